Context: an optimization exercise on an open-source flow, tuned for small area, a short achievable clock period and few clock cycles. The choices shown serve that exercise and are no tape-out recipe. Where RTL was checked, it was by simulation tests only, not by an equivalence proof against the original. The runs stand in the order in which they began. Some may have run side by side, so a run need not build on the results above it, and the first need not be the original design. Some runs may be left out. An edit can pass the tests and still lose a function that they never use. Function not checked in runs 2 to 10 and 13 to 15: the RTL went through the layout flow alone. Power figures rest on the tool's default switching activity, not on a simulated workload.

$ cat flow/run.sh
#!/bin/bash
# synth_recipe.tcl (not shown) runs the flow's synth.tcl, then flattens the netlist and writes it again
# the make line also repeats each setting of config.mk as NAME=value (left out here)
make -C /OpenROAD-flow-scripts/flow DESIGN_CONFIG=/design/flow/config.mk WORK_HOME=/design/flow/orfs CLKGATE_MAP_FILE= SYNTH_SCRIPT=/design/flow/synth_recipe.tcl finish
$ cat flow/config.mk
export PLATFORM = sky130hd
export DESIGN_NAME = divider
export DESIGN_NICKNAME = divider
export VERILOG_FILES = /design/flow/design.v
export SDC_FILE = /design/flow/constraint.sdc
export NUM_CORES = 4
export LEC_CHECK = 0
export CAP_MARGIN = 20
export CORE_MARGIN = 2
export CORE_UTILIZATION = 40
export SLEW_MARGIN = 20
$ cat flow/constraint.sdc
create_clock -name core_clock -period 8.0 [get_ports {div_clk}]
set_input_delay 1.6000 -clock core_clock [delete_from_list [all_inputs] [get_ports {div_clk}]]
set_output_delay 1.6000 -clock core_clock [all_outputs]
set_load 0.01 [all_outputs]
$ cat flow/design.v
module divider (
    input div_clk, reset,
    input div,
    input div_signed,
    input [31:0] x, y,
    input use_mod,
    output [31:0] div_result,
    output div_ok
);
    wire [31:0] s;
    wire [31:0] r;
    wire complete;
    wire div0_err;
    assign div_result = use_mod ? r : s;
    assign div_ok = complete || !div;
    srt_divider my_srt(
        .srt_clk(div_clk),
        .reset(reset),
        .div(div),
        .div_signed(div_signed),
        .dividend(x), .divisor(y), .Q(s), .rem(r),
        .complete(complete),
        .div_zero_err(div0_err)
    );
endmodule
module srt_divider (
    input srt_clk,
    input div,
    input reset,
    input div_signed,
    input [31:0] dividend,
    input [31:0] divisor,
    output reg complete,
    output reg div_zero_err,
    output reg [31:0] Q,
    output reg [31:0] rem
);
    reg [1:0] status;
    localparam WAITING   = 2'b00;
    localparam NORMALIZE = 2'b01;
    localparam DIVIDING  = 2'b10;
    localparam FINISHED  = 2'b11;
    reg [32:0] S; 
    reg [32:0] D, mD;
    wire [32:0] SpD  = S + D;
    wire [32:0] SpmD = S + mD;
    reg [5:0] counter, rounds, shifter;
    wire Q_is_neg, S_is_neg, D_is_neg, R_is_neg;
    assign Q_is_neg = div_signed & (dividend[31] ^ divisor[31]);
    assign S_is_neg = div_signed & dividend[31];
    assign D_is_neg = div_signed & divisor[31];
    assign R_is_neg = S_is_neg;
    reg q_sign, rem_sign;
    wire [5:0] s_zero, s_one, d_zero;
    wire [5:0] delta_zero = d_zero - s_zero;
    leading0_detector div_s0(
        .data(S[31:0]),
        .zero_count(s_zero)
    );
    leading0_detector norm_d(
        .data({D[31] | D[32], D[30:0]}),
        .zero_count(d_zero)
    );
    wire [31:0] ulp = {31'd0, S[32]};
    reg [31:0] posQ, negQ;  
    always @(posedge srt_clk) begin
        if(reset | complete) begin
            complete <= 1'b0;
            status <= WAITING;
            S  <= 33'd0;
            D  <= 33'd0;
            mD <= 33'd0;
            q_sign  <= 1'b0;
            rem_sign<= 1'b0;
            counter <= 6'd0;
            rounds  <= 6'd0;
            div_zero_err <= 1'b0;
            posQ <= 32'd0;
            negQ <= 32'd0;
        end else if(div) begin
            case(status)
                WAITING: begin 
                    status <= NORMALIZE;
                    S <= S_is_neg ? {1'b0, -dividend} : {1'b0, dividend};
                    D <= D_is_neg ? {1'b0, -divisor } : {1'b0,  divisor};
                    q_sign   <= Q_is_neg;
                    rem_sign <= R_is_neg;
                    complete <= 1'b0;
                    posQ <= 32'd0;
                    negQ <= 32'd0;
                    counter <= 6'd0;
                    rounds  <= 6'd0;
                    div_zero_err <= 1'b0;
                end
                NORMALIZE: begin
                    if(d_zero == 6'd32) begin: divide_zero_error
                        div_zero_err <= 1'b1;
                        complete <= 1'b1;
                        status <= WAITING;
                    end else if (delta_zero[5]) begin
                        complete <= 1'b1;
                        status <= WAITING;
                        rem <= dividend;
                        Q <= 32'd0;
                    end begin
                        S  <=  S   << s_zero;
                        D  <=  D   << d_zero;
                        mD <= (-D) << d_zero;
                        posQ    <= 32'd0;
                        negQ    <= 32'd0;
                        shifter <= s_zero;
                        counter <= 6'd0;
                        rounds  <= delta_zero;
                        status  <= DIVIDING;
                    end
                end
                DIVIDING: begin
                    if(counter == rounds) begin
                        case(S[32:31])
                            2'b11: begin
                                posQ <= {posQ[30:0], 1'b0};
                                negQ <= {negQ[30:0], 1'b0};
                            end
                            2'b00: begin
                                posQ <= {posQ[30:0], 1'b0};
                                negQ <= {negQ[30:0], 1'b0};
                            end
                            2'b01: begin: q_1_last
                                S    <= SpmD;
                                posQ <= {posQ[30:0], 1'b1};
                                negQ <= {negQ[30:0], 1'b0};
                            end
                            2'b10: begin: q_m1_last
                                S    <= SpD;
                                posQ <= {posQ[30:0], 1'b0};
                                negQ <= {negQ[30:0], 1'b1};
                            end
                        endcase
                        status <= FINISHED;
                    end else begin
                        counter <= counter + 6'd1;
                        case(S[32:31])
                            2'b11: begin
                                S    <= {S[31:0],    1'b0};
                                posQ <= {posQ[30:0], 1'b0};
                                negQ <= {negQ[30:0], 1'b0};
                            end
                            2'b00: begin
                                S    <= {S[31:0],    1'b0};
                                posQ <= {posQ[30:0], 1'b0};
                                negQ <= {negQ[30:0], 1'b0};
                            end
                            2'b01: begin: q_1
                                S    <= {SpmD[31:0], 1'b0};
                                posQ <= {posQ[30:0], 1'b1};
                                negQ <= {negQ[30:0], 1'b0};
                            end
                            2'b10: begin: q_m1
                                S    <= {SpD[31:0] , 1'b0};
                                posQ <= {posQ[30:0], 1'b0};
                                negQ <= {negQ[30
                                :0], 1'b1};
                            end
                        endcase
                    end
                end
                FINISHED: begin
                    complete <= 1'b1;
                    rem <= rem_sign ? -((S[32] ? (S+D) : S) >> (rounds + shifter)) : ((S[32] ? (S+D) : S) >> (rounds + shifter));
                    Q <= q_sign ? (negQ - posQ + ulp) : (posQ - negQ - ulp);
                    S <= {1'b0, dividend};
                    D <= {1'b0, divisor };
                    mD <= 33'd0;
                    status <= WAITING;
                end
            endcase
        end
    end
endmodule
module leading0_detector(
    input [31:0] data,
    output reg [5:0] zero_count
);
    wire [31:0] x;
    assign x = data;
    always @* begin
    case(x[31:16])
        16'd0: begin  
            case(x[15:8]) 
                8'd0: begin  
                    case(x[7:4])
                        4'd0: begin  
                            case(x[3:2])
                            2'b00: begin  
                                if(x[1] == 1'b1) zero_count = 6'd30;
                                else if(x[0] == 1'b1) zero_count = 6'd31;
                                else zero_count = 6'd32;
                            end
                            default: begin  
                                if(x[3] == 1'b1) zero_count = 6'd28;
                                else zero_count = 6'd29;
                            end
                            endcase
                        end
                        default: begin  
                            case(x[7:6])
                            2'b00: begin  
                                if(x[5] == 1'b1) zero_count = 6'd26;
                                else zero_count = 6'd27;
                            end
                            default:begin  
                                if(x[7] == 1'b1) zero_count = 6'd24;
                                else zero_count = 6'd25;
                            end
                            endcase
                        end
                    endcase
                end
                default: begin  
                    case(x[15:12])
                        4'd0: begin  
                            case(x[11:10])
                            2'b00: begin  
                                if(x[9] == 1'b1) zero_count = 6'd22;
                                else zero_count = 6'd23;
                            end
                            default:begin  
                                if(x[11] == 1'b1) zero_count = 6'd20;
                                else zero_count = 6'd21;
                            end
                            endcase
                        end
                        default: begin 
                            case(x[15:14])
                            2'b00: begin  
                                if(x[13] == 1'b1) zero_count = 6'd18;
                                else zero_count = 6'd19;
                            end
                            default:begin  
                                if(x[15] == 1'b1) zero_count = 6'd16;
                                else zero_count = 6'd17;
                            end
                            endcase
                        end
                    endcase
                end
            endcase
        end
        default: begin  
            case(x[31:24])
                8'd0: begin  
                    case(x[23:20])
                        4'd0: begin  
                            case(x[19:18])
                            2'b00: begin  
                                if(x[17] == 1'b1) zero_count = 6'd14;
                                else zero_count = 6'd15;
                            end
                            default: begin  
                                if(x[19] == 1'b1) zero_count = 6'd12;
                                else zero_count = 6'd13;
                            end
                            endcase
                        end
                        default: begin 
                            case(x[23:22])
                            2'b00: begin  
                                if(x[21] == 1'b1) zero_count = 6'd10;
                                else zero_count = 6'd11;
                            end
                            default:begin  
                                if(x[23] == 1'b1) zero_count = 6'd8;
                                else zero_count = 6'd9;
                            end
                            endcase
                        end
                    endcase
                end
                default: begin  
                    case(x[31:28])
                        4'd0: begin 
                            case(x[27:26])
                            2'b00: begin  
                                if(x[25] == 1'b1) zero_count = 6'd6;
                                else zero_count = 6'd7;
                            end
                            default:begin  
                                if(x[27] == 1'b1) zero_count = 6'd4;
                                else zero_count = 6'd5;
                            end
                            endcase
                        end
                        default: begin 
                            case(x[31:30])
                            2'b00: begin  
                                if(x[29] == 1'b1) zero_count = 6'd2;
                                else zero_count = 6'd3;
                            end
                            default:begin  
                                if(x[31] == 1'b1) zero_count = 6'd0;
                                else zero_count = 6'd1;
                            end
                            endcase
                        end
                    endcase
                end
            endcase
        end
    endcase
    end
endmodule
==> impl_results.html, run 1 <==
<table>
<tr><th>Metric</th><th>Value</th></tr>
<tr><th colspan="2">Routing</th></tr>
<tr><td>Initial DRT Pass Iterations</td><td>9</td></tr>
<tr><td>Number of nets with antenna violations after detailed routing</td><td>0</td></tr>
<tr><td>Violation count after the first detailed-route iteration</td><td>4,058</td></tr>
<tr><td>DRC Markers</td><td>0</td></tr>
<tr><td>Via count normalized by instance count</td><td>6.559</td></tr>
<tr><td>Routed length on met1</td><td>56,030 µm</td></tr>
<tr><td>Routed WL per cell</td><td>25.91 µm</td></tr>
<tr><td>Routed length on met3</td><td>13,030 µm</td></tr>
<tr><td>Via count</td><td>34,290</td></tr>
<tr><td>Highest routed metal layer</td><td>met5</td></tr>
<tr><td>Met2 Routed Length</td><td>57,170 µm</td></tr>
<tr><td>Final wirelength</td><td>135,500 µm</td></tr>
<tr><th colspan="2">Min path</th></tr>
<tr><td>Worst hold path class</td><td>reg -&gt; reg</td></tr>
<tr><th colspan="2">Clocking</th></tr>
<tr><td>Clock transition at the register clock pins on the worst setup and hold paths after CTS</td><td>0.06 ns</td></tr>
<tr><td>Postcts setup bufs</td><td>0</td></tr>
<tr><td>Number of cells upsized or downsized after cts</td><td>0</td></tr>
<tr><td>CTS hold repair buffers</td><td>0</td></tr>
<tr><td>Sinks on the clock net</td><td>250</td></tr>
<tr><td>Cell chosen for the clock root</td><td>clkbuf_16</td></tr>
<tr><td>Clock tree buffer depth</td><td>3</td></tr>
<tr><td>Clock tree from TritonCTS</td><td>yes</td></tr>
<tr><td>H-tree depth</td><td>2</td></tr>
<tr><td>Clock buffer count from CTS</td><td>35</td></tr>
<tr><td>Worst skew pair latency</td><td>0.59 ns</td></tr>
<tr><th colspan="2">Placed design</th></tr>
<tr><td>Number of buffers added on ports</td><td>101</td></tr>
<tr><td>Half-perimeter wire length after detailed placement</td><td>102,700 µm</td></tr>
<tr><td>Final RePlAce weighted congestion</td><td>1.024</td></tr>
<tr><td>Post-DP Area</td><td>32,730 µm²</td></tr>
<tr><th colspan="2">Floorplan</th></tr>
<tr><td>Num ports</td><td>102</td></tr>
<tr><td>Total Die Area</td><td>79,300 µm²</td></tr>
<tr><td>Overall die height</td><td>281.6 µm</td></tr>
<tr><td>Area of the core region</td><td>76,080 µm²</td></tr>
<tr><td>Standard-cell rows</td><td>101</td></tr>
<tr><td>Initial Util</td><td>40.52%</td></tr>
<tr><td>Die X-Extent</td><td>281.6 µm</td></tr>
<tr><th colspan="2">Yosys</th></tr>
<tr><td>Library cells used by synthesis</td><td>95</td></tr>
<tr><td>Number of synthesized flops with an enable pin</td><td>70</td></tr>
<tr><td>Sequential share of the synthesized area</td><td>18.51%</td></tr>
<tr><td>Total of flip-flops plus latches after synthesis</td><td>250</td></tr>
<tr><td>Average footprint of a synthesized cell</td><td>7.230 µm²</td></tr>
<tr><td>Async set-reset flop share out of synthesis</td><td>0%</td></tr>
<tr><td>Number of instances in the synthesized netlist</td><td>4,263</td></tr>
<tr><td>Mapped cell area</td><td>30,820 µm²</td></tr>
<tr><td>Total of warnings raised by yosys</td><td>2</td></tr>
<tr><td>Synthesized netlist net count</td><td>4,519</td></tr>
<tr><td>Dominant synthesized flop cell</td><td>dfxtp_1</td></tr>
<tr><th colspan="2">Layout</th></tr>
<tr><td>Post-route cell area</td><td>33,850 µm²</td></tr>
<tr><td>Leading cell type in the layout, fill and taps excluded</td><td>nand2_1</td></tr>
<tr><td>Signed area change from the synthesized netlist to the final layout</td><td>9.819%</td></tr>
<tr><td>FILL cells</td><td>7,860</td></tr>
<tr><td>Commonest cells after routing, fill and taps aside</td><td>423 x nand2_1, 418 x nor2_1, 384 x a21oi_1</td></tr>
<tr><td>Fraction of final layout cells sized beyond drive strength 1</td><td>7.076%</td></tr>
<tr><td>Number of nets in the layout</td><td>4,427</td></tr>
<tr><th colspan="2">Setup path</th></tr>
<tr><td>Data required, critical path</td><td>8.40 ns</td></tr>
<tr><td>Sort of element at the start of the critical path</td><td>flip-flop</td></tr>
<tr><td>Crit Path Max Fanout</td><td>14</td></tr>
<tr><td>Endpoint arrival time on the critical path</td><td>6.97 ns</td></tr>
<tr><td>Category of the worst setup path capture point</td><td>flip-flop</td></tr>
<tr><td>Critical Setup Path Class</td><td>reg -&gt; reg</td></tr>
<tr><th colspan="2">Power</th></tr>
<tr><td>Total power per unit cell area</td><td>242.1 nW/µm²</td></tr>
<tr><td>Switching share of power</td><td>52.20%</td></tr>
<tr><td>Power share of the combinational group</td><td>61.5%</td></tr>
<tr><td>Power share of the sequential group</td><td>19.4%</td></tr>
<tr><td>Share of power burned in the clock network</td><td>19.2%</td></tr>
<tr><td>NetSw</td><td>0.004278 W</td></tr>
<tr><td>Reported leakage power</td><td>12.80 nW</td></tr>
<tr><td>Peak VDD IR</td><td>0.1582 mV</td></tr>
<tr><td>Internal</td><td>0.003917 W</td></tr>
<tr><th colspan="2">Timing</th></tr>
<tr><td>Worst slew slack as a fraction of its limit</td><td>26.89%</td></tr>
<tr><td>Unrepaired setup endpoints after global routing</td><td>no</td></tr>
<tr><td>TNS Setup</td><td>0 ns</td></tr>
<tr><td>Clock tree skew after final layout</td><td>0.03868 ns</td></tr>
<tr><td>Final setup violation count</td><td>0</td></tr>
<tr><td>Final worst path period need</td><td>6.573 ns</td></tr>
<tr><td>Final worst-path cycle share</td><td>82.17%</td></tr>
<tr><td>Final max-slew violation count</td><td>0</td></tr>
<tr><td>Maximum clock frequency</td><td>152.1 MHz</td></tr>
<tr><td>Tightest Pin Transition</td><td>1.089 ns</td></tr>
<tr><td>Number of hold violations in the final report</td><td>0</td></tr>
<tr><th colspan="2">Global routing</th></tr>
<tr><td>Global-route usage over all layers</td><td>33.13%</td></tr>
<tr><td>Vias in the first global route</td><td>31,780</td></tr>
<tr><td>Pin count of the biggest net entering global routing</td><td>80</td></tr>
<tr><td>Total global routing overflow</td><td>0</td></tr>
<tr><td>Global-route wire length before repair</td><td>201,600 µm</td></tr>
<tr><td>Number of antenna violations at the first check in global routing</td><td>6</td></tr>
<tr><th colspan="2">Run status</th></tr>
<tr><td>Outcome</td><td>complete, no violations</td></tr>
<tr><th colspan="2">Job</th></tr>
<tr><td>Max cap viols</td><td>0</td></tr>
</table>
worst paths after layout:
check | startpoint | endpoint | slack (ns) | cells past startpoint
worst min-delay path | my_srt.posQ[12]$_SDFFE_PP0P_ | my_srt.posQ[12]$_SDFFE_PP0P_ | 0.46 | 2
worst max-delay path | my_srt.S[0]$_SDFFE_PP0P_ | my_srt.rem[23]$_DFFE_PP_ | 1.43 | 16
worst max register to register | my_srt.S[0]$_SDFFE_PP0P_ | my_srt.rem[23]$_DFFE_PP_ | 1.43 | 16
worst min register to register | my_srt.posQ[12]$_SDFFE_PP0P_ | my_srt.posQ[12]$_SDFFE_PP0P_ | 0.46 | 2
flip-flops by register name (all words and copies together), names as in the netlist, 2 cells and up:
| register | flops |
|---|---|
| my_srt.S | 33 |
| my_srt.shifter | 6 |
| my_srt.rounds | 6 |
| my_srt.mD | 33 |
| my_srt.rem | 32 |
| my_srt.counter | 6 |
| my_srt.negQ | 32 |
| my_srt.Q | 32 |
| my_srt.D | 33 |
| my_srt.posQ | 32 |
| my_srt.status | 2 |
final cells by class:
cell class | instances | area, µm² | share of cell area (%)
multi-input combinational | 3510 | 23360 | 69.00
clock buffer | 53 | 983.4 | 2.905
clock inverter | 10 | 105.1 | 0.3105
timing repair buffer | 191 | 1719 | 5.079
inverter | 183 | 686.9 | 2.029
antenna | 1 | 2.502 | 0.007393
tap | 1030 | 1289 | 3.807
sequential | 250 | 5708 | 16.86
synth_stat cells (all sizes together), types with 17 or more instances:
library cell / number / area [µm²]
inv: 177 / 664.4
mux2i: 173 / 1732
o41ai: 18 / 165.2
nand3: 163 / 815.8
or4: 24 / 183.9
buf: 57 / 227.7
or3: 32 / 200.2
a21o: 55 / 412.9
a211oi: 94 / 730.7
a221oi: 43 / 389.1
dfxtp: 180 / 3603
a21oi: 385 / 1938
o21bai: 27 / 202.7
nor4: 32 / 221.5
nor2: 419 / 1573
a2111oi: 18 / 157.7
ha: 180 / 2252
o221ai: 30 / 262.8
o22ai: 18 / 112.6
a31oi: 59 / 369.1
nand2: 424 / 1592
xnor2: 127 / 1112
edfxtp: 70 / 2102
o211ai: 73 / 548.0
nor3: 110 / 550.5
o21ai: 272 / 1365
mux2: 67 / 754.5
a211o: 23 / 201.4
o31ai: 42 / 315.3
xor2: 83 / 727.0
nor2b: 32 / 200.2
or2: 18 / 112.6
o21a: 47 / 352.8
clkbuf: 263 / 988.4
nand2b: 35 / 219.0
and2: 30 / 187.7
o2111ai: 17 / 148.9
and3: 21 / 131.4
a22oi: 50 / 375.4
nand4: 45 / 281.5
metal layers:
layer / GRT usage [%] / vias up
met4: 19.48 / 8
met3: 6.389 / 442
met1: 43.84 / 16170
met5: 0 / -
li1: - / 15750
met2: 50.00 / 1917
through the flow:
stage / instances / power, W / hold WS [ns] / setup slack [ns] / util, %
after floorplan: 4263 / 0.004829 / 0.4315 / 1.656 / -
after global placement: 5163 / 0.006437 / 0.4523 / 1.648 / 43.02
after detailed placement: 5163 / 0.006420 / 0.4609 / 1.570 / 43.02
after CTS: 5226 / 0.007996 / 0.4699 / 1.542 / 44.45
after global routing: 5227 / 0.008540 / 0.4812 / 1.080 / 44.49
final: 5228 / 0.008195 / 0.4647 / 1.427 / 44.50
cell families (layout without fill, tap and decap cells):
kind of cell	count (synthesis)	in the layout	share of synthesized area (%)
AO/OA/AOI/OAI	1448	1448	31.46
AND/OR/NAND/NOR	1411	1411	21.04
buffers and inverters	503	437	6.174
multiplexers	254	254	9.089
flip-flops	250	250	18.51
XOR/XNOR	210	210	5.967
adder cells (fa/ha/maj)	187	187	7.761
other	0	1	0
power by group through the flow:
stage	Sequential, W	Combinational (W)	Clock (W)
after floorplan	0.00149	0.00334	0
after global placement	0.00160	0.00484	0
after detailed placement	0.00160	0.00482	0
after CTS	0.00157	0.00484	0.00158
final	0.00159	0.00504	0.00157
after global routing	0.00159	0.00532	0.00163
worst max-delay path, stage by stage (launching register included):
cell	delay, ns
dfxtp_1	0.43
ha_1	0.31
fa_1	0.47
a211oi_1	0.38
o21ai_1	0.26
a31oi_1	0.55
xnor2_1	0.24
o22ai_1	0.47
nor2_1	0.13
mux4_2	0.50
a222oi_1	0.43
nor2_1	0.09
nand3b_1	0.18
or4b_1	0.82
or4_4	0.64
or4_1	0.41
o311ai_1	0.08
Testbench counts, summed over its fixed seeds: cycles 33,445.
==> run 2, diff against run 1 <==
==> flow/design.v (replaced) <==
module divider (
    input div_clk, reset,
    input div,
    input div_signed,
    input [31:0] x, y,
    input use_mod,
    output [31:0] div_result,
    output div_ok
);
    localparam IDLE = 2'd0, NORM = 2'd1, ITER = 2'd2, DONE = 2'd3;
    reg  [1:0]  state;
    reg         done;
    reg  [32:0] V;       
    reg  [32:0] D;       
    reg  [31:0] A, B;    
    reg  [4:0]  cnt;
    reg         xneg, yneg, qneg, mod, sub;
    assign div_ok     = done;
    assign div_result = mod ? V[31:0] : A;
    wire [31:0] xa = V[31:0] ^ {32{xneg}};    
    wire [31:0] ya = D[31:0] ^ {32{yneg}};    
    wire [5:0]  xz, yz;
    wire        xall0, yall0;
    lzc32 lzx (.a(xa), .z(xz), .all0(xall0));
    lzc32 lzy (.a(ya), .z(yz), .all0(yall0));
    wire xp = xneg & ~|(~V[31:1] & V[30:0]);
    wire yp = yneg & ~|(~D[31:1] & D[30:0]);
    wire [5:0]  cx = xz - {5'd0, xp};         
    wire [5:0]  cy = yz - {5'd0, yp};         
    wire [6:0]  dd = {1'b0, cy} - {1'b0, cx};
    wire        trivial = dd[6] | (cy == 6'd32);    
    wire [32:0] Dsh = D << dd[4:0];
    wire [32:0] T = V + D + {32'd0, sub};
    wire [32:0] zs = (V ^ D) ^ {(V[31:0] | D[31:0]), 1'b0};
    wire        Z  = sub ? (V == ~D) : ~|zs;
    wire        acc = xneg ? (T[32] | Z) : ~T[32];
    wire [31:0] M = qneg ? B : A;
    always @(posedge div_clk) begin
        if (reset) begin
            state <= IDLE;
            done  <= 1'b0;
        end else begin
            case (state)
                IDLE: if (div) state <= NORM;
                NORM: if (trivial) begin
                          state <= DONE;
                          done  <= 1'b1;
                      end else
                          state <= ITER;
                ITER: if (cnt == 5'd0) begin
                          state <= DONE;
                          done  <= 1'b1;
                      end
                DONE: begin
                          state <= IDLE;
                          done  <= 1'b0;
                      end
            endcase
        end
    end
    always @(posedge div_clk) begin
        case (state)
            IDLE: begin
                V    <= {div_signed & x[31], x};
                D    <= {div_signed & y[31], y};
                xneg <= div_signed & x[31];
                yneg <= div_signed & y[31];
                qneg <= div_signed & (x[31] ^ y[31]);
                sub  <= ~(div_signed & (x[31] ^ y[31]));
                mod  <= use_mod;
                A    <= 32'd0;
                B    <= 32'hffffffff;
            end
            NORM: begin
                D   <= Dsh ^ {33{sub}};
                cnt <= dd[4:0];
            end
            ITER: begin
                if (acc) V <= T;
                D <= {D[32], D[32:1]};
                A <= acc ? {M[30:0], 1'b1} : {A[30:0], 1'b0};
                B <= acc ? {M[30:0], 1'b0} : {B[30:0], 1'b1};
                cnt <= cnt - 5'd1;
            end
            default: ;
        endcase
    end
endmodule
module lzc32 (
    input  [31:0] a,
    output [5:0]  z,
    output        all0
);
    wire [15:0] v1; wire [15:0] c1;           
    wire [7:0]  v2; wire [15:0] c2;           
    wire [3:0]  v3; wire [11:0] c3;           
    wire [1:0]  v4; wire [7:0]  c4;           
    genvar i;
    generate
        for (i = 0; i < 16; i = i + 1) begin : g1
            assign v1[i] = a[2*i+1] | a[2*i];
            assign c1[i] = ~a[2*i+1];
        end
        for (i = 0; i < 8; i = i + 1) begin : g2
            assign v2[i] = v1[2*i+1] | v1[2*i];
            assign c2[2*i+1:2*i] = v1[2*i+1] ? {1'b0, c1[2*i+1]} : {1'b1, c1[2*i]};
        end
        for (i = 0; i < 4; i = i + 1) begin : g3
            assign v3[i] = v2[2*i+1] | v2[2*i];
            assign c3[3*i+2:3*i] = v2[2*i+1] ? {1'b0, c2[4*i+3:4*i+2]} : {1'b1, c2[4*i+1:4*i]};
        end
        for (i = 0; i < 2; i = i + 1) begin : g4
            assign v4[i] = v3[2*i+1] | v3[2*i];
            assign c4[4*i+3:4*i] = v3[2*i+1] ? {1'b0, c3[6*i+5:6*i+3]} : {1'b1, c3[6*i+2:6*i]};
        end
    endgenerate
    assign all0 = ~(v4[1] | v4[0]);
    assign z = all0 ? 6'd32 : (v4[1] ? {2'b00, c4[7:4]} : {2'b01, c4[3:0]});
endmodule
--- a/flow/config.mk
+++ b/flow/config.mk
@@ -6,6 +6,8 @@
 export NUM_CORES = 4
 export LEC_CHECK = 0
+export ABC_CLOCK_PERIOD_IN_PS = 2500
 export CAP_MARGIN = 20
 export CORE_MARGIN = 2
 export CORE_UTILIZATION = 40
+export SETUP_SLACK_MARGIN = 5
 export SLEW_MARGIN = 20
==> run 2 against run 1 <==
Net effect: still clean; utilization is 13 points higher; setup slack better by 1.2 ns; die area is 54% lower; cell count is 56% lower; global-route usage is 3.5 points lower; synthesized cell count is 63% lower; clock-buffer cell count is 36 lower; cell area is 41% lower; critical path type unchanged; highest routed layer unchanged.
==> impl_results.html, run 2 <==
<table>
<tr><th>Metric</th><th>Value</th></tr>
<tr><th colspan="2">Timing</th></tr>
<tr><td>Tightest Pin Transition</td><td>1.022 ns (-0.06650 ns)</td></tr>
<tr><td>TNS Setup</td><td>0 ns (unchanged)</td></tr>
<tr><td>Final worst-path cycle share</td><td>67.28% (-15 points)</td></tr>
<tr><td>Clock tree skew after final layout</td><td>0.01384 ns (-0.02485 ns)</td></tr>
<tr><td>Unrepaired setup endpoints after global routing</td><td>yes</td></tr>
<tr><td>Number of hold violations in the final report</td><td>0 (unchanged)</td></tr>
<tr><td>Final worst path period need</td><td>5.383 ns (-1.191 ns)</td></tr>
<tr><td>Maximum clock frequency</td><td>185.8 MHz (+22%)</td></tr>
<tr><td>Final setup violation count</td><td>0 (unchanged)</td></tr>
<tr><td>Worst slew slack as a fraction of its limit</td><td>31.85% (+5.0 points)</td></tr>
<tr><td>Final max-slew violation count</td><td>0 (unchanged)</td></tr>
<tr><th colspan="2">Job</th></tr>
<tr><td>Max cap viols</td><td>0 (unchanged)</td></tr>
<tr><th colspan="2">Setup path</th></tr>
<tr><td>Data required, critical path</td><td>8.17 ns (-0.23 ns)</td></tr>
<tr><td>Minimum setup slack among reg-to-reg paths</td><td>2.62 ns (+1.19 ns)</td></tr>
<tr><td>Worst reg2reg endpoint</td><td>D[31]$_DFFE_PP_</td></tr>
<tr><td>Critical R2R Launch</td><td>V[1]$_DFFE_PP_</td></tr>
<tr><td>Peak per-stage delay on the critical path</td><td>0.86 ns (+0.04 ns)</td></tr>
<tr><td>Crit-path most repeated cell</td><td>a21oi_2</td></tr>
<tr><td>Crit Path Max Fanout</td><td>11 (-3)</td></tr>
<tr><td>Endpoint arrival time on the critical path</td><td>5.55 ns (-1.42 ns)</td></tr>
<tr><td>Worst reg2reg path depth</td><td>26 (+10)</td></tr>
<tr><td>Category of the worst setup path capture point</td><td>flip-flop</td></tr>
<tr><td>Sort of element at the start of the critical path</td><td>flip-flop</td></tr>
<tr><td>Critical Setup Path Class</td><td>reg -&gt; reg</td></tr>
<tr><td>Cell with the largest stage delay on the worst path</td><td>fa_4</td></tr>
<tr><th colspan="2">Global routing</th></tr>
<tr><td>Global-route wire length before repair</td><td>81,540 µm (-60%)</td></tr>
<tr><td>Pin count of the biggest net entering global routing</td><td>106 (+33%)</td></tr>
<tr><td>Total global routing overflow</td><td>0 (unchanged)</td></tr>
<tr><td>Number of antenna violations at the first check in global routing</td><td>1 (-5)</td></tr>
<tr><td>Global-route usage over all layers</td><td>29.60% (-3.5 points)</td></tr>
<tr><td>Vias in the first global route</td><td>13,530 (-57%)</td></tr>
<tr><th colspan="2">Yosys</th></tr>
<tr><td>Library cells used by synthesis</td><td>91 (-4.2%)</td></tr>
<tr><td>Number of synthesized flops with an enable pin</td><td>139 (+99%)</td></tr>
<tr><td>Largest area contributor in the netlist</td><td>edfxtp_1</td></tr>
<tr><td>Total of flip-flops plus latches after synthesis</td><td>142 (-43%)</td></tr>
<tr><td>Sequential share of the synthesized area</td><td>30.22% (+12 points)</td></tr>
<tr><td>Number of instances in the synthesized netlist</td><td>1,559 (-63%)</td></tr>
<tr><td>Most common library cells after synthesis</td><td>191 x nand2_1, 139 x edfxtp_1, 120 x inv_1</td></tr>
<tr><td>Total of warnings raised by yosys</td><td>1 (-1)</td></tr>
<tr><td>Most frequent cell after synthesis</td><td>nand2_1</td></tr>
<tr><td>Synthesized netlist net count</td><td>1,711 (-62%)</td></tr>
<tr><td>Share of Yosys cell area claimed by the top area cell type</td><td>29.79% (+18 points)</td></tr>
<tr><td>Async set-reset flop share out of synthesis</td><td>0% (unchanged)</td></tr>
<tr><td>Dominant synthesized flop cell</td><td>edfxtp_1</td></tr>
<tr><td>Average footprint of a synthesized cell</td><td>8.986 µm² (+24%)</td></tr>
<tr><td>Mapped cell area</td><td>14,010 µm² (-55%)</td></tr>
<tr><td>Top area cells in the synthesized netlist</td><td>edfxtp_1 30%, mux2i_1 7.8%, ha_1 7.1%, nand2_1 5.1%, mux2_2 4.7%</td></tr>
<tr><th colspan="2">Routing</th></tr>
<tr><td>Final wirelength</td><td>56,380 µm (-58%)</td></tr>
<tr><td>Number of nets with antenna violations after detailed routing</td><td>0 (unchanged)</td></tr>
<tr><td>Initial DRT Pass Iterations</td><td>7 (-2)</td></tr>
<tr><td>Via count</td><td>14,400 (-58%)</td></tr>
<tr><td>Via count normalized by instance count</td><td>6.206 (-5.4%)</td></tr>
<tr><td>DRC Markers</td><td>0 (unchanged)</td></tr>
<tr><td>Violation count after the first detailed-route iteration</td><td>1,645 (-59%)</td></tr>
<tr><td>Routed WL per cell</td><td>24.30 µm (-6.2%)</td></tr>
<tr><th colspan="2">Clocking</th></tr>
<tr><td>Clock buffer count from CTS</td><td>17 (-51%)</td></tr>
<tr><td>Clock transition at the register clock pins on the worst setup and hold paths after CTS</td><td>0.06 ns (about the same)</td></tr>
<tr><td>H-tree depth</td><td>4 (+2)</td></tr>
<tr><td>Sinks on the clock net</td><td>142 (-43%)</td></tr>
<tr><td>Cell chosen for the clock root</td><td>clkbuf_16</td></tr>
<tr><td>Clock tree from TritonCTS</td><td>yes</td></tr>
<tr><td>Clock tree buffer depth</td><td>2 (-1)</td></tr>
<tr><td>Worst skew pair latency</td><td>0.46 ns (-0.13 ns)</td></tr>
<tr><th colspan="2">Placed design</th></tr>
<tr><td>Post-DP Area</td><td>15,410 µm² (-53%)</td></tr>
<tr><td>Half-perimeter wire length after detailed placement</td><td>32,670 µm (-68%)</td></tr>
<tr><td>Final RePlAce weighted congestion</td><td>0.9267 (-9.5%)</td></tr>
<tr><td>Number of buffers added on ports</td><td>101 (unchanged)</td></tr>
<tr><th colspan="2">Layout</th></tr>
<tr><td>Signed area change from the synthesized netlist to the final layout</td><td>41.55%</td></tr>
<tr><td>Ant diodes</td><td>0 (-1)</td></tr>
<tr><td>FILL cells</td><td>2,938 (-63%)</td></tr>
<tr><td>Fraction of final layout cells sized beyond drive strength 1</td><td>34.69% (+28 points)</td></tr>
<tr><td>Finished Core Util</td><td>57.41% (+13 points)</td></tr>
<tr><td>Leading cell type in the layout, fill and taps excluded</td><td>buf_4</td></tr>
<tr><td>Commonest cells after routing, fill and taps aside</td><td>183 x buf_4, 182 x nand2_1, 139 x edfxtp_1</td></tr>
<tr><td>Post-route cell area</td><td>19,830 µm² (-41%)</td></tr>
<tr><td>Largest regs</td><td>D (33), V (33), A (32)</td></tr>
<tr><td>Number of nets in the layout</td><td>2,005 (-55%)</td></tr>
<tr><th colspan="2">Run status</th></tr>
<tr><td>Outcome</td><td>complete, no violations</td></tr>
<tr><th colspan="2">Floorplan</th></tr>
<tr><td>Num ports</td><td>102 (unchanged)</td></tr>
<tr><td>Initial Util</td><td>40.56% (about the same)</td></tr>
<tr><td>Overall die height</td><td>191.1 µm (-32%)</td></tr>
<tr><td>Standard-cell rows</td><td>68 (-33%)</td></tr>
<tr><td>Total Die Area</td><td>36,540 µm² (-54%)</td></tr>
<tr><td>Area of the core region</td><td>34,540 µm² (-55%)</td></tr>
<tr><td>Die X-Extent</td><td>191.1 µm (-32%)</td></tr>
<tr><th colspan="2">Min path</th></tr>
<tr><td>Min-Delay Endpoint</td><td>done$_SDFFE_PP0P_</td></tr>
<tr><td>Worst hold path class</td><td>reg -&gt; reg</td></tr>
<tr><td>Hold Crit Start</td><td>done$_SDFFE_PP0P_</td></tr>
<tr><td>Cell count of the worst hold path</td><td>2 (unchanged)</td></tr>
</table>
-- run 2: changes by cell type after synthesis, moves of 62 or more --
cell / change
nor3_1: -82
mux2i_1: -64
xnor2_1: -74
nand2_1: -233
a211oi_1: -77
ha_1: -100
o211ai_1: -62
o21ai_0: -189
clkbuf_1: -169
a21oi_1: -288
nand3_1: -108
nor2_1: -340
edfxtp_1: +69
dfxtp_1: -177
-- run 2: final cells by class --
| class | instances | area (µm²) | area share (%) |
|---|---|---|---|
| clock buffer | 17 | 425.4 | 2.145 |
| inverter | 123 | 484.2 | 2.442 |
| timing repair buffer | 383 | 3836 | 19.35 |
| tap | 455 | 569.3 | 2.871 |
| multi-input combinational | 1186 | 10180 | 51.36 |
| clock inverter | 14 | 96.34 | 0.4858 |
| sequential | 142 | 4234 | 21.35 |
-- run 2: cell families after synthesis --
logic type                 Yosys count  share of synthesized area [%]
AOI/OAI and AO/OA                  359                          17.83
xor gates and xnor gates            96                          6.377
adders and majority gates           83                          7.573
buffers and inverters              238                          6.743
DFF                                142                          30.22
muxes                              189                          15.91
and+or+nand+nor                    452                          15.35
-- run 2: layer usage --
metal / share of wire (%) / global-route usage, % / up-vias / wire [µm]
met2: 44 / 45.86 / 939 / 24940
met4: 5.3 / 13.17 / 4 / 2972
met1: 41 / 40.07 / 6922 / 22930
li1: - / - / 6316 / -
met5: 0.074 / 0 / - / 42
met3: 9.7 / 5.710 / 217 / 5489
-- run 2: worst max-delay path, delay by kind of cell (launching register included) --
family,cells,cell delay [ns]
adder cells (fa/ha/maj),3,1.36
multiplexers,2,0.60
buffers and inverters,5,0.61
flip-flops,1,0.48
XOR/XNOR,1,0.16
AND/OR/NAND/NOR,3,0.31
AO/OA/AOI/OAI,12,1.56
-- run 2: stage by stage --
| step | worst slack [ns] | hold WS (ns) | cells |
|---|---|---|---|
| 2_1_floorplan | 3.192 | 0.5228 | 1559 |
| 3_3_place_gp | 1.618 | 0.5147 | 2012 |
| 3_5_place_dp | 1.618 | 0.5224 | 2012 |
| 4_1_cts | 2.809 | 0.5413 | 2267 |
| 5_1_grt | 2.486 | 0.5774 | 2320 |
| 6_report | 2.617 | 0.5179 | 2320 |
-- run 2: worst max path at each step --
| stage | start | to | slack (ns) | cells after the start |
|---|---|---|---|---|
| 2_1_floorplan | D[1]$_DFFE_PP_ | D[17]$_DFFE_PP_ | 3.19 | 21 |
| 3_3_place_gp | xneg$_DFFE_PP_ | D[31]$_DFFE_PP_ | 1.62 | 25 |
| 3_5_place_dp | xneg$_DFFE_PP_ | D[31]$_DFFE_PP_ | 1.62 | 25 |
| 4_1_cts | D[17]$_DFFE_PP_ | D[31]$_DFFE_PP_ | 2.81 | 17 |
| 5_1_grt | V[1]$_DFFE_PP_ | D[22]$_DFFE_PP_ | 2.49 | 26 |
| 6_report | V[1]$_DFFE_PP_ | D[31]$_DFFE_PP_ | 2.62 | 26 |
-- run 2: what timing repair did --
item	in CTS	in global routing
setup buffers	210	51
hold buffers	0	0
endpoints found under the hold margin	0	0
gates cloned	14	2
pin swaps	68	79
setup endpoints to repair	191	192
gates resized for setup	382	120
Power of run 2 is not shown: default switching activity piles up to over one toggle a cycle in this logic, so the estimate is an artifact.
==> run 3, diff against run 2 <==
--- a/flow/design.v
+++ b/flow/design.v
@@ -18,18 +18,19 @@
     assign div_ok     = done;
     assign div_result = mod ? V[31:0] : A;
-    wire [31:0] xa = V[31:0] ^ {32{xneg}};    
-    wire [31:0] ya = D[31:0] ^ {32{yneg}};    
-    wire [5:0]  xz, yz;
+    wire        sx = div_signed & x[31];
+    wire        sy = div_signed & y[31];
+    wire [5:0]  xz_in, yz_in;
     wire        xall0, yall0;
-    lzc32 lzx (.a(xa), .z(xz), .all0(xall0));
-    lzc32 lzy (.a(ya), .z(yz), .all0(yall0));
-    wire xp = xneg & ~|(~V[31:1] & V[30:0]);
-    wire yp = yneg & ~|(~D[31:1] & D[30:0]);
-    wire [5:0]  cx = xz - {5'd0, xp};         
-    wire [5:0]  cy = yz - {5'd0, yp};         
-    wire [6:0]  dd = {1'b0, cy} - {1'b0, cx};
-    wire        trivial = dd[6] | (cy == 6'd32);    
+    lzc32 lzx (.a(x ^ {32{sx}}), .z(xz_in), .all0(xall0));
+    lzc32 lzy (.a(y ^ {32{sy}}), .z(yz_in), .all0(yall0));
+    wire        xp_in = sx & ~|(~x[31:1] & x[30:0]);
+    wire        yp_in = sy & ~|(~y[31:1] & y[30:0]);
+    reg  [5:0]  xz, yz;
+    reg         xp, yp;
+    wire [6:0]  dd = {1'b0, yz} + {1'b1, ~xz} + {6'd0, xp} + {6'd0, ~yp};
+    wire        trivial = dd[6] | (yz[5] & ~yp);    
     wire [32:0] Dsh = D << dd[4:0];
-    wire [32:0] T = V + D + {32'd0, sub};
+    wire [33:0] Tc = {V, 1'b1} + {D, sub};
+    wire [32:0] T = Tc[33:1];
     wire [32:0] zs = (V ^ D) ^ {(V[31:0] | D[31:0]), 1'b0};
     wire        Z  = sub ? (V == ~D) : ~|zs;
@@ -69,4 +70,8 @@
                 sub  <= ~(div_signed & (x[31] ^ y[31]));
                 mod  <= use_mod;
+                xz   <= xz_in;
+                yz   <= yz_in;
+                xp   <= xp_in;
+                yp   <= yp_in;
                 A    <= 32'd0;
                 B    <= 32'hffffffff;
--- a/flow/config.mk
+++ b/flow/config.mk
@@ -6,8 +6,7 @@
 export NUM_CORES = 4
 export LEC_CHECK = 0
-export ABC_CLOCK_PERIOD_IN_PS = 2500
 export CAP_MARGIN = 20
 export CORE_MARGIN = 2
 export CORE_UTILIZATION = 40
-export SETUP_SLACK_MARGIN = 5
+export SETUP_SLACK_MARGIN = 4
 export SLEW_MARGIN = 20
==> run 3 against run 2 <==
Net effect: clock-buffer cell count unchanged; critical path depth decreased by 19; area after synthesis increased by 3.7%; synthesized cell count increased by 4.1%; clock skew decreased by 0.00075 ns; register-to-register slack improved by 1.5 ns; utilization decreased by 11 points; sequential share of layout area increased by 6.8 points; maximum frequency increased by 37%; setup slack improved by 1.5 ns; die area increased by 3.6%; via count decreased by 15%.
==> impl_results.html, run 3 <==
<table>
<tr><th>Metric</th><th>Value</th></tr>
<tr><th colspan="2">Run status</th></tr>
<tr><td>Outcome</td><td>complete, no violations</td></tr>
<tr><th colspan="2">Floorplan</th></tr>
<tr><td>Die X-Extent</td><td>194.6 µm (+1.8%)</td></tr>
<tr><td>Overall die height</td><td>194.6 µm (+1.8%)</td></tr>
<tr><td>Num ports</td><td>102 (unchanged)</td></tr>
<tr><td>Area of the core region</td><td>35,660 µm² (+3.2%)</td></tr>
<tr><td>Total Die Area</td><td>37,860 µm² (+3.6%)</td></tr>
<tr><td>Standard-cell rows</td><td>69 (+1.5%)</td></tr>
<tr><td>Initial Util</td><td>40.74% (+0.18 points)</td></tr>
<tr><th colspan="2">Yosys</th></tr>
<tr><td>Number of instances in the synthesized netlist</td><td>1,623 (+4.1%)</td></tr>
<tr><td>Async set-reset flop share out of synthesis</td><td>0% (unchanged)</td></tr>
<tr><td>Most frequent cell after synthesis</td><td>nor2_1</td></tr>
<tr><td>Share of Yosys cell area claimed by the top area cell type</td><td>31.42% (+1.6 points)</td></tr>
<tr><td>Largest area contributor in the netlist</td><td>edfxtp_1</td></tr>
<tr><td>Library cells used by synthesis</td><td>84 (-7.7%)</td></tr>
<tr><td>Top area cells in the synthesized netlist</td><td>edfxtp_1 31%, mux2i_1 8.4%, ha_1 7.1%, mux2_2 4.7%, nor2_1 4.6%</td></tr>
<tr><td>Sequential share of the synthesized area</td><td>31.83% (+1.6 points)</td></tr>
<tr><td>Total of flip-flops plus latches after synthesis</td><td>155 (+9.2%)</td></tr>
<tr><td>Synthesized netlist net count</td><td>1,777 (+3.9%)</td></tr>
<tr><td>Total of warnings raised by yosys</td><td>1 (unchanged)</td></tr>
<tr><td>Average footprint of a synthesized cell</td><td>8.950 µm² (-0.40%)</td></tr>
<tr><td>Number of synthesized flops with an enable pin</td><td>152 (+9.4%)</td></tr>
<tr><td>Dominant synthesized flop cell</td><td>edfxtp_1</td></tr>
<tr><td>Most common library cells after synthesis</td><td>177 x nor2_1, 169 x nand2_1, 152 x edfxtp_1</td></tr>
<tr><td>Mapped cell area</td><td>14,530 µm² (+3.7%)</td></tr>
<tr><th colspan="2">Setup path</th></tr>
<tr><td>Worst reg2reg endpoint</td><td>D[24]$_DFFE_PP_</td></tr>
<tr><td>Cell family with most CP delay</td><td>simple AND/OR/NAND/NOR gates</td></tr>
<tr><td>Cell with the largest stage delay on the worst path</td><td>clkdlybuf4s50_1</td></tr>
<tr><td>Crit Path Max Fanout</td><td>9 (-2)</td></tr>
<tr><td>Category of the worst setup path capture point</td><td>flip-flop</td></tr>
<tr><td>Minimum setup slack among reg-to-reg paths</td><td>4.10 ns (+1.48 ns)</td></tr>
<tr><td>Worst path buffer plus inverter count</td><td>1 (-4)</td></tr>
<tr><td>Endpoint arrival time on the critical path</td><td>4.12 ns (-1.43 ns)</td></tr>
<tr><td>Worst reg2reg path depth</td><td>12 (-54%)</td></tr>
<tr><td>Peak per-stage delay on the critical path</td><td>0.68 ns (-0.18 ns)</td></tr>
<tr><td>Critical Setup Path Class</td><td>in -&gt; reg</td></tr>
<tr><td>Critical R2R Launch</td><td>yz[0]$_SDFFCE_PN0P_</td></tr>
<tr><td>Critical-path cell list</td><td>clkdlybuf4s50_1 &gt; or3_1 &gt; o22ai_1 &gt; nand2_1 &gt; or3_1 &gt; nor3_1 &gt; nor3_1</td></tr>
<tr><td>Sort of element at the start of the critical path</td><td>input pin</td></tr>
<tr><td>Data required, critical path</td><td>8.19 ns (+0.02 ns)</td></tr>
<tr><th colspan="2">Timing</th></tr>
<tr><td>Tightest Pin Transition</td><td>0.8749 ns (-0.1474 ns)</td></tr>
<tr><td>Final max-slew violation count</td><td>0 (unchanged)</td></tr>
<tr><td>Maximum clock frequency</td><td>254.5 MHz (+37%)</td></tr>
<tr><td>Clock tree skew after final layout</td><td>0.01309 ns (-0.0007463 ns)</td></tr>
<tr><td>TNS Setup</td><td>0 ns (unchanged)</td></tr>
<tr><td>Final worst path period need</td><td>3.929 ns (-1.454 ns)</td></tr>
<tr><td>Worst slew slack as a fraction of its limit</td><td>41.68% (+9.8 points)</td></tr>
<tr><td>Final setup violation count</td><td>0 (unchanged)</td></tr>
<tr><td>Number of hold violations in the final report</td><td>0 (unchanged)</td></tr>
<tr><td>Unrepaired setup endpoints after global routing</td><td>yes</td></tr>
<tr><td>Final worst-path cycle share</td><td>49.11% (-18 points)</td></tr>
<tr><th colspan="2">Layout</th></tr>
<tr><td>Footprint of the flip-flops and latches</td><td>4624 µm² (+9.2%)</td></tr>
<tr><td>Leading cell type in the layout, fill and taps excluded</td><td>nor2_1</td></tr>
<tr><td>Largest regs</td><td>D (33), V (33), A (32)</td></tr>
<tr><td>Ant diodes</td><td>0 (unchanged)</td></tr>
<tr><td>Commonest cells after routing, fill and taps aside</td><td>177 x nor2_1, 165 x nand2_1, 152 x edfxtp_1</td></tr>
<tr><td>Post-route cell area</td><td>16,460 µm² (-17%)</td></tr>
<tr><td>FILL cells</td><td>3,436 (+17%)</td></tr>
<tr><td>Area taken by multi-input logic gates</td><td>9045 µm² (-11%)</td></tr>
<tr><td>Fraction of final layout cells sized beyond drive strength 1</td><td>11.04% (-24 points)</td></tr>
<tr><td>Signed area change from the synthesized netlist to the final layout</td><td>13.28%</td></tr>
<tr><td>Number of nets in the layout</td><td>1,807 (-9.9%)</td></tr>
<tr><td>Finished Core Util</td><td>46.15% (-11 points)</td></tr>
<tr><th colspan="2">Clocking</th></tr>
<tr><td>Clock tree from TritonCTS</td><td>yes</td></tr>
<tr><td>Clock buffer count from CTS</td><td>17 (unchanged)</td></tr>
<tr><td>Cell chosen for the clock root</td><td>clkbuf_16</td></tr>
<tr><td>Worst skew pair latency</td><td>0.46 ns (about the same)</td></tr>
<tr><td>H-tree depth</td><td>4 (unchanged)</td></tr>
<tr><td>Clock tree buffer depth</td><td>2 (unchanged)</td></tr>
<tr><td>Clock transition at the register clock pins on the worst setup and hold paths after CTS</td><td>0.06 ns (about the same)</td></tr>
<tr><td>Sinks on the clock net</td><td>155 (+9.2%)</td></tr>
<tr><th colspan="2">Min path</th></tr>
<tr><td>Worst hold path class</td><td>reg -&gt; reg</td></tr>
<tr><td>Cell count of the worst hold path</td><td>2 (unchanged)</td></tr>
<tr><td>Hold Crit Start</td><td>done$_SDFFE_PP0P_</td></tr>
<tr><td>Min-Delay Endpoint</td><td>done$_SDFFE_PP0P_</td></tr>
<tr><th colspan="2">Routing</th></tr>
<tr><td>Number of nets with antenna violations after detailed routing</td><td>0 (unchanged)</td></tr>
<tr><td>Initial DRT Pass Iterations</td><td>5 (-2)</td></tr>
<tr><td>DRC Markers</td><td>0 (unchanged)</td></tr>
<tr><td>Final wirelength</td><td>43,620 µm (-23%)</td></tr>
<tr><td>Via count normalized by instance count</td><td>5.748 (-7.4%)</td></tr>
<tr><td>Routed WL per cell</td><td>20.51 µm (-16%)</td></tr>
<tr><td>Violation count after the first detailed-route iteration</td><td>1,163 (-29%)</td></tr>
<tr><td>Via count</td><td>12,230 (-15%)</td></tr>
<tr><th colspan="2">Placed design</th></tr>
<tr><td>Post-DP Area</td><td>15,690 µm² (+1.9%)</td></tr>
<tr><td>Half-perimeter wire length after detailed placement</td><td>32,450 µm (-0.66%)</td></tr>
<tr><td>Final RePlAce weighted congestion</td><td>0.9083 (-2.0%)</td></tr>
<tr><td>Number of buffers added on ports</td><td>101 (unchanged)</td></tr>
<tr><th colspan="2">Global routing</th></tr>
<tr><td>Total global routing overflow</td><td>0 (unchanged)</td></tr>
<tr><td>Pin count of the biggest net entering global routing</td><td>78 (-26%)</td></tr>
<tr><td>Vias in the first global route</td><td>11,800 (-13%)</td></tr>
<tr><td>Global-route wire length before repair</td><td>67,900 µm (-17%)</td></tr>
<tr><td>Number of antenna violations at the first check in global routing</td><td>0 (-1)</td></tr>
<tr><td>Global-route usage over all layers</td><td>23.11% (-6.5 points)</td></tr>
<tr><th colspan="2">Job</th></tr>
<tr><td>Max cap viols</td><td>0 (unchanged)</td></tr>
</table>
[run 3: cell types whose count changed after synthesis, sizes merged, moves of 21 or more]
| cell | change |
|---|---|
| buf | +33 |
| a22oi | +30 |
| clkbuf | -42 |
| nor2 | +98 |
| o221ai | -25 |
| a21oi | +21 |
| nand2 | -21 |
| nand3 | -23 |
[run 3: metal layers]
layer  share of wire [%]  GRT usage, %  vias up
met5                   0             0        -
met4                 1.7         6.325        0
met3                 6.8         5.518       51
met2                  46         36.67      385
met1                  46         31.49     5893
li1                    -             -     5897
[run 3: area by class of cell]
class	instances	share of cell area (%)
multi-input cells	1240	54.96
inverters	117	2.676
flip-flops and latches	155	28.10
repair buffers	122	7.314
clock inverters	15	0.8516
clock buffers	17	2.585
well taps	461	3.505
[run 3: worst max-delay path by stage]
| stage | depth (start not counted) | from | slack [ns] | to |
|---|---|---|---|---|
| after floorplan | 13 | yz[0]$_SDFFCE_PN0P_ | 4.34 | D[26]$_DFFE_PP_ |
| after global placement | 10 | div_signed | 3.02 | xz[1]$_SDFFCE_PN0P_ |
| after detailed placement | 10 | div_signed | 2.84 | xz[1]$_SDFFCE_PN0P_ |
| after CTS | 10 | x[31] | 3.99 | xz[1]$_SDFFCE_PN0P_ |
| after global routing | 13 | yz[0]$_SDFFCE_PN0P_ | 3.98 | D[19]$_DFFE_PP_ |
| final | 7 | x[23] | 4.07 | xz[1]$_SDFFCE_PN0P_ |
[run 3: stage by stage]
stage / setup slack [ns] / cells / hold WS (ns)
after floorplan: 4.335 / 1623 / 0.5149
after global placement: 3.019 / 2089 / 0.5215
after detailed placement: 2.842 / 2089 / 0.5254
final: 4.071 / 2127 / 0.5322
after CTS: 3.993 / 2123 / 0.5412
after global routing: 3.985 / 2127 / 0.5613
[run 3: worst register-to-register path, delay by kind of cell, from the launching register on]
family,cells,cell delay [ns]
compound gates,3,0.47
mux,2,0.82
flops,1,0.38
fa+ha+maj,3,1.54
buf+inv,3,0.26
xor+xnor,1,0.16
[run 3: logic make-up (layout without fill, tap and decap cells)]
kind of cell / count (synthesis) / count (layout) / synth area share (%)
AND/OR/NAND/NOR: 510 / 510 / 15.86
AO/OA/AOI/OAI: 339 / 339 / 15.15
buffers and inverters: 229 / 271 / 7.063
multiplexers: 203 / 203 / 16.31
flip-flops: 155 / 155 / 31.83
XOR/XNOR: 102 / 103 / 6.305
adder cells (fa/ha/maj): 85 / 85 / 7.476
[run 3: repair_timing]
item | in CTS | in global routing
pin swaps | 1 | 15
hold buffers | 0 | 0
cloned | 0 | 1
endpoints found under the setup margin | 69 | 54
buffers inserted | 2 | 3
gates resized for setup | 10 | 29
Power of run 3 is left out for the same reason.
==> run 4, diff against run 3 <==
--- a/flow/config.mk
+++ b/flow/config.mk
@@ -9,4 +9,4 @@
 export CORE_MARGIN = 2
 export CORE_UTILIZATION = 40
-export SETUP_SLACK_MARGIN = 4
+export SETUP_SLACK_MARGIN = 0
 export SLEW_MARGIN = 20
==> run 4 against run 3 <==
Net effect: global-route usage down 0.15 points; die area unchanged; cell count fell by 0.28%; via count decreased by 1.2%; sequential share of layout area up 0.34 points; largest cell class unchanged.
==> impl_results.html, run 4 <==
<table>
<tr><th>Metric</th><th>Value</th></tr>
<tr><th colspan="2">Yosys</th></tr>
<tr><td>Sequential share of the synthesized area</td><td>31.83% (unchanged)</td></tr>
<tr><td>Average footprint of a synthesized cell</td><td>8.950 µm² (unchanged)</td></tr>
<tr><td>Largest area contributor in the netlist</td><td>edfxtp_1</td></tr>
<tr><td>Mapped cell area</td><td>14,530 µm² (unchanged)</td></tr>
<tr><td>Most frequent cell after synthesis</td><td>nor2_1</td></tr>
<tr><td>Top area cells in the synthesized netlist</td><td>edfxtp_1 31%, mux2i_1 8.4%, ha_1 7.1%, mux2_2 4.7%, nor2_1 4.6%</td></tr>
<tr><td>Async set-reset flop share out of synthesis</td><td>0% (unchanged)</td></tr>
<tr><td>Synthesized netlist net count</td><td>1,777 (unchanged)</td></tr>
<tr><td>Number of synthesized flops with an enable pin</td><td>152 (unchanged)</td></tr>
<tr><td>Library cells used by synthesis</td><td>84 (unchanged)</td></tr>
<tr><td>Number of instances in the synthesized netlist</td><td>1,623 (unchanged)</td></tr>
<tr><td>Share of Yosys cell area claimed by the top area cell type</td><td>31.42% (unchanged)</td></tr>
<tr><td>Total of warnings raised by yosys</td><td>1 (unchanged)</td></tr>
<tr><td>Dominant synthesized flop cell</td><td>edfxtp_1</td></tr>
<tr><td>Total of flip-flops plus latches after synthesis</td><td>155 (unchanged)</td></tr>
<tr><td>Most common library cells after synthesis</td><td>177 x nor2_1, 169 x nand2_1, 152 x edfxtp_1</td></tr>
<tr><th colspan="2">Floorplan</th></tr>
<tr><td>Standard-cell rows</td><td>69 (unchanged)</td></tr>
<tr><td>Initial Util</td><td>40.74% (unchanged)</td></tr>
<tr><td>Overall die height</td><td>194.6 µm (unchanged)</td></tr>
<tr><td>Num ports</td><td>102 (unchanged)</td></tr>
<tr><td>Total Die Area</td><td>37,860 µm² (unchanged)</td></tr>
<tr><td>Die X-Extent</td><td>194.6 µm (unchanged)</td></tr>
<tr><td>Area of the core region</td><td>35,660 µm² (unchanged)</td></tr>
<tr><th colspan="2">Setup path</th></tr>
<tr><td>Critical Setup Path Class</td><td>in -&gt; reg</td></tr>
<tr><td>Data required, critical path</td><td>8.19 ns (about the same)</td></tr>
<tr><td>Category of the worst setup path capture point</td><td>flip-flop</td></tr>
<tr><td>Worst path buffer plus inverter count</td><td>2 (+1)</td></tr>
<tr><td>Cell family with most CP delay</td><td>buffers and inverters</td></tr>
<tr><td>Endpoint arrival time on the critical path</td><td>4.92 ns (+0.80 ns)</td></tr>
<tr><td>Critical-path cell list</td><td>clkdlybuf4s50_1 &gt; nand2_1 &gt; clkinv_1 &gt; o22ai_1 &gt; nor2b_1 &gt; a211oi_1 &gt; o221ai_1 &gt; a221oi_1 &gt; a21oi_1 &gt; nor3_1</td></tr>
<tr><td>Cell with the largest stage delay on the worst path</td><td>clkdlybuf4s50_1</td></tr>
<tr><td>Crit Path Max Fanout</td><td>19 (+10)</td></tr>
<tr><td>Sort of element at the start of the critical path</td><td>input pin</td></tr>
<tr><td>Peak per-stage delay on the critical path</td><td>0.68 ns (about the same)</td></tr>
<tr><th colspan="2">Clocking</th></tr>
<tr><td>Sinks on the clock net</td><td>155 (unchanged)</td></tr>
<tr><td>Clock tree from TritonCTS</td><td>yes</td></tr>
<tr><td>Clock tree buffer depth</td><td>2 (unchanged)</td></tr>
<tr><td>Postcts setup bufs</td><td>0 (-2)</td></tr>
<tr><td>Cell chosen for the clock root</td><td>clkbuf_16</td></tr>
<tr><td>H-tree depth</td><td>4 (unchanged)</td></tr>
<tr><td>Clock buffer count from CTS</td><td>17 (unchanged)</td></tr>
<tr><td>Clock transition at the register clock pins on the worst setup and hold paths after CTS</td><td>0.06 ns (about the same)</td></tr>
<tr><td>Number of cells upsized or downsized after cts</td><td>0 (-10)</td></tr>
<tr><td>Worst skew pair latency</td><td>0.46 ns (about the same)</td></tr>
<tr><td>CTS hold repair buffers</td><td>0 (unchanged)</td></tr>
<tr><th colspan="2">Timing</th></tr>
<tr><td>Number of hold violations in the final report</td><td>0 (unchanged)</td></tr>
<tr><td>Tightest Pin Transition</td><td>0.9937 ns (+0.1189 ns)</td></tr>
<tr><td>Final max-slew violation count</td><td>0 (unchanged)</td></tr>
<tr><td>TNS Setup</td><td>0 ns (unchanged)</td></tr>
<tr><td>Maximum clock frequency</td><td>211.5 MHz (-17%)</td></tr>
<tr><td>Final worst path period need</td><td>4.727 ns (+0.7980 ns)</td></tr>
<tr><td>Unrepaired setup endpoints after global routing</td><td>no</td></tr>
<tr><td>Final setup violation count</td><td>0 (unchanged)</td></tr>
<tr><td>Clock tree skew after final layout</td><td>0.01331 ns (+0.0002180 ns)</td></tr>
<tr><td>Final worst-path cycle share</td><td>59.09% (+10 points)</td></tr>
<tr><td>Worst slew slack as a fraction of its limit</td><td>33.75% (-7.9 points)</td></tr>
<tr><th colspan="2">Layout</th></tr>
<tr><td>Leading cell type in the layout, fill and taps excluded</td><td>nor2_1</td></tr>
<tr><td>Signed area change from the synthesized netlist to the final layout</td><td>11.93%</td></tr>
<tr><td>FILL cells</td><td>3,447 (+0.32%)</td></tr>
<tr><td>Post-route cell area</td><td>16,260 µm² (-1.2%)</td></tr>
<tr><td>Ant diodes</td><td>0 (unchanged)</td></tr>
<tr><td>Finished Core Util</td><td>45.60% (-0.55 points)</td></tr>
<tr><td>Largest regs</td><td>D (33), V (33), A (32)</td></tr>
<tr><td>Number of nets in the layout</td><td>1,801 (-0.33%)</td></tr>
<tr><td>Commonest cells after routing, fill and taps aside</td><td>177 x nor2_1, 169 x nand2_1, 152 x edfxtp_1</td></tr>
<tr><td>Fraction of final layout cells sized beyond drive strength 1</td><td>9.458% (-1.6 points)</td></tr>
<tr><th colspan="2">Routing</th></tr>
<tr><td>Final wirelength</td><td>43,140 µm (-1.1%)</td></tr>
<tr><td>Initial DRT Pass Iterations</td><td>5 (unchanged)</td></tr>
<tr><td>Number of nets with antenna violations after detailed routing</td><td>0 (unchanged)</td></tr>
<tr><td>Violation count after the first detailed-route iteration</td><td>1,104 (-5.1%)</td></tr>
<tr><td>DRC Markers</td><td>0 (unchanged)</td></tr>
<tr><td>Via count normalized by instance count</td><td>5.696 (-0.90%)</td></tr>
<tr><td>Routed WL per cell</td><td>20.34 µm (-0.82%)</td></tr>
<tr><td>Via count</td><td>12,080 (-1.2%)</td></tr>
<tr><th colspan="2">Placed design</th></tr>
<tr><td>Final RePlAce weighted congestion</td><td>0.9083 (unchanged)</td></tr>
<tr><td>Half-perimeter wire length after detailed placement</td><td>32,450 µm (unchanged)</td></tr>
<tr><td>Number of buffers added on ports</td><td>101 (unchanged)</td></tr>
<tr><td>Post-DP Area</td><td>15,690 µm² (unchanged)</td></tr>
<tr><th colspan="2">Job</th></tr>
<tr><td>Max cap viols</td><td>0 (unchanged)</td></tr>
<tr><th colspan="2">Run status</th></tr>
<tr><td>Outcome</td><td>complete, no violations</td></tr>
<tr><th colspan="2">Global routing</th></tr>
<tr><td>Met3 usage in global routing</td><td>5.501% (-0.017 points)</td></tr>
<tr><td>Pin count of the biggest net entering global routing</td><td>78 (unchanged)</td></tr>
<tr><td>Total global routing overflow</td><td>0 (unchanged)</td></tr>
<tr><td>Fraction of met2 tracks used by global routing</td><td>36.47% (-0.20 points)</td></tr>
<tr><td>Most Crowded Layer GR</td><td>met2</td></tr>
<tr><td>Vias in the first global route</td><td>11,750 (-0.39%)</td></tr>
<tr><td>Number of antenna violations at the first check in global routing</td><td>0 (unchanged)</td></tr>
<tr><td>Global-route usage over all layers</td><td>22.96% (-0.15 points)</td></tr>
<tr><td>Global routing met1 resource utilization</td><td>31.23% (-0.26 points)</td></tr>
<tr><td>Global-route wire length before repair</td><td>67,540 µm (-0.53%)</td></tr>
<tr><th colspan="2">Min path</th></tr>
<tr><td>Worst hold path class</td><td>reg -&gt; reg</td></tr>
</table>
-- run 4: cell counts after synthesis --
No cell type changed its count.
-- run 4: cell families (layout without fill, tap and decap cells) --
group                    after synthesis  after routing  share of synthesized area [%]
adder cells (fa/ha/maj)               85             85                          7.476
flip-flops                           155            155                          31.83
multiplexers                         203            203                          16.31
AO/OA/AOI/OAI                        339            339                          15.15
buffers and inverters                229            266                          7.063
AND/OR/NAND/NOR                      510            510                          15.86
XOR/XNOR                             102            102                          6.305
-- run 4: area by class of cell --
type | count | area, µm² | area share, %
clock inverter | 15 | 140.1 | 0.8619
sequential | 155 | 4624 | 28.44
inverter | 117 | 439.2 | 2.701
multi-input combinational | 1239 | 8922 | 54.88
clock buffer | 17 | 425.4 | 2.616
tap | 461 | 576.8 | 3.548
timing repair buffer | 117 | 1131 | 6.957
-- run 4: through the flow --
step	std cells	hold WS (ns)	worst slack [ns]
CTS	2121	0.5412	3.351
floorplan	1623	0.5149	4.335
detailed placement	2089	0.5254	2.842
global placement	2089	0.5215	3.019
global route	2121	0.5613	3.024
finish	2121	0.5324	3.273
-- run 4: final timing paths --
| kind | startpoint | to | slack, ns | cells past startpoint |
|---|---|---|---|---|
| setup / recovery | div_signed | xz[1]$_SDFFCE_PN0P_ | 3.27 | 10 |
| hold / removal | done$_SDFFE_PP0P_ | done$_SDFFE_PP0P_ | 0.53 | 2 |
| setup reg to reg | yz[0]$_SDFFCE_PN0P_ | D[24]$_DFFE_PP_ | 3.70 | 11 |
| hold reg to reg | done$_SDFFE_PP0P_ | done$_SDFFE_PP0P_ | 0.53 | 2 |
-- run 4: worst reg2reg max path, cell delays in order (launching register included) --
cell      delay (ns)
edfxtp_1        0.36
inv_1           0.09
fa_1            0.54
inv_1           0.05
ha_2            0.18
fa_2            1.23
mux2_2          0.45
o21a_1          0.21
mux4_2          0.51
xnor2_1         0.16
a22oi_1         0.16
a21oi_1         0.09
-- run 4: layer usage --
layer / wire length, µm / part of all wire [%]
met1: 19820 / 46
met2: 19780 / 46
met3: 2744 / 6.4
met4: 790 / 1.8
met5: 0 / 0
Power of run 4 is left out for the same reason.
==> run 5, diff against run 4 <==
--- a/flow/design.v
+++ b/flow/design.v
@@ -13,7 +13,7 @@
     reg  [32:0] V;       
     reg  [32:0] D;       
-    reg  [31:0] A, B;    
+    reg  [31:0] A;       
     reg  [4:0]  cnt;
-    reg         xneg, yneg, qneg, mod, sub;
+    reg         xneg, qneg, mod, sub;
     assign div_ok     = done;
     assign div_result = mod ? V[31:0] : A;
@@ -36,5 +36,4 @@
     wire        Z  = sub ? (V == ~D) : ~|zs;
     wire        acc = xneg ? (T[32] | Z) : ~T[32];
-    wire [31:0] M = qneg ? B : A;
     always @(posedge div_clk) begin
         if (reset) begin
@@ -66,5 +65,4 @@
                 D    <= {div_signed & y[31], y};
                 xneg <= div_signed & x[31];
-                yneg <= div_signed & y[31];
                 qneg <= div_signed & (x[31] ^ y[31]);
                 sub  <= ~(div_signed & (x[31] ^ y[31]));
@@ -74,8 +72,9 @@
                 xp   <= xp_in;
                 yp   <= yp_in;
-                A    <= 32'd0;
-                B    <= 32'hffffffff;
             end
             NORM: begin
+                if (qneg & acc) V <= T;
+                qneg <= qneg & acc;
+                A    <= {32{qneg & acc}};
                 D   <= Dsh ^ {33{sub}};
                 cnt <= dd[4:0];
@@ -84,6 +83,5 @@
                 if (acc) V <= T;
                 D <= {D[32], D[32:1]};
-                A <= acc ? {M[30:0], 1'b1} : {A[30:0], 1'b0};
-                B <= acc ? {M[30:0], 1'b0} : {B[30:0], 1'b1};
+                A <= {A[30:0], acc ^ qneg};
                 cnt <= cnt - 5'd1;
             end
--- a/flow/config.mk
+++ b/flow/config.mk
@@ -9,4 +9,4 @@
 export CORE_MARGIN = 2
 export CORE_UTILIZATION = 40
-export SETUP_SLACK_MARGIN = 0
+export SETUP_SLACK_MARGIN = 5
 export SLEW_MARGIN = 20
==> run 5 against run 4 <==
Net effect: global-route usage grew 5.1 points; cell area grew 6.1%; wire length grew 12%; maximum frequency grew 23%; sequential share of layout area shrank 7.0 points; flip-flop and latch count shrank 31; clock-buffer cell count grew 2; synthesized cell count shrank 11%; register-to-register slack gained 0.44 ns; clock skew grew 0.0040 ns.
==> impl_results.html, run 5 <==
<table>
<tr><th>Metric</th><th>Value</th></tr>
<tr><th colspan="2">Placed design</th></tr>
<tr><td>Number of buffers added on ports</td><td>101 (unchanged)</td></tr>
<tr><td>Final RePlAce weighted congestion</td><td>0.9415 (+3.7%)</td></tr>
<tr><td>Half-perimeter wire length after detailed placement</td><td>29,570 µm (-8.9%)</td></tr>
<tr><th colspan="2">Clocking</th></tr>
<tr><td>H-tree depth</td><td>4 (unchanged)</td></tr>
<tr><td>Cell chosen for the clock root</td><td>clkbuf_16</td></tr>
<tr><td>Clock tree buffer depth</td><td>2 (unchanged)</td></tr>
<tr><td>Worst skew pair latency</td><td>0.45 ns (about the same)</td></tr>
<tr><td>Clock transition at the register clock pins on the worst setup and hold paths after CTS</td><td>0.07 ns (about the same)</td></tr>
<tr><td>Clock tree from TritonCTS</td><td>yes</td></tr>
<tr><td>Clock buffer count from CTS</td><td>17 (unchanged)</td></tr>
<tr><td>Sinks on the clock net</td><td>124 (-20%)</td></tr>
<tr><th colspan="2">Yosys</th></tr>
<tr><td>Top area cells in the synthesized netlist</td><td>edfxtp_1 30%, ha_1 8.5%, xnor2_1 5.9%, nand2_1 5.0%, mux2_2 5.0%</td></tr>
<tr><td>Dominant synthesized flop cell</td><td>edfxtp_1</td></tr>
<tr><td>Number of instances in the synthesized netlist</td><td>1,437 (-11%)</td></tr>
<tr><td>Mux cell area share after synthesis</td><td>11.51% (-4.8 points)</td></tr>
<tr><td>Synthesized netlist net count</td><td>1,592 (-10%)</td></tr>
<tr><td>Total of warnings raised by yosys</td><td>1 (unchanged)</td></tr>
<tr><td>Library cells used by synthesis</td><td>68 (-19%)</td></tr>
<tr><td>Total of flip-flops plus latches after synthesis</td><td>124 (-20%)</td></tr>
<tr><td>Synth Area in Simple Gates</td><td>16.97% (+1.1 points)</td></tr>
<tr><td>Largest area contributor in the netlist</td><td>edfxtp_1</td></tr>
<tr><td>Mapped cell area</td><td>12,270 µm² (-16%)</td></tr>
<tr><td>Average footprint of a synthesized cell</td><td>8.540 µm² (-4.6%)</td></tr>
<tr><td>Most common library cells after synthesis</td><td>165 x nand2_1, 122 x nor2_1, 121 x edfxtp_1</td></tr>
<tr><td>Xor and xnor fraction of the mapped netlist area</td><td>7.351% (+1.0 points)</td></tr>
<tr><td>Combinational family with the most area after synthesis</td><td>compound AO/OA/AOI/OAI gates</td></tr>
<tr><td>Sequential share of the synthesized area</td><td>30.10% (-1.7 points)</td></tr>
<tr><td>Async set-reset flop share out of synthesis</td><td>0% (unchanged)</td></tr>
<tr><td>Post-Synth Adder-Cell Area</td><td>8.952% (+1.5 points)</td></tr>
<tr><td>Number of synthesized flops with an enable pin</td><td>121 (-20%)</td></tr>
<tr><td>Share of the synthesized area in compound gates (AO/OA/AOI/OAI)</td><td>18.29% (+3.1 points)</td></tr>
<tr><td>Most frequent cell after synthesis</td><td>nand2_1</td></tr>
<tr><td>Share of Yosys cell area claimed by the top area cell type</td><td>29.61% (-1.8 points)</td></tr>
<tr><th colspan="2">Run status</th></tr>
<tr><td>Outcome</td><td>complete, no violations</td></tr>
<tr><th colspan="2">Timing</th></tr>
<tr><td>Clock tree skew after final layout</td><td>0.01734 ns (+0.004035 ns)</td></tr>
<tr><td>Final worst path period need</td><td>3.855 ns (-0.8717 ns)</td></tr>
<tr><td>Final worst-path cycle share</td><td>48.19% (-11 points)</td></tr>
<tr><td>Final setup violation count</td><td>0 (unchanged)</td></tr>
<tr><td>Tightest Pin Transition</td><td>1.179 ns (+0.1850 ns)</td></tr>
<tr><td>Unrepaired setup endpoints after global routing</td><td>yes</td></tr>
<tr><td>Worst slew slack as a fraction of its limit</td><td>21.33% (-12 points)</td></tr>
<tr><td>TNS Setup</td><td>0 ns (unchanged)</td></tr>
<tr><td>Maximum clock frequency</td><td>259.4 MHz (+23%)</td></tr>
<tr><td>Number of hold violations in the final report</td><td>0 (unchanged)</td></tr>
<tr><td>Final max-slew violation count</td><td>0 (unchanged)</td></tr>
<tr><th colspan="2">Setup path</th></tr>
<tr><td>Critical-path cell list</td><td>inv_2 &gt; fa_1 &gt; inv_1 &gt; ha_2 &gt; fa_4 &gt; buf_12 &gt; mux4_2 &gt; nand2_1 &gt; nand2_1 &gt; nor2_1 &gt; a211oi_1 &gt; a31oi_1 &gt; xnor2_1 &gt; a221oi_2 &gt; nor2_1</td></tr>
<tr><td>Data required, critical path</td><td>8.19 ns (about the same)</td></tr>
<tr><td>Category of the worst setup path capture point</td><td>flip-flop</td></tr>
<tr><td>Crit Path Max Fanout</td><td>11 (-8)</td></tr>
<tr><td>Peak per-stage delay on the critical path</td><td>0.85 ns (+0.17 ns)</td></tr>
<tr><td>Sort of element at the start of the critical path</td><td>flip-flop</td></tr>
<tr><td>Critical Setup Path Class</td><td>reg -&gt; reg</td></tr>
<tr><td>Cell with the largest stage delay on the worst path</td><td>fa_4</td></tr>
<tr><td>Endpoint arrival time on the critical path</td><td>4.04 ns (-0.88 ns)</td></tr>
<tr><td>Minimum setup slack among reg-to-reg paths</td><td>4.14 ns (+0.44 ns)</td></tr>
<tr><th colspan="2">Floorplan</th></tr>
<tr><td>Standard-cell rows</td><td>64 (-7.2%)</td></tr>
<tr><td>Die X-Extent</td><td>179.2 µm (-7.9%)</td></tr>
<tr><td>Num ports</td><td>102 (unchanged)</td></tr>
<tr><td>Total Die Area</td><td>32,100 µm² (-15%)</td></tr>
<tr><td>Area of the core region</td><td>30,430 µm² (-15%)</td></tr>
<tr><td>Initial Util</td><td>40.33% (-0.41 points)</td></tr>
<tr><td>Overall die height</td><td>179.2 µm (-7.9%)</td></tr>
<tr><th colspan="2">Layout</th></tr>
<tr><td>Leading cell type in the layout, fill and taps excluded</td><td>nand2_1</td></tr>
<tr><td>Number of nets in the layout</td><td>1,793 (-0.44%)</td></tr>
<tr><td>Signed area change from the synthesized netlist to the final layout</td><td>40.54%</td></tr>
<tr><td>Fraction of final layout cells sized beyond drive strength 1</td><td>35.33% (+26 points)</td></tr>
<tr><td>Ant diodes</td><td>0 (unchanged)</td></tr>
<tr><td>Commonest cells after routing, fill and taps aside</td><td>153 x nand2_1, 130 x buf_4, 121 x edfxtp_1</td></tr>
<tr><td>Largest regs</td><td>D (33), V (33), A (32)</td></tr>
<tr><th colspan="2">Routing</th></tr>
<tr><td>Initial DRT Pass Iterations</td><td>6 (+1)</td></tr>
<tr><td>Violation count after the first detailed-route iteration</td><td>1,455 (+32%)</td></tr>
<tr><td>Number of nets with antenna violations after detailed routing</td><td>0 (unchanged)</td></tr>
<tr><td>Via count</td><td>12,490 (+3.4%)</td></tr>
<tr><td>Via count normalized by instance count</td><td>6.105 (+7.2%)</td></tr>
<tr><td>Final wirelength</td><td>48,150 µm (+12%)</td></tr>
<tr><td>DRC Markers</td><td>0 (unchanged)</td></tr>
<tr><td>Routed WL per cell</td><td>23.53 µm (+16%)</td></tr>
<tr><th colspan="2">Job</th></tr>
<tr><td>Max cap viols</td><td>0 (unchanged)</td></tr>
<tr><th colspan="2">Global routing</th></tr>
<tr><td>Pin count of the biggest net entering global routing</td><td>75 (-3.8%)</td></tr>
<tr><td>Total global routing overflow</td><td>0 (unchanged)</td></tr>
<tr><td>Global-route usage over all layers</td><td>28.02% (+5.1 points)</td></tr>
<tr><td>Vias in the first global route</td><td>11,160 (-5.0%)</td></tr>
<tr><td>Global-route wire length before repair</td><td>67,030 µm (-0.76%)</td></tr>
<tr><td>Number of antenna violations at the first check in global routing</td><td>2 (+2)</td></tr>
<tr><th colspan="2">Min path</th></tr>
<tr><td>Worst hold path class</td><td>reg -&gt; reg</td></tr>
</table>
run 5: changes by cell type after synthesis, moves of 16 or more:
cell,delta
a21oi_1,-16
xor2_1,-25
a211oi_1,+23
edfxtp_1,-31
clkbuf_1,+18
nor2_1,-55
a22oi_1,-34
mux2i_1,-81
xnor2_1,+29
a221oi_1,+29
run 5: what timing repair did:
action | in CTS | in global routing
resized for setup | 371 | 257
pin swaps | 56 | 79
endpoints found under the setup margin | 162 | 158
gates cloned | 9 | 6
hold buffers | 0 | 0
buffers inserted | 65 | 88
run 5: final timing paths:
check | cells after the start | to | start
worst min-delay path | 2 | A[23]$_DFFE_PN_ | A[22]$_DFFE_PN_
worst max register to register | 15 | D[19]$_DFFE_PP_ | xp$_DFFE_PP_
worst max-delay path | 15 | D[19]$_DFFE_PP_ | xp$_DFFE_PP_
worst min register to register | 2 | A[23]$_DFFE_PN_ | A[22]$_DFFE_PN_
run 5: metal layers:
metal  up-vias  GRT usage, %  part of all wire (%)
met5         -             0                     0
met4         0         12.74                   5.0
met3       136         5.344                   9.7
met2       686         42.53                    45
met1      6028         38.56                    41
li1       5641             -                     -
run 5: kinds of logic after synthesis:
family	count (synthesis)
and+or+nand+nor	455
AOI/OAI and AO/OA	338
buffers and inverters	218
DFF	124
muxes	113
xor gates and xnor gates	103
adders and majority gates	86
run 5: final cells by class:
class                           count  area (µm²)
Clock buffer                       19       432.9
Timing Repair Buffer              271        2629
Fill cell                        2720       13180
Sequential cell                   124        3694
Timing Repair inverter              1       7.507
Clock inverter                     12       125.1
Inverter                          118       457.9
Tap cell                          396       495.5
Multi-Input combinational cell   1105        9405
run 5: stage by stage:
| stage | hold WS (ns) | utilization (%) | worst slack (ns) | cell area [µm²] | instances |
|---|---|---|---|---|---|
| detailed placement | 0.4981 | 45.14 | 3.190 | 13740 | 1847 |
| floorplan | 0.5149 | - | 4.643 | 12670 | 1437 |
| CTS | 0.5063 | 51.33 | 4.158 | 15620 | 1952 |
| finish | 0.5444 | 56.68 | 4.145 | 17250 | 2046 |
| global placement | 0.4969 | 45.14 | 3.286 | 13740 | 1847 |
| global route | 0.5683 | 56.68 | 3.997 | 17250 | 2046 |
run 5: critical path: cells and delay by family (launching register included):
kind | cells | cell delay (ns)
adders and majority gates | 3 | 1.53
AOI/OAI and AO/OA | 3 | 0.61
DFF | 1 | 0.39
muxes | 1 | 0.33
and+or+nand+nor | 4 | 0.33
buffers and inverters | 3 | 0.27
xor gates and xnor gates | 1 | 0.12
Power of run 5 is left out for the same reason.
==> run 6, diff against run 5 <==
--- a/flow/config.mk
+++ b/flow/config.mk
@@ -9,4 +9,4 @@
 export CORE_MARGIN = 2
 export CORE_UTILIZATION = 40
-export SETUP_SLACK_MARGIN = 5
+export SETUP_SLACK_MARGIN = 4.5
 export SLEW_MARGIN = 20
==> run 6 against run 5 <==
Net effect: flip-flop and latch count unchanged; clock skew decreased by 0.0033 ns; cell area decreased by 11%; setup slack got worse by 0.013 ns; maximum frequency decreased by 0.34%; utilization decreased by 6.1 points; cell count decreased by 4.7%; via count decreased by 6.1%; first-iteration DRC count decreased by 11%; hold slack got worse by 0.038 ns; highest routed layer unchanged.
==> impl_results.html, run 6 <==
<table>
<tr><th>Metric</th><th>Value</th></tr>
<tr><th colspan="2">Clocking</th></tr>
<tr><td>CTS hold repair buffers</td><td>0 (unchanged)</td></tr>
<tr><td>Clock transition at the register clock pins on the worst setup and hold paths after CTS</td><td>0.06 ns (about the same)</td></tr>
<tr><td>Worst skew pair latency</td><td>0.44 ns (about the same)</td></tr>
<tr><td>Clock tree buffer depth</td><td>2 (unchanged)</td></tr>
<tr><td>Clock tree from TritonCTS</td><td>yes</td></tr>
<tr><td>Sinks on the clock net</td><td>124 (unchanged)</td></tr>
<tr><td>H-tree depth</td><td>4 (unchanged)</td></tr>
<tr><td>Clock buffer count from CTS</td><td>17 (unchanged)</td></tr>
<tr><td>Cell chosen for the clock root</td><td>clkbuf_16</td></tr>
<tr><th colspan="2">Routing</th></tr>
<tr><td>Number of nets with antenna violations after detailed routing</td><td>0 (unchanged)</td></tr>
<tr><td>Violation count after the first detailed-route iteration</td><td>1,298 (-11%)</td></tr>
<tr><td>Initial DRT Pass Iterations</td><td>5 (-1)</td></tr>
<tr><td>Via count</td><td>11,720 (-6.1%)</td></tr>
<tr><td>DRC Markers</td><td>0 (unchanged)</td></tr>
<tr><td>Final wirelength</td><td>44,070 µm (-8.5%)</td></tr>
<tr><td>Via count normalized by instance count</td><td>6.015 (-1.5%)</td></tr>
<tr><td>Routed WL per cell</td><td>22.61 µm (-3.9%)</td></tr>
<tr><th colspan="2">Yosys</th></tr>
<tr><td>Number of synthesized flops with an enable pin</td><td>121 (unchanged)</td></tr>
<tr><td>Dominant synthesized flop cell</td><td>edfxtp_1</td></tr>
<tr><td>Most frequent cell after synthesis</td><td>nand2_1</td></tr>
<tr><td>Number of instances in the synthesized netlist</td><td>1,437 (unchanged)</td></tr>
<tr><td>Total of warnings raised by yosys</td><td>1 (unchanged)</td></tr>
<tr><td>Average footprint of a synthesized cell</td><td>8.540 µm² (unchanged)</td></tr>
<tr><td>Most common library cells after synthesis</td><td>165 x nand2_1, 122 x nor2_1, 121 x edfxtp_1</td></tr>
<tr><td>Sequential share of the synthesized area</td><td>30.10% (unchanged)</td></tr>
<tr><td>Top area cells in the synthesized netlist</td><td>edfxtp_1 30%, ha_1 8.5%, xnor2_1 5.9%, nand2_1 5.0%, mux2_2 5.0%</td></tr>
<tr><td>Mapped cell area</td><td>12,270 µm² (unchanged)</td></tr>
<tr><td>Async set-reset flop share out of synthesis</td><td>0% (unchanged)</td></tr>
<tr><td>Share of Yosys cell area claimed by the top area cell type</td><td>29.61% (unchanged)</td></tr>
<tr><td>Largest area contributor in the netlist</td><td>edfxtp_1</td></tr>
<tr><td>Library cells used by synthesis</td><td>68 (unchanged)</td></tr>
<tr><td>Synthesized netlist net count</td><td>1,592 (unchanged)</td></tr>
<tr><td>Total of flip-flops plus latches after synthesis</td><td>124 (unchanged)</td></tr>
<tr><th colspan="2">Global routing</th></tr>
<tr><td>Vias in the first global route</td><td>10,680 (-4.3%)</td></tr>
<tr><td>Total global routing overflow</td><td>0 (unchanged)</td></tr>
<tr><td>Global-route usage over all layers</td><td>27.28% (-0.74 points)</td></tr>
<tr><td>Number of antenna violations at the first check in global routing</td><td>1 (-1)</td></tr>
<tr><td>Pin count of the biggest net entering global routing</td><td>75 (unchanged)</td></tr>
<tr><td>Global-route wire length before repair</td><td>64,940 µm (-3.1%)</td></tr>
<tr><th colspan="2">Layout</th></tr>
<tr><td>Leading cell type in the layout, fill and taps excluded</td><td>nand2_1</td></tr>
<tr><td>Largest regs</td><td>D (33), V (33), A (32)</td></tr>
<tr><td>Ant diodes</td><td>0 (unchanged)</td></tr>
<tr><td>Signed area change from the synthesized netlist to the final layout</td><td>25.41%</td></tr>
<tr><td>Area taken by multi-input logic gates</td><td>8403 µm² (-11%)</td></tr>
<tr><td>Number of nets in the layout</td><td>1,695 (-5.5%)</td></tr>
<tr><td>Commonest cells after routing, fill and taps aside</td><td>156 x nand2_1, 121 x edfxtp_1, 119 x nor2_1</td></tr>
<tr><td>FILL cells</td><td>2,943 (+8.2%)</td></tr>
<tr><td>Footprint of the flip-flops and latches</td><td>3694 µm² (unchanged)</td></tr>
<tr><td>Fraction of final layout cells sized beyond drive strength 1</td><td>19.19% (-16 points)</td></tr>
<tr><th colspan="2">Setup path</th></tr>
<tr><td>Category of the worst setup path capture point</td><td>flip-flop</td></tr>
<tr><td>Endpoint arrival time on the critical path</td><td>4.04 ns (about the same)</td></tr>
<tr><td>Crit Path Max Fanout</td><td>4 (-7)</td></tr>
<tr><td>Crit path launch</td><td>yz[0]$_SDFFCE_PN0P_</td></tr>
<tr><td>Sort of element at the start of the critical path</td><td>flip-flop</td></tr>
<tr><td>Data required, critical path</td><td>8.17 ns (-0.02 ns)</td></tr>
<tr><td>Critical Setup Path Class</td><td>reg -&gt; reg</td></tr>
<tr><td>Critical R2R Launch</td><td>yz[0]$_SDFFCE_PN0P_</td></tr>
<tr><th colspan="2">Floorplan</th></tr>
<tr><td>Die X-Extent</td><td>179.2 µm (unchanged)</td></tr>
<tr><td>Standard-cell rows</td><td>64 (unchanged)</td></tr>
<tr><td>Initial Util</td><td>40.33% (unchanged)</td></tr>
<tr><td>Area of the core region</td><td>30,430 µm² (unchanged)</td></tr>
<tr><td>Num ports</td><td>102 (unchanged)</td></tr>
<tr><td>Overall die height</td><td>179.2 µm (unchanged)</td></tr>
<tr><td>Total Die Area</td><td>32,100 µm² (unchanged)</td></tr>
<tr><th colspan="2">Timing</th></tr>
<tr><td>Final worst-path cycle share</td><td>48.36% (+0.16 points)</td></tr>
<tr><td>Clock tree skew after final layout</td><td>0.01401 ns (-0.003328 ns)</td></tr>
<tr><td>Final worst path period need</td><td>3.869 ns (+0.01319 ns)</td></tr>
<tr><td>Final max-slew violation count</td><td>0 (unchanged)</td></tr>
<tr><td>Tightest Pin Transition</td><td>0.8764 ns (-0.3023 ns)</td></tr>
<tr><td>Unrepaired setup endpoints after global routing</td><td>yes</td></tr>
<tr><td>Number of hold violations in the final report</td><td>0 (unchanged)</td></tr>
<tr><td>Worst slew slack as a fraction of its limit</td><td>41.57% (+20 points)</td></tr>
<tr><td>Maximum clock frequency</td><td>258.5 MHz (-0.34%)</td></tr>
<tr><td>Final setup violation count</td><td>0 (unchanged)</td></tr>
<tr><td>TNS Setup</td><td>0 ns (unchanged)</td></tr>
<tr><th colspan="2">Min path</th></tr>
<tr><td>Worst hold path class</td><td>reg -&gt; reg</td></tr>
<tr><td>Hold Crit Start</td><td>done$_SDFFE_PP0P_</td></tr>
<tr><th colspan="2">Placed design</th></tr>
<tr><td>Number of buffers added on ports</td><td>101 (unchanged)</td></tr>
<tr><td>Half-perimeter wire length after detailed placement</td><td>29,350 µm (-0.76%)</td></tr>
<tr><td>Final RePlAce weighted congestion</td><td>0.9110 (-3.2%)</td></tr>
<tr><th colspan="2">Job</th></tr>
<tr><td>Max cap viols</td><td>0 (unchanged)</td></tr>
<tr><th colspan="2">Run status</th></tr>
<tr><td>Outcome</td><td>complete, no violations</td></tr>
</table>
## run 6: cell types whose count changed in the layout (fill, tap and decap cells not counted), sizes merged, moves of 5 or more
cell	change
buf	-134
clkdlybuf4s50	+45
clkbuf	-8
dlygate4sd2	+5
## run 6: logic make-up after synthesis
family	after synthesis	synth area share, %
XOR/XNOR	103	7.351
adder cells (fa/ha/maj)	86	8.952
multiplexers	113	11.51
AO/OA/AOI/OAI	338	18.29
buffers and inverters	218	6.831
AND/OR/NAND/NOR	455	16.97
flip-flops	124	30.10
## run 6: critical path, stage by stage, from the launching register on
cell and delay [ns]:
edfxtp_1 0.36, inv_2 0.05, fa_1 0.55, inv_2 0.05, ha_4 0.16, fa_4 0.81
buf_12 0.13, buf_6 0.10, mux4_2 0.32, mux2_4 0.31, nor2_1 0.09, a21oi_1 0.07
mux2i_1 0.19, xnor2_1 0.09, a221oi_1 0.26, nor2_1 0.08
## run 6: final timing paths
kind                       endpoint  depth (start not counted)  slack (ns)
setup / recovery    D[29]$_DFFE_PP_                         15        4.13
hold reg to reg   done$_SDFFE_PP0P_                          2        0.51
setup reg to reg    D[29]$_DFFE_PP_                         15        4.13
hold / removal    done$_SDFFE_PP0P_                          2        0.51
## run 6: repair_timing
action                                  CTS  global route
pin swaps                                24            27
resized for setup                       106            94
cloned                                    7             2
endpoints found under the setup margin  145           135
hold endpoints to repair                  0             0
buffers inserted                         45            14
## run 6: per-layer routing
metal / share of wire [%] / vias up / GRT usage [%]
met5: 0 / - / 0
met4: 4.4 / 0 / 11.73
met3: 7.6 / 96 / 4.644
met2: 45 / 530 / 42.04
met1: 43 / 5658 / 37.64
li1: - / 5439 / -
## run 6: through the flow
step                setup WS [ns]  instances  area [µm²]  hold slack, ns  utilization [%]
floorplan                   4.501       1437       12300          0.5149                -
global placement            2.839       1849       13550          0.4940            44.54
detailed placement          2.736       1849       13550          0.5047            44.54
CTS                         4.157       1933       14900          0.5127            48.96
global route                4.035       1949       15390          0.5416            50.58
finish                      4.131       1949       15390          0.5066            50.58
## run 6: layout make-up
type                            count  share of cell area (%)
Clock buffer                       17                   2.764
Timing Repair Buffer              180                   11.67
Clock inverter                     15                  0.8130
Tap cell                          396                   3.220
Multi-Input combinational cell   1098                   54.60
Sequential cell                   124                   24.00
Inverter                          118                   2.902
Timing Repair inverter              1                 0.03252
Power of run 6 is left out for the same reason.
==> run 7, diff against run 6 <==
--- a/flow/design.v
+++ b/flow/design.v
@@ -26,9 +26,15 @@
     wire        xp_in = sx & ~|(~x[31:1] & x[30:0]);
     wire        yp_in = sy & ~|(~y[31:1] & y[30:0]);
-    reg  [5:0]  xz, yz;
-    reg         xp, yp;
-    wire [6:0]  dd = {1'b0, yz} + {1'b1, ~xz} + {6'd0, xp} + {6'd0, ~yp};
-    wire        trivial = dd[6] | (yz[5] & ~yp);    
-    wire [32:0] Dsh = D << dd[4:0];
+    reg  [5:0]  ncx, cy;                      
+    wire [6:0]  dd = {1'b0, cy} + {1'b1, ncx} + 7'd1;   
+    wire        trivial = dd[6] | cy[5];      
+    wire [32:0] s1  = dd[0] ? {D[31:0],   sub}        : D;
+    wire [32:0] s2  = dd[1] ? {s1[30:0],  {2{sub}}}   : s1;
+    wire [32:0] s3  = dd[2] ? {s2[28:0],  {4{sub}}}   : s2;
+    wire [32:0] s4  = dd[3] ? {s3[24:0],  {8{sub}}}   : s3;
+    wire [32:0] Dsh = dd[4] ? {s4[16:0],  {16{sub}}}  : s4;
+    wire        msb_lt;
+    msb_less lt (.a(x ^ {32{sx}}), .b(y ^ {32{sy}}), .lt(msb_lt));
+    wire        fast = msb_lt & ~xp_in;
     wire [33:0] Tc = {V, 1'b1} + {D, sub};
     wire [32:0] T = Tc[33:1];
@@ -42,5 +48,11 @@
         end else begin
             case (state)
-                IDLE: if (div) state <= NORM;
+                IDLE: if (div) begin
+                          if (fast) begin
+                              state <= DONE;
+                              done  <= 1'b1;
+                          end else
+                              state <= NORM;
+                      end
                 NORM: if (trivial) begin
                           state <= DONE;
@@ -63,13 +75,12 @@
             IDLE: begin
                 V    <= {div_signed & x[31], x};
-                D    <= {div_signed & y[31], y};
+                D    <= {div_signed & y[31], y} ^ {33{~(div_signed & (x[31] ^ y[31]))}};
                 xneg <= div_signed & x[31];
                 qneg <= div_signed & (x[31] ^ y[31]);
                 sub  <= ~(div_signed & (x[31] ^ y[31]));
                 mod  <= use_mod;
-                xz   <= xz_in;
-                yz   <= yz_in;
-                xp   <= xp_in;
-                yp   <= yp_in;
+                ncx  <= ~(xz_in - {5'd0, xp_in});
+                cy   <= yz_in - {5'd0, yp_in};
+                A    <= 32'd0;
             end
             NORM: begin
@@ -77,5 +88,5 @@
                 qneg <= qneg & acc;
                 A    <= {32{qneg & acc}};
-                D   <= Dsh ^ {33{sub}};
+                D   <= Dsh;
                 cnt <= dd[4:0];
             end
@@ -121,2 +132,35 @@
     assign z = all0 ? 6'd32 : (v4[1] ? {2'b00, c4[7:4]} : {2'b01, c4[3:0]});
 endmodule
+module msb_less (
+    input  [31:0] a, b,
+    output        lt
+);
+    wire [15:0] a1, b1, l1;
+    wire [7:0]  a2, b2, l2;
+    wire [3:0]  a3, b3, l3;
+    wire [1:0]  a4, b4, l4;
+    genvar i;
+    generate
+        for (i = 0; i < 16; i = i + 1) begin : g1
+            assign a1[i] = a[2*i+1] | a[2*i];
+            assign b1[i] = b[2*i+1] | b[2*i];
+            assign l1[i] = (a[2*i+1] | b[2*i+1]) ? ~a[2*i+1] : (b[2*i] & ~a[2*i]);
+        end
+        for (i = 0; i < 8; i = i + 1) begin : g2
+            assign a2[i] = a1[2*i+1] | a1[2*i];
+            assign b2[i] = b1[2*i+1] | b1[2*i];
+            assign l2[i] = (a1[2*i+1] | b1[2*i+1]) ? l1[2*i+1] : l1[2*i];
+        end
+        for (i = 0; i < 4; i = i + 1) begin : g3
+            assign a3[i] = a2[2*i+1] | a2[2*i];
+            assign b3[i] = b2[2*i+1] | b2[2*i];
+            assign l3[i] = (a2[2*i+1] | b2[2*i+1]) ? l2[2*i+1] : l2[2*i];
+        end
+        for (i = 0; i < 2; i = i + 1) begin : g4
+            assign a4[i] = a3[2*i+1] | a3[2*i];
+            assign b4[i] = b3[2*i+1] | b3[2*i];
+            assign l4[i] = (a3[2*i+1] | b3[2*i+1]) ? l3[2*i+1] : l3[2*i];
+        end
+    endgenerate
+    assign lt = (a4[1] | b4[1]) ? l4[1] : l4[0];
+endmodule
--- a/flow/config.mk
+++ b/flow/config.mk
@@ -6,7 +6,8 @@
 export NUM_CORES = 4
 export LEC_CHECK = 0
+export ABC_AREA = 1
 export CAP_MARGIN = 20
 export CORE_MARGIN = 2
 export CORE_UTILIZATION = 40
-export SETUP_SLACK_MARGIN = 4.5
+export SETUP_SLACK_MARGIN = 5
 export SLEW_MARGIN = 20
==> run 7 against run 6 <==
Net effect: critical path depth grew 1; via count rose by 42%; register-to-register slack gained 0.65 ns; area after synthesis grew 12%; clock skew is 0.0021 ns lower; clock-buffer cell count rose by 2; hold slack gained 0.014 ns; die area increased by 12%; utilization is 9.0 points higher; setup slack improved by 0.39 ns; synthesized cell count increased by 45%.
==> impl_results.html, run 7 <==
<table>
<tr><th>Metric</th><th>Value</th></tr>
<tr><th colspan="2">Run status</th></tr>
<tr><td>Outcome</td><td>complete, no violations</td></tr>
<tr><th colspan="2">Setup path</th></tr>
<tr><td>Critical R2R Launch</td><td>V[28]$_DFFE_PP_</td></tr>
<tr><td>Worst path buffer plus inverter count</td><td>4 (unchanged)</td></tr>
<tr><td>Cell family with most CP delay</td><td>simple AND/OR/NAND/NOR gates</td></tr>
<tr><td>Category of the worst setup path capture point</td><td>flip-flop</td></tr>
<tr><td>Worst reg2reg endpoint</td><td>V[7]$_DFFE_PP_</td></tr>
<tr><td>Data required, critical path</td><td>8.20 ns (+0.03 ns)</td></tr>
<tr><td>Cell with the largest stage delay on the worst path</td><td>bufbuf_16</td></tr>
<tr><td>Sort of element at the start of the critical path</td><td>input pin</td></tr>
<tr><td>Critical Setup Path Class</td><td>in -&gt; reg</td></tr>
<tr><td>Minimum setup slack among reg-to-reg paths</td><td>4.78 ns (+0.65 ns)</td></tr>
<tr><td>Endpoint arrival time on the critical path</td><td>3.68 ns (-0.36 ns)</td></tr>
<tr><td>Crit Path Max Fanout</td><td>12 (+8)</td></tr>
<tr><td>Critical-path cell list</td><td>buf_12 &gt; bufbuf_16 &gt; nand3_2 &gt; nand2_2 &gt; inv_1 &gt; nand2_2 &gt; clkinv_1 &gt; nand2_1 &gt; nor2_4 &gt; nand2_4 &gt; nor2_4 &gt; a32oi_2 &gt; ha_4 &gt; ha_4 &gt; nand3_2 &gt; xnor2_1</td></tr>
<tr><td>Worst reg2reg path depth</td><td>17 (+2)</td></tr>
<tr><td>Peak per-stage delay on the critical path</td><td>0.32 ns (-0.49 ns)</td></tr>
<tr><th colspan="2">Clocking</th></tr>
<tr><td>Clock tree buffer depth</td><td>2 (unchanged)</td></tr>
<tr><td>Cell chosen for the clock root</td><td>clkbuf_16</td></tr>
<tr><td>CTS hold repair buffers</td><td>0 (unchanged)</td></tr>
<tr><td>H-tree depth</td><td>4 (unchanged)</td></tr>
<tr><td>Sinks on the clock net</td><td>122 (-1.6%)</td></tr>
<tr><td>Clock transition at the register clock pins on the worst setup and hold paths after CTS</td><td>0.07 ns (about the same)</td></tr>
<tr><td>Clock tree from TritonCTS</td><td>yes</td></tr>
<tr><td>Worst skew pair latency</td><td>0.45 ns (about the same)</td></tr>
<tr><td>Clock buffer count from CTS</td><td>17 (unchanged)</td></tr>
<tr><th colspan="2">Global routing</th></tr>
<tr><td>Global-route wire length before repair</td><td>101,300 µm (+56%)</td></tr>
<tr><td>Total global routing overflow</td><td>0 (unchanged)</td></tr>
<tr><td>Met3 usage in global routing</td><td>7.099% (+2.5 points)</td></tr>
<tr><td>Number of antenna violations at the first check in global routing</td><td>0 (-1)</td></tr>
<tr><td>Vias in the first global route</td><td>15,630 (+46%)</td></tr>
<tr><td>Fraction of met2 tracks used by global routing</td><td>63.79% (+22 points)</td></tr>
<tr><td>Global routing met1 resource utilization</td><td>46.47% (+8.8 points)</td></tr>
<tr><td>Global-route usage over all layers</td><td>38.86% (+12 points)</td></tr>
<tr><td>Most Crowded Layer GR</td><td>met2</td></tr>
<tr><td>Pin count of the biggest net entering global routing</td><td>70 (-6.7%)</td></tr>
<tr><th colspan="2">Floorplan</th></tr>
<tr><td>Overall die height</td><td>189.3 µm (+5.7%)</td></tr>
<tr><td>Standard-cell rows</td><td>67 (+4.7%)</td></tr>
<tr><td>Total Die Area</td><td>35,830 µm² (+12%)</td></tr>
<tr><td>Num ports</td><td>102 (unchanged)</td></tr>
<tr><td>Initial Util</td><td>40.75% (+0.42 points)</td></tr>
<tr><td>Area of the core region</td><td>33,700 µm² (+11%)</td></tr>
<tr><td>Die X-Extent</td><td>189.3 µm (+5.7%)</td></tr>
<tr><th colspan="2">Timing</th></tr>
<tr><td>Tightest Pin Transition</td><td>0.8984 ns (+0.02201 ns)</td></tr>
<tr><td>Final worst-path cycle share</td><td>43.54% (-4.8 points)</td></tr>
<tr><td>Final worst path period need</td><td>3.483 ns (-0.3855 ns)</td></tr>
<tr><td>Clock tree skew after final layout</td><td>0.01193 ns (-0.002080 ns)</td></tr>
<tr><td>Final max-slew violation count</td><td>0 (unchanged)</td></tr>
<tr><td>TNS Setup</td><td>0 ns (unchanged)</td></tr>
<tr><td>Number of hold violations in the final report</td><td>0 (unchanged)</td></tr>
<tr><td>Worst slew slack as a fraction of its limit</td><td>39.67% (-1.9 points)</td></tr>
<tr><td>Unrepaired setup endpoints after global routing</td><td>yes</td></tr>
<tr><td>Final setup violation count</td><td>0 (unchanged)</td></tr>
<tr><td>Maximum clock frequency</td><td>287.1 MHz (+11%)</td></tr>
<tr><th colspan="2">Job</th></tr>
<tr><td>Max cap viols</td><td>0 (unchanged)</td></tr>
<tr><th colspan="2">Yosys</th></tr>
<tr><td>Number of instances in the synthesized netlist</td><td>2,079 (+45%)</td></tr>
<tr><td>Library cells used by synthesis</td><td>54 (-21%)</td></tr>
<tr><td>Top area cells in the synthesized netlist</td><td>edfxtp_1 26%, nand2_1 17%, ha_1 7.5%, inv_1 6.6%, a21oi_1 6.6%</td></tr>
<tr><td>Async set-reset flop share out of synthesis</td><td>0% (unchanged)</td></tr>
<tr><td>Mapped cell area</td><td>13,730 µm² (+12%)</td></tr>
<tr><td>Number of synthesized flops with an enable pin</td><td>119 (-1.7%)</td></tr>
<tr><td>Synthesized netlist net count</td><td>2,232 (+40%)</td></tr>
<tr><td>Largest area contributor in the netlist</td><td>edfxtp_1</td></tr>
<tr><td>Dominant synthesized flop cell</td><td>edfxtp_1</td></tr>
<tr><td>Total of flip-flops plus latches after synthesis</td><td>122 (-1.6%)</td></tr>
<tr><td>Most common library cells after synthesis</td><td>616 x nand2_1, 243 x inv_1, 181 x a21oi_1</td></tr>
<tr><td>Average footprint of a synthesized cell</td><td>6.606 µm² (-23%)</td></tr>
<tr><td>Most frequent cell after synthesis</td><td>nand2_1</td></tr>
<tr><td>Sequential share of the synthesized area</td><td>26.46% (-3.6 points)</td></tr>
<tr><td>Total of warnings raised by yosys</td><td>1 (unchanged)</td></tr>
<tr><td>Share of Yosys cell area claimed by the top area cell type</td><td>26.02% (-3.6 points)</td></tr>
<tr><th colspan="2">Layout</th></tr>
<tr><td>Commonest cells after routing, fill and taps aside</td><td>541 x nand2_1, 172 x inv_1, 163 x buf_4</td></tr>
<tr><td>FILL cells</td><td>3,167 (+7.6%)</td></tr>
<tr><td>Largest regs</td><td>D (33), V (33), A (32)</td></tr>
<tr><td>Ant diodes</td><td>0 (unchanged)</td></tr>
<tr><td>Leading cell type in the layout, fill and taps excluded</td><td>nand2_1</td></tr>
<tr><td>Number of nets in the layout</td><td>2,522 (+49%)</td></tr>
<tr><td>Area taken by multi-input logic gates</td><td>10,850 µm² (+29%)</td></tr>
<tr><td>Signed area change from the synthesized netlist to the final layout</td><td>46.16%</td></tr>
<tr><td>Fraction of final layout cells sized beyond drive strength 1</td><td>32.20% (+13 points)</td></tr>
<tr><td>Footprint of the flip-flops and latches</td><td>3633 µm² (-1.6%)</td></tr>
<tr><th colspan="2">Routing</th></tr>
<tr><td>DRC Markers</td><td>0 (unchanged)</td></tr>
<tr><td>Via count normalized by instance count</td><td>5.876 (-2.3%)</td></tr>
<tr><td>Via count</td><td>16,630 (+42%)</td></tr>
<tr><td>Final wirelength</td><td>72,510 µm (+65%)</td></tr>
<tr><td>Initial DRT Pass Iterations</td><td>5 (unchanged)</td></tr>
<tr><td>Number of nets with antenna violations after detailed routing</td><td>0 (unchanged)</td></tr>
<tr><td>Violation count after the first detailed-route iteration</td><td>1,839 (+42%)</td></tr>
<tr><td>Routed WL per cell</td><td>25.62 µm (+13%)</td></tr>
<tr><th colspan="2">Placed design</th></tr>
<tr><td>Number of buffers added on ports</td><td>101 (unchanged)</td></tr>
<tr><td>Final RePlAce weighted congestion</td><td>1.033 (+13%)</td></tr>
<tr><td>Half-perimeter wire length after detailed placement</td><td>49,630 µm (+69%)</td></tr>
<tr><th colspan="2">Min path</th></tr>
<tr><td>Hold Crit Start</td><td>done$_SDFFE_PP0P_</td></tr>
<tr><td>Worst hold path class</td><td>reg -&gt; reg</td></tr>
<tr><td>Cell count of the worst hold path</td><td>2 (unchanged)</td></tr>
<tr><td>Min-Delay Endpoint</td><td>done$_SDFFE_PP0P_</td></tr>
</table>
==> run 7: cell count changes after synthesis, sizes merged, moves of 26 or more <==
cell    change
a211oi     -31
nand3     +102
a221oi     -27
xnor2      -61
a21oi      +80
mux2       -55
inv       +128
nand2     +465
nor2       +26
o21ai     +128
xor2       +27
==> run 7: worst max path at each step <==
stage | start | slack [ns] | end | depth (start not counted)
final | div_signed | 4.52 | cy[4]$_DFFE_PP_ | 16
after global routing | div_signed | 4.44 | cy[4]$_DFFE_PP_ | 16
after CTS | div_signed | 4.60 | cy[4]$_DFFE_PP_ | 15
after detailed placement | x[31] | 2.55 | ncx[4]$_DFFE_PP_ | 15
after global placement | x[31] | 2.60 | ncx[4]$_DFFE_PP_ | 15
after floorplan | y[31] | 4.34 | cy[4]$_DFFE_PP_ | 16
==> run 7: routing by layer <==
layer | up-vias | wire [µm]
li1 | 7553 | -
met1 | 7805 | 26910
met2 | 1002 | 33400
met3 | 269 | 6380
met4 | 0 | 5816
met5 | - | 0
==> run 7: metrics by stage <==
stage               hold WS (ns)  util, %  setup WS (ns)  area [µm²]  instances
global placement          0.5202    44.74          2.601       15080       2548
floorplan                 0.4878        -          4.339       13890       2079
CTS                       0.5099    55.57          4.596       18730       2752
global route              0.5308    59.56          4.436       20070       2830
detailed placement        0.4966    44.74          2.549       15080       2548
finish                    0.5205    59.56          4.517       20070       2830
==> run 7: final cells by class <==
class                      count  area share, %
tap                          448          2.792
timing repair buffer         342          16.99
sequential                   122          18.10
clock buffer                  19          2.207
timing repair inverter         7         0.2680
clock inverter                13         0.6483
multi-input combinational   1629          54.03
inverter                     250          4.962
==> run 7: worst reg2reg max path, delay by kind of cell, from the launching register on <==
family | cells | cell delay [ns]
AND/OR/NAND/NOR | 11 | 1.52
buffers and inverters | 4 | 0.47
flip-flops | 1 | 0.47
adder cells (fa/ha/maj) | 2 | 0.47
==> run 7: logic make-up after synthesis <==
logic type / count (synthesis) / synth area share (%)
buf+inv: 343 / 10.28
mux: 23 / 1.676
simple gates: 969 / 29.87
compound gates: 469 / 19.33
flops: 122 / 26.46
xor+xnor: 69 / 4.619
fa+ha+maj: 84 / 7.762
==> run 7: what timing repair did <==
action                                  CTS  global route
buffers inserted                        142            69
cloned                                   30             9
gates resized for setup                 664           173
pin swaps                               100            79
endpoints found under the setup margin  163           152
Power of run 7 is not shown: the default activity estimate is doubtful for this run.
==> run 8, diff against run 7 <==
--- a/flow/config.mk
+++ b/flow/config.mk
@@ -10,4 +10,4 @@
 export CORE_MARGIN = 2
 export CORE_UTILIZATION = 40
-export SETUP_SLACK_MARGIN = 5
+export SETUP_SLACK_MARGIN = 4.5
 export SLEW_MARGIN = 20
==> run 8 against run 7 <==
Net effect: sequential share of layout area increased by 2.5 points; synthesized cell count unchanged; cell area fell by 12%; hold slack worse by 0.041 ns; via count fell by 4.8%; first-iteration DRC count increased by 13%; maximum frequency is 2.4% lower; global-route usage decreased by 3.4 points; setup slack lost 0.086 ns; critical path type unchanged.
==> impl_results.html, run 8 <==
<table>
<tr><th>Metric</th><th>Value</th></tr>
<tr><th colspan="2">Floorplan</th></tr>
<tr><td>Standard-cell rows</td><td>67 (unchanged)</td></tr>
<tr><td>Total Die Area</td><td>35,830 µm² (unchanged)</td></tr>
<tr><td>Initial Util</td><td>40.75% (unchanged)</td></tr>
<tr><td>Die X-Extent</td><td>189.3 µm (unchanged)</td></tr>
<tr><td>Overall die height</td><td>189.3 µm (unchanged)</td></tr>
<tr><td>Area of the core region</td><td>33,700 µm² (unchanged)</td></tr>
<tr><td>Num ports</td><td>102 (unchanged)</td></tr>
<tr><th colspan="2">Yosys</th></tr>
<tr><td>Total of warnings raised by yosys</td><td>1 (unchanged)</td></tr>
<tr><td>Library cells used by synthesis</td><td>54 (unchanged)</td></tr>
<tr><td>Average footprint of a synthesized cell</td><td>6.606 µm² (unchanged)</td></tr>
<tr><td>Sequential share of the synthesized area</td><td>26.46% (unchanged)</td></tr>
<tr><td>Async set-reset flop share out of synthesis</td><td>0% (unchanged)</td></tr>
<tr><td>Number of instances in the synthesized netlist</td><td>2,079 (unchanged)</td></tr>
<tr><td>Most common library cells after synthesis</td><td>616 x nand2_1, 243 x inv_1, 181 x a21oi_1</td></tr>
<tr><td>Top area cells in the synthesized netlist</td><td>edfxtp_1 26%, nand2_1 17%, ha_1 7.5%, inv_1 6.6%, a21oi_1 6.6%</td></tr>
<tr><td>Synthesized netlist net count</td><td>2,232 (unchanged)</td></tr>
<tr><td>Mapped cell area</td><td>13,730 µm² (unchanged)</td></tr>
<tr><td>Number of synthesized flops with an enable pin</td><td>119 (unchanged)</td></tr>
<tr><td>Largest area contributor in the netlist</td><td>edfxtp_1</td></tr>
<tr><td>Total of flip-flops plus latches after synthesis</td><td>122 (unchanged)</td></tr>
<tr><td>Share of Yosys cell area claimed by the top area cell type</td><td>26.02% (unchanged)</td></tr>
<tr><td>Dominant synthesized flop cell</td><td>edfxtp_1</td></tr>
<tr><td>Most frequent cell after synthesis</td><td>nand2_1</td></tr>
<tr><th colspan="2">Clocking</th></tr>
<tr><td>Sinks on the clock net</td><td>122 (unchanged)</td></tr>
<tr><td>Clock tree buffer depth</td><td>2 (unchanged)</td></tr>
<tr><td>CTS hold repair buffers</td><td>0 (unchanged)</td></tr>
<tr><td>Clock transition at the register clock pins on the worst setup and hold paths after CTS</td><td>0.06 ns (about the same)</td></tr>
<tr><td>H-tree depth</td><td>4 (unchanged)</td></tr>
<tr><td>Worst skew pair latency</td><td>0.45 ns (about the same)</td></tr>
<tr><td>Clock tree from TritonCTS</td><td>yes</td></tr>
<tr><td>Clock buffer count from CTS</td><td>17 (unchanged)</td></tr>
<tr><td>Cell chosen for the clock root</td><td>clkbuf_16</td></tr>
<tr><th colspan="2">Routing</th></tr>
<tr><td>Violation count after the first detailed-route iteration</td><td>2,086 (+13%)</td></tr>
<tr><td>Initial DRT Pass Iterations</td><td>6 (+1)</td></tr>
<tr><td>Final wirelength</td><td>65,960 µm (-9.0%)</td></tr>
<tr><td>Via count</td><td>15,830 (-4.8%)</td></tr>
<tr><td>Via count normalized by instance count</td><td>5.868 (-0.13%)</td></tr>
<tr><td>Number of nets with antenna violations after detailed routing</td><td>0 (unchanged)</td></tr>
<tr><td>DRC Markers</td><td>0 (unchanged)</td></tr>
<tr><td>Routed WL per cell</td><td>24.46 µm (-4.5%)</td></tr>
<tr><th colspan="2">Global routing</th></tr>
<tr><td>Pin count of the biggest net entering global routing</td><td>74 (+5.7%)</td></tr>
<tr><td>Total global routing overflow</td><td>0 (unchanged)</td></tr>
<tr><td>Global-route wire length before repair</td><td>92,560 µm (-8.7%)</td></tr>
<tr><td>Vias in the first global route</td><td>14,310 (-8.5%)</td></tr>
<tr><td>Global-route usage over all layers</td><td>35.44% (-3.4 points)</td></tr>
<tr><td>Number of antenna violations at the first check in global routing</td><td>3 (+3)</td></tr>
<tr><th colspan="2">Min path</th></tr>
<tr><td>Cell count of the worst hold path</td><td>2 (unchanged)</td></tr>
<tr><td>Worst hold path class</td><td>reg -&gt; reg</td></tr>
<tr><td>Hold Crit Start</td><td>done$_SDFFE_PP0P_</td></tr>
<tr><td>Min-Delay Endpoint</td><td>done$_SDFFE_PP0P_</td></tr>
<tr><th colspan="2">Layout</th></tr>
<tr><td>Largest regs</td><td>D (33), V (33), A (32)</td></tr>
<tr><td>Leading cell type in the layout, fill and taps excluded</td><td>nand2_1</td></tr>
<tr><td>FILL cells</td><td>3,445 (+8.8%)</td></tr>
<tr><td>Commonest cells after routing, fill and taps aside</td><td>578 x nand2_1, 208 x inv_1, 171 x a21oi_1</td></tr>
<tr><td>Fraction of final layout cells sized beyond drive strength 1</td><td>17.30% (-15 points)</td></tr>
<tr><td>Signed area change from the synthesized netlist to the final layout</td><td>28.33%</td></tr>
<tr><td>Number of nets in the layout</td><td>2,388 (-5.3%)</td></tr>
<tr><th colspan="2">Job</th></tr>
<tr><td>Max cap viols</td><td>0 (unchanged)</td></tr>
<tr><th colspan="2">Timing</th></tr>
<tr><td>Maximum clock frequency</td><td>280.2 MHz (-2.4%)</td></tr>
<tr><td>TNS Setup</td><td>0 ns (unchanged)</td></tr>
<tr><td>Worst slew slack as a fraction of its limit</td><td>36.95% (-2.7 points)</td></tr>
<tr><td>Number of hold violations in the final report</td><td>0 (unchanged)</td></tr>
<tr><td>Unrepaired setup endpoints after global routing</td><td>yes</td></tr>
<tr><td>Clock tree skew after final layout</td><td>0.01207 ns (+0.0001375 ns)</td></tr>
<tr><td>Final worst-path cycle share</td><td>44.62% (+1.1 points)</td></tr>
<tr><td>Final max-slew violation count</td><td>0 (unchanged)</td></tr>
<tr><td>Final setup violation count</td><td>0 (unchanged)</td></tr>
<tr><td>Tightest Pin Transition</td><td>0.9458 ns (+0.04737 ns)</td></tr>
<tr><td>Final worst path period need</td><td>3.569 ns (+0.08623 ns)</td></tr>
<tr><th colspan="2">Setup path</th></tr>
<tr><td>Endpoint arrival time on the critical path</td><td>3.77 ns (+0.09 ns)</td></tr>
<tr><td>Cell with the largest stage delay on the worst path</td><td>clkdlybuf4s50_1</td></tr>
<tr><td>Category of the worst setup path capture point</td><td>flip-flop</td></tr>
<tr><td>Critical-path cell list</td><td>clkdlybuf4s50_1 &gt; inv_2 &gt; nand2_1 &gt; o2111ai_1 &gt; a2111oi_2 &gt; and3_1 &gt; ha_2 &gt; ha_4 &gt; nand3_2 &gt; xnor2_1</td></tr>
<tr><td>Crit Path Max Fanout</td><td>3 (-9)</td></tr>
<tr><td>Minimum setup slack among reg-to-reg paths</td><td>4.58 ns (-0.20 ns)</td></tr>
<tr><td>Worst reg2reg path depth</td><td>17 (unchanged)</td></tr>
<tr><td>Critical R2R Launch</td><td>D[15]$_DFFE_PP_</td></tr>
<tr><td>Worst reg2reg endpoint</td><td>V[26]$_DFFE_PP_</td></tr>
<tr><td>Critical Setup Path Class</td><td>in -&gt; reg</td></tr>
<tr><td>Sort of element at the start of the critical path</td><td>input pin</td></tr>
<tr><td>Peak per-stage delay on the critical path</td><td>0.50 ns (+0.18 ns)</td></tr>
<tr><td>Data required, critical path</td><td>8.20 ns (about the same)</td></tr>
<tr><td>Crit path launch</td><td>x[23]</td></tr>
<tr><th colspan="2">Placed design</th></tr>
<tr><td>Half-perimeter wire length after detailed placement</td><td>48,690 µm (-1.9%)</td></tr>
<tr><td>Number of buffers added on ports</td><td>101 (unchanged)</td></tr>
<tr><td>Final RePlAce weighted congestion</td><td>1.016 (-1.7%)</td></tr>
<tr><th colspan="2">Run status</th></tr>
<tr><td>Outcome</td><td>complete, no violations</td></tr>
</table>
==> run 8: worst max-delay path, delay by kind of cell <==
kind / cells / cell delay (ns)
simple gates: 3 / 0.56
compound gates: 2 / 0.54
buf+inv: 2 / 0.57
xor+xnor: 1 / 0.12
fa+ha+maj: 2 / 0.37
==> run 8: worst max path at each step <==
stage | to | cells after the start
2_1_floorplan | cy[4]$_DFFE_PP_ | 15
3_3_place_gp | cy[4]$_DFFE_PP_ | 16
3_5_place_dp | cy[4]$_DFFE_PP_ | 16
4_1_cts | div_result[30] | 4
5_1_grt | ncx[4]$_DFFE_PP_ | 16
6_report | ncx[4]$_DFFE_PP_ | 10
==> run 8: routing by layer <==
metal,wire length [µm],up-vias,share of wire [%],GRT usage [%]
met3,5732,155,8.7,5.542
met1,26990,7445,41,47.02
met5,0,-,0,0
li1,-,7270,-,-
met4,3852,0,5.8,20.27
met2,29390,957,45,54.86
==> run 8: through the flow <==
stage	util [%]	worst slack (ns)	instance area, µm²	std cells	hold slack [ns]
2_1_floorplan	-	4.339	13810	2079	0.4878
3_3_place_gp	44.62	3.060	15040	2550	0.4688
3_5_place_dp	44.62	3.024	15040	2550	0.4692
4_1_cts	49.60	4.443	16720	2647	0.4839
5_1_grt	52.29	4.421	17620	2696	0.5143
6_report	52.30	4.431	17620	2697	0.4797
==> run 8: timing repair <==
item,CTS,global route
gates resized for setup,219,155
setup buffers,49,43
pin swaps,26,42
gates cloned,16,6
setup endpoints to repair,140,110
==> run 8: cells by family after synthesis <==
kind of cell	Yosys count	share of synthesized area (%)
AND/OR/NAND/NOR	969	29.87
AO/OA/AOI/OAI	469	19.33
buffers and inverters	343	10.28
flip-flops	122	26.46
adder cells (fa/ha/maj)	84	7.762
XOR/XNOR	69	4.619
multiplexers	23	1.676
==> run 8: layout make-up <==
class	instances	area, µm²	share of cell area, %
Timing Repair inverter	4	43.79	0.2485
Antenna cell	1	2.502	0.01420
Inverter	250	984.7	5.587
Clock buffer	17	425.4	2.414
Multi-Input combinational cell	1623	9642	54.71
Clock inverter	15	118.9	0.6744
Timing Repair Buffer	217	2213	12.56
Sequential cell	122	3633	20.62
Tap cell	448	560.5	3.180
Power of run 8 is not shown: the default activity estimate is doubtful for this run.
==> run 9, diff against run 8 <==
--- a/flow/config.mk
+++ b/flow/config.mk
@@ -10,4 +10,4 @@
 export CORE_MARGIN = 2
 export CORE_UTILIZATION = 40
-export SETUP_SLACK_MARGIN = 4.5
+export SETUP_SLACK_MARGIN = 4
 export SLEW_MARGIN = 20
==> run 9 against run 8 <==
Net effect: non-clock buffer count shrank 92; flip-flop and latch count stayed put; die area unchanged; critical endpoint is now cy[4]$_DFFE_PP_.
==> impl_results.html, run 9 <==
<table>
<tr><th>Metric</th><th>Value</th></tr>
<tr><th colspan="2">Run status</th></tr>
<tr><td>Outcome</td><td>complete, no violations</td></tr>
<tr><th colspan="2">Floorplan</th></tr>
<tr><td>Overall die height</td><td>189.3 µm (unchanged)</td></tr>
<tr><td>Area of the core region</td><td>33,700 µm² (unchanged)</td></tr>
<tr><td>Die X-Extent</td><td>189.3 µm (unchanged)</td></tr>
<tr><td>Standard-cell rows</td><td>67 (unchanged)</td></tr>
<tr><td>Total Die Area</td><td>35,830 µm² (unchanged)</td></tr>
<tr><td>Initial Util</td><td>40.75% (unchanged)</td></tr>
<tr><td>Num ports</td><td>102 (unchanged)</td></tr>
<tr><th colspan="2">Timing</th></tr>
<tr><td>Least setup slack across all paths after layout</td><td>4.024 ns (-0.4067 ns)</td></tr>
<tr><td>TNS Setup</td><td>0 ns (unchanged)</td></tr>
<tr><td>Final worst-path cycle share</td><td>49.70% (+5.1 points)</td></tr>
<tr><td>Worst hold slack across all endpoints</td><td>0.4971 ns (+0.01741 ns)</td></tr>
<tr><td>Final worst path period need</td><td>3.976 ns (+0.4067 ns)</td></tr>
<tr><td>Tightest Pin Transition</td><td>0.9502 ns (+0.004389 ns)</td></tr>
<tr><td>Worst slew slack as a fraction of its limit</td><td>36.65% (-0.29 points)</td></tr>
<tr><td>Unrepaired setup endpoints after global routing</td><td>yes</td></tr>
<tr><td>Number of hold violations in the final report</td><td>0 (unchanged)</td></tr>
<tr><td>Final setup violation count</td><td>0 (unchanged)</td></tr>
<tr><td>Final max-slew violation count</td><td>0 (unchanged)</td></tr>
<tr><td>Maximum clock frequency</td><td>251.5 MHz (-10%)</td></tr>
<tr><td>Clock tree skew after final layout</td><td>0.01360 ns (+0.001529 ns)</td></tr>
<tr><th colspan="2">Global routing</th></tr>
<tr><td>Total global routing overflow</td><td>0 (unchanged)</td></tr>
<tr><td>Global-route wire length before repair</td><td>91,070 µm (-1.6%)</td></tr>
<tr><td>Vias in the first global route</td><td>14,050 (-1.8%)</td></tr>
<tr><td>Global-route usage over all layers</td><td>34.69% (-0.75 points)</td></tr>
<tr><td>Number of antenna violations at the first check in global routing</td><td>2 (-1)</td></tr>
<tr><td>Pin count of the biggest net entering global routing</td><td>100 (+35%)</td></tr>
<tr><th colspan="2">Setup path</th></tr>
<tr><td>Category of the worst setup path capture point</td><td>flip-flop</td></tr>
<tr><td>Data required, critical path</td><td>8.20 ns (about the same)</td></tr>
<tr><td>Sort of element at the start of the critical path</td><td>input pin</td></tr>
<tr><td>Endpoint arrival time on the critical path</td><td>4.18 ns (+0.41 ns)</td></tr>
<tr><td>Crit Path Max Fanout</td><td>4 (+1)</td></tr>
<tr><td>Critical Setup Path Class</td><td>in -&gt; reg</td></tr>
<tr><th colspan="2">Yosys</th></tr>
<tr><td>Average footprint of a synthesized cell</td><td>6.606 µm² (unchanged)</td></tr>
<tr><td>Total of flip-flops plus latches after synthesis</td><td>122 (unchanged)</td></tr>
<tr><td>Async set-reset flop share out of synthesis</td><td>0% (unchanged)</td></tr>
<tr><td>Most common library cells after synthesis</td><td>616 x nand2_1, 243 x inv_1, 181 x a21oi_1</td></tr>
<tr><td>Number of instances in the synthesized netlist</td><td>2,079 (unchanged)</td></tr>
<tr><td>Sequential share of the synthesized area</td><td>26.46% (unchanged)</td></tr>
<tr><td>Total of warnings raised by yosys</td><td>1 (unchanged)</td></tr>
<tr><td>Dominant synthesized flop cell</td><td>edfxtp_1</td></tr>
<tr><td>Top area cells in the synthesized netlist</td><td>edfxtp_1 26%, nand2_1 17%, ha_1 7.5%, inv_1 6.6%, a21oi_1 6.6%</td></tr>
<tr><td>Synthesized netlist net count</td><td>2,232 (unchanged)</td></tr>
<tr><td>Most frequent cell after synthesis</td><td>nand2_1</td></tr>
<tr><td>Mapped cell area</td><td>13,730 µm² (unchanged)</td></tr>
<tr><td>Share of Yosys cell area claimed by the top area cell type</td><td>26.02% (unchanged)</td></tr>
<tr><td>Largest area contributor in the netlist</td><td>edfxtp_1</td></tr>
<tr><td>Number of synthesized flops with an enable pin</td><td>119 (unchanged)</td></tr>
<tr><td>Library cells used by synthesis</td><td>54 (unchanged)</td></tr>
<tr><th colspan="2">Clocking</th></tr>
<tr><td>Clock tree from TritonCTS</td><td>yes</td></tr>
<tr><td>Sinks on the clock net</td><td>122 (unchanged)</td></tr>
<tr><td>Clock transition at the register clock pins on the worst setup and hold paths after CTS</td><td>0.06 ns (about the same)</td></tr>
<tr><td>Clock buffer count from CTS</td><td>17 (unchanged)</td></tr>
<tr><td>Worst skew pair latency</td><td>0.46 ns (about the same)</td></tr>
<tr><td>Clock tree buffer depth</td><td>2 (unchanged)</td></tr>
<tr><td>H-tree depth</td><td>4 (unchanged)</td></tr>
<tr><td>Cell chosen for the clock root</td><td>clkbuf_16</td></tr>
<tr><th colspan="2">Routing</th></tr>
<tr><td>Via count normalized by instance count</td><td>5.776 (-1.6%)</td></tr>
<tr><td>Initial DRT Pass Iterations</td><td>6 (unchanged)</td></tr>
<tr><td>Violation count after the first detailed-route iteration</td><td>1,981 (-5.0%)</td></tr>
<tr><td>Routed length on met3</td><td>5611 µm (-2.1%)</td></tr>
<tr><td>Via count</td><td>14,990 (-5.3%)</td></tr>
<tr><td>Routed length on met1</td><td>26,420 µm (-2.1%)</td></tr>
<tr><td>Routed WL per cell</td><td>24.21 µm (-1.0%)</td></tr>
<tr><td>Met2 Routed Length</td><td>27,490 µm (-6.5%)</td></tr>
<tr><td>DRC Markers</td><td>0 (unchanged)</td></tr>
<tr><td>Final wirelength</td><td>62,820 µm (-4.8%)</td></tr>
<tr><td>Highest routed metal layer</td><td>met4</td></tr>
<tr><td>Number of nets with antenna violations after detailed routing</td><td>0 (unchanged)</td></tr>
<tr><th colspan="2">Layout</th></tr>
<tr><td>Largest regs</td><td>D (33), V (33), A (32)</td></tr>
<tr><td>Commonest cells after routing, fill and taps aside</td><td>615 x nand2_1, 227 x inv_1, 180 x a21oi_1</td></tr>
<tr><td>FILL cells</td><td>3,591 (+4.2%)</td></tr>
<tr><td>Fraction of final layout cells sized beyond drive strength 1</td><td>7.313% (-10 points)</td></tr>
<tr><td>Ant diodes</td><td>0 (-1)</td></tr>
<tr><td>Number of nets in the layout</td><td>2,287 (-4.2%)</td></tr>
<tr><td>Footprint of the flip-flops and latches</td><td>3633 µm² (unchanged)</td></tr>
<tr><td>Leading cell type in the layout, fill and taps excluded</td><td>nand2_1</td></tr>
<tr><td>Signed area change from the synthesized netlist to the final layout</td><td>15.84%</td></tr>
<tr><td>Area taken by multi-input logic gates</td><td>8876 µm² (-7.9%)</td></tr>
<tr><th colspan="2">Placed design</th></tr>
<tr><td>Pre-CTS WS</td><td>2.631 ns (-0.3927 ns)</td></tr>
<tr><td>Half-perimeter wire length after detailed placement</td><td>49,990 µm (+2.7%)</td></tr>
<tr><td>Number of buffers added on ports</td><td>101 (unchanged)</td></tr>
<tr><td>Final RePlAce weighted congestion</td><td>1.044 (+2.8%)</td></tr>
<tr><th colspan="2">Job</th></tr>
<tr><td>Max cap viols</td><td>0 (unchanged)</td></tr>
<tr><th colspan="2">Min path</th></tr>
<tr><td>Worst hold path class</td><td>reg -&gt; reg</td></tr>
</table>
==> run 9: cell counts after synthesis <==
No cell type changed its count.
==> run 9: repair_timing <==
action	4_1_cts	5_1_grt
resized for setup	29	54
buffers inserted	2	5
cloned	3	2
hold buffers	0	0
endpoints found under the hold margin	0	0
setup endpoints to repair	77	80
pin swaps	3	3
==> run 9: cell families (layout without fill, tap and decap cells) <==
logic type / after synthesis / after routing / synth area share (%)
adder cells (fa/ha/maj): 84 / 84 / 7.762
buffers and inverters: 343 / 407 / 10.28
AND/OR/NAND/NOR: 969 / 973 / 29.87
flip-flops: 122 / 122 / 26.46
AO/OA/AOI/OAI: 469 / 469 / 19.33
XOR/XNOR: 69 / 69 / 4.619
multiplexers: 23 / 23 / 1.676
==> run 9: through the flow <==
step	util, %	instance area (µm²)	std cells
floorplan	-	13730	2079
global placement	44.44	14980	2551
detailed placement	44.44	14980	2551
CTS	46.58	15700	2588
global route	47.21	15910	2595
finish	47.21	15910	2595
==> run 9: layout make-up <==
cell class	count	area share, %
Clock buffer	18	2.761
Clock inverter	14	1.085
Inverter	250	6.024
Multi-Input combinational cell	1618	55.79
Sequential cell	122	22.84
Tap cell	448	3.523
Timing Repair Buffer	125	7.975
==> run 9: worst paths after layout <==
kind	startpoint	to	slack, ns	cells past startpoint
worst max-delay path	y[24]	cy[4]$_DFFE_PP_	4.02	11
worst min register to register	done$_SDFFE_PP0P_	done$_SDFFE_PP0P_	0.50	2
worst min-delay path	done$_SDFFE_PP0P_	done$_SDFFE_PP0P_	0.50	2
worst max register to register	D[1]$_DFFE_PP_	V[27]$_DFFE_PP_	4.20	19
==> run 9: metal layers <==
layer	global-route usage, %	vias up
li1	-	7043
met1	46.48	7037
met2	53.07	799
met3	6.710	109
met4	17.92	0
met5	0	-
==> run 9: critical path, stage by stage <==
cell and delay [ns]:
clkdlybuf4s50_1 0.69, inv_2 0.18, nand2_1 0.09, o211ai_1 0.22, a2111oi_0 0.36, nand2_1 0.13, nor3_2 0.20, ha_2 0.26
ha_1 0.20, nand3_2 0.09, xnor2_1 0.14
Power of run 9 is not shown: the default activity estimate is doubtful for this run.
==> run 10, diff against run 9 <==
--- a/flow/config.mk
+++ b/flow/config.mk
@@ -6,8 +6,7 @@
 export NUM_CORES = 4
 export LEC_CHECK = 0
-export ABC_AREA = 1
 export CAP_MARGIN = 20
 export CORE_MARGIN = 2
 export CORE_UTILIZATION = 40
-export SETUP_SLACK_MARGIN = 4
+export SETUP_SLACK_MARGIN = 4.5
 export SLEW_MARGIN = 20
==> run 10 against run 9 <==
Net effect: still clean; cell count decreased by 12%; area after synthesis increased by 2.2%; cell area increased by 12%; global-route usage decreased by 4.7 points; first-iteration DRC count increased by 0.61%.
==> impl_results.html, run 10 <==
<table>
<tr><th>Metric</th><th>Value</th></tr>
<tr><th colspan="2">Setup path</th></tr>
<tr><td>Cell family with most CP delay</td><td>buffers and inverters</td></tr>
<tr><td>Category of the worst setup path capture point</td><td>flip-flop</td></tr>
<tr><td>Critical Setup Path Class</td><td>in -&gt; reg</td></tr>
<tr><td>Crit Path Max Fanout</td><td>6 (+2)</td></tr>
<tr><td>Sort of element at the start of the critical path</td><td>input pin</td></tr>
<tr><td>Critical-path cell list</td><td>dlygate4sd2_1 &gt; inv_1 &gt; a222oi_1 &gt; nand3_1 &gt; nor4_2 &gt; ha_2 &gt; ha_4 &gt; nand2_2 &gt; mux2_4</td></tr>
<tr><td>Cell with the largest stage delay on the worst path</td><td>a222oi_1</td></tr>
<tr><td>Worst path buffer plus inverter count</td><td>2 (unchanged)</td></tr>
<tr><td>Endpoint arrival time on the critical path</td><td>4.08 ns (-0.10 ns)</td></tr>
<tr><td>Peak per-stage delay on the critical path</td><td>0.49 ns (-0.20 ns)</td></tr>
<tr><td>Data required, critical path</td><td>8.18 ns (-0.02 ns)</td></tr>
<tr><th colspan="2">Min path</th></tr>
<tr><td>Worst hold path class</td><td>reg -&gt; reg</td></tr>
<tr><th colspan="2">Routing</th></tr>
<tr><td>Via count</td><td>14,630 (-2.4%)</td></tr>
<tr><td>Via count normalized by instance count</td><td>6.389 (+11%)</td></tr>
<tr><td>Number of nets with antenna violations after detailed routing</td><td>0 (unchanged)</td></tr>
<tr><td>Violation count after the first detailed-route iteration</td><td>1,993 (+0.61%)</td></tr>
<tr><td>Final wirelength</td><td>57,560 µm (-8.4%)</td></tr>
<tr><td>Initial DRT Pass Iterations</td><td>7 (+1)</td></tr>
<tr><td>DRC Markers</td><td>0 (unchanged)</td></tr>
<tr><td>Routed WL per cell</td><td>25.14 µm (+3.8%)</td></tr>
<tr><th colspan="2">Yosys</th></tr>
<tr><td>Library cells used by synthesis</td><td>91 (+69%)</td></tr>
<tr><td>Sequential share of the synthesized area</td><td>25.89% (-0.57 points)</td></tr>
<tr><td>Number of synthesized flops with an enable pin</td><td>119 (unchanged)</td></tr>
<tr><td>Most frequent cell after synthesis</td><td>nand2_1</td></tr>
<tr><td>Top area cells in the synthesized netlist</td><td>edfxtp_1 25%, ha_1 7.3%, a21oi_1 5.6%, nand2_1 5.0%, o21ai_0 3.9%</td></tr>
<tr><td>Synthesized netlist net count</td><td>1,876 (-16%)</td></tr>
<tr><td>Number of instances in the synthesized netlist</td><td>1,723 (-17%)</td></tr>
<tr><td>Most common library cells after synthesis</td><td>186 x nand2_1, 157 x a21oi_1, 127 x inv_1</td></tr>
<tr><td>Largest area contributor in the netlist</td><td>edfxtp_1</td></tr>
<tr><td>Async set-reset flop share out of synthesis</td><td>0% (unchanged)</td></tr>
<tr><td>Total of warnings raised by yosys</td><td>1 (unchanged)</td></tr>
<tr><td>Dominant synthesized flop cell</td><td>edfxtp_1</td></tr>
<tr><td>Total of flip-flops plus latches after synthesis</td><td>122 (unchanged)</td></tr>
<tr><td>Mapped cell area</td><td>14,030 µm² (+2.2%)</td></tr>
<tr><td>Average footprint of a synthesized cell</td><td>8.145 µm² (+23%)</td></tr>
<tr><td>Share of Yosys cell area claimed by the top area cell type</td><td>25.46% (-0.56 points)</td></tr>
<tr><th colspan="2">Layout</th></tr>
<tr><td>Ant diodes</td><td>0 (unchanged)</td></tr>
<tr><td>Post-route cell area</td><td>17,760 µm² (+12%)</td></tr>
<tr><td>Number of nets in the layout</td><td>1,975 (-14%)</td></tr>
<tr><td>Signed area change from the synthesized netlist to the final layout</td><td>26.53%</td></tr>
<tr><td>Leading cell type in the layout, fill and taps excluded</td><td>nand2_1</td></tr>
<tr><td>Commonest cells after routing, fill and taps aside</td><td>178 x nand2_1, 122 x a21oi_1, 119 x edfxtp_1</td></tr>
<tr><td>Post-layout instance count excluding filler cells</td><td>2,290 (-12%)</td></tr>
<tr><td>Fraction of final layout cells sized beyond drive strength 1</td><td>23.22% (+16 points)</td></tr>
<tr><td>Largest regs</td><td>D (33), V (33), A (32)</td></tr>
<tr><th colspan="2">Clocking</th></tr>
<tr><td>Clock buffer count from CTS</td><td>17 (unchanged)</td></tr>
<tr><td>Clock transition at the register clock pins on the worst setup and hold paths after CTS</td><td>0.06 ns (about the same)</td></tr>
<tr><td>Worst skew pair latency</td><td>0.44 ns (-0.02 ns)</td></tr>
<tr><td>Sinks on the clock net</td><td>122 (unchanged)</td></tr>
<tr><td>H-tree depth</td><td>4 (unchanged)</td></tr>
<tr><td>Cell chosen for the clock root</td><td>clkbuf_16</td></tr>
<tr><td>Clock tree from TritonCTS</td><td>yes</td></tr>
<tr><td>Clock tree buffer depth</td><td>2 (unchanged)</td></tr>
<tr><th colspan="2">Run status</th></tr>
<tr><td>Outcome</td><td>complete, no violations</td></tr>
<tr><th colspan="2">Timing</th></tr>
<tr><td>Maximum clock frequency</td><td>256.1 MHz (+1.8%)</td></tr>
<tr><td>Final worst path period need</td><td>3.905 ns (-0.07084 ns)</td></tr>
<tr><td>Unrepaired setup endpoints after global routing</td><td>yes</td></tr>
<tr><td>Final worst-path cycle share</td><td>48.81% (-0.89 points)</td></tr>
<tr><td>Worst hold slack across all endpoints</td><td>0.5979 ns (+0.1008 ns)</td></tr>
<tr><td>TNS Setup</td><td>0 ns (unchanged)</td></tr>
<tr><td>Worst slew slack as a fraction of its limit</td><td>30.05% (-6.6 points)</td></tr>
<tr><td>Number of hold violations in the final report</td><td>0 (unchanged)</td></tr>
<tr><td>Final max-slew violation count</td><td>0 (unchanged)</td></tr>
<tr><td>Final setup violation count</td><td>0 (unchanged)</td></tr>
<tr><td>Tightest Pin Transition</td><td>1.049 ns (+0.09901 ns)</td></tr>
<tr><td>Clock tree skew after final layout</td><td>0.01489 ns (+0.001284 ns)</td></tr>
<tr><th colspan="2">Global routing</th></tr>
<tr><td>Total global routing overflow</td><td>0 (unchanged)</td></tr>
<tr><td>Global-route usage over all layers</td><td>29.97% (-4.7 points)</td></tr>
<tr><td>Pin count of the biggest net entering global routing</td><td>76 (-24%)</td></tr>
<tr><td>Number of antenna violations at the first check in global routing</td><td>3 (+1)</td></tr>
<tr><td>Global-route wire length before repair</td><td>82,500 µm (-9.4%)</td></tr>
<tr><td>Vias in the first global route</td><td>13,420 (-4.5%)</td></tr>
<tr><th colspan="2">Placed design</th></tr>
<tr><td>Final RePlAce weighted congestion</td><td>0.9680 (-7.3%)</td></tr>
<tr><td>Post-Place Cells</td><td>2,149 (-16%)</td></tr>
<tr><td>Half-perimeter wire length after detailed placement</td><td>38,320 µm (-23%)</td></tr>
<tr><td>Number of buffers added on ports</td><td>101 (unchanged)</td></tr>
<tr><td>Post-DP Area</td><td>15,250 µm² (+1.8%)</td></tr>
<tr><th colspan="2">Floorplan</th></tr>
<tr><td>Overall die height</td><td>191.3 µm (+1.1%)</td></tr>
<tr><td>Area of the core region</td><td>34,540 µm² (+2.5%)</td></tr>
<tr><td>Standard-cell rows</td><td>68 (+1.5%)</td></tr>
<tr><td>Die X-Extent</td><td>191.3 µm (+1.1%)</td></tr>
<tr><td>Total Die Area</td><td>36,600 µm² (+2.1%)</td></tr>
<tr><td>Num ports</td><td>102 (unchanged)</td></tr>
<tr><td>Initial Util</td><td>40.63% (-0.13 points)</td></tr>
<tr><th colspan="2">Job</th></tr>
<tr><td>Max cap viols</td><td>0 (unchanged)</td></tr>
</table>
## run 10: path summary, 6_finish.rpt
check                         from                    end  slack (ns)  depth (start not counted)
min          state[1]$_SDFFE_PP0P_  state[1]$_SDFFE_PP0P_        0.60                          2
max                          x[12]       ncx[4]$_DFFE_PP_        4.09                          9
max reg2reg         D[2]$_DFFE_PP_        V[21]$_DFFE_PP_        4.30                         13
min reg2reg  state[1]$_SDFFE_PP0P_  state[1]$_SDFFE_PP0P_        0.60                          2
## run 10: kinds of logic after synthesis
logic type | synth area share (%)
multiplexers | 9.469
AO/OA/AOI/OAI | 25.85
buffers and inverters | 8.024
XOR/XNOR | 7.543
AND/OR/NAND/NOR | 15.63
flip-flops | 25.89
adder cells (fa/ha/maj) | 7.596
## run 10: per-stage QoR
step / util [%] / worst slack [ns]
after floorplan: - / 3.907
after global placement: 44.14 / 2.286
after global routing: 51.41 / 4.123
final: 51.41 / 4.095
after detailed placement: 44.14 / 2.168
after CTS: 49.03 / 4.245
## run 10: timing repair
| item | in CTS | in global routing |
|---|---|---|
| pin swaps | 27 | 18 |
| setup endpoints to repair | 134 | 122 |
| resized for setup | 261 | 134 |
| hold buffers | 0 | 0 |
| buffers inserted | 53 | 36 |
| cloned | 13 | 7 |
## run 10: worst min-delay path: cells and delay by family (launching register included)
kind            cells  cell delay (ns)
compound gates      1             0.06
flops               1             0.37
simple gates        1             0.13
## run 10: layer usage
layer | track usage (%) | share of wire (%)
met5 | 0 | 0.045
met4 | 16.86 | 5.8
met3 | 4.865 | 9.3
met1 | 39.73 | 40
met2 | 46.28 | 45
## run 10: cell type report
class                   instances  area (µm²)
clock buffers                  17       425.4
clock inverters                15       173.9
multi-input cells            1330       10120
repair inverters                1       8.758
repair buffers                221        2311
fillers                      3290       16790
flip-flops and latches        122        3633
well taps                     455       569.3
inverters                     129       510.5
Power of run 10 is not shown: the default activity estimate is doubtful for this run.
==> run 11, diff against run 10 <==
--- a/flow/design.v
+++ b/flow/design.v
@@ -14,5 +14,4 @@
     reg  [32:0] D;       
     reg  [31:0] A;       
-    reg  [4:0]  cnt;
     reg         xneg, qneg, mod, sub;
     assign div_ok     = done;
@@ -20,11 +19,11 @@
     wire        sx = div_signed & x[31];
     wire        sy = div_signed & y[31];
+    wire [31:0] xu = sx ? {~x[30:0], 1'b1} : x;
+    wire [31:0] yu = sy ? {~y[31:1], 1'b1} : y;      
     wire [5:0]  xz_in, yz_in;
     wire        xall0, yall0;
-    lzc32 lzx (.a(x ^ {32{sx}}), .z(xz_in), .all0(xall0));
-    lzc32 lzy (.a(y ^ {32{sy}}), .z(yz_in), .all0(yall0));
-    wire        xp_in = sx & ~|(~x[31:1] & x[30:0]);
-    wire        yp_in = sy & ~|(~y[31:1] & y[30:0]);
-    reg  [5:0]  ncx, cy;                      
+    lzc32 lzx (.a(xu), .z(xz_in), .all0(xall0));
+    lzc32 lzy (.a(yu), .z(yz_in), .all0(yall0));
+    reg  [5:0]  ncx, cy;   
     wire [6:0]  dd = {1'b0, cy} + {1'b1, ncx} + 7'd1;   
     wire        trivial = dd[6] | cy[5];      
@@ -34,7 +33,6 @@
     wire [32:0] s4  = dd[3] ? {s3[24:0],  {8{sub}}}   : s3;
     wire [32:0] Dsh = dd[4] ? {s4[16:0],  {16{sub}}}  : s4;
-    wire        msb_lt;
-    msb_less lt (.a(x ^ {32{sx}}), .b(y ^ {32{sy}}), .lt(msb_lt));
-    wire        fast = msb_lt & ~xp_in;
+    wire        fast;
+    msb_less lt (.a(xu), .b(yu), .lt(fast));
     wire [33:0] Tc = {V, 1'b1} + {D, sub};
     wire [32:0] T = Tc[33:1];
@@ -60,5 +58,5 @@
                       end else
                           state <= ITER;
-                ITER: if (cnt == 5'd0) begin
+                ITER: if (cy[4:0] == 5'd0) begin
                           state <= DONE;
                           done  <= 1'b1;
@@ -80,6 +78,6 @@
                 sub  <= ~(div_signed & (x[31] ^ y[31]));
                 mod  <= use_mod;
-                ncx  <= ~(xz_in - {5'd0, xp_in});
-                cy   <= yz_in - {5'd0, yp_in};
+                ncx  <= ~xz_in;
+                cy   <= yz_in;
                 A    <= 32'd0;
             end
@@ -89,5 +87,5 @@
                 A    <= {32{qneg & acc}};
                 D   <= Dsh;
-                cnt <= dd[4:0];
+                cy  <= {1'b0, dd[4:0]};
             end
             ITER: begin
@@ -95,5 +93,5 @@
                 D <= {D[32], D[32:1]};
                 A <= {A[30:0], acc ^ qneg};
-                cnt <= cnt - 5'd1;
+                cy  <= cy - 6'd1;
             end
             default: ;
==> flow/flow/run.sh (new file) <==
#!/bin/bash
# The standard layout, with the ports buffered by buf_4 cells instead of
# the delay cells buffer_ports picks by default. Each step's output goes to a
# log of its own.
set -euo pipefail
bash standard.sh synth > synth.log 2>&1
bash standard.sh 'BUFFER_PORTS_ARGS=-buffer_cell sky130_fd_sc_hd__buf_4' finish > layout.log 2>&1
==> flow/standard.sh (new file) <==
#!/bin/bash
# synth_recipe.tcl (not shown) runs the flow's synth.tcl, then flattens the netlist and writes it again
# the make line also repeats each setting of config.mk as NAME=value (left out here)
make -C /OpenROAD-flow-scripts/flow DESIGN_CONFIG=/design/flow/config.mk WORK_HOME=/design/flow/orfs CLKGATE_MAP_FILE= SYNTH_SCRIPT=/design/flow/synth_recipe.tcl "${@:-finish}"
--- a/flow/config.mk
+++ b/flow/config.mk
@@ -6,4 +6,5 @@
 export NUM_CORES = 4
 export LEC_CHECK = 0
+export ABC_AREA = 1
 export CAP_MARGIN = 20
 export CORE_MARGIN = 2
removed: flow/run.sh
==> run 11 against run 10 <==
Net effect: highest routed layer is now met4; still clean; cell count grew 4.8%; hold slack worse by 0.10 ns; critical endpoint is now cy[2]$_DFFE_PP_; non-clock buffer count fell by 99; cell area is 19% lower; die area decreased by 9.8%; register-to-register slack improved by 0.39 ns; clock-buffer cell count did not move; clock skew increased by 0.0027 ns; flip-flop and latch count fell by 5.
==> impl_results.html, run 11 <==
<table>
<tr><th>Metric</th><th>Value</th></tr>
<tr><th colspan="2">Run status</th></tr>
<tr><td>Outcome</td><td>complete, no violations</td></tr>
<tr><th colspan="2">Routing</th></tr>
<tr><td>Final wirelength</td><td>51,240 µm (-11%)</td></tr>
<tr><td>Initial DRT Pass Iterations</td><td>6 (-1)</td></tr>
<tr><td>Via count normalized by instance count</td><td>5.614 (-12%)</td></tr>
<tr><td>DRC Markers</td><td>0 (unchanged)</td></tr>
<tr><td>Number of nets with antenna violations after detailed routing</td><td>0 (unchanged)</td></tr>
<tr><td>Violation count after the first detailed-route iteration</td><td>1,234 (-38%)</td></tr>
<tr><td>Via count</td><td>13,480 (-7.9%)</td></tr>
<tr><td>Routed WL per cell</td><td>21.34 µm (-15%)</td></tr>
<tr><th colspan="2">Yosys</th></tr>
<tr><td>Library cells used by synthesis</td><td>59 (-35%)</td></tr>
<tr><td>Sequential share of the synthesized area</td><td>27.59% (+1.7 points)</td></tr>
<tr><td>Mapped cell area</td><td>12,620 µm² (-10%)</td></tr>
<tr><td>Top area cells in the synthesized netlist</td><td>edfxtp_1 27%, nand2_1 16%, o21ai_0 9.4%, inv_1 7.6%, ha_1 7.5%</td></tr>
<tr><td>Total of flip-flops plus latches after synthesis</td><td>117 (-4.1%)</td></tr>
<tr><td>Most common library cells after synthesis</td><td>551 x nand2_1, 256 x inv_1, 236 x o21ai_0</td></tr>
<tr><td>Largest area contributor in the netlist</td><td>edfxtp_1</td></tr>
<tr><td>Synthesized netlist net count</td><td>2,073 (+11%)</td></tr>
<tr><td>Average footprint of a synthesized cell</td><td>6.555 µm² (-20%)</td></tr>
<tr><td>Number of synthesized flops with an enable pin</td><td>114 (-4.2%)</td></tr>
<tr><td>Async set-reset flop share out of synthesis</td><td>0% (unchanged)</td></tr>
<tr><td>Dominant synthesized flop cell</td><td>edfxtp_1</td></tr>
<tr><td>Total of warnings raised by yosys</td><td>1 (unchanged)</td></tr>
<tr><td>Number of instances in the synthesized netlist</td><td>1,926 (+12%)</td></tr>
<tr><td>Most frequent cell after synthesis</td><td>nand2_1</td></tr>
<tr><td>Share of Yosys cell area claimed by the top area cell type</td><td>27.12% (+1.7 points)</td></tr>
<tr><th colspan="2">Floorplan</th></tr>
<tr><td>Overall die height</td><td>181.7 µm (-5.0%)</td></tr>
<tr><td>Area of the core region</td><td>31,310 µm² (-9.4%)</td></tr>
<tr><td>Die X-Extent</td><td>181.7 µm (-5.0%)</td></tr>
<tr><td>Standard-cell rows</td><td>65 (-4.4%)</td></tr>
<tr><td>Initial Util</td><td>40.32% (-0.31 points)</td></tr>
<tr><td>Num ports</td><td>102 (unchanged)</td></tr>
<tr><td>Total Die Area</td><td>33,000 µm² (-9.8%)</td></tr>
<tr><th colspan="2">Timing</th></tr>
<tr><td>Worst slew slack as a fraction of its limit</td><td>45.22% (+15 points)</td></tr>
<tr><td>Clock tree skew after final layout</td><td>0.01754 ns (+0.002660 ns)</td></tr>
<tr><td>Unrepaired setup endpoints after global routing</td><td>no</td></tr>
<tr><td>Maximum clock frequency</td><td>293.3 MHz (+15%)</td></tr>
<tr><td>Tightest Pin Transition</td><td>0.8205 ns (-0.2287 ns)</td></tr>
<tr><td>Final worst-path cycle share</td><td>42.62% (-6.2 points)</td></tr>
<tr><td>Number of hold violations in the final report</td><td>0 (unchanged)</td></tr>
<tr><td>Final max-slew violation count</td><td>0 (unchanged)</td></tr>
<tr><td>Final setup violation count</td><td>0 (unchanged)</td></tr>
<tr><td>TNS Setup</td><td>0 ns (unchanged)</td></tr>
<tr><td>Final worst path period need</td><td>3.410 ns (-0.4953 ns)</td></tr>
<tr><th colspan="2">Layout</th></tr>
<tr><td>Area taken by multi-input logic gates</td><td>7903 µm² (-22%)</td></tr>
<tr><td>Largest regs</td><td>D (33), V (33), A (32)</td></tr>
<tr><td>Fraction of final layout cells sized beyond drive strength 1</td><td>11.96% (-11 points)</td></tr>
<tr><td>Footprint of the flip-flops and latches</td><td>3483 µm² (-4.1%)</td></tr>
<tr><td>Signed area change from the synthesized netlist to the final layout</td><td>14.20%</td></tr>
<tr><td>Leading cell type in the layout, fill and taps excluded</td><td>nand2_1</td></tr>
<tr><td>FILL cells</td><td>3,281 (-0.27%)</td></tr>
<tr><td>Commonest cells after routing, fill and taps aside</td><td>549 x nand2_1, 251 x inv_1, 231 x o21ai_0</td></tr>
<tr><td>Number of nets in the layout</td><td>2,133 (+8.0%)</td></tr>
<tr><td>Ant diodes</td><td>0 (unchanged)</td></tr>
<tr><th colspan="2">Global routing</th></tr>
<tr><td>Global-route wire length before repair</td><td>76,110 µm (-7.7%)</td></tr>
<tr><td>Pin count of the biggest net entering global routing</td><td>68 (-11%)</td></tr>
<tr><td>Number of antenna violations at the first check in global routing</td><td>1 (-2)</td></tr>
<tr><td>Total global routing overflow</td><td>0 (unchanged)</td></tr>
<tr><td>Vias in the first global route</td><td>12,640 (-5.8%)</td></tr>
<tr><td>Global-route usage over all layers</td><td>30.77% (+0.80 points)</td></tr>
<tr><th colspan="2">Clocking</th></tr>
<tr><td>Clock buffer count from CTS</td><td>17 (unchanged)</td></tr>
<tr><td>Clock tree buffer depth</td><td>2 (unchanged)</td></tr>
<tr><td>Clock tree from TritonCTS</td><td>yes</td></tr>
<tr><td>Clock transition at the register clock pins on the worst setup and hold paths after CTS</td><td>0.06 ns (about the same)</td></tr>
<tr><td>Sinks on the clock net</td><td>117 (-4.1%)</td></tr>
<tr><td>Cell chosen for the clock root</td><td>clkbuf_16</td></tr>
<tr><td>Worst skew pair latency</td><td>0.44 ns (about the same)</td></tr>
<tr><td>H-tree depth</td><td>4 (unchanged)</td></tr>
<tr><th colspan="2">Setup path</th></tr>
<tr><td>Worst reg2reg path depth</td><td>18 (+5)</td></tr>
<tr><td>Sort of element at the start of the critical path</td><td>input pin</td></tr>
<tr><td>Worst reg2reg endpoint</td><td>V[28]$_DFFE_PP_</td></tr>
<tr><td>Endpoint arrival time on the critical path</td><td>3.56 ns (-0.52 ns)</td></tr>
<tr><td>Data required, critical path</td><td>8.15 ns (-0.03 ns)</td></tr>
<tr><td>Critical R2R Launch</td><td>D[26]$_DFFE_PP_</td></tr>
<tr><td>Critical Setup Path Class</td><td>in -&gt; reg</td></tr>
<tr><td>Minimum setup slack among reg-to-reg paths</td><td>4.69 ns (+0.39 ns)</td></tr>
<tr><td>Crit Path Max Fanout</td><td>26 (+20)</td></tr>
<tr><td>Category of the worst setup path capture point</td><td>flip-flop</td></tr>
<tr><th colspan="2">Placed design</th></tr>
<tr><td>Half-perimeter wire length after detailed placement</td><td>40,070 µm (+4.5%)</td></tr>
<tr><td>Final RePlAce weighted congestion</td><td>0.9980 (+3.1%)</td></tr>
<tr><td>Number of buffers added on ports</td><td>101 (unchanged)</td></tr>
<tr><th colspan="2">Min path</th></tr>
<tr><td>Cell count of the worst hold path</td><td>2 (unchanged)</td></tr>
<tr><td>Min-Delay Endpoint</td><td>done$_SDFFE_PP0P_</td></tr>
<tr><td>Hold Crit Start</td><td>done$_SDFFE_PP0P_</td></tr>
<tr><td>Worst hold path class</td><td>reg -&gt; reg</td></tr>
<tr><th colspan="2">Job</th></tr>
<tr><td>Max cap viols</td><td>0 (unchanged)</td></tr>
</table>
run 11: timing repair:
| item | CTS | global route |
|---|---|---|
| setup endpoints to repair | 104 | 90 |
| gates resized for setup | 11 | 43 |
| hold buffers | 0 | 0 |
| gates cloned | 0 | 3 |
| pin swaps | 2 | 5 |
| setup buffers | 1 | 7 |
run 11: how the worst max path moves through the flow:
stage                   start               to  slack [ns]  cells after the start
3_3_place_gp       div_signed  cy[2]$_DFFE_PP_        3.82                     11
4_1_cts        D[3]$_DFFE_PP_  V[11]$_DFFE_PP_        4.51                     19
6_report           div_signed  cy[2]$_DFFE_PP_        4.59                     12
2_1_floorplan      div_signed  cy[4]$_DFFE_PP_        4.74                     10
5_1_grt        D[9]$_DFFE_PP_  V[17]$_DFFE_PP_        4.48                     18
3_5_place_dp       div_signed  cy[3]$_DFFE_PP_        3.72                     11
run 11: metal layers:
metal / track usage, % / vias to the layer above / routed length, µm
li1: - / 6529 / -
met1: 42.82 / 6305 / 22860
met2: 49.49 / 574 / 23270
met3: 3.690 / 71 / 3536
met4: 10.44 / 0 / 1570
met5: 0 / - / 0
run 11: critical path: stages:
cell	delay [ns]
buf_8	0.20
nand2_8	0.17
clkinv_4	0.15
nand2_1	0.08
nand2_1	0.08
nor2_1	0.06
nand2_1	0.16
inv_1	0.07
o21ai_0	0.49
o22ai_1	0.22
nand3_1	0.13
o221ai_1	0.12
run 11: metrics by stage:
stage                     worst slack (ns)  hold WS (ns)  area (µm²)  instances  util [%]
after global routing                 4.484        0.5253       14420       2401     46.05
after global placement               3.819        0.4917       13570       2358     43.34
final                                4.590        0.4963       14420       2401     46.05
after CTS                            4.505        0.5046       14200       2391     45.34
after detailed placement             3.723        0.4917       13570       2358     43.34
after floorplan                      4.737        0.4724       12620       1926         -
run 11: kinds of logic (layout without fill, tap and decap cells):
logic type / count (synthesis) / in the layout / synth area share [%]
AND/OR/NAND/NOR: 872 / 874 / 28.79
AO/OA/AOI/OAI: 448 / 448 / 19.84
buffers and inverters: 349 / 420 / 11.15
flip-flops: 117 / 117 / 27.59
adder cells (fa/ha/maj): 78 / 78 / 7.849
XOR/XNOR: 44 / 44 / 3.350
multiplexers: 18 / 18 / 1.427
run 11: final cells by class:
class / instances / area share, %
Tap cell: 402 / 3.489
Clock inverter: 15 / 0.9720
Multi-Input combinational cell: 1462 / 54.81
Timing Repair Buffer: 122 / 6.613
Sequential cell: 117 / 24.16
Clock buffer: 17 / 2.951
Inverter: 266 / 7.003
Testbench counts for the RTL of run 11, summed over its fixed seeds: cycles 30,551.
Power of run 11 is not shown: the default activity estimate is doubtful for this run.
==> run 12, diff against run 11 <==
==> flow/run.sh (new file) <==
#!/bin/bash
# synth_recipe.tcl (not shown) runs the flow's synth.tcl, then flattens the netlist and writes it again
# the make line also repeats each setting of config.mk as NAME=value (left out here)
make -C /OpenROAD-flow-scripts/flow DESIGN_CONFIG=/design/flow/config.mk WORK_HOME=/design/flow/orfs CLKGATE_MAP_FILE= SYNTH_SCRIPT=/design/flow/synth_recipe.tcl finish
removed: flow/flow/run.sh
removed: flow/standard.sh
==> run 12 against run 11 <==
Net effect: utilization is 2.4 points higher; sequential share of layout area is 1.2 points lower; setup slack got worse by 0.036 ns; area after synthesis did not move; synthesized cell count is the same; clock-buffer cell count grew 1; hold slack better by 0.018 ns; flip-flop and latch count stayed put; register-to-register slack got worse by 0.07 ns; critical path type is now reg -> out.
==> impl_results.html, run 12 <==
<table>
<tr><th>Metric</th><th>Value</th></tr>
<tr><th colspan="2">Run status</th></tr>
<tr><td>Outcome</td><td>complete, no violations</td></tr>
<tr><th colspan="2">Timing</th></tr>
<tr><td>TNS Setup</td><td>0 ns (unchanged)</td></tr>
<tr><td>Unrepaired setup endpoints after global routing</td><td>yes</td></tr>
<tr><td>Tightest Pin Transition</td><td>0.8852 ns (+0.06475 ns)</td></tr>
<tr><td>Worst slew slack as a fraction of its limit</td><td>40.98% (-4.2 points)</td></tr>
<tr><td>Final max-slew violation count</td><td>0 (unchanged)</td></tr>
<tr><td>Final setup violation count</td><td>0 (unchanged)</td></tr>
<tr><td>Maximum clock frequency</td><td>290.2 MHz (-1.0%)</td></tr>
<tr><td>Final worst-path cycle share</td><td>43.07% (+0.44 points)</td></tr>
<tr><td>Number of hold violations in the final report</td><td>0 (unchanged)</td></tr>
<tr><td>Clock tree skew after final layout</td><td>0.01340 ns (-0.004149 ns)</td></tr>
<tr><td>Final worst path period need</td><td>3.445 ns (+0.03552 ns)</td></tr>
<tr><th colspan="2">Clocking</th></tr>
<tr><td>Clock transition at the register clock pins on the worst setup and hold paths after CTS</td><td>0.06 ns (about the same)</td></tr>
<tr><td>H-tree depth</td><td>4 (unchanged)</td></tr>
<tr><td>Clock tree from TritonCTS</td><td>yes</td></tr>
<tr><td>Cell chosen for the clock root</td><td>clkbuf_16</td></tr>
<tr><td>Worst skew pair latency</td><td>0.44 ns (about the same)</td></tr>
<tr><td>Sinks on the clock net</td><td>117 (unchanged)</td></tr>
<tr><td>Clock buffer count from CTS</td><td>17 (unchanged)</td></tr>
<tr><td>CTS hold repair buffers</td><td>0 (unchanged)</td></tr>
<tr><td>Clock tree buffer depth</td><td>2 (unchanged)</td></tr>
<tr><th colspan="2">Yosys</th></tr>
<tr><td>Sequential share of the synthesized area</td><td>27.59% (unchanged)</td></tr>
<tr><td>Number of synthesized flops with an enable pin</td><td>114 (unchanged)</td></tr>
<tr><td>Async set-reset flop share out of synthesis</td><td>0% (unchanged)</td></tr>
<tr><td>Combinational family with the most area after synthesis</td><td>simple AND/OR/NAND/NOR gates</td></tr>
<tr><td>Mux cell area share after synthesis</td><td>1.427% (unchanged)</td></tr>
<tr><td>Library cells used by synthesis</td><td>59 (unchanged)</td></tr>
<tr><td>Mapped cell area</td><td>12,620 µm² (unchanged)</td></tr>
<tr><td>Share of the synthesized area in compound gates (AO/OA/AOI/OAI)</td><td>19.84% (unchanged)</td></tr>
<tr><td>Synthesized netlist net count</td><td>2,073 (unchanged)</td></tr>
<tr><td>Synth Area in Simple Gates</td><td>28.79% (unchanged)</td></tr>
<tr><td>Largest area contributor in the netlist</td><td>edfxtp_1</td></tr>
<tr><td>Total of warnings raised by yosys</td><td>1 (unchanged)</td></tr>
<tr><td>Total of flip-flops plus latches after synthesis</td><td>117 (unchanged)</td></tr>
<tr><td>Most common library cells after synthesis</td><td>551 x nand2_1, 256 x inv_1, 236 x o21ai_0</td></tr>
<tr><td>Number of instances in the synthesized netlist</td><td>1,926 (unchanged)</td></tr>
<tr><td>Top area cells in the synthesized netlist</td><td>edfxtp_1 27%, nand2_1 16%, o21ai_0 9.4%, inv_1 7.6%, ha_1 7.5%</td></tr>
<tr><td>Xor and xnor fraction of the mapped netlist area</td><td>3.350% (unchanged)</td></tr>
<tr><td>Average footprint of a synthesized cell</td><td>6.555 µm² (unchanged)</td></tr>
<tr><td>Most frequent cell after synthesis</td><td>nand2_1</td></tr>
<tr><td>Dominant synthesized flop cell</td><td>edfxtp_1</td></tr>
<tr><td>Share of Yosys cell area claimed by the top area cell type</td><td>27.12% (unchanged)</td></tr>
<tr><td>Post-Synth Adder-Cell Area</td><td>7.849% (unchanged)</td></tr>
<tr><th colspan="2">Routing</th></tr>
<tr><td>Number of nets with antenna violations after detailed routing</td><td>0 (unchanged)</td></tr>
<tr><td>Via count</td><td>13,600 (+0.88%)</td></tr>
<tr><td>DRC Markers</td><td>0 (unchanged)</td></tr>
<tr><td>Initial DRT Pass Iterations</td><td>6 (unchanged)</td></tr>
<tr><td>Via count normalized by instance count</td><td>5.598 (-0.28%)</td></tr>
<tr><td>Routed WL per cell</td><td>21.50 µm (+0.76%)</td></tr>
<tr><td>Final wirelength</td><td>52,230 µm (+1.9%)</td></tr>
<tr><td>Violation count after the first detailed-route iteration</td><td>1,316 (+6.6%)</td></tr>
<tr><th colspan="2">Min path</th></tr>
<tr><td>Min-Delay Endpoint</td><td>state[0]$_SDFFE_PP0P_</td></tr>
<tr><td>Hold Crit Start</td><td>state[0]$_SDFFE_PP0P_</td></tr>
<tr><td>Worst hold path class</td><td>reg -&gt; reg</td></tr>
<tr><td>Cell count of the worst hold path</td><td>2 (unchanged)</td></tr>
<tr><th colspan="2">Floorplan</th></tr>
<tr><td>Standard-cell rows</td><td>65 (unchanged)</td></tr>
<tr><td>Die X-Extent</td><td>181.7 µm (unchanged)</td></tr>
<tr><td>Area of the core region</td><td>31,310 µm² (unchanged)</td></tr>
<tr><td>Initial Util</td><td>40.32% (unchanged)</td></tr>
<tr><td>Total Die Area</td><td>33,000 µm² (unchanged)</td></tr>
<tr><td>Overall die height</td><td>181.7 µm (unchanged)</td></tr>
<tr><td>Num ports</td><td>102 (unchanged)</td></tr>
<tr><th colspan="2">Layout</th></tr>
<tr><td>Signed area change from the synthesized netlist to the final layout</td><td>20.06%</td></tr>
<tr><td>Leading cell type in the layout, fill and taps excluded</td><td>nand2_1</td></tr>
<tr><td>Footprint of the flip-flops and latches</td><td>3483 µm² (unchanged)</td></tr>
<tr><td>Number of nets in the layout</td><td>2,161 (+1.3%)</td></tr>
<tr><td>Post-route cell area</td><td>15,160 µm² (+5.1%)</td></tr>
<tr><td>FILL cells</td><td>3,199 (-2.5%)</td></tr>
<tr><td>Finished Core Util</td><td>48.41% (+2.4 points)</td></tr>
<tr><td>Area taken by multi-input logic gates</td><td>8026 µm² (+1.6%)</td></tr>
<tr><td>Commonest cells after routing, fill and taps aside</td><td>546 x nand2_1, 243 x inv_1, 227 x o21ai_0</td></tr>
<tr><td>Ant diodes</td><td>0 (unchanged)</td></tr>
<tr><td>Fraction of final layout cells sized beyond drive strength 1</td><td>9.521% (-2.4 points)</td></tr>
<tr><td>Largest regs</td><td>D (33), V (33), A (32)</td></tr>
<tr><th colspan="2">Setup path</th></tr>
<tr><td>Crit Path Max Fanout</td><td>64 (+150%)</td></tr>
<tr><td>Worst reg2reg endpoint</td><td>V[28]$_DFFE_PP_</td></tr>
<tr><td>Worst reg2reg path depth</td><td>19 (+1)</td></tr>
<tr><td>Critical Setup Path Class</td><td>reg -&gt; out</td></tr>
<tr><td>Data required, critical path</td><td>6.40 ns (-1.75 ns)</td></tr>
<tr><td>Endpoint arrival time on the critical path</td><td>1.85 ns (-1.71 ns)</td></tr>
<tr><td>Critical R2R Launch</td><td>D[25]$_DFFE_PP_</td></tr>
<tr><td>Crit path launch</td><td>mod$_DFFE_PP_</td></tr>
<tr><td>Category of the worst setup path capture point</td><td>output pin</td></tr>
<tr><td>Sort of element at the start of the critical path</td><td>flip-flop</td></tr>
<tr><td>Minimum setup slack among reg-to-reg paths</td><td>4.62 ns (-0.07 ns)</td></tr>
<tr><th colspan="2">Global routing</th></tr>
<tr><td>Global-route wire length before repair</td><td>75,940 µm (-0.23%)</td></tr>
<tr><td>Vias in the first global route</td><td>12,570 (-0.56%)</td></tr>
<tr><td>Number of antenna violations at the first check in global routing</td><td>1 (unchanged)</td></tr>
<tr><td>Pin count of the biggest net entering global routing</td><td>68 (unchanged)</td></tr>
<tr><td>Global-route usage over all layers</td><td>30.86% (+0.095 points)</td></tr>
<tr><td>Total global routing overflow</td><td>0 (unchanged)</td></tr>
<tr><th colspan="2">Placed design</th></tr>
<tr><td>Number of buffers added on ports</td><td>101 (unchanged)</td></tr>
<tr><td>Final RePlAce weighted congestion</td><td>0.9966 (-0.14%)</td></tr>
<tr><td>Post-DP Area</td><td>13,840 µm² (+2.0%)</td></tr>
<tr><td>Half-perimeter wire length after detailed placement</td><td>40,260 µm (+0.50%)</td></tr>
<tr><th colspan="2">Job</th></tr>
<tr><td>Max cap viols</td><td>0 (unchanged)</td></tr>
</table>
==> run 12: changes by cell type in the layout (fill, tap and decap cells not counted), moves of 4 or more <==
| cell | previous run | this run |
|---|---|---|
| o21ai_0 | 231 | 227 |
| o21ai_1 | 24 | 28 |
| buf_4 | 119 | 38 |
| ha_4 | 3 | 7 |
| nor2_1 | 127 | 122 |
| ha_1 | 56 | 52 |
| dlymetal6s2s_1 | 0 | 10 |
| clkdlybuf4s50_1 | 0 | 87 |
| inv_1 | 251 | 243 |
| inv_2 | 10 | 17 |
==> run 12: repair_timing <==
action,CTS,global route
gates resized for setup,30,93
buffers inserted,5,25
endpoints found under the hold margin,0,0
pin swaps,2,5
gates cloned,3,4
endpoints found under the setup margin,136,94
==> run 12: layer usage <==
metal	GRT usage [%]	wire length (µm)	up-vias
met5	0	0	-
met4	12.03	1865	0
met3	3.389	3312	82
met2	50.57	24210	532
met1	41.80	22840	6415
li1	-	-	6569
==> run 12: logic make-up (layout without fill, tap and decap cells) <==
kind of cell             after synthesis  in the layout
adder cells (fa/ha/maj)               78             78
buffers and inverters                349            447
flip-flops                           117            117
multiplexers                          18             18
AO/OA/AOI/OAI                        448            448
XOR/XNOR                              44             44
AND/OR/NAND/NOR                      872            875
==> run 12: layout make-up <==
| type | count | share of cell area, % |
|---|---|---|
| clock buffers | 18 | 2.831 |
| flip-flops and latches | 117 | 22.98 |
| repair buffers | 149 | 9.914 |
| multi-input cells | 1463 | 52.96 |
| clock inverters | 14 | 1.222 |
| inverters | 266 | 6.777 |
| well taps | 402 | 3.318 |
==> run 12: worst max-delay path by stage <==
stage,end,slack [ns],depth (start not counted)
global placement,cy[2]$_DFFE_PP_,3.12,12
floorplan,cy[4]$_DFFE_PP_,4.74,10
CTS,A[24]$_DFFE_PP_,4.46,17
detailed placement,cy[4]$_DFFE_PP_,3.02,11
global route,V[11]$_DFFE_PP_,4.46,21
finish,div_result[4],4.55,4
==> run 12: critical path, stage by stage, from the launching register on <==
cell and delay (ns):
edfxtp_1 0.37, buf_12 0.24, nand2_1 0.11, o21ai_0 0.08, clkdlybuf4s50_1 0.56
==> run 12: stage by stage <==
step	hold WS, ns	cells	setup slack, ns
floorplan	0.4724	1926	4.737
global placement	0.5024	2360	3.115
detailed placement	0.5041	2360	3.021
CTS	0.5160	2400	4.461
global route	0.5374	2429	4.457
finish	0.5145	2429	4.555
Power of run 12 is not shown: the default activity estimate is doubtful for this run.
==> run 13, diff against run 12 <==
--- a/flow/design.v
+++ b/flow/design.v
@@ -16,5 +16,5 @@
     reg         xneg, qneg, mod, sub;
     assign div_ok     = done;
-    assign div_result = mod ? V[31:0] : A;
+    assign div_result = A;
     wire        sx = div_signed & x[31];
     wire        sy = div_signed & y[31];
@@ -80,10 +80,13 @@
                 ncx  <= ~xz_in;
                 cy   <= yz_in;
-                A    <= 32'd0;
+                A    <= use_mod ? x : 32'd0;
             end
             NORM: begin
                 if (qneg & acc) V <= T;
                 qneg <= qneg & acc;
-                A    <= {32{qneg & acc}};
+                if (mod) begin
+                    if (qneg & acc) A <= T[31:0];
+                end else
+                    A <= {32{qneg & acc}};
                 D   <= Dsh;
                 cy  <= {1'b0, dd[4:0]};
@@ -92,5 +95,8 @@
                 if (acc) V <= T;
                 D <= {D[32], D[32:1]};
-                A <= {A[30:0], acc ^ qneg};
+                if (mod) begin
+                    if (acc) A <= T[31:0];
+                end else
+                    A <= {A[30:0], acc ^ qneg};
                 cy  <= cy - 6'd1;
             end
==> flow/flow/run.sh (new file) <==
#!/bin/bash
# The standard layout, with the ports buffered by buf_4 cells instead of
# the delay cells buffer_ports picks by default. Each step's output goes to a
# log of its own.
set -euo pipefail
bash standard.sh synth > synth.log 2>&1
bash standard.sh 'BUFFER_PORTS_ARGS=-buffer_cell sky130_fd_sc_hd__buf_4' finish > layout.log 2>&1
==> flow/standard.sh (new file) <==
#!/bin/bash
# synth_recipe.tcl (not shown) runs the flow's synth.tcl, then flattens the netlist and writes it again
# the make line also repeats each setting of config.mk as NAME=value (left out here)
make -C /OpenROAD-flow-scripts/flow DESIGN_CONFIG=/design/flow/config.mk WORK_HOME=/design/flow/orfs CLKGATE_MAP_FILE= SYNTH_SCRIPT=/design/flow/synth_recipe.tcl "${@:-finish}"
removed: flow/run.sh
==> run 13 against run 12 <==
Net effect: die area grew 1.0%; cell area fell by 0.88%; cell count grew 0.86%; hold slack gained 0.00078 ns; clock skew increased by 0.0015 ns; non-clock buffer count increased by 13; critical path type is now reg -> reg; largest cell class unchanged.
==> impl_results.html, run 13 <==
<table>
<tr><th>Metric</th><th>Value</th></tr>
<tr><th colspan="2">Timing</th></tr>
<tr><td>Number of hold violations in the final report</td><td>0 (unchanged)</td></tr>
<tr><td>Unrepaired setup endpoints after global routing</td><td>yes</td></tr>
<tr><td>Clock tree skew after final layout</td><td>0.01489 ns (+0.001494 ns)</td></tr>
<tr><td>TNS Setup</td><td>0 ns (unchanged)</td></tr>
<tr><td>Final max-slew violation count</td><td>0 (unchanged)</td></tr>
<tr><td>Final setup violation count</td><td>0 (unchanged)</td></tr>
<tr><td>Final worst-path cycle share</td><td>42.86% (-0.20 points)</td></tr>
<tr><td>Maximum clock frequency</td><td>291.6 MHz (+0.47%)</td></tr>
<tr><td>Worst hold slack across all endpoints</td><td>0.5153 ns (+0.0007840 ns)</td></tr>
<tr><td>Tightest Pin Transition</td><td>1.009 ns (+0.1241 ns)</td></tr>
<tr><td>Final worst path period need</td><td>3.429 ns (-0.01622 ns)</td></tr>
<tr><td>Worst slew slack as a fraction of its limit</td><td>32.71% (-8.3 points)</td></tr>
<tr><th colspan="2">Setup path</th></tr>
<tr><td>Critical Setup Path Class</td><td>reg -&gt; reg</td></tr>
<tr><td>Critical R2R Launch</td><td>V[15]$_DFFE_PP_</td></tr>
<tr><td>Crit path launch</td><td>V[15]$_DFFE_PP_</td></tr>
<tr><td>Sort of element at the start of the critical path</td><td>flip-flop</td></tr>
<tr><td>Cell family with most CP delay</td><td>compound AO/OA/AOI/OAI gates</td></tr>
<tr><td>Cell with the largest stage delay on the worst path</td><td>edfxtp_1</td></tr>
<tr><td>Peak per-stage delay on the critical path</td><td>0.47 ns (-0.09 ns)</td></tr>
<tr><td>Data required, critical path</td><td>8.17 ns (+1.77 ns)</td></tr>
<tr><td>Endpoint arrival time on the critical path</td><td>3.59 ns (+1.74 ns)</td></tr>
<tr><td>Worst path buffer plus inverter count</td><td>3 (+1)</td></tr>
<tr><td>Category of the worst setup path capture point</td><td>flip-flop</td></tr>
<tr><td>Critical-path cell list</td><td>inv_1 &gt; ha_4 &gt; a21oi_1 &gt; o21ai_0 &gt; a21oi_1 &gt; nand2_1 &gt; nand2_1 &gt; nand2_1 &gt; nand2_1 &gt; nand2_1 &gt; nand2_1 &gt; nand2_1 &gt; ha_1 &gt; nor2_2 &gt; nor2_4 &gt; clkinvlp_4 &gt; buf_6 &gt; o21ai_0 &gt; o21ai_0 &gt; o31ai_1</td></tr>
<tr><td>Crit Path Max Fanout</td><td>16 (-75%)</td></tr>
<tr><td>Worst reg2reg endpoint</td><td>A[15]$_DFFE_PP_</td></tr>
<tr><td>Crit-path most repeated cell</td><td>nand2_1</td></tr>
<tr><td>Worst reg2reg path depth</td><td>20 (+1)</td></tr>
<tr><td>Minimum setup slack among reg-to-reg paths</td><td>4.57 ns (-0.05 ns)</td></tr>
<tr><th colspan="2">Floorplan</th></tr>
<tr><td>Initial Util</td><td>40.53% (+0.21 points)</td></tr>
<tr><td>Total Die Area</td><td>33,340 µm² (+1.0%)</td></tr>
<tr><td>Die X-Extent</td><td>182.6 µm (+0.51%)</td></tr>
<tr><td>Num ports</td><td>102 (unchanged)</td></tr>
<tr><td>Area of the core region</td><td>31,470 µm² (+0.52%)</td></tr>
<tr><td>Standard-cell rows</td><td>65 (unchanged)</td></tr>
<tr><td>Overall die height</td><td>182.6 µm (+0.51%)</td></tr>
<tr><th colspan="2">Min path</th></tr>
<tr><td>Min-Delay Endpoint</td><td>state[0]$_SDFFE_PP0P_</td></tr>
<tr><td>Cell count of the worst hold path</td><td>2 (unchanged)</td></tr>
<tr><td>Worst hold path class</td><td>reg -&gt; reg</td></tr>
<tr><td>Hold Crit Start</td><td>state[0]$_SDFFE_PP0P_</td></tr>
<tr><th colspan="2">Yosys</th></tr>
<tr><td>Combinational family with the most area after synthesis</td><td>simple AND/OR/NAND/NOR gates</td></tr>
<tr><td>Number of synthesized flops with an enable pin</td><td>114 (unchanged)</td></tr>
<tr><td>Xor and xnor fraction of the mapped netlist area</td><td>4.404% (+1.1 points)</td></tr>
<tr><td>Post-Synth Adder-Cell Area</td><td>7.768% (-0.082 points)</td></tr>
<tr><td>Dominant synthesized flop cell</td><td>edfxtp_1</td></tr>
<tr><td>Average footprint of a synthesized cell</td><td>6.596 µm² (+0.63%)</td></tr>
<tr><td>Mapped cell area</td><td>12,760 µm² (+1.1%)</td></tr>
<tr><td>Largest area contributor in the netlist</td><td>edfxtp_1</td></tr>
<tr><td>Total of flip-flops plus latches after synthesis</td><td>117 (unchanged)</td></tr>
<tr><td>Total of warnings raised by yosys</td><td>1 (unchanged)</td></tr>
<tr><td>Async set-reset flop share out of synthesis</td><td>0% (unchanged)</td></tr>
<tr><td>Share of Yosys cell area claimed by the top area cell type</td><td>26.83% (-0.28 points)</td></tr>
<tr><td>Number of instances in the synthesized netlist</td><td>1,934 (+0.42%)</td></tr>
<tr><td>Mux cell area share after synthesis</td><td>1.491% (+0.064 points)</td></tr>
<tr><td>Library cells used by synthesis</td><td>60 (+1.7%)</td></tr>
<tr><td>Synth Area in Simple Gates</td><td>29.34% (+0.54 points)</td></tr>
<tr><td>Sequential share of the synthesized area</td><td>27.30% (-0.29 points)</td></tr>
<tr><td>Most common library cells after synthesis</td><td>574 x nand2_1, 250 x o21ai_0, 212 x inv_1</td></tr>
<tr><td>Synthesized netlist net count</td><td>2,081 (+0.39%)</td></tr>
<tr><td>Most frequent cell after synthesis</td><td>nand2_1</td></tr>
<tr><td>Top area cells in the synthesized netlist</td><td>edfxtp_1 27%, nand2_1 17%, o21ai_0 9.8%, ha_1 7.5%, inv_1 6.2%</td></tr>
<tr><td>Share of the synthesized area in compound gates (AO/OA/AOI/OAI)</td><td>19.76% (-0.079 points)</td></tr>
<tr><th colspan="2">Routing</th></tr>
<tr><td>DRC Markers</td><td>0 (unchanged)</td></tr>
<tr><td>Via count</td><td>14,030 (+3.2%)</td></tr>
<tr><td>Routed WL per cell</td><td>22.83 µm (+6.2%)</td></tr>
<tr><td>Number of nets with antenna violations after detailed routing</td><td>0 (unchanged)</td></tr>
<tr><td>Violation count after the first detailed-route iteration</td><td>1,842 (+40%)</td></tr>
<tr><td>Via count normalized by instance count</td><td>5.728 (+2.3%)</td></tr>
<tr><td>Initial DRT Pass Iterations</td><td>5 (-1)</td></tr>
<tr><td>Final wirelength</td><td>55,940 µm (+7.1%)</td></tr>
<tr><th colspan="2">Placed design</th></tr>
<tr><td>Post-Place Cells</td><td>2,368 (+0.34%)</td></tr>
<tr><td>Half-perimeter wire length after detailed placement</td><td>44,150 µm (+9.7%)</td></tr>
<tr><td>Post-DP Area</td><td>13,730 µm² (-0.81%)</td></tr>
<tr><td>Final RePlAce weighted congestion</td><td>0.9809 (-1.6%)</td></tr>
<tr><td>Number of buffers added on ports</td><td>101 (unchanged)</td></tr>
<tr><th colspan="2">Job</th></tr>
<tr><td>Max cap viols</td><td>0 (unchanged)</td></tr>
<tr><th colspan="2">Layout</th></tr>
<tr><td>Fraction of final layout cells sized beyond drive strength 1</td><td>14.75% (+5.2 points)</td></tr>
<tr><td>Largest regs</td><td>D (33), V (33), A (32)</td></tr>
<tr><td>Number of nets in the layout</td><td>2,181 (+0.93%)</td></tr>
<tr><td>Post-route cell area</td><td>15,020 µm² (-0.88%)</td></tr>
<tr><td>Commonest cells after routing, fill and taps aside</td><td>573 x nand2_1, 248 x o21ai_0, 207 x inv_1</td></tr>
<tr><td>Area taken by multi-input logic gates</td><td>8319 µm² (+3.6%)</td></tr>
<tr><td>Footprint of the flip-flops and latches</td><td>3483 µm² (unchanged)</td></tr>
<tr><td>FILL cells</td><td>3,263 (+2.0%)</td></tr>
<tr><td>Signed area change from the synthesized netlist to the final layout</td><td>17.76%</td></tr>
<tr><td>Leading cell type in the layout, fill and taps excluded</td><td>nand2_1</td></tr>
<tr><td>Post-layout instance count excluding filler cells</td><td>2,450 (+0.86%)</td></tr>
<tr><th colspan="2">Clocking</th></tr>
<tr><td>H-tree depth</td><td>4 (unchanged)</td></tr>
<tr><td>Clock buffer count from CTS</td><td>17 (unchanged)</td></tr>
<tr><td>Worst skew pair latency</td><td>0.45 ns (about the same)</td></tr>
<tr><td>CTS hold repair buffers</td><td>0 (unchanged)</td></tr>
<tr><td>Clock transition at the register clock pins on the worst setup and hold paths after CTS</td><td>0.07 ns (about the same)</td></tr>
<tr><td>Cell chosen for the clock root</td><td>clkbuf_16</td></tr>
<tr><td>Clock tree buffer depth</td><td>2 (unchanged)</td></tr>
<tr><td>Sinks on the clock net</td><td>117 (unchanged)</td></tr>
<tr><td>Clock tree from TritonCTS</td><td>yes</td></tr>
<tr><th colspan="2">Global routing</th></tr>
<tr><td>Global-route usage over all layers</td><td>32.97% (+2.1 points)</td></tr>
<tr><td>Global-route wire length before repair</td><td>80,810 µm (+6.4%)</td></tr>
<tr><td>Number of antenna violations at the first check in global routing</td><td>0 (-1)</td></tr>
<tr><td>Vias in the first global route</td><td>12,610 (+0.33%)</td></tr>
<tr><td>Pin count of the biggest net entering global routing</td><td>94 (+38%)</td></tr>
<tr><td>Total global routing overflow</td><td>0 (unchanged)</td></tr>
<tr><th colspan="2">Run status</th></tr>
<tr><td>Outcome</td><td>complete, no violations</td></tr>
</table>
## run 13: cell count changes in the layout (fill, tap and decap cells not counted), sizes merged, moves of 7 or more
cell           previous run  this run
inv                     260       231
dlymetal6s2s             10         0
clkbuf                   24        17
or2                      15         5
clkinv                   11         3
a22o                      0        14
o21ai                   260       275
clkdlybuf4s50            87         0
nand2                   563       590
nand4                    13         5
buf                      44       162
nor2                    137       147
o221ai                   18         9
xnor2                    15        29
## run 13: cell type report
type | instances | area share [%]
clock buffers | 17 | 2.832
repair buffers | 162 | 8.462
multi-input cells | 1512 | 55.38
diodes | 1 | 0.01666
well taps | 402 | 3.348
clock inverters | 15 | 1.016
flip-flops and latches | 117 | 23.19
repair inverters | 1 | 0.04997
inverters | 223 | 5.713
## run 13: worst register-to-register path, cell delays in order, from the launching register on
cell and delay [ns]:
edfxtp_1 0.47, inv_1 0.14, ha_4 0.23, a21oi_1 0.26
o21ai_0 0.24, a21oi_1 0.17, nand2_1 0.13, nand2_1 0.10
nand2_1 0.05, nand2_1 0.07, nand2_1 0.08, nand2_1 0.09
nand2_1 0.08, ha_1 0.21, nor2_2 0.13, nor2_4 0.08
clkinvlp_4 0.09, buf_6 0.19, o21ai_0 0.14, o21ai_0 0.10
o31ai_1 0.11
## run 13: kinds of logic after synthesis
logic type      count (synthesis)
compound gates                455
fa+ha+maj                      78
mux                            19
buf+inv                       306
xor+xnor                       59
simple gates                  900
flops                         117
## run 13: worst max-delay path by stage
stage,end,slack [ns],cells past startpoint
after global routing,A[15]$_DFFE_PP_,4.39,22
after CTS,A[15]$_DFFE_PP_,4.46,21
after detailed placement,A[15]$_DFFE_PP_,3.76,20
after global placement,A[23]$_DFFE_PP_,3.73,20
final,A[15]$_DFFE_PP_,4.57,20
after floorplan,A[0]$_DFFE_PP_,4.79,19
## run 13: what timing repair did
action,CTS,global route
gates resized for setup,16,62
setup buffers,10,37
gates cloned,1,1
pin swaps,1,4
endpoints found under the setup margin,109,118
## run 13: metal layers
metal / vias up / GRT usage [%] / wire length [µm]
li1: 6621 / - / -
met4: 0 / 10.26 / 1443
met5: - / 0 / 0
met1: 6565 / 46.38 / 24360
met2: 771 / 50.63 / 24510
met3: 76 / 6.825 / 5613
## run 13: through the flow
step | utilization [%] | setup WS [ns]
finish | 47.73 | 4.571
CTS | 45.87 | 4.457
global route | 47.72 | 4.392
global placement | 43.53 | 3.727
floorplan | - | 4.793
detailed placement | 43.61 | 3.762
Power of run 13 is not shown: the default activity estimate is doubtful for this run.
==> run 14, diff against run 13 <==
--- a/flow/design.v
+++ b/flow/design.v
@@ -70,13 +70,13 @@
     end
     always @(posedge div_clk) begin
+        xneg <= div_signed & x[31];
+        sub  <= ~(div_signed & (x[31] ^ y[31]));
+        mod  <= use_mod;
+        ncx  <= ~xz_in;
         case (state)
             IDLE: begin
                 V    <= {div_signed & x[31], x};
                 D    <= {div_signed & y[31], y} ^ {33{~(div_signed & (x[31] ^ y[31]))}};
-                xneg <= div_signed & x[31];
                 qneg <= div_signed & (x[31] ^ y[31]);
-                sub  <= ~(div_signed & (x[31] ^ y[31]));
-                mod  <= use_mod;
-                ncx  <= ~xz_in;
                 cy   <= yz_in;
                 A    <= use_mod ? x : 32'd0;
@@ -92,14 +92,13 @@
                 cy  <= {1'b0, dd[4:0]};
             end
-            ITER: begin
+            default: begin
                 if (acc) V <= T;
-                D <= {D[32], D[32:1]};
                 if (mod) begin
                     if (acc) A <= T[31:0];
                 end else
                     A <= {A[30:0], acc ^ qneg};
+                D   <= {D[32], D[32:1]};
                 cy  <= cy - 6'd1;
             end
-            default: ;
         endcase
     end
==> run 14 against run 13 <==
Net effect: wire length is 5.6% lower; maximum frequency increased by 2.9%; hold slack lost 0.024 ns; flip-flop and latch count stayed put; largest cell class unchanged.
==> impl_results.html, run 14 <==
<table>
<tr><th>Metric</th><th>Value</th></tr>
<tr><th colspan="2">Min path</th></tr>
<tr><td>Cell count of the worst hold path</td><td>2 (unchanged)</td></tr>
<tr><td>Hold Crit Start</td><td>done$_SDFFE_PP0P_</td></tr>
<tr><td>Worst hold path class</td><td>reg -&gt; reg</td></tr>
<tr><td>Min-Delay Endpoint</td><td>done$_SDFFE_PP0P_</td></tr>
<tr><th colspan="2">Layout</th></tr>
<tr><td>Largest regs</td><td>D (33), V (33), A (32)</td></tr>
<tr><td>FILL cells</td><td>3,205 (-1.8%)</td></tr>
<tr><td>Signed area change from the synthesized netlist to the final layout</td><td>17.44%</td></tr>
<tr><td>Fraction of final layout cells sized beyond drive strength 1</td><td>14.96% (+0.20 points)</td></tr>
<tr><td>Commonest cells after routing, fill and taps aside</td><td>560 x nand2_1, 247 x o21ai_0, 211 x inv_1</td></tr>
<tr><td>Area taken by multi-input logic gates</td><td>8408 µm² (+1.1%)</td></tr>
<tr><td>Footprint of the flip-flops and latches</td><td>3049 µm² (-12%)</td></tr>
<tr><td>Leading cell type in the layout, fill and taps excluded</td><td>nand2_1</td></tr>
<tr><td>Ant diodes</td><td>0 (-1)</td></tr>
<tr><td>Number of nets in the layout</td><td>2,160 (-0.96%)</td></tr>
<tr><th colspan="2">Global routing</th></tr>
<tr><td>Number of antenna violations at the first check in global routing</td><td>0 (unchanged)</td></tr>
<tr><td>Total global routing overflow</td><td>0 (unchanged)</td></tr>
<tr><td>Pin count of the biggest net entering global routing</td><td>66 (-30%)</td></tr>
<tr><td>Global-route wire length before repair</td><td>77,720 µm (-3.8%)</td></tr>
<tr><td>Global-route usage over all layers</td><td>31.52% (-1.5 points)</td></tr>
<tr><td>Vias in the first global route</td><td>12,870 (+2.0%)</td></tr>
<tr><th colspan="2">Floorplan</th></tr>
<tr><td>Area of the core region</td><td>30,510 µm² (-3.1%)</td></tr>
<tr><td>Standard-cell rows</td><td>64 (-1.5%)</td></tr>
<tr><td>Num ports</td><td>102 (unchanged)</td></tr>
<tr><td>Total Die Area</td><td>32,290 µm² (-3.1%)</td></tr>
<tr><td>Initial Util</td><td>40.47% (-0.059 points)</td></tr>
<tr><td>Die X-Extent</td><td>179.7 µm (-1.6%)</td></tr>
<tr><td>Overall die height</td><td>179.7 µm (-1.6%)</td></tr>
<tr><th colspan="2">Clocking</th></tr>
<tr><td>Clock tree from TritonCTS</td><td>yes</td></tr>
<tr><td>H-tree depth</td><td>4 (unchanged)</td></tr>
<tr><td>CTS hold repair buffers</td><td>0 (unchanged)</td></tr>
<tr><td>Clock tree buffer depth</td><td>2 (unchanged)</td></tr>
<tr><td>Clock transition at the register clock pins on the worst setup and hold paths after CTS</td><td>0.08 ns (about the same)</td></tr>
<tr><td>Worst skew pair latency</td><td>0.45 ns (about the same)</td></tr>
<tr><td>Cell chosen for the clock root</td><td>clkbuf_16</td></tr>
<tr><td>Sinks on the clock net</td><td>117 (unchanged)</td></tr>
<tr><td>Clock buffer count from CTS</td><td>17 (unchanged)</td></tr>
<tr><th colspan="2">Yosys</th></tr>
<tr><td>Number of instances in the synthesized netlist</td><td>1,946 (+0.62%)</td></tr>
<tr><td>Most frequent cell after synthesis</td><td>nand2_1</td></tr>
<tr><td>Total of flip-flops plus latches after synthesis</td><td>117 (unchanged)</td></tr>
<tr><td>Number of synthesized flops with an enable pin</td><td>68 (-40%)</td></tr>
<tr><td>Top area cells in the synthesized netlist</td><td>nand2_1 17%, edfxtp_1 17%, o21ai_0 10%, dfxtp_1 7.9%, ha_1 7.7%</td></tr>
<tr><td>Sequential share of the synthesized area</td><td>24.48% (-2.8 points)</td></tr>
<tr><td>Library cells used by synthesis</td><td>59 (-1.7%)</td></tr>
<tr><td>Async set-reset flop share out of synthesis</td><td>0% (unchanged)</td></tr>
<tr><td>Most common library cells after synthesis</td><td>566 x nand2_1, 254 x o21ai_0, 220 x inv_1</td></tr>
<tr><td>Share of Yosys cell area claimed by the top area cell type</td><td>17.21% (-9.6 points)</td></tr>
<tr><td>Dominant synthesized flop cell</td><td>edfxtp_1</td></tr>
<tr><td>Mapped cell area</td><td>12,350 µm² (-3.2%)</td></tr>
<tr><td>Largest area contributor in the netlist</td><td>nand2_1</td></tr>
<tr><td>Average footprint of a synthesized cell</td><td>6.345 µm² (-3.8%)</td></tr>
<tr><td>Synthesized netlist net count</td><td>2,093 (+0.58%)</td></tr>
<tr><td>Total of warnings raised by yosys</td><td>1 (unchanged)</td></tr>
<tr><th colspan="2">Placed design</th></tr>
<tr><td>Number of buffers added on ports</td><td>101 (unchanged)</td></tr>
<tr><td>Final RePlAce weighted congestion</td><td>0.9764 (-0.46%)</td></tr>
<tr><td>Half-perimeter wire length after detailed placement</td><td>41,280 µm (-6.5%)</td></tr>
<tr><th colspan="2">Routing</th></tr>
<tr><td>Routed WL per cell</td><td>21.79 µm (-4.5%)</td></tr>
<tr><td>Final wirelength</td><td>52,780 µm (-5.6%)</td></tr>
<tr><td>Via count</td><td>13,870 (-1.1%)</td></tr>
<tr><td>Violation count after the first detailed-route iteration</td><td>1,502 (-18%)</td></tr>
<tr><td>Initial DRT Pass Iterations</td><td>8 (+3)</td></tr>
<tr><td>Number of nets with antenna violations after detailed routing</td><td>0 (unchanged)</td></tr>
<tr><td>DRC Markers</td><td>0 (unchanged)</td></tr>
<tr><td>Via count normalized by instance count</td><td>5.727 (about the same)</td></tr>
<tr><th colspan="2">Timing</th></tr>
<tr><td>Worst slew slack as a fraction of its limit</td><td>24.16% (-8.6 points)</td></tr>
<tr><td>TNS Setup</td><td>0 ns (unchanged)</td></tr>
<tr><td>Number of hold violations in the final report</td><td>0 (unchanged)</td></tr>
<tr><td>Final setup violation count</td><td>0 (unchanged)</td></tr>
<tr><td>Maximum clock frequency</td><td>300.2 MHz (+2.9%)</td></tr>
<tr><td>Unrepaired setup endpoints after global routing</td><td>yes</td></tr>
<tr><td>Final worst-path cycle share</td><td>41.64% (-1.2 points)</td></tr>
<tr><td>Clock tree skew after final layout</td><td>0.01695 ns (+0.002059 ns)</td></tr>
<tr><td>Final max-slew violation count</td><td>0 (unchanged)</td></tr>
<tr><td>Tightest Pin Transition</td><td>1.136 ns (+0.1271 ns)</td></tr>
<tr><td>Final worst path period need</td><td>3.331 ns (-0.09788 ns)</td></tr>
<tr><th colspan="2">Setup path</th></tr>
<tr><td>Worst reg2reg path depth</td><td>21 (+5.0%)</td></tr>
<tr><td>Minimum setup slack among reg-to-reg paths</td><td>4.67 ns (+0.10 ns)</td></tr>
<tr><td>Data required, critical path</td><td>8.28 ns (+0.11 ns)</td></tr>
<tr><td>Category of the worst setup path capture point</td><td>flip-flop</td></tr>
<tr><td>Critical R2R Launch</td><td>D[11]$_DFF_P_</td></tr>
<tr><td>Crit Path Max Fanout</td><td>7 (-9)</td></tr>
<tr><td>Endpoint arrival time on the critical path</td><td>3.62 ns (+0.03 ns)</td></tr>
<tr><td>Worst reg2reg endpoint</td><td>A[16]$_DFFE_PP_</td></tr>
<tr><td>Sort of element at the start of the critical path</td><td>flip-flop</td></tr>
<tr><td>Critical Setup Path Class</td><td>reg -&gt; reg</td></tr>
<tr><th colspan="2">Run status</th></tr>
<tr><td>Outcome</td><td>complete, no violations</td></tr>
<tr><th colspan="2">Job</th></tr>
<tr><td>Max cap viols</td><td>0 (unchanged)</td></tr>
</table>
[run 14: cell count changes after synthesis, moves of 9 or more]
cell,change
a21oi_1,+11
clkbuf_1,+11
dfxtp_1,+46
edfxtp_1,-46
nand4_1,+12
nor2_1,-9
nor3_1,-9
o211ai_1,+19
[run 14: area by class of cell]
class,instances,share of cell area (%)
Clock inverter,15,1.199
Timing Repair inverter,2,0.08628
Tap cell,396,3.417
Clock buffer,17,2.934
Timing Repair Buffer,139,7.299
Sequential cell,117,21.03
Inverter,229,6.057
Multi-Input combinational cell,1507,57.98
[run 14: cell families after synthesis]
logic type | share of synthesized area [%]
AND/OR/NAND/NOR | 30.09
AO/OA/AOI/OAI | 21.47
buffers and inverters | 10.83
flip-flops | 24.48
adder cells (fa/ha/maj) | 8.025
XOR/XNOR | 3.232
multiplexers | 1.864
[run 14: worst max-delay path, cell delays in order (launching register included)]
cell        delay, ns
dfxtp_2          0.37
inv_1            0.12
ha_4             0.32
nand2_1          0.13
nor2_2           0.20
nand2_2          0.11
nor3_4           0.13
nor2_1           0.06
nand2_1          0.12
nand2_1          0.08
nand2_1          0.06
nand2_1          0.06
nand2_1          0.11
nand2_1          0.09
nand2_2          0.11
ha_2             0.18
nor2_1           0.06
nor2_4           0.23
clkinvlp_4       0.16
buf_4            0.18
a22o_1           0.20
o21ai_0          0.06
[run 14: how the worst max path moves through the flow]
stage,start,endpoint,cells after the start
2_1_floorplan,D[10]$_DFF_P_,A[0]$_DFFE_PP_,19
3_3_place_gp,D[2]$_DFF_P_,A[11]$_DFFE_PP_,19
3_5_place_dp,D[10]$_DFF_P_,A[13]$_DFFE_PP_,20
4_1_cts,D[13]$_DFF_P_,A[3]$_DFFE_PP_,21
5_1_grt,D[24]$_DFF_P_,A[3]$_DFFE_PP_,19
6_report,D[11]$_DFF_P_,A[16]$_DFFE_PP_,21
[run 14: metal layers]
layer	vias up	global-route usage [%]	part of all wire (%)
met5	-	0	0
li1	6596	-	-
met2	731	50.15	45
met4	0	14.02	4.5
met1	6409	41.45	42
met3	136	6.199	9.0
[run 14: per-stage QoR]
stage	instances	util, %	hold slack, ns	instance area, µm²	worst slack [ns]
floorplan	1946	-	0.4755	12350	4.697
CTS	2401	45.74	0.4948	13960	4.503
detailed placement	2363	43.45	0.4791	13260	3.939
global route	2422	47.53	0.5277	14500	4.469
finish	2422	47.53	0.4909	14500	4.669
global placement	2363	43.45	0.4669	13260	3.973
[run 14: timing repair]
| action | in CTS | in global routing |
|---|---|---|
| setup endpoints to repair | 128 | 122 |
| pin swaps | 1 | 13 |
| gates cloned | 1 | 1 |
| gates resized for setup | 17 | 101 |
| buffers inserted | 5 | 20 |
Power of run 14 is not shown: the default activity estimate is doubtful for this run.
==> run 15, diff against run 14 <==
--- a/flow/config.mk
+++ b/flow/config.mk
@@ -9,5 +9,6 @@
 export CAP_MARGIN = 20
 export CORE_MARGIN = 2
-export CORE_UTILIZATION = 40
+export CORE_UTILIZATION = 60
+export PLACE_DENSITY = 0.7
 export SETUP_SLACK_MARGIN = 4.5
 export SLEW_MARGIN = 20
==> run 15 against run 14 <==
Net effect: first-iteration DRC count grew 21%; clock-buffer cell count is the same; sequential share of layout area grew 0.47 points; die area shrank 33%; maximum frequency shrank 3.8%; global-route usage grew 13 points; cell count shrank 5.7%; hold slack lost 0.00095 ns.
==> impl_results.html, run 15 <==
<table>
<tr><th>Metric</th><th>Value</th></tr>
<tr><th colspan="2">Global routing</th></tr>
<tr><td>Global-route usage over all layers</td><td>44.03% (+13 points)</td></tr>
<tr><td>Vias in the first global route</td><td>13,020 (+1.2%)</td></tr>
<tr><td>Pin count of the biggest net entering global routing</td><td>66 (unchanged)</td></tr>
<tr><td>Number of antenna violations at the first check in global routing</td><td>0 (unchanged)</td></tr>
<tr><td>Global-route wire length before repair</td><td>73,330 µm (-5.7%)</td></tr>
<tr><td>Total global routing overflow</td><td>0 (unchanged)</td></tr>
<tr><th colspan="2">Setup path</th></tr>
<tr><td>Cell with the largest stage delay on the worst path</td><td>ha_1</td></tr>
<tr><td>Data required, critical path</td><td>8.26 ns (-0.02 ns)</td></tr>
<tr><td>Critical Setup Path Class</td><td>reg -&gt; reg</td></tr>
<tr><td>Critical-path cell list</td><td>inv_1 &gt; ha_1 &gt; inv_1 &gt; nor3_2 &gt; nor3b_2 &gt; nand2_1 &gt; inv_1 &gt; nand2_1 &gt; nand2_1 &gt; nand2_1 &gt; nand2_1 &gt; nand2_1 &gt; nand2_1 &gt; ha_2 &gt; nor2_2 &gt; nor2_4 &gt; clkinvlp_4 &gt; buf_4 &gt; a22o_1 &gt; o21ai_0</td></tr>
<tr><td>Minimum setup slack among reg-to-reg paths</td><td>4.54 ns (-0.13 ns)</td></tr>
<tr><td>Sort of element at the start of the critical path</td><td>flip-flop</td></tr>
<tr><td>Crit Path Max Fanout</td><td>15 (+8)</td></tr>
<tr><td>Crit-path most repeated cell</td><td>nand2_1</td></tr>
<tr><td>Endpoint arrival time on the critical path</td><td>3.73 ns (+0.11 ns)</td></tr>
<tr><td>Worst path buffer plus inverter count</td><td>5 (+2)</td></tr>
<tr><td>Peak per-stage delay on the critical path</td><td>0.44 ns (+0.07 ns)</td></tr>
<tr><td>Category of the worst setup path capture point</td><td>flip-flop</td></tr>
<tr><td>Cell family with most CP delay</td><td>simple AND/OR/NAND/NOR gates</td></tr>
<tr><th colspan="2">Routing</th></tr>
<tr><td>DRC Markers</td><td>0 (unchanged)</td></tr>
<tr><td>Via count</td><td>14,400 (+3.8%)</td></tr>
<tr><td>Violation count after the first detailed-route iteration</td><td>1,815 (+21%)</td></tr>
<tr><td>Number of nets with antenna violations after detailed routing</td><td>0 (unchanged)</td></tr>
<tr><td>Routed WL per cell</td><td>21.85 µm (+0.28%)</td></tr>
<tr><td>Via count normalized by instance count</td><td>6.306 (+10%)</td></tr>
<tr><td>Initial DRT Pass Iterations</td><td>8 (unchanged)</td></tr>
<tr><td>Final wirelength</td><td>49,910 µm (-5.4%)</td></tr>
<tr><th colspan="2">Floorplan</th></tr>
<tr><td>Die X-Extent</td><td>147.5 µm (-18%)</td></tr>
<tr><td>Total Die Area</td><td>21,740 µm² (-33%)</td></tr>
<tr><td>Num ports</td><td>102 (unchanged)</td></tr>
<tr><td>Initial Util</td><td>61.03% (+21 points)</td></tr>
<tr><td>Area of the core region</td><td>20,230 µm² (-34%)</td></tr>
<tr><td>Standard-cell rows</td><td>52 (-19%)</td></tr>
<tr><td>Overall die height</td><td>147.5 µm (-18%)</td></tr>
<tr><th colspan="2">Layout</th></tr>
<tr><td>Number of nets in the layout</td><td>2,148 (-0.56%)</td></tr>
<tr><td>Leading cell type in the layout, fill and taps excluded</td><td>nand2_1</td></tr>
<tr><td>Ant diodes</td><td>0 (unchanged)</td></tr>
<tr><td>Signed area change from the synthesized netlist to the final layout</td><td>14.39%</td></tr>
<tr><td>Finished Core Util</td><td>69.81% (+22 points)</td></tr>
<tr><td>FILL cells</td><td>1,797 (-44%)</td></tr>
<tr><td>Commonest cells after routing, fill and taps aside</td><td>563 x nand2_1, 248 x o21ai_0, 212 x inv_1</td></tr>
<tr><td>Fraction of final layout cells sized beyond drive strength 1</td><td>13.16% (-1.8 points)</td></tr>
<tr><td>Largest regs</td><td>D (33), V (33), A (32)</td></tr>
<tr><th colspan="2">Timing</th></tr>
<tr><td>Final max-slew violation count</td><td>0 (unchanged)</td></tr>
<tr><td>Final setup violation count</td><td>0 (unchanged)</td></tr>
<tr><td>Number of hold violations in the final report</td><td>0 (unchanged)</td></tr>
<tr><td>Worst slew slack as a fraction of its limit</td><td>25.33% (+1.2 points)</td></tr>
<tr><td>Least setup slack across all paths after layout</td><td>4.538 ns (-0.1306 ns)</td></tr>
<tr><td>Clock tree skew after final layout</td><td>0.01627 ns (-0.0006804 ns)</td></tr>
<tr><td>Final worst path period need</td><td>3.462 ns (+0.1306 ns)</td></tr>
<tr><td>Unrepaired setup endpoints after global routing</td><td>yes</td></tr>
<tr><td>Final worst-path cycle share</td><td>43.27% (+1.6 points)</td></tr>
<tr><td>TNS Setup</td><td>0 ns (unchanged)</td></tr>
<tr><td>Tightest Pin Transition</td><td>1.116 ns (-0.02043 ns)</td></tr>
<tr><td>Maximum clock frequency</td><td>288.9 MHz (-3.8%)</td></tr>
<tr><th colspan="2">Yosys</th></tr>
<tr><td>Library cells used by synthesis</td><td>59 (unchanged)</td></tr>
<tr><td>Average footprint of a synthesized cell</td><td>6.345 µm² (unchanged)</td></tr>
<tr><td>Mapped cell area</td><td>12,350 µm² (unchanged)</td></tr>
<tr><td>Number of synthesized flops with an enable pin</td><td>68 (unchanged)</td></tr>
<tr><td>Sequential share of the synthesized area</td><td>24.48% (unchanged)</td></tr>
<tr><td>Top area cells in the synthesized netlist</td><td>nand2_1 17%, edfxtp_1 17%, o21ai_0 10%, dfxtp_1 7.9%, ha_1 7.7%</td></tr>
<tr><td>Async set-reset flop share out of synthesis</td><td>0% (unchanged)</td></tr>
<tr><td>Number of instances in the synthesized netlist</td><td>1,946 (unchanged)</td></tr>
<tr><td>Total of flip-flops plus latches after synthesis</td><td>117 (unchanged)</td></tr>
<tr><td>Synthesized netlist net count</td><td>2,093 (unchanged)</td></tr>
<tr><td>Share of Yosys cell area claimed by the top area cell type</td><td>17.21% (unchanged)</td></tr>
<tr><td>Total of warnings raised by yosys</td><td>1 (unchanged)</td></tr>
<tr><td>Most frequent cell after synthesis</td><td>nand2_1</td></tr>
<tr><td>Dominant synthesized flop cell</td><td>edfxtp_1</td></tr>
<tr><td>Most common library cells after synthesis</td><td>566 x nand2_1, 254 x o21ai_0, 220 x inv_1</td></tr>
<tr><td>Largest area contributor in the netlist</td><td>nand2_1</td></tr>
<tr><th colspan="2">Placed design</th></tr>
<tr><td>Final RePlAce weighted congestion</td><td>1.041 (+6.6%)</td></tr>
<tr><td>Half-perimeter wire length after detailed placement</td><td>37,960 µm (-8.1%)</td></tr>
<tr><td>Number of buffers added on ports</td><td>101 (unchanged)</td></tr>
<tr><td>Pre-CTS WS</td><td>3.732 ns (-0.2065 ns)</td></tr>
<tr><th colspan="2">Clocking</th></tr>
<tr><td>Cell chosen for the clock root</td><td>clkbuf_16</td></tr>
<tr><td>Clock buffer count from CTS</td><td>17 (unchanged)</td></tr>
<tr><td>Clock tree buffer depth</td><td>2 (unchanged)</td></tr>
<tr><td>Clock tree from TritonCTS</td><td>yes</td></tr>
<tr><td>H-tree depth</td><td>4 (unchanged)</td></tr>
<tr><td>Worst skew pair latency</td><td>0.44 ns (about the same)</td></tr>
<tr><td>Sinks on the clock net</td><td>117 (unchanged)</td></tr>
<tr><td>Clock transition at the register clock pins on the worst setup and hold paths after CTS</td><td>0.07 ns (about the same)</td></tr>
<tr><th colspan="2">Job</th></tr>
<tr><td>Max cap viols</td><td>0 (unchanged)</td></tr>
<tr><th colspan="2">Min path</th></tr>
<tr><td>Worst hold path class</td><td>reg -&gt; reg</td></tr>
<tr><th colspan="2">Run status</th></tr>
<tr><td>Outcome</td><td>complete, no violations</td></tr>
</table>
-- run 15: layout make-up --
type                       count  area (µm²)  share of cell area, %
timing repair buffer         126       964.7                  6.830
inverter                     229       877.1                  6.210
clock inverter                15       156.4                  1.107
timing repair inverter         2       12.51                0.08858
tap                          270       337.8                  2.392
clock buffer                  17       425.4                  3.012
sequential                   117        3037                  21.50
multi-input combinational   1508        8314                  58.86
-- run 15: path summary, 6_finish.rpt --
path,endpoint,from,cells after the start
worst max-delay path,A[16]$_DFFE_PP_,D[30]$_DFF_P_,20
worst min-delay path,done$_SDFFE_PP0P_,done$_SDFFE_PP0P_,2
worst max register to register,A[16]$_DFFE_PP_,D[30]$_DFF_P_,20
worst min register to register,done$_SDFFE_PP0P_,done$_SDFFE_PP0P_,2
-- run 15: repair_timing --
item / 4_1_cts / 5_1_grt
hold buffers: 0 / 0
pin swaps: 0 / 8
gates resized for setup: 16 / 71
cloned: 1 / 2
endpoints found under the setup margin: 128 / 131
setup buffers: 4 / 8
-- run 15: metrics by stage --
step / instance area [µm²] / hold WS (ns) / cells
2_1_floorplan: 12350 / 0.4755 / 1946
6_report: 14120 / 0.4900 / 2284
3_3_place_gp: 13100 / 0.4687 / 2237
4_1_cts: 13770 / 0.4997 / 2274
3_5_place_dp: 13100 / 0.4834 / 2237
5_1_grt: 14120 / 0.5360 / 2284
-- run 15: cell families (layout without fill, tap and decap cells) --
family,count (synthesis),after routing,share of synthesized area [%]
and+or+nand+nor,886,887,30.09
AOI/OAI and AO/OA,477,477,21.47
buffers and inverters,322,389,10.83
DFF,117,117,24.48
adders and majority gates,78,78,8.025
xor gates and xnor gates,43,43,3.232
muxes,23,23,1.864
-- run 15: worst reg2reg max path, stage by stage, from the launching register on --
cell and delay, ns:
dfxtp_1 0.33, inv_1 0.08, ha_1 0.44, inv_1 0.11, nor3_2 0.25, nor3b_2 0.28, nand2_1 0.09, inv_1 0.08
nand2_1 0.07, nand2_1 0.06, nand2_1 0.06, nand2_1 0.10, nand2_1 0.08, nand2_1 0.11, ha_2 0.21, nor2_2 0.05
nor2_4 0.25, clkinvlp_4 0.15, buf_4 0.21, a22o_1 0.22, o21ai_0 0.08
-- run 15: layer usage --
metal / GRT usage, % / vias to the layer above / share of wire [%]
met5: 0 / - / 0
met1: 58.02 / 6522 / 38
met3: 12.22 / 211 / 14
met4: 19.76 / 0 / 5.4
met2: 67.69 / 1100 / 43
li1: - / 6569 / -
Power of run 15 is not shown: the default activity estimate is doubtful for this run.
==> run 16, diff against run 15 <==
--- a/flow/design.v
+++ b/flow/design.v
@@ -35,9 +35,10 @@
     wire        fast;
     msb_less lt (.a(xu), .b(yu), .lt(fast));
-    wire [33:0] Tc = {V, 1'b1} + {D, sub};
-    wire [32:0] T = Tc[33:1];
+    wire [33:0] Tc = {1'b0, V[31:0], 1'b1} + {1'b0, D[31:0], sub};
+    wire        c32 = Tc[33];
+    wire [32:0] T = {V[32] ^ D[32] ^ c32, Tc[32:1]};
     wire [32:0] zs = (V ^ D) ^ {(V[31:0] | D[31:0]), 1'b0};
     wire        Z  = sub ? (V == ~D) : ~|zs;
-    wire        acc = xneg ? (T[32] | Z) : ~T[32];
+    wire        acc = xneg ? ((V[32] ^ c32) | Z) : c32;
     always @(posedge div_clk) begin
         if (reset) begin
--- a/flow/config.mk
+++ b/flow/config.mk
@@ -9,6 +9,5 @@
 export CAP_MARGIN = 20
 export CORE_MARGIN = 2
-export CORE_UTILIZATION = 60
-export PLACE_DENSITY = 0.7
+export CORE_UTILIZATION = 40
 export SETUP_SLACK_MARGIN = 4.5
 export SLEW_MARGIN = 20
==> run 16 against run 15 <==
Net effect: clock skew fell by 0.0021 ns; setup slack improved by 0.057 ns; maximum frequency rose by 1.7%; clock-buffer cell count rose by 7; die area rose by 45%; register-to-register slack improved by 0.06 ns; area after synthesis fell by 2.3%; non-clock buffer count fell by 10; global-route usage fell by 14 points; critical endpoint is now D[23]$_DFF_P_; largest cell class unchanged; highest routed layer is now met5.
==> impl_results.html, run 16 <==
<table>
<tr><th>Metric</th><th>Value</th></tr>
<tr><th colspan="2">Placed design</th></tr>
<tr><td>Final RePlAce weighted congestion</td><td>1.022 (-1.8%)</td></tr>
<tr><td>Half-perimeter wire length after detailed placement</td><td>38,260 µm (+0.80%)</td></tr>
<tr><td>Number of buffers added on ports</td><td>101 (unchanged)</td></tr>
<tr><th colspan="2">Yosys</th></tr>
<tr><td>Synthesized netlist net count</td><td>2,061 (-1.5%)</td></tr>
<tr><td>Largest area contributor in the netlist</td><td>nand2_1</td></tr>
<tr><td>Average footprint of a synthesized cell</td><td>6.304 µm² (-0.66%)</td></tr>
<tr><td>Mapped cell area</td><td>12,070 µm² (-2.3%)</td></tr>
<tr><td>Top area cells in the synthesized netlist</td><td>nand2_1 17%, edfxtp_1 17%, o21ai_0 9.9%, dfxtp_1 8.1%, ha_1 7.9%</td></tr>
<tr><td>Total of warnings raised by yosys</td><td>1 (unchanged)</td></tr>
<tr><td>Async set-reset flop share out of synthesis</td><td>0% (unchanged)</td></tr>
<tr><td>Number of synthesized flops with an enable pin</td><td>68 (unchanged)</td></tr>
<tr><td>Number of instances in the synthesized netlist</td><td>1,914 (-1.6%)</td></tr>
<tr><td>Total of flip-flops plus latches after synthesis</td><td>117 (unchanged)</td></tr>
<tr><td>Most common library cells after synthesis</td><td>558 x nand2_1, 238 x o21ai_0, 227 x inv_1</td></tr>
<tr><td>Library cells used by synthesis</td><td>54 (-8.5%)</td></tr>
<tr><td>Share of Yosys cell area claimed by the top area cell type</td><td>17.36% (+0.15 points)</td></tr>
<tr><td>Most frequent cell after synthesis</td><td>nand2_1</td></tr>
<tr><td>Sequential share of the synthesized area</td><td>25.05% (+0.57 points)</td></tr>
<tr><td>Dominant synthesized flop cell</td><td>edfxtp_1</td></tr>
<tr><th colspan="2">Clocking</th></tr>
<tr><td>Clock transition at the register clock pins on the worst setup and hold paths after CTS</td><td>0.06 ns (about the same)</td></tr>
<tr><td>Clock buffer count from CTS</td><td>17 (unchanged)</td></tr>
<tr><td>CTS hold repair buffers</td><td>0 (unchanged)</td></tr>
<tr><td>Clock tree buffer depth</td><td>2 (unchanged)</td></tr>
<tr><td>Worst skew pair latency</td><td>0.43 ns (about the same)</td></tr>
<tr><td>Cell chosen for the clock root</td><td>clkbuf_16</td></tr>
<tr><td>Sinks on the clock net</td><td>117 (unchanged)</td></tr>
<tr><td>Clock tree from TritonCTS</td><td>yes</td></tr>
<tr><td>Postcts setup bufs</td><td>0 (-4)</td></tr>
<tr><td>H-tree depth</td><td>4 (unchanged)</td></tr>
<tr><th colspan="2">Layout</th></tr>
<tr><td>Fraction of final layout cells sized beyond drive strength 1</td><td>9.692% (-3.5 points)</td></tr>
<tr><td>Signed area change from the synthesized netlist to the final layout</td><td>13.98%</td></tr>
<tr><td>Commonest cells after routing, fill and taps aside</td><td>555 x nand2_1, 237 x o21ai_0, 226 x inv_1</td></tr>
<tr><td>Number of nets in the layout</td><td>2,115 (-1.5%)</td></tr>
<tr><td>Ant diodes</td><td>0 (unchanged)</td></tr>
<tr><td>Leading cell type in the layout, fill and taps excluded</td><td>nand2_1</td></tr>
<tr><td>Largest regs</td><td>D (33), V (33), A (32)</td></tr>
<tr><td>FILL cells</td><td>3,181 (+77%)</td></tr>
<tr><th colspan="2">Global routing</th></tr>
<tr><td>Number of antenna violations at the first check in global routing</td><td>1 (+1)</td></tr>
<tr><td>Total global routing overflow</td><td>0 (unchanged)</td></tr>
<tr><td>Global-route wire length before repair</td><td>71,370 µm (-2.7%)</td></tr>
<tr><td>Pin count of the biggest net entering global routing</td><td>67 (+1.5%)</td></tr>
<tr><td>Global-route usage over all layers</td><td>30.25% (-14 points)</td></tr>
<tr><td>Vias in the first global route</td><td>12,130 (-6.8%)</td></tr>
<tr><th colspan="2">Routing</th></tr>
<tr><td>Routed WL per cell</td><td>20.44 µm (-6.5%)</td></tr>
<tr><td>Number of nets with antenna violations after detailed routing</td><td>0 (unchanged)</td></tr>
<tr><td>Via count normalized by instance count</td><td>5.554 (-12%)</td></tr>
<tr><td>DRC Markers</td><td>0 (unchanged)</td></tr>
<tr><td>Violation count after the first detailed-route iteration</td><td>1,577 (-13%)</td></tr>
<tr><td>Initial DRT Pass Iterations</td><td>6 (-2)</td></tr>
<tr><td>Final wirelength</td><td>48,470 µm (-2.9%)</td></tr>
<tr><td>Via count</td><td>13,170 (-8.6%)</td></tr>
<tr><th colspan="2">Timing</th></tr>
<tr><td>Unrepaired setup endpoints after global routing</td><td>yes</td></tr>
<tr><td>Maximum clock frequency</td><td>293.7 MHz (+1.7%)</td></tr>
<tr><td>Final max-slew violation count</td><td>0 (unchanged)</td></tr>
<tr><td>Final worst-path cycle share</td><td>42.56% (-0.71 points)</td></tr>
<tr><td>Number of hold violations in the final report</td><td>0 (unchanged)</td></tr>
<tr><td>Final worst path period need</td><td>3.405 ns (-0.05686 ns)</td></tr>
<tr><td>Worst slew slack as a fraction of its limit</td><td>44.43% (+19 points)</td></tr>
<tr><td>Clock tree skew after final layout</td><td>0.01412 ns (-0.002146 ns)</td></tr>
<tr><td>Final setup violation count</td><td>0 (unchanged)</td></tr>
<tr><td>TNS Setup</td><td>0 ns (unchanged)</td></tr>
<tr><td>Tightest Pin Transition</td><td>0.8306 ns (-0.2854 ns)</td></tr>
<tr><th colspan="2">Floorplan</th></tr>
<tr><td>Standard-cell rows</td><td>63 (+21%)</td></tr>
<tr><td>Overall die height</td><td>177.7 µm (+20%)</td></tr>
<tr><td>Num ports</td><td>102 (unchanged)</td></tr>
<tr><td>Die X-Extent</td><td>177.7 µm (+20%)</td></tr>
<tr><td>Total Die Area</td><td>31,570 µm² (+45%)</td></tr>
<tr><td>Initial Util</td><td>40.71% (-20 points)</td></tr>
<tr><td>Area of the core region</td><td>29,640 µm² (+46%)</td></tr>
<tr><th colspan="2">Setup path</th></tr>
<tr><td>Data required, critical path</td><td>8.37 ns (+0.11 ns)</td></tr>
<tr><td>Crit Path Max Fanout</td><td>11 (-4)</td></tr>
<tr><td>Worst reg2reg path depth</td><td>12 (-40%)</td></tr>
<tr><td>Endpoint arrival time on the critical path</td><td>3.78 ns (+0.05 ns)</td></tr>
<tr><td>Critical R2R Launch</td><td>cy[0]$_DFF_P_</td></tr>
<tr><td>Sort of element at the start of the critical path</td><td>flip-flop</td></tr>
<tr><td>Worst reg2reg endpoint</td><td>D[23]$_DFF_P_</td></tr>
<tr><td>Crit path launch</td><td>cy[0]$_DFF_P_</td></tr>
<tr><td>Minimum setup slack among reg-to-reg paths</td><td>4.60 ns (+0.06 ns)</td></tr>
<tr><td>Category of the worst setup path capture point</td><td>flip-flop</td></tr>
<tr><td>Critical Setup Path Class</td><td>reg -&gt; reg</td></tr>
<tr><th colspan="2">Min path</th></tr>
<tr><td>Min-Delay Endpoint</td><td>done$_SDFFE_PP0P_</td></tr>
<tr><td>Worst hold path class</td><td>reg -&gt; reg</td></tr>
<tr><td>Hold Crit Start</td><td>done$_SDFFE_PP0P_</td></tr>
<tr><td>Cell count of the worst hold path</td><td>2 (unchanged)</td></tr>
<tr><th colspan="2">Job</th></tr>
<tr><td>Max cap viols</td><td>0 (unchanged)</td></tr>
<tr><th colspan="2">Run status</th></tr>
<tr><td>Outcome</td><td>complete, no violations</td></tr>
</table>
[run 16: cell types whose count changed after synthesis, sizes merged, moves of 7 or more]
cell   change
o21ai     -14
a21oi      -7
buf       -11
inv       +10
nand3     -23
nand2     -17
nor2      +10
xnor2      +8
[run 16: metrics by stage]
stage / instances / utilization [%] / setup slack [ns] / cell area [µm²] / hold slack, ns
6_report: 2371 / 46.40 / 4.595 / 13750 / 0.4850
5_1_grt: 2371 / 46.40 / 4.456 / 13750 / 0.5245
4_1_cts: 2370 / 46.16 / 4.494 / 13680 / 0.4907
3_5_place_dp: 2338 / 44.14 / 3.377 / 13080 / 0.4743
3_3_place_gp: 2338 / 44.14 / 3.377 / 13080 / 0.4676
2_1_floorplan: 1914 / - / 4.745 / 12070 / 0.4705
[run 16: area by class of cell]
cell class / instances / area [µm²] / share of cell area [%]
clock buffer: 24 / 483.0 / 3.512
tap: 390 / 488.0 / 3.548
inverter: 238 / 905.9 / 6.587
sequential: 117 / 3024 / 21.99
clock inverter: 8 / 73.82 / 0.5368
timing repair buffer: 116 / 889.6 / 6.469
multi-input combinational: 1478 / 7888 / 57.36
[run 16: kinds of logic (layout without fill, tap and decap cells)]
family / count (synthesis) / in the layout / share of synthesized area [%]
XOR/XNOR: 53 / 53 / 3.972
multiplexers: 20 / 20 / 1.659
flip-flops: 117 / 117 / 25.05
buffers and inverters: 320 / 386 / 10.45
AND/OR/NAND/NOR: 853 / 854 / 28.73
adder cells (fa/ha/maj): 78 / 78 / 8.213
AO/OA/AOI/OAI: 473 / 473 / 21.92
[run 16: timing repair]
item,CTS,global route
resized for setup,12,19
endpoints found under the setup margin,73,106
cloned,0,1
pin swaps,0,1
[run 16: per-layer routing]
metal	vias up	track usage (%)	part of all wire (%)
li1	6433	-	-
met4	2	10.01	2.9
met3	81	4.284	6.7
met1	6089	39.91	43
met5	-	0	0.037
met2	564	50.65	47
[run 16: worst max-delay path: stages (launching register included)]
cell	delay, ns
dfxtp_1	0.33
inv_1	0.07
ha_1	0.21
fa_1	0.43
nand3b_1	0.18
nand2_1	0.09
or2_1	0.10
nand2_1	0.19
nor2_1	0.70
inv_1	0.42
o211ai_1	0.43
o21ai_0	0.13
inv_1	0.06
[run 16: worst max path at each step]
stage | endpoint | slack [ns] | depth (start not counted)
global route | A[10]$_DFFE_PP_ | 4.46 | 19
global placement | cy[1]$_DFF_P_ | 3.38 | 12
CTS | cy[1]$_DFF_P_ | 4.49 | 12
finish | D[23]$_DFF_P_ | 4.60 | 12
floorplan | A[0]$_DFFE_PP_ | 4.75 | 17
detailed placement | cy[1]$_DFF_P_ | 3.38 | 12
Testbench counts for the RTL of run 16, summed over its fixed seeds: cycles 30,551.
Power of run 16 is not shown: the default activity estimate is doubtful for this run.
==> run 17, diff against run 16 <==
--- a/flow/config.mk
+++ b/flow/config.mk
@@ -10,4 +10,6 @@
 export CORE_MARGIN = 2
 export CORE_UTILIZATION = 40
+export CTS_BUF_LIST = sky130_fd_sc_hd__clkbuf_8
+export CTS_CLUSTER_SIZE = 25
 export SETUP_SLACK_MARGIN = 4.5
 export SLEW_MARGIN = 20
==> run 17 against run 16 <==
Net effect: die area did not move; area after synthesis did not move; clock skew rose by 0.0085 ns; first-iteration DRC count fell by 5.5%; maximum frequency rose by 1.8%; utilization fell by 0.66 points; via count fell by 0.58%; largest cell class unchanged.
==> impl_results.html, run 17 <==
<table>
<tr><th>Metric</th><th>Value</th></tr>
<tr><th colspan="2">Yosys</th></tr>
<tr><td>Dominant synthesized flop cell</td><td>edfxtp_1</td></tr>
<tr><td>Share of Yosys cell area claimed by the top area cell type</td><td>17.36% (unchanged)</td></tr>
<tr><td>Largest area contributor in the netlist</td><td>nand2_1</td></tr>
<tr><td>Average footprint of a synthesized cell</td><td>6.304 µm² (unchanged)</td></tr>
<tr><td>Total of flip-flops plus latches after synthesis</td><td>117 (unchanged)</td></tr>
<tr><td>Sequential share of the synthesized area</td><td>25.05% (unchanged)</td></tr>
<tr><td>Total of warnings raised by yosys</td><td>1 (unchanged)</td></tr>
<tr><td>Async set-reset flop share out of synthesis</td><td>0% (unchanged)</td></tr>
<tr><td>Number of instances in the synthesized netlist</td><td>1,914 (unchanged)</td></tr>
<tr><td>Number of synthesized flops with an enable pin</td><td>68 (unchanged)</td></tr>
<tr><td>Mapped cell area</td><td>12,070 µm² (unchanged)</td></tr>
<tr><td>Most frequent cell after synthesis</td><td>nand2_1</td></tr>
<tr><td>Synthesized netlist net count</td><td>2,061 (unchanged)</td></tr>
<tr><td>Library cells used by synthesis</td><td>54 (unchanged)</td></tr>
<tr><td>Most common library cells after synthesis</td><td>558 x nand2_1, 238 x o21ai_0, 227 x inv_1</td></tr>
<tr><td>Top area cells in the synthesized netlist</td><td>nand2_1 17%, edfxtp_1 17%, o21ai_0 9.9%, dfxtp_1 8.1%, ha_1 7.9%</td></tr>
<tr><th colspan="2">Timing</th></tr>
<tr><td>Tightest Pin Transition</td><td>0.7781 ns (-0.05245 ns)</td></tr>
<tr><td>Number of hold violations in the final report</td><td>0 (unchanged)</td></tr>
<tr><td>Clock tree skew after final layout</td><td>0.02259 ns (+0.008463 ns)</td></tr>
<tr><td>Final setup violation count</td><td>0 (unchanged)</td></tr>
<tr><td>Worst slew slack as a fraction of its limit</td><td>48.07% (+3.6 points)</td></tr>
<tr><td>Final worst-path cycle share</td><td>41.80% (-0.76 points)</td></tr>
<tr><td>TNS Setup</td><td>0 ns (unchanged)</td></tr>
<tr><td>Maximum clock frequency</td><td>299.0 MHz (+1.8%)</td></tr>
<tr><td>Unrepaired setup endpoints after global routing</td><td>no</td></tr>
<tr><td>Final max-slew violation count</td><td>0 (unchanged)</td></tr>
<tr><td>Least setup slack across all paths after layout</td><td>4.656 ns (+0.06064 ns)</td></tr>
<tr><td>Final worst path period need</td><td>3.344 ns (-0.06064 ns)</td></tr>
<tr><th colspan="2">Floorplan</th></tr>
<tr><td>Area of the core region</td><td>29,640 µm² (unchanged)</td></tr>
<tr><td>Total Die Area</td><td>31,570 µm² (unchanged)</td></tr>
<tr><td>Num ports</td><td>102 (unchanged)</td></tr>
<tr><td>Die X-Extent</td><td>177.7 µm (unchanged)</td></tr>
<tr><td>Standard-cell rows</td><td>63 (unchanged)</td></tr>
<tr><td>Initial Util</td><td>40.71% (unchanged)</td></tr>
<tr><td>Overall die height</td><td>177.7 µm (unchanged)</td></tr>
<tr><th colspan="2">Setup path</th></tr>
<tr><td>Crit-path most repeated cell</td><td>nand2_1</td></tr>
<tr><td>Cell with the largest stage delay on the worst path</td><td>nor3b_4</td></tr>
<tr><td>Category of the worst setup path capture point</td><td>flip-flop</td></tr>
<tr><td>Crit Path Max Fanout</td><td>34 (+23)</td></tr>
<tr><td>Endpoint arrival time on the critical path</td><td>3.66 ns (-0.12 ns)</td></tr>
<tr><td>Critical-path cell list</td><td>buf_6 &gt; nand2_8 &gt; inv_6 &gt; nand2_1 &gt; nand2_1 &gt; nand3_1 &gt; nor2_2 &gt; nand2_2 &gt; nor3b_4 &gt; nand2_1 &gt; nand4_1 &gt; o211ai_1</td></tr>
<tr><td>Sort of element at the start of the critical path</td><td>input pin</td></tr>
<tr><td>Critical Setup Path Class</td><td>in -&gt; reg</td></tr>
<tr><td>Data required, critical path</td><td>8.32 ns (-0.05 ns)</td></tr>
<tr><td>Peak per-stage delay on the critical path</td><td>0.27 ns (-0.43 ns)</td></tr>
<tr><th colspan="2">Placed design</th></tr>
<tr><td>Half-perimeter wire length after detailed placement</td><td>38,260 µm (unchanged)</td></tr>
<tr><td>Number of buffers added on ports</td><td>101 (unchanged)</td></tr>
<tr><td>Final RePlAce weighted congestion</td><td>1.022 (unchanged)</td></tr>
<tr><td>Pre-CTS WS</td><td>3.377 ns (unchanged)</td></tr>
<tr><th colspan="2">Global routing</th></tr>
<tr><td>Vias in the first global route</td><td>12,030 (-0.80%)</td></tr>
<tr><td>Pin count of the biggest net entering global routing</td><td>67 (unchanged)</td></tr>
<tr><td>Global-route wire length before repair</td><td>71,130 µm (-0.34%)</td></tr>
<tr><td>Global-route usage over all layers</td><td>30.10% (-0.14 points)</td></tr>
<tr><td>Total global routing overflow</td><td>0 (unchanged)</td></tr>
<tr><td>Number of antenna violations at the first check in global routing</td><td>1 (unchanged)</td></tr>
<tr><th colspan="2">Layout</th></tr>
<tr><td>Number of nets in the layout</td><td>2,114 (-0.047%)</td></tr>
<tr><td>Signed area change from the synthesized netlist to the final layout</td><td>12.36%</td></tr>
<tr><td>Finished Core Util</td><td>45.74% (-0.66 points)</td></tr>
<tr><td>Commonest cells after routing, fill and taps aside</td><td>555 x nand2_1, 237 x o21ai_0, 231 x inv_1</td></tr>
<tr><td>Largest regs</td><td>D (33), V (33), A (32)</td></tr>
<tr><td>Ant diodes</td><td>0 (unchanged)</td></tr>
<tr><td>Fraction of final layout cells sized beyond drive strength 1</td><td>9.697% (about the same)</td></tr>
<tr><td>Leading cell type in the layout, fill and taps excluded</td><td>nand2_1</td></tr>
<tr><th colspan="2">Routing</th></tr>
<tr><td>Routed WL per cell</td><td>20.31 µm (-0.63%)</td></tr>
<tr><td>Number of nets with antenna violations after detailed routing</td><td>0 (unchanged)</td></tr>
<tr><td>Initial DRT Pass Iterations</td><td>7 (+1)</td></tr>
<tr><td>Via count normalized by instance count</td><td>5.524 (-0.54%)</td></tr>
<tr><td>Violation count after the first detailed-route iteration</td><td>1,490 (-5.5%)</td></tr>
<tr><td>Via count</td><td>13,090 (-0.58%)</td></tr>
<tr><td>Final wirelength</td><td>48,140 µm (-0.67%)</td></tr>
<tr><td>DRC Markers</td><td>0 (unchanged)</td></tr>
<tr><th colspan="2">Min path</th></tr>
<tr><td>Worst hold path class</td><td>reg -&gt; reg</td></tr>
<tr><th colspan="2">Clocking</th></tr>
<tr><td>Clock tree buffer depth</td><td>2 (unchanged)</td></tr>
<tr><td>Sinks on the clock net</td><td>117 (unchanged)</td></tr>
<tr><td>Postcts setup bufs</td><td>0 (unchanged)</td></tr>
<tr><td>H-tree depth</td><td>4 (unchanged)</td></tr>
<tr><td>Clock transition at the register clock pins on the worst setup and hold paths after CTS</td><td>0.09 ns (+0.03 ns)</td></tr>
<tr><td>Worst skew pair latency</td><td>0.47 ns (+0.04 ns)</td></tr>
<tr><td>Clock buffer count from CTS</td><td>17 (unchanged)</td></tr>
<tr><td>Cell chosen for the clock root</td><td>clkbuf_8</td></tr>
<tr><td>Clock tree from TritonCTS</td><td>yes</td></tr>
<tr><th colspan="2">Job</th></tr>
<tr><td>Max cap viols</td><td>0 (unchanged)</td></tr>
<tr><th colspan="2">Run status</th></tr>
<tr><td>Outcome</td><td>complete, no violations</td></tr>
</table>
==> run 17: changes by cell type in the layout (fill, tap and decap cells not counted), moves of 5 or more <==
cell	previous run	this run
clkbuf_1	5	0
clkbuf_8	1	18
inv_1	226	231
clkbuf_16	18	0
==> run 17: worst max-delay path: cells and delay by family <==
family / cells / cell delay, ns
and+or+nand+nor: 9 / 1.48
buffers and inverters: 2 / 0.44
AOI/OAI and AO/OA: 1 / 0.12
==> run 17: per-layer routing <==
| metal | GRT usage, % | part of all wire, % | up-vias |
|---|---|---|---|
| met3 | 3.706 | 6.8 | 85 |
| met2 | 50.45 | 47 | 551 |
| met5 | 0 | 0.029 | - |
| li1 | - | - | 6423 |
| met1 | 40.24 | 43 | 6032 |
| met4 | 9.426 | 2.9 | 2 |
==> run 17: logic make-up after synthesis <==
family	Yosys count	synth area share (%)
AOI/OAI and AO/OA	473	21.92
buffers and inverters	320	10.45
DFF	117	25.05
xor gates and xnor gates	53	3.972
muxes	20	1.659
and+or+nand+nor	853	28.73
adders and majority gates	78	8.213
==> run 17: area by class of cell <==
| cell class | instances | area (µm²) |
|---|---|---|
| Multi-Input combinational cell | 1477 | 7879 |
| Tap cell | 390 | 488.0 |
| Inverter | 238 | 905.9 |
| Fill cell | 3199 | 16080 |
| Clock buffer | 18 | 247.7 |
| Timing Repair Buffer | 116 | 889.6 |
| Sequential cell | 117 | 3024 |
| Clock inverter | 14 | 122.6 |
==> run 17: timing repair <==
item | CTS | global route
hold buffers | 0 | 0
gates resized for setup | 10 | 22
setup endpoints to repair | 68 | 109
endpoints found under the hold margin | 0 | 0
==> run 17: through the flow <==
stage	hold slack [ns]	area [µm²]	instances
after floorplan	0.4705	12070	1914
after global placement	0.4676	13080	2338
after detailed placement	0.4743	13080	2338
after CTS	0.4967	13490	2370
after global routing	0.5317	13560	2370
final	0.4907	13560	2370
==> run 17: worst paths after layout <==
kind	from	to	slack [ns]	cells after the start
max reg2reg	D[19]$_DFF_P_	A[10]$_DFFE_PP_	4.75	18
min	done$_SDFFE_PP0P_	done$_SDFFE_PP0P_	0.49	2
min reg2reg	done$_SDFFE_PP0P_	done$_SDFFE_PP0P_	0.49	2
max	div_signed	cy[1]$_DFF_P_	4.66	12
Power of run 17 is not shown: the default activity estimate is doubtful for this run.
==> run 18, diff against run 17 <==
--- a/flow/config.mk
+++ b/flow/config.mk
@@ -10,6 +10,4 @@
 export CORE_MARGIN = 2
 export CORE_UTILIZATION = 40
-export CTS_BUF_LIST = sky130_fd_sc_hd__clkbuf_8
-export CTS_CLUSTER_SIZE = 25
-export SETUP_SLACK_MARGIN = 4.5
+export SETUP_SLACK_MARGIN = 4.7
 export SLEW_MARGIN = 20
==> run 18 against run 17 <==
Net effect: still clean; cell count increased by 0.46%; sequential share of layout area decreased by 0.98 points; global-route usage increased by 0.21 points; utilization increased by 2.3 points; critical path type is now reg -> reg.
==> impl_results.html, run 18 <==
<table>
<tr><th>Metric</th><th>Value</th></tr>
<tr><th colspan="2">Setup path</th></tr>
<tr><td>Category of the worst setup path capture point</td><td>flip-flop</td></tr>
<tr><td>Worst reg2reg path depth</td><td>12 (-6)</td></tr>
<tr><td>Crit Path Max Fanout</td><td>33 (-2.9%)</td></tr>
<tr><td>Peak per-stage delay on the critical path</td><td>0.43 ns (+0.16 ns)</td></tr>
<tr><td>Cell with the largest stage delay on the worst path</td><td>fa_1</td></tr>
<tr><td>Cell family with most CP delay</td><td>buffers and inverters</td></tr>
<tr><td>Critical-path cell list</td><td>inv_1 &gt; ha_1 &gt; fa_1 &gt; buf_4 &gt; inv_1 &gt; buf_4 &gt; mux2i_1 &gt; mux2i_1 &gt; o21ai_0 &gt; o211ai_1 &gt; o21ai_0 &gt; inv_1</td></tr>
<tr><td>Minimum setup slack among reg-to-reg paths</td><td>4.79 ns (+0.04 ns)</td></tr>
<tr><td>Endpoint arrival time on the critical path</td><td>3.52 ns (-0.14 ns)</td></tr>
<tr><td>Crit-path most repeated cell</td><td>inv_1</td></tr>
<tr><td>Sort of element at the start of the critical path</td><td>flip-flop</td></tr>
<tr><td>Critical Setup Path Class</td><td>reg -&gt; reg</td></tr>
<tr><td>Worst reg2reg endpoint</td><td>D[22]$_DFF_P_</td></tr>
<tr><td>Worst path buffer plus inverter count</td><td>5 (+3)</td></tr>
<tr><td>Critical R2R Launch</td><td>cy[0]$_DFF_P_</td></tr>
<tr><td>Data required, critical path</td><td>8.31 ns (about the same)</td></tr>
<tr><th colspan="2">Yosys</th></tr>
<tr><td>Synthesized netlist net count</td><td>2,061 (unchanged)</td></tr>
<tr><td>Number of synthesized flops with an enable pin</td><td>68 (unchanged)</td></tr>
<tr><td>Dominant synthesized flop cell</td><td>edfxtp_1</td></tr>
<tr><td>Top area cells in the synthesized netlist</td><td>nand2_1 17%, edfxtp_1 17%, o21ai_0 9.9%, dfxtp_1 8.1%, ha_1 7.9%</td></tr>
<tr><td>Average footprint of a synthesized cell</td><td>6.304 µm² (unchanged)</td></tr>
<tr><td>Async set-reset flop share out of synthesis</td><td>0% (unchanged)</td></tr>
<tr><td>Share of Yosys cell area claimed by the top area cell type</td><td>17.36% (unchanged)</td></tr>
<tr><td>Most frequent cell after synthesis</td><td>nand2_1</td></tr>
<tr><td>Mapped cell area</td><td>12,070 µm² (unchanged)</td></tr>
<tr><td>Total of warnings raised by yosys</td><td>1 (unchanged)</td></tr>
<tr><td>Total of flip-flops plus latches after synthesis</td><td>117 (unchanged)</td></tr>
<tr><td>Most common library cells after synthesis</td><td>558 x nand2_1, 238 x o21ai_0, 227 x inv_1</td></tr>
<tr><td>Library cells used by synthesis</td><td>54 (unchanged)</td></tr>
<tr><td>Number of instances in the synthesized netlist</td><td>1,914 (unchanged)</td></tr>
<tr><td>Sequential share of the synthesized area</td><td>25.05% (unchanged)</td></tr>
<tr><td>Largest area contributor in the netlist</td><td>nand2_1</td></tr>
<tr><th colspan="2">Floorplan</th></tr>
<tr><td>Area of the core region</td><td>29,640 µm² (unchanged)</td></tr>
<tr><td>Overall die height</td><td>177.7 µm (unchanged)</td></tr>
<tr><td>Die X-Extent</td><td>177.7 µm (unchanged)</td></tr>
<tr><td>Initial Util</td><td>40.71% (unchanged)</td></tr>
<tr><td>Total Die Area</td><td>31,570 µm² (unchanged)</td></tr>
<tr><td>Num ports</td><td>102 (unchanged)</td></tr>
<tr><td>Standard-cell rows</td><td>63 (unchanged)</td></tr>
<tr><th colspan="2">Layout</th></tr>
<tr><td>Largest regs</td><td>D (33), V (33), A (32)</td></tr>
<tr><td>Post-layout instance count excluding filler cells</td><td>2,381 (+0.46%)</td></tr>
<tr><td>Commonest cells after routing, fill and taps aside</td><td>555 x nand2_1, 234 x o21ai_0, 226 x inv_1</td></tr>
<tr><td>Fraction of final layout cells sized beyond drive strength 1</td><td>12.96% (+3.3 points)</td></tr>
<tr><td>Ant diodes</td><td>0 (unchanged)</td></tr>
<tr><td>Number of nets in the layout</td><td>2,125 (+0.52%)</td></tr>
<tr><td>Leading cell type in the layout, fill and taps excluded</td><td>nand2_1</td></tr>
<tr><td>Signed area change from the synthesized netlist to the final layout</td><td>17.90%</td></tr>
<tr><td>Finished Core Util</td><td>47.99% (+2.3 points)</td></tr>
<tr><th colspan="2">Global routing</th></tr>
<tr><td>Total global routing overflow</td><td>0 (unchanged)</td></tr>
<tr><td>Number of antenna violations at the first check in global routing</td><td>1 (unchanged)</td></tr>
<tr><td>Global-route usage over all layers</td><td>30.31% (+0.21 points)</td></tr>
<tr><td>Global-route wire length before repair</td><td>71,490 µm (+0.51%)</td></tr>
<tr><td>Pin count of the biggest net entering global routing</td><td>67 (unchanged)</td></tr>
<tr><td>Vias in the first global route</td><td>12,160 (+1.0%)</td></tr>
<tr><th colspan="2">Min path</th></tr>
<tr><td>Hold Crit Start</td><td>done$_SDFFE_PP0P_</td></tr>
<tr><td>Cell count of the worst hold path</td><td>2 (unchanged)</td></tr>
<tr><td>Min-Delay Endpoint</td><td>done$_SDFFE_PP0P_</td></tr>
<tr><td>Worst hold path class</td><td>reg -&gt; reg</td></tr>
<tr><th colspan="2">Routing</th></tr>
<tr><td>Number of nets with antenna violations after detailed routing</td><td>0 (unchanged)</td></tr>
<tr><td>DRC Markers</td><td>0 (unchanged)</td></tr>
<tr><td>Via count</td><td>13,270 (+1.3%)</td></tr>
<tr><td>Routed WL per cell</td><td>20.69 µm (+1.8%)</td></tr>
<tr><td>Via count normalized by instance count</td><td>5.572 (+0.85%)</td></tr>
<tr><td>Violation count after the first detailed-route iteration</td><td>1,472 (-1.2%)</td></tr>
<tr><td>Final wirelength</td><td>49,260 µm (+2.3%)</td></tr>
<tr><td>Initial DRT Pass Iterations</td><td>8 (+1)</td></tr>
<tr><th colspan="2">Placed design</th></tr>
<tr><td>Final RePlAce weighted congestion</td><td>1.022 (unchanged)</td></tr>
<tr><td>Post-Place Cells</td><td>2,338 (unchanged)</td></tr>
<tr><td>Half-perimeter wire length after detailed placement</td><td>38,260 µm (unchanged)</td></tr>
<tr><td>Number of buffers added on ports</td><td>101 (unchanged)</td></tr>
<tr><th colspan="2">Timing</th></tr>
<tr><td>Number of hold violations in the final report</td><td>0 (unchanged)</td></tr>
<tr><td>Worst slew slack as a fraction of its limit</td><td>47.64% (-0.43 points)</td></tr>
<tr><td>Tightest Pin Transition</td><td>0.7773 ns (-0.0008461 ns)</td></tr>
<tr><td>Final max-slew violation count</td><td>0 (unchanged)</td></tr>
<tr><td>Final setup violation count</td><td>0 (unchanged)</td></tr>
<tr><td>Final worst path period need</td><td>3.209 ns (-0.1357 ns)</td></tr>
<tr><td>Clock tree skew after final layout</td><td>0.01487 ns (-0.007710 ns)</td></tr>
<tr><td>Final worst-path cycle share</td><td>40.11% (-1.7 points)</td></tr>
<tr><td>Unrepaired setup endpoints after global routing</td><td>yes</td></tr>
<tr><td>Maximum clock frequency</td><td>311.7 MHz (+4.2%)</td></tr>
<tr><td>TNS Setup</td><td>0 ns (unchanged)</td></tr>
<tr><th colspan="2">Run status</th></tr>
<tr><td>Outcome</td><td>complete, no violations</td></tr>
<tr><th colspan="2">Clocking</th></tr>
<tr><td>H-tree depth</td><td>4 (unchanged)</td></tr>
<tr><td>Cell chosen for the clock root</td><td>clkbuf_16</td></tr>
<tr><td>Clock tree buffer depth</td><td>2 (unchanged)</td></tr>
<tr><td>Worst skew pair latency</td><td>0.44 ns (-0.03 ns)</td></tr>
<tr><td>Clock buffer count from CTS</td><td>17 (unchanged)</td></tr>
<tr><td>Clock transition at the register clock pins on the worst setup and hold paths after CTS</td><td>0.06 ns (-0.03 ns)</td></tr>
<tr><td>Clock tree from TritonCTS</td><td>yes</td></tr>
<tr><td>Sinks on the clock net</td><td>117 (unchanged)</td></tr>
<tr><th colspan="2">Job</th></tr>
<tr><td>Max cap viols</td><td>0 (unchanged)</td></tr>
</table>
==> run 18: cell counts after synthesis <==
No cell type changed its count.
==> run 18: metal layers <==
metal	GRT usage (%)	share of wire (%)	vias to the layer above	wire length, µm
met4	10.28	3.1	2	1526
met2	50.66	47	611	23300
li1	-	-	6461	-
met5	0	0.026	-	13
met1	40.00	42	6109	20720
met3	4.263	7.5	83	3693
==> run 18: worst max-delay path by stage <==
stage | slack (ns) | cells past startpoint | startpoint | end
floorplan | 4.75 | 17 | D[0]$_DFF_P_ | A[0]$_DFFE_PP_
global placement | 3.38 | 12 | div_signed | cy[1]$_DFF_P_
detailed placement | 3.38 | 12 | div_signed | cy[1]$_DFF_P_
CTS | 4.70 | 12 | cy[0]$_DFF_P_ | D[19]$_DFF_P_
global route | 4.62 | 19 | V[11]$_DFFE_PP_ | A[19]$_DFFE_PP_
finish | 4.79 | 12 | cy[0]$_DFF_P_ | D[22]$_DFF_P_
==> run 18: layout make-up <==
class                      instances  area [µm²]
fill                            3123       15410
multi-input combinational       1479        8233
sequential                       117        3034
timing repair buffer             122       975.9
inverter                         238       913.4
tap                              390       488.0
clock buffer                      24       483.0
clock inverter                     8       73.82
timing repair inverter             3       23.77
==> run 18: cell families after synthesis <==
| group | share of synthesized area [%] |
|---|---|
| AO/OA/AOI/OAI | 21.92 |
| XOR/XNOR | 3.972 |
| adder cells (fa/ha/maj) | 8.213 |
| buffers and inverters | 10.45 |
| flip-flops | 25.05 |
| multiplexers | 1.659 |
| AND/OR/NAND/NOR | 28.73 |
==> run 18: what timing repair did <==
| item | CTS | global route |
|---|---|---|
| hold buffers | 0 | 0 |
| gates cloned | 1 | 4 |
| setup endpoints to repair | 139 | 133 |
| setup buffers | 0 | 6 |
| pin swaps | 0 | 2 |
| resized for setup | 25 | 96 |
==> run 18: per-stage QoR <==
step | setup WS [ns] | instance area (µm²) | hold slack (ns)
floorplan | 4.745 | 12070 | 0.4705
global placement | 3.377 | 13080 | 0.4676
detailed placement | 3.377 | 13080 | 0.4743
CTS | 4.699 | 13730 | 0.4907
global route | 4.620 | 14220 | 0.5245
finish | 4.791 | 14220 | 0.4849
==> run 18: worst reg2reg max path, stage by stage, from the launching register on <==
cell	delay [ns]
dfxtp_1	0.33
inv_1	0.07
ha_1	0.21
fa_1	0.43
buf_4	0.24
inv_1	0.09
buf_4	0.36
mux2i_1	0.38
mux2i_1	0.18
o21ai_0	0.32
o211ai_1	0.20
o21ai_0	0.21
inv_1	0.06
Power of run 18 is not shown: the default activity estimate is doubtful for this run.
==> run 19, diff against run 18 <==
==> flow/flow/run.sh (replaced) <==
#!/bin/bash
# The standard layout, with the ports buffered by buf_2 cells instead of
# the delay cells buffer_ports picks by default. Each step's output goes to a
# log of its own.
set -euo pipefail
bash standard.sh synth > synth.log 2>&1
bash standard.sh 'BUFFER_PORTS_ARGS=-buffer_cell sky130_fd_sc_hd__buf_2' finish > layout.log 2>&1
--- a/flow/config.mk
+++ b/flow/config.mk
@@ -10,4 +10,6 @@
 export CORE_MARGIN = 2
 export CORE_UTILIZATION = 40
+export CTS_BUF_LIST = sky130_fd_sc_hd__clkbuf_8
+export CTS_CLUSTER_SIZE = 25
 export SETUP_SLACK_MARGIN = 4.7
 export SLEW_MARGIN = 20
==> run 19 against run 18 <==
Net effect: critical path depth rose by 3; via count decreased by 0.17%; largest cell class unchanged; cell area down 3.3%; die area unchanged; synthesized cell count stayed put; utilization decreased by 1.6 points; sequential share of layout area up 0.73 points.
==> impl_results.html, run 19 <==
<table>
<tr><th>Metric</th><th>Value</th></tr>
<tr><th colspan="2">Run status</th></tr>
<tr><td>Outcome</td><td>complete, no violations</td></tr>
<tr><th colspan="2">Clocking</th></tr>
<tr><td>Clock buffer count from CTS</td><td>17 (unchanged)</td></tr>
<tr><td>H-tree depth</td><td>4 (unchanged)</td></tr>
<tr><td>Clock transition at the register clock pins on the worst setup and hold paths after CTS</td><td>0.08 ns (+0.02 ns)</td></tr>
<tr><td>Clock tree buffer depth</td><td>2 (unchanged)</td></tr>
<tr><td>CTS hold repair buffers</td><td>0 (unchanged)</td></tr>
<tr><td>Clock tree from TritonCTS</td><td>yes</td></tr>
<tr><td>Worst skew pair latency</td><td>0.49 ns (+0.05 ns)</td></tr>
<tr><td>Cell chosen for the clock root</td><td>clkbuf_8</td></tr>
<tr><td>Sinks on the clock net</td><td>117 (unchanged)</td></tr>
<tr><th colspan="2">Yosys</th></tr>
<tr><td>Library cells used by synthesis</td><td>54 (unchanged)</td></tr>
<tr><td>Async set-reset flop share out of synthesis</td><td>0% (unchanged)</td></tr>
<tr><td>Synth Area in Simple Gates</td><td>28.73% (unchanged)</td></tr>
<tr><td>Top area cells in the synthesized netlist</td><td>nand2_1 17%, edfxtp_1 17%, o21ai_0 9.9%, dfxtp_1 8.1%, ha_1 7.9%</td></tr>
<tr><td>Sequential share of the synthesized area</td><td>25.05% (unchanged)</td></tr>
<tr><td>Synthesized netlist net count</td><td>2,061 (unchanged)</td></tr>
<tr><td>Most common library cells after synthesis</td><td>558 x nand2_1, 238 x o21ai_0, 227 x inv_1</td></tr>
<tr><td>Combinational family with the most area after synthesis</td><td>simple AND/OR/NAND/NOR gates</td></tr>
<tr><td>Mux cell area share after synthesis</td><td>1.659% (unchanged)</td></tr>
<tr><td>Number of synthesized flops with an enable pin</td><td>68 (unchanged)</td></tr>
<tr><td>Total of flip-flops plus latches after synthesis</td><td>117 (unchanged)</td></tr>
<tr><td>Dominant synthesized flop cell</td><td>edfxtp_1</td></tr>
<tr><td>Share of the synthesized area in compound gates (AO/OA/AOI/OAI)</td><td>21.92% (unchanged)</td></tr>
<tr><td>Mapped cell area</td><td>12,070 µm² (unchanged)</td></tr>
<tr><td>Average footprint of a synthesized cell</td><td>6.304 µm² (unchanged)</td></tr>
<tr><td>Post-Synth Adder-Cell Area</td><td>8.213% (unchanged)</td></tr>
<tr><td>Share of Yosys cell area claimed by the top area cell type</td><td>17.36% (unchanged)</td></tr>
<tr><td>Total of warnings raised by yosys</td><td>1 (unchanged)</td></tr>
<tr><td>Most frequent cell after synthesis</td><td>nand2_1</td></tr>
<tr><td>Number of instances in the synthesized netlist</td><td>1,914 (unchanged)</td></tr>
<tr><td>Largest area contributor in the netlist</td><td>nand2_1</td></tr>
<tr><td>Xor and xnor fraction of the mapped netlist area</td><td>3.972% (unchanged)</td></tr>
<tr><th colspan="2">Setup path</th></tr>
<tr><td>Sort of element at the start of the critical path</td><td>input pin</td></tr>
<tr><td>Data required, critical path</td><td>8.38 ns (+0.07 ns)</td></tr>
<tr><td>Endpoint arrival time on the critical path</td><td>3.56 ns (+0.04 ns)</td></tr>
<tr><td>Worst path buffer plus inverter count</td><td>3 (-2)</td></tr>
<tr><td>Crit Path Max Fanout</td><td>34 (+3.0%)</td></tr>
<tr><td>Crit-path most repeated cell</td><td>nand2_1</td></tr>
<tr><td>Critical-path cell list</td><td>buf_4 &gt; nand2_8 &gt; buf_12 &gt; o21ai_2 &gt; nand2_1 &gt; nor2_2 &gt; inv_1 &gt; nor2_1 &gt; a21oi_1 &gt; nand2_1 &gt; nand2_1 &gt; nand2_1 &gt; nand3_1 &gt; nand2_1 &gt; nor2_1</td></tr>
<tr><td>Peak per-stage delay on the critical path</td><td>0.23 ns (-0.20 ns)</td></tr>
<tr><td>Category of the worst setup path capture point</td><td>flip-flop</td></tr>
<tr><td>Cell with the largest stage delay on the worst path</td><td>buf_4</td></tr>
<tr><td>Critical Setup Path Class</td><td>in -&gt; reg</td></tr>
<tr><td>Cell family with most CP delay</td><td>simple AND/OR/NAND/NOR gates</td></tr>
<tr><th colspan="2">Routing</th></tr>
<tr><td>Initial DRT Pass Iterations</td><td>6 (-2)</td></tr>
<tr><td>Routed WL per cell</td><td>20.49 µm (-0.96%)</td></tr>
<tr><td>Number of nets with antenna violations after detailed routing</td><td>0 (unchanged)</td></tr>
<tr><td>DRC Markers</td><td>0 (unchanged)</td></tr>
<tr><td>Final wirelength</td><td>48,930 µm (-0.67%)</td></tr>
<tr><td>Violation count after the first detailed-route iteration</td><td>1,473 (+0.068%)</td></tr>
<tr><td>Via count normalized by instance count</td><td>5.546 (-0.46%)</td></tr>
<tr><td>Via count</td><td>13,240 (-0.17%)</td></tr>
<tr><th colspan="2">Floorplan</th></tr>
<tr><td>Overall die height</td><td>177.7 µm (unchanged)</td></tr>
<tr><td>Standard-cell rows</td><td>63 (unchanged)</td></tr>
<tr><td>Total Die Area</td><td>31,570 µm² (unchanged)</td></tr>
<tr><td>Die X-Extent</td><td>177.7 µm (unchanged)</td></tr>
<tr><td>Initial Util</td><td>40.71% (unchanged)</td></tr>
<tr><td>Num ports</td><td>102 (unchanged)</td></tr>
<tr><td>Area of the core region</td><td>29,640 µm² (unchanged)</td></tr>
<tr><th colspan="2">Layout</th></tr>
<tr><td>Post-route cell area</td><td>13,760 µm² (-3.3%)</td></tr>
<tr><td>Leading cell type in the layout, fill and taps excluded</td><td>nand2_1</td></tr>
<tr><td>Ant diodes</td><td>0 (unchanged)</td></tr>
<tr><td>FILL cells</td><td>3,205 (+2.6%)</td></tr>
<tr><td>Commonest cells after routing, fill and taps aside</td><td>556 x nand2_1, 234 x o21ai_0, 225 x inv_1</td></tr>
<tr><td>Number of nets in the layout</td><td>2,132 (+0.33%)</td></tr>
<tr><td>Signed area change from the synthesized netlist to the final layout</td><td>14.06%</td></tr>
<tr><td>Fraction of final layout cells sized beyond drive strength 1</td><td>12.86% (-0.095 points)</td></tr>
<tr><td>Largest regs</td><td>D (33), V (33), A (32)</td></tr>
<tr><th colspan="2">Placed design</th></tr>
<tr><td>Final RePlAce weighted congestion</td><td>0.9390 (-8.1%)</td></tr>
<tr><td>Number of buffers added on ports</td><td>101 (unchanged)</td></tr>
<tr><td>Half-perimeter wire length after detailed placement</td><td>38,660 µm (+1.0%)</td></tr>
<tr><td>Post-DP Area</td><td>12,840 µm² (-1.9%)</td></tr>
<tr><th colspan="2">Global routing</th></tr>
<tr><td>Vias in the first global route</td><td>12,270 (+0.89%)</td></tr>
<tr><td>Global-route usage over all layers</td><td>30.71% (+0.40 points)</td></tr>
<tr><td>Global-route wire length before repair</td><td>72,440 µm (+1.3%)</td></tr>
<tr><td>Number of antenna violations at the first check in global routing</td><td>0 (-1)</td></tr>
<tr><td>Pin count of the biggest net entering global routing</td><td>67 (unchanged)</td></tr>
<tr><td>Total global routing overflow</td><td>0 (unchanged)</td></tr>
<tr><th colspan="2">Timing</th></tr>
<tr><td>Clock tree skew after final layout</td><td>0.01744 ns (+0.002561 ns)</td></tr>
<tr><td>Tightest Pin Transition</td><td>0.8152 ns (+0.03795 ns)</td></tr>
<tr><td>Worst slew slack as a fraction of its limit</td><td>45.08% (-2.6 points)</td></tr>
<tr><td>Number of hold violations in the final report</td><td>0 (unchanged)</td></tr>
<tr><td>Maximum clock frequency</td><td>315.0 MHz (+1.1%)</td></tr>
<tr><td>Final worst path period need</td><td>3.175 ns (-0.03385 ns)</td></tr>
<tr><td>TNS Setup</td><td>0 ns (unchanged)</td></tr>
<tr><td>Final worst-path cycle share</td><td>39.68% (-0.42 points)</td></tr>
<tr><td>Final max-slew violation count</td><td>0 (unchanged)</td></tr>
<tr><td>Unrepaired setup endpoints after global routing</td><td>no</td></tr>
<tr><td>Final setup violation count</td><td>0 (unchanged)</td></tr>
<tr><th colspan="2">Job</th></tr>
<tr><td>Max cap viols</td><td>0 (unchanged)</td></tr>
<tr><th colspan="2">Min path</th></tr>
<tr><td>Worst hold path class</td><td>reg -&gt; reg</td></tr>
</table>
## run 19: worst min-delay path, cell delays in order, from the launching register on
cell     delay, ns
dfxtp_1       0.35
a21oi_1       0.05
nor2_1        0.09
## run 19: area by class of cell
cell class | count | area (µm²) | share of cell area (%)
clock buffer | 17 | 234.0 | 1.700
clock inverter | 15 | 152.6 | 1.109
inverter | 238 | 908.4 | 6.601
multi-input combinational | 1478 | 8135 | 59.11
sequential | 117 | 3035 | 22.06
tap | 390 | 488.0 | 3.546
timing repair buffer | 131 | 793.3 | 5.764
timing repair inverter | 2 | 15.01 | 0.1091
## run 19: stage by stage
| stage | hold slack, ns | setup slack, ns | util (%) | cells |
|---|---|---|---|---|
| 6_report | 0.5105 | 4.825 | 46.43 | 2388 |
| 5_1_grt | 0.5512 | 4.643 | 46.43 | 2388 |
| 4_1_cts | 0.5137 | 4.697 | 45.03 | 2373 |
| 3_5_place_dp | 0.4924 | 3.427 | 43.31 | 2339 |
| 3_3_place_gp | 0.4800 | 3.366 | 43.31 | 2339 |
| 2_1_floorplan | 0.4705 | 4.745 | - | 1914 |
## run 19: logic make-up after synthesis
| group | Yosys count |
|---|---|
| mux | 20 |
| flops | 117 |
| simple gates | 853 |
| fa+ha+maj | 78 |
| buf+inv | 320 |
| xor+xnor | 53 |
| compound gates | 473 |
## run 19: repair_timing
item,4_1_cts,5_1_grt
hold endpoints to repair,0,0
setup endpoints to repair,141,132
pin swaps,1,7
resized for setup,33,73
cloned,1,2
buffers inserted,1,13
## run 19: per-layer routing
metal	up-vias	GRT usage (%)	wire length [µm]
met4	0	11.20	1537
met2	541	51.28	23180
met1	6167	40.32	20610
li1	6465	-	-
met3	71	4.220	3595
met5	-	0	0
## run 19: path summary, 6_finish.rpt
kind                     start           endpoint  slack, ns  cells past startpoint
min          done$_SDFFE_PP0P_  done$_SDFFE_PP0P_       0.51                      2
max                      x[31]  done$_SDFFE_PP0P_       4.83                     15
max reg2reg     V[7]$_DFFE_PP_    A[30]$_DFFE_PP_       4.83                     19
min reg2reg  done$_SDFFE_PP0P_  done$_SDFFE_PP0P_       0.51                      2
Power of run 19 is not shown: the default activity estimate is doubtful for this run.
==> run 20, diff against run 19 <==
==> flow/flow/run.sh (replaced) <==
#!/bin/bash
# The standard layout, with the ports buffered by buf_4 cells instead of
# the delay cells buffer_ports picks by default. Each step's output goes to a
# log of its own.
set -euo pipefail
bash standard.sh synth > synth.log 2>&1
bash standard.sh 'BUFFER_PORTS_ARGS=-buffer_cell sky130_fd_sc_hd__buf_4' finish > layout.log 2>&1
==> run 20 against run 19 <==
Net effect: still clean; setup slack worse by 0.056 ns; synthesized cell count unchanged; die area unchanged; largest cell class unchanged; maximum frequency down 1.7%.
==> impl_results.html, run 20 <==
<table>
<tr><th>Metric</th><th>Value</th></tr>
<tr><th colspan="2">Run status</th></tr>
<tr><td>Outcome</td><td>complete, no violations</td></tr>
<tr><th colspan="2">Layout</th></tr>
<tr><td>Fraction of final layout cells sized beyond drive strength 1</td><td>11.92% (-0.95 points)</td></tr>
<tr><td>Number of nets in the layout</td><td>2,123 (-0.42%)</td></tr>
<tr><td>Leading cell type in the layout, fill and taps excluded</td><td>nand2_1</td></tr>
<tr><td>Commonest cells after routing, fill and taps aside</td><td>553 x nand2_1, 235 x o21ai_0, 230 x inv_1</td></tr>
<tr><td>Signed area change from the synthesized netlist to the final layout</td><td>14.90%</td></tr>
<tr><td>Ant diodes</td><td>0 (unchanged)</td></tr>
<tr><td>Post-route cell area</td><td>13,860 µm² (+0.74%)</td></tr>
<tr><td>Largest regs</td><td>D (33), V (33), A (32)</td></tr>
<tr><th colspan="2">Floorplan</th></tr>
<tr><td>Initial Util</td><td>40.71% (unchanged)</td></tr>
<tr><td>Die X-Extent</td><td>177.7 µm (unchanged)</td></tr>
<tr><td>Area of the core region</td><td>29,640 µm² (unchanged)</td></tr>
<tr><td>Overall die height</td><td>177.7 µm (unchanged)</td></tr>
<tr><td>Standard-cell rows</td><td>63 (unchanged)</td></tr>
<tr><td>Total Die Area</td><td>31,570 µm² (unchanged)</td></tr>
<tr><td>Num ports</td><td>102 (unchanged)</td></tr>
<tr><th colspan="2">Job</th></tr>
<tr><td>Max cap viols</td><td>0 (unchanged)</td></tr>
<tr><th colspan="2">Routing</th></tr>
<tr><td>Initial DRT Pass Iterations</td><td>8 (+2)</td></tr>
<tr><td>Via count</td><td>13,310 (+0.47%)</td></tr>
<tr><td>Number of nets with antenna violations after detailed routing</td><td>0 (unchanged)</td></tr>
<tr><td>Via count normalized by instance count</td><td>5.593 (+0.85%)</td></tr>
<tr><td>DRC Markers</td><td>0 (unchanged)</td></tr>
<tr><td>Final wirelength</td><td>48,830 µm (-0.21%)</td></tr>
<tr><td>Violation count after the first detailed-route iteration</td><td>1,441 (-2.2%)</td></tr>
<tr><td>Routed WL per cell</td><td>20.52 µm (+0.17%)</td></tr>
<tr><th colspan="2">Setup path</th></tr>
<tr><td>Cell family with most CP delay</td><td>compound AO/OA/AOI/OAI gates</td></tr>
<tr><td>Critical-path cell list</td><td>buf_4 &gt; nand2_8 &gt; buf_8 &gt; o21ai_1 &gt; nand2_1 &gt; nor2_4 &gt; nand2_2 &gt; o21ai_0 &gt; nand2_1 &gt; o2111ai_1</td></tr>
<tr><td>Worst path buffer plus inverter count</td><td>2 (-1)</td></tr>
<tr><td>Number of logic stages on the critical path including buffering</td><td>10 (-5)</td></tr>
<tr><td>Crit Path Max Fanout</td><td>31 (-8.8%)</td></tr>
<tr><td>Worst reg2reg path depth</td><td>12 (-7)</td></tr>
<tr><td>Cell with the largest stage delay on the worst path</td><td>o21ai_0</td></tr>
<tr><td>Endpoint arrival time on the critical path</td><td>3.57 ns (about the same)</td></tr>
<tr><td>Peak per-stage delay on the critical path</td><td>0.42 ns (+0.19 ns)</td></tr>
<tr><td>Category of the worst setup path capture point</td><td>flip-flop</td></tr>
<tr><td>Data required, critical path</td><td>8.34 ns (-0.04 ns)</td></tr>
<tr><td>Crit-path most repeated cell</td><td>nand2_1</td></tr>
<tr><td>Critical Setup Path Class</td><td>in -&gt; reg</td></tr>
<tr><td>Sort of element at the start of the critical path</td><td>input pin</td></tr>
<tr><th colspan="2">Yosys</th></tr>
<tr><td>Top area cells in the synthesized netlist</td><td>nand2_1 17%, edfxtp_1 17%, o21ai_0 9.9%, dfxtp_1 8.1%, ha_1 7.9%</td></tr>
<tr><td>Library cells used by synthesis</td><td>54 (unchanged)</td></tr>
<tr><td>Average footprint of a synthesized cell</td><td>6.304 µm² (unchanged)</td></tr>
<tr><td>Most common library cells after synthesis</td><td>558 x nand2_1, 238 x o21ai_0, 227 x inv_1</td></tr>
<tr><td>Async set-reset flop share out of synthesis</td><td>0% (unchanged)</td></tr>
<tr><td>Largest area contributor in the netlist</td><td>nand2_1</td></tr>
<tr><td>Total of flip-flops plus latches after synthesis</td><td>117 (unchanged)</td></tr>
<tr><td>Mapped cell area</td><td>12,070 µm² (unchanged)</td></tr>
<tr><td>Number of synthesized flops with an enable pin</td><td>68 (unchanged)</td></tr>
<tr><td>Dominant synthesized flop cell</td><td>edfxtp_1</td></tr>
<tr><td>Synthesized netlist net count</td><td>2,061 (unchanged)</td></tr>
<tr><td>Most frequent cell after synthesis</td><td>nand2_1</td></tr>
<tr><td>Sequential share of the synthesized area</td><td>25.05% (unchanged)</td></tr>
<tr><td>Number of instances in the synthesized netlist</td><td>1,914 (unchanged)</td></tr>
<tr><td>Total of warnings raised by yosys</td><td>1 (unchanged)</td></tr>
<tr><td>Share of Yosys cell area claimed by the top area cell type</td><td>17.36% (unchanged)</td></tr>
<tr><th colspan="2">Clocking</th></tr>
<tr><td>Cell chosen for the clock root</td><td>clkbuf_8</td></tr>
<tr><td>Clock tree from TritonCTS</td><td>yes</td></tr>
<tr><td>Worst skew pair latency</td><td>0.47 ns (-0.02 ns)</td></tr>
<tr><td>Clock buffer count from CTS</td><td>17 (unchanged)</td></tr>
<tr><td>H-tree depth</td><td>4 (unchanged)</td></tr>
<tr><td>CTS hold repair buffers</td><td>0 (unchanged)</td></tr>
<tr><td>Clock tree buffer depth</td><td>2 (unchanged)</td></tr>
<tr><td>Sinks on the clock net</td><td>117 (unchanged)</td></tr>
<tr><td>Clock transition at the register clock pins on the worst setup and hold paths after CTS</td><td>0.09 ns (about the same)</td></tr>
<tr><th colspan="2">Global routing</th></tr>
<tr><td>Pin count of the biggest net entering global routing</td><td>67 (unchanged)</td></tr>
<tr><td>Vias in the first global route</td><td>12,060 (-1.7%)</td></tr>
<tr><td>Number of antenna violations at the first check in global routing</td><td>1 (+1)</td></tr>
<tr><td>Global-route usage over all layers</td><td>30.15% (-0.56 points)</td></tr>
<tr><td>Total global routing overflow</td><td>0 (unchanged)</td></tr>
<tr><td>Global-route wire length before repair</td><td>71,210 µm (-1.7%)</td></tr>
<tr><th colspan="2">Placed design</th></tr>
<tr><td>Number of buffers added on ports</td><td>101 (unchanged)</td></tr>
<tr><td>Post-DP Area</td><td>13,080 µm² (+1.9%)</td></tr>
<tr><td>Pre-CTS WS</td><td>3.377 ns (-0.05055 ns)</td></tr>
<tr><td>Half-perimeter wire length after detailed placement</td><td>38,260 µm (-1.0%)</td></tr>
<tr><td>Final RePlAce weighted congestion</td><td>1.022 (+8.8%)</td></tr>
<tr><th colspan="2">Timing</th></tr>
<tr><td>Number of hold violations in the final report</td><td>0 (unchanged)</td></tr>
<tr><td>Final worst-path cycle share</td><td>40.38% (+0.70 points)</td></tr>
<tr><td>Least setup slack across all paths after layout</td><td>4.770 ns (-0.05564 ns)</td></tr>
<tr><td>TNS Setup</td><td>0 ns (unchanged)</td></tr>
<tr><td>Maximum clock frequency</td><td>309.6 MHz (-1.7%)</td></tr>
<tr><td>Clock tree skew after final layout</td><td>0.02167 ns (+0.004236 ns)</td></tr>
<tr><td>Tightest Pin Transition</td><td>0.7562 ns (-0.05900 ns)</td></tr>
<tr><td>Final max-slew violation count</td><td>0 (unchanged)</td></tr>
<tr><td>Final worst path period need</td><td>3.230 ns (+0.05564 ns)</td></tr>
<tr><td>Unrepaired setup endpoints after global routing</td><td>yes</td></tr>
<tr><td>Final setup violation count</td><td>0 (unchanged)</td></tr>
<tr><td>Worst hold slack across all endpoints</td><td>0.4909 ns (-0.01954 ns)</td></tr>
<tr><td>Worst slew slack as a fraction of its limit</td><td>49.53% (+4.5 points)</td></tr>
<tr><th colspan="2">Min path</th></tr>
<tr><td>Worst hold path class</td><td>reg -&gt; reg</td></tr>
<tr><td>Cell count of the worst hold path</td><td>2 (unchanged)</td></tr>
</table>
## run 20: cell counts after synthesis
Identical to the previous run, type by type.
## run 20: metrics by stage
| stage | utilization, % | std cells |
|---|---|---|
| floorplan | - | 1914 |
| CTS | 45.69 | 2371 |
| detailed placement | 44.14 | 2338 |
| finish | 46.77 | 2379 |
| global placement | 44.14 | 2338 |
| global route | 46.77 | 2379 |
## run 20: timing repair
item | 4_1_cts | 5_1_grt
setup endpoints to repair | 139 | 134
gates resized for setup | 23 | 64
cloned | 1 | 4
buffers inserted | 0 | 4
pin swaps | 0 | 2
## run 20: kinds of logic (layout without fill, tap and decap cells)
kind of cell / count (synthesis) / count (layout) / synth area share, %
AO/OA/AOI/OAI: 473 / 473 / 21.92
XOR/XNOR: 53 / 53 / 3.972
adder cells (fa/ha/maj): 78 / 78 / 8.213
buffers and inverters: 320 / 393 / 10.45
flip-flops: 117 / 117 / 25.05
multiplexers: 20 / 20 / 1.659
AND/OR/NAND/NOR: 853 / 855 / 28.73
## run 20: final cells by class
class                      count  area [µm²]
clock buffer                  18       247.7
clock inverter                14       122.6
inverter                     238       908.4
fill                        3169       15780
timing repair buffer         123        1027
multi-input combinational   1479        8040
tap                          390       488.0
sequential                   117        3029
## run 20: worst register-to-register path: stages, from the launching register on
cell      delay (ns)
dfxtp_1         0.34
inv_1           0.07
ha_1            0.21
fa_1            0.43
nand3b_1        0.18
nand2_1         0.09
or2_1           0.10
nand2_1         0.21
nor2_2          0.52
inv_1           0.36
o211ai_1        0.43
o21ai_0         0.13
inv_1           0.06
## run 20: worst paths after layout
kind	startpoint	endpoint	slack (ns)
max	x[31]	ncx[1]$_DFF_P_	4.77
min reg2reg	done$_SDFFE_PP0P_	done$_SDFFE_PP0P_	0.49
max reg2reg	cy[0]$_DFF_P_	D[23]$_DFF_P_	4.82
min	done$_SDFFE_PP0P_	done$_SDFFE_PP0P_	0.49
## run 20: per-layer routing
layer | track usage (%) | part of all wire (%) | up-vias
li1 | - | - | 6457
met1 | 40.13 | 42 | 6176
met2 | 50.42 | 47 | 592
met3 | 3.920 | 7.7 | 79
met4 | 9.768 | 3.0 | 2
met5 | 0 | 0.037 | -
Power of run 20 is not shown: the default activity estimate is doubtful for this run.
==> run 21, diff against run 20 <==
--- a/flow/design.v
+++ b/flow/design.v
@@ -16,5 +16,5 @@
     reg         xneg, qneg, mod, sub;
     assign div_ok     = done;
-    assign div_result = A;
+    assign div_result = mod ? V[31:0] : A;
     wire        sx = div_signed & x[31];
     wire        sy = div_signed & y[31];
@@ -81,13 +81,10 @@
                 qneg <= div_signed & (x[31] ^ y[31]);
                 cy   <= yz_in;
-                A    <= use_mod ? x : 32'd0;
+                A    <= 32'd0;
             end
             NORM: begin
                 if (qneg & acc) V <= T;
                 qneg <= qneg & acc;
-                if (mod) begin
-                    if (qneg & acc) A <= T[31:0];
-                end else
-                    A <= {32{qneg & acc}};
+                A    <= {32{qneg & acc}};
                 D   <= Dsh;
                 cy  <= {1'b0, dd[4:0]};
@@ -95,8 +92,5 @@
             default: begin
                 if (acc) V <= T;
-                if (mod) begin
-                    if (acc) A <= T[31:0];
-                end else
-                    A <= {A[30:0], acc ^ qneg};
+                A    <= {A[30:0], acc ^ qneg};
                 D   <= {D[32], D[32:1]};
                 cy  <= cy - 6'd1;
==> flow/flow/run.sh (replaced) <==
#!/bin/bash
# The standard layout, with the ports buffered by buf_2 cells instead of
# the delay cells buffer_ports picks by default. Each step's output goes to a
# log of its own.
set -euo pipefail
bash standard.sh synth > synth.log 2>&1
bash standard.sh 'BUFFER_PORTS_ARGS=-buffer_cell sky130_fd_sc_hd__buf_2' finish > layout.log 2>&1
==> run 21 against run 20 <==
Net effect: still clean on timing, DRC and antenna; utilization shrank 0.29 points; flip-flop and latch count stayed put; sequential share of layout area fell by 1.5 points; wire length shrank 5.9%; non-clock buffer count up 10; die area is 2.8% lower; largest cell class unchanged; highest routed layer unchanged.
==> impl_results.html, run 21 <==
<table>
<tr><th>Metric</th><th>Value</th></tr>
<tr><th colspan="2">Routing</th></tr>
<tr><td>Routed WL per cell</td><td>19.30 µm (-6.0%)</td></tr>
<tr><td>Via count</td><td>13,100 (-1.5%)</td></tr>
<tr><td>Via count normalized by instance count</td><td>5.503 (-1.6%)</td></tr>
<tr><td>Initial DRT Pass Iterations</td><td>6 (-2)</td></tr>
<tr><td>Violation count after the first detailed-route iteration</td><td>1,275 (-12%)</td></tr>
<tr><td>Final wirelength</td><td>45,960 µm (-5.9%)</td></tr>
<tr><td>Number of nets with antenna violations after detailed routing</td><td>0 (unchanged)</td></tr>
<tr><td>DRC Markers</td><td>0 (unchanged)</td></tr>
<tr><th colspan="2">Placed design</th></tr>
<tr><td>Post-Place Cells</td><td>2,326 (-0.51%)</td></tr>
<tr><td>Number of buffers added on ports</td><td>101 (unchanged)</td></tr>
<tr><td>Final RePlAce weighted congestion</td><td>1.013 (-0.85%)</td></tr>
<tr><td>Half-perimeter wire length after detailed placement</td><td>35,990 µm (-5.9%)</td></tr>
<tr><th colspan="2">Yosys</th></tr>
<tr><td>Mapped cell area</td><td>11,720 µm² (-2.9%)</td></tr>
<tr><td>Total of flip-flops plus latches after synthesis</td><td>117 (unchanged)</td></tr>
<tr><td>Dominant synthesized flop cell</td><td>dfxtp_1</td></tr>
<tr><td>Most common library cells after synthesis</td><td>523 x nand2_1, 264 x inv_1, 258 x o21ai_0</td></tr>
<tr><td>Number of synthesized flops with an enable pin</td><td>36 (-47%)</td></tr>
<tr><td>Synthesized netlist net count</td><td>2,062 (+0.049%)</td></tr>
<tr><td>Largest area contributor in the netlist</td><td>nand2_1</td></tr>
<tr><td>Total of warnings raised by yosys</td><td>1 (unchanged)</td></tr>
<tr><td>Top area cells in the synthesized netlist</td><td>nand2_1 17%, dfxtp_1 14%, o21ai_0 11%, edfxtp_1 9.2%, inv_1 8.5%</td></tr>
<tr><td>Async set-reset flop share out of synthesis</td><td>0% (unchanged)</td></tr>
<tr><td>Most frequent cell after synthesis</td><td>nand2_1</td></tr>
<tr><td>Sequential share of the synthesized area</td><td>23.06% (-2.0 points)</td></tr>
<tr><td>Average footprint of a synthesized cell</td><td>6.119 µm² (-2.9%)</td></tr>
<tr><td>Number of instances in the synthesized netlist</td><td>1,915 (+0.052%)</td></tr>
<tr><td>Share of Yosys cell area claimed by the top area cell type</td><td>16.75% (-0.61 points)</td></tr>
<tr><td>Library cells used by synthesis</td><td>53 (-1.9%)</td></tr>
<tr><th colspan="2">Timing</th></tr>
<tr><td>Final worst-path cycle share</td><td>39.91% (-0.47 points)</td></tr>
<tr><td>Final setup violation count</td><td>0 (unchanged)</td></tr>
<tr><td>Number of hold violations in the final report</td><td>0 (unchanged)</td></tr>
<tr><td>Final max-slew violation count</td><td>0 (unchanged)</td></tr>
<tr><td>Worst slew slack as a fraction of its limit</td><td>43.00% (-6.5 points)</td></tr>
<tr><td>Unrepaired setup endpoints after global routing</td><td>yes</td></tr>
<tr><td>Maximum clock frequency</td><td>313.2 MHz (+1.2%)</td></tr>
<tr><td>Tightest Pin Transition</td><td>0.8550 ns (+0.09884 ns)</td></tr>
<tr><td>Clock tree skew after final layout</td><td>0.02217 ns (+0.0005013 ns)</td></tr>
<tr><td>TNS Setup</td><td>0 ns (unchanged)</td></tr>
<tr><td>Worst hold slack across all endpoints</td><td>0.4676 ns (-0.02334 ns)</td></tr>
<tr><td>Final worst path period need</td><td>3.192 ns (-0.03797 ns)</td></tr>
<tr><th colspan="2">Clocking</th></tr>
<tr><td>Clock tree buffer depth</td><td>2 (unchanged)</td></tr>
<tr><td>Clock buffer count from CTS</td><td>17 (unchanged)</td></tr>
<tr><td>Cell chosen for the clock root</td><td>clkbuf_8</td></tr>
<tr><td>Clock tree from TritonCTS</td><td>yes</td></tr>
<tr><td>Sinks on the clock net</td><td>117 (unchanged)</td></tr>
<tr><td>Worst skew pair latency</td><td>0.47 ns (about the same)</td></tr>
<tr><td>CTS hold repair buffers</td><td>0 (unchanged)</td></tr>
<tr><td>Clock transition at the register clock pins on the worst setup and hold paths after CTS</td><td>0.09 ns (about the same)</td></tr>
<tr><td>H-tree depth</td><td>4 (unchanged)</td></tr>
<tr><th colspan="2">Floorplan</th></tr>
<tr><td>Overall die height</td><td>175.2 µm (-1.4%)</td></tr>
<tr><td>Total Die Area</td><td>30,680 µm² (-2.8%)</td></tr>
<tr><td>Num ports</td><td>102 (unchanged)</td></tr>
<tr><td>Initial Util</td><td>40.71% (about the same)</td></tr>
<tr><td>Die X-Extent</td><td>175.2 µm (-1.4%)</td></tr>
<tr><td>Area of the core region</td><td>28,780 µm² (-2.9%)</td></tr>
<tr><td>Standard-cell rows</td><td>62 (-1.6%)</td></tr>
<tr><th colspan="2">Setup path</th></tr>
<tr><td>Critical path destination</td><td>V[27]$_DFFE_PP_</td></tr>
<tr><td>Category of the worst setup path capture point</td><td>flip-flop</td></tr>
<tr><td>Worst reg2reg endpoint</td><td>V[27]$_DFFE_PP_</td></tr>
<tr><td>Sort of element at the start of the critical path</td><td>flip-flop</td></tr>
<tr><td>Worst reg2reg path depth</td><td>15 (+3)</td></tr>
<tr><td>Critical Setup Path Class</td><td>reg -&gt; reg</td></tr>
<tr><td>Crit Path Max Fanout</td><td>16 (-48%)</td></tr>
<tr><td>Critical R2R Launch</td><td>D[31]$_DFFE_PP_</td></tr>
<tr><td>Endpoint arrival time on the critical path</td><td>3.35 ns (-0.22 ns)</td></tr>
<tr><td>Crit path launch</td><td>D[31]$_DFFE_PP_</td></tr>
<tr><td>Data required, critical path</td><td>8.16 ns (-0.18 ns)</td></tr>
<tr><td>Minimum setup slack among reg-to-reg paths</td><td>4.81 ns (about the same)</td></tr>
<tr><th colspan="2">Layout</th></tr>
<tr><td>Post-layout instance count excluding filler cells</td><td>2,381 (+0.084%)</td></tr>
<tr><td>Signed area change from the synthesized netlist to the final layout</td><td>14.18%</td></tr>
<tr><td>Number of nets in the layout</td><td>2,131 (+0.38%)</td></tr>
<tr><td>Commonest cells after routing, fill and taps aside</td><td>516 x nand2_1, 260 x inv_1, 253 x o21ai_0</td></tr>
<tr><td>Largest regs</td><td>D (33), V (33), A (32)</td></tr>
<tr><td>Leading cell type in the layout, fill and taps excluded</td><td>nand2_1</td></tr>
<tr><td>FILL cells</td><td>3,086 (-2.6%)</td></tr>
<tr><td>Fraction of final layout cells sized beyond drive strength 1</td><td>13.87% (+2.0 points)</td></tr>
<tr><td>Ant diodes</td><td>0 (unchanged)</td></tr>
<tr><th colspan="2">Min path</th></tr>
<tr><td>Worst hold path class</td><td>reg -&gt; reg</td></tr>
<tr><td>Hold Crit Start</td><td>A[18]$_DFF_P_</td></tr>
<tr><th colspan="2">Global routing</th></tr>
<tr><td>Vias in the first global route</td><td>11,940 (-0.98%)</td></tr>
<tr><td>Global-route usage over all layers</td><td>29.21% (-0.94 points)</td></tr>
<tr><td>Number of antenna violations at the first check in global routing</td><td>1 (unchanged)</td></tr>
<tr><td>Pin count of the biggest net entering global routing</td><td>76 (+13%)</td></tr>
<tr><td>Global-route wire length before repair</td><td>68,820 µm (-3.4%)</td></tr>
<tr><td>Total global routing overflow</td><td>0 (unchanged)</td></tr>
<tr><th colspan="2">Job</th></tr>
<tr><td>Max cap viols</td><td>0 (unchanged)</td></tr>
<tr><th colspan="2">Run status</th></tr>
<tr><td>Outcome</td><td>complete, no violations</td></tr>
</table>
==> run 21: cell types whose count changed after synthesis, moves of 12 or more <==
cell,previous run,this run
nor2_1,143,108
o211ai_1,37,25
nand3_1,103,116
o21ai_0,238,258
edfxtp_1,68,36
nand2_1,558,523
dfxtp_1,49,81
inv_1,227,264
or2_2,8,26
==> run 21: logic make-up (layout without fill, tap and decap cells) <==
family / Yosys count / count (layout) / share of synthesized area, %
buffers and inverters: 357 / 436 / 12.07
AOI/OAI and AO/OA: 485 / 486 / 22.84
xor gates and xnor gates: 35 / 35 / 2.680
muxes: 20 / 20 / 1.708
adders and majority gates: 78 / 78 / 8.457
and+or+nand+nor: 823 / 825 / 29.18
DFF: 117 / 117 / 23.06
==> run 21: worst min-delay path by stage <==
stage / endpoint / slack (ns) / cells after the start
after detailed placement: A[2]$_DFF_P_ / 0.46 / 2
after global routing: A[2]$_DFF_P_ / 0.49 / 2
after CTS: A[19]$_DFF_P_ / 0.46 / 2
final: A[19]$_DFF_P_ / 0.47 / 2
after global placement: A[9]$_DFF_P_ / 0.45 / 2
after floorplan: A[10]$_DFF_P_ / 0.45 / 2
==> run 21: through the flow <==
stage          utilization [%]  setup WS, ns  cell area [µm²]
2_1_floorplan                -         4.810            11720
3_3_place_gp             43.12         3.296            12410
3_5_place_dp             43.21         3.348            12440
4_1_cts                  45.13         4.677            12990
5_1_grt                  46.49         4.642            13380
6_report                 46.49         4.808            13380
==> run 21: cell type report <==
cell class	instances	area, µm²	share of cell area [%]
inverter	270	1036	7.743
timing repair buffer	133	789.5	5.901
tap	384	480.5	3.591
clock buffer	18	247.7	1.852
clock inverter	14	147.6	1.104
timing repair inverter	1	11.26	0.08417
multi-input combinational	1444	7946	59.39
sequential	117	2720	20.33
==> run 21: per-layer routing <==
layer  share of wire (%)  up-vias  track usage [%]  routed length [µm]
li1                    -     6428                -                   -
met1                  43     6043            39.74               19780
met2                  45      562            47.42               20830
met3                 8.3       68            4.112                3821
met4                 3.3        2            9.757                1517
met5               0.024        -                0                  11
==> run 21: repair_timing <==
item / in CTS / in global routing
resized for setup: 27 / 73
setup endpoints to repair: 116 / 99
gates cloned: 1 / 3
pin swaps: 2 / 8
buffers inserted: 7 / 12
==> run 21: critical path, cell delays in order (launching register included) <==
cell and delay, ns:
edfxtp_1 0.46, inv_1 0.11, ha_2 0.32, nand2_4 0.12
nand4_1 0.14, nor3_4 0.32, nand4_1 0.21, nor2_2 0.19
nand2_1 0.07, nand2_1 0.06, nand2_1 0.08, nand2_1 0.11
ha_2 0.22, or2_2 0.15, nand2_4 0.13, inv_8 0.19
Testbench counts for the RTL of run 21, summed over its fixed seeds: cycles 30,551.
Power of run 21 is not shown: the default activity estimate is doubtful for this run.
==> run 22, diff against run 21 <==
--- a/flow/config.mk
+++ b/flow/config.mk
@@ -12,4 +12,4 @@
 export CTS_BUF_LIST = sky130_fd_sc_hd__clkbuf_8
 export CTS_CLUSTER_SIZE = 25
-export SETUP_SLACK_MARGIN = 4.7
+export SETUP_SLACK_MARGIN = 4.9
 export SLEW_MARGIN = 20
==> run 22 against run 21 <==
Net effect: still clean on timing, DRC and antenna; first-iteration DRC count fell by 2.4%; register-to-register slack improved by 0.07 ns; cell area grew 5.6%; sequential share of layout area decreased by 0.96 points; hold slack lost 0.0072 ns; critical path type unchanged; highest routed layer is now met4.
==> impl_results.html, run 22 <==
<table>
<tr><th>Metric</th><th>Value</th></tr>
<tr><th colspan="2">Routing</th></tr>
<tr><td>Initial DRT Pass Iterations</td><td>6 (unchanged)</td></tr>
<tr><td>DRC Markers</td><td>0 (unchanged)</td></tr>
<tr><td>Number of nets with antenna violations after detailed routing</td><td>0 (unchanged)</td></tr>
<tr><td>Final wirelength</td><td>46,060 µm (+0.22%)</td></tr>
<tr><td>Violation count after the first detailed-route iteration</td><td>1,245 (-2.4%)</td></tr>
<tr><td>Via count</td><td>13,190 (+0.69%)</td></tr>
<tr><td>Via count normalized by instance count</td><td>5.463 (-0.72%)</td></tr>
<tr><td>Routed WL per cell</td><td>19.07 µm (-1.2%)</td></tr>
<tr><th colspan="2">Timing</th></tr>
<tr><td>Number of hold violations in the final report</td><td>0 (unchanged)</td></tr>
<tr><td>Final worst path period need</td><td>3.124 ns (-0.06858 ns)</td></tr>
<tr><td>Maximum clock frequency</td><td>320.1 MHz (+2.2%)</td></tr>
<tr><td>TNS Setup</td><td>0 ns (unchanged)</td></tr>
<tr><td>Unrepaired setup endpoints after global routing</td><td>yes</td></tr>
<tr><td>Clock tree skew after final layout</td><td>0.02193 ns (-0.0002405 ns)</td></tr>
<tr><td>Worst slew slack as a fraction of its limit</td><td>42.32% (-0.68 points)</td></tr>
<tr><td>Final worst-path cycle share</td><td>39.05% (-0.86 points)</td></tr>
<tr><td>Final setup violation count</td><td>0 (unchanged)</td></tr>
<tr><td>Tightest Pin Transition</td><td>0.8652 ns (+0.01015 ns)</td></tr>
<tr><td>Final max-slew violation count</td><td>0 (unchanged)</td></tr>
<tr><th colspan="2">Clocking</th></tr>
<tr><td>H-tree depth</td><td>4 (unchanged)</td></tr>
<tr><td>Cell chosen for the clock root</td><td>clkbuf_8</td></tr>
<tr><td>Clock buffer count from CTS</td><td>17 (unchanged)</td></tr>
<tr><td>Clock tree buffer depth</td><td>2 (unchanged)</td></tr>
<tr><td>Clock transition at the register clock pins on the worst setup and hold paths after CTS</td><td>0.09 ns (about the same)</td></tr>
<tr><td>Sinks on the clock net</td><td>117 (unchanged)</td></tr>
<tr><td>Worst skew pair latency</td><td>0.48 ns (about the same)</td></tr>
<tr><td>Clock tree from TritonCTS</td><td>yes</td></tr>
<tr><th colspan="2">Floorplan</th></tr>
<tr><td>Num ports</td><td>102 (unchanged)</td></tr>
<tr><td>Standard-cell rows</td><td>62 (unchanged)</td></tr>
<tr><td>Die X-Extent</td><td>175.2 µm (unchanged)</td></tr>
<tr><td>Total Die Area</td><td>30,680 µm² (unchanged)</td></tr>
<tr><td>Area of the core region</td><td>28,780 µm² (unchanged)</td></tr>
<tr><td>Overall die height</td><td>175.2 µm (unchanged)</td></tr>
<tr><td>Initial Util</td><td>40.71% (unchanged)</td></tr>
<tr><th colspan="2">Setup path</th></tr>
<tr><td>Crit Path Max Fanout</td><td>8 (-8)</td></tr>
<tr><td>Endpoint arrival time on the critical path</td><td>3.34 ns (about the same)</td></tr>
<tr><td>Data required, critical path</td><td>8.22 ns (+0.06 ns)</td></tr>
<tr><td>Minimum setup slack among reg-to-reg paths</td><td>4.88 ns (+0.07 ns)</td></tr>
<tr><td>Worst reg2reg path depth</td><td>16 (+1)</td></tr>
<tr><td>Category of the worst setup path capture point</td><td>flip-flop</td></tr>
<tr><td>Sort of element at the start of the critical path</td><td>flip-flop</td></tr>
<tr><td>Critical Setup Path Class</td><td>reg -&gt; reg</td></tr>
<tr><th colspan="2">Min path</th></tr>
<tr><td>Cell count of the worst hold path</td><td>2 (unchanged)</td></tr>
<tr><td>Worst hold path class</td><td>reg -&gt; reg</td></tr>
<tr><th colspan="2">Yosys</th></tr>
<tr><td>Top area cells in the synthesized netlist</td><td>nand2_1 17%, dfxtp_1 14%, o21ai_0 11%, edfxtp_1 9.2%, inv_1 8.5%</td></tr>
<tr><td>Number of synthesized flops with an enable pin</td><td>36 (unchanged)</td></tr>
<tr><td>Largest area contributor in the netlist</td><td>nand2_1</td></tr>
<tr><td>Synth Area in Simple Gates</td><td>29.18% (unchanged)</td></tr>
<tr><td>Synthesized netlist net count</td><td>2,062 (unchanged)</td></tr>
<tr><td>Most frequent cell after synthesis</td><td>nand2_1</td></tr>
<tr><td>Number of instances in the synthesized netlist</td><td>1,915 (unchanged)</td></tr>
<tr><td>Share of Yosys cell area claimed by the top area cell type</td><td>16.75% (unchanged)</td></tr>
<tr><td>Total of warnings raised by yosys</td><td>1 (unchanged)</td></tr>
<tr><td>Mux cell area share after synthesis</td><td>1.708% (unchanged)</td></tr>
<tr><td>Mapped cell area</td><td>11,720 µm² (unchanged)</td></tr>
<tr><td>Total of flip-flops plus latches after synthesis</td><td>117 (unchanged)</td></tr>
<tr><td>Post-Synth Adder-Cell Area</td><td>8.457% (unchanged)</td></tr>
<tr><td>Dominant synthesized flop cell</td><td>dfxtp_1</td></tr>
<tr><td>Share of the synthesized area in compound gates (AO/OA/AOI/OAI)</td><td>22.84% (unchanged)</td></tr>
<tr><td>Sequential share of the synthesized area</td><td>23.06% (unchanged)</td></tr>
<tr><td>Most common library cells after synthesis</td><td>523 x nand2_1, 264 x inv_1, 258 x o21ai_0</td></tr>
<tr><td>Xor and xnor fraction of the mapped netlist area</td><td>2.680% (unchanged)</td></tr>
<tr><td>Library cells used by synthesis</td><td>53 (unchanged)</td></tr>
<tr><td>Average footprint of a synthesized cell</td><td>6.119 µm² (unchanged)</td></tr>
<tr><td>Async set-reset flop share out of synthesis</td><td>0% (unchanged)</td></tr>
<tr><td>Combinational family with the most area after synthesis</td><td>simple AND/OR/NAND/NOR gates</td></tr>
<tr><th colspan="2">Global routing</th></tr>
<tr><td>Pin count of the biggest net entering global routing</td><td>77 (+1.3%)</td></tr>
<tr><td>Most Crowded Layer GR</td><td>met2</td></tr>
<tr><td>Global-route wire length before repair</td><td>67,410 µm (-2.0%)</td></tr>
<tr><td>Number of antenna violations at the first check in global routing</td><td>0 (-1)</td></tr>
<tr><td>Global-route usage over all layers</td><td>28.59% (-0.62 points)</td></tr>
<tr><td>Global routing met1 resource utilization</td><td>40.00% (+0.26 points)</td></tr>
<tr><td>Met3 usage in global routing</td><td>3.634% (-0.48 points)</td></tr>
<tr><td>Total global routing overflow</td><td>0 (unchanged)</td></tr>
<tr><td>Fraction of met2 tracks used by global routing</td><td>45.23% (-2.2 points)</td></tr>
<tr><td>Vias in the first global route</td><td>11,940 (-0.0084%)</td></tr>
<tr><th colspan="2">Layout</th></tr>
<tr><td>Leading cell type in the layout, fill and taps excluded</td><td>nand2_1</td></tr>
<tr><td>Commonest cells after routing, fill and taps aside</td><td>506 x nand2_1, 256 x inv_1, 245 x o21ai_0</td></tr>
<tr><td>Largest regs</td><td>D (33), V (33), A (32)</td></tr>
<tr><td>Number of nets in the layout</td><td>2,166 (+1.6%)</td></tr>
<tr><td>Finished Core Util</td><td>49.09% (+2.6 points)</td></tr>
<tr><td>Post-route cell area</td><td>14,130 µm² (+5.6%)</td></tr>
<tr><td>Fraction of final layout cells sized beyond drive strength 1</td><td>18.22% (+4.3 points)</td></tr>
<tr><td>Ant diodes</td><td>0 (unchanged)</td></tr>
<tr><td>Signed area change from the synthesized netlist to the final layout</td><td>20.58%</td></tr>
<tr><th colspan="2">Placed design</th></tr>
<tr><td>Post-DP Area</td><td>12,450 µm² (+0.11%)</td></tr>
<tr><td>Final RePlAce weighted congestion</td><td>0.9889 (-2.4%)</td></tr>
<tr><td>Half-perimeter wire length after detailed placement</td><td>34,040 µm (-5.4%)</td></tr>
<tr><td>Number of buffers added on ports</td><td>101 (unchanged)</td></tr>
<tr><th colspan="2">Job</th></tr>
<tr><td>Max cap viols</td><td>0 (unchanged)</td></tr>
<tr><th colspan="2">Run status</th></tr>
<tr><td>Outcome</td><td>complete, no violations</td></tr>
</table>
[run 22: cell type report]
type,count,area (µm²)
inverter,270,1025
fill,3034,14650
clock inverter,11,73.82
tap,384,480.5
clock buffer,20,275.3
timing repair inverter,1,7.507
multi-input combinational,1445,8371
sequential,117,2736
timing repair buffer,167,1160
[run 22: worst paths after layout]
path / start / end
worst min register to register: A[11]$_DFF_P_ / A[12]$_DFF_P_
worst min-delay path: A[11]$_DFF_P_ / A[12]$_DFF_P_
worst max-delay path: D[26]$_DFF_P_ / V[13]$_DFFE_PP_
worst max register to register: D[26]$_DFF_P_ / V[13]$_DFFE_PP_
[run 22: stage by stage]
| step | setup slack [ns] | hold WS, ns | cells |
|---|---|---|---|
| final | 4.876 | 0.4605 | 2415 |
| after CTS | 4.877 | 0.4592 | 2377 |
| after global routing | 4.818 | 0.4799 | 2415 |
| after detailed placement | 3.289 | 0.4615 | 2325 |
| after floorplan | 4.903 | 0.4458 | 1915 |
| after global placement | 3.290 | 0.4511 | 2325 |
[run 22: kinds of logic after synthesis]
family | Yosys count
flops | 117
simple gates | 823
mux | 20
buf+inv | 357
xor+xnor | 35
compound gates | 485
fa+ha+maj | 78
[run 22: metal layers]
metal,share of wire [%],wire [µm]
met1,44,20450
met2,45,20880
met3,7.2,3296
met4,3.1,1431
met5,0,0
[run 22: repair_timing]
action                     in CTS  in global routing
gates resized for setup        74                120
setup endpoints to repair     146                115
pin swaps                       6                 14
gates cloned                    3                  4
hold buffers                    0                  0
buffers inserted               18                 34
[run 22: critical path: stages, from the launching register on]
cell and delay (ns):
dfxtp_2 0.43, inv_1 0.07, ha_2 0.40, nand2_1 0.15, o21ai_2 0.24, nand2_1 0.08, nand3_1 0.14, a31oi_4 0.06
nand2_2 0.10, nand2_1 0.06, nand2_2 0.08, nand2_2 0.07, ha_4 0.17, or2_2 0.31, nand2_4 0.12, clkinvlp_4 0.18
clkbuf_16 0.21
Power of run 22 is not shown: the default activity estimate is doubtful for this run.
==> run 23, diff against run 22 <==
==> flow/flow/run.sh (replaced) <==
#!/bin/bash
# The standard layout, with the ports buffered by buf_1 cells instead of
# the delay cells buffer_ports picks by default. Each step's output goes to a
# log of its own.
set -euo pipefail
bash standard.sh synth > synth.log 2>&1
bash standard.sh 'BUFFER_PORTS_ARGS=-buffer_cell sky130_fd_sc_hd__buf_1' finish > layout.log 2>&1
--- a/flow/config.mk
+++ b/flow/config.mk
@@ -12,4 +12,4 @@
 export CTS_BUF_LIST = sky130_fd_sc_hd__clkbuf_8
 export CTS_CLUSTER_SIZE = 25
-export SETUP_SLACK_MARGIN = 4.9
+export SETUP_SLACK_MARGIN = 4.7
 export SLEW_MARGIN = 20
==> run 23 against run 22 <==
Net effect: still clean on timing, DRC and antenna; synthesized cell count did not move; utilization decreased by 2.7 points; die area is the same; non-clock buffer count fell by 32; critical path depth unchanged; clock-buffer cell count is 2 lower; sequential share of layout area grew 1.0 points; wire length is 2.4% higher; register-to-register slack worse by 0.14 ns; area after synthesis stayed put; setup slack worse by 0.14 ns; cell area is 5.6% lower; critical path type unchanged.
==> impl_results.html, run 23 <==
<table>
<tr><th>Metric</th><th>Value</th></tr>
<tr><th colspan="2">Routing</th></tr>
<tr><td>DRC Markers</td><td>0 (unchanged)</td></tr>
<tr><td>Via count</td><td>13,170 (-0.21%)</td></tr>
<tr><td>Routed WL per cell</td><td>19.77 µm (+3.7%)</td></tr>
<tr><td>Number of nets with antenna violations after detailed routing</td><td>0 (unchanged)</td></tr>
<tr><td>Final wirelength</td><td>47,150 µm (+2.4%)</td></tr>
<tr><td>Initial DRT Pass Iterations</td><td>5 (-1)</td></tr>
<tr><td>Via count normalized by instance count</td><td>5.520 (+1.0%)</td></tr>
<tr><td>Violation count after the first detailed-route iteration</td><td>1,233 (-0.96%)</td></tr>
<tr><th colspan="2">Timing</th></tr>
<tr><td>Tightest Pin Transition</td><td>0.8415 ns (-0.02373 ns)</td></tr>
<tr><td>TNS Setup</td><td>0 ns (unchanged)</td></tr>
<tr><td>Clock tree skew after final layout</td><td>0.02022 ns (-0.001707 ns)</td></tr>
<tr><td>Final worst path period need</td><td>3.269 ns (+0.1447 ns)</td></tr>
<tr><td>Worst hold slack across all endpoints</td><td>0.4691 ns (+0.008673 ns)</td></tr>
<tr><td>Maximum clock frequency</td><td>305.9 MHz (-4.4%)</td></tr>
<tr><td>Final max-slew violation count</td><td>0 (unchanged)</td></tr>
<tr><td>Worst slew slack as a fraction of its limit</td><td>43.90% (+1.6 points)</td></tr>
<tr><td>Final setup violation count</td><td>0 (unchanged)</td></tr>
<tr><td>Final worst-path cycle share</td><td>40.86% (+1.8 points)</td></tr>
<tr><td>Number of hold violations in the final report</td><td>0 (unchanged)</td></tr>
<tr><td>Unrepaired setup endpoints after global routing</td><td>yes</td></tr>
<tr><th colspan="2">Placed design</th></tr>
<tr><td>Final RePlAce weighted congestion</td><td>0.9548 (-3.4%)</td></tr>
<tr><td>Number of buffers added on ports</td><td>101 (unchanged)</td></tr>
<tr><td>Half-perimeter wire length after detailed placement</td><td>36,430 µm (+7.0%)</td></tr>
<tr><td>Post-DP Area</td><td>12,310 µm² (-1.2%)</td></tr>
<tr><th colspan="2">Setup path</th></tr>
<tr><td>Sort of element at the start of the critical path</td><td>flip-flop</td></tr>
<tr><td>Critical Setup Path Class</td><td>reg -&gt; reg</td></tr>
<tr><td>Minimum setup slack among reg-to-reg paths</td><td>4.73 ns (-0.14 ns)</td></tr>
<tr><td>Endpoint arrival time on the critical path</td><td>3.43 ns (+0.09 ns)</td></tr>
<tr><td>Crit Path Max Fanout</td><td>16 (+8)</td></tr>
<tr><td>Data required, critical path</td><td>8.16 ns (-0.06 ns)</td></tr>
<tr><td>Category of the worst setup path capture point</td><td>flip-flop</td></tr>
<tr><td>Worst reg2reg path depth</td><td>16 (unchanged)</td></tr>
<tr><th colspan="2">Yosys</th></tr>
<tr><td>Combinational family with the most area after synthesis</td><td>simple AND/OR/NAND/NOR gates</td></tr>
<tr><td>Most frequent cell after synthesis</td><td>nand2_1</td></tr>
<tr><td>Number of instances in the synthesized netlist</td><td>1,915 (unchanged)</td></tr>
<tr><td>Total of warnings raised by yosys</td><td>1 (unchanged)</td></tr>
<tr><td>Most common library cells after synthesis</td><td>523 x nand2_1, 264 x inv_1, 258 x o21ai_0</td></tr>
<tr><td>Xor and xnor fraction of the mapped netlist area</td><td>2.680% (unchanged)</td></tr>
<tr><td>Mapped cell area</td><td>11,720 µm² (unchanged)</td></tr>
<tr><td>Top area cells in the synthesized netlist</td><td>nand2_1 17%, dfxtp_1 14%, o21ai_0 11%, edfxtp_1 9.2%, inv_1 8.5%</td></tr>
<tr><td>Largest area contributor in the netlist</td><td>nand2_1</td></tr>
<tr><td>Post-Synth Adder-Cell Area</td><td>8.457% (unchanged)</td></tr>
<tr><td>Share of Yosys cell area claimed by the top area cell type</td><td>16.75% (unchanged)</td></tr>
<tr><td>Library cells used by synthesis</td><td>53 (unchanged)</td></tr>
<tr><td>Mux cell area share after synthesis</td><td>1.708% (unchanged)</td></tr>
<tr><td>Share of the synthesized area in compound gates (AO/OA/AOI/OAI)</td><td>22.84% (unchanged)</td></tr>
<tr><td>Synth Area in Simple Gates</td><td>29.18% (unchanged)</td></tr>
<tr><td>Number of synthesized flops with an enable pin</td><td>36 (unchanged)</td></tr>
<tr><td>Total of flip-flops plus latches after synthesis</td><td>117 (unchanged)</td></tr>
<tr><td>Average footprint of a synthesized cell</td><td>6.119 µm² (unchanged)</td></tr>
<tr><td>Sequential share of the synthesized area</td><td>23.06% (unchanged)</td></tr>
<tr><td>Dominant synthesized flop cell</td><td>dfxtp_1</td></tr>
<tr><td>Async set-reset flop share out of synthesis</td><td>0% (unchanged)</td></tr>
<tr><td>Synthesized netlist net count</td><td>2,062 (unchanged)</td></tr>
<tr><th colspan="2">Global routing</th></tr>
<tr><td>Global-route usage over all layers</td><td>29.53% (+0.94 points)</td></tr>
<tr><td>Vias in the first global route</td><td>12,040 (+0.88%)</td></tr>
<tr><td>Pin count of the biggest net entering global routing</td><td>76 (-1.3%)</td></tr>
<tr><td>Total global routing overflow</td><td>0 (unchanged)</td></tr>
<tr><td>Global-route wire length before repair</td><td>69,320 µm (+2.8%)</td></tr>
<tr><td>Number of antenna violations at the first check in global routing</td><td>0 (unchanged)</td></tr>
<tr><th colspan="2">Floorplan</th></tr>
<tr><td>Die X-Extent</td><td>175.2 µm (unchanged)</td></tr>
<tr><td>Area of the core region</td><td>28,780 µm² (unchanged)</td></tr>
<tr><td>Total Die Area</td><td>30,680 µm² (unchanged)</td></tr>
<tr><td>Initial Util</td><td>40.71% (unchanged)</td></tr>
<tr><td>Num ports</td><td>102 (unchanged)</td></tr>
<tr><td>Standard-cell rows</td><td>62 (unchanged)</td></tr>
<tr><td>Overall die height</td><td>175.2 µm (unchanged)</td></tr>
<tr><th colspan="2">Layout</th></tr>
<tr><td>Post-route cell area</td><td>13,340 µm² (-5.6%)</td></tr>
<tr><td>Commonest cells after routing, fill and taps aside</td><td>515 x nand2_1, 263 x inv_1, 254 x o21ai_0</td></tr>
<tr><td>Signed area change from the synthesized netlist to the final layout</td><td>13.87%</td></tr>
<tr><td>Number of nets in the layout</td><td>2,134 (-1.5%)</td></tr>
<tr><td>Largest regs</td><td>D (33), V (33), A (32)</td></tr>
<tr><td>Finished Core Util</td><td>46.36% (-2.7 points)</td></tr>
<tr><td>Leading cell type in the layout, fill and taps excluded</td><td>nand2_1</td></tr>
<tr><td>Fraction of final layout cells sized beyond drive strength 1</td><td>9.200% (-9.0 points)</td></tr>
<tr><td>FILL cells</td><td>3,155 (+4.0%)</td></tr>
<tr><th colspan="2">Clocking</th></tr>
<tr><td>Clock transition at the register clock pins on the worst setup and hold paths after CTS</td><td>0.09 ns (about the same)</td></tr>
<tr><td>CTS hold repair buffers</td><td>0 (unchanged)</td></tr>
<tr><td>H-tree depth</td><td>4 (unchanged)</td></tr>
<tr><td>Clock buffer count from CTS</td><td>17 (unchanged)</td></tr>
<tr><td>Clock tree from TritonCTS</td><td>yes</td></tr>
<tr><td>Sinks on the clock net</td><td>117 (unchanged)</td></tr>
<tr><td>Clock tree buffer depth</td><td>2 (unchanged)</td></tr>
<tr><td>Worst skew pair latency</td><td>0.47 ns (about the same)</td></tr>
<tr><td>Cell chosen for the clock root</td><td>clkbuf_8</td></tr>
<tr><th colspan="2">Min path</th></tr>
<tr><td>Cell count of the worst hold path</td><td>2 (unchanged)</td></tr>
<tr><td>Worst hold path class</td><td>reg -&gt; reg</td></tr>
<tr><th colspan="2">Job</th></tr>
<tr><td>Max cap viols</td><td>0 (unchanged)</td></tr>
<tr><th colspan="2">Run status</th></tr>
<tr><td>Outcome</td><td>complete, no violations</td></tr>
</table>
## run 23: final cells by class
class	instances	area, µm²	share of cell area [%]
clock buffer	18	247.7	1.857
antenna	1	2.502	0.01875
sequential	117	2719	20.38
clock inverter	14	122.6	0.9190
timing repair buffer	135	763.2	5.720
multi-input combinational	1446	7981	59.82
inverter	270	1026	7.689
tap	384	480.5	3.601
## run 23: cell families (layout without fill, tap and decap cells)
kind of cell,count (synthesis),after routing
simple gates,823,828
compound gates,485,485
buf+inv,357,437
flops,117,117
fa+ha+maj,78,78
xor+xnor,35,35
mux,20,20
other cells,0,1
## run 23: worst paths after layout
kind,to,start
worst max-delay path,V[20]$_DFFE_PP_,V[9]$_DFFE_PP_
worst min-delay path,A[21]$_DFF_P_,A[20]$_DFF_P_
worst max register to register,V[20]$_DFFE_PP_,V[9]$_DFFE_PP_
worst min register to register,A[21]$_DFF_P_,A[20]$_DFF_P_
## run 23: metrics by stage
stage / instances / setup slack [ns]
2_1_floorplan: 1915 / 4.810
3_3_place_gp: 2328 / 3.113
3_5_place_dp: 2328 / 3.050
4_1_cts: 2368 / 4.688
5_1_grt: 2384 / 4.608
6_report: 2385 / 4.731
## run 23: what timing repair did
| item | in CTS | in global routing |
|---|---|---|
| pin swaps | 2 | 5 |
| setup endpoints to repair | 116 | 84 |
| resized for setup | 40 | 73 |
| setup buffers | 6 | 8 |
| gates cloned | 2 | 8 |
## run 23: worst max-delay path, stage by stage (launching register included)
cell and delay (ns):
edfxtp_1 0.43, inv_1 0.07, ha_2 0.40, or2_2 0.13, nand4_1 0.12, nor3_4 0.34
nand4_1 0.25, nor2_2 0.21, nand2_1 0.07, nand2_1 0.05, nand2_1 0.07, nand2_1 0.08
ha_2 0.21, or2_2 0.12, nand2_1 0.08, inv_4 0.13, buf_12 0.18
## run 23: layer usage
metal	vias to the layer above	global-route usage [%]	wire length (µm)
met5	-	0	0
met4	0	10.52	1775
met3	96	4.330	3367
met2	547	48.21	21640
met1	6095	39.58	20360
li1	6428	-	-
Power of run 23 is not shown: the default activity estimate is doubtful for this run.
==> run 24, diff against run 23 <==
==> flow/flow/run.sh (replaced) <==
#!/bin/bash
# The standard layout, with the ports buffered by buf_2 cells instead of
# the delay cells buffer_ports picks by default. Each step's output goes to a
# log of its own.
set -euo pipefail
bash standard.sh synth > synth.log 2>&1
bash standard.sh 'BUFFER_PORTS_ARGS=-buffer_cell sky130_fd_sc_hd__buf_2' finish > layout.log 2>&1
--- a/flow/config.mk
+++ b/flow/config.mk
@@ -12,4 +12,5 @@
 export CTS_BUF_LIST = sky130_fd_sc_hd__clkbuf_8
 export CTS_CLUSTER_SIZE = 25
+export PLACE_DENSITY = 0.7
 export SETUP_SLACK_MARGIN = 4.7
 export SLEW_MARGIN = 20
==> run 24 against run 23 <==
Net effect: first-iteration DRC count increased by 15%; clock skew grew 0.0073 ns; flip-flop and latch count unchanged; critical endpoint is now div_result[5]; highest routed layer unchanged.
==> impl_results.html, run 24 <==
<table>
<tr><th>Metric</th><th>Value</th></tr>
<tr><th colspan="2">Floorplan</th></tr>
<tr><td>Initial Util</td><td>40.71% (unchanged)</td></tr>
<tr><td>Die X-Extent</td><td>175.2 µm (unchanged)</td></tr>
<tr><td>Total Die Area</td><td>30,680 µm² (unchanged)</td></tr>
<tr><td>Area of the core region</td><td>28,780 µm² (unchanged)</td></tr>
<tr><td>Standard-cell rows</td><td>62 (unchanged)</td></tr>
<tr><td>Overall die height</td><td>175.2 µm (unchanged)</td></tr>
<tr><td>Num ports</td><td>102 (unchanged)</td></tr>
<tr><th colspan="2">Yosys</th></tr>
<tr><td>Most frequent cell after synthesis</td><td>nand2_1</td></tr>
<tr><td>Synthesized netlist net count</td><td>2,062 (unchanged)</td></tr>
<tr><td>Mapped cell area</td><td>11,720 µm² (unchanged)</td></tr>
<tr><td>Largest area contributor in the netlist</td><td>nand2_1</td></tr>
<tr><td>Total of warnings raised by yosys</td><td>1 (unchanged)</td></tr>
<tr><td>Dominant synthesized flop cell</td><td>dfxtp_1</td></tr>
<tr><td>Top area cells in the synthesized netlist</td><td>nand2_1 17%, dfxtp_1 14%, o21ai_0 11%, edfxtp_1 9.2%, inv_1 8.5%</td></tr>
<tr><td>Share of Yosys cell area claimed by the top area cell type</td><td>16.75% (unchanged)</td></tr>
<tr><td>Number of instances in the synthesized netlist</td><td>1,915 (unchanged)</td></tr>
<tr><td>Average footprint of a synthesized cell</td><td>6.119 µm² (unchanged)</td></tr>
<tr><td>Number of synthesized flops with an enable pin</td><td>36 (unchanged)</td></tr>
<tr><td>Sequential share of the synthesized area</td><td>23.06% (unchanged)</td></tr>
<tr><td>Library cells used by synthesis</td><td>53 (unchanged)</td></tr>
<tr><td>Async set-reset flop share out of synthesis</td><td>0% (unchanged)</td></tr>
<tr><td>Total of flip-flops plus latches after synthesis</td><td>117 (unchanged)</td></tr>
<tr><td>Most common library cells after synthesis</td><td>523 x nand2_1, 264 x inv_1, 258 x o21ai_0</td></tr>
<tr><th colspan="2">Clocking</th></tr>
<tr><td>H-tree depth</td><td>4 (unchanged)</td></tr>
<tr><td>Sinks on the clock net</td><td>117 (unchanged)</td></tr>
<tr><td>Clock tree buffer depth</td><td>2 (unchanged)</td></tr>
<tr><td>Clock transition at the register clock pins on the worst setup and hold paths after CTS</td><td>0.08 ns (about the same)</td></tr>
<tr><td>Clock buffer count from CTS</td><td>17 (unchanged)</td></tr>
<tr><td>Clock tree from TritonCTS</td><td>yes</td></tr>
<tr><td>Cell chosen for the clock root</td><td>clkbuf_8</td></tr>
<tr><td>Worst skew pair latency</td><td>0.49 ns (+0.02 ns)</td></tr>
<tr><th colspan="2">Setup path</th></tr>
<tr><td>Category of the worst setup path capture point</td><td>output pin</td></tr>
<tr><td>Worst reg2reg endpoint</td><td>V[29]$_DFFE_PP_</td></tr>
<tr><td>Crit path launch</td><td>mod$_DFF_P_</td></tr>
<tr><td>Sort of element at the start of the critical path</td><td>flip-flop</td></tr>
<tr><td>Critical R2R Launch</td><td>D[11]$_DFF_P_</td></tr>
<tr><td>Critical Setup Path Class</td><td>reg -&gt; out</td></tr>
<tr><td>Worst reg2reg path depth</td><td>17 (+1)</td></tr>
<tr><td>Data required, critical path</td><td>6.40 ns (-1.76 ns)</td></tr>
<tr><td>Minimum setup slack among reg-to-reg paths</td><td>4.77 ns (+0.04 ns)</td></tr>
<tr><td>Endpoint arrival time on the critical path</td><td>1.65 ns (-1.78 ns)</td></tr>
<tr><td>Crit Path Max Fanout</td><td>33 (+17)</td></tr>
<tr><th colspan="2">Timing</th></tr>
<tr><td>Maximum clock frequency</td><td>308.1 MHz (+0.71%)</td></tr>
<tr><td>Final worst-path cycle share</td><td>40.57% (-0.29 points)</td></tr>
<tr><td>TNS Setup</td><td>0 ns (unchanged)</td></tr>
<tr><td>Tightest Pin Transition</td><td>0.8411 ns (-0.0003974 ns)</td></tr>
<tr><td>Final setup violation count</td><td>0 (unchanged)</td></tr>
<tr><td>Worst slew slack as a fraction of its limit</td><td>43.93% (about the same)</td></tr>
<tr><td>Final worst path period need</td><td>3.245 ns (-0.02314 ns)</td></tr>
<tr><td>Final max-slew violation count</td><td>0 (unchanged)</td></tr>
<tr><td>Number of hold violations in the final report</td><td>0 (unchanged)</td></tr>
<tr><td>Clock tree skew after final layout</td><td>0.02754 ns (+0.007316 ns)</td></tr>
<tr><td>Unrepaired setup endpoints after global routing</td><td>no</td></tr>
<tr><th colspan="2">Routing</th></tr>
<tr><td>Number of nets with antenna violations after detailed routing</td><td>0 (unchanged)</td></tr>
<tr><td>Via count normalized by instance count</td><td>5.660 (+2.5%)</td></tr>
<tr><td>DRC Markers</td><td>0 (unchanged)</td></tr>
<tr><td>Highest routed metal layer</td><td>met4</td></tr>
<tr><td>Routed WL per cell</td><td>19.01 µm (-3.8%)</td></tr>
<tr><td>Violation count after the first detailed-route iteration</td><td>1,417 (+15%)</td></tr>
<tr><td>Via count</td><td>13,580 (+3.2%)</td></tr>
<tr><td>Met2 Routed Length</td><td>20,470 µm (-5.4%)</td></tr>
<tr><td>Initial DRT Pass Iterations</td><td>6 (+1)</td></tr>
<tr><td>Routed length on met3</td><td>4662 µm (+38%)</td></tr>
<tr><td>Routed length on met1</td><td>18,880 µm (-7.3%)</td></tr>
<tr><td>Final wirelength</td><td>45,630 µm (-3.2%)</td></tr>
<tr><th colspan="2">Layout</th></tr>
<tr><td>Leading cell type in the layout, fill and taps excluded</td><td>nand2_1</td></tr>
<tr><td>FILL cells</td><td>2,944 (-6.7%)</td></tr>
<tr><td>Post-route cell area</td><td>13,840 µm² (+3.8%)</td></tr>
<tr><td>Largest regs</td><td>D (33), V (33), A (32)</td></tr>
<tr><td>Ant diodes</td><td>0 (-1)</td></tr>
<tr><td>Signed area change from the synthesized netlist to the final layout</td><td>18.14%</td></tr>
<tr><td>Commonest cells after routing, fill and taps aside</td><td>509 x nand2_1, 258 x inv_1, 251 x o21ai_0</td></tr>
<tr><td>Fraction of final layout cells sized beyond drive strength 1</td><td>16.57% (+7.4 points)</td></tr>
<tr><td>Number of nets in the layout</td><td>2,151 (+0.80%)</td></tr>
<tr><th colspan="2">Min path</th></tr>
<tr><td>Cell count of the worst hold path</td><td>2 (unchanged)</td></tr>
<tr><td>Worst hold path class</td><td>reg -&gt; reg</td></tr>
<tr><td>Hold Crit Start</td><td>A[14]$_DFF_P_</td></tr>
<tr><td>Min-Delay Endpoint</td><td>A[15]$_DFF_P_</td></tr>
<tr><th colspan="2">Global routing</th></tr>
<tr><td>Vias in the first global route</td><td>11,950 (-0.76%)</td></tr>
<tr><td>Total global routing overflow</td><td>0 (unchanged)</td></tr>
<tr><td>Global-route wire length before repair</td><td>66,850 µm (-3.6%)</td></tr>
<tr><td>Pin count of the biggest net entering global routing</td><td>76 (unchanged)</td></tr>
<tr><td>Number of antenna violations at the first check in global routing</td><td>0 (unchanged)</td></tr>
<tr><td>Global-route usage over all layers</td><td>28.22% (-1.3 points)</td></tr>
<tr><th colspan="2">Placed design</th></tr>
<tr><td>Number of buffers added on ports</td><td>101 (unchanged)</td></tr>
<tr><td>Final RePlAce weighted congestion</td><td>1.113 (+17%)</td></tr>
<tr><td>Half-perimeter wire length after detailed placement</td><td>34,760 µm (-4.6%)</td></tr>
<tr><td>Post-DP Area</td><td>12,420 µm² (+0.95%)</td></tr>
<tr><th colspan="2">Run status</th></tr>
<tr><td>Outcome</td><td>complete, no violations</td></tr>
<tr><th colspan="2">Job</th></tr>
<tr><td>Max cap viols</td><td>0 (unchanged)</td></tr>
</table>
==> run 24: cell counts after synthesis <==
No cell type changed its count.
==> run 24: how the worst max path moves through the flow <==
stage | endpoint | slack (ns)
floorplan | V[0]$_DFFE_PP_ | 4.81
global placement | done$_SDFFE_PP0P_ | 3.42
detailed placement | done$_SDFFE_PP0P_ | 3.39
CTS | div_result[0] | 4.70
global route | V[29]$_DFFE_PP_ | 4.63
finish | div_result[5] | 4.75
==> run 24: layer usage <==
metal	vias up	global-route usage [%]
li1	6461	-
met4	0	9.757
met2	768	44.87
met1	6258	38.54
met3	96	4.809
met5	-	0
==> run 24: metrics by stage <==
stage	util, %	setup WS, ns	std cells	hold slack [ns]
4_1_cts	45.21	4.703	2363	0.4629
6_report	48.10	4.755	2400	0.4588
3_5_place_dp	43.16	3.385	2325	0.4602
3_3_place_gp	43.09	3.420	2324	0.4484
2_1_floorplan	-	4.810	1915	0.4458
5_1_grt	48.10	4.633	2400	0.4941
==> run 24: cell type report <==
class / instances / area [µm²] / share of cell area [%]
repair buffers: 155 / 1047 / 7.565
multi-input cells: 1443 / 8130 / 58.73
clock buffers: 19 / 261.5 / 1.889
well taps: 384 / 480.5 / 3.471
flip-flops and latches: 117 / 2738 / 19.78
clock inverters: 12 / 163.9 / 1.184
inverters: 270 / 1022 / 7.384
==> run 24: kinds of logic after synthesis <==
group	synth area share [%]
compound gates	22.84
buf+inv	12.07
mux	1.708
fa+ha+maj	8.457
flops	23.06
xor+xnor	2.680
simple gates	29.18
==> run 24: timing repair <==
| item | in CTS | in global routing |
|---|---|---|
| hold buffers | 0 | 0 |
| resized for setup | 33 | 119 |
| endpoints found under the hold margin | 0 | 0 |
| setup endpoints to repair | 147 | 98 |
| cloned | 0 | 6 |
| setup buffers | 7 | 31 |
| pin swaps | 3 | 8 |
==> run 24: worst max-delay path: stages, from the launching register on <==
cell,delay (ns)
dfxtp_4,0.61
buf_16,0.23
nand2_1,0.07
o21ai_0,0.09
buf_2,0.17
Power of run 24 is not shown: the default activity estimate is doubtful for this run.
==> run 25, diff against run 24 <==
--- a/flow/config.mk
+++ b/flow/config.mk
@@ -11,6 +11,6 @@
 export CORE_UTILIZATION = 40
 export CTS_BUF_LIST = sky130_fd_sc_hd__clkbuf_8
+export CTS_CLUSTER_DIAMETER = 60
 export CTS_CLUSTER_SIZE = 25
-export PLACE_DENSITY = 0.7
 export SETUP_SLACK_MARGIN = 4.7
 export SLEW_MARGIN = 20
==> run 25 against run 24 <==
Net effect: area after synthesis did not move; wire length rose by 0.72%; first-iteration DRC count fell by 10%; cell count fell by 0.79%; maximum frequency rose by 1.7%; setup slack improved by 0.053 ns; clock skew fell by 0.0054 ns; critical path type is now reg -> reg; critical endpoint is now V[27]$_DFFE_PP_.
==> impl_results.html, run 25 <==
<table>
<tr><th>Metric</th><th>Value</th></tr>
<tr><th colspan="2">Clocking</th></tr>
<tr><td>H-tree depth</td><td>4 (unchanged)</td></tr>
<tr><td>Sinks on the clock net</td><td>117 (unchanged)</td></tr>
<tr><td>Clock tree buffer depth</td><td>2 (unchanged)</td></tr>
<tr><td>Clock transition at the register clock pins on the worst setup and hold paths after CTS</td><td>0.09 ns (about the same)</td></tr>
<tr><td>Clock buffer count from CTS</td><td>17 (unchanged)</td></tr>
<tr><td>Worst skew pair latency</td><td>0.47 ns (-0.02 ns)</td></tr>
<tr><td>Clock tree from TritonCTS</td><td>yes</td></tr>
<tr><td>CTS hold repair buffers</td><td>0 (unchanged)</td></tr>
<tr><td>Cell chosen for the clock root</td><td>clkbuf_8</td></tr>
<tr><th colspan="2">Routing</th></tr>
<tr><td>Violation count after the first detailed-route iteration</td><td>1,275 (-10%)</td></tr>
<tr><td>Number of nets with antenna violations after detailed routing</td><td>0 (unchanged)</td></tr>
<tr><td>Via count normalized by instance count</td><td>5.503 (-2.8%)</td></tr>
<tr><td>Final wirelength</td><td>45,960 µm (+0.72%)</td></tr>
<tr><td>Via count</td><td>13,100 (-3.5%)</td></tr>
<tr><td>Routed WL per cell</td><td>19.30 µm (+1.5%)</td></tr>
<tr><td>Initial DRT Pass Iterations</td><td>6 (unchanged)</td></tr>
<tr><td>DRC Markers</td><td>0 (unchanged)</td></tr>
<tr><th colspan="2">Layout</th></tr>
<tr><td>Largest regs</td><td>D (33), V (33), A (32)</td></tr>
<tr><td>Fraction of final layout cells sized beyond drive strength 1</td><td>13.87% (-2.7 points)</td></tr>
<tr><td>FILL cells</td><td>3,086 (+4.8%)</td></tr>
<tr><td>Signed area change from the synthesized netlist to the final layout</td><td>14.18%</td></tr>
<tr><td>Finished Core Util</td><td>46.49% (-1.6 points)</td></tr>
<tr><td>Commonest cells after routing, fill and taps aside</td><td>516 x nand2_1, 260 x inv_1, 253 x o21ai_0</td></tr>
<tr><td>Ant diodes</td><td>0 (unchanged)</td></tr>
<tr><td>Number of nets in the layout</td><td>2,131 (-0.93%)</td></tr>
<tr><td>Leading cell type in the layout, fill and taps excluded</td><td>nand2_1</td></tr>
<tr><th colspan="2">Global routing</th></tr>
<tr><td>Number of antenna violations at the first check in global routing</td><td>1 (+1)</td></tr>
<tr><td>Vias in the first global route</td><td>11,940 (-0.10%)</td></tr>
<tr><td>Global-route wire length before repair</td><td>68,820 µm (+3.0%)</td></tr>
<tr><td>Pin count of the biggest net entering global routing</td><td>76 (unchanged)</td></tr>
<tr><td>Total global routing overflow</td><td>0 (unchanged)</td></tr>
<tr><td>Global-route usage over all layers</td><td>29.21% (+0.99 points)</td></tr>
<tr><th colspan="2">Yosys</th></tr>
<tr><td>Total of warnings raised by yosys</td><td>1 (unchanged)</td></tr>
<tr><td>Largest area contributor in the netlist</td><td>nand2_1</td></tr>
<tr><td>Synthesized netlist net count</td><td>2,062 (unchanged)</td></tr>
<tr><td>Dominant synthesized flop cell</td><td>dfxtp_1</td></tr>
<tr><td>Mapped cell area</td><td>11,720 µm² (unchanged)</td></tr>
<tr><td>Async set-reset flop share out of synthesis</td><td>0% (unchanged)</td></tr>
<tr><td>Most common library cells after synthesis</td><td>523 x nand2_1, 264 x inv_1, 258 x o21ai_0</td></tr>
<tr><td>Top area cells in the synthesized netlist</td><td>nand2_1 17%, dfxtp_1 14%, o21ai_0 11%, edfxtp_1 9.2%, inv_1 8.5%</td></tr>
<tr><td>Total of flip-flops plus latches after synthesis</td><td>117 (unchanged)</td></tr>
<tr><td>Number of synthesized flops with an enable pin</td><td>36 (unchanged)</td></tr>
<tr><td>Share of Yosys cell area claimed by the top area cell type</td><td>16.75% (unchanged)</td></tr>
<tr><td>Library cells used by synthesis</td><td>53 (unchanged)</td></tr>
<tr><td>Sequential share of the synthesized area</td><td>23.06% (unchanged)</td></tr>
<tr><td>Number of instances in the synthesized netlist</td><td>1,915 (unchanged)</td></tr>
<tr><td>Average footprint of a synthesized cell</td><td>6.119 µm² (unchanged)</td></tr>
<tr><td>Most frequent cell after synthesis</td><td>nand2_1</td></tr>
<tr><th colspan="2">Min path</th></tr>
<tr><td>Worst hold path class</td><td>reg -&gt; reg</td></tr>
<tr><th colspan="2">Setup path</th></tr>
<tr><td>Worst reg2reg path depth</td><td>15 (-2)</td></tr>
<tr><td>Endpoint arrival time on the critical path</td><td>3.35 ns (+1.70 ns)</td></tr>
<tr><td>Crit path launch</td><td>D[31]$_DFFE_PP_</td></tr>
<tr><td>Critical Setup Path Class</td><td>reg -&gt; reg</td></tr>
<tr><td>Category of the worst setup path capture point</td><td>flip-flop</td></tr>
<tr><td>Crit Path Max Fanout</td><td>16 (-52%)</td></tr>
<tr><td>Minimum setup slack among reg-to-reg paths</td><td>4.81 ns (+0.04 ns)</td></tr>
<tr><td>Sort of element at the start of the critical path</td><td>flip-flop</td></tr>
<tr><td>Worst reg2reg endpoint</td><td>V[27]$_DFFE_PP_</td></tr>
<tr><td>Critical path destination</td><td>V[27]$_DFFE_PP_</td></tr>
<tr><td>Critical R2R Launch</td><td>D[31]$_DFFE_PP_</td></tr>
<tr><td>Data required, critical path</td><td>8.16 ns (+1.76 ns)</td></tr>
<tr><th colspan="2">Floorplan</th></tr>
<tr><td>Die X-Extent</td><td>175.2 µm (unchanged)</td></tr>
<tr><td>Initial Util</td><td>40.71% (unchanged)</td></tr>
<tr><td>Area of the core region</td><td>28,780 µm² (unchanged)</td></tr>
<tr><td>Overall die height</td><td>175.2 µm (unchanged)</td></tr>
<tr><td>Standard-cell rows</td><td>62 (unchanged)</td></tr>
<tr><td>Num ports</td><td>102 (unchanged)</td></tr>
<tr><td>Total Die Area</td><td>30,680 µm² (unchanged)</td></tr>
<tr><th colspan="2">Timing</th></tr>
<tr><td>Maximum clock frequency</td><td>313.2 MHz (+1.7%)</td></tr>
<tr><td>TNS Setup</td><td>0 ns (unchanged)</td></tr>
<tr><td>Tightest Pin Transition</td><td>0.8550 ns (+0.01398 ns)</td></tr>
<tr><td>Final setup violation count</td><td>0 (unchanged)</td></tr>
<tr><td>Unrepaired setup endpoints after global routing</td><td>yes</td></tr>
<tr><td>Final max-slew violation count</td><td>0 (unchanged)</td></tr>
<tr><td>Final worst-path cycle share</td><td>39.91% (-0.66 points)</td></tr>
<tr><td>Final worst path period need</td><td>3.192 ns (-0.05297 ns)</td></tr>
<tr><td>Clock tree skew after final layout</td><td>0.02217 ns (-0.005368 ns)</td></tr>
<tr><td>Worst slew slack as a fraction of its limit</td><td>43.00% (-0.93 points)</td></tr>
<tr><td>Number of hold violations in the final report</td><td>0 (unchanged)</td></tr>
<tr><th colspan="2">Placed design</th></tr>
<tr><td>Final RePlAce weighted congestion</td><td>1.013 (-9.0%)</td></tr>
<tr><td>Half-perimeter wire length after detailed placement</td><td>35,990 µm (+3.5%)</td></tr>
<tr><td>Number of buffers added on ports</td><td>101 (unchanged)</td></tr>
<tr><th colspan="2">Job</th></tr>
<tr><td>Max cap viols</td><td>0 (unchanged)</td></tr>
<tr><th colspan="2">Run status</th></tr>
<tr><td>Outcome</td><td>complete, no violations</td></tr>
</table>
==> run 25: cell counts after synthesis <==
No cell type changed its count.
==> run 25: area by class of cell <==
type / instances / area [µm²] / area share (%)
Sequential cell: 117 / 2720 / 20.33
Clock buffer: 18 / 247.7 / 1.852
Clock inverter: 14 / 147.6 / 1.104
Inverter: 270 / 1036 / 7.743
Timing Repair inverter: 1 / 11.26 / 0.08417
Multi-Input combinational cell: 1444 / 7946 / 59.39
Tap cell: 384 / 480.5 / 3.591
Timing Repair Buffer: 133 / 789.5 / 5.901
==> run 25: how the worst min path moves through the flow <==
stage,slack (ns),cells after the start,end,start
3_3_place_gp,0.45,2,A[9]$_DFF_P_,A[8]$_DFF_P_
5_1_grt,0.49,2,A[2]$_DFF_P_,A[1]$_DFF_P_
6_report,0.47,2,A[19]$_DFF_P_,A[18]$_DFF_P_
3_5_place_dp,0.46,2,A[2]$_DFF_P_,A[1]$_DFF_P_
4_1_cts,0.46,2,A[19]$_DFF_P_,A[18]$_DFF_P_
2_1_floorplan,0.45,2,A[10]$_DFF_P_,A[9]$_DFF_P_
==> run 25: routing by layer <==
layer	vias up	share of wire, %	global-route usage (%)
met3	68	8.3	4.112
met5	-	0.024	0
met4	2	3.3	9.757
li1	6428	-	-
met1	6043	43	39.74
met2	562	45	47.42
==> run 25: critical path, stage by stage (launching register included) <==
cell and delay, ns:
edfxtp_1 0.46, inv_1 0.11, ha_2 0.32, nand2_4 0.12, nand4_1 0.14, nor3_4 0.32
nand4_1 0.21, nor2_2 0.19, nand2_1 0.07, nand2_1 0.06, nand2_1 0.08, nand2_1 0.11
ha_2 0.22, or2_2 0.15, nand2_4 0.13, inv_8 0.19
==> run 25: kinds of logic after synthesis <==
logic type                 after synthesis  synth area share (%)
xor gates and xnor gates                35                 2.680
adders and majority gates               78                 8.457
AOI/OAI and AO/OA                      485                 22.84
muxes                                   20                 1.708
buffers and inverters                  357                 12.07
and+or+nand+nor                        823                 29.18
DFF                                    117                 23.06
==> run 25: stage by stage <==
| stage | std cells | area (µm²) | hold WS, ns | worst slack [ns] |
|---|---|---|---|---|
| after floorplan | 1915 | 11720 | 0.4458 | 4.810 |
| after global placement | 2325 | 12410 | 0.4504 | 3.296 |
| after detailed placement | 2326 | 12440 | 0.4617 | 3.348 |
| after CTS | 2366 | 12990 | 0.4622 | 4.677 |
| after global routing | 2381 | 13380 | 0.4864 | 4.642 |
| final | 2381 | 13380 | 0.4676 | 4.808 |
==> run 25: what timing repair did <==
action,CTS,global route
resized for setup,27,73
setup buffers,7,12
cloned,1,3
setup endpoints to repair,116,99
pin swaps,2,8
Power of run 25 is not shown: the default activity estimate is doubtful for this run.
==> run 26, diff against run 25 <==
==> flow/flow/run.sh (replaced) <==
#!/bin/bash
# The standard layout, with the ports buffered by buf_2 cells instead of
# the delay cells buffer_ports picks by default. Each step's output goes to a
# log of its own in this folder (ORFS also keeps its per-step logs in orfs/logs).
set -euo pipefail
BUF='BUFFER_PORTS_ARGS=-buffer_cell sky130_fd_sc_hd__buf_2'
bash standard.sh synth > synth.log 2>&1
bash standard.sh "$BUF" floorplan > floorplan.log 2>&1
bash standard.sh "$BUF" place > place.log 2>&1
bash standard.sh "$BUF" cts > cts.log 2>&1
bash standard.sh "$BUF" route > route.log 2>&1
bash standard.sh "$BUF" finish > finish.log 2>&1
--- a/flow/config.mk
+++ b/flow/config.mk
@@ -11,6 +11,6 @@
 export CORE_UTILIZATION = 40
 export CTS_BUF_LIST = sky130_fd_sc_hd__clkbuf_8
-export CTS_CLUSTER_DIAMETER = 60
 export CTS_CLUSTER_SIZE = 25
+export GPL_ROUTABILITY_DRIVEN = 0
 export SETUP_SLACK_MARGIN = 4.7
 export SLEW_MARGIN = 20
==> run 26 against run 25 <==
Net effect: flip-flop and latch count is the same; non-clock buffer count shrank 3; first-iteration DRC count grew 2.6%.
==> impl_results.html, run 26 <==
<table>
<tr><th>Metric</th><th>Value</th></tr>
<tr><th colspan="2">Routing</th></tr>
<tr><td>Routed WL per cell</td><td>18.91 µm (-2.0%)</td></tr>
<tr><td>Number of nets with antenna violations after detailed routing</td><td>0 (unchanged)</td></tr>
<tr><td>Violation count after the first detailed-route iteration</td><td>1,308 (+2.6%)</td></tr>
<tr><td>Initial DRT Pass Iterations</td><td>7 (+1)</td></tr>
<tr><td>DRC Markers</td><td>0 (unchanged)</td></tr>
<tr><td>Via count normalized by instance count</td><td>5.556 (+0.95%)</td></tr>
<tr><td>Via count</td><td>13,220 (+0.87%)</td></tr>
<tr><td>Final wirelength</td><td>44,980 µm (-2.1%)</td></tr>
<tr><th colspan="2">Yosys</th></tr>
<tr><td>Most frequent cell after synthesis</td><td>nand2_1</td></tr>
<tr><td>Total of flip-flops plus latches after synthesis</td><td>117 (unchanged)</td></tr>
<tr><td>Synthesized netlist net count</td><td>2,062 (unchanged)</td></tr>
<tr><td>Sequential share of the synthesized area</td><td>23.06% (unchanged)</td></tr>
<tr><td>Dominant synthesized flop cell</td><td>dfxtp_1</td></tr>
<tr><td>Top area cells in the synthesized netlist</td><td>nand2_1 17%, dfxtp_1 14%, o21ai_0 11%, edfxtp_1 9.2%, inv_1 8.5%</td></tr>
<tr><td>Library cells used by synthesis</td><td>53 (unchanged)</td></tr>
<tr><td>Largest area contributor in the netlist</td><td>nand2_1</td></tr>
<tr><td>Mapped cell area</td><td>11,720 µm² (unchanged)</td></tr>
<tr><td>Share of Yosys cell area claimed by the top area cell type</td><td>16.75% (unchanged)</td></tr>
<tr><td>Number of instances in the synthesized netlist</td><td>1,915 (unchanged)</td></tr>
<tr><td>Average footprint of a synthesized cell</td><td>6.119 µm² (unchanged)</td></tr>
<tr><td>Number of synthesized flops with an enable pin</td><td>36 (unchanged)</td></tr>
<tr><td>Total of warnings raised by yosys</td><td>1 (unchanged)</td></tr>
<tr><td>Most common library cells after synthesis</td><td>523 x nand2_1, 264 x inv_1, 258 x o21ai_0</td></tr>
<tr><td>Async set-reset flop share out of synthesis</td><td>0% (unchanged)</td></tr>
<tr><th colspan="2">Clocking</th></tr>
<tr><td>Clock buffer count from CTS</td><td>17 (unchanged)</td></tr>
<tr><td>Clock tree buffer depth</td><td>2 (unchanged)</td></tr>
<tr><td>Clock transition at the register clock pins on the worst setup and hold paths after CTS</td><td>0.09 ns (about the same)</td></tr>
<tr><td>CTS hold repair buffers</td><td>0 (unchanged)</td></tr>
<tr><td>Cell chosen for the clock root</td><td>clkbuf_8</td></tr>
<tr><td>Clock tree from TritonCTS</td><td>yes</td></tr>
<tr><td>H-tree depth</td><td>4 (unchanged)</td></tr>
<tr><td>Sinks on the clock net</td><td>117 (unchanged)</td></tr>
<tr><td>Worst skew pair latency</td><td>0.46 ns (about the same)</td></tr>
<tr><th colspan="2">Job</th></tr>
<tr><td>Max cap viols</td><td>0 (unchanged)</td></tr>
<tr><th colspan="2">Setup path</th></tr>
<tr><td>Crit Path Max Fanout</td><td>30 (+14)</td></tr>
<tr><td>Cell with the largest stage delay on the worst path</td><td>fa_1</td></tr>
<tr><td>Critical Setup Path Class</td><td>reg -&gt; reg</td></tr>
<tr><td>Sort of element at the start of the critical path</td><td>flip-flop</td></tr>
<tr><td>Crit-path most repeated cell</td><td>o21ai_0</td></tr>
<tr><td>Worst path buffer plus inverter count</td><td>4 (+2)</td></tr>
<tr><td>Data required, critical path</td><td>8.31 ns (+0.15 ns)</td></tr>
<tr><td>Category of the worst setup path capture point</td><td>flip-flop</td></tr>
<tr><td>Critical-path cell list</td><td>inv_1 &gt; ha_1 &gt; fa_1 &gt; buf_4 &gt; inv_1 &gt; buf_4 &gt; or2_2 &gt; o21ai_0 &gt; mux2i_1 &gt; nand2_1 &gt; o21ai_0 &gt; o21ai_0 &gt; o211ai_1</td></tr>
<tr><td>Cell family with most CP delay</td><td>compound AO/OA/AOI/OAI gates</td></tr>
<tr><td>Peak per-stage delay on the critical path</td><td>0.48 ns (+0.02 ns)</td></tr>
<tr><td>Endpoint arrival time on the critical path</td><td>3.48 ns (+0.13 ns)</td></tr>
<tr><th colspan="2">Floorplan</th></tr>
<tr><td>Total Die Area</td><td>30,680 µm² (unchanged)</td></tr>
<tr><td>Initial Util</td><td>40.71% (unchanged)</td></tr>
<tr><td>Num ports</td><td>102 (unchanged)</td></tr>
<tr><td>Area of the core region</td><td>28,780 µm² (unchanged)</td></tr>
<tr><td>Overall die height</td><td>175.2 µm (unchanged)</td></tr>
<tr><td>Standard-cell rows</td><td>62 (unchanged)</td></tr>
<tr><td>Die X-Extent</td><td>175.2 µm (unchanged)</td></tr>
<tr><th colspan="2">Layout</th></tr>
<tr><td>Leading cell type in the layout, fill and taps excluded</td><td>nand2_1</td></tr>
<tr><td>Area taken by multi-input logic gates</td><td>7991 µm² (+0.57%)</td></tr>
<tr><td>Footprint of the flip-flops and latches</td><td>2725 µm² (+0.18%)</td></tr>
<tr><td>Largest regs</td><td>D (33), V (33), A (32)</td></tr>
<tr><td>Commonest cells after routing, fill and taps aside</td><td>516 x nand2_1, 258 x inv_1, 253 x o21ai_0</td></tr>
<tr><td>Ant diodes</td><td>0 (unchanged)</td></tr>
<tr><td>Finished Core Util</td><td>46.66% (+0.17 points)</td></tr>
<tr><td>Fraction of final layout cells sized beyond drive strength 1</td><td>14.49% (+0.62 points)</td></tr>
<tr><td>FILL cells</td><td>3,072 (-0.45%)</td></tr>
<tr><td>Number of nets in the layout</td><td>2,129 (-0.094%)</td></tr>
<tr><td>Signed area change from the synthesized netlist to the final layout</td><td>14.61%</td></tr>
<tr><td>Post-layout instance count excluding filler cells</td><td>2,379 (-0.084%)</td></tr>
<tr><th colspan="2">Global routing</th></tr>
<tr><td>Vias in the first global route</td><td>12,040 (+0.84%)</td></tr>
<tr><td>Global-route usage over all layers</td><td>28.58% (-0.64 points)</td></tr>
<tr><td>Pin count of the biggest net entering global routing</td><td>77 (+1.3%)</td></tr>
<tr><td>Number of antenna violations at the first check in global routing</td><td>1 (unchanged)</td></tr>
<tr><td>Global-route wire length before repair</td><td>67,580 µm (-1.8%)</td></tr>
<tr><td>Total global routing overflow</td><td>0 (unchanged)</td></tr>
<tr><th colspan="2">Timing</th></tr>
<tr><td>Maximum clock frequency</td><td>315.6 MHz (+0.77%)</td></tr>
<tr><td>Final worst-path cycle share</td><td>39.60% (-0.30 points)</td></tr>
<tr><td>Unrepaired setup endpoints after global routing</td><td>no</td></tr>
<tr><td>Tightest Pin Transition</td><td>0.9040 ns (+0.04894 ns)</td></tr>
<tr><td>Worst slew slack as a fraction of its limit</td><td>39.73% (-3.3 points)</td></tr>
<tr><td>TNS Setup</td><td>0 ns (unchanged)</td></tr>
<tr><td>Final worst path period need</td><td>3.168 ns (-0.02430 ns)</td></tr>
<tr><td>Least setup slack across all paths after layout</td><td>4.832 ns (+0.02430 ns)</td></tr>
<tr><td>Clock tree skew after final layout</td><td>0.01781 ns (-0.004364 ns)</td></tr>
<tr><td>Final max-slew violation count</td><td>0 (unchanged)</td></tr>
<tr><td>Final setup violation count</td><td>0 (unchanged)</td></tr>
<tr><td>Number of hold violations in the final report</td><td>0 (unchanged)</td></tr>
<tr><th colspan="2">Placed design</th></tr>
<tr><td>Half-perimeter wire length after detailed placement</td><td>35,080 µm (-2.5%)</td></tr>
<tr><td>Post-Place Cells</td><td>2,326 (unchanged)</td></tr>
<tr><td>Number of buffers added on ports</td><td>101 (unchanged)</td></tr>
<tr><td>Pre-CTS WS</td><td>3.435 ns (+0.08738 ns)</td></tr>
<tr><th colspan="2">Min path</th></tr>
<tr><td>Worst hold path class</td><td>reg -&gt; reg</td></tr>
<tr><th colspan="2">Run status</th></tr>
<tr><td>Outcome</td><td>complete, no violations</td></tr>
</table>
-- run 26: kinds of logic after synthesis --
logic type / count (synthesis) / share of synthesized area, %
buffers and inverters: 357 / 12.07
AND/OR/NAND/NOR: 823 / 29.18
AO/OA/AOI/OAI: 485 / 22.84
XOR/XNOR: 35 / 2.680
adder cells (fa/ha/maj): 78 / 8.457
flip-flops: 117 / 23.06
multiplexers: 20 / 1.708
-- run 26: timing repair --
item,4_1_cts,5_1_grt
setup buffers,7,9
pin swaps,3,8
cloned,2,3
resized for setup,31,82
endpoints found under the hold margin,0,0
setup endpoints to repair,115,101
-- run 26: final cells by class --
| type | count | share of cell area [%] |
|---|---|---|
| Sequential cell | 117 | 20.29 |
| Inverter | 270 | 7.715 |
| Multi-Input combinational cell | 1445 | 59.51 |
| Timing Repair Buffer | 130 | 5.711 |
| Clock inverter | 14 | 1.267 |
| Tap cell | 384 | 3.578 |
| Timing Repair inverter | 1 | 0.08385 |
| Clock buffer | 18 | 1.845 |
-- run 26: stage by stage --
step | hold slack (ns) | area [µm²]
finish | 0.4692 | 13430
global route | 0.4940 | 13430
CTS | 0.4684 | 13050
detailed placement | 0.4627 | 12440
global placement | 0.4482 | 12410
floorplan | 0.4458 | 11720
-- run 26: worst paths after layout --
kind | startpoint | end | slack [ns] | depth (start not counted)
min | A[11]$_DFF_P_ | A[12]$_DFF_P_ | 0.47 | 2
min reg2reg | A[11]$_DFF_P_ | A[12]$_DFF_P_ | 0.47 | 2
max | cy[0]$_DFF_P_ | D[11]$_DFF_P_ | 4.83 | 13
max reg2reg | cy[0]$_DFF_P_ | D[11]$_DFF_P_ | 4.83 | 13
-- run 26: tightest hold or removal path, stage by stage, from the launching register on --
cell	delay [ns]
dfxtp_1	0.30
inv_1	0.05
o21ai_0	0.07
-- run 26: routing by layer --
| layer | track usage, % | share of wire [%] | vias to the layer above |
|---|---|---|---|
| met5 | 0 | 0.024 | - |
| met4 | 10.69 | 4.2 | 2 |
| met3 | 5.983 | 9.1 | 106 |
| met2 | 45.73 | 44 | 648 |
| met1 | 37.80 | 43 | 6047 |
| li1 | - | - | 6414 |
Power of run 26 is not shown: the default activity estimate is doubtful for this run.
==> run 27, diff against run 26 <==
--- a/flow/config.mk
+++ b/flow/config.mk
@@ -12,5 +12,4 @@
 export CTS_BUF_LIST = sky130_fd_sc_hd__clkbuf_8
 export CTS_CLUSTER_SIZE = 25
-export GPL_ROUTABILITY_DRIVEN = 0
-export SETUP_SLACK_MARGIN = 4.7
+export SETUP_SLACK_MARGIN = 4.6
 export SLEW_MARGIN = 20
==> run 27 against run 26 <==
Net effect: highest routed layer unchanged; clock-buffer cell count unchanged; utilization decreased by 0.50 points; register-to-register slack got worse by 0.17 ns; cell area decreased by 1.1%; critical path type unchanged; non-clock buffer count decreased by 3; via count decreased by 0.73%; area after synthesis unchanged; setup slack got worse by 0.17 ns; first-iteration DRC count decreased by 1.1%; clock skew increased by 0.0050 ns; critical path depth increased by 2.
==> impl_results.html, run 27 <==
<table>
<tr><th>Metric</th><th>Value</th></tr>
<tr><th colspan="2">Layout</th></tr>
<tr><td>Commonest cells after routing, fill and taps aside</td><td>516 x nand2_1, 261 x inv_1, 256 x o21ai_0</td></tr>
<tr><td>Largest regs</td><td>D (33), V (33), A (32)</td></tr>
<tr><td>Leading cell type in the layout, fill and taps excluded</td><td>nand2_1</td></tr>
<tr><td>Number of nets in the layout</td><td>2,125 (-0.19%)</td></tr>
<tr><td>Signed area change from the synthesized netlist to the final layout</td><td>13.37%</td></tr>
<tr><td>Ant diodes</td><td>0 (unchanged)</td></tr>
<tr><td>Fraction of final layout cells sized beyond drive strength 1</td><td>13.26% (-1.2 points)</td></tr>
<tr><th colspan="2">Routing</th></tr>
<tr><td>Routed WL per cell</td><td>19.30 µm (+2.1%)</td></tr>
<tr><td>Violation count after the first detailed-route iteration</td><td>1,294 (-1.1%)</td></tr>
<tr><td>Number of nets with antenna violations after detailed routing</td><td>0 (unchanged)</td></tr>
<tr><td>Final wirelength</td><td>45,850 µm (+1.9%)</td></tr>
<tr><td>Via count</td><td>13,120 (-0.73%)</td></tr>
<tr><td>Initial DRT Pass Iterations</td><td>6 (-1)</td></tr>
<tr><td>DRC Markers</td><td>0 (unchanged)</td></tr>
<tr><td>Via count normalized by instance count</td><td>5.524 (-0.57%)</td></tr>
<tr><th colspan="2">Clocking</th></tr>
<tr><td>Clock buffer count from CTS</td><td>17 (unchanged)</td></tr>
<tr><td>Clock tree buffer depth</td><td>2 (unchanged)</td></tr>
<tr><td>Clock transition at the register clock pins on the worst setup and hold paths after CTS</td><td>0.08 ns (about the same)</td></tr>
<tr><td>CTS hold repair buffers</td><td>0 (unchanged)</td></tr>
<tr><td>Sinks on the clock net</td><td>117 (unchanged)</td></tr>
<tr><td>Worst skew pair latency</td><td>0.47 ns (about the same)</td></tr>
<tr><td>H-tree depth</td><td>4 (unchanged)</td></tr>
<tr><td>Clock tree from TritonCTS</td><td>yes</td></tr>
<tr><td>Cell chosen for the clock root</td><td>clkbuf_8</td></tr>
<tr><th colspan="2">Yosys</th></tr>
<tr><td>Total of flip-flops plus latches after synthesis</td><td>117 (unchanged)</td></tr>
<tr><td>Library cells used by synthesis</td><td>53 (unchanged)</td></tr>
<tr><td>Sequential share of the synthesized area</td><td>23.06% (unchanged)</td></tr>
<tr><td>Largest area contributor in the netlist</td><td>nand2_1</td></tr>
<tr><td>Most frequent cell after synthesis</td><td>nand2_1</td></tr>
<tr><td>Most common library cells after synthesis</td><td>523 x nand2_1, 264 x inv_1, 258 x o21ai_0</td></tr>
<tr><td>Number of synthesized flops with an enable pin</td><td>36 (unchanged)</td></tr>
<tr><td>Mapped cell area</td><td>11,720 µm² (unchanged)</td></tr>
<tr><td>Number of instances in the synthesized netlist</td><td>1,915 (unchanged)</td></tr>
<tr><td>Top area cells in the synthesized netlist</td><td>nand2_1 17%, dfxtp_1 14%, o21ai_0 11%, edfxtp_1 9.2%, inv_1 8.5%</td></tr>
<tr><td>Share of Yosys cell area claimed by the top area cell type</td><td>16.75% (unchanged)</td></tr>
<tr><td>Async set-reset flop share out of synthesis</td><td>0% (unchanged)</td></tr>
<tr><td>Dominant synthesized flop cell</td><td>dfxtp_1</td></tr>
<tr><td>Average footprint of a synthesized cell</td><td>6.119 µm² (unchanged)</td></tr>
<tr><td>Synthesized netlist net count</td><td>2,062 (unchanged)</td></tr>
<tr><td>Total of warnings raised by yosys</td><td>1 (unchanged)</td></tr>
<tr><th colspan="2">Setup path</th></tr>
<tr><td>Worst path buffer plus inverter count</td><td>3 (-1)</td></tr>
<tr><td>Crit Path Max Fanout</td><td>17 (-43%)</td></tr>
<tr><td>Data required, critical path</td><td>8.21 ns (-0.10 ns)</td></tr>
<tr><td>Endpoint arrival time on the critical path</td><td>3.55 ns (+0.07 ns)</td></tr>
<tr><td>Minimum setup slack among reg-to-reg paths</td><td>4.66 ns (-0.17 ns)</td></tr>
<tr><td>Sort of element at the start of the critical path</td><td>flip-flop</td></tr>
<tr><td>Peak per-stage delay on the critical path</td><td>0.45 ns (-0.03 ns)</td></tr>
<tr><td>Category of the worst setup path capture point</td><td>flip-flop</td></tr>
<tr><td>Critical R2R Launch</td><td>D[21]$_DFF_P_</td></tr>
<tr><td>Crit-path most repeated cell</td><td>nand2_1</td></tr>
<tr><td>Worst reg2reg endpoint</td><td>V[12]$_DFFE_PP_</td></tr>
<tr><td>Critical Setup Path Class</td><td>reg -&gt; reg</td></tr>
<tr><td>Critical-path cell list</td><td>inv_1 &gt; ha_2 &gt; inv_1 &gt; o21ai_0 &gt; a21boi_2 &gt; o21ai_0 &gt; a31oi_1 &gt; nand2_1 &gt; nand2_1 &gt; nand2_1 &gt; nand2_1 &gt; ha_1 &gt; or2_2 &gt; nand2_4 &gt; bufinv_16</td></tr>
<tr><td>Cell family with most CP delay</td><td>simple AND/OR/NAND/NOR gates</td></tr>
<tr><td>Worst reg2reg path depth</td><td>15 (+2)</td></tr>
<tr><td>Cell with the largest stage delay on the worst path</td><td>ha_2</td></tr>
<tr><th colspan="2">Global routing</th></tr>
<tr><td>Number of antenna violations at the first check in global routing</td><td>1 (unchanged)</td></tr>
<tr><td>Global-route wire length before repair</td><td>68,700 µm (+1.7%)</td></tr>
<tr><td>Total global routing overflow</td><td>0 (unchanged)</td></tr>
<tr><td>Vias in the first global route</td><td>11,970 (-0.56%)</td></tr>
<tr><td>Pin count of the biggest net entering global routing</td><td>76 (-1.3%)</td></tr>
<tr><td>Global-route usage over all layers</td><td>29.18% (+0.60 points)</td></tr>
<tr><th colspan="2">Min path</th></tr>
<tr><td>Min-Delay Endpoint</td><td>A[19]$_DFF_P_</td></tr>
<tr><td>Hold Crit Start</td><td>A[18]$_DFF_P_</td></tr>
<tr><td>Worst hold path class</td><td>reg -&gt; reg</td></tr>
<tr><td>Cell count of the worst hold path</td><td>2 (unchanged)</td></tr>
<tr><th colspan="2">Timing</th></tr>
<tr><td>Final worst path period need</td><td>3.343 ns (+0.1749 ns)</td></tr>
<tr><td>Final max-slew violation count</td><td>0 (unchanged)</td></tr>
<tr><td>Final setup violation count</td><td>0 (unchanged)</td></tr>
<tr><td>Maximum clock frequency</td><td>299.1 MHz (-5.2%)</td></tr>
<tr><td>Unrepaired setup endpoints after global routing</td><td>yes</td></tr>
<tr><td>Tightest Pin Transition</td><td>0.8474 ns (-0.05658 ns)</td></tr>
<tr><td>Clock tree skew after final layout</td><td>0.02282 ns (+0.005008 ns)</td></tr>
<tr><td>Worst slew slack as a fraction of its limit</td><td>43.51% (+3.8 points)</td></tr>
<tr><td>Number of hold violations in the final report</td><td>0 (unchanged)</td></tr>
<tr><td>TNS Setup</td><td>0 ns (unchanged)</td></tr>
<tr><td>Final worst-path cycle share</td><td>41.79% (+2.2 points)</td></tr>
<tr><th colspan="2">Floorplan</th></tr>
<tr><td>Initial Util</td><td>40.71% (unchanged)</td></tr>
<tr><td>Standard-cell rows</td><td>62 (unchanged)</td></tr>
<tr><td>Overall die height</td><td>175.2 µm (unchanged)</td></tr>
<tr><td>Area of the core region</td><td>28,780 µm² (unchanged)</td></tr>
<tr><td>Die X-Extent</td><td>175.2 µm (unchanged)</td></tr>
<tr><td>Total Die Area</td><td>30,680 µm² (unchanged)</td></tr>
<tr><td>Num ports</td><td>102 (unchanged)</td></tr>
<tr><th colspan="2">Placed design</th></tr>
<tr><td>Half-perimeter wire length after detailed placement</td><td>35,990 µm (+2.6%)</td></tr>
<tr><td>Number of buffers added on ports</td><td>101 (unchanged)</td></tr>
<tr><td>Final RePlAce weighted congestion</td><td>1.013</td></tr>
<tr><th colspan="2">Job</th></tr>
<tr><td>Max cap viols</td><td>0 (unchanged)</td></tr>
<tr><th colspan="2">Run status</th></tr>
<tr><td>Outcome</td><td>complete, no violations</td></tr>
</table>
run 27: cell families after synthesis:
family                   after synthesis  synth area share, %
adder cells (fa/ha/maj)               78                8.457
flip-flops                           117                23.06
AO/OA/AOI/OAI                        485                22.84
AND/OR/NAND/NOR                      823                29.18
XOR/XNOR                              35                2.680
multiplexers                          20                1.708
buffers and inverters                357                12.07
run 27: cell type report:
cell class / instances / area [µm²]
inverter: 270 / 1044
tap: 384 / 480.5
clock buffer: 18 / 247.7
fill: 3081 / 15500
timing repair buffer: 127 / 739.5
sequential: 117 / 2716
multi-input combinational: 1444 / 7900
clock inverter: 14 / 147.6
timing repair inverter: 1 / 8.758
run 27: metal layers:
layer	wire [µm]	vias up	GRT usage (%)
met2	20640	544	47.28
met3	3331	81	4.439
li1	-	6417	-
met1	20250	6076	39.49
met5	11	-	0
met4	1613	2	9.965
run 27: worst max-delay path by stage:
stage / start / endpoint / slack [ns] / cells past startpoint
after global routing: y[31] / done$_SDFFE_PP0P_ / 4.60 / 16
after CTS: div_signed / done$_SDFFE_PP0P_ / 4.55 / 16
final: D[21]$_DFF_P_ / V[12]$_DFFE_PP_ / 4.66 / 15
after global placement: div_signed / D[16]$_DFF_P_ / 3.30 / 10
after floorplan: V[1]$_DFFE_PP_ / V[0]$_DFFE_PP_ / 4.81 / 18
after detailed placement: div_signed / done$_SDFFE_PP0P_ / 3.35 / 16
run 27: what timing repair did:
action | in CTS | in global routing
pin swaps | 1 | 3
setup endpoints to repair | 113 | 90
gates cloned | 1 | 3
resized for setup | 16 | 64
hold endpoints to repair | 0 | 0
setup buffers | 6 | 7
run 27: worst register-to-register path, stage by stage, from the launching register on:
cell	delay (ns)
dfxtp_2	0.41
inv_1	0.12
ha_2	0.45
inv_1	0.06
o21ai_0	0.31
a21boi_2	0.11
o21ai_0	0.14
a31oi_1	0.17
nand2_1	0.14
nand2_1	0.06
nand2_1	0.08
nand2_1	0.09
ha_1	0.23
or2_2	0.34
nand2_4	0.14
bufinv_16	0.22
run 27: metrics by stage:
stage / setup WS (ns) / area (µm²) / instances / util, % / hold slack [ns]
floorplan: 4.810 / 11720 / 1915 / - / 0.4458
global placement: 3.296 / 12410 / 2325 / 43.12 / 0.4504
detailed placement: 3.348 / 12440 / 2326 / 43.21 / 0.4617
CTS: 4.554 / 12960 / 2365 / 45.04 / 0.4622
global route: 4.598 / 13280 / 2375 / 46.16 / 0.4864
finish: 4.657 / 13280 / 2375 / 46.16 / 0.4642
Power of run 27 is not shown: the default activity estimate is doubtful for this run.
==> run 28, diff against run 27 <==
==> flow/run.sh (new file) <==
#!/bin/bash
# synth_recipe.tcl (not shown) runs the flow's synth.tcl, then flattens the netlist and writes it again
# the make line also repeats each setting of config.mk as NAME=value (left out here)
make -C /OpenROAD-flow-scripts/flow DESIGN_CONFIG=/design/flow/config.mk WORK_HOME=/design/flow/orfs CLKGATE_MAP_FILE= SYNTH_SCRIPT=/design/flow/synth_recipe.tcl finish
--- a/flow/config.mk
+++ b/flow/config.mk
@@ -12,4 +12,4 @@
 export CTS_BUF_LIST = sky130_fd_sc_hd__clkbuf_8
 export CTS_CLUSTER_SIZE = 25
-export SETUP_SLACK_MARGIN = 4.6
+export SETUP_SLACK_MARGIN = 4.7
 export SLEW_MARGIN = 20
removed: flow/flow/run.sh
removed: flow/standard.sh
==> run 28 against run 27 <==
Net effect: cell area up 7.1%; maximum frequency grew 2.7%; critical path type is now in -> reg; utilization is 3.3 points higher; clock skew is 0.0066 ns lower; setup slack improved by 0.088 ns.
==> impl_results.html, run 28 <==
<table>
<tr><th>Metric</th><th>Value</th></tr>
<tr><th colspan="2">Run status</th></tr>
<tr><td>Outcome</td><td>complete, no violations</td></tr>
<tr><th colspan="2">Global routing</th></tr>
<tr><td>Global-route usage over all layers</td><td>30.86% (+1.7 points)</td></tr>
<tr><td>Global-route wire length before repair</td><td>72,100 µm (+4.9%)</td></tr>
<tr><td>Total global routing overflow</td><td>0 (unchanged)</td></tr>
<tr><td>Vias in the first global route</td><td>12,450 (+4.0%)</td></tr>
<tr><td>Number of antenna violations at the first check in global routing</td><td>0 (-1)</td></tr>
<tr><td>Pin count of the biggest net entering global routing</td><td>71 (-6.6%)</td></tr>
<tr><th colspan="2">Routing</th></tr>
<tr><td>Initial DRT Pass Iterations</td><td>8 (+2)</td></tr>
<tr><td>Highest routed metal layer</td><td>met4</td></tr>
<tr><td>Routed length on met3</td><td>3679 µm (+10%)</td></tr>
<tr><td>Number of nets with antenna violations after detailed routing</td><td>0 (unchanged)</td></tr>
<tr><td>Via count</td><td>13,350 (+1.7%)</td></tr>
<tr><td>Violation count after the first detailed-route iteration</td><td>1,293 (-0.077%)</td></tr>
<tr><td>Via count normalized by instance count</td><td>5.568 (+0.80%)</td></tr>
<tr><td>Routed WL per cell</td><td>20.21 µm (+4.7%)</td></tr>
<tr><td>Met2 Routed Length</td><td>22,430 µm (+8.7%)</td></tr>
<tr><td>DRC Markers</td><td>0 (unchanged)</td></tr>
<tr><td>Final wirelength</td><td>48,450 µm (+5.7%)</td></tr>
<tr><td>Routed length on met1</td><td>20,600 µm (+1.7%)</td></tr>
<tr><th colspan="2">Yosys</th></tr>
<tr><td>Dominant synthesized flop cell</td><td>dfxtp_1</td></tr>
<tr><td>Largest area contributor in the netlist</td><td>nand2_1</td></tr>
<tr><td>Total of warnings raised by yosys</td><td>1 (unchanged)</td></tr>
<tr><td>Number of instances in the synthesized netlist</td><td>1,915 (unchanged)</td></tr>
<tr><td>Top area cells in the synthesized netlist</td><td>nand2_1 17%, dfxtp_1 14%, o21ai_0 11%, edfxtp_1 9.2%, inv_1 8.5%</td></tr>
<tr><td>Async set-reset flop share out of synthesis</td><td>0% (unchanged)</td></tr>
<tr><td>Sequential share of the synthesized area</td><td>23.06% (unchanged)</td></tr>
<tr><td>Most frequent cell after synthesis</td><td>nand2_1</td></tr>
<tr><td>Synthesized netlist net count</td><td>2,062 (unchanged)</td></tr>
<tr><td>Most common library cells after synthesis</td><td>523 x nand2_1, 264 x inv_1, 258 x o21ai_0</td></tr>
<tr><td>Total of flip-flops plus latches after synthesis</td><td>117 (unchanged)</td></tr>
<tr><td>Average footprint of a synthesized cell</td><td>6.119 µm² (unchanged)</td></tr>
<tr><td>Mapped cell area</td><td>11,720 µm² (unchanged)</td></tr>
<tr><td>Number of synthesized flops with an enable pin</td><td>36 (unchanged)</td></tr>
<tr><td>Library cells used by synthesis</td><td>53 (unchanged)</td></tr>
<tr><td>Share of Yosys cell area claimed by the top area cell type</td><td>16.75% (unchanged)</td></tr>
<tr><th colspan="2">Clocking</th></tr>
<tr><td>Sinks on the clock net</td><td>117 (unchanged)</td></tr>
<tr><td>Cell chosen for the clock root</td><td>clkbuf_8</td></tr>
<tr><td>H-tree depth</td><td>4 (unchanged)</td></tr>
<tr><td>CTS hold repair buffers</td><td>0 (unchanged)</td></tr>
<tr><td>Clock tree buffer depth</td><td>2 (unchanged)</td></tr>
<tr><td>Clock buffer count from CTS</td><td>17 (unchanged)</td></tr>
<tr><td>Worst skew pair latency</td><td>0.48 ns (about the same)</td></tr>
<tr><td>Clock tree from TritonCTS</td><td>yes</td></tr>
<tr><td>Clock transition at the register clock pins on the worst setup and hold paths after CTS</td><td>0.08 ns (about the same)</td></tr>
<tr><th colspan="2">Setup path</th></tr>
<tr><td>Sort of element at the start of the critical path</td><td>input pin</td></tr>
<tr><td>Critical Setup Path Class</td><td>in -&gt; reg</td></tr>
<tr><td>Crit Path Max Fanout</td><td>8 (-9)</td></tr>
<tr><td>Data required, critical path</td><td>8.32 ns (+0.11 ns)</td></tr>
<tr><td>Category of the worst setup path capture point</td><td>flip-flop</td></tr>
<tr><td>Endpoint arrival time on the critical path</td><td>3.57 ns (+0.02 ns)</td></tr>
<tr><td>Minimum setup slack among reg-to-reg paths</td><td>4.81 ns (+0.15 ns)</td></tr>
<tr><th colspan="2">Timing</th></tr>
<tr><td>Clock tree skew after final layout</td><td>0.01626 ns (-0.006554 ns)</td></tr>
<tr><td>Final max-slew violation count</td><td>0 (unchanged)</td></tr>
<tr><td>Final worst-path cycle share</td><td>40.68% (-1.1 points)</td></tr>
<tr><td>Final setup violation count</td><td>0 (unchanged)</td></tr>
<tr><td>Tightest Pin Transition</td><td>0.7844 ns (-0.06295 ns)</td></tr>
<tr><td>Final worst path period need</td><td>3.255 ns (-0.08832 ns)</td></tr>
<tr><td>Unrepaired setup endpoints after global routing</td><td>no</td></tr>
<tr><td>Number of hold violations in the final report</td><td>0 (unchanged)</td></tr>
<tr><td>Worst slew slack as a fraction of its limit</td><td>47.70% (+4.2 points)</td></tr>
<tr><td>TNS Setup</td><td>0 ns (unchanged)</td></tr>
<tr><td>Maximum clock frequency</td><td>307.2 MHz (+2.7%)</td></tr>
<tr><th colspan="2">Floorplan</th></tr>
<tr><td>Initial Util</td><td>40.71% (unchanged)</td></tr>
<tr><td>Die X-Extent</td><td>175.2 µm (unchanged)</td></tr>
<tr><td>Overall die height</td><td>175.2 µm (unchanged)</td></tr>
<tr><td>Standard-cell rows</td><td>62 (unchanged)</td></tr>
<tr><td>Area of the core region</td><td>28,780 µm² (unchanged)</td></tr>
<tr><td>Num ports</td><td>102 (unchanged)</td></tr>
<tr><td>Total Die Area</td><td>30,680 µm² (unchanged)</td></tr>
<tr><th colspan="2">Layout</th></tr>
<tr><td>Commonest cells after routing, fill and taps aside</td><td>507 x nand2_1, 253 x inv_1, 249 x o21ai_0</td></tr>
<tr><td>Ant diodes</td><td>0 (unchanged)</td></tr>
<tr><td>Number of nets in the layout</td><td>2,147 (+1.0%)</td></tr>
<tr><td>Fraction of final layout cells sized beyond drive strength 1</td><td>10.88% (-2.4 points)</td></tr>
<tr><td>Leading cell type in the layout, fill and taps excluded</td><td>nand2_1</td></tr>
<tr><td>Signed area change from the synthesized netlist to the final layout</td><td>21.40%</td></tr>
<tr><td>Largest regs</td><td>D (33), V (33), A (32)</td></tr>
<tr><th colspan="2">Placed design</th></tr>
<tr><td>Half-perimeter wire length after detailed placement</td><td>37,240 µm (+3.5%)</td></tr>
<tr><td>Final RePlAce weighted congestion</td><td>1.024 (+1.1%)</td></tr>
<tr><td>Number of buffers added on ports</td><td>101 (unchanged)</td></tr>
<tr><th colspan="2">Min path</th></tr>
<tr><td>Worst hold path class</td><td>reg -&gt; reg</td></tr>
<tr><th colspan="2">Job</th></tr>
<tr><td>Max cap viols</td><td>0 (unchanged)</td></tr>
</table>
run 28: kinds of logic (layout without fill, tap and decap cells):
logic type      after synthesis  in the layout  share of synthesized area, %
simple gates                823            829                         29.18
compound gates              485            486                         22.84
buf+inv                     357            448                         12.07
fa+ha+maj                    78             78                         8.457
xor+xnor                     35             35                         2.680
mux                          20             20                         1.708
flops                       117            117                         23.06
run 28: cell type report:
type	count	area, µm²
Sequential cell	117	2724
Clock inverter	14	222.7
Inverter	270	1031
Tap cell	384	480.5
Multi-Input combinational cell	1448	8066
Clock buffer	18	247.7
Fill cell	3057	14560
Timing Repair Buffer	146	1453
run 28: path summary, 6_finish.rpt:
kind                   startpoint         endpoint  depth (start not counted)
setup / recovery       div_signed  D[31]$_DFFE_PP_                          9
hold / removal       A[3]$_DFF_P_     A[4]$_DFF_P_                          2
setup reg to reg  V[15]$_DFFE_PP_   V[4]$_DFFE_PP_                         16
hold reg to reg      A[3]$_DFF_P_     A[4]$_DFF_P_                          2
run 28: through the flow:
step / worst slack [ns] / cells / hold WS [ns] / area, µm² / utilization [%]
2_1_floorplan: 4.810 / 1915 / 0.4458 / 11720 / -
3_3_place_gp: 2.440 / 2326 / 0.4495 / 12920 / 44.90
3_5_place_dp: 2.468 / 2327 / 0.4601 / 12950 / 45.00
4_1_cts: 4.700 / 2382 / 0.4744 / 13830 / 48.05
5_1_grt: 4.667 / 2397 / 0.5025 / 14220 / 49.43
6_report: 4.745 / 2397 / 0.4700 / 14220 / 49.43
run 28: repair_timing:
item | in CTS | in global routing
pin swaps | 4 | 5
cloned | 6 | 3
buffers inserted | 17 | 12
gates resized for setup | 95 | 81
endpoints found under the setup margin | 116 | 92
run 28: worst max-delay path, cell delays in order:
cell and delay, ns:
clkbuf_2 0.15, buf_12 0.17, buf_12 0.15, nand2_8 0.11, clkinvlp_4 0.17, buf_4 0.17, nor2_1 0.43, o21ai_0 0.34
a31oi_1 0.26
run 28: per-layer routing:
metal,global-route usage [%],up-vias
li1,-,6456
met1,40.88,6218
met2,50.95,577
met3,4.439,96
met4,11.25,0
met5,0,-
Power of run 28 is not shown: the default activity estimate is doubtful for this run.
==> run 29, diff against run 28 <==
==> flow/flow/run.sh (new file) <==
#!/bin/bash
# The standard layout, with the ports buffered by buf_2 cells instead of
# the delay cells buffer_ports picks by default, and clock tree synthesis
# without dummy loads. Each step's output goes to a log of its own in this
# folder (ORFS also keeps its per-step logs in orfs/logs).
set -euo pipefail
BUF='BUFFER_PORTS_ARGS=-buffer_cell sky130_fd_sc_hd__buf_2'
CTS='CTS_ARGS=-sink_clustering_enable -repair_clock_nets -sink_clustering_size 25 -buf_list sky130_fd_sc_hd__clkbuf_8 -dont_use_dummy_load'
bash standard.sh synth > synth.log 2>&1
bash standard.sh "$BUF" floorplan > floorplan.log 2>&1
bash standard.sh "$BUF" place > place.log 2>&1
bash standard.sh "$BUF" "$CTS" cts > cts.log 2>&1
bash standard.sh "$BUF" "$CTS" route > route.log 2>&1
bash standard.sh "$BUF" "$CTS" finish > finish.log 2>&1
==> flow/standard.sh (new file) <==
#!/bin/bash
# synth_recipe.tcl (not shown) runs the flow's synth.tcl, then flattens the netlist and writes it again
# the make line also repeats each setting of config.mk as NAME=value (left out here)
make -C /OpenROAD-flow-scripts/flow DESIGN_CONFIG=/design/flow/config.mk WORK_HOME=/design/flow/orfs CLKGATE_MAP_FILE= SYNTH_SCRIPT=/design/flow/synth_recipe.tcl "${@:-finish}"
removed: flow/run.sh
==> run 29 against run 28 <==
Net effect: still clean on timing, DRC and antenna; sequential share of layout area rose by 1.3 points; clock-buffer cell count fell by 1; maximum frequency rose by 0.39%; synthesized cell count did not move; first-iteration DRC count fell by 5.7%; wire length fell by 5.0%; non-clock buffer count fell by 11.
==> impl_results.html, run 29 <==
<table>
<tr><th>Metric</th><th>Value</th></tr>
<tr><th colspan="2">Routing</th></tr>
<tr><td>Via count normalized by instance count</td><td>5.522 (-0.82%)</td></tr>
<tr><td>DRC Markers</td><td>0 (unchanged)</td></tr>
<tr><td>Number of nets with antenna violations after detailed routing</td><td>0 (unchanged)</td></tr>
<tr><td>Final wirelength</td><td>46,050 µm (-5.0%)</td></tr>
<tr><td>Violation count after the first detailed-route iteration</td><td>1,219 (-5.7%)</td></tr>
<tr><td>Via count</td><td>13,080 (-2.0%)</td></tr>
<tr><td>Initial DRT Pass Iterations</td><td>5 (-3)</td></tr>
<tr><td>Routed WL per cell</td><td>19.45 µm (-3.8%)</td></tr>
<tr><th colspan="2">Floorplan</th></tr>
<tr><td>Num ports</td><td>102 (unchanged)</td></tr>
<tr><td>Overall die height</td><td>175.2 µm (unchanged)</td></tr>
<tr><td>Initial Util</td><td>40.71% (unchanged)</td></tr>
<tr><td>Area of the core region</td><td>28,780 µm² (unchanged)</td></tr>
<tr><td>Standard-cell rows</td><td>62 (unchanged)</td></tr>
<tr><td>Die X-Extent</td><td>175.2 µm (unchanged)</td></tr>
<tr><td>Total Die Area</td><td>30,680 µm² (unchanged)</td></tr>
<tr><th colspan="2">Setup path</th></tr>
<tr><td>Peak per-stage delay on the critical path</td><td>0.45 ns (+0.02 ns)</td></tr>
<tr><td>Data required, critical path</td><td>8.14 ns (-0.18 ns)</td></tr>
<tr><td>Cell family with most CP delay</td><td>simple AND/OR/NAND/NOR gates</td></tr>
<tr><td>Category of the worst setup path capture point</td><td>flip-flop</td></tr>
<tr><td>Critical Setup Path Class</td><td>reg -&gt; reg</td></tr>
<tr><td>Crit-path most repeated cell</td><td>nand2_1</td></tr>
<tr><td>Cell with the largest stage delay on the worst path</td><td>edfxtp_1</td></tr>
<tr><td>Worst path buffer plus inverter count</td><td>2 (-3)</td></tr>
<tr><td>Sort of element at the start of the critical path</td><td>flip-flop</td></tr>
<tr><td>Endpoint arrival time on the critical path</td><td>3.38 ns (-0.19 ns)</td></tr>
<tr><td>Critical-path cell list</td><td>inv_1 &gt; ha_2 &gt; nand2_2 &gt; nand4_1 &gt; nor3_4 &gt; nand4_1 &gt; nor2_2 &gt; nand2_1 &gt; nand2_1 &gt; nand2_1 &gt; nand2_1 &gt; ha_2 &gt; or2_2 &gt; nand2_4 &gt; inv_8</td></tr>
<tr><td>Crit Path Max Fanout</td><td>16 (+8)</td></tr>
<tr><th colspan="2">Yosys</th></tr>
<tr><td>Dominant synthesized flop cell</td><td>dfxtp_1</td></tr>
<tr><td>Sequential share of the synthesized area</td><td>23.06% (unchanged)</td></tr>
<tr><td>Largest area contributor in the netlist</td><td>nand2_1</td></tr>
<tr><td>Mapped cell area</td><td>11,720 µm² (unchanged)</td></tr>
<tr><td>Share of the synthesized area in compound gates (AO/OA/AOI/OAI)</td><td>22.84% (unchanged)</td></tr>
<tr><td>Average footprint of a synthesized cell</td><td>6.119 µm² (unchanged)</td></tr>
<tr><td>Most common library cells after synthesis</td><td>523 x nand2_1, 264 x inv_1, 258 x o21ai_0</td></tr>
<tr><td>Most frequent cell after synthesis</td><td>nand2_1</td></tr>
<tr><td>Synth Area in Simple Gates</td><td>29.18% (unchanged)</td></tr>
<tr><td>Number of synthesized flops with an enable pin</td><td>36 (unchanged)</td></tr>
<tr><td>Mux cell area share after synthesis</td><td>1.708% (unchanged)</td></tr>
<tr><td>Combinational family with the most area after synthesis</td><td>simple AND/OR/NAND/NOR gates</td></tr>
<tr><td>Top area cells in the synthesized netlist</td><td>nand2_1 17%, dfxtp_1 14%, o21ai_0 11%, edfxtp_1 9.2%, inv_1 8.5%</td></tr>
<tr><td>Total of warnings raised by yosys</td><td>1 (unchanged)</td></tr>
<tr><td>Post-Synth Adder-Cell Area</td><td>8.457% (unchanged)</td></tr>
<tr><td>Total of flip-flops plus latches after synthesis</td><td>117 (unchanged)</td></tr>
<tr><td>Number of instances in the synthesized netlist</td><td>1,915 (unchanged)</td></tr>
<tr><td>Synthesized netlist net count</td><td>2,062 (unchanged)</td></tr>
<tr><td>Async set-reset flop share out of synthesis</td><td>0% (unchanged)</td></tr>
<tr><td>Share of Yosys cell area claimed by the top area cell type</td><td>16.75% (unchanged)</td></tr>
<tr><td>Library cells used by synthesis</td><td>53 (unchanged)</td></tr>
<tr><td>Xor and xnor fraction of the mapped netlist area</td><td>2.680% (unchanged)</td></tr>
<tr><th colspan="2">Clocking</th></tr>
<tr><td>Clock transition at the register clock pins on the worst setup and hold paths after CTS</td><td>0.08 ns (about the same)</td></tr>
<tr><td>Cell chosen for the clock root</td><td>clkbuf_8</td></tr>
<tr><td>Clock buffer count from CTS</td><td>17 (unchanged)</td></tr>
<tr><td>H-tree depth</td><td>4 (unchanged)</td></tr>
<tr><td>Clock tree buffer depth</td><td>2 (unchanged)</td></tr>
<tr><td>Worst skew pair latency</td><td>0.47 ns (about the same)</td></tr>
<tr><td>Sinks on the clock net</td><td>117 (unchanged)</td></tr>
<tr><td>CTS hold repair buffers</td><td>0 (unchanged)</td></tr>
<tr><td>Clock tree from TritonCTS</td><td>yes</td></tr>
<tr><th colspan="2">Global routing</th></tr>
<tr><td>Global-route wire length before repair</td><td>68,700 µm (-4.7%)</td></tr>
<tr><td>Total global routing overflow</td><td>0 (unchanged)</td></tr>
<tr><td>Global-route usage over all layers</td><td>29.16% (-1.7 points)</td></tr>
<tr><td>Pin count of the biggest net entering global routing</td><td>76 (+7.0%)</td></tr>
<tr><td>Vias in the first global route</td><td>11,930 (-4.2%)</td></tr>
<tr><td>Number of antenna violations at the first check in global routing</td><td>1 (+1)</td></tr>
<tr><th colspan="2">Timing</th></tr>
<tr><td>Final setup violation count</td><td>0 (unchanged)</td></tr>
<tr><td>Tightest Pin Transition</td><td>0.8468 ns (+0.06237 ns)</td></tr>
<tr><td>Worst slew slack as a fraction of its limit</td><td>43.55% (-4.2 points)</td></tr>
<tr><td>TNS Setup</td><td>0 ns (unchanged)</td></tr>
<tr><td>Final worst-path cycle share</td><td>40.53% (-0.16 points)</td></tr>
<tr><td>Maximum clock frequency</td><td>308.4 MHz (+0.39%)</td></tr>
<tr><td>Number of hold violations in the final report</td><td>0 (unchanged)</td></tr>
<tr><td>Unrepaired setup endpoints after global routing</td><td>yes</td></tr>
<tr><td>Clock tree skew after final layout</td><td>0.03706 ns (+0.02079 ns)</td></tr>
<tr><td>Final max-slew violation count</td><td>0 (unchanged)</td></tr>
<tr><td>Final worst path period need</td><td>3.242 ns (-0.01253 ns)</td></tr>
<tr><th colspan="2">Layout</th></tr>
<tr><td>Number of nets in the layout</td><td>2,133 (-0.65%)</td></tr>
<tr><td>Signed area change from the synthesized netlist to the final layout</td><td>13.31%</td></tr>
<tr><td>Commonest cells after routing, fill and taps aside</td><td>515 x nand2_1, 259 x inv_1, 253 x o21ai_0</td></tr>
<tr><td>Fraction of final layout cells sized beyond drive strength 1</td><td>13.81% (+2.9 points)</td></tr>
<tr><td>Leading cell type in the layout, fill and taps excluded</td><td>nand2_1</td></tr>
<tr><td>Largest regs</td><td>D (33), V (33), A (32)</td></tr>
<tr><td>Ant diodes</td><td>0 (unchanged)</td></tr>
<tr><th colspan="2">Placed design</th></tr>
<tr><td>Number of buffers added on ports</td><td>101 (unchanged)</td></tr>
<tr><td>Final RePlAce weighted congestion</td><td>1.013 (-1.1%)</td></tr>
<tr><td>Half-perimeter wire length after detailed placement</td><td>35,990 µm (-3.4%)</td></tr>
<tr><th colspan="2">Job</th></tr>
<tr><td>Max cap viols</td><td>0 (unchanged)</td></tr>
<tr><th colspan="2">Run status</th></tr>
<tr><td>Outcome</td><td>complete, no violations</td></tr>
<tr><th colspan="2">Min path</th></tr>
<tr><td>Worst hold path class</td><td>reg -&gt; reg</td></tr>
</table>
-- run 29: layout make-up --
class | count | area, µm²
tap | 384 | 480.5
inverter | 270 | 1037
sequential | 117 | 2720
clock buffer | 17 | 234.0
timing repair inverter | 1 | 11.26
multi-input combinational | 1444 | 7985
timing repair buffer | 135 | 808.3
fill | 3105 | 15500
-- run 29: timing repair --
item | in CTS | in global routing
resized for setup | 26 | 86
endpoints found under the setup margin | 115 | 119
cloned | 1 | 3
buffers inserted | 7 | 14
pin swaps | 2 | 8
-- run 29: worst reg2reg max path: stages, from the launching register on --
cell      delay, ns
edfxtp_1       0.45
inv_1          0.11
ha_2           0.32
nand2_2        0.15
nand4_1        0.16
nor3_4         0.32
nand4_1        0.21
nor2_2         0.16
nand2_1        0.07
nand2_1        0.06
nand2_1        0.08
nand2_1        0.12
ha_2           0.22
or2_2          0.15
nand2_4        0.14
inv_8          0.20
-- run 29: path summary, 6_finish.rpt --
kind	slack (ns)	cells after the start	from	to
worst min register to register	0.45	2	A[18]$_DFF_P_	A[19]$_DFF_P_
worst max-delay path	4.76	15	D[31]$_DFFE_PP_	V[31]$_DFFE_PP_
worst min-delay path	0.45	2	A[18]$_DFF_P_	A[19]$_DFF_P_
worst max register to register	4.76	15	D[31]$_DFFE_PP_	V[31]$_DFFE_PP_
-- run 29: per-stage QoR --
step	setup slack (ns)	instance area [µm²]	hold slack, ns	util, %	std cells
6_report	4.758	13280	0.4521	46.13	2368
5_1_grt	4.683	13280	0.4883	46.13	2368
4_1_cts	4.677	12820	0.4485	44.56	2351
3_5_place_dp	3.348	12440	0.4617	43.21	2326
3_3_place_gp	3.296	12410	0.4504	43.12	2325
2_1_floorplan	4.810	11720	0.4458	-	1915
-- run 29: cell families (layout without fill, tap and decap cells) --
family | count (synthesis) | after routing
and+or+nand+nor | 823 | 825
adders and majority gates | 78 | 78
DFF | 117 | 117
buffers and inverters | 357 | 423
muxes | 20 | 20
AOI/OAI and AO/OA | 485 | 486
xor gates and xnor gates | 35 | 35
-- run 29: metal layers --
layer / part of all wire, % / track usage [%]
met4: 3.8 / 10.21
met5: 0.024 / 0
met2: 45 / 47.15
met1: 43 / 39.62
met3: 7.9 / 4.134
Power of run 29 is not shown: the default activity estimate is doubtful for this run.
==> run 30, diff against run 29 <==
--- a/flow/config.mk
+++ b/flow/config.mk
@@ -12,4 +12,4 @@
 export CTS_BUF_LIST = sky130_fd_sc_hd__clkbuf_8
 export CTS_CLUSTER_SIZE = 25
-export SETUP_SLACK_MARGIN = 4.7
+export SETUP_SLACK_MARGIN = 4.8
 export SLEW_MARGIN = 20
==> run 30 against run 29 <==
Net effect: hold slack better by 0.0027 ns; largest cell class unchanged; die area unchanged; sequential share of layout area down 0.19 points; utilization up 0.44 points; non-clock buffer count up 6; register-to-register slack better by 0.11 ns; clock skew up 0.00075 ns; setup slack better by 0.11 ns; wire length up 0.52%; critical path type unchanged.
==> impl_results.html, run 30 <==
<table>
<tr><th>Metric</th><th>Value</th></tr>
<tr><th colspan="2">Setup path</th></tr>
<tr><td>Critical-path cell list</td><td>inv_1 &gt; ha_2 &gt; nand2_2 &gt; nand4_1 &gt; nor3_4 &gt; nand4_1 &gt; nor2_2 &gt; nand2_1 &gt; nand2_1 &gt; nand2_1 &gt; nand2_1 &gt; ha_1 &gt; or2_4 &gt; nand2_8 &gt; inv_12</td></tr>
<tr><td>Crit-path most repeated cell</td><td>nand2_1</td></tr>
<tr><td>Sort of element at the start of the critical path</td><td>flip-flop</td></tr>
<tr><td>Endpoint arrival time on the critical path</td><td>3.28 ns (-0.10 ns)</td></tr>
<tr><td>Peak per-stage delay on the critical path</td><td>0.39 ns (-0.06 ns)</td></tr>
<tr><td>Crit Path Max Fanout</td><td>16 (unchanged)</td></tr>
<tr><td>Minimum setup slack among reg-to-reg paths</td><td>4.87 ns (+0.11 ns)</td></tr>
<tr><td>Worst reg2reg endpoint</td><td>V[31]$_DFFE_PP_</td></tr>
<tr><td>Critical Setup Path Class</td><td>reg -&gt; reg</td></tr>
<tr><td>Cell with the largest stage delay on the worst path</td><td>edfxtp_1</td></tr>
<tr><td>Category of the worst setup path capture point</td><td>flip-flop</td></tr>
<tr><td>Crit path launch</td><td>V[31]$_DFFE_PP_</td></tr>
<tr><td>Worst reg2reg path depth</td><td>15 (unchanged)</td></tr>
<tr><td>Data required, critical path</td><td>8.15 ns (about the same)</td></tr>
<tr><td>Critical R2R Launch</td><td>V[31]$_DFFE_PP_</td></tr>
<tr><th colspan="2">Global routing</th></tr>
<tr><td>Number of antenna violations at the first check in global routing</td><td>1 (unchanged)</td></tr>
<tr><td>Vias in the first global route</td><td>12,080 (+1.3%)</td></tr>
<tr><td>Total global routing overflow</td><td>0 (unchanged)</td></tr>
<tr><td>Global-route usage over all layers</td><td>29.80% (+0.64 points)</td></tr>
<tr><td>Pin count of the biggest net entering global routing</td><td>76 (unchanged)</td></tr>
<tr><td>Global-route wire length before repair</td><td>69,980 µm (+1.9%)</td></tr>
<tr><th colspan="2">Timing</th></tr>
<tr><td>Maximum clock frequency</td><td>319.4 MHz (+3.6%)</td></tr>
<tr><td>Final max-slew violation count</td><td>0 (unchanged)</td></tr>
<tr><td>Unrepaired setup endpoints after global routing</td><td>yes</td></tr>
<tr><td>Tightest Pin Transition</td><td>0.8536 ns (+0.006812 ns)</td></tr>
<tr><td>Final worst path period need</td><td>3.131 ns (-0.1116 ns)</td></tr>
<tr><td>Final setup violation count</td><td>0 (unchanged)</td></tr>
<tr><td>Final worst-path cycle share</td><td>39.13% (-1.4 points)</td></tr>
<tr><td>Clock tree skew after final layout</td><td>0.03781 ns (+0.0007494 ns)</td></tr>
<tr><td>Number of hold violations in the final report</td><td>0 (unchanged)</td></tr>
<tr><td>Worst slew slack as a fraction of its limit</td><td>43.09% (-0.45 points)</td></tr>
<tr><td>TNS Setup</td><td>0 ns (unchanged)</td></tr>
<tr><th colspan="2">Layout</th></tr>
<tr><td>Largest regs</td><td>D (33), V (33), A (32)</td></tr>
<tr><td>Leading cell type in the layout, fill and taps excluded</td><td>nand2_1</td></tr>
<tr><td>Area taken by multi-input logic gates</td><td>8040 µm² (+0.69%)</td></tr>
<tr><td>Post-route cell area</td><td>13,400 µm² (+0.96%)</td></tr>
<tr><td>Number of nets in the layout</td><td>2,139 (+0.28%)</td></tr>
<tr><td>Post-layout instance count excluding filler cells</td><td>2,374 (+0.25%)</td></tr>
<tr><td>FILL cells</td><td>3,090 (-0.48%)</td></tr>
<tr><td>Footprint of the flip-flops and latches</td><td>2721 µm² (about the same)</td></tr>
<tr><td>Signed area change from the synthesized netlist to the final layout</td><td>14.39%</td></tr>
<tr><td>Commonest cells after routing, fill and taps aside</td><td>514 x nand2_1, 257 x inv_1, 249 x o21ai_0</td></tr>
<tr><td>Fraction of final layout cells sized beyond drive strength 1</td><td>14.42% (+0.61 points)</td></tr>
<tr><td>Ant diodes</td><td>0 (unchanged)</td></tr>
<tr><th colspan="2">Placed design</th></tr>
<tr><td>Half-perimeter wire length after detailed placement</td><td>35,990 µm (unchanged)</td></tr>
<tr><td>Final RePlAce weighted congestion</td><td>1.013 (unchanged)</td></tr>
<tr><td>Post-Place Cells</td><td>2,326 (unchanged)</td></tr>
<tr><td>Post-DP Area</td><td>12,440 µm² (unchanged)</td></tr>
<tr><td>Number of buffers added on ports</td><td>101 (unchanged)</td></tr>
<tr><th colspan="2">Clocking</th></tr>
<tr><td>Worst skew pair latency</td><td>0.47 ns (about the same)</td></tr>
<tr><td>Clock buffer count from CTS</td><td>17 (unchanged)</td></tr>
<tr><td>H-tree depth</td><td>4 (unchanged)</td></tr>
<tr><td>Clock tree buffer depth</td><td>2 (unchanged)</td></tr>
<tr><td>Clock tree from TritonCTS</td><td>yes</td></tr>
<tr><td>Sinks on the clock net</td><td>117 (unchanged)</td></tr>
<tr><td>Cell chosen for the clock root</td><td>clkbuf_8</td></tr>
<tr><td>Clock transition at the register clock pins on the worst setup and hold paths after CTS</td><td>0.07 ns (about the same)</td></tr>
<tr><th colspan="2">Routing</th></tr>
<tr><td>Routed length on met1</td><td>19,640 µm (-1.5%)</td></tr>
<tr><td>Via count</td><td>13,120 (+0.33%)</td></tr>
<tr><td>Highest routed metal layer</td><td>met5</td></tr>
<tr><td>Initial DRT Pass Iterations</td><td>7 (+2)</td></tr>
<tr><td>Final wirelength</td><td>46,290 µm (+0.52%)</td></tr>
<tr><td>Number of nets with antenna violations after detailed routing</td><td>0 (unchanged)</td></tr>
<tr><td>Met2 Routed Length</td><td>20,940 µm (+1.2%)</td></tr>
<tr><td>Violation count after the first detailed-route iteration</td><td>1,240 (+1.7%)</td></tr>
<tr><td>Routed length on met3</td><td>4102 µm (+12%)</td></tr>
<tr><td>Routed WL per cell</td><td>19.50 µm (+0.26%)</td></tr>
<tr><td>Via count normalized by instance count</td><td>5.527 (about the same)</td></tr>
<tr><td>DRC Markers</td><td>0 (unchanged)</td></tr>
<tr><th colspan="2">Min path</th></tr>
<tr><td>Worst hold path class</td><td>reg -&gt; reg</td></tr>
<tr><td>Hold Crit Start</td><td>A[18]$_DFF_P_</td></tr>
<tr><td>Min-Delay Endpoint</td><td>A[19]$_DFF_P_</td></tr>
<tr><td>Cell count of the worst hold path</td><td>2 (unchanged)</td></tr>
<tr><th colspan="2">Yosys</th></tr>
<tr><td>Most common library cells after synthesis</td><td>523 x nand2_1, 264 x inv_1, 258 x o21ai_0</td></tr>
<tr><td>Dominant synthesized flop cell</td><td>dfxtp_1</td></tr>
<tr><td>Sequential share of the synthesized area</td><td>23.06% (unchanged)</td></tr>
<tr><td>Most frequent cell after synthesis</td><td>nand2_1</td></tr>
<tr><td>Library cells used by synthesis</td><td>53 (unchanged)</td></tr>
<tr><td>Mapped cell area</td><td>11,720 µm² (unchanged)</td></tr>
<tr><td>Share of Yosys cell area claimed by the top area cell type</td><td>16.75% (unchanged)</td></tr>
<tr><td>Total of warnings raised by yosys</td><td>1 (unchanged)</td></tr>
<tr><td>Largest area contributor in the netlist</td><td>nand2_1</td></tr>
<tr><td>Top area cells in the synthesized netlist</td><td>nand2_1 17%, dfxtp_1 14%, o21ai_0 11%, edfxtp_1 9.2%, inv_1 8.5%</td></tr>
<tr><td>Total of flip-flops plus latches after synthesis</td><td>117 (unchanged)</td></tr>
<tr><td>Async set-reset flop share out of synthesis</td><td>0% (unchanged)</td></tr>
<tr><td>Number of instances in the synthesized netlist</td><td>1,915 (unchanged)</td></tr>
<tr><td>Synthesized netlist net count</td><td>2,062 (unchanged)</td></tr>
<tr><td>Number of synthesized flops with an enable pin</td><td>36 (unchanged)</td></tr>
<tr><td>Average footprint of a synthesized cell</td><td>6.119 µm² (unchanged)</td></tr>
<tr><th colspan="2">Floorplan</th></tr>
<tr><td>Total Die Area</td><td>30,680 µm² (unchanged)</td></tr>
<tr><td>Initial Util</td><td>40.71% (unchanged)</td></tr>
<tr><td>Standard-cell rows</td><td>62 (unchanged)</td></tr>
<tr><td>Num ports</td><td>102 (unchanged)</td></tr>
<tr><td>Die X-Extent</td><td>175.2 µm (unchanged)</td></tr>
<tr><td>Overall die height</td><td>175.2 µm (unchanged)</td></tr>
<tr><td>Area of the core region</td><td>28,780 µm² (unchanged)</td></tr>
<tr><th colspan="2">Run status</th></tr>
<tr><td>Outcome</td><td>complete, no violations</td></tr>
<tr><th colspan="2">Job</th></tr>
<tr><td>Max cap viols</td><td>0 (unchanged)</td></tr>
</table>
==> run 30: routing by layer <==
metal	track usage, %	vias up
met2	47.93	594
met5	0	-
met4	11.32	2
met1	40.09	6011
met3	4.678	86
li1	-	6427
==> run 30: repair_timing <==
action                     CTS  global route
hold endpoints to repair     0             0
gates resized for setup     77            55
hold buffers                 0             0
setup endpoints to repair  128            96
pin swaps                    5             9
setup buffers               14            13
cloned                       4             0
==> run 30: worst max-delay path by stage <==
stage                     slack (ns)                 to
after CTS                       4.75  done$_SDFFE_PP0P_
after floorplan                 4.81     V[0]$_DFFE_PP_
final                           4.87    V[31]$_DFFE_PP_
after global placement          3.30      D[16]$_DFF_P_
after detailed placement        3.35  done$_SDFFE_PP0P_
after global routing            4.77  done$_SDFFE_PP0P_
==> run 30: cell type report <==
type,instances,share of cell area [%]
inverters,270,7.785
multi-input cells,1444,59.98
repair inverters,1,0.1213
well taps,384,3.584
clock buffers,17,1.746
flip-flops and latches,117,20.30
repair buffers,141,6.478
==> run 30: per-stage QoR <==
stage               util (%)  hold slack (ns)  worst slack [ns]
floorplan                  -           0.4458             4.810
global placement       43.12           0.4504             3.296
detailed placement     43.21           0.4617             3.348
CTS                    45.51           0.4485             4.751
global route           46.57           0.4883             4.773
finish                 46.57           0.4548             4.869
==> run 30: kinds of logic (layout without fill, tap and decap cells) <==
family / after synthesis / count (layout) / share of synthesized area [%]
buffers and inverters: 357 / 429 / 12.07
multiplexers: 20 / 20 / 1.708
AO/OA/AOI/OAI: 485 / 486 / 22.84
XOR/XNOR: 35 / 35 / 2.680
AND/OR/NAND/NOR: 823 / 825 / 29.18
adder cells (fa/ha/maj): 78 / 78 / 8.457
flip-flops: 117 / 117 / 23.06
==> run 30: worst max-delay path, delay by kind of cell, from the launching register on <==
kind | cells | cell delay, ns
adder cells (fa/ha/maj) | 2 | 0.56
flip-flops | 1 | 0.39
buffers and inverters | 2 | 0.29
AND/OR/NAND/NOR | 11 | 1.58
Power of run 30 is not shown: the default activity estimate is doubtful for this run.

-- afterwards: timing with drivers on the ports --
Ports are ideal in the flow. The routed layouts listed here were re-timed in OpenROAD. Step 1 sets driving cells, clkbuf_16 on the clock port and buf_2 on the other inputs (assumed; they add their load-dependent delay and slew). Step 2 adds t to the input delays and takes it off the output delays; t is the mean of the earliest and latest rising clock arrival at the registers after step 1. Input paths then give back, and output paths get back, about the clock's delay inside the block. a / b / c = ideal / step 1 / step 2; a / b = the first two.
| run | t (ns) | slack for setup (ns) | clock arrival spread, ns |
|---|---|---|---|
| run 1 | 0.649 | 1.427 / 1.427 / 1.427 | 0.039 / 0.039 |
| run 2 | 0.511 | 2.617 / 2.617 / 2.617 | 0.014 / 0.014 |
| run 3 | 0.508 | 4.071 / 4.098 / 3.594 | 0.013 / 0.013 |
| run 4 | 0.510 | 3.273 / 3.307 / 2.797 | 0.014 / 0.013 |
| run 5 | 0.484 | 4.145 / 4.145 / 4.145 | 0.017 / 0.017 |
| run 6 | 0.486 | 4.131 / 4.131 / 4.131 | 0.014 / 0.014 |
| run 7 | 0.495 | 4.517 / 4.510 / 4.015 | 0.011 / 0.012 |
| run 8 | 0.496 | 4.431 / 4.458 / 3.962 | 0.012 / 0.012 |
| run 9 | 0.504 | 4.024 / 4.033 / 3.529 | 0.014 / 0.013 |
| run 10 | 0.480 | 4.095 / 4.129 / 3.648 | 0.014 / 0.015 |
| run 11 | 0.482 | 4.590 / 4.591 / 4.109 | 0.017 / 0.018 |
| run 12 | 0.489 | 4.555 / 4.501 / 4.182 | 0.014 / 0.014 |
| run 13 | 0.495 | 4.571 / 4.571 / 4.142 | 0.015 / 0.015 |
| run 14 | 0.491 | 4.669 / 4.669 / 4.237 | 0.017 / 0.017 |
| run 15 | 0.486 | 4.538 / 4.538 / 4.173 | 0.016 / 0.017 |
| run 16 | 0.476 | 4.595 / 4.595 / 4.174 | 0.014 / 0.014 |
| run 17 | 0.506 | 4.656 / 4.663 / 4.156 | 0.023 / 0.023 |
| run 18 | 0.476 | 4.791 / 4.791 / 4.346 | 0.015 / 0.015 |
| run 19 | 0.522 | 4.825 / 4.832 / 4.322 | 0.019 / 0.019 |
| run 20 | 0.504 | 4.770 / 4.781 / 4.277 | 0.021 / 0.022 |
| run 21 | 0.497 | 4.808 / 4.769 / 4.358 | 0.022 / 0.022 |
| run 22 | 0.511 | 4.876 / 4.876 / 4.392 | 0.022 / 0.022 |
| run 23 | 0.508 | 4.731 / 4.731 / 4.377 | 0.020 / 0.020 |
| run 24 | 0.522 | 4.755 / 4.705 / 4.336 | 0.027 / 0.027 |
| run 25 | 0.497 | 4.808 / 4.769 / 4.358 | 0.022 / 0.022 |
| run 26 | 0.498 | 4.832 / 4.832 / 4.360 | 0.018 / 0.018 |
| run 27 | 0.500 | 4.657 / 4.657 / 4.270 | 0.022 / 0.023 |
| run 28 | 0.514 | 4.745 / 4.766 / 4.252 | 0.017 / 0.017 |
| run 29 | 0.495 | 4.758 / 4.758 / 4.383 | 0.037 / 0.037 |
| run 30 | 0.501 | 4.869 / 4.836 / 4.422 | 0.038 / 0.038 |
After both steps setup and hold are still met in every run listed. For run 19, which loses most, drivers alone change the setup slack by +0.007 ns; drivers and shift together by -0.503 ns.
